From an optimization exercise on the open Yosys and OpenROAD flow, aimed at small area, a short achievable clock period and few clock cycles per item; shortcuts taken in it are not production practice.
Only simulation tests tie the RTL to the original design; equivalence was not proved.
Runs are listed by start time; runs that overlapped did not see each other's results, and the first one shown may already differ from the original design.
Not every run is shown, and edits may drop behaviour that the tests do not exercise.
No activity file was given, so power comes from the tool's default toggle rates.

$ cat design/flow/config.mk
export PLATFORM = sky130hd
export DESIGN_NAME = top_level_enc
export DESIGN_NICKNAME = top_level_enc
export VERILOG_FILES = /design/flow/design.v
export SDC_FILE = /design/flow/constraint.sdc
export NUM_CORES = 4
export LEC_CHECK = 0
export CAP_MARGIN = 20
export CORE_MARGIN = 2
export CORE_UTILIZATION = 45
export PLACE_DENSITY = 0.6
export SLEW_MARGIN = 20
$ cat design/flow/constraint.sdc
create_clock -name core_clock -period 10.0 [get_ports {clk}]
set_input_delay 2.0000 -clock core_clock [delete_from_list [all_inputs] [get_ports {clk}]]
set_output_delay 2.0000 -clock core_clock [all_outputs]
set_load 0.01 [all_outputs]
$ cat design/flow/design.v
`timescale 1ns / 1ps
module top_level_enc(
	input  clk,
	input  reset,
	input  start,
	input  [127:0] message,
	input  [127:0] e_key,
	input  [127:0] n,
	output [127:0] c,
	output reg done
    );
	localparam K  = 4;
	localparam IT = 33;
	localparam RB = 132;
	localparam [2:0] IDLE = 3'd0, DBL = 3'd1, PREP = 3'd2, ITER = 3'd3,
	                 CONV = 3'd4, FIN = 3'd5;
	localparam [1:0] K_SQ = 2'd0, K_MM = 2'd1, K_FN = 2'd2;
	reg  [2:0]   state;
	reg  [1:0]   kind;         
	reg  [7:0]   cnt;
	reg  [7:0]   bitidx;       
	reg          ebq;          
	reg          found;        
	reg  [128:0] X;           
	reg  [127:0] M;            
	reg  [127:0] N;            
	reg  [K-1:0] np;           
	reg  [129:0] Ss, Sc;      
	reg          cin;          
	reg  [K-1:0] adig;         
	assign c = X[127:0];
	function [K-1:0] negInv(input [K-1:0] v);
		reg [K+1:0] x;
		integer t;
		begin
			x = v;                       
			for (t = 0; t < 3; t = t + 1)
				x = x * (2 - v * x);
			negInv = -x;
		end
	endfunction
	wire selB_X = (kind == K_SQ);
	wire selB_M = (kind == K_MM);
	wire selB_1 = (kind == K_FN);
	wire [128:0] B = ({129{selB_X}} & X) | ({129{selB_M}} & {1'b0, M}) | {128'd0, selB_1};
	wire [128:0] pp0 = {129{adig[0]}} & B;
	wire [128:0] pp1 = {129{adig[1]}} & B;
	wire [128:0] pp2 = {129{adig[2]}} & B;
	wire [128:0] pp3 = {129{adig[3]}} & B;
	wire [K-1:0] vlow = Ss[K-1:0] + Sc[K-1:0] + {{(K-1){1'b0}}, cin} + (pp0[K-1:0] << 0) + (pp1[K-1:0] << 1) + (pp2[K-1:0] << 2) + (pp3[K-1:0] << 3);
	wire [2*K-1:0] qfull = vlow * np;
	wire [K-1:0] q = qfull[K-1:0];
	wire [127:0] qq0 = {128{q[0]}} & N;
	wire [127:0] qq1 = {128{q[1]}} & N;
	wire [127:0] qq2 = {128{q[2]}} & N;
	wire [127:0] qq3 = {128{q[3]}} & N;
	wire [133:0] ts, tc;
  wire f0_s = Ss[0] ^ Sc[0] ^ cin;
  wire f0_c = (Ss[0] & Sc[0]) | (Ss[0] & cin) | (Sc[0] & cin);
  wire f1_s = pp0[0] ^ f0_s ^ qq0[0];
  wire f1_c = (pp0[0] & f0_s) | (pp0[0] & qq0[0]) | (f0_s & qq0[0]);
  wire f2_s = Ss[1] ^ Sc[1] ^ f0_c;
  wire f2_c = (Ss[1] & Sc[1]) | (Ss[1] & f0_c) | (Sc[1] & f0_c);
  wire f3_s = pp0[1] ^ pp1[0] ^ f2_s;
  wire f3_c = (pp0[1] & pp1[0]) | (pp0[1] & f2_s) | (pp1[0] & f2_s);
  wire f4_s = f3_s ^ qq0[1] ^ qq1[0];
  wire f4_c = (f3_s & qq0[1]) | (f3_s & qq1[0]) | (qq0[1] & qq1[0]);
  wire f5_s = Ss[2] ^ Sc[2] ^ pp0[2];
  wire f5_c = (Ss[2] & Sc[2]) | (Ss[2] & pp0[2]) | (Sc[2] & pp0[2]);
  wire f6_s = pp1[1] ^ pp2[0] ^ f2_c;
  wire f6_c = (pp1[1] & pp2[0]) | (pp1[1] & f2_c) | (pp2[0] & f2_c);
  wire f7_s = f5_s ^ f6_s ^ f3_c;
  wire f7_c = (f5_s & f6_s) | (f5_s & f3_c) | (f6_s & f3_c);
  wire f8_s = qq0[2] ^ qq1[1] ^ qq2[0];
  wire f8_c = (qq0[2] & qq1[1]) | (qq0[2] & qq2[0]) | (qq1[1] & qq2[0]);
  wire f9_s = f7_s ^ f4_c ^ f8_s;
  wire f9_c = (f7_s & f4_c) | (f7_s & f8_s) | (f4_c & f8_s);
  wire f10_s = Ss[3] ^ Sc[3] ^ pp0[3];
  wire f10_c = (Ss[3] & Sc[3]) | (Ss[3] & pp0[3]) | (Sc[3] & pp0[3]);
  wire f11_s = pp1[2] ^ pp2[1] ^ pp3[0];
  wire f11_c = (pp1[2] & pp2[1]) | (pp1[2] & pp3[0]) | (pp2[1] & pp3[0]);
  wire f12_s = f5_c ^ f10_s ^ f11_s;
  wire f12_c = (f5_c & f10_s) | (f5_c & f11_s) | (f10_s & f11_s);
  wire f13_s = f6_c ^ qq0[3] ^ qq1[2];
  wire f13_c = (f6_c & qq0[3]) | (f6_c & qq1[2]) | (qq0[3] & qq1[2]);
  wire f14_s = qq2[1] ^ qq3[0] ^ f12_s;
  wire f14_c = (qq2[1] & qq3[0]) | (qq2[1] & f12_s) | (qq3[0] & f12_s);
  wire f15_s = f7_c ^ f8_c ^ f13_s;
  wire f15_c = (f7_c & f8_c) | (f7_c & f13_s) | (f8_c & f13_s);
  wire f16_s = f14_s ^ f9_c ^ f15_s;
  wire f16_c = (f14_s & f9_c) | (f14_s & f15_s) | (f9_c & f15_s);
  wire f17_s = Ss[4] ^ Sc[4] ^ pp0[4];
  wire f17_c = (Ss[4] & Sc[4]) | (Ss[4] & pp0[4]) | (Sc[4] & pp0[4]);
  wire f18_s = pp1[3] ^ pp2[2] ^ pp3[1];
  wire f18_c = (pp1[3] & pp2[2]) | (pp1[3] & pp3[1]) | (pp2[2] & pp3[1]);
  wire f19_s = f10_c ^ f11_c ^ f17_s;
  wire f19_c = (f10_c & f11_c) | (f10_c & f17_s) | (f11_c & f17_s);
  wire f20_s = f18_s ^ f12_c ^ qq0[4];
  wire f20_c = (f18_s & f12_c) | (f18_s & qq0[4]) | (f12_c & qq0[4]);
  wire f21_s = qq1[3] ^ qq2[2] ^ qq3[1];
  wire f21_c = (qq1[3] & qq2[2]) | (qq1[3] & qq3[1]) | (qq2[2] & qq3[1]);
  wire f22_s = f19_s ^ f13_c ^ f14_c;
  wire f22_c = (f19_s & f13_c) | (f19_s & f14_c) | (f13_c & f14_c);
  wire f23_s = f20_s ^ f21_s ^ f15_c;
  wire f23_c = (f20_s & f21_s) | (f20_s & f15_c) | (f21_s & f15_c);
  wire f24_s = f22_s ^ f16_c ^ f23_s;
  wire f24_c = (f22_s & f16_c) | (f22_s & f23_s) | (f16_c & f23_s);
  wire f25_s = Ss[5] ^ Sc[5] ^ pp0[5];
  wire f25_c = (Ss[5] & Sc[5]) | (Ss[5] & pp0[5]) | (Sc[5] & pp0[5]);
  wire f26_s = pp1[4] ^ pp2[3] ^ pp3[2];
  wire f26_c = (pp1[4] & pp2[3]) | (pp1[4] & pp3[2]) | (pp2[3] & pp3[2]);
  wire f27_s = f17_c ^ f18_c ^ f25_s;
  wire f27_c = (f17_c & f18_c) | (f17_c & f25_s) | (f18_c & f25_s);
  wire f28_s = f26_s ^ f19_c ^ qq0[5];
  wire f28_c = (f26_s & f19_c) | (f26_s & qq0[5]) | (f19_c & qq0[5]);
  wire f29_s = qq1[4] ^ qq2[3] ^ qq3[2];
  wire f29_c = (qq1[4] & qq2[3]) | (qq1[4] & qq3[2]) | (qq2[3] & qq3[2]);
  wire f30_s = f27_s ^ f20_c ^ f21_c;
  wire f30_c = (f27_s & f20_c) | (f27_s & f21_c) | (f20_c & f21_c);
  wire f31_s = f28_s ^ f29_s ^ f22_c;
  wire f31_c = (f28_s & f29_s) | (f28_s & f22_c) | (f29_s & f22_c);
  wire f32_s = f30_s ^ f23_c ^ f31_s;
  wire f32_c = (f30_s & f23_c) | (f30_s & f31_s) | (f23_c & f31_s);
  wire f33_s = Ss[6] ^ Sc[6] ^ pp0[6];
  wire f33_c = (Ss[6] & Sc[6]) | (Ss[6] & pp0[6]) | (Sc[6] & pp0[6]);
  wire f34_s = pp1[5] ^ pp2[4] ^ pp3[3];
  wire f34_c = (pp1[5] & pp2[4]) | (pp1[5] & pp3[3]) | (pp2[4] & pp3[3]);
  wire f35_s = f25_c ^ f26_c ^ f33_s;
  wire f35_c = (f25_c & f26_c) | (f25_c & f33_s) | (f26_c & f33_s);
  wire f36_s = f34_s ^ f27_c ^ qq0[6];
  wire f36_c = (f34_s & f27_c) | (f34_s & qq0[6]) | (f27_c & qq0[6]);
  wire f37_s = qq1[5] ^ qq2[4] ^ qq3[3];
  wire f37_c = (qq1[5] & qq2[4]) | (qq1[5] & qq3[3]) | (qq2[4] & qq3[3]);
  wire f38_s = f35_s ^ f28_c ^ f29_c;
  wire f38_c = (f35_s & f28_c) | (f35_s & f29_c) | (f28_c & f29_c);
  wire f39_s = f36_s ^ f37_s ^ f30_c;
  wire f39_c = (f36_s & f37_s) | (f36_s & f30_c) | (f37_s & f30_c);
  wire f40_s = f38_s ^ f31_c ^ f39_s;
  wire f40_c = (f38_s & f31_c) | (f38_s & f39_s) | (f31_c & f39_s);
  wire f41_s = Ss[7] ^ Sc[7] ^ pp0[7];
  wire f41_c = (Ss[7] & Sc[7]) | (Ss[7] & pp0[7]) | (Sc[7] & pp0[7]);
  wire f42_s = pp1[6] ^ pp2[5] ^ pp3[4];
  wire f42_c = (pp1[6] & pp2[5]) | (pp1[6] & pp3[4]) | (pp2[5] & pp3[4]);
  wire f43_s = f33_c ^ f34_c ^ f41_s;
  wire f43_c = (f33_c & f34_c) | (f33_c & f41_s) | (f34_c & f41_s);
  wire f44_s = f42_s ^ f35_c ^ qq0[7];
  wire f44_c = (f42_s & f35_c) | (f42_s & qq0[7]) | (f35_c & qq0[7]);
  wire f45_s = qq1[6] ^ qq2[5] ^ qq3[4];
  wire f45_c = (qq1[6] & qq2[5]) | (qq1[6] & qq3[4]) | (qq2[5] & qq3[4]);
  wire f46_s = f43_s ^ f36_c ^ f37_c;
  wire f46_c = (f43_s & f36_c) | (f43_s & f37_c) | (f36_c & f37_c);
  wire f47_s = f44_s ^ f45_s ^ f38_c;
  wire f47_c = (f44_s & f45_s) | (f44_s & f38_c) | (f45_s & f38_c);
  wire f48_s = f46_s ^ f39_c ^ f47_s;
  wire f48_c = (f46_s & f39_c) | (f46_s & f47_s) | (f39_c & f47_s);
  wire f49_s = Ss[8] ^ Sc[8] ^ pp0[8];
  wire f49_c = (Ss[8] & Sc[8]) | (Ss[8] & pp0[8]) | (Sc[8] & pp0[8]);
  wire f50_s = pp1[7] ^ pp2[6] ^ pp3[5];
  wire f50_c = (pp1[7] & pp2[6]) | (pp1[7] & pp3[5]) | (pp2[6] & pp3[5]);
  wire f51_s = f41_c ^ f42_c ^ f49_s;
  wire f51_c = (f41_c & f42_c) | (f41_c & f49_s) | (f42_c & f49_s);
  wire f52_s = f50_s ^ f43_c ^ qq0[8];
  wire f52_c = (f50_s & f43_c) | (f50_s & qq0[8]) | (f43_c & qq0[8]);
  wire f53_s = qq1[7] ^ qq2[6] ^ qq3[5];
  wire f53_c = (qq1[7] & qq2[6]) | (qq1[7] & qq3[5]) | (qq2[6] & qq3[5]);
  wire f54_s = f51_s ^ f44_c ^ f45_c;
  wire f54_c = (f51_s & f44_c) | (f51_s & f45_c) | (f44_c & f45_c);
  wire f55_s = f52_s ^ f53_s ^ f46_c;
  wire f55_c = (f52_s & f53_s) | (f52_s & f46_c) | (f53_s & f46_c);
  wire f56_s = f54_s ^ f47_c ^ f55_s;
  wire f56_c = (f54_s & f47_c) | (f54_s & f55_s) | (f47_c & f55_s);
  wire f57_s = Ss[9] ^ Sc[9] ^ pp0[9];
  wire f57_c = (Ss[9] & Sc[9]) | (Ss[9] & pp0[9]) | (Sc[9] & pp0[9]);
  wire f58_s = pp1[8] ^ pp2[7] ^ pp3[6];
  wire f58_c = (pp1[8] & pp2[7]) | (pp1[8] & pp3[6]) | (pp2[7] & pp3[6]);
  wire f59_s = f49_c ^ f50_c ^ f57_s;
  wire f59_c = (f49_c & f50_c) | (f49_c & f57_s) | (f50_c & f57_s);
  wire f60_s = f58_s ^ f51_c ^ qq0[9];
  wire f60_c = (f58_s & f51_c) | (f58_s & qq0[9]) | (f51_c & qq0[9]);
  wire f61_s = qq1[8] ^ qq2[7] ^ qq3[6];
  wire f61_c = (qq1[8] & qq2[7]) | (qq1[8] & qq3[6]) | (qq2[7] & qq3[6]);
  wire f62_s = f59_s ^ f52_c ^ f53_c;
  wire f62_c = (f59_s & f52_c) | (f59_s & f53_c) | (f52_c & f53_c);
  wire f63_s = f60_s ^ f61_s ^ f54_c;
  wire f63_c = (f60_s & f61_s) | (f60_s & f54_c) | (f61_s & f54_c);
  wire f64_s = f62_s ^ f55_c ^ f63_s;
  wire f64_c = (f62_s & f55_c) | (f62_s & f63_s) | (f55_c & f63_s);
  wire f65_s = Ss[10] ^ Sc[10] ^ pp0[10];
  wire f65_c = (Ss[10] & Sc[10]) | (Ss[10] & pp0[10]) | (Sc[10] & pp0[10]);
  wire f66_s = pp1[9] ^ pp2[8] ^ pp3[7];
  wire f66_c = (pp1[9] & pp2[8]) | (pp1[9] & pp3[7]) | (pp2[8] & pp3[7]);
  wire f67_s = f57_c ^ f58_c ^ f65_s;
  wire f67_c = (f57_c & f58_c) | (f57_c & f65_s) | (f58_c & f65_s);
  wire f68_s = f66_s ^ f59_c ^ qq0[10];
  wire f68_c = (f66_s & f59_c) | (f66_s & qq0[10]) | (f59_c & qq0[10]);
  wire f69_s = qq1[9] ^ qq2[8] ^ qq3[7];
  wire f69_c = (qq1[9] & qq2[8]) | (qq1[9] & qq3[7]) | (qq2[8] & qq3[7]);
  wire f70_s = f67_s ^ f60_c ^ f61_c;
  wire f70_c = (f67_s & f60_c) | (f67_s & f61_c) | (f60_c & f61_c);
  wire f71_s = f68_s ^ f69_s ^ f62_c;
  wire f71_c = (f68_s & f69_s) | (f68_s & f62_c) | (f69_s & f62_c);
  wire f72_s = f70_s ^ f63_c ^ f71_s;
  wire f72_c = (f70_s & f63_c) | (f70_s & f71_s) | (f63_c & f71_s);
  wire f73_s = Ss[11] ^ Sc[11] ^ pp0[11];
  wire f73_c = (Ss[11] & Sc[11]) | (Ss[11] & pp0[11]) | (Sc[11] & pp0[11]);
  wire f74_s = pp1[10] ^ pp2[9] ^ pp3[8];
  wire f74_c = (pp1[10] & pp2[9]) | (pp1[10] & pp3[8]) | (pp2[9] & pp3[8]);
  wire f75_s = f65_c ^ f66_c ^ f73_s;
  wire f75_c = (f65_c & f66_c) | (f65_c & f73_s) | (f66_c & f73_s);
  wire f76_s = f74_s ^ f67_c ^ qq0[11];
  wire f76_c = (f74_s & f67_c) | (f74_s & qq0[11]) | (f67_c & qq0[11]);
  wire f77_s = qq1[10] ^ qq2[9] ^ qq3[8];
  wire f77_c = (qq1[10] & qq2[9]) | (qq1[10] & qq3[8]) | (qq2[9] & qq3[8]);
  wire f78_s = f75_s ^ f68_c ^ f69_c;
  wire f78_c = (f75_s & f68_c) | (f75_s & f69_c) | (f68_c & f69_c);
  wire f79_s = f76_s ^ f77_s ^ f70_c;
  wire f79_c = (f76_s & f77_s) | (f76_s & f70_c) | (f77_s & f70_c);
  wire f80_s = f78_s ^ f71_c ^ f79_s;
  wire f80_c = (f78_s & f71_c) | (f78_s & f79_s) | (f71_c & f79_s);
  wire f81_s = Ss[12] ^ Sc[12] ^ pp0[12];
  wire f81_c = (Ss[12] & Sc[12]) | (Ss[12] & pp0[12]) | (Sc[12] & pp0[12]);
  wire f82_s = pp1[11] ^ pp2[10] ^ pp3[9];
  wire f82_c = (pp1[11] & pp2[10]) | (pp1[11] & pp3[9]) | (pp2[10] & pp3[9]);
  wire f83_s = f73_c ^ f74_c ^ f81_s;
  wire f83_c = (f73_c & f74_c) | (f73_c & f81_s) | (f74_c & f81_s);
  wire f84_s = f82_s ^ f75_c ^ qq0[12];
  wire f84_c = (f82_s & f75_c) | (f82_s & qq0[12]) | (f75_c & qq0[12]);
  wire f85_s = qq1[11] ^ qq2[10] ^ qq3[9];
  wire f85_c = (qq1[11] & qq2[10]) | (qq1[11] & qq3[9]) | (qq2[10] & qq3[9]);
  wire f86_s = f83_s ^ f76_c ^ f77_c;
  wire f86_c = (f83_s & f76_c) | (f83_s & f77_c) | (f76_c & f77_c);
  wire f87_s = f84_s ^ f85_s ^ f78_c;
  wire f87_c = (f84_s & f85_s) | (f84_s & f78_c) | (f85_s & f78_c);
  wire f88_s = f86_s ^ f79_c ^ f87_s;
  wire f88_c = (f86_s & f79_c) | (f86_s & f87_s) | (f79_c & f87_s);
  wire f89_s = Ss[13] ^ Sc[13] ^ pp0[13];
  wire f89_c = (Ss[13] & Sc[13]) | (Ss[13] & pp0[13]) | (Sc[13] & pp0[13]);
  wire f90_s = pp1[12] ^ pp2[11] ^ pp3[10];
  wire f90_c = (pp1[12] & pp2[11]) | (pp1[12] & pp3[10]) | (pp2[11] & pp3[10]);
  wire f91_s = f81_c ^ f82_c ^ f89_s;
  wire f91_c = (f81_c & f82_c) | (f81_c & f89_s) | (f82_c & f89_s);
  wire f92_s = f90_s ^ f83_c ^ qq0[13];
  wire f92_c = (f90_s & f83_c) | (f90_s & qq0[13]) | (f83_c & qq0[13]);
  wire f93_s = qq1[12] ^ qq2[11] ^ qq3[10];
  wire f93_c = (qq1[12] & qq2[11]) | (qq1[12] & qq3[10]) | (qq2[11] & qq3[10]);
  wire f94_s = f91_s ^ f84_c ^ f85_c;
  wire f94_c = (f91_s & f84_c) | (f91_s & f85_c) | (f84_c & f85_c);
  wire f95_s = f92_s ^ f93_s ^ f86_c;
  wire f95_c = (f92_s & f93_s) | (f92_s & f86_c) | (f93_s & f86_c);
  wire f96_s = f94_s ^ f87_c ^ f95_s;
  wire f96_c = (f94_s & f87_c) | (f94_s & f95_s) | (f87_c & f95_s);
  wire f97_s = Ss[14] ^ Sc[14] ^ pp0[14];
  wire f97_c = (Ss[14] & Sc[14]) | (Ss[14] & pp0[14]) | (Sc[14] & pp0[14]);
  wire f98_s = pp1[13] ^ pp2[12] ^ pp3[11];
  wire f98_c = (pp1[13] & pp2[12]) | (pp1[13] & pp3[11]) | (pp2[12] & pp3[11]);
  wire f99_s = f89_c ^ f90_c ^ f97_s;
  wire f99_c = (f89_c & f90_c) | (f89_c & f97_s) | (f90_c & f97_s);
  wire f100_s = f98_s ^ f91_c ^ qq0[14];
  wire f100_c = (f98_s & f91_c) | (f98_s & qq0[14]) | (f91_c & qq0[14]);
  wire f101_s = qq1[13] ^ qq2[12] ^ qq3[11];
  wire f101_c = (qq1[13] & qq2[12]) | (qq1[13] & qq3[11]) | (qq2[12] & qq3[11]);
  wire f102_s = f99_s ^ f92_c ^ f93_c;
  wire f102_c = (f99_s & f92_c) | (f99_s & f93_c) | (f92_c & f93_c);
  wire f103_s = f100_s ^ f101_s ^ f94_c;
  wire f103_c = (f100_s & f101_s) | (f100_s & f94_c) | (f101_s & f94_c);
  wire f104_s = f102_s ^ f95_c ^ f103_s;
  wire f104_c = (f102_s & f95_c) | (f102_s & f103_s) | (f95_c & f103_s);
  wire f105_s = Ss[15] ^ Sc[15] ^ pp0[15];
  wire f105_c = (Ss[15] & Sc[15]) | (Ss[15] & pp0[15]) | (Sc[15] & pp0[15]);
  wire f106_s = pp1[14] ^ pp2[13] ^ pp3[12];
  wire f106_c = (pp1[14] & pp2[13]) | (pp1[14] & pp3[12]) | (pp2[13] & pp3[12]);
  wire f107_s = f97_c ^ f98_c ^ f105_s;
  wire f107_c = (f97_c & f98_c) | (f97_c & f105_s) | (f98_c & f105_s);
  wire f108_s = f106_s ^ f99_c ^ qq0[15];
  wire f108_c = (f106_s & f99_c) | (f106_s & qq0[15]) | (f99_c & qq0[15]);
  wire f109_s = qq1[14] ^ qq2[13] ^ qq3[12];
  wire f109_c = (qq1[14] & qq2[13]) | (qq1[14] & qq3[12]) | (qq2[13] & qq3[12]);
  wire f110_s = f107_s ^ f100_c ^ f101_c;
  wire f110_c = (f107_s & f100_c) | (f107_s & f101_c) | (f100_c & f101_c);
  wire f111_s = f108_s ^ f109_s ^ f102_c;
  wire f111_c = (f108_s & f109_s) | (f108_s & f102_c) | (f109_s & f102_c);
  wire f112_s = f110_s ^ f103_c ^ f111_s;
  wire f112_c = (f110_s & f103_c) | (f110_s & f111_s) | (f103_c & f111_s);
  wire f113_s = Ss[16] ^ Sc[16] ^ pp0[16];
  wire f113_c = (Ss[16] & Sc[16]) | (Ss[16] & pp0[16]) | (Sc[16] & pp0[16]);
  wire f114_s = pp1[15] ^ pp2[14] ^ pp3[13];
  wire f114_c = (pp1[15] & pp2[14]) | (pp1[15] & pp3[13]) | (pp2[14] & pp3[13]);
  wire f115_s = f105_c ^ f106_c ^ f113_s;
  wire f115_c = (f105_c & f106_c) | (f105_c & f113_s) | (f106_c & f113_s);
  wire f116_s = f114_s ^ f107_c ^ qq0[16];
  wire f116_c = (f114_s & f107_c) | (f114_s & qq0[16]) | (f107_c & qq0[16]);
  wire f117_s = qq1[15] ^ qq2[14] ^ qq3[13];
  wire f117_c = (qq1[15] & qq2[14]) | (qq1[15] & qq3[13]) | (qq2[14] & qq3[13]);
  wire f118_s = f115_s ^ f108_c ^ f109_c;
  wire f118_c = (f115_s & f108_c) | (f115_s & f109_c) | (f108_c & f109_c);
  wire f119_s = f116_s ^ f117_s ^ f110_c;
  wire f119_c = (f116_s & f117_s) | (f116_s & f110_c) | (f117_s & f110_c);
  wire f120_s = f118_s ^ f111_c ^ f119_s;
  wire f120_c = (f118_s & f111_c) | (f118_s & f119_s) | (f111_c & f119_s);
  wire f121_s = Ss[17] ^ Sc[17] ^ pp0[17];
  wire f121_c = (Ss[17] & Sc[17]) | (Ss[17] & pp0[17]) | (Sc[17] & pp0[17]);
  wire f122_s = pp1[16] ^ pp2[15] ^ pp3[14];
  wire f122_c = (pp1[16] & pp2[15]) | (pp1[16] & pp3[14]) | (pp2[15] & pp3[14]);
  wire f123_s = f113_c ^ f114_c ^ f121_s;
  wire f123_c = (f113_c & f114_c) | (f113_c & f121_s) | (f114_c & f121_s);
  wire f124_s = f122_s ^ f115_c ^ qq0[17];
  wire f124_c = (f122_s & f115_c) | (f122_s & qq0[17]) | (f115_c & qq0[17]);
  wire f125_s = qq1[16] ^ qq2[15] ^ qq3[14];
  wire f125_c = (qq1[16] & qq2[15]) | (qq1[16] & qq3[14]) | (qq2[15] & qq3[14]);
  wire f126_s = f123_s ^ f116_c ^ f117_c;
  wire f126_c = (f123_s & f116_c) | (f123_s & f117_c) | (f116_c & f117_c);
  wire f127_s = f124_s ^ f125_s ^ f118_c;
  wire f127_c = (f124_s & f125_s) | (f124_s & f118_c) | (f125_s & f118_c);
  wire f128_s = f126_s ^ f119_c ^ f127_s;
  wire f128_c = (f126_s & f119_c) | (f126_s & f127_s) | (f119_c & f127_s);
  wire f129_s = Ss[18] ^ Sc[18] ^ pp0[18];
  wire f129_c = (Ss[18] & Sc[18]) | (Ss[18] & pp0[18]) | (Sc[18] & pp0[18]);
  wire f130_s = pp1[17] ^ pp2[16] ^ pp3[15];
  wire f130_c = (pp1[17] & pp2[16]) | (pp1[17] & pp3[15]) | (pp2[16] & pp3[15]);
  wire f131_s = f121_c ^ f122_c ^ f129_s;
  wire f131_c = (f121_c & f122_c) | (f121_c & f129_s) | (f122_c & f129_s);
  wire f132_s = f130_s ^ f123_c ^ qq0[18];
  wire f132_c = (f130_s & f123_c) | (f130_s & qq0[18]) | (f123_c & qq0[18]);
  wire f133_s = qq1[17] ^ qq2[16] ^ qq3[15];
  wire f133_c = (qq1[17] & qq2[16]) | (qq1[17] & qq3[15]) | (qq2[16] & qq3[15]);
  wire f134_s = f131_s ^ f124_c ^ f125_c;
  wire f134_c = (f131_s & f124_c) | (f131_s & f125_c) | (f124_c & f125_c);
  wire f135_s = f132_s ^ f133_s ^ f126_c;
  wire f135_c = (f132_s & f133_s) | (f132_s & f126_c) | (f133_s & f126_c);
  wire f136_s = f134_s ^ f127_c ^ f135_s;
  wire f136_c = (f134_s & f127_c) | (f134_s & f135_s) | (f127_c & f135_s);
  wire f137_s = Ss[19] ^ Sc[19] ^ pp0[19];
  wire f137_c = (Ss[19] & Sc[19]) | (Ss[19] & pp0[19]) | (Sc[19] & pp0[19]);
  wire f138_s = pp1[18] ^ pp2[17] ^ pp3[16];
  wire f138_c = (pp1[18] & pp2[17]) | (pp1[18] & pp3[16]) | (pp2[17] & pp3[16]);
  wire f139_s = f129_c ^ f130_c ^ f137_s;
  wire f139_c = (f129_c & f130_c) | (f129_c & f137_s) | (f130_c & f137_s);
  wire f140_s = f138_s ^ f131_c ^ qq0[19];
  wire f140_c = (f138_s & f131_c) | (f138_s & qq0[19]) | (f131_c & qq0[19]);
  wire f141_s = qq1[18] ^ qq2[17] ^ qq3[16];
  wire f141_c = (qq1[18] & qq2[17]) | (qq1[18] & qq3[16]) | (qq2[17] & qq3[16]);
  wire f142_s = f139_s ^ f132_c ^ f133_c;
  wire f142_c = (f139_s & f132_c) | (f139_s & f133_c) | (f132_c & f133_c);
  wire f143_s = f140_s ^ f141_s ^ f134_c;
  wire f143_c = (f140_s & f141_s) | (f140_s & f134_c) | (f141_s & f134_c);
  wire f144_s = f142_s ^ f135_c ^ f143_s;
  wire f144_c = (f142_s & f135_c) | (f142_s & f143_s) | (f135_c & f143_s);
  wire f145_s = Ss[20] ^ Sc[20] ^ pp0[20];
  wire f145_c = (Ss[20] & Sc[20]) | (Ss[20] & pp0[20]) | (Sc[20] & pp0[20]);
  wire f146_s = pp1[19] ^ pp2[18] ^ pp3[17];
  wire f146_c = (pp1[19] & pp2[18]) | (pp1[19] & pp3[17]) | (pp2[18] & pp3[17]);
  wire f147_s = f137_c ^ f138_c ^ f145_s;
  wire f147_c = (f137_c & f138_c) | (f137_c & f145_s) | (f138_c & f145_s);
  wire f148_s = f146_s ^ f139_c ^ qq0[20];
  wire f148_c = (f146_s & f139_c) | (f146_s & qq0[20]) | (f139_c & qq0[20]);
  wire f149_s = qq1[19] ^ qq2[18] ^ qq3[17];
  wire f149_c = (qq1[19] & qq2[18]) | (qq1[19] & qq3[17]) | (qq2[18] & qq3[17]);
  wire f150_s = f147_s ^ f140_c ^ f141_c;
  wire f150_c = (f147_s & f140_c) | (f147_s & f141_c) | (f140_c & f141_c);
  wire f151_s = f148_s ^ f149_s ^ f142_c;
  wire f151_c = (f148_s & f149_s) | (f148_s & f142_c) | (f149_s & f142_c);
  wire f152_s = f150_s ^ f143_c ^ f151_s;
  wire f152_c = (f150_s & f143_c) | (f150_s & f151_s) | (f143_c & f151_s);
  wire f153_s = Ss[21] ^ Sc[21] ^ pp0[21];
  wire f153_c = (Ss[21] & Sc[21]) | (Ss[21] & pp0[21]) | (Sc[21] & pp0[21]);
  wire f154_s = pp1[20] ^ pp2[19] ^ pp3[18];
  wire f154_c = (pp1[20] & pp2[19]) | (pp1[20] & pp3[18]) | (pp2[19] & pp3[18]);
  wire f155_s = f145_c ^ f146_c ^ f153_s;
  wire f155_c = (f145_c & f146_c) | (f145_c & f153_s) | (f146_c & f153_s);
  wire f156_s = f154_s ^ f147_c ^ qq0[21];
  wire f156_c = (f154_s & f147_c) | (f154_s & qq0[21]) | (f147_c & qq0[21]);
  wire f157_s = qq1[20] ^ qq2[19] ^ qq3[18];
  wire f157_c = (qq1[20] & qq2[19]) | (qq1[20] & qq3[18]) | (qq2[19] & qq3[18]);
  wire f158_s = f155_s ^ f148_c ^ f149_c;
  wire f158_c = (f155_s & f148_c) | (f155_s & f149_c) | (f148_c & f149_c);
  wire f159_s = f156_s ^ f157_s ^ f150_c;
  wire f159_c = (f156_s & f157_s) | (f156_s & f150_c) | (f157_s & f150_c);
  wire f160_s = f158_s ^ f151_c ^ f159_s;
  wire f160_c = (f158_s & f151_c) | (f158_s & f159_s) | (f151_c & f159_s);
  wire f161_s = Ss[22] ^ Sc[22] ^ pp0[22];
  wire f161_c = (Ss[22] & Sc[22]) | (Ss[22] & pp0[22]) | (Sc[22] & pp0[22]);
  wire f162_s = pp1[21] ^ pp2[20] ^ pp3[19];
  wire f162_c = (pp1[21] & pp2[20]) | (pp1[21] & pp3[19]) | (pp2[20] & pp3[19]);
  wire f163_s = f153_c ^ f154_c ^ f161_s;
  wire f163_c = (f153_c & f154_c) | (f153_c & f161_s) | (f154_c & f161_s);
  wire f164_s = f162_s ^ f155_c ^ qq0[22];
  wire f164_c = (f162_s & f155_c) | (f162_s & qq0[22]) | (f155_c & qq0[22]);
  wire f165_s = qq1[21] ^ qq2[20] ^ qq3[19];
  wire f165_c = (qq1[21] & qq2[20]) | (qq1[21] & qq3[19]) | (qq2[20] & qq3[19]);
  wire f166_s = f163_s ^ f156_c ^ f157_c;
  wire f166_c = (f163_s & f156_c) | (f163_s & f157_c) | (f156_c & f157_c);
  wire f167_s = f164_s ^ f165_s ^ f158_c;
  wire f167_c = (f164_s & f165_s) | (f164_s & f158_c) | (f165_s & f158_c);
  wire f168_s = f166_s ^ f159_c ^ f167_s;
  wire f168_c = (f166_s & f159_c) | (f166_s & f167_s) | (f159_c & f167_s);
  wire f169_s = Ss[23] ^ Sc[23] ^ pp0[23];
  wire f169_c = (Ss[23] & Sc[23]) | (Ss[23] & pp0[23]) | (Sc[23] & pp0[23]);
  wire f170_s = pp1[22] ^ pp2[21] ^ pp3[20];
  wire f170_c = (pp1[22] & pp2[21]) | (pp1[22] & pp3[20]) | (pp2[21] & pp3[20]);
  wire f171_s = f161_c ^ f162_c ^ f169_s;
  wire f171_c = (f161_c & f162_c) | (f161_c & f169_s) | (f162_c & f169_s);
  wire f172_s = f170_s ^ f163_c ^ qq0[23];
  wire f172_c = (f170_s & f163_c) | (f170_s & qq0[23]) | (f163_c & qq0[23]);
  wire f173_s = qq1[22] ^ qq2[21] ^ qq3[20];
  wire f173_c = (qq1[22] & qq2[21]) | (qq1[22] & qq3[20]) | (qq2[21] & qq3[20]);
  wire f174_s = f171_s ^ f164_c ^ f165_c;
  wire f174_c = (f171_s & f164_c) | (f171_s & f165_c) | (f164_c & f165_c);
  wire f175_s = f172_s ^ f173_s ^ f166_c;
  wire f175_c = (f172_s & f173_s) | (f172_s & f166_c) | (f173_s & f166_c);
  wire f176_s = f174_s ^ f167_c ^ f175_s;
  wire f176_c = (f174_s & f167_c) | (f174_s & f175_s) | (f167_c & f175_s);
  wire f177_s = Ss[24] ^ Sc[24] ^ pp0[24];
  wire f177_c = (Ss[24] & Sc[24]) | (Ss[24] & pp0[24]) | (Sc[24] & pp0[24]);
  wire f178_s = pp1[23] ^ pp2[22] ^ pp3[21];
  wire f178_c = (pp1[23] & pp2[22]) | (pp1[23] & pp3[21]) | (pp2[22] & pp3[21]);
  wire f179_s = f169_c ^ f170_c ^ f177_s;
  wire f179_c = (f169_c & f170_c) | (f169_c & f177_s) | (f170_c & f177_s);
  wire f180_s = f178_s ^ f171_c ^ qq0[24];
  wire f180_c = (f178_s & f171_c) | (f178_s & qq0[24]) | (f171_c & qq0[24]);
  wire f181_s = qq1[23] ^ qq2[22] ^ qq3[21];
  wire f181_c = (qq1[23] & qq2[22]) | (qq1[23] & qq3[21]) | (qq2[22] & qq3[21]);
  wire f182_s = f179_s ^ f172_c ^ f173_c;
  wire f182_c = (f179_s & f172_c) | (f179_s & f173_c) | (f172_c & f173_c);
  wire f183_s = f180_s ^ f181_s ^ f174_c;
  wire f183_c = (f180_s & f181_s) | (f180_s & f174_c) | (f181_s & f174_c);
  wire f184_s = f182_s ^ f175_c ^ f183_s;
  wire f184_c = (f182_s & f175_c) | (f182_s & f183_s) | (f175_c & f183_s);
  wire f185_s = Ss[25] ^ Sc[25] ^ pp0[25];
  wire f185_c = (Ss[25] & Sc[25]) | (Ss[25] & pp0[25]) | (Sc[25] & pp0[25]);
  wire f186_s = pp1[24] ^ pp2[23] ^ pp3[22];
  wire f186_c = (pp1[24] & pp2[23]) | (pp1[24] & pp3[22]) | (pp2[23] & pp3[22]);
  wire f187_s = f177_c ^ f178_c ^ f185_s;
  wire f187_c = (f177_c & f178_c) | (f177_c & f185_s) | (f178_c & f185_s);
  wire f188_s = f186_s ^ f179_c ^ qq0[25];
  wire f188_c = (f186_s & f179_c) | (f186_s & qq0[25]) | (f179_c & qq0[25]);
  wire f189_s = qq1[24] ^ qq2[23] ^ qq3[22];
  wire f189_c = (qq1[24] & qq2[23]) | (qq1[24] & qq3[22]) | (qq2[23] & qq3[22]);
  wire f190_s = f187_s ^ f180_c ^ f181_c;
  wire f190_c = (f187_s & f180_c) | (f187_s & f181_c) | (f180_c & f181_c);
  wire f191_s = f188_s ^ f189_s ^ f182_c;
  wire f191_c = (f188_s & f189_s) | (f188_s & f182_c) | (f189_s & f182_c);
  wire f192_s = f190_s ^ f183_c ^ f191_s;
  wire f192_c = (f190_s & f183_c) | (f190_s & f191_s) | (f183_c & f191_s);
  wire f193_s = Ss[26] ^ Sc[26] ^ pp0[26];
  wire f193_c = (Ss[26] & Sc[26]) | (Ss[26] & pp0[26]) | (Sc[26] & pp0[26]);
  wire f194_s = pp1[25] ^ pp2[24] ^ pp3[23];
  wire f194_c = (pp1[25] & pp2[24]) | (pp1[25] & pp3[23]) | (pp2[24] & pp3[23]);
  wire f195_s = f185_c ^ f186_c ^ f193_s;
  wire f195_c = (f185_c & f186_c) | (f185_c & f193_s) | (f186_c & f193_s);
  wire f196_s = f194_s ^ f187_c ^ qq0[26];
  wire f196_c = (f194_s & f187_c) | (f194_s & qq0[26]) | (f187_c & qq0[26]);
  wire f197_s = qq1[25] ^ qq2[24] ^ qq3[23];
  wire f197_c = (qq1[25] & qq2[24]) | (qq1[25] & qq3[23]) | (qq2[24] & qq3[23]);
  wire f198_s = f195_s ^ f188_c ^ f189_c;
  wire f198_c = (f195_s & f188_c) | (f195_s & f189_c) | (f188_c & f189_c);
  wire f199_s = f196_s ^ f197_s ^ f190_c;
  wire f199_c = (f196_s & f197_s) | (f196_s & f190_c) | (f197_s & f190_c);
  wire f200_s = f198_s ^ f191_c ^ f199_s;
  wire f200_c = (f198_s & f191_c) | (f198_s & f199_s) | (f191_c & f199_s);
  wire f201_s = Ss[27] ^ Sc[27] ^ pp0[27];
  wire f201_c = (Ss[27] & Sc[27]) | (Ss[27] & pp0[27]) | (Sc[27] & pp0[27]);
  wire f202_s = pp1[26] ^ pp2[25] ^ pp3[24];
  wire f202_c = (pp1[26] & pp2[25]) | (pp1[26] & pp3[24]) | (pp2[25] & pp3[24]);
  wire f203_s = f193_c ^ f194_c ^ f201_s;
  wire f203_c = (f193_c & f194_c) | (f193_c & f201_s) | (f194_c & f201_s);
  wire f204_s = f202_s ^ f195_c ^ qq0[27];
  wire f204_c = (f202_s & f195_c) | (f202_s & qq0[27]) | (f195_c & qq0[27]);
  wire f205_s = qq1[26] ^ qq2[25] ^ qq3[24];
  wire f205_c = (qq1[26] & qq2[25]) | (qq1[26] & qq3[24]) | (qq2[25] & qq3[24]);
  wire f206_s = f203_s ^ f196_c ^ f197_c;
  wire f206_c = (f203_s & f196_c) | (f203_s & f197_c) | (f196_c & f197_c);
  wire f207_s = f204_s ^ f205_s ^ f198_c;
  wire f207_c = (f204_s & f205_s) | (f204_s & f198_c) | (f205_s & f198_c);
  wire f208_s = f206_s ^ f199_c ^ f207_s;
  wire f208_c = (f206_s & f199_c) | (f206_s & f207_s) | (f199_c & f207_s);
  wire f209_s = Ss[28] ^ Sc[28] ^ pp0[28];
  wire f209_c = (Ss[28] & Sc[28]) | (Ss[28] & pp0[28]) | (Sc[28] & pp0[28]);
  wire f210_s = pp1[27] ^ pp2[26] ^ pp3[25];
  wire f210_c = (pp1[27] & pp2[26]) | (pp1[27] & pp3[25]) | (pp2[26] & pp3[25]);
  wire f211_s = f201_c ^ f202_c ^ f209_s;
  wire f211_c = (f201_c & f202_c) | (f201_c & f209_s) | (f202_c & f209_s);
  wire f212_s = f210_s ^ f203_c ^ qq0[28];
  wire f212_c = (f210_s & f203_c) | (f210_s & qq0[28]) | (f203_c & qq0[28]);
  wire f213_s = qq1[27] ^ qq2[26] ^ qq3[25];
  wire f213_c = (qq1[27] & qq2[26]) | (qq1[27] & qq3[25]) | (qq2[26] & qq3[25]);
  wire f214_s = f211_s ^ f204_c ^ f205_c;
  wire f214_c = (f211_s & f204_c) | (f211_s & f205_c) | (f204_c & f205_c);
  wire f215_s = f212_s ^ f213_s ^ f206_c;
  wire f215_c = (f212_s & f213_s) | (f212_s & f206_c) | (f213_s & f206_c);
  wire f216_s = f214_s ^ f207_c ^ f215_s;
  wire f216_c = (f214_s & f207_c) | (f214_s & f215_s) | (f207_c & f215_s);
  wire f217_s = Ss[29] ^ Sc[29] ^ pp0[29];
  wire f217_c = (Ss[29] & Sc[29]) | (Ss[29] & pp0[29]) | (Sc[29] & pp0[29]);
  wire f218_s = pp1[28] ^ pp2[27] ^ pp3[26];
  wire f218_c = (pp1[28] & pp2[27]) | (pp1[28] & pp3[26]) | (pp2[27] & pp3[26]);
  wire f219_s = f209_c ^ f210_c ^ f217_s;
  wire f219_c = (f209_c & f210_c) | (f209_c & f217_s) | (f210_c & f217_s);
  wire f220_s = f218_s ^ f211_c ^ qq0[29];
  wire f220_c = (f218_s & f211_c) | (f218_s & qq0[29]) | (f211_c & qq0[29]);
  wire f221_s = qq1[28] ^ qq2[27] ^ qq3[26];
  wire f221_c = (qq1[28] & qq2[27]) | (qq1[28] & qq3[26]) | (qq2[27] & qq3[26]);
  wire f222_s = f219_s ^ f212_c ^ f213_c;
  wire f222_c = (f219_s & f212_c) | (f219_s & f213_c) | (f212_c & f213_c);
  wire f223_s = f220_s ^ f221_s ^ f214_c;
  wire f223_c = (f220_s & f221_s) | (f220_s & f214_c) | (f221_s & f214_c);
  wire f224_s = f222_s ^ f215_c ^ f223_s;
  wire f224_c = (f222_s & f215_c) | (f222_s & f223_s) | (f215_c & f223_s);
  wire f225_s = Ss[30] ^ Sc[30] ^ pp0[30];
  wire f225_c = (Ss[30] & Sc[30]) | (Ss[30] & pp0[30]) | (Sc[30] & pp0[30]);
  wire f226_s = pp1[29] ^ pp2[28] ^ pp3[27];
  wire f226_c = (pp1[29] & pp2[28]) | (pp1[29] & pp3[27]) | (pp2[28] & pp3[27]);
  wire f227_s = f217_c ^ f218_c ^ f225_s;
  wire f227_c = (f217_c & f218_c) | (f217_c & f225_s) | (f218_c & f225_s);
  wire f228_s = f226_s ^ f219_c ^ qq0[30];
  wire f228_c = (f226_s & f219_c) | (f226_s & qq0[30]) | (f219_c & qq0[30]);
  wire f229_s = qq1[29] ^ qq2[28] ^ qq3[27];
  wire f229_c = (qq1[29] & qq2[28]) | (qq1[29] & qq3[27]) | (qq2[28] & qq3[27]);
  wire f230_s = f227_s ^ f220_c ^ f221_c;
  wire f230_c = (f227_s & f220_c) | (f227_s & f221_c) | (f220_c & f221_c);
  wire f231_s = f228_s ^ f229_s ^ f222_c;
  wire f231_c = (f228_s & f229_s) | (f228_s & f222_c) | (f229_s & f222_c);
  wire f232_s = f230_s ^ f223_c ^ f231_s;
  wire f232_c = (f230_s & f223_c) | (f230_s & f231_s) | (f223_c & f231_s);
  wire f233_s = Ss[31] ^ Sc[31] ^ pp0[31];
  wire f233_c = (Ss[31] & Sc[31]) | (Ss[31] & pp0[31]) | (Sc[31] & pp0[31]);
  wire f234_s = pp1[30] ^ pp2[29] ^ pp3[28];
  wire f234_c = (pp1[30] & pp2[29]) | (pp1[30] & pp3[28]) | (pp2[29] & pp3[28]);
  wire f235_s = f225_c ^ f226_c ^ f233_s;
  wire f235_c = (f225_c & f226_c) | (f225_c & f233_s) | (f226_c & f233_s);
  wire f236_s = f234_s ^ f227_c ^ qq0[31];
  wire f236_c = (f234_s & f227_c) | (f234_s & qq0[31]) | (f227_c & qq0[31]);
  wire f237_s = qq1[30] ^ qq2[29] ^ qq3[28];
  wire f237_c = (qq1[30] & qq2[29]) | (qq1[30] & qq3[28]) | (qq2[29] & qq3[28]);
  wire f238_s = f235_s ^ f228_c ^ f229_c;
  wire f238_c = (f235_s & f228_c) | (f235_s & f229_c) | (f228_c & f229_c);
  wire f239_s = f236_s ^ f237_s ^ f230_c;
  wire f239_c = (f236_s & f237_s) | (f236_s & f230_c) | (f237_s & f230_c);
  wire f240_s = f238_s ^ f231_c ^ f239_s;
  wire f240_c = (f238_s & f231_c) | (f238_s & f239_s) | (f231_c & f239_s);
  wire f241_s = Ss[32] ^ Sc[32] ^ pp0[32];
  wire f241_c = (Ss[32] & Sc[32]) | (Ss[32] & pp0[32]) | (Sc[32] & pp0[32]);
  wire f242_s = pp1[31] ^ pp2[30] ^ pp3[29];
  wire f242_c = (pp1[31] & pp2[30]) | (pp1[31] & pp3[29]) | (pp2[30] & pp3[29]);
  wire f243_s = f233_c ^ f234_c ^ f241_s;
  wire f243_c = (f233_c & f234_c) | (f233_c & f241_s) | (f234_c & f241_s);
  wire f244_s = f242_s ^ f235_c ^ qq0[32];
  wire f244_c = (f242_s & f235_c) | (f242_s & qq0[32]) | (f235_c & qq0[32]);
  wire f245_s = qq1[31] ^ qq2[30] ^ qq3[29];
  wire f245_c = (qq1[31] & qq2[30]) | (qq1[31] & qq3[29]) | (qq2[30] & qq3[29]);
  wire f246_s = f243_s ^ f236_c ^ f237_c;
  wire f246_c = (f243_s & f236_c) | (f243_s & f237_c) | (f236_c & f237_c);
  wire f247_s = f244_s ^ f245_s ^ f238_c;
  wire f247_c = (f244_s & f245_s) | (f244_s & f238_c) | (f245_s & f238_c);
  wire f248_s = f246_s ^ f239_c ^ f247_s;
  wire f248_c = (f246_s & f239_c) | (f246_s & f247_s) | (f239_c & f247_s);
  wire f249_s = Ss[33] ^ Sc[33] ^ pp0[33];
  wire f249_c = (Ss[33] & Sc[33]) | (Ss[33] & pp0[33]) | (Sc[33] & pp0[33]);
  wire f250_s = pp1[32] ^ pp2[31] ^ pp3[30];
  wire f250_c = (pp1[32] & pp2[31]) | (pp1[32] & pp3[30]) | (pp2[31] & pp3[30]);
  wire f251_s = f241_c ^ f242_c ^ f249_s;
  wire f251_c = (f241_c & f242_c) | (f241_c & f249_s) | (f242_c & f249_s);
  wire f252_s = f250_s ^ f243_c ^ qq0[33];
  wire f252_c = (f250_s & f243_c) | (f250_s & qq0[33]) | (f243_c & qq0[33]);
  wire f253_s = qq1[32] ^ qq2[31] ^ qq3[30];
  wire f253_c = (qq1[32] & qq2[31]) | (qq1[32] & qq3[30]) | (qq2[31] & qq3[30]);
  wire f254_s = f251_s ^ f244_c ^ f245_c;
  wire f254_c = (f251_s & f244_c) | (f251_s & f245_c) | (f244_c & f245_c);
  wire f255_s = f252_s ^ f253_s ^ f246_c;
  wire f255_c = (f252_s & f253_s) | (f252_s & f246_c) | (f253_s & f246_c);
  wire f256_s = f254_s ^ f247_c ^ f255_s;
  wire f256_c = (f254_s & f247_c) | (f254_s & f255_s) | (f247_c & f255_s);
  wire f257_s = Ss[34] ^ Sc[34] ^ pp0[34];
  wire f257_c = (Ss[34] & Sc[34]) | (Ss[34] & pp0[34]) | (Sc[34] & pp0[34]);
  wire f258_s = pp1[33] ^ pp2[32] ^ pp3[31];
  wire f258_c = (pp1[33] & pp2[32]) | (pp1[33] & pp3[31]) | (pp2[32] & pp3[31]);
  wire f259_s = f249_c ^ f250_c ^ f257_s;
  wire f259_c = (f249_c & f250_c) | (f249_c & f257_s) | (f250_c & f257_s);
  wire f260_s = f258_s ^ f251_c ^ qq0[34];
  wire f260_c = (f258_s & f251_c) | (f258_s & qq0[34]) | (f251_c & qq0[34]);
  wire f261_s = qq1[33] ^ qq2[32] ^ qq3[31];
  wire f261_c = (qq1[33] & qq2[32]) | (qq1[33] & qq3[31]) | (qq2[32] & qq3[31]);
  wire f262_s = f259_s ^ f252_c ^ f253_c;
  wire f262_c = (f259_s & f252_c) | (f259_s & f253_c) | (f252_c & f253_c);
  wire f263_s = f260_s ^ f261_s ^ f254_c;
  wire f263_c = (f260_s & f261_s) | (f260_s & f254_c) | (f261_s & f254_c);
  wire f264_s = f262_s ^ f255_c ^ f263_s;
  wire f264_c = (f262_s & f255_c) | (f262_s & f263_s) | (f255_c & f263_s);
  wire f265_s = Ss[35] ^ Sc[35] ^ pp0[35];
  wire f265_c = (Ss[35] & Sc[35]) | (Ss[35] & pp0[35]) | (Sc[35] & pp0[35]);
  wire f266_s = pp1[34] ^ pp2[33] ^ pp3[32];
  wire f266_c = (pp1[34] & pp2[33]) | (pp1[34] & pp3[32]) | (pp2[33] & pp3[32]);
  wire f267_s = f257_c ^ f258_c ^ f265_s;
  wire f267_c = (f257_c & f258_c) | (f257_c & f265_s) | (f258_c & f265_s);
  wire f268_s = f266_s ^ f259_c ^ qq0[35];
  wire f268_c = (f266_s & f259_c) | (f266_s & qq0[35]) | (f259_c & qq0[35]);
  wire f269_s = qq1[34] ^ qq2[33] ^ qq3[32];
  wire f269_c = (qq1[34] & qq2[33]) | (qq1[34] & qq3[32]) | (qq2[33] & qq3[32]);
  wire f270_s = f267_s ^ f260_c ^ f261_c;
  wire f270_c = (f267_s & f260_c) | (f267_s & f261_c) | (f260_c & f261_c);
  wire f271_s = f268_s ^ f269_s ^ f262_c;
  wire f271_c = (f268_s & f269_s) | (f268_s & f262_c) | (f269_s & f262_c);
  wire f272_s = f270_s ^ f263_c ^ f271_s;
  wire f272_c = (f270_s & f263_c) | (f270_s & f271_s) | (f263_c & f271_s);
  wire f273_s = Ss[36] ^ Sc[36] ^ pp0[36];
  wire f273_c = (Ss[36] & Sc[36]) | (Ss[36] & pp0[36]) | (Sc[36] & pp0[36]);
  wire f274_s = pp1[35] ^ pp2[34] ^ pp3[33];
  wire f274_c = (pp1[35] & pp2[34]) | (pp1[35] & pp3[33]) | (pp2[34] & pp3[33]);
  wire f275_s = f265_c ^ f266_c ^ f273_s;
  wire f275_c = (f265_c & f266_c) | (f265_c & f273_s) | (f266_c & f273_s);
  wire f276_s = f274_s ^ f267_c ^ qq0[36];
  wire f276_c = (f274_s & f267_c) | (f274_s & qq0[36]) | (f267_c & qq0[36]);
  wire f277_s = qq1[35] ^ qq2[34] ^ qq3[33];
  wire f277_c = (qq1[35] & qq2[34]) | (qq1[35] & qq3[33]) | (qq2[34] & qq3[33]);
  wire f278_s = f275_s ^ f268_c ^ f269_c;
  wire f278_c = (f275_s & f268_c) | (f275_s & f269_c) | (f268_c & f269_c);
  wire f279_s = f276_s ^ f277_s ^ f270_c;
  wire f279_c = (f276_s & f277_s) | (f276_s & f270_c) | (f277_s & f270_c);
  wire f280_s = f278_s ^ f271_c ^ f279_s;
  wire f280_c = (f278_s & f271_c) | (f278_s & f279_s) | (f271_c & f279_s);
  wire f281_s = Ss[37] ^ Sc[37] ^ pp0[37];
  wire f281_c = (Ss[37] & Sc[37]) | (Ss[37] & pp0[37]) | (Sc[37] & pp0[37]);
  wire f282_s = pp1[36] ^ pp2[35] ^ pp3[34];
  wire f282_c = (pp1[36] & pp2[35]) | (pp1[36] & pp3[34]) | (pp2[35] & pp3[34]);
  wire f283_s = f273_c ^ f274_c ^ f281_s;
  wire f283_c = (f273_c & f274_c) | (f273_c & f281_s) | (f274_c & f281_s);
  wire f284_s = f282_s ^ f275_c ^ qq0[37];
  wire f284_c = (f282_s & f275_c) | (f282_s & qq0[37]) | (f275_c & qq0[37]);
  wire f285_s = qq1[36] ^ qq2[35] ^ qq3[34];
  wire f285_c = (qq1[36] & qq2[35]) | (qq1[36] & qq3[34]) | (qq2[35] & qq3[34]);
  wire f286_s = f283_s ^ f276_c ^ f277_c;
  wire f286_c = (f283_s & f276_c) | (f283_s & f277_c) | (f276_c & f277_c);
  wire f287_s = f284_s ^ f285_s ^ f278_c;
  wire f287_c = (f284_s & f285_s) | (f284_s & f278_c) | (f285_s & f278_c);
  wire f288_s = f286_s ^ f279_c ^ f287_s;
  wire f288_c = (f286_s & f279_c) | (f286_s & f287_s) | (f279_c & f287_s);
  wire f289_s = Ss[38] ^ Sc[38] ^ pp0[38];
  wire f289_c = (Ss[38] & Sc[38]) | (Ss[38] & pp0[38]) | (Sc[38] & pp0[38]);
  wire f290_s = pp1[37] ^ pp2[36] ^ pp3[35];
  wire f290_c = (pp1[37] & pp2[36]) | (pp1[37] & pp3[35]) | (pp2[36] & pp3[35]);
  wire f291_s = f281_c ^ f282_c ^ f289_s;
  wire f291_c = (f281_c & f282_c) | (f281_c & f289_s) | (f282_c & f289_s);
  wire f292_s = f290_s ^ f283_c ^ qq0[38];
  wire f292_c = (f290_s & f283_c) | (f290_s & qq0[38]) | (f283_c & qq0[38]);
  wire f293_s = qq1[37] ^ qq2[36] ^ qq3[35];
  wire f293_c = (qq1[37] & qq2[36]) | (qq1[37] & qq3[35]) | (qq2[36] & qq3[35]);
  wire f294_s = f291_s ^ f284_c ^ f285_c;
  wire f294_c = (f291_s & f284_c) | (f291_s & f285_c) | (f284_c & f285_c);
  wire f295_s = f292_s ^ f293_s ^ f286_c;
  wire f295_c = (f292_s & f293_s) | (f292_s & f286_c) | (f293_s & f286_c);
  wire f296_s = f294_s ^ f287_c ^ f295_s;
  wire f296_c = (f294_s & f287_c) | (f294_s & f295_s) | (f287_c & f295_s);
  wire f297_s = Ss[39] ^ Sc[39] ^ pp0[39];
  wire f297_c = (Ss[39] & Sc[39]) | (Ss[39] & pp0[39]) | (Sc[39] & pp0[39]);
  wire f298_s = pp1[38] ^ pp2[37] ^ pp3[36];
  wire f298_c = (pp1[38] & pp2[37]) | (pp1[38] & pp3[36]) | (pp2[37] & pp3[36]);
  wire f299_s = f289_c ^ f290_c ^ f297_s;
  wire f299_c = (f289_c & f290_c) | (f289_c & f297_s) | (f290_c & f297_s);
  wire f300_s = f298_s ^ f291_c ^ qq0[39];
  wire f300_c = (f298_s & f291_c) | (f298_s & qq0[39]) | (f291_c & qq0[39]);
  wire f301_s = qq1[38] ^ qq2[37] ^ qq3[36];
  wire f301_c = (qq1[38] & qq2[37]) | (qq1[38] & qq3[36]) | (qq2[37] & qq3[36]);
  wire f302_s = f299_s ^ f292_c ^ f293_c;
  wire f302_c = (f299_s & f292_c) | (f299_s & f293_c) | (f292_c & f293_c);
  wire f303_s = f300_s ^ f301_s ^ f294_c;
  wire f303_c = (f300_s & f301_s) | (f300_s & f294_c) | (f301_s & f294_c);
  wire f304_s = f302_s ^ f295_c ^ f303_s;
  wire f304_c = (f302_s & f295_c) | (f302_s & f303_s) | (f295_c & f303_s);
  wire f305_s = Ss[40] ^ Sc[40] ^ pp0[40];
  wire f305_c = (Ss[40] & Sc[40]) | (Ss[40] & pp0[40]) | (Sc[40] & pp0[40]);
  wire f306_s = pp1[39] ^ pp2[38] ^ pp3[37];
  wire f306_c = (pp1[39] & pp2[38]) | (pp1[39] & pp3[37]) | (pp2[38] & pp3[37]);
  wire f307_s = f297_c ^ f298_c ^ f305_s;
  wire f307_c = (f297_c & f298_c) | (f297_c & f305_s) | (f298_c & f305_s);
  wire f308_s = f306_s ^ f299_c ^ qq0[40];
  wire f308_c = (f306_s & f299_c) | (f306_s & qq0[40]) | (f299_c & qq0[40]);
  wire f309_s = qq1[39] ^ qq2[38] ^ qq3[37];
  wire f309_c = (qq1[39] & qq2[38]) | (qq1[39] & qq3[37]) | (qq2[38] & qq3[37]);
  wire f310_s = f307_s ^ f300_c ^ f301_c;
  wire f310_c = (f307_s & f300_c) | (f307_s & f301_c) | (f300_c & f301_c);
  wire f311_s = f308_s ^ f309_s ^ f302_c;
  wire f311_c = (f308_s & f309_s) | (f308_s & f302_c) | (f309_s & f302_c);
  wire f312_s = f310_s ^ f303_c ^ f311_s;
  wire f312_c = (f310_s & f303_c) | (f310_s & f311_s) | (f303_c & f311_s);
  wire f313_s = Ss[41] ^ Sc[41] ^ pp0[41];
  wire f313_c = (Ss[41] & Sc[41]) | (Ss[41] & pp0[41]) | (Sc[41] & pp0[41]);
  wire f314_s = pp1[40] ^ pp2[39] ^ pp3[38];
  wire f314_c = (pp1[40] & pp2[39]) | (pp1[40] & pp3[38]) | (pp2[39] & pp3[38]);
  wire f315_s = f305_c ^ f306_c ^ f313_s;
  wire f315_c = (f305_c & f306_c) | (f305_c & f313_s) | (f306_c & f313_s);
  wire f316_s = f314_s ^ f307_c ^ qq0[41];
  wire f316_c = (f314_s & f307_c) | (f314_s & qq0[41]) | (f307_c & qq0[41]);
  wire f317_s = qq1[40] ^ qq2[39] ^ qq3[38];
  wire f317_c = (qq1[40] & qq2[39]) | (qq1[40] & qq3[38]) | (qq2[39] & qq3[38]);
  wire f318_s = f315_s ^ f308_c ^ f309_c;
  wire f318_c = (f315_s & f308_c) | (f315_s & f309_c) | (f308_c & f309_c);
  wire f319_s = f316_s ^ f317_s ^ f310_c;
  wire f319_c = (f316_s & f317_s) | (f316_s & f310_c) | (f317_s & f310_c);
  wire f320_s = f318_s ^ f311_c ^ f319_s;
  wire f320_c = (f318_s & f311_c) | (f318_s & f319_s) | (f311_c & f319_s);
  wire f321_s = Ss[42] ^ Sc[42] ^ pp0[42];
  wire f321_c = (Ss[42] & Sc[42]) | (Ss[42] & pp0[42]) | (Sc[42] & pp0[42]);
  wire f322_s = pp1[41] ^ pp2[40] ^ pp3[39];
  wire f322_c = (pp1[41] & pp2[40]) | (pp1[41] & pp3[39]) | (pp2[40] & pp3[39]);
  wire f323_s = f313_c ^ f314_c ^ f321_s;
  wire f323_c = (f313_c & f314_c) | (f313_c & f321_s) | (f314_c & f321_s);
  wire f324_s = f322_s ^ f315_c ^ qq0[42];
  wire f324_c = (f322_s & f315_c) | (f322_s & qq0[42]) | (f315_c & qq0[42]);
  wire f325_s = qq1[41] ^ qq2[40] ^ qq3[39];
  wire f325_c = (qq1[41] & qq2[40]) | (qq1[41] & qq3[39]) | (qq2[40] & qq3[39]);
  wire f326_s = f323_s ^ f316_c ^ f317_c;
  wire f326_c = (f323_s & f316_c) | (f323_s & f317_c) | (f316_c & f317_c);
  wire f327_s = f324_s ^ f325_s ^ f318_c;
  wire f327_c = (f324_s & f325_s) | (f324_s & f318_c) | (f325_s & f318_c);
  wire f328_s = f326_s ^ f319_c ^ f327_s;
  wire f328_c = (f326_s & f319_c) | (f326_s & f327_s) | (f319_c & f327_s);
  wire f329_s = Ss[43] ^ Sc[43] ^ pp0[43];
  wire f329_c = (Ss[43] & Sc[43]) | (Ss[43] & pp0[43]) | (Sc[43] & pp0[43]);
  wire f330_s = pp1[42] ^ pp2[41] ^ pp3[40];
  wire f330_c = (pp1[42] & pp2[41]) | (pp1[42] & pp3[40]) | (pp2[41] & pp3[40]);
  wire f331_s = f321_c ^ f322_c ^ f329_s;
  wire f331_c = (f321_c & f322_c) | (f321_c & f329_s) | (f322_c & f329_s);
  wire f332_s = f330_s ^ f323_c ^ qq0[43];
  wire f332_c = (f330_s & f323_c) | (f330_s & qq0[43]) | (f323_c & qq0[43]);
  wire f333_s = qq1[42] ^ qq2[41] ^ qq3[40];
  wire f333_c = (qq1[42] & qq2[41]) | (qq1[42] & qq3[40]) | (qq2[41] & qq3[40]);
  wire f334_s = f331_s ^ f324_c ^ f325_c;
  wire f334_c = (f331_s & f324_c) | (f331_s & f325_c) | (f324_c & f325_c);
  wire f335_s = f332_s ^ f333_s ^ f326_c;
  wire f335_c = (f332_s & f333_s) | (f332_s & f326_c) | (f333_s & f326_c);
  wire f336_s = f334_s ^ f327_c ^ f335_s;
  wire f336_c = (f334_s & f327_c) | (f334_s & f335_s) | (f327_c & f335_s);
  wire f337_s = Ss[44] ^ Sc[44] ^ pp0[44];
  wire f337_c = (Ss[44] & Sc[44]) | (Ss[44] & pp0[44]) | (Sc[44] & pp0[44]);
  wire f338_s = pp1[43] ^ pp2[42] ^ pp3[41];
  wire f338_c = (pp1[43] & pp2[42]) | (pp1[43] & pp3[41]) | (pp2[42] & pp3[41]);
  wire f339_s = f329_c ^ f330_c ^ f337_s;
  wire f339_c = (f329_c & f330_c) | (f329_c & f337_s) | (f330_c & f337_s);
  wire f340_s = f338_s ^ f331_c ^ qq0[44];
  wire f340_c = (f338_s & f331_c) | (f338_s & qq0[44]) | (f331_c & qq0[44]);
  wire f341_s = qq1[43] ^ qq2[42] ^ qq3[41];
  wire f341_c = (qq1[43] & qq2[42]) | (qq1[43] & qq3[41]) | (qq2[42] & qq3[41]);
  wire f342_s = f339_s ^ f332_c ^ f333_c;
  wire f342_c = (f339_s & f332_c) | (f339_s & f333_c) | (f332_c & f333_c);
  wire f343_s = f340_s ^ f341_s ^ f334_c;
  wire f343_c = (f340_s & f341_s) | (f340_s & f334_c) | (f341_s & f334_c);
  wire f344_s = f342_s ^ f335_c ^ f343_s;
  wire f344_c = (f342_s & f335_c) | (f342_s & f343_s) | (f335_c & f343_s);
  wire f345_s = Ss[45] ^ Sc[45] ^ pp0[45];
  wire f345_c = (Ss[45] & Sc[45]) | (Ss[45] & pp0[45]) | (Sc[45] & pp0[45]);
  wire f346_s = pp1[44] ^ pp2[43] ^ pp3[42];
  wire f346_c = (pp1[44] & pp2[43]) | (pp1[44] & pp3[42]) | (pp2[43] & pp3[42]);
  wire f347_s = f337_c ^ f338_c ^ f345_s;
  wire f347_c = (f337_c & f338_c) | (f337_c & f345_s) | (f338_c & f345_s);
  wire f348_s = f346_s ^ f339_c ^ qq0[45];
  wire f348_c = (f346_s & f339_c) | (f346_s & qq0[45]) | (f339_c & qq0[45]);
  wire f349_s = qq1[44] ^ qq2[43] ^ qq3[42];
  wire f349_c = (qq1[44] & qq2[43]) | (qq1[44] & qq3[42]) | (qq2[43] & qq3[42]);
  wire f350_s = f347_s ^ f340_c ^ f341_c;
  wire f350_c = (f347_s & f340_c) | (f347_s & f341_c) | (f340_c & f341_c);
  wire f351_s = f348_s ^ f349_s ^ f342_c;
  wire f351_c = (f348_s & f349_s) | (f348_s & f342_c) | (f349_s & f342_c);
  wire f352_s = f350_s ^ f343_c ^ f351_s;
  wire f352_c = (f350_s & f343_c) | (f350_s & f351_s) | (f343_c & f351_s);
  wire f353_s = Ss[46] ^ Sc[46] ^ pp0[46];
  wire f353_c = (Ss[46] & Sc[46]) | (Ss[46] & pp0[46]) | (Sc[46] & pp0[46]);
  wire f354_s = pp1[45] ^ pp2[44] ^ pp3[43];
  wire f354_c = (pp1[45] & pp2[44]) | (pp1[45] & pp3[43]) | (pp2[44] & pp3[43]);
  wire f355_s = f345_c ^ f346_c ^ f353_s;
  wire f355_c = (f345_c & f346_c) | (f345_c & f353_s) | (f346_c & f353_s);
  wire f356_s = f354_s ^ f347_c ^ qq0[46];
  wire f356_c = (f354_s & f347_c) | (f354_s & qq0[46]) | (f347_c & qq0[46]);
  wire f357_s = qq1[45] ^ qq2[44] ^ qq3[43];
  wire f357_c = (qq1[45] & qq2[44]) | (qq1[45] & qq3[43]) | (qq2[44] & qq3[43]);
  wire f358_s = f355_s ^ f348_c ^ f349_c;
  wire f358_c = (f355_s & f348_c) | (f355_s & f349_c) | (f348_c & f349_c);
  wire f359_s = f356_s ^ f357_s ^ f350_c;
  wire f359_c = (f356_s & f357_s) | (f356_s & f350_c) | (f357_s & f350_c);
  wire f360_s = f358_s ^ f351_c ^ f359_s;
  wire f360_c = (f358_s & f351_c) | (f358_s & f359_s) | (f351_c & f359_s);
  wire f361_s = Ss[47] ^ Sc[47] ^ pp0[47];
  wire f361_c = (Ss[47] & Sc[47]) | (Ss[47] & pp0[47]) | (Sc[47] & pp0[47]);
  wire f362_s = pp1[46] ^ pp2[45] ^ pp3[44];
  wire f362_c = (pp1[46] & pp2[45]) | (pp1[46] & pp3[44]) | (pp2[45] & pp3[44]);
  wire f363_s = f353_c ^ f354_c ^ f361_s;
  wire f363_c = (f353_c & f354_c) | (f353_c & f361_s) | (f354_c & f361_s);
  wire f364_s = f362_s ^ f355_c ^ qq0[47];
  wire f364_c = (f362_s & f355_c) | (f362_s & qq0[47]) | (f355_c & qq0[47]);
  wire f365_s = qq1[46] ^ qq2[45] ^ qq3[44];
  wire f365_c = (qq1[46] & qq2[45]) | (qq1[46] & qq3[44]) | (qq2[45] & qq3[44]);
  wire f366_s = f363_s ^ f356_c ^ f357_c;
  wire f366_c = (f363_s & f356_c) | (f363_s & f357_c) | (f356_c & f357_c);
  wire f367_s = f364_s ^ f365_s ^ f358_c;
  wire f367_c = (f364_s & f365_s) | (f364_s & f358_c) | (f365_s & f358_c);
  wire f368_s = f366_s ^ f359_c ^ f367_s;
  wire f368_c = (f366_s & f359_c) | (f366_s & f367_s) | (f359_c & f367_s);
  wire f369_s = Ss[48] ^ Sc[48] ^ pp0[48];
  wire f369_c = (Ss[48] & Sc[48]) | (Ss[48] & pp0[48]) | (Sc[48] & pp0[48]);
  wire f370_s = pp1[47] ^ pp2[46] ^ pp3[45];
  wire f370_c = (pp1[47] & pp2[46]) | (pp1[47] & pp3[45]) | (pp2[46] & pp3[45]);
  wire f371_s = f361_c ^ f362_c ^ f369_s;
  wire f371_c = (f361_c & f362_c) | (f361_c & f369_s) | (f362_c & f369_s);
  wire f372_s = f370_s ^ f363_c ^ qq0[48];
  wire f372_c = (f370_s & f363_c) | (f370_s & qq0[48]) | (f363_c & qq0[48]);
  wire f373_s = qq1[47] ^ qq2[46] ^ qq3[45];
  wire f373_c = (qq1[47] & qq2[46]) | (qq1[47] & qq3[45]) | (qq2[46] & qq3[45]);
  wire f374_s = f371_s ^ f364_c ^ f365_c;
  wire f374_c = (f371_s & f364_c) | (f371_s & f365_c) | (f364_c & f365_c);
  wire f375_s = f372_s ^ f373_s ^ f366_c;
  wire f375_c = (f372_s & f373_s) | (f372_s & f366_c) | (f373_s & f366_c);
  wire f376_s = f374_s ^ f367_c ^ f375_s;
  wire f376_c = (f374_s & f367_c) | (f374_s & f375_s) | (f367_c & f375_s);
  wire f377_s = Ss[49] ^ Sc[49] ^ pp0[49];
  wire f377_c = (Ss[49] & Sc[49]) | (Ss[49] & pp0[49]) | (Sc[49] & pp0[49]);
  wire f378_s = pp1[48] ^ pp2[47] ^ pp3[46];
  wire f378_c = (pp1[48] & pp2[47]) | (pp1[48] & pp3[46]) | (pp2[47] & pp3[46]);
  wire f379_s = f369_c ^ f370_c ^ f377_s;
  wire f379_c = (f369_c & f370_c) | (f369_c & f377_s) | (f370_c & f377_s);
  wire f380_s = f378_s ^ f371_c ^ qq0[49];
  wire f380_c = (f378_s & f371_c) | (f378_s & qq0[49]) | (f371_c & qq0[49]);
  wire f381_s = qq1[48] ^ qq2[47] ^ qq3[46];
  wire f381_c = (qq1[48] & qq2[47]) | (qq1[48] & qq3[46]) | (qq2[47] & qq3[46]);
  wire f382_s = f379_s ^ f372_c ^ f373_c;
  wire f382_c = (f379_s & f372_c) | (f379_s & f373_c) | (f372_c & f373_c);
  wire f383_s = f380_s ^ f381_s ^ f374_c;
  wire f383_c = (f380_s & f381_s) | (f380_s & f374_c) | (f381_s & f374_c);
  wire f384_s = f382_s ^ f375_c ^ f383_s;
  wire f384_c = (f382_s & f375_c) | (f382_s & f383_s) | (f375_c & f383_s);
  wire f385_s = Ss[50] ^ Sc[50] ^ pp0[50];
  wire f385_c = (Ss[50] & Sc[50]) | (Ss[50] & pp0[50]) | (Sc[50] & pp0[50]);
  wire f386_s = pp1[49] ^ pp2[48] ^ pp3[47];
  wire f386_c = (pp1[49] & pp2[48]) | (pp1[49] & pp3[47]) | (pp2[48] & pp3[47]);
  wire f387_s = f377_c ^ f378_c ^ f385_s;
  wire f387_c = (f377_c & f378_c) | (f377_c & f385_s) | (f378_c & f385_s);
  wire f388_s = f386_s ^ f379_c ^ qq0[50];
  wire f388_c = (f386_s & f379_c) | (f386_s & qq0[50]) | (f379_c & qq0[50]);
  wire f389_s = qq1[49] ^ qq2[48] ^ qq3[47];
  wire f389_c = (qq1[49] & qq2[48]) | (qq1[49] & qq3[47]) | (qq2[48] & qq3[47]);
  wire f390_s = f387_s ^ f380_c ^ f381_c;
  wire f390_c = (f387_s & f380_c) | (f387_s & f381_c) | (f380_c & f381_c);
  wire f391_s = f388_s ^ f389_s ^ f382_c;
  wire f391_c = (f388_s & f389_s) | (f388_s & f382_c) | (f389_s & f382_c);
  wire f392_s = f390_s ^ f383_c ^ f391_s;
  wire f392_c = (f390_s & f383_c) | (f390_s & f391_s) | (f383_c & f391_s);
  wire f393_s = Ss[51] ^ Sc[51] ^ pp0[51];
  wire f393_c = (Ss[51] & Sc[51]) | (Ss[51] & pp0[51]) | (Sc[51] & pp0[51]);
  wire f394_s = pp1[50] ^ pp2[49] ^ pp3[48];
  wire f394_c = (pp1[50] & pp2[49]) | (pp1[50] & pp3[48]) | (pp2[49] & pp3[48]);
  wire f395_s = f385_c ^ f386_c ^ f393_s;
  wire f395_c = (f385_c & f386_c) | (f385_c & f393_s) | (f386_c & f393_s);
  wire f396_s = f394_s ^ f387_c ^ qq0[51];
  wire f396_c = (f394_s & f387_c) | (f394_s & qq0[51]) | (f387_c & qq0[51]);
  wire f397_s = qq1[50] ^ qq2[49] ^ qq3[48];
  wire f397_c = (qq1[50] & qq2[49]) | (qq1[50] & qq3[48]) | (qq2[49] & qq3[48]);
  wire f398_s = f395_s ^ f388_c ^ f389_c;
  wire f398_c = (f395_s & f388_c) | (f395_s & f389_c) | (f388_c & f389_c);
  wire f399_s = f396_s ^ f397_s ^ f390_c;
  wire f399_c = (f396_s & f397_s) | (f396_s & f390_c) | (f397_s & f390_c);
  wire f400_s = f398_s ^ f391_c ^ f399_s;
  wire f400_c = (f398_s & f391_c) | (f398_s & f399_s) | (f391_c & f399_s);
  wire f401_s = Ss[52] ^ Sc[52] ^ pp0[52];
  wire f401_c = (Ss[52] & Sc[52]) | (Ss[52] & pp0[52]) | (Sc[52] & pp0[52]);
  wire f402_s = pp1[51] ^ pp2[50] ^ pp3[49];
  wire f402_c = (pp1[51] & pp2[50]) | (pp1[51] & pp3[49]) | (pp2[50] & pp3[49]);
  wire f403_s = f393_c ^ f394_c ^ f401_s;
  wire f403_c = (f393_c & f394_c) | (f393_c & f401_s) | (f394_c & f401_s);
  wire f404_s = f402_s ^ f395_c ^ qq0[52];
  wire f404_c = (f402_s & f395_c) | (f402_s & qq0[52]) | (f395_c & qq0[52]);
  wire f405_s = qq1[51] ^ qq2[50] ^ qq3[49];
  wire f405_c = (qq1[51] & qq2[50]) | (qq1[51] & qq3[49]) | (qq2[50] & qq3[49]);
  wire f406_s = f403_s ^ f396_c ^ f397_c;
  wire f406_c = (f403_s & f396_c) | (f403_s & f397_c) | (f396_c & f397_c);
  wire f407_s = f404_s ^ f405_s ^ f398_c;
  wire f407_c = (f404_s & f405_s) | (f404_s & f398_c) | (f405_s & f398_c);
  wire f408_s = f406_s ^ f399_c ^ f407_s;
  wire f408_c = (f406_s & f399_c) | (f406_s & f407_s) | (f399_c & f407_s);
  wire f409_s = Ss[53] ^ Sc[53] ^ pp0[53];
  wire f409_c = (Ss[53] & Sc[53]) | (Ss[53] & pp0[53]) | (Sc[53] & pp0[53]);
  wire f410_s = pp1[52] ^ pp2[51] ^ pp3[50];
  wire f410_c = (pp1[52] & pp2[51]) | (pp1[52] & pp3[50]) | (pp2[51] & pp3[50]);
  wire f411_s = f401_c ^ f402_c ^ f409_s;
  wire f411_c = (f401_c & f402_c) | (f401_c & f409_s) | (f402_c & f409_s);
  wire f412_s = f410_s ^ f403_c ^ qq0[53];
  wire f412_c = (f410_s & f403_c) | (f410_s & qq0[53]) | (f403_c & qq0[53]);
  wire f413_s = qq1[52] ^ qq2[51] ^ qq3[50];
  wire f413_c = (qq1[52] & qq2[51]) | (qq1[52] & qq3[50]) | (qq2[51] & qq3[50]);
  wire f414_s = f411_s ^ f404_c ^ f405_c;
  wire f414_c = (f411_s & f404_c) | (f411_s & f405_c) | (f404_c & f405_c);
  wire f415_s = f412_s ^ f413_s ^ f406_c;
  wire f415_c = (f412_s & f413_s) | (f412_s & f406_c) | (f413_s & f406_c);
  wire f416_s = f414_s ^ f407_c ^ f415_s;
  wire f416_c = (f414_s & f407_c) | (f414_s & f415_s) | (f407_c & f415_s);
  wire f417_s = Ss[54] ^ Sc[54] ^ pp0[54];
  wire f417_c = (Ss[54] & Sc[54]) | (Ss[54] & pp0[54]) | (Sc[54] & pp0[54]);
  wire f418_s = pp1[53] ^ pp2[52] ^ pp3[51];
  wire f418_c = (pp1[53] & pp2[52]) | (pp1[53] & pp3[51]) | (pp2[52] & pp3[51]);
  wire f419_s = f409_c ^ f410_c ^ f417_s;
  wire f419_c = (f409_c & f410_c) | (f409_c & f417_s) | (f410_c & f417_s);
  wire f420_s = f418_s ^ f411_c ^ qq0[54];
  wire f420_c = (f418_s & f411_c) | (f418_s & qq0[54]) | (f411_c & qq0[54]);
  wire f421_s = qq1[53] ^ qq2[52] ^ qq3[51];
  wire f421_c = (qq1[53] & qq2[52]) | (qq1[53] & qq3[51]) | (qq2[52] & qq3[51]);
  wire f422_s = f419_s ^ f412_c ^ f413_c;
  wire f422_c = (f419_s & f412_c) | (f419_s & f413_c) | (f412_c & f413_c);
  wire f423_s = f420_s ^ f421_s ^ f414_c;
  wire f423_c = (f420_s & f421_s) | (f420_s & f414_c) | (f421_s & f414_c);
  wire f424_s = f422_s ^ f415_c ^ f423_s;
  wire f424_c = (f422_s & f415_c) | (f422_s & f423_s) | (f415_c & f423_s);
  wire f425_s = Ss[55] ^ Sc[55] ^ pp0[55];
  wire f425_c = (Ss[55] & Sc[55]) | (Ss[55] & pp0[55]) | (Sc[55] & pp0[55]);
  wire f426_s = pp1[54] ^ pp2[53] ^ pp3[52];
  wire f426_c = (pp1[54] & pp2[53]) | (pp1[54] & pp3[52]) | (pp2[53] & pp3[52]);
  wire f427_s = f417_c ^ f418_c ^ f425_s;
  wire f427_c = (f417_c & f418_c) | (f417_c & f425_s) | (f418_c & f425_s);
  wire f428_s = f426_s ^ f419_c ^ qq0[55];
  wire f428_c = (f426_s & f419_c) | (f426_s & qq0[55]) | (f419_c & qq0[55]);
  wire f429_s = qq1[54] ^ qq2[53] ^ qq3[52];
  wire f429_c = (qq1[54] & qq2[53]) | (qq1[54] & qq3[52]) | (qq2[53] & qq3[52]);
  wire f430_s = f427_s ^ f420_c ^ f421_c;
  wire f430_c = (f427_s & f420_c) | (f427_s & f421_c) | (f420_c & f421_c);
  wire f431_s = f428_s ^ f429_s ^ f422_c;
  wire f431_c = (f428_s & f429_s) | (f428_s & f422_c) | (f429_s & f422_c);
  wire f432_s = f430_s ^ f423_c ^ f431_s;
  wire f432_c = (f430_s & f423_c) | (f430_s & f431_s) | (f423_c & f431_s);
  wire f433_s = Ss[56] ^ Sc[56] ^ pp0[56];
  wire f433_c = (Ss[56] & Sc[56]) | (Ss[56] & pp0[56]) | (Sc[56] & pp0[56]);
  wire f434_s = pp1[55] ^ pp2[54] ^ pp3[53];
  wire f434_c = (pp1[55] & pp2[54]) | (pp1[55] & pp3[53]) | (pp2[54] & pp3[53]);
  wire f435_s = f425_c ^ f426_c ^ f433_s;
  wire f435_c = (f425_c & f426_c) | (f425_c & f433_s) | (f426_c & f433_s);
  wire f436_s = f434_s ^ f427_c ^ qq0[56];
  wire f436_c = (f434_s & f427_c) | (f434_s & qq0[56]) | (f427_c & qq0[56]);
  wire f437_s = qq1[55] ^ qq2[54] ^ qq3[53];
  wire f437_c = (qq1[55] & qq2[54]) | (qq1[55] & qq3[53]) | (qq2[54] & qq3[53]);
  wire f438_s = f435_s ^ f428_c ^ f429_c;
  wire f438_c = (f435_s & f428_c) | (f435_s & f429_c) | (f428_c & f429_c);
  wire f439_s = f436_s ^ f437_s ^ f430_c;
  wire f439_c = (f436_s & f437_s) | (f436_s & f430_c) | (f437_s & f430_c);
  wire f440_s = f438_s ^ f431_c ^ f439_s;
  wire f440_c = (f438_s & f431_c) | (f438_s & f439_s) | (f431_c & f439_s);
  wire f441_s = Ss[57] ^ Sc[57] ^ pp0[57];
  wire f441_c = (Ss[57] & Sc[57]) | (Ss[57] & pp0[57]) | (Sc[57] & pp0[57]);
  wire f442_s = pp1[56] ^ pp2[55] ^ pp3[54];
  wire f442_c = (pp1[56] & pp2[55]) | (pp1[56] & pp3[54]) | (pp2[55] & pp3[54]);
  wire f443_s = f433_c ^ f434_c ^ f441_s;
  wire f443_c = (f433_c & f434_c) | (f433_c & f441_s) | (f434_c & f441_s);
  wire f444_s = f442_s ^ f435_c ^ qq0[57];
  wire f444_c = (f442_s & f435_c) | (f442_s & qq0[57]) | (f435_c & qq0[57]);
  wire f445_s = qq1[56] ^ qq2[55] ^ qq3[54];
  wire f445_c = (qq1[56] & qq2[55]) | (qq1[56] & qq3[54]) | (qq2[55] & qq3[54]);
  wire f446_s = f443_s ^ f436_c ^ f437_c;
  wire f446_c = (f443_s & f436_c) | (f443_s & f437_c) | (f436_c & f437_c);
  wire f447_s = f444_s ^ f445_s ^ f438_c;
  wire f447_c = (f444_s & f445_s) | (f444_s & f438_c) | (f445_s & f438_c);
  wire f448_s = f446_s ^ f439_c ^ f447_s;
  wire f448_c = (f446_s & f439_c) | (f446_s & f447_s) | (f439_c & f447_s);
  wire f449_s = Ss[58] ^ Sc[58] ^ pp0[58];
  wire f449_c = (Ss[58] & Sc[58]) | (Ss[58] & pp0[58]) | (Sc[58] & pp0[58]);
  wire f450_s = pp1[57] ^ pp2[56] ^ pp3[55];
  wire f450_c = (pp1[57] & pp2[56]) | (pp1[57] & pp3[55]) | (pp2[56] & pp3[55]);
  wire f451_s = f441_c ^ f442_c ^ f449_s;
  wire f451_c = (f441_c & f442_c) | (f441_c & f449_s) | (f442_c & f449_s);
  wire f452_s = f450_s ^ f443_c ^ qq0[58];
  wire f452_c = (f450_s & f443_c) | (f450_s & qq0[58]) | (f443_c & qq0[58]);
  wire f453_s = qq1[57] ^ qq2[56] ^ qq3[55];
  wire f453_c = (qq1[57] & qq2[56]) | (qq1[57] & qq3[55]) | (qq2[56] & qq3[55]);
  wire f454_s = f451_s ^ f444_c ^ f445_c;
  wire f454_c = (f451_s & f444_c) | (f451_s & f445_c) | (f444_c & f445_c);
  wire f455_s = f452_s ^ f453_s ^ f446_c;
  wire f455_c = (f452_s & f453_s) | (f452_s & f446_c) | (f453_s & f446_c);
  wire f456_s = f454_s ^ f447_c ^ f455_s;
  wire f456_c = (f454_s & f447_c) | (f454_s & f455_s) | (f447_c & f455_s);
  wire f457_s = Ss[59] ^ Sc[59] ^ pp0[59];
  wire f457_c = (Ss[59] & Sc[59]) | (Ss[59] & pp0[59]) | (Sc[59] & pp0[59]);
  wire f458_s = pp1[58] ^ pp2[57] ^ pp3[56];
  wire f458_c = (pp1[58] & pp2[57]) | (pp1[58] & pp3[56]) | (pp2[57] & pp3[56]);
  wire f459_s = f449_c ^ f450_c ^ f457_s;
  wire f459_c = (f449_c & f450_c) | (f449_c & f457_s) | (f450_c & f457_s);
  wire f460_s = f458_s ^ f451_c ^ qq0[59];
  wire f460_c = (f458_s & f451_c) | (f458_s & qq0[59]) | (f451_c & qq0[59]);
  wire f461_s = qq1[58] ^ qq2[57] ^ qq3[56];
  wire f461_c = (qq1[58] & qq2[57]) | (qq1[58] & qq3[56]) | (qq2[57] & qq3[56]);
  wire f462_s = f459_s ^ f452_c ^ f453_c;
  wire f462_c = (f459_s & f452_c) | (f459_s & f453_c) | (f452_c & f453_c);
  wire f463_s = f460_s ^ f461_s ^ f454_c;
  wire f463_c = (f460_s & f461_s) | (f460_s & f454_c) | (f461_s & f454_c);
  wire f464_s = f462_s ^ f455_c ^ f463_s;
  wire f464_c = (f462_s & f455_c) | (f462_s & f463_s) | (f455_c & f463_s);
  wire f465_s = Ss[60] ^ Sc[60] ^ pp0[60];
  wire f465_c = (Ss[60] & Sc[60]) | (Ss[60] & pp0[60]) | (Sc[60] & pp0[60]);
  wire f466_s = pp1[59] ^ pp2[58] ^ pp3[57];
  wire f466_c = (pp1[59] & pp2[58]) | (pp1[59] & pp3[57]) | (pp2[58] & pp3[57]);
  wire f467_s = f457_c ^ f458_c ^ f465_s;
  wire f467_c = (f457_c & f458_c) | (f457_c & f465_s) | (f458_c & f465_s);
  wire f468_s = f466_s ^ f459_c ^ qq0[60];
  wire f468_c = (f466_s & f459_c) | (f466_s & qq0[60]) | (f459_c & qq0[60]);
  wire f469_s = qq1[59] ^ qq2[58] ^ qq3[57];
  wire f469_c = (qq1[59] & qq2[58]) | (qq1[59] & qq3[57]) | (qq2[58] & qq3[57]);
  wire f470_s = f467_s ^ f460_c ^ f461_c;
  wire f470_c = (f467_s & f460_c) | (f467_s & f461_c) | (f460_c & f461_c);
  wire f471_s = f468_s ^ f469_s ^ f462_c;
  wire f471_c = (f468_s & f469_s) | (f468_s & f462_c) | (f469_s & f462_c);
  wire f472_s = f470_s ^ f463_c ^ f471_s;
  wire f472_c = (f470_s & f463_c) | (f470_s & f471_s) | (f463_c & f471_s);
  wire f473_s = Ss[61] ^ Sc[61] ^ pp0[61];
  wire f473_c = (Ss[61] & Sc[61]) | (Ss[61] & pp0[61]) | (Sc[61] & pp0[61]);
  wire f474_s = pp1[60] ^ pp2[59] ^ pp3[58];
  wire f474_c = (pp1[60] & pp2[59]) | (pp1[60] & pp3[58]) | (pp2[59] & pp3[58]);
  wire f475_s = f465_c ^ f466_c ^ f473_s;
  wire f475_c = (f465_c & f466_c) | (f465_c & f473_s) | (f466_c & f473_s);
  wire f476_s = f474_s ^ f467_c ^ qq0[61];
  wire f476_c = (f474_s & f467_c) | (f474_s & qq0[61]) | (f467_c & qq0[61]);
  wire f477_s = qq1[60] ^ qq2[59] ^ qq3[58];
  wire f477_c = (qq1[60] & qq2[59]) | (qq1[60] & qq3[58]) | (qq2[59] & qq3[58]);
  wire f478_s = f475_s ^ f468_c ^ f469_c;
  wire f478_c = (f475_s & f468_c) | (f475_s & f469_c) | (f468_c & f469_c);
  wire f479_s = f476_s ^ f477_s ^ f470_c;
  wire f479_c = (f476_s & f477_s) | (f476_s & f470_c) | (f477_s & f470_c);
  wire f480_s = f478_s ^ f471_c ^ f479_s;
  wire f480_c = (f478_s & f471_c) | (f478_s & f479_s) | (f471_c & f479_s);
  wire f481_s = Ss[62] ^ Sc[62] ^ pp0[62];
  wire f481_c = (Ss[62] & Sc[62]) | (Ss[62] & pp0[62]) | (Sc[62] & pp0[62]);
  wire f482_s = pp1[61] ^ pp2[60] ^ pp3[59];
  wire f482_c = (pp1[61] & pp2[60]) | (pp1[61] & pp3[59]) | (pp2[60] & pp3[59]);
  wire f483_s = f473_c ^ f474_c ^ f481_s;
  wire f483_c = (f473_c & f474_c) | (f473_c & f481_s) | (f474_c & f481_s);
  wire f484_s = f482_s ^ f475_c ^ qq0[62];
  wire f484_c = (f482_s & f475_c) | (f482_s & qq0[62]) | (f475_c & qq0[62]);
  wire f485_s = qq1[61] ^ qq2[60] ^ qq3[59];
  wire f485_c = (qq1[61] & qq2[60]) | (qq1[61] & qq3[59]) | (qq2[60] & qq3[59]);
  wire f486_s = f483_s ^ f476_c ^ f477_c;
  wire f486_c = (f483_s & f476_c) | (f483_s & f477_c) | (f476_c & f477_c);
  wire f487_s = f484_s ^ f485_s ^ f478_c;
  wire f487_c = (f484_s & f485_s) | (f484_s & f478_c) | (f485_s & f478_c);
  wire f488_s = f486_s ^ f479_c ^ f487_s;
  wire f488_c = (f486_s & f479_c) | (f486_s & f487_s) | (f479_c & f487_s);
  wire f489_s = Ss[63] ^ Sc[63] ^ pp0[63];
  wire f489_c = (Ss[63] & Sc[63]) | (Ss[63] & pp0[63]) | (Sc[63] & pp0[63]);
  wire f490_s = pp1[62] ^ pp2[61] ^ pp3[60];
  wire f490_c = (pp1[62] & pp2[61]) | (pp1[62] & pp3[60]) | (pp2[61] & pp3[60]);
  wire f491_s = f481_c ^ f482_c ^ f489_s;
  wire f491_c = (f481_c & f482_c) | (f481_c & f489_s) | (f482_c & f489_s);
  wire f492_s = f490_s ^ f483_c ^ qq0[63];
  wire f492_c = (f490_s & f483_c) | (f490_s & qq0[63]) | (f483_c & qq0[63]);
  wire f493_s = qq1[62] ^ qq2[61] ^ qq3[60];
  wire f493_c = (qq1[62] & qq2[61]) | (qq1[62] & qq3[60]) | (qq2[61] & qq3[60]);
  wire f494_s = f491_s ^ f484_c ^ f485_c;
  wire f494_c = (f491_s & f484_c) | (f491_s & f485_c) | (f484_c & f485_c);
  wire f495_s = f492_s ^ f493_s ^ f486_c;
  wire f495_c = (f492_s & f493_s) | (f492_s & f486_c) | (f493_s & f486_c);
  wire f496_s = f494_s ^ f487_c ^ f495_s;
  wire f496_c = (f494_s & f487_c) | (f494_s & f495_s) | (f487_c & f495_s);
  wire f497_s = Ss[64] ^ Sc[64] ^ pp0[64];
  wire f497_c = (Ss[64] & Sc[64]) | (Ss[64] & pp0[64]) | (Sc[64] & pp0[64]);
  wire f498_s = pp1[63] ^ pp2[62] ^ pp3[61];
  wire f498_c = (pp1[63] & pp2[62]) | (pp1[63] & pp3[61]) | (pp2[62] & pp3[61]);
  wire f499_s = f489_c ^ f490_c ^ f497_s;
  wire f499_c = (f489_c & f490_c) | (f489_c & f497_s) | (f490_c & f497_s);
  wire f500_s = f498_s ^ f491_c ^ qq0[64];
  wire f500_c = (f498_s & f491_c) | (f498_s & qq0[64]) | (f491_c & qq0[64]);
  wire f501_s = qq1[63] ^ qq2[62] ^ qq3[61];
  wire f501_c = (qq1[63] & qq2[62]) | (qq1[63] & qq3[61]) | (qq2[62] & qq3[61]);
  wire f502_s = f499_s ^ f492_c ^ f493_c;
  wire f502_c = (f499_s & f492_c) | (f499_s & f493_c) | (f492_c & f493_c);
  wire f503_s = f500_s ^ f501_s ^ f494_c;
  wire f503_c = (f500_s & f501_s) | (f500_s & f494_c) | (f501_s & f494_c);
  wire f504_s = f502_s ^ f495_c ^ f503_s;
  wire f504_c = (f502_s & f495_c) | (f502_s & f503_s) | (f495_c & f503_s);
  wire f505_s = Ss[65] ^ Sc[65] ^ pp0[65];
  wire f505_c = (Ss[65] & Sc[65]) | (Ss[65] & pp0[65]) | (Sc[65] & pp0[65]);
  wire f506_s = pp1[64] ^ pp2[63] ^ pp3[62];
  wire f506_c = (pp1[64] & pp2[63]) | (pp1[64] & pp3[62]) | (pp2[63] & pp3[62]);
  wire f507_s = f497_c ^ f498_c ^ f505_s;
  wire f507_c = (f497_c & f498_c) | (f497_c & f505_s) | (f498_c & f505_s);
  wire f508_s = f506_s ^ f499_c ^ qq0[65];
  wire f508_c = (f506_s & f499_c) | (f506_s & qq0[65]) | (f499_c & qq0[65]);
  wire f509_s = qq1[64] ^ qq2[63] ^ qq3[62];
  wire f509_c = (qq1[64] & qq2[63]) | (qq1[64] & qq3[62]) | (qq2[63] & qq3[62]);
  wire f510_s = f507_s ^ f500_c ^ f501_c;
  wire f510_c = (f507_s & f500_c) | (f507_s & f501_c) | (f500_c & f501_c);
  wire f511_s = f508_s ^ f509_s ^ f502_c;
  wire f511_c = (f508_s & f509_s) | (f508_s & f502_c) | (f509_s & f502_c);
  wire f512_s = f510_s ^ f503_c ^ f511_s;
  wire f512_c = (f510_s & f503_c) | (f510_s & f511_s) | (f503_c & f511_s);
  wire f513_s = Ss[66] ^ Sc[66] ^ pp0[66];
  wire f513_c = (Ss[66] & Sc[66]) | (Ss[66] & pp0[66]) | (Sc[66] & pp0[66]);
  wire f514_s = pp1[65] ^ pp2[64] ^ pp3[63];
  wire f514_c = (pp1[65] & pp2[64]) | (pp1[65] & pp3[63]) | (pp2[64] & pp3[63]);
  wire f515_s = f505_c ^ f506_c ^ f513_s;
  wire f515_c = (f505_c & f506_c) | (f505_c & f513_s) | (f506_c & f513_s);
  wire f516_s = f514_s ^ f507_c ^ qq0[66];
  wire f516_c = (f514_s & f507_c) | (f514_s & qq0[66]) | (f507_c & qq0[66]);
  wire f517_s = qq1[65] ^ qq2[64] ^ qq3[63];
  wire f517_c = (qq1[65] & qq2[64]) | (qq1[65] & qq3[63]) | (qq2[64] & qq3[63]);
  wire f518_s = f515_s ^ f508_c ^ f509_c;
  wire f518_c = (f515_s & f508_c) | (f515_s & f509_c) | (f508_c & f509_c);
  wire f519_s = f516_s ^ f517_s ^ f510_c;
  wire f519_c = (f516_s & f517_s) | (f516_s & f510_c) | (f517_s & f510_c);
  wire f520_s = f518_s ^ f511_c ^ f519_s;
  wire f520_c = (f518_s & f511_c) | (f518_s & f519_s) | (f511_c & f519_s);
  wire f521_s = Ss[67] ^ Sc[67] ^ pp0[67];
  wire f521_c = (Ss[67] & Sc[67]) | (Ss[67] & pp0[67]) | (Sc[67] & pp0[67]);
  wire f522_s = pp1[66] ^ pp2[65] ^ pp3[64];
  wire f522_c = (pp1[66] & pp2[65]) | (pp1[66] & pp3[64]) | (pp2[65] & pp3[64]);
  wire f523_s = f513_c ^ f514_c ^ f521_s;
  wire f523_c = (f513_c & f514_c) | (f513_c & f521_s) | (f514_c & f521_s);
  wire f524_s = f522_s ^ f515_c ^ qq0[67];
  wire f524_c = (f522_s & f515_c) | (f522_s & qq0[67]) | (f515_c & qq0[67]);
  wire f525_s = qq1[66] ^ qq2[65] ^ qq3[64];
  wire f525_c = (qq1[66] & qq2[65]) | (qq1[66] & qq3[64]) | (qq2[65] & qq3[64]);
  wire f526_s = f523_s ^ f516_c ^ f517_c;
  wire f526_c = (f523_s & f516_c) | (f523_s & f517_c) | (f516_c & f517_c);
  wire f527_s = f524_s ^ f525_s ^ f518_c;
  wire f527_c = (f524_s & f525_s) | (f524_s & f518_c) | (f525_s & f518_c);
  wire f528_s = f526_s ^ f519_c ^ f527_s;
  wire f528_c = (f526_s & f519_c) | (f526_s & f527_s) | (f519_c & f527_s);
  wire f529_s = Ss[68] ^ Sc[68] ^ pp0[68];
  wire f529_c = (Ss[68] & Sc[68]) | (Ss[68] & pp0[68]) | (Sc[68] & pp0[68]);
  wire f530_s = pp1[67] ^ pp2[66] ^ pp3[65];
  wire f530_c = (pp1[67] & pp2[66]) | (pp1[67] & pp3[65]) | (pp2[66] & pp3[65]);
  wire f531_s = f521_c ^ f522_c ^ f529_s;
  wire f531_c = (f521_c & f522_c) | (f521_c & f529_s) | (f522_c & f529_s);
  wire f532_s = f530_s ^ f523_c ^ qq0[68];
  wire f532_c = (f530_s & f523_c) | (f530_s & qq0[68]) | (f523_c & qq0[68]);
  wire f533_s = qq1[67] ^ qq2[66] ^ qq3[65];
  wire f533_c = (qq1[67] & qq2[66]) | (qq1[67] & qq3[65]) | (qq2[66] & qq3[65]);
  wire f534_s = f531_s ^ f524_c ^ f525_c;
  wire f534_c = (f531_s & f524_c) | (f531_s & f525_c) | (f524_c & f525_c);
  wire f535_s = f532_s ^ f533_s ^ f526_c;
  wire f535_c = (f532_s & f533_s) | (f532_s & f526_c) | (f533_s & f526_c);
  wire f536_s = f534_s ^ f527_c ^ f535_s;
  wire f536_c = (f534_s & f527_c) | (f534_s & f535_s) | (f527_c & f535_s);
  wire f537_s = Ss[69] ^ Sc[69] ^ pp0[69];
  wire f537_c = (Ss[69] & Sc[69]) | (Ss[69] & pp0[69]) | (Sc[69] & pp0[69]);
  wire f538_s = pp1[68] ^ pp2[67] ^ pp3[66];
  wire f538_c = (pp1[68] & pp2[67]) | (pp1[68] & pp3[66]) | (pp2[67] & pp3[66]);
  wire f539_s = f529_c ^ f530_c ^ f537_s;
  wire f539_c = (f529_c & f530_c) | (f529_c & f537_s) | (f530_c & f537_s);
  wire f540_s = f538_s ^ f531_c ^ qq0[69];
  wire f540_c = (f538_s & f531_c) | (f538_s & qq0[69]) | (f531_c & qq0[69]);
  wire f541_s = qq1[68] ^ qq2[67] ^ qq3[66];
  wire f541_c = (qq1[68] & qq2[67]) | (qq1[68] & qq3[66]) | (qq2[67] & qq3[66]);
  wire f542_s = f539_s ^ f532_c ^ f533_c;
  wire f542_c = (f539_s & f532_c) | (f539_s & f533_c) | (f532_c & f533_c);
  wire f543_s = f540_s ^ f541_s ^ f534_c;
  wire f543_c = (f540_s & f541_s) | (f540_s & f534_c) | (f541_s & f534_c);
  wire f544_s = f542_s ^ f535_c ^ f543_s;
  wire f544_c = (f542_s & f535_c) | (f542_s & f543_s) | (f535_c & f543_s);
  wire f545_s = Ss[70] ^ Sc[70] ^ pp0[70];
  wire f545_c = (Ss[70] & Sc[70]) | (Ss[70] & pp0[70]) | (Sc[70] & pp0[70]);
  wire f546_s = pp1[69] ^ pp2[68] ^ pp3[67];
  wire f546_c = (pp1[69] & pp2[68]) | (pp1[69] & pp3[67]) | (pp2[68] & pp3[67]);
  wire f547_s = f537_c ^ f538_c ^ f545_s;
  wire f547_c = (f537_c & f538_c) | (f537_c & f545_s) | (f538_c & f545_s);
  wire f548_s = f546_s ^ f539_c ^ qq0[70];
  wire f548_c = (f546_s & f539_c) | (f546_s & qq0[70]) | (f539_c & qq0[70]);
  wire f549_s = qq1[69] ^ qq2[68] ^ qq3[67];
  wire f549_c = (qq1[69] & qq2[68]) | (qq1[69] & qq3[67]) | (qq2[68] & qq3[67]);
  wire f550_s = f547_s ^ f540_c ^ f541_c;
  wire f550_c = (f547_s & f540_c) | (f547_s & f541_c) | (f540_c & f541_c);
  wire f551_s = f548_s ^ f549_s ^ f542_c;
  wire f551_c = (f548_s & f549_s) | (f548_s & f542_c) | (f549_s & f542_c);
  wire f552_s = f550_s ^ f543_c ^ f551_s;
  wire f552_c = (f550_s & f543_c) | (f550_s & f551_s) | (f543_c & f551_s);
  wire f553_s = Ss[71] ^ Sc[71] ^ pp0[71];
  wire f553_c = (Ss[71] & Sc[71]) | (Ss[71] & pp0[71]) | (Sc[71] & pp0[71]);
  wire f554_s = pp1[70] ^ pp2[69] ^ pp3[68];
  wire f554_c = (pp1[70] & pp2[69]) | (pp1[70] & pp3[68]) | (pp2[69] & pp3[68]);
  wire f555_s = f545_c ^ f546_c ^ f553_s;
  wire f555_c = (f545_c & f546_c) | (f545_c & f553_s) | (f546_c & f553_s);
  wire f556_s = f554_s ^ f547_c ^ qq0[71];
  wire f556_c = (f554_s & f547_c) | (f554_s & qq0[71]) | (f547_c & qq0[71]);
  wire f557_s = qq1[70] ^ qq2[69] ^ qq3[68];
  wire f557_c = (qq1[70] & qq2[69]) | (qq1[70] & qq3[68]) | (qq2[69] & qq3[68]);
  wire f558_s = f555_s ^ f548_c ^ f549_c;
  wire f558_c = (f555_s & f548_c) | (f555_s & f549_c) | (f548_c & f549_c);
  wire f559_s = f556_s ^ f557_s ^ f550_c;
  wire f559_c = (f556_s & f557_s) | (f556_s & f550_c) | (f557_s & f550_c);
  wire f560_s = f558_s ^ f551_c ^ f559_s;
  wire f560_c = (f558_s & f551_c) | (f558_s & f559_s) | (f551_c & f559_s);
  wire f561_s = Ss[72] ^ Sc[72] ^ pp0[72];
  wire f561_c = (Ss[72] & Sc[72]) | (Ss[72] & pp0[72]) | (Sc[72] & pp0[72]);
  wire f562_s = pp1[71] ^ pp2[70] ^ pp3[69];
  wire f562_c = (pp1[71] & pp2[70]) | (pp1[71] & pp3[69]) | (pp2[70] & pp3[69]);
  wire f563_s = f553_c ^ f554_c ^ f561_s;
  wire f563_c = (f553_c & f554_c) | (f553_c & f561_s) | (f554_c & f561_s);
  wire f564_s = f562_s ^ f555_c ^ qq0[72];
  wire f564_c = (f562_s & f555_c) | (f562_s & qq0[72]) | (f555_c & qq0[72]);
  wire f565_s = qq1[71] ^ qq2[70] ^ qq3[69];
  wire f565_c = (qq1[71] & qq2[70]) | (qq1[71] & qq3[69]) | (qq2[70] & qq3[69]);
  wire f566_s = f563_s ^ f556_c ^ f557_c;
  wire f566_c = (f563_s & f556_c) | (f563_s & f557_c) | (f556_c & f557_c);
  wire f567_s = f564_s ^ f565_s ^ f558_c;
  wire f567_c = (f564_s & f565_s) | (f564_s & f558_c) | (f565_s & f558_c);
  wire f568_s = f566_s ^ f559_c ^ f567_s;
  wire f568_c = (f566_s & f559_c) | (f566_s & f567_s) | (f559_c & f567_s);
  wire f569_s = Ss[73] ^ Sc[73] ^ pp0[73];
  wire f569_c = (Ss[73] & Sc[73]) | (Ss[73] & pp0[73]) | (Sc[73] & pp0[73]);
  wire f570_s = pp1[72] ^ pp2[71] ^ pp3[70];
  wire f570_c = (pp1[72] & pp2[71]) | (pp1[72] & pp3[70]) | (pp2[71] & pp3[70]);
  wire f571_s = f561_c ^ f562_c ^ f569_s;
  wire f571_c = (f561_c & f562_c) | (f561_c & f569_s) | (f562_c & f569_s);
  wire f572_s = f570_s ^ f563_c ^ qq0[73];
  wire f572_c = (f570_s & f563_c) | (f570_s & qq0[73]) | (f563_c & qq0[73]);
  wire f573_s = qq1[72] ^ qq2[71] ^ qq3[70];
  wire f573_c = (qq1[72] & qq2[71]) | (qq1[72] & qq3[70]) | (qq2[71] & qq3[70]);
  wire f574_s = f571_s ^ f564_c ^ f565_c;
  wire f574_c = (f571_s & f564_c) | (f571_s & f565_c) | (f564_c & f565_c);
  wire f575_s = f572_s ^ f573_s ^ f566_c;
  wire f575_c = (f572_s & f573_s) | (f572_s & f566_c) | (f573_s & f566_c);
  wire f576_s = f574_s ^ f567_c ^ f575_s;
  wire f576_c = (f574_s & f567_c) | (f574_s & f575_s) | (f567_c & f575_s);
  wire f577_s = Ss[74] ^ Sc[74] ^ pp0[74];
  wire f577_c = (Ss[74] & Sc[74]) | (Ss[74] & pp0[74]) | (Sc[74] & pp0[74]);
  wire f578_s = pp1[73] ^ pp2[72] ^ pp3[71];
  wire f578_c = (pp1[73] & pp2[72]) | (pp1[73] & pp3[71]) | (pp2[72] & pp3[71]);
  wire f579_s = f569_c ^ f570_c ^ f577_s;
  wire f579_c = (f569_c & f570_c) | (f569_c & f577_s) | (f570_c & f577_s);
  wire f580_s = f578_s ^ f571_c ^ qq0[74];
  wire f580_c = (f578_s & f571_c) | (f578_s & qq0[74]) | (f571_c & qq0[74]);
  wire f581_s = qq1[73] ^ qq2[72] ^ qq3[71];
  wire f581_c = (qq1[73] & qq2[72]) | (qq1[73] & qq3[71]) | (qq2[72] & qq3[71]);
  wire f582_s = f579_s ^ f572_c ^ f573_c;
  wire f582_c = (f579_s & f572_c) | (f579_s & f573_c) | (f572_c & f573_c);
  wire f583_s = f580_s ^ f581_s ^ f574_c;
  wire f583_c = (f580_s & f581_s) | (f580_s & f574_c) | (f581_s & f574_c);
  wire f584_s = f582_s ^ f575_c ^ f583_s;
  wire f584_c = (f582_s & f575_c) | (f582_s & f583_s) | (f575_c & f583_s);
  wire f585_s = Ss[75] ^ Sc[75] ^ pp0[75];
  wire f585_c = (Ss[75] & Sc[75]) | (Ss[75] & pp0[75]) | (Sc[75] & pp0[75]);
  wire f586_s = pp1[74] ^ pp2[73] ^ pp3[72];
  wire f586_c = (pp1[74] & pp2[73]) | (pp1[74] & pp3[72]) | (pp2[73] & pp3[72]);
  wire f587_s = f577_c ^ f578_c ^ f585_s;
  wire f587_c = (f577_c & f578_c) | (f577_c & f585_s) | (f578_c & f585_s);
  wire f588_s = f586_s ^ f579_c ^ qq0[75];
  wire f588_c = (f586_s & f579_c) | (f586_s & qq0[75]) | (f579_c & qq0[75]);
  wire f589_s = qq1[74] ^ qq2[73] ^ qq3[72];
  wire f589_c = (qq1[74] & qq2[73]) | (qq1[74] & qq3[72]) | (qq2[73] & qq3[72]);
  wire f590_s = f587_s ^ f580_c ^ f581_c;
  wire f590_c = (f587_s & f580_c) | (f587_s & f581_c) | (f580_c & f581_c);
  wire f591_s = f588_s ^ f589_s ^ f582_c;
  wire f591_c = (f588_s & f589_s) | (f588_s & f582_c) | (f589_s & f582_c);
  wire f592_s = f590_s ^ f583_c ^ f591_s;
  wire f592_c = (f590_s & f583_c) | (f590_s & f591_s) | (f583_c & f591_s);
  wire f593_s = Ss[76] ^ Sc[76] ^ pp0[76];
  wire f593_c = (Ss[76] & Sc[76]) | (Ss[76] & pp0[76]) | (Sc[76] & pp0[76]);
  wire f594_s = pp1[75] ^ pp2[74] ^ pp3[73];
  wire f594_c = (pp1[75] & pp2[74]) | (pp1[75] & pp3[73]) | (pp2[74] & pp3[73]);
  wire f595_s = f585_c ^ f586_c ^ f593_s;
  wire f595_c = (f585_c & f586_c) | (f585_c & f593_s) | (f586_c & f593_s);
  wire f596_s = f594_s ^ f587_c ^ qq0[76];
  wire f596_c = (f594_s & f587_c) | (f594_s & qq0[76]) | (f587_c & qq0[76]);
  wire f597_s = qq1[75] ^ qq2[74] ^ qq3[73];
  wire f597_c = (qq1[75] & qq2[74]) | (qq1[75] & qq3[73]) | (qq2[74] & qq3[73]);
  wire f598_s = f595_s ^ f588_c ^ f589_c;
  wire f598_c = (f595_s & f588_c) | (f595_s & f589_c) | (f588_c & f589_c);
  wire f599_s = f596_s ^ f597_s ^ f590_c;
  wire f599_c = (f596_s & f597_s) | (f596_s & f590_c) | (f597_s & f590_c);
  wire f600_s = f598_s ^ f591_c ^ f599_s;
  wire f600_c = (f598_s & f591_c) | (f598_s & f599_s) | (f591_c & f599_s);
  wire f601_s = Ss[77] ^ Sc[77] ^ pp0[77];
  wire f601_c = (Ss[77] & Sc[77]) | (Ss[77] & pp0[77]) | (Sc[77] & pp0[77]);
  wire f602_s = pp1[76] ^ pp2[75] ^ pp3[74];
  wire f602_c = (pp1[76] & pp2[75]) | (pp1[76] & pp3[74]) | (pp2[75] & pp3[74]);
  wire f603_s = f593_c ^ f594_c ^ f601_s;
  wire f603_c = (f593_c & f594_c) | (f593_c & f601_s) | (f594_c & f601_s);
  wire f604_s = f602_s ^ f595_c ^ qq0[77];
  wire f604_c = (f602_s & f595_c) | (f602_s & qq0[77]) | (f595_c & qq0[77]);
  wire f605_s = qq1[76] ^ qq2[75] ^ qq3[74];
  wire f605_c = (qq1[76] & qq2[75]) | (qq1[76] & qq3[74]) | (qq2[75] & qq3[74]);
  wire f606_s = f603_s ^ f596_c ^ f597_c;
  wire f606_c = (f603_s & f596_c) | (f603_s & f597_c) | (f596_c & f597_c);
  wire f607_s = f604_s ^ f605_s ^ f598_c;
  wire f607_c = (f604_s & f605_s) | (f604_s & f598_c) | (f605_s & f598_c);
  wire f608_s = f606_s ^ f599_c ^ f607_s;
  wire f608_c = (f606_s & f599_c) | (f606_s & f607_s) | (f599_c & f607_s);
  wire f609_s = Ss[78] ^ Sc[78] ^ pp0[78];
  wire f609_c = (Ss[78] & Sc[78]) | (Ss[78] & pp0[78]) | (Sc[78] & pp0[78]);
  wire f610_s = pp1[77] ^ pp2[76] ^ pp3[75];
  wire f610_c = (pp1[77] & pp2[76]) | (pp1[77] & pp3[75]) | (pp2[76] & pp3[75]);
  wire f611_s = f601_c ^ f602_c ^ f609_s;
  wire f611_c = (f601_c & f602_c) | (f601_c & f609_s) | (f602_c & f609_s);
  wire f612_s = f610_s ^ f603_c ^ qq0[78];
  wire f612_c = (f610_s & f603_c) | (f610_s & qq0[78]) | (f603_c & qq0[78]);
  wire f613_s = qq1[77] ^ qq2[76] ^ qq3[75];
  wire f613_c = (qq1[77] & qq2[76]) | (qq1[77] & qq3[75]) | (qq2[76] & qq3[75]);
  wire f614_s = f611_s ^ f604_c ^ f605_c;
  wire f614_c = (f611_s & f604_c) | (f611_s & f605_c) | (f604_c & f605_c);
  wire f615_s = f612_s ^ f613_s ^ f606_c;
  wire f615_c = (f612_s & f613_s) | (f612_s & f606_c) | (f613_s & f606_c);
  wire f616_s = f614_s ^ f607_c ^ f615_s;
  wire f616_c = (f614_s & f607_c) | (f614_s & f615_s) | (f607_c & f615_s);
  wire f617_s = Ss[79] ^ Sc[79] ^ pp0[79];
  wire f617_c = (Ss[79] & Sc[79]) | (Ss[79] & pp0[79]) | (Sc[79] & pp0[79]);
  wire f618_s = pp1[78] ^ pp2[77] ^ pp3[76];
  wire f618_c = (pp1[78] & pp2[77]) | (pp1[78] & pp3[76]) | (pp2[77] & pp3[76]);
  wire f619_s = f609_c ^ f610_c ^ f617_s;
  wire f619_c = (f609_c & f610_c) | (f609_c & f617_s) | (f610_c & f617_s);
  wire f620_s = f618_s ^ f611_c ^ qq0[79];
  wire f620_c = (f618_s & f611_c) | (f618_s & qq0[79]) | (f611_c & qq0[79]);
  wire f621_s = qq1[78] ^ qq2[77] ^ qq3[76];
  wire f621_c = (qq1[78] & qq2[77]) | (qq1[78] & qq3[76]) | (qq2[77] & qq3[76]);
  wire f622_s = f619_s ^ f612_c ^ f613_c;
  wire f622_c = (f619_s & f612_c) | (f619_s & f613_c) | (f612_c & f613_c);
  wire f623_s = f620_s ^ f621_s ^ f614_c;
  wire f623_c = (f620_s & f621_s) | (f620_s & f614_c) | (f621_s & f614_c);
  wire f624_s = f622_s ^ f615_c ^ f623_s;
  wire f624_c = (f622_s & f615_c) | (f622_s & f623_s) | (f615_c & f623_s);
  wire f625_s = Ss[80] ^ Sc[80] ^ pp0[80];
  wire f625_c = (Ss[80] & Sc[80]) | (Ss[80] & pp0[80]) | (Sc[80] & pp0[80]);
  wire f626_s = pp1[79] ^ pp2[78] ^ pp3[77];
  wire f626_c = (pp1[79] & pp2[78]) | (pp1[79] & pp3[77]) | (pp2[78] & pp3[77]);
  wire f627_s = f617_c ^ f618_c ^ f625_s;
  wire f627_c = (f617_c & f618_c) | (f617_c & f625_s) | (f618_c & f625_s);
  wire f628_s = f626_s ^ f619_c ^ qq0[80];
  wire f628_c = (f626_s & f619_c) | (f626_s & qq0[80]) | (f619_c & qq0[80]);
  wire f629_s = qq1[79] ^ qq2[78] ^ qq3[77];
  wire f629_c = (qq1[79] & qq2[78]) | (qq1[79] & qq3[77]) | (qq2[78] & qq3[77]);
  wire f630_s = f627_s ^ f620_c ^ f621_c;
  wire f630_c = (f627_s & f620_c) | (f627_s & f621_c) | (f620_c & f621_c);
  wire f631_s = f628_s ^ f629_s ^ f622_c;
  wire f631_c = (f628_s & f629_s) | (f628_s & f622_c) | (f629_s & f622_c);
  wire f632_s = f630_s ^ f623_c ^ f631_s;
  wire f632_c = (f630_s & f623_c) | (f630_s & f631_s) | (f623_c & f631_s);
  wire f633_s = Ss[81] ^ Sc[81] ^ pp0[81];
  wire f633_c = (Ss[81] & Sc[81]) | (Ss[81] & pp0[81]) | (Sc[81] & pp0[81]);
  wire f634_s = pp1[80] ^ pp2[79] ^ pp3[78];
  wire f634_c = (pp1[80] & pp2[79]) | (pp1[80] & pp3[78]) | (pp2[79] & pp3[78]);
  wire f635_s = f625_c ^ f626_c ^ f633_s;
  wire f635_c = (f625_c & f626_c) | (f625_c & f633_s) | (f626_c & f633_s);
  wire f636_s = f634_s ^ f627_c ^ qq0[81];
  wire f636_c = (f634_s & f627_c) | (f634_s & qq0[81]) | (f627_c & qq0[81]);
  wire f637_s = qq1[80] ^ qq2[79] ^ qq3[78];
  wire f637_c = (qq1[80] & qq2[79]) | (qq1[80] & qq3[78]) | (qq2[79] & qq3[78]);
  wire f638_s = f635_s ^ f628_c ^ f629_c;
  wire f638_c = (f635_s & f628_c) | (f635_s & f629_c) | (f628_c & f629_c);
  wire f639_s = f636_s ^ f637_s ^ f630_c;
  wire f639_c = (f636_s & f637_s) | (f636_s & f630_c) | (f637_s & f630_c);
  wire f640_s = f638_s ^ f631_c ^ f639_s;
  wire f640_c = (f638_s & f631_c) | (f638_s & f639_s) | (f631_c & f639_s);
  wire f641_s = Ss[82] ^ Sc[82] ^ pp0[82];
  wire f641_c = (Ss[82] & Sc[82]) | (Ss[82] & pp0[82]) | (Sc[82] & pp0[82]);
  wire f642_s = pp1[81] ^ pp2[80] ^ pp3[79];
  wire f642_c = (pp1[81] & pp2[80]) | (pp1[81] & pp3[79]) | (pp2[80] & pp3[79]);
  wire f643_s = f633_c ^ f634_c ^ f641_s;
  wire f643_c = (f633_c & f634_c) | (f633_c & f641_s) | (f634_c & f641_s);
  wire f644_s = f642_s ^ f635_c ^ qq0[82];
  wire f644_c = (f642_s & f635_c) | (f642_s & qq0[82]) | (f635_c & qq0[82]);
  wire f645_s = qq1[81] ^ qq2[80] ^ qq3[79];
  wire f645_c = (qq1[81] & qq2[80]) | (qq1[81] & qq3[79]) | (qq2[80] & qq3[79]);
  wire f646_s = f643_s ^ f636_c ^ f637_c;
  wire f646_c = (f643_s & f636_c) | (f643_s & f637_c) | (f636_c & f637_c);
  wire f647_s = f644_s ^ f645_s ^ f638_c;
  wire f647_c = (f644_s & f645_s) | (f644_s & f638_c) | (f645_s & f638_c);
  wire f648_s = f646_s ^ f639_c ^ f647_s;
  wire f648_c = (f646_s & f639_c) | (f646_s & f647_s) | (f639_c & f647_s);
  wire f649_s = Ss[83] ^ Sc[83] ^ pp0[83];
  wire f649_c = (Ss[83] & Sc[83]) | (Ss[83] & pp0[83]) | (Sc[83] & pp0[83]);
  wire f650_s = pp1[82] ^ pp2[81] ^ pp3[80];
  wire f650_c = (pp1[82] & pp2[81]) | (pp1[82] & pp3[80]) | (pp2[81] & pp3[80]);
  wire f651_s = f641_c ^ f642_c ^ f649_s;
  wire f651_c = (f641_c & f642_c) | (f641_c & f649_s) | (f642_c & f649_s);
  wire f652_s = f650_s ^ f643_c ^ qq0[83];
  wire f652_c = (f650_s & f643_c) | (f650_s & qq0[83]) | (f643_c & qq0[83]);
  wire f653_s = qq1[82] ^ qq2[81] ^ qq3[80];
  wire f653_c = (qq1[82] & qq2[81]) | (qq1[82] & qq3[80]) | (qq2[81] & qq3[80]);
  wire f654_s = f651_s ^ f644_c ^ f645_c;
  wire f654_c = (f651_s & f644_c) | (f651_s & f645_c) | (f644_c & f645_c);
  wire f655_s = f652_s ^ f653_s ^ f646_c;
  wire f655_c = (f652_s & f653_s) | (f652_s & f646_c) | (f653_s & f646_c);
  wire f656_s = f654_s ^ f647_c ^ f655_s;
  wire f656_c = (f654_s & f647_c) | (f654_s & f655_s) | (f647_c & f655_s);
  wire f657_s = Ss[84] ^ Sc[84] ^ pp0[84];
  wire f657_c = (Ss[84] & Sc[84]) | (Ss[84] & pp0[84]) | (Sc[84] & pp0[84]);
  wire f658_s = pp1[83] ^ pp2[82] ^ pp3[81];
  wire f658_c = (pp1[83] & pp2[82]) | (pp1[83] & pp3[81]) | (pp2[82] & pp3[81]);
  wire f659_s = f649_c ^ f650_c ^ f657_s;
  wire f659_c = (f649_c & f650_c) | (f649_c & f657_s) | (f650_c & f657_s);
  wire f660_s = f658_s ^ f651_c ^ qq0[84];
  wire f660_c = (f658_s & f651_c) | (f658_s & qq0[84]) | (f651_c & qq0[84]);
  wire f661_s = qq1[83] ^ qq2[82] ^ qq3[81];
  wire f661_c = (qq1[83] & qq2[82]) | (qq1[83] & qq3[81]) | (qq2[82] & qq3[81]);
  wire f662_s = f659_s ^ f652_c ^ f653_c;
  wire f662_c = (f659_s & f652_c) | (f659_s & f653_c) | (f652_c & f653_c);
  wire f663_s = f660_s ^ f661_s ^ f654_c;
  wire f663_c = (f660_s & f661_s) | (f660_s & f654_c) | (f661_s & f654_c);
  wire f664_s = f662_s ^ f655_c ^ f663_s;
  wire f664_c = (f662_s & f655_c) | (f662_s & f663_s) | (f655_c & f663_s);
  wire f665_s = Ss[85] ^ Sc[85] ^ pp0[85];
  wire f665_c = (Ss[85] & Sc[85]) | (Ss[85] & pp0[85]) | (Sc[85] & pp0[85]);
  wire f666_s = pp1[84] ^ pp2[83] ^ pp3[82];
  wire f666_c = (pp1[84] & pp2[83]) | (pp1[84] & pp3[82]) | (pp2[83] & pp3[82]);
  wire f667_s = f657_c ^ f658_c ^ f665_s;
  wire f667_c = (f657_c & f658_c) | (f657_c & f665_s) | (f658_c & f665_s);
  wire f668_s = f666_s ^ f659_c ^ qq0[85];
  wire f668_c = (f666_s & f659_c) | (f666_s & qq0[85]) | (f659_c & qq0[85]);
  wire f669_s = qq1[84] ^ qq2[83] ^ qq3[82];
  wire f669_c = (qq1[84] & qq2[83]) | (qq1[84] & qq3[82]) | (qq2[83] & qq3[82]);
  wire f670_s = f667_s ^ f660_c ^ f661_c;
  wire f670_c = (f667_s & f660_c) | (f667_s & f661_c) | (f660_c & f661_c);
  wire f671_s = f668_s ^ f669_s ^ f662_c;
  wire f671_c = (f668_s & f669_s) | (f668_s & f662_c) | (f669_s & f662_c);
  wire f672_s = f670_s ^ f663_c ^ f671_s;
  wire f672_c = (f670_s & f663_c) | (f670_s & f671_s) | (f663_c & f671_s);
  wire f673_s = Ss[86] ^ Sc[86] ^ pp0[86];
  wire f673_c = (Ss[86] & Sc[86]) | (Ss[86] & pp0[86]) | (Sc[86] & pp0[86]);
  wire f674_s = pp1[85] ^ pp2[84] ^ pp3[83];
  wire f674_c = (pp1[85] & pp2[84]) | (pp1[85] & pp3[83]) | (pp2[84] & pp3[83]);
  wire f675_s = f665_c ^ f666_c ^ f673_s;
  wire f675_c = (f665_c & f666_c) | (f665_c & f673_s) | (f666_c & f673_s);
  wire f676_s = f674_s ^ f667_c ^ qq0[86];
  wire f676_c = (f674_s & f667_c) | (f674_s & qq0[86]) | (f667_c & qq0[86]);
  wire f677_s = qq1[85] ^ qq2[84] ^ qq3[83];
  wire f677_c = (qq1[85] & qq2[84]) | (qq1[85] & qq3[83]) | (qq2[84] & qq3[83]);
  wire f678_s = f675_s ^ f668_c ^ f669_c;
  wire f678_c = (f675_s & f668_c) | (f675_s & f669_c) | (f668_c & f669_c);
  wire f679_s = f676_s ^ f677_s ^ f670_c;
  wire f679_c = (f676_s & f677_s) | (f676_s & f670_c) | (f677_s & f670_c);
  wire f680_s = f678_s ^ f671_c ^ f679_s;
  wire f680_c = (f678_s & f671_c) | (f678_s & f679_s) | (f671_c & f679_s);
  wire f681_s = Ss[87] ^ Sc[87] ^ pp0[87];
  wire f681_c = (Ss[87] & Sc[87]) | (Ss[87] & pp0[87]) | (Sc[87] & pp0[87]);
  wire f682_s = pp1[86] ^ pp2[85] ^ pp3[84];
  wire f682_c = (pp1[86] & pp2[85]) | (pp1[86] & pp3[84]) | (pp2[85] & pp3[84]);
  wire f683_s = f673_c ^ f674_c ^ f681_s;
  wire f683_c = (f673_c & f674_c) | (f673_c & f681_s) | (f674_c & f681_s);
  wire f684_s = f682_s ^ f675_c ^ qq0[87];
  wire f684_c = (f682_s & f675_c) | (f682_s & qq0[87]) | (f675_c & qq0[87]);
  wire f685_s = qq1[86] ^ qq2[85] ^ qq3[84];
  wire f685_c = (qq1[86] & qq2[85]) | (qq1[86] & qq3[84]) | (qq2[85] & qq3[84]);
  wire f686_s = f683_s ^ f676_c ^ f677_c;
  wire f686_c = (f683_s & f676_c) | (f683_s & f677_c) | (f676_c & f677_c);
  wire f687_s = f684_s ^ f685_s ^ f678_c;
  wire f687_c = (f684_s & f685_s) | (f684_s & f678_c) | (f685_s & f678_c);
  wire f688_s = f686_s ^ f679_c ^ f687_s;
  wire f688_c = (f686_s & f679_c) | (f686_s & f687_s) | (f679_c & f687_s);
  wire f689_s = Ss[88] ^ Sc[88] ^ pp0[88];
  wire f689_c = (Ss[88] & Sc[88]) | (Ss[88] & pp0[88]) | (Sc[88] & pp0[88]);
  wire f690_s = pp1[87] ^ pp2[86] ^ pp3[85];
  wire f690_c = (pp1[87] & pp2[86]) | (pp1[87] & pp3[85]) | (pp2[86] & pp3[85]);
  wire f691_s = f681_c ^ f682_c ^ f689_s;
  wire f691_c = (f681_c & f682_c) | (f681_c & f689_s) | (f682_c & f689_s);
  wire f692_s = f690_s ^ f683_c ^ qq0[88];
  wire f692_c = (f690_s & f683_c) | (f690_s & qq0[88]) | (f683_c & qq0[88]);
  wire f693_s = qq1[87] ^ qq2[86] ^ qq3[85];
  wire f693_c = (qq1[87] & qq2[86]) | (qq1[87] & qq3[85]) | (qq2[86] & qq3[85]);
  wire f694_s = f691_s ^ f684_c ^ f685_c;
  wire f694_c = (f691_s & f684_c) | (f691_s & f685_c) | (f684_c & f685_c);
  wire f695_s = f692_s ^ f693_s ^ f686_c;
  wire f695_c = (f692_s & f693_s) | (f692_s & f686_c) | (f693_s & f686_c);
  wire f696_s = f694_s ^ f687_c ^ f695_s;
  wire f696_c = (f694_s & f687_c) | (f694_s & f695_s) | (f687_c & f695_s);
  wire f697_s = Ss[89] ^ Sc[89] ^ pp0[89];
  wire f697_c = (Ss[89] & Sc[89]) | (Ss[89] & pp0[89]) | (Sc[89] & pp0[89]);
  wire f698_s = pp1[88] ^ pp2[87] ^ pp3[86];
  wire f698_c = (pp1[88] & pp2[87]) | (pp1[88] & pp3[86]) | (pp2[87] & pp3[86]);
  wire f699_s = f689_c ^ f690_c ^ f697_s;
  wire f699_c = (f689_c & f690_c) | (f689_c & f697_s) | (f690_c & f697_s);
  wire f700_s = f698_s ^ f691_c ^ qq0[89];
  wire f700_c = (f698_s & f691_c) | (f698_s & qq0[89]) | (f691_c & qq0[89]);
  wire f701_s = qq1[88] ^ qq2[87] ^ qq3[86];
  wire f701_c = (qq1[88] & qq2[87]) | (qq1[88] & qq3[86]) | (qq2[87] & qq3[86]);
  wire f702_s = f699_s ^ f692_c ^ f693_c;
  wire f702_c = (f699_s & f692_c) | (f699_s & f693_c) | (f692_c & f693_c);
  wire f703_s = f700_s ^ f701_s ^ f694_c;
  wire f703_c = (f700_s & f701_s) | (f700_s & f694_c) | (f701_s & f694_c);
  wire f704_s = f702_s ^ f695_c ^ f703_s;
  wire f704_c = (f702_s & f695_c) | (f702_s & f703_s) | (f695_c & f703_s);
  wire f705_s = Ss[90] ^ Sc[90] ^ pp0[90];
  wire f705_c = (Ss[90] & Sc[90]) | (Ss[90] & pp0[90]) | (Sc[90] & pp0[90]);
  wire f706_s = pp1[89] ^ pp2[88] ^ pp3[87];
  wire f706_c = (pp1[89] & pp2[88]) | (pp1[89] & pp3[87]) | (pp2[88] & pp3[87]);
  wire f707_s = f697_c ^ f698_c ^ f705_s;
  wire f707_c = (f697_c & f698_c) | (f697_c & f705_s) | (f698_c & f705_s);
  wire f708_s = f706_s ^ f699_c ^ qq0[90];
  wire f708_c = (f706_s & f699_c) | (f706_s & qq0[90]) | (f699_c & qq0[90]);
  wire f709_s = qq1[89] ^ qq2[88] ^ qq3[87];
  wire f709_c = (qq1[89] & qq2[88]) | (qq1[89] & qq3[87]) | (qq2[88] & qq3[87]);
  wire f710_s = f707_s ^ f700_c ^ f701_c;
  wire f710_c = (f707_s & f700_c) | (f707_s & f701_c) | (f700_c & f701_c);
  wire f711_s = f708_s ^ f709_s ^ f702_c;
  wire f711_c = (f708_s & f709_s) | (f708_s & f702_c) | (f709_s & f702_c);
  wire f712_s = f710_s ^ f703_c ^ f711_s;
  wire f712_c = (f710_s & f703_c) | (f710_s & f711_s) | (f703_c & f711_s);
  wire f713_s = Ss[91] ^ Sc[91] ^ pp0[91];
  wire f713_c = (Ss[91] & Sc[91]) | (Ss[91] & pp0[91]) | (Sc[91] & pp0[91]);
  wire f714_s = pp1[90] ^ pp2[89] ^ pp3[88];
  wire f714_c = (pp1[90] & pp2[89]) | (pp1[90] & pp3[88]) | (pp2[89] & pp3[88]);
  wire f715_s = f705_c ^ f706_c ^ f713_s;
  wire f715_c = (f705_c & f706_c) | (f705_c & f713_s) | (f706_c & f713_s);
  wire f716_s = f714_s ^ f707_c ^ qq0[91];
  wire f716_c = (f714_s & f707_c) | (f714_s & qq0[91]) | (f707_c & qq0[91]);
  wire f717_s = qq1[90] ^ qq2[89] ^ qq3[88];
  wire f717_c = (qq1[90] & qq2[89]) | (qq1[90] & qq3[88]) | (qq2[89] & qq3[88]);
  wire f718_s = f715_s ^ f708_c ^ f709_c;
  wire f718_c = (f715_s & f708_c) | (f715_s & f709_c) | (f708_c & f709_c);
  wire f719_s = f716_s ^ f717_s ^ f710_c;
  wire f719_c = (f716_s & f717_s) | (f716_s & f710_c) | (f717_s & f710_c);
  wire f720_s = f718_s ^ f711_c ^ f719_s;
  wire f720_c = (f718_s & f711_c) | (f718_s & f719_s) | (f711_c & f719_s);
  wire f721_s = Ss[92] ^ Sc[92] ^ pp0[92];
  wire f721_c = (Ss[92] & Sc[92]) | (Ss[92] & pp0[92]) | (Sc[92] & pp0[92]);
  wire f722_s = pp1[91] ^ pp2[90] ^ pp3[89];
  wire f722_c = (pp1[91] & pp2[90]) | (pp1[91] & pp3[89]) | (pp2[90] & pp3[89]);
  wire f723_s = f713_c ^ f714_c ^ f721_s;
  wire f723_c = (f713_c & f714_c) | (f713_c & f721_s) | (f714_c & f721_s);
  wire f724_s = f722_s ^ f715_c ^ qq0[92];
  wire f724_c = (f722_s & f715_c) | (f722_s & qq0[92]) | (f715_c & qq0[92]);
  wire f725_s = qq1[91] ^ qq2[90] ^ qq3[89];
  wire f725_c = (qq1[91] & qq2[90]) | (qq1[91] & qq3[89]) | (qq2[90] & qq3[89]);
  wire f726_s = f723_s ^ f716_c ^ f717_c;
  wire f726_c = (f723_s & f716_c) | (f723_s & f717_c) | (f716_c & f717_c);
  wire f727_s = f724_s ^ f725_s ^ f718_c;
  wire f727_c = (f724_s & f725_s) | (f724_s & f718_c) | (f725_s & f718_c);
  wire f728_s = f726_s ^ f719_c ^ f727_s;
  wire f728_c = (f726_s & f719_c) | (f726_s & f727_s) | (f719_c & f727_s);
  wire f729_s = Ss[93] ^ Sc[93] ^ pp0[93];
  wire f729_c = (Ss[93] & Sc[93]) | (Ss[93] & pp0[93]) | (Sc[93] & pp0[93]);
  wire f730_s = pp1[92] ^ pp2[91] ^ pp3[90];
  wire f730_c = (pp1[92] & pp2[91]) | (pp1[92] & pp3[90]) | (pp2[91] & pp3[90]);
  wire f731_s = f721_c ^ f722_c ^ f729_s;
  wire f731_c = (f721_c & f722_c) | (f721_c & f729_s) | (f722_c & f729_s);
  wire f732_s = f730_s ^ f723_c ^ qq0[93];
  wire f732_c = (f730_s & f723_c) | (f730_s & qq0[93]) | (f723_c & qq0[93]);
  wire f733_s = qq1[92] ^ qq2[91] ^ qq3[90];
  wire f733_c = (qq1[92] & qq2[91]) | (qq1[92] & qq3[90]) | (qq2[91] & qq3[90]);
  wire f734_s = f731_s ^ f724_c ^ f725_c;
  wire f734_c = (f731_s & f724_c) | (f731_s & f725_c) | (f724_c & f725_c);
  wire f735_s = f732_s ^ f733_s ^ f726_c;
  wire f735_c = (f732_s & f733_s) | (f732_s & f726_c) | (f733_s & f726_c);
  wire f736_s = f734_s ^ f727_c ^ f735_s;
  wire f736_c = (f734_s & f727_c) | (f734_s & f735_s) | (f727_c & f735_s);
  wire f737_s = Ss[94] ^ Sc[94] ^ pp0[94];
  wire f737_c = (Ss[94] & Sc[94]) | (Ss[94] & pp0[94]) | (Sc[94] & pp0[94]);
  wire f738_s = pp1[93] ^ pp2[92] ^ pp3[91];
  wire f738_c = (pp1[93] & pp2[92]) | (pp1[93] & pp3[91]) | (pp2[92] & pp3[91]);
  wire f739_s = f729_c ^ f730_c ^ f737_s;
  wire f739_c = (f729_c & f730_c) | (f729_c & f737_s) | (f730_c & f737_s);
  wire f740_s = f738_s ^ f731_c ^ qq0[94];
  wire f740_c = (f738_s & f731_c) | (f738_s & qq0[94]) | (f731_c & qq0[94]);
  wire f741_s = qq1[93] ^ qq2[92] ^ qq3[91];
  wire f741_c = (qq1[93] & qq2[92]) | (qq1[93] & qq3[91]) | (qq2[92] & qq3[91]);
  wire f742_s = f739_s ^ f732_c ^ f733_c;
  wire f742_c = (f739_s & f732_c) | (f739_s & f733_c) | (f732_c & f733_c);
  wire f743_s = f740_s ^ f741_s ^ f734_c;
  wire f743_c = (f740_s & f741_s) | (f740_s & f734_c) | (f741_s & f734_c);
  wire f744_s = f742_s ^ f735_c ^ f743_s;
  wire f744_c = (f742_s & f735_c) | (f742_s & f743_s) | (f735_c & f743_s);
  wire f745_s = Ss[95] ^ Sc[95] ^ pp0[95];
  wire f745_c = (Ss[95] & Sc[95]) | (Ss[95] & pp0[95]) | (Sc[95] & pp0[95]);
  wire f746_s = pp1[94] ^ pp2[93] ^ pp3[92];
  wire f746_c = (pp1[94] & pp2[93]) | (pp1[94] & pp3[92]) | (pp2[93] & pp3[92]);
  wire f747_s = f737_c ^ f738_c ^ f745_s;
  wire f747_c = (f737_c & f738_c) | (f737_c & f745_s) | (f738_c & f745_s);
  wire f748_s = f746_s ^ f739_c ^ qq0[95];
  wire f748_c = (f746_s & f739_c) | (f746_s & qq0[95]) | (f739_c & qq0[95]);
  wire f749_s = qq1[94] ^ qq2[93] ^ qq3[92];
  wire f749_c = (qq1[94] & qq2[93]) | (qq1[94] & qq3[92]) | (qq2[93] & qq3[92]);
  wire f750_s = f747_s ^ f740_c ^ f741_c;
  wire f750_c = (f747_s & f740_c) | (f747_s & f741_c) | (f740_c & f741_c);
  wire f751_s = f748_s ^ f749_s ^ f742_c;
  wire f751_c = (f748_s & f749_s) | (f748_s & f742_c) | (f749_s & f742_c);
  wire f752_s = f750_s ^ f743_c ^ f751_s;
  wire f752_c = (f750_s & f743_c) | (f750_s & f751_s) | (f743_c & f751_s);
  wire f753_s = Ss[96] ^ Sc[96] ^ pp0[96];
  wire f753_c = (Ss[96] & Sc[96]) | (Ss[96] & pp0[96]) | (Sc[96] & pp0[96]);
  wire f754_s = pp1[95] ^ pp2[94] ^ pp3[93];
  wire f754_c = (pp1[95] & pp2[94]) | (pp1[95] & pp3[93]) | (pp2[94] & pp3[93]);
  wire f755_s = f745_c ^ f746_c ^ f753_s;
  wire f755_c = (f745_c & f746_c) | (f745_c & f753_s) | (f746_c & f753_s);
  wire f756_s = f754_s ^ f747_c ^ qq0[96];
  wire f756_c = (f754_s & f747_c) | (f754_s & qq0[96]) | (f747_c & qq0[96]);
  wire f757_s = qq1[95] ^ qq2[94] ^ qq3[93];
  wire f757_c = (qq1[95] & qq2[94]) | (qq1[95] & qq3[93]) | (qq2[94] & qq3[93]);
  wire f758_s = f755_s ^ f748_c ^ f749_c;
  wire f758_c = (f755_s & f748_c) | (f755_s & f749_c) | (f748_c & f749_c);
  wire f759_s = f756_s ^ f757_s ^ f750_c;
  wire f759_c = (f756_s & f757_s) | (f756_s & f750_c) | (f757_s & f750_c);
  wire f760_s = f758_s ^ f751_c ^ f759_s;
  wire f760_c = (f758_s & f751_c) | (f758_s & f759_s) | (f751_c & f759_s);
  wire f761_s = Ss[97] ^ Sc[97] ^ pp0[97];
  wire f761_c = (Ss[97] & Sc[97]) | (Ss[97] & pp0[97]) | (Sc[97] & pp0[97]);
  wire f762_s = pp1[96] ^ pp2[95] ^ pp3[94];
  wire f762_c = (pp1[96] & pp2[95]) | (pp1[96] & pp3[94]) | (pp2[95] & pp3[94]);
  wire f763_s = f753_c ^ f754_c ^ f761_s;
  wire f763_c = (f753_c & f754_c) | (f753_c & f761_s) | (f754_c & f761_s);
  wire f764_s = f762_s ^ f755_c ^ qq0[97];
  wire f764_c = (f762_s & f755_c) | (f762_s & qq0[97]) | (f755_c & qq0[97]);
  wire f765_s = qq1[96] ^ qq2[95] ^ qq3[94];
  wire f765_c = (qq1[96] & qq2[95]) | (qq1[96] & qq3[94]) | (qq2[95] & qq3[94]);
  wire f766_s = f763_s ^ f756_c ^ f757_c;
  wire f766_c = (f763_s & f756_c) | (f763_s & f757_c) | (f756_c & f757_c);
  wire f767_s = f764_s ^ f765_s ^ f758_c;
  wire f767_c = (f764_s & f765_s) | (f764_s & f758_c) | (f765_s & f758_c);
  wire f768_s = f766_s ^ f759_c ^ f767_s;
  wire f768_c = (f766_s & f759_c) | (f766_s & f767_s) | (f759_c & f767_s);
  wire f769_s = Ss[98] ^ Sc[98] ^ pp0[98];
  wire f769_c = (Ss[98] & Sc[98]) | (Ss[98] & pp0[98]) | (Sc[98] & pp0[98]);
  wire f770_s = pp1[97] ^ pp2[96] ^ pp3[95];
  wire f770_c = (pp1[97] & pp2[96]) | (pp1[97] & pp3[95]) | (pp2[96] & pp3[95]);
  wire f771_s = f761_c ^ f762_c ^ f769_s;
  wire f771_c = (f761_c & f762_c) | (f761_c & f769_s) | (f762_c & f769_s);
  wire f772_s = f770_s ^ f763_c ^ qq0[98];
  wire f772_c = (f770_s & f763_c) | (f770_s & qq0[98]) | (f763_c & qq0[98]);
  wire f773_s = qq1[97] ^ qq2[96] ^ qq3[95];
  wire f773_c = (qq1[97] & qq2[96]) | (qq1[97] & qq3[95]) | (qq2[96] & qq3[95]);
  wire f774_s = f771_s ^ f764_c ^ f765_c;
  wire f774_c = (f771_s & f764_c) | (f771_s & f765_c) | (f764_c & f765_c);
  wire f775_s = f772_s ^ f773_s ^ f766_c;
  wire f775_c = (f772_s & f773_s) | (f772_s & f766_c) | (f773_s & f766_c);
  wire f776_s = f774_s ^ f767_c ^ f775_s;
  wire f776_c = (f774_s & f767_c) | (f774_s & f775_s) | (f767_c & f775_s);
  wire f777_s = Ss[99] ^ Sc[99] ^ pp0[99];
  wire f777_c = (Ss[99] & Sc[99]) | (Ss[99] & pp0[99]) | (Sc[99] & pp0[99]);
  wire f778_s = pp1[98] ^ pp2[97] ^ pp3[96];
  wire f778_c = (pp1[98] & pp2[97]) | (pp1[98] & pp3[96]) | (pp2[97] & pp3[96]);
  wire f779_s = f769_c ^ f770_c ^ f777_s;
  wire f779_c = (f769_c & f770_c) | (f769_c & f777_s) | (f770_c & f777_s);
  wire f780_s = f778_s ^ f771_c ^ qq0[99];
  wire f780_c = (f778_s & f771_c) | (f778_s & qq0[99]) | (f771_c & qq0[99]);
  wire f781_s = qq1[98] ^ qq2[97] ^ qq3[96];
  wire f781_c = (qq1[98] & qq2[97]) | (qq1[98] & qq3[96]) | (qq2[97] & qq3[96]);
  wire f782_s = f779_s ^ f772_c ^ f773_c;
  wire f782_c = (f779_s & f772_c) | (f779_s & f773_c) | (f772_c & f773_c);
  wire f783_s = f780_s ^ f781_s ^ f774_c;
  wire f783_c = (f780_s & f781_s) | (f780_s & f774_c) | (f781_s & f774_c);
  wire f784_s = f782_s ^ f775_c ^ f783_s;
  wire f784_c = (f782_s & f775_c) | (f782_s & f783_s) | (f775_c & f783_s);
  wire f785_s = Ss[100] ^ Sc[100] ^ pp0[100];
  wire f785_c = (Ss[100] & Sc[100]) | (Ss[100] & pp0[100]) | (Sc[100] & pp0[100]);
  wire f786_s = pp1[99] ^ pp2[98] ^ pp3[97];
  wire f786_c = (pp1[99] & pp2[98]) | (pp1[99] & pp3[97]) | (pp2[98] & pp3[97]);
  wire f787_s = f777_c ^ f778_c ^ f785_s;
  wire f787_c = (f777_c & f778_c) | (f777_c & f785_s) | (f778_c & f785_s);
  wire f788_s = f786_s ^ f779_c ^ qq0[100];
  wire f788_c = (f786_s & f779_c) | (f786_s & qq0[100]) | (f779_c & qq0[100]);
  wire f789_s = qq1[99] ^ qq2[98] ^ qq3[97];
  wire f789_c = (qq1[99] & qq2[98]) | (qq1[99] & qq3[97]) | (qq2[98] & qq3[97]);
  wire f790_s = f787_s ^ f780_c ^ f781_c;
  wire f790_c = (f787_s & f780_c) | (f787_s & f781_c) | (f780_c & f781_c);
  wire f791_s = f788_s ^ f789_s ^ f782_c;
  wire f791_c = (f788_s & f789_s) | (f788_s & f782_c) | (f789_s & f782_c);
  wire f792_s = f790_s ^ f783_c ^ f791_s;
  wire f792_c = (f790_s & f783_c) | (f790_s & f791_s) | (f783_c & f791_s);
  wire f793_s = Ss[101] ^ Sc[101] ^ pp0[101];
  wire f793_c = (Ss[101] & Sc[101]) | (Ss[101] & pp0[101]) | (Sc[101] & pp0[101]);
  wire f794_s = pp1[100] ^ pp2[99] ^ pp3[98];
  wire f794_c = (pp1[100] & pp2[99]) | (pp1[100] & pp3[98]) | (pp2[99] & pp3[98]);
  wire f795_s = f785_c ^ f786_c ^ f793_s;
  wire f795_c = (f785_c & f786_c) | (f785_c & f793_s) | (f786_c & f793_s);
  wire f796_s = f794_s ^ f787_c ^ qq0[101];
  wire f796_c = (f794_s & f787_c) | (f794_s & qq0[101]) | (f787_c & qq0[101]);
  wire f797_s = qq1[100] ^ qq2[99] ^ qq3[98];
  wire f797_c = (qq1[100] & qq2[99]) | (qq1[100] & qq3[98]) | (qq2[99] & qq3[98]);
  wire f798_s = f795_s ^ f788_c ^ f789_c;
  wire f798_c = (f795_s & f788_c) | (f795_s & f789_c) | (f788_c & f789_c);
  wire f799_s = f796_s ^ f797_s ^ f790_c;
  wire f799_c = (f796_s & f797_s) | (f796_s & f790_c) | (f797_s & f790_c);
  wire f800_s = f798_s ^ f791_c ^ f799_s;
  wire f800_c = (f798_s & f791_c) | (f798_s & f799_s) | (f791_c & f799_s);
  wire f801_s = Ss[102] ^ Sc[102] ^ pp0[102];
  wire f801_c = (Ss[102] & Sc[102]) | (Ss[102] & pp0[102]) | (Sc[102] & pp0[102]);
  wire f802_s = pp1[101] ^ pp2[100] ^ pp3[99];
  wire f802_c = (pp1[101] & pp2[100]) | (pp1[101] & pp3[99]) | (pp2[100] & pp3[99]);
  wire f803_s = f793_c ^ f794_c ^ f801_s;
  wire f803_c = (f793_c & f794_c) | (f793_c & f801_s) | (f794_c & f801_s);
  wire f804_s = f802_s ^ f795_c ^ qq0[102];
  wire f804_c = (f802_s & f795_c) | (f802_s & qq0[102]) | (f795_c & qq0[102]);
  wire f805_s = qq1[101] ^ qq2[100] ^ qq3[99];
  wire f805_c = (qq1[101] & qq2[100]) | (qq1[101] & qq3[99]) | (qq2[100] & qq3[99]);
  wire f806_s = f803_s ^ f796_c ^ f797_c;
  wire f806_c = (f803_s & f796_c) | (f803_s & f797_c) | (f796_c & f797_c);
  wire f807_s = f804_s ^ f805_s ^ f798_c;
  wire f807_c = (f804_s & f805_s) | (f804_s & f798_c) | (f805_s & f798_c);
  wire f808_s = f806_s ^ f799_c ^ f807_s;
  wire f808_c = (f806_s & f799_c) | (f806_s & f807_s) | (f799_c & f807_s);
  wire f809_s = Ss[103] ^ Sc[103] ^ pp0[103];
  wire f809_c = (Ss[103] & Sc[103]) | (Ss[103] & pp0[103]) | (Sc[103] & pp0[103]);
  wire f810_s = pp1[102] ^ pp2[101] ^ pp3[100];
  wire f810_c = (pp1[102] & pp2[101]) | (pp1[102] & pp3[100]) | (pp2[101] & pp3[100]);
  wire f811_s = f801_c ^ f802_c ^ f809_s;
  wire f811_c = (f801_c & f802_c) | (f801_c & f809_s) | (f802_c & f809_s);
  wire f812_s = f810_s ^ f803_c ^ qq0[103];
  wire f812_c = (f810_s & f803_c) | (f810_s & qq0[103]) | (f803_c & qq0[103]);
  wire f813_s = qq1[102] ^ qq2[101] ^ qq3[100];
  wire f813_c = (qq1[102] & qq2[101]) | (qq1[102] & qq3[100]) | (qq2[101] & qq3[100]);
  wire f814_s = f811_s ^ f804_c ^ f805_c;
  wire f814_c = (f811_s & f804_c) | (f811_s & f805_c) | (f804_c & f805_c);
  wire f815_s = f812_s ^ f813_s ^ f806_c;
  wire f815_c = (f812_s & f813_s) | (f812_s & f806_c) | (f813_s & f806_c);
  wire f816_s = f814_s ^ f807_c ^ f815_s;
  wire f816_c = (f814_s & f807_c) | (f814_s & f815_s) | (f807_c & f815_s);
  wire f817_s = Ss[104] ^ Sc[104] ^ pp0[104];
  wire f817_c = (Ss[104] & Sc[104]) | (Ss[104] & pp0[104]) | (Sc[104] & pp0[104]);
  wire f818_s = pp1[103] ^ pp2[102] ^ pp3[101];
  wire f818_c = (pp1[103] & pp2[102]) | (pp1[103] & pp3[101]) | (pp2[102] & pp3[101]);
  wire f819_s = f809_c ^ f810_c ^ f817_s;
  wire f819_c = (f809_c & f810_c) | (f809_c & f817_s) | (f810_c & f817_s);
  wire f820_s = f818_s ^ f811_c ^ qq0[104];
  wire f820_c = (f818_s & f811_c) | (f818_s & qq0[104]) | (f811_c & qq0[104]);
  wire f821_s = qq1[103] ^ qq2[102] ^ qq3[101];
  wire f821_c = (qq1[103] & qq2[102]) | (qq1[103] & qq3[101]) | (qq2[102] & qq3[101]);
  wire f822_s = f819_s ^ f812_c ^ f813_c;
  wire f822_c = (f819_s & f812_c) | (f819_s & f813_c) | (f812_c & f813_c);
  wire f823_s = f820_s ^ f821_s ^ f814_c;
  wire f823_c = (f820_s & f821_s) | (f820_s & f814_c) | (f821_s & f814_c);
  wire f824_s = f822_s ^ f815_c ^ f823_s;
  wire f824_c = (f822_s & f815_c) | (f822_s & f823_s) | (f815_c & f823_s);
  wire f825_s = Ss[105] ^ Sc[105] ^ pp0[105];
  wire f825_c = (Ss[105] & Sc[105]) | (Ss[105] & pp0[105]) | (Sc[105] & pp0[105]);
  wire f826_s = pp1[104] ^ pp2[103] ^ pp3[102];
  wire f826_c = (pp1[104] & pp2[103]) | (pp1[104] & pp3[102]) | (pp2[103] & pp3[102]);
  wire f827_s = f817_c ^ f818_c ^ f825_s;
  wire f827_c = (f817_c & f818_c) | (f817_c & f825_s) | (f818_c & f825_s);
  wire f828_s = f826_s ^ f819_c ^ qq0[105];
  wire f828_c = (f826_s & f819_c) | (f826_s & qq0[105]) | (f819_c & qq0[105]);
  wire f829_s = qq1[104] ^ qq2[103] ^ qq3[102];
  wire f829_c = (qq1[104] & qq2[103]) | (qq1[104] & qq3[102]) | (qq2[103] & qq3[102]);
  wire f830_s = f827_s ^ f820_c ^ f821_c;
  wire f830_c = (f827_s & f820_c) | (f827_s & f821_c) | (f820_c & f821_c);
  wire f831_s = f828_s ^ f829_s ^ f822_c;
  wire f831_c = (f828_s & f829_s) | (f828_s & f822_c) | (f829_s & f822_c);
  wire f832_s = f830_s ^ f823_c ^ f831_s;
  wire f832_c = (f830_s & f823_c) | (f830_s & f831_s) | (f823_c & f831_s);
  wire f833_s = Ss[106] ^ Sc[106] ^ pp0[106];
  wire f833_c = (Ss[106] & Sc[106]) | (Ss[106] & pp0[106]) | (Sc[106] & pp0[106]);
  wire f834_s = pp1[105] ^ pp2[104] ^ pp3[103];
  wire f834_c = (pp1[105] & pp2[104]) | (pp1[105] & pp3[103]) | (pp2[104] & pp3[103]);
  wire f835_s = f825_c ^ f826_c ^ f833_s;
  wire f835_c = (f825_c & f826_c) | (f825_c & f833_s) | (f826_c & f833_s);
  wire f836_s = f834_s ^ f827_c ^ qq0[106];
  wire f836_c = (f834_s & f827_c) | (f834_s & qq0[106]) | (f827_c & qq0[106]);
  wire f837_s = qq1[105] ^ qq2[104] ^ qq3[103];
  wire f837_c = (qq1[105] & qq2[104]) | (qq1[105] & qq3[103]) | (qq2[104] & qq3[103]);
  wire f838_s = f835_s ^ f828_c ^ f829_c;
  wire f838_c = (f835_s & f828_c) | (f835_s & f829_c) | (f828_c & f829_c);
  wire f839_s = f836_s ^ f837_s ^ f830_c;
  wire f839_c = (f836_s & f837_s) | (f836_s & f830_c) | (f837_s & f830_c);
  wire f840_s = f838_s ^ f831_c ^ f839_s;
  wire f840_c = (f838_s & f831_c) | (f838_s & f839_s) | (f831_c & f839_s);
  wire f841_s = Ss[107] ^ Sc[107] ^ pp0[107];
  wire f841_c = (Ss[107] & Sc[107]) | (Ss[107] & pp0[107]) | (Sc[107] & pp0[107]);
  wire f842_s = pp1[106] ^ pp2[105] ^ pp3[104];
  wire f842_c = (pp1[106] & pp2[105]) | (pp1[106] & pp3[104]) | (pp2[105] & pp3[104]);
  wire f843_s = f833_c ^ f834_c ^ f841_s;
  wire f843_c = (f833_c & f834_c) | (f833_c & f841_s) | (f834_c & f841_s);
  wire f844_s = f842_s ^ f835_c ^ qq0[107];
  wire f844_c = (f842_s & f835_c) | (f842_s & qq0[107]) | (f835_c & qq0[107]);
  wire f845_s = qq1[106] ^ qq2[105] ^ qq3[104];
  wire f845_c = (qq1[106] & qq2[105]) | (qq1[106] & qq3[104]) | (qq2[105] & qq3[104]);
  wire f846_s = f843_s ^ f836_c ^ f837_c;
  wire f846_c = (f843_s & f836_c) | (f843_s & f837_c) | (f836_c & f837_c);
  wire f847_s = f844_s ^ f845_s ^ f838_c;
  wire f847_c = (f844_s & f845_s) | (f844_s & f838_c) | (f845_s & f838_c);
  wire f848_s = f846_s ^ f839_c ^ f847_s;
  wire f848_c = (f846_s & f839_c) | (f846_s & f847_s) | (f839_c & f847_s);
  wire f849_s = Ss[108] ^ Sc[108] ^ pp0[108];
  wire f849_c = (Ss[108] & Sc[108]) | (Ss[108] & pp0[108]) | (Sc[108] & pp0[108]);
  wire f850_s = pp1[107] ^ pp2[106] ^ pp3[105];
  wire f850_c = (pp1[107] & pp2[106]) | (pp1[107] & pp3[105]) | (pp2[106] & pp3[105]);
  wire f851_s = f841_c ^ f842_c ^ f849_s;
  wire f851_c = (f841_c & f842_c) | (f841_c & f849_s) | (f842_c & f849_s);
  wire f852_s = f850_s ^ f843_c ^ qq0[108];
  wire f852_c = (f850_s & f843_c) | (f850_s & qq0[108]) | (f843_c & qq0[108]);
  wire f853_s = qq1[107] ^ qq2[106] ^ qq3[105];
  wire f853_c = (qq1[107] & qq2[106]) | (qq1[107] & qq3[105]) | (qq2[106] & qq3[105]);
  wire f854_s = f851_s ^ f844_c ^ f845_c;
  wire f854_c = (f851_s & f844_c) | (f851_s & f845_c) | (f844_c & f845_c);
  wire f855_s = f852_s ^ f853_s ^ f846_c;
  wire f855_c = (f852_s & f853_s) | (f852_s & f846_c) | (f853_s & f846_c);
  wire f856_s = f854_s ^ f847_c ^ f855_s;
  wire f856_c = (f854_s & f847_c) | (f854_s & f855_s) | (f847_c & f855_s);
  wire f857_s = Ss[109] ^ Sc[109] ^ pp0[109];
  wire f857_c = (Ss[109] & Sc[109]) | (Ss[109] & pp0[109]) | (Sc[109] & pp0[109]);
  wire f858_s = pp1[108] ^ pp2[107] ^ pp3[106];
  wire f858_c = (pp1[108] & pp2[107]) | (pp1[108] & pp3[106]) | (pp2[107] & pp3[106]);
  wire f859_s = f849_c ^ f850_c ^ f857_s;
  wire f859_c = (f849_c & f850_c) | (f849_c & f857_s) | (f850_c & f857_s);
  wire f860_s = f858_s ^ f851_c ^ qq0[109];
  wire f860_c = (f858_s & f851_c) | (f858_s & qq0[109]) | (f851_c & qq0[109]);
  wire f861_s = qq1[108] ^ qq2[107] ^ qq3[106];
  wire f861_c = (qq1[108] & qq2[107]) | (qq1[108] & qq3[106]) | (qq2[107] & qq3[106]);
  wire f862_s = f859_s ^ f852_c ^ f853_c;
  wire f862_c = (f859_s & f852_c) | (f859_s & f853_c) | (f852_c & f853_c);
  wire f863_s = f860_s ^ f861_s ^ f854_c;
  wire f863_c = (f860_s & f861_s) | (f860_s & f854_c) | (f861_s & f854_c);
  wire f864_s = f862_s ^ f855_c ^ f863_s;
  wire f864_c = (f862_s & f855_c) | (f862_s & f863_s) | (f855_c & f863_s);
  wire f865_s = Ss[110] ^ Sc[110] ^ pp0[110];
  wire f865_c = (Ss[110] & Sc[110]) | (Ss[110] & pp0[110]) | (Sc[110] & pp0[110]);
  wire f866_s = pp1[109] ^ pp2[108] ^ pp3[107];
  wire f866_c = (pp1[109] & pp2[108]) | (pp1[109] & pp3[107]) | (pp2[108] & pp3[107]);
  wire f867_s = f857_c ^ f858_c ^ f865_s;
  wire f867_c = (f857_c & f858_c) | (f857_c & f865_s) | (f858_c & f865_s);
  wire f868_s = f866_s ^ f859_c ^ qq0[110];
  wire f868_c = (f866_s & f859_c) | (f866_s & qq0[110]) | (f859_c & qq0[110]);
  wire f869_s = qq1[109] ^ qq2[108] ^ qq3[107];
  wire f869_c = (qq1[109] & qq2[108]) | (qq1[109] & qq3[107]) | (qq2[108] & qq3[107]);
  wire f870_s = f867_s ^ f860_c ^ f861_c;
  wire f870_c = (f867_s & f860_c) | (f867_s & f861_c) | (f860_c & f861_c);
  wire f871_s = f868_s ^ f869_s ^ f862_c;
  wire f871_c = (f868_s & f869_s) | (f868_s & f862_c) | (f869_s & f862_c);
  wire f872_s = f870_s ^ f863_c ^ f871_s;
  wire f872_c = (f870_s & f863_c) | (f870_s & f871_s) | (f863_c & f871_s);
  wire f873_s = Ss[111] ^ Sc[111] ^ pp0[111];
  wire f873_c = (Ss[111] & Sc[111]) | (Ss[111] & pp0[111]) | (Sc[111] & pp0[111]);
  wire f874_s = pp1[110] ^ pp2[109] ^ pp3[108];
  wire f874_c = (pp1[110] & pp2[109]) | (pp1[110] & pp3[108]) | (pp2[109] & pp3[108]);
  wire f875_s = f865_c ^ f866_c ^ f873_s;
  wire f875_c = (f865_c & f866_c) | (f865_c & f873_s) | (f866_c & f873_s);
  wire f876_s = f874_s ^ f867_c ^ qq0[111];
  wire f876_c = (f874_s & f867_c) | (f874_s & qq0[111]) | (f867_c & qq0[111]);
  wire f877_s = qq1[110] ^ qq2[109] ^ qq3[108];
  wire f877_c = (qq1[110] & qq2[109]) | (qq1[110] & qq3[108]) | (qq2[109] & qq3[108]);
  wire f878_s = f875_s ^ f868_c ^ f869_c;
  wire f878_c = (f875_s & f868_c) | (f875_s & f869_c) | (f868_c & f869_c);
  wire f879_s = f876_s ^ f877_s ^ f870_c;
  wire f879_c = (f876_s & f877_s) | (f876_s & f870_c) | (f877_s & f870_c);
  wire f880_s = f878_s ^ f871_c ^ f879_s;
  wire f880_c = (f878_s & f871_c) | (f878_s & f879_s) | (f871_c & f879_s);
  wire f881_s = Ss[112] ^ Sc[112] ^ pp0[112];
  wire f881_c = (Ss[112] & Sc[112]) | (Ss[112] & pp0[112]) | (Sc[112] & pp0[112]);
  wire f882_s = pp1[111] ^ pp2[110] ^ pp3[109];
  wire f882_c = (pp1[111] & pp2[110]) | (pp1[111] & pp3[109]) | (pp2[110] & pp3[109]);
  wire f883_s = f873_c ^ f874_c ^ f881_s;
  wire f883_c = (f873_c & f874_c) | (f873_c & f881_s) | (f874_c & f881_s);
  wire f884_s = f882_s ^ f875_c ^ qq0[112];
  wire f884_c = (f882_s & f875_c) | (f882_s & qq0[112]) | (f875_c & qq0[112]);
  wire f885_s = qq1[111] ^ qq2[110] ^ qq3[109];
  wire f885_c = (qq1[111] & qq2[110]) | (qq1[111] & qq3[109]) | (qq2[110] & qq3[109]);
  wire f886_s = f883_s ^ f876_c ^ f877_c;
  wire f886_c = (f883_s & f876_c) | (f883_s & f877_c) | (f876_c & f877_c);
  wire f887_s = f884_s ^ f885_s ^ f878_c;
  wire f887_c = (f884_s & f885_s) | (f884_s & f878_c) | (f885_s & f878_c);
  wire f888_s = f886_s ^ f879_c ^ f887_s;
  wire f888_c = (f886_s & f879_c) | (f886_s & f887_s) | (f879_c & f887_s);
  wire f889_s = Ss[113] ^ Sc[113] ^ pp0[113];
  wire f889_c = (Ss[113] & Sc[113]) | (Ss[113] & pp0[113]) | (Sc[113] & pp0[113]);
  wire f890_s = pp1[112] ^ pp2[111] ^ pp3[110];
  wire f890_c = (pp1[112] & pp2[111]) | (pp1[112] & pp3[110]) | (pp2[111] & pp3[110]);
  wire f891_s = f881_c ^ f882_c ^ f889_s;
  wire f891_c = (f881_c & f882_c) | (f881_c & f889_s) | (f882_c & f889_s);
  wire f892_s = f890_s ^ f883_c ^ qq0[113];
  wire f892_c = (f890_s & f883_c) | (f890_s & qq0[113]) | (f883_c & qq0[113]);
  wire f893_s = qq1[112] ^ qq2[111] ^ qq3[110];
  wire f893_c = (qq1[112] & qq2[111]) | (qq1[112] & qq3[110]) | (qq2[111] & qq3[110]);
  wire f894_s = f891_s ^ f884_c ^ f885_c;
  wire f894_c = (f891_s & f884_c) | (f891_s & f885_c) | (f884_c & f885_c);
  wire f895_s = f892_s ^ f893_s ^ f886_c;
  wire f895_c = (f892_s & f893_s) | (f892_s & f886_c) | (f893_s & f886_c);
  wire f896_s = f894_s ^ f887_c ^ f895_s;
  wire f896_c = (f894_s & f887_c) | (f894_s & f895_s) | (f887_c & f895_s);
  wire f897_s = Ss[114] ^ Sc[114] ^ pp0[114];
  wire f897_c = (Ss[114] & Sc[114]) | (Ss[114] & pp0[114]) | (Sc[114] & pp0[114]);
  wire f898_s = pp1[113] ^ pp2[112] ^ pp3[111];
  wire f898_c = (pp1[113] & pp2[112]) | (pp1[113] & pp3[111]) | (pp2[112] & pp3[111]);
  wire f899_s = f889_c ^ f890_c ^ f897_s;
  wire f899_c = (f889_c & f890_c) | (f889_c & f897_s) | (f890_c & f897_s);
  wire f900_s = f898_s ^ f891_c ^ qq0[114];
  wire f900_c = (f898_s & f891_c) | (f898_s & qq0[114]) | (f891_c & qq0[114]);
  wire f901_s = qq1[113] ^ qq2[112] ^ qq3[111];
  wire f901_c = (qq1[113] & qq2[112]) | (qq1[113] & qq3[111]) | (qq2[112] & qq3[111]);
  wire f902_s = f899_s ^ f892_c ^ f893_c;
  wire f902_c = (f899_s & f892_c) | (f899_s & f893_c) | (f892_c & f893_c);
  wire f903_s = f900_s ^ f901_s ^ f894_c;
  wire f903_c = (f900_s & f901_s) | (f900_s & f894_c) | (f901_s & f894_c);
  wire f904_s = f902_s ^ f895_c ^ f903_s;
  wire f904_c = (f902_s & f895_c) | (f902_s & f903_s) | (f895_c & f903_s);
  wire f905_s = Ss[115] ^ Sc[115] ^ pp0[115];
  wire f905_c = (Ss[115] & Sc[115]) | (Ss[115] & pp0[115]) | (Sc[115] & pp0[115]);
  wire f906_s = pp1[114] ^ pp2[113] ^ pp3[112];
  wire f906_c = (pp1[114] & pp2[113]) | (pp1[114] & pp3[112]) | (pp2[113] & pp3[112]);
  wire f907_s = f897_c ^ f898_c ^ f905_s;
  wire f907_c = (f897_c & f898_c) | (f897_c & f905_s) | (f898_c & f905_s);
  wire f908_s = f906_s ^ f899_c ^ qq0[115];
  wire f908_c = (f906_s & f899_c) | (f906_s & qq0[115]) | (f899_c & qq0[115]);
  wire f909_s = qq1[114] ^ qq2[113] ^ qq3[112];
  wire f909_c = (qq1[114] & qq2[113]) | (qq1[114] & qq3[112]) | (qq2[113] & qq3[112]);
  wire f910_s = f907_s ^ f900_c ^ f901_c;
  wire f910_c = (f907_s & f900_c) | (f907_s & f901_c) | (f900_c & f901_c);
  wire f911_s = f908_s ^ f909_s ^ f902_c;
  wire f911_c = (f908_s & f909_s) | (f908_s & f902_c) | (f909_s & f902_c);
  wire f912_s = f910_s ^ f903_c ^ f911_s;
  wire f912_c = (f910_s & f903_c) | (f910_s & f911_s) | (f903_c & f911_s);
  wire f913_s = Ss[116] ^ Sc[116] ^ pp0[116];
  wire f913_c = (Ss[116] & Sc[116]) | (Ss[116] & pp0[116]) | (Sc[116] & pp0[116]);
  wire f914_s = pp1[115] ^ pp2[114] ^ pp3[113];
  wire f914_c = (pp1[115] & pp2[114]) | (pp1[115] & pp3[113]) | (pp2[114] & pp3[113]);
  wire f915_s = f905_c ^ f906_c ^ f913_s;
  wire f915_c = (f905_c & f906_c) | (f905_c & f913_s) | (f906_c & f913_s);
  wire f916_s = f914_s ^ f907_c ^ qq0[116];
  wire f916_c = (f914_s & f907_c) | (f914_s & qq0[116]) | (f907_c & qq0[116]);
  wire f917_s = qq1[115] ^ qq2[114] ^ qq3[113];
  wire f917_c = (qq1[115] & qq2[114]) | (qq1[115] & qq3[113]) | (qq2[114] & qq3[113]);
  wire f918_s = f915_s ^ f908_c ^ f909_c;
  wire f918_c = (f915_s & f908_c) | (f915_s & f909_c) | (f908_c & f909_c);
  wire f919_s = f916_s ^ f917_s ^ f910_c;
  wire f919_c = (f916_s & f917_s) | (f916_s & f910_c) | (f917_s & f910_c);
  wire f920_s = f918_s ^ f911_c ^ f919_s;
  wire f920_c = (f918_s & f911_c) | (f918_s & f919_s) | (f911_c & f919_s);
  wire f921_s = Ss[117] ^ Sc[117] ^ pp0[117];
  wire f921_c = (Ss[117] & Sc[117]) | (Ss[117] & pp0[117]) | (Sc[117] & pp0[117]);
  wire f922_s = pp1[116] ^ pp2[115] ^ pp3[114];
  wire f922_c = (pp1[116] & pp2[115]) | (pp1[116] & pp3[114]) | (pp2[115] & pp3[114]);
  wire f923_s = f913_c ^ f914_c ^ f921_s;
  wire f923_c = (f913_c & f914_c) | (f913_c & f921_s) | (f914_c & f921_s);
  wire f924_s = f922_s ^ f915_c ^ qq0[117];
  wire f924_c = (f922_s & f915_c) | (f922_s & qq0[117]) | (f915_c & qq0[117]);
  wire f925_s = qq1[116] ^ qq2[115] ^ qq3[114];
  wire f925_c = (qq1[116] & qq2[115]) | (qq1[116] & qq3[114]) | (qq2[115] & qq3[114]);
  wire f926_s = f923_s ^ f916_c ^ f917_c;
  wire f926_c = (f923_s & f916_c) | (f923_s & f917_c) | (f916_c & f917_c);
  wire f927_s = f924_s ^ f925_s ^ f918_c;
  wire f927_c = (f924_s & f925_s) | (f924_s & f918_c) | (f925_s & f918_c);
  wire f928_s = f926_s ^ f919_c ^ f927_s;
  wire f928_c = (f926_s & f919_c) | (f926_s & f927_s) | (f919_c & f927_s);
  wire f929_s = Ss[118] ^ Sc[118] ^ pp0[118];
  wire f929_c = (Ss[118] & Sc[118]) | (Ss[118] & pp0[118]) | (Sc[118] & pp0[118]);
  wire f930_s = pp1[117] ^ pp2[116] ^ pp3[115];
  wire f930_c = (pp1[117] & pp2[116]) | (pp1[117] & pp3[115]) | (pp2[116] & pp3[115]);
  wire f931_s = f921_c ^ f922_c ^ f929_s;
  wire f931_c = (f921_c & f922_c) | (f921_c & f929_s) | (f922_c & f929_s);
  wire f932_s = f930_s ^ f923_c ^ qq0[118];
  wire f932_c = (f930_s & f923_c) | (f930_s & qq0[118]) | (f923_c & qq0[118]);
  wire f933_s = qq1[117] ^ qq2[116] ^ qq3[115];
  wire f933_c = (qq1[117] & qq2[116]) | (qq1[117] & qq3[115]) | (qq2[116] & qq3[115]);
  wire f934_s = f931_s ^ f924_c ^ f925_c;
  wire f934_c = (f931_s & f924_c) | (f931_s & f925_c) | (f924_c & f925_c);
  wire f935_s = f932_s ^ f933_s ^ f926_c;
  wire f935_c = (f932_s & f933_s) | (f932_s & f926_c) | (f933_s & f926_c);
  wire f936_s = f934_s ^ f927_c ^ f935_s;
  wire f936_c = (f934_s & f927_c) | (f934_s & f935_s) | (f927_c & f935_s);
  wire f937_s = Ss[119] ^ Sc[119] ^ pp0[119];
  wire f937_c = (Ss[119] & Sc[119]) | (Ss[119] & pp0[119]) | (Sc[119] & pp0[119]);
  wire f938_s = pp1[118] ^ pp2[117] ^ pp3[116];
  wire f938_c = (pp1[118] & pp2[117]) | (pp1[118] & pp3[116]) | (pp2[117] & pp3[116]);
  wire f939_s = f929_c ^ f930_c ^ f937_s;
  wire f939_c = (f929_c & f930_c) | (f929_c & f937_s) | (f930_c & f937_s);
  wire f940_s = f938_s ^ f931_c ^ qq0[119];
  wire f940_c = (f938_s & f931_c) | (f938_s & qq0[119]) | (f931_c & qq0[119]);
  wire f941_s = qq1[118] ^ qq2[117] ^ qq3[116];
  wire f941_c = (qq1[118] & qq2[117]) | (qq1[118] & qq3[116]) | (qq2[117] & qq3[116]);
  wire f942_s = f939_s ^ f932_c ^ f933_c;
  wire f942_c = (f939_s & f932_c) | (f939_s & f933_c) | (f932_c & f933_c);
  wire f943_s = f940_s ^ f941_s ^ f934_c;
  wire f943_c = (f940_s & f941_s) | (f940_s & f934_c) | (f941_s & f934_c);
  wire f944_s = f942_s ^ f935_c ^ f943_s;
  wire f944_c = (f942_s & f935_c) | (f942_s & f943_s) | (f935_c & f943_s);
  wire f945_s = Ss[120] ^ Sc[120] ^ pp0[120];
  wire f945_c = (Ss[120] & Sc[120]) | (Ss[120] & pp0[120]) | (Sc[120] & pp0[120]);
  wire f946_s = pp1[119] ^ pp2[118] ^ pp3[117];
  wire f946_c = (pp1[119] & pp2[118]) | (pp1[119] & pp3[117]) | (pp2[118] & pp3[117]);
  wire f947_s = f937_c ^ f938_c ^ f945_s;
  wire f947_c = (f937_c & f938_c) | (f937_c & f945_s) | (f938_c & f945_s);
  wire f948_s = f946_s ^ f939_c ^ qq0[120];
  wire f948_c = (f946_s & f939_c) | (f946_s & qq0[120]) | (f939_c & qq0[120]);
  wire f949_s = qq1[119] ^ qq2[118] ^ qq3[117];
  wire f949_c = (qq1[119] & qq2[118]) | (qq1[119] & qq3[117]) | (qq2[118] & qq3[117]);
  wire f950_s = f947_s ^ f940_c ^ f941_c;
  wire f950_c = (f947_s & f940_c) | (f947_s & f941_c) | (f940_c & f941_c);
  wire f951_s = f948_s ^ f949_s ^ f942_c;
  wire f951_c = (f948_s & f949_s) | (f948_s & f942_c) | (f949_s & f942_c);
  wire f952_s = f950_s ^ f943_c ^ f951_s;
  wire f952_c = (f950_s & f943_c) | (f950_s & f951_s) | (f943_c & f951_s);
  wire f953_s = Ss[121] ^ Sc[121] ^ pp0[121];
  wire f953_c = (Ss[121] & Sc[121]) | (Ss[121] & pp0[121]) | (Sc[121] & pp0[121]);
  wire f954_s = pp1[120] ^ pp2[119] ^ pp3[118];
  wire f954_c = (pp1[120] & pp2[119]) | (pp1[120] & pp3[118]) | (pp2[119] & pp3[118]);
  wire f955_s = f945_c ^ f946_c ^ f953_s;
  wire f955_c = (f945_c & f946_c) | (f945_c & f953_s) | (f946_c & f953_s);
  wire f956_s = f954_s ^ f947_c ^ qq0[121];
  wire f956_c = (f954_s & f947_c) | (f954_s & qq0[121]) | (f947_c & qq0[121]);
  wire f957_s = qq1[120] ^ qq2[119] ^ qq3[118];
  wire f957_c = (qq1[120] & qq2[119]) | (qq1[120] & qq3[118]) | (qq2[119] & qq3[118]);
  wire f958_s = f955_s ^ f948_c ^ f949_c;
  wire f958_c = (f955_s & f948_c) | (f955_s & f949_c) | (f948_c & f949_c);
  wire f959_s = f956_s ^ f957_s ^ f950_c;
  wire f959_c = (f956_s & f957_s) | (f956_s & f950_c) | (f957_s & f950_c);
  wire f960_s = f958_s ^ f951_c ^ f959_s;
  wire f960_c = (f958_s & f951_c) | (f958_s & f959_s) | (f951_c & f959_s);
  wire f961_s = Ss[122] ^ Sc[122] ^ pp0[122];
  wire f961_c = (Ss[122] & Sc[122]) | (Ss[122] & pp0[122]) | (Sc[122] & pp0[122]);
  wire f962_s = pp1[121] ^ pp2[120] ^ pp3[119];
  wire f962_c = (pp1[121] & pp2[120]) | (pp1[121] & pp3[119]) | (pp2[120] & pp3[119]);
  wire f963_s = f953_c ^ f954_c ^ f961_s;
  wire f963_c = (f953_c & f954_c) | (f953_c & f961_s) | (f954_c & f961_s);
  wire f964_s = f962_s ^ f955_c ^ qq0[122];
  wire f964_c = (f962_s & f955_c) | (f962_s & qq0[122]) | (f955_c & qq0[122]);
  wire f965_s = qq1[121] ^ qq2[120] ^ qq3[119];
  wire f965_c = (qq1[121] & qq2[120]) | (qq1[121] & qq3[119]) | (qq2[120] & qq3[119]);
  wire f966_s = f963_s ^ f956_c ^ f957_c;
  wire f966_c = (f963_s & f956_c) | (f963_s & f957_c) | (f956_c & f957_c);
  wire f967_s = f964_s ^ f965_s ^ f958_c;
  wire f967_c = (f964_s & f965_s) | (f964_s & f958_c) | (f965_s & f958_c);
  wire f968_s = f966_s ^ f959_c ^ f967_s;
  wire f968_c = (f966_s & f959_c) | (f966_s & f967_s) | (f959_c & f967_s);
  wire f969_s = Ss[123] ^ Sc[123] ^ pp0[123];
  wire f969_c = (Ss[123] & Sc[123]) | (Ss[123] & pp0[123]) | (Sc[123] & pp0[123]);
  wire f970_s = pp1[122] ^ pp2[121] ^ pp3[120];
  wire f970_c = (pp1[122] & pp2[121]) | (pp1[122] & pp3[120]) | (pp2[121] & pp3[120]);
  wire f971_s = f961_c ^ f962_c ^ f969_s;
  wire f971_c = (f961_c & f962_c) | (f961_c & f969_s) | (f962_c & f969_s);
  wire f972_s = f970_s ^ f963_c ^ qq0[123];
  wire f972_c = (f970_s & f963_c) | (f970_s & qq0[123]) | (f963_c & qq0[123]);
  wire f973_s = qq1[122] ^ qq2[121] ^ qq3[120];
  wire f973_c = (qq1[122] & qq2[121]) | (qq1[122] & qq3[120]) | (qq2[121] & qq3[120]);
  wire f974_s = f971_s ^ f964_c ^ f965_c;
  wire f974_c = (f971_s & f964_c) | (f971_s & f965_c) | (f964_c & f965_c);
  wire f975_s = f972_s ^ f973_s ^ f966_c;
  wire f975_c = (f972_s & f973_s) | (f972_s & f966_c) | (f973_s & f966_c);
  wire f976_s = f974_s ^ f967_c ^ f975_s;
  wire f976_c = (f974_s & f967_c) | (f974_s & f975_s) | (f967_c & f975_s);
  wire f977_s = Ss[124] ^ Sc[124] ^ pp0[124];
  wire f977_c = (Ss[124] & Sc[124]) | (Ss[124] & pp0[124]) | (Sc[124] & pp0[124]);
  wire f978_s = pp1[123] ^ pp2[122] ^ pp3[121];
  wire f978_c = (pp1[123] & pp2[122]) | (pp1[123] & pp3[121]) | (pp2[122] & pp3[121]);
  wire f979_s = f969_c ^ f970_c ^ f977_s;
  wire f979_c = (f969_c & f970_c) | (f969_c & f977_s) | (f970_c & f977_s);
  wire f980_s = f978_s ^ f971_c ^ qq0[124];
  wire f980_c = (f978_s & f971_c) | (f978_s & qq0[124]) | (f971_c & qq0[124]);
  wire f981_s = qq1[123] ^ qq2[122] ^ qq3[121];
  wire f981_c = (qq1[123] & qq2[122]) | (qq1[123] & qq3[121]) | (qq2[122] & qq3[121]);
  wire f982_s = f979_s ^ f972_c ^ f973_c;
  wire f982_c = (f979_s & f972_c) | (f979_s & f973_c) | (f972_c & f973_c);
  wire f983_s = f980_s ^ f981_s ^ f974_c;
  wire f983_c = (f980_s & f981_s) | (f980_s & f974_c) | (f981_s & f974_c);
  wire f984_s = f982_s ^ f975_c ^ f983_s;
  wire f984_c = (f982_s & f975_c) | (f982_s & f983_s) | (f975_c & f983_s);
  wire f985_s = Ss[125] ^ Sc[125] ^ pp0[125];
  wire f985_c = (Ss[125] & Sc[125]) | (Ss[125] & pp0[125]) | (Sc[125] & pp0[125]);
  wire f986_s = pp1[124] ^ pp2[123] ^ pp3[122];
  wire f986_c = (pp1[124] & pp2[123]) | (pp1[124] & pp3[122]) | (pp2[123] & pp3[122]);
  wire f987_s = f977_c ^ f978_c ^ f985_s;
  wire f987_c = (f977_c & f978_c) | (f977_c & f985_s) | (f978_c & f985_s);
  wire f988_s = f986_s ^ f979_c ^ qq0[125];
  wire f988_c = (f986_s & f979_c) | (f986_s & qq0[125]) | (f979_c & qq0[125]);
  wire f989_s = qq1[124] ^ qq2[123] ^ qq3[122];
  wire f989_c = (qq1[124] & qq2[123]) | (qq1[124] & qq3[122]) | (qq2[123] & qq3[122]);
  wire f990_s = f987_s ^ f980_c ^ f981_c;
  wire f990_c = (f987_s & f980_c) | (f987_s & f981_c) | (f980_c & f981_c);
  wire f991_s = f988_s ^ f989_s ^ f982_c;
  wire f991_c = (f988_s & f989_s) | (f988_s & f982_c) | (f989_s & f982_c);
  wire f992_s = f990_s ^ f983_c ^ f991_s;
  wire f992_c = (f990_s & f983_c) | (f990_s & f991_s) | (f983_c & f991_s);
  wire f993_s = Ss[126] ^ Sc[126] ^ pp0[126];
  wire f993_c = (Ss[126] & Sc[126]) | (Ss[126] & pp0[126]) | (Sc[126] & pp0[126]);
  wire f994_s = pp1[125] ^ pp2[124] ^ pp3[123];
  wire f994_c = (pp1[125] & pp2[124]) | (pp1[125] & pp3[123]) | (pp2[124] & pp3[123]);
  wire f995_s = f985_c ^ f986_c ^ f993_s;
  wire f995_c = (f985_c & f986_c) | (f985_c & f993_s) | (f986_c & f993_s);
  wire f996_s = f994_s ^ f987_c ^ qq0[126];
  wire f996_c = (f994_s & f987_c) | (f994_s & qq0[126]) | (f987_c & qq0[126]);
  wire f997_s = qq1[125] ^ qq2[124] ^ qq3[123];
  wire f997_c = (qq1[125] & qq2[124]) | (qq1[125] & qq3[123]) | (qq2[124] & qq3[123]);
  wire f998_s = f995_s ^ f988_c ^ f989_c;
  wire f998_c = (f995_s & f988_c) | (f995_s & f989_c) | (f988_c & f989_c);
  wire f999_s = f996_s ^ f997_s ^ f990_c;
  wire f999_c = (f996_s & f997_s) | (f996_s & f990_c) | (f997_s & f990_c);
  wire f1000_s = f998_s ^ f991_c ^ f999_s;
  wire f1000_c = (f998_s & f991_c) | (f998_s & f999_s) | (f991_c & f999_s);
  wire f1001_s = Ss[127] ^ Sc[127] ^ pp0[127];
  wire f1001_c = (Ss[127] & Sc[127]) | (Ss[127] & pp0[127]) | (Sc[127] & pp0[127]);
  wire f1002_s = pp1[126] ^ pp2[125] ^ pp3[124];
  wire f1002_c = (pp1[126] & pp2[125]) | (pp1[126] & pp3[124]) | (pp2[125] & pp3[124]);
  wire f1003_s = f993_c ^ f994_c ^ f1001_s;
  wire f1003_c = (f993_c & f994_c) | (f993_c & f1001_s) | (f994_c & f1001_s);
  wire f1004_s = f1002_s ^ f995_c ^ qq0[127];
  wire f1004_c = (f1002_s & f995_c) | (f1002_s & qq0[127]) | (f995_c & qq0[127]);
  wire f1005_s = qq1[126] ^ qq2[125] ^ qq3[124];
  wire f1005_c = (qq1[126] & qq2[125]) | (qq1[126] & qq3[124]) | (qq2[125] & qq3[124]);
  wire f1006_s = f1003_s ^ f996_c ^ f997_c;
  wire f1006_c = (f1003_s & f996_c) | (f1003_s & f997_c) | (f996_c & f997_c);
  wire f1007_s = f1004_s ^ f1005_s ^ f998_c;
  wire f1007_c = (f1004_s & f1005_s) | (f1004_s & f998_c) | (f1005_s & f998_c);
  wire f1008_s = f1006_s ^ f999_c ^ f1007_s;
  wire f1008_c = (f1006_s & f999_c) | (f1006_s & f1007_s) | (f999_c & f1007_s);
  wire f1009_s = Ss[128] ^ Sc[128] ^ pp0[128];
  wire f1009_c = (Ss[128] & Sc[128]) | (Ss[128] & pp0[128]) | (Sc[128] & pp0[128]);
  wire f1010_s = pp1[127] ^ pp2[126] ^ pp3[125];
  wire f1010_c = (pp1[127] & pp2[126]) | (pp1[127] & pp3[125]) | (pp2[126] & pp3[125]);
  wire f1011_s = f1001_c ^ f1002_c ^ f1009_s;
  wire f1011_c = (f1001_c & f1002_c) | (f1001_c & f1009_s) | (f1002_c & f1009_s);
  wire f1012_s = f1010_s ^ f1003_c ^ qq1[127];
  wire f1012_c = (f1010_s & f1003_c) | (f1010_s & qq1[127]) | (f1003_c & qq1[127]);
  wire f1013_s = qq2[126] ^ qq3[125] ^ f1011_s;
  wire f1013_c = (qq2[126] & qq3[125]) | (qq2[126] & f1011_s) | (qq3[125] & f1011_s);
  wire f1014_s = f1004_c ^ f1005_c ^ f1012_s;
  wire f1014_c = (f1004_c & f1005_c) | (f1004_c & f1012_s) | (f1005_c & f1012_s);
  wire f1015_s = f1013_s ^ f1006_c ^ f1014_s;
  wire f1015_c = (f1013_s & f1006_c) | (f1013_s & f1014_s) | (f1006_c & f1014_s);
  wire f1016_s = f1007_c ^ f1015_s ^ f1008_c;
  wire f1016_c = (f1007_c & f1015_s) | (f1007_c & f1008_c) | (f1015_s & f1008_c);
  wire f1017_s = Ss[129] ^ Sc[129] ^ pp1[128];
  wire f1017_c = (Ss[129] & Sc[129]) | (Ss[129] & pp1[128]) | (Sc[129] & pp1[128]);
  wire f1018_s = pp2[127] ^ pp3[126] ^ f1009_c;
  wire f1018_c = (pp2[127] & pp3[126]) | (pp2[127] & f1009_c) | (pp3[126] & f1009_c);
  wire f1019_s = f1010_c ^ f1017_s ^ f1018_s;
  wire f1019_c = (f1010_c & f1017_s) | (f1010_c & f1018_s) | (f1017_s & f1018_s);
  wire f1020_s = f1011_c ^ qq2[127] ^ qq3[126];
  wire f1020_c = (f1011_c & qq2[127]) | (f1011_c & qq3[126]) | (qq2[127] & qq3[126]);
  wire f1021_s = f1012_c ^ f1013_c ^ f1019_s;
  wire f1021_c = (f1012_c & f1013_c) | (f1012_c & f1019_s) | (f1013_c & f1019_s);
  wire f1022_s = f1020_s ^ f1014_c ^ f1021_s;
  wire f1022_c = (f1020_s & f1014_c) | (f1020_s & f1021_s) | (f1014_c & f1021_s);
  wire f1023_s = f1015_c ^ f1022_s ^ f1016_c;
  wire f1023_c = (f1015_c & f1022_s) | (f1015_c & f1016_c) | (f1022_s & f1016_c);
  wire f1024_s = pp2[128] ^ pp3[127] ^ f1017_c;
  wire f1024_c = (pp2[128] & pp3[127]) | (pp2[128] & f1017_c) | (pp3[127] & f1017_c);
  wire f1025_s = f1018_c ^ f1024_s ^ qq3[127];
  wire f1025_c = (f1018_c & f1024_s) | (f1018_c & qq3[127]) | (f1024_s & qq3[127]);
  wire f1026_s = f1019_c ^ f1020_c ^ f1025_s;
  wire f1026_c = (f1019_c & f1020_c) | (f1019_c & f1025_s) | (f1020_c & f1025_s);
  wire f1027_s = f1021_c ^ f1026_s ^ f1022_c;
  wire f1027_c = (f1021_c & f1026_s) | (f1021_c & f1022_c) | (f1026_s & f1022_c);
  wire f1028_s = pp3[128] ^ f1024_c ^ f1025_c;
  wire f1028_c = (pp3[128] & f1024_c) | (pp3[128] & f1025_c) | (f1024_c & f1025_c);
  wire f1029_s = f1026_c ^ f1028_s ^ f1027_c;
  wire f1029_c = (f1026_c & f1028_s) | (f1026_c & f1027_c) | (f1028_s & f1027_c);
  assign ts[0] = f1_s;
  assign tc[0] = 1'b0;
  assign ts[1] = f1_c;
  assign tc[1] = f4_s;
  assign ts[2] = f9_s;
  assign tc[2] = 1'b0;
  assign ts[3] = f16_s;
  assign tc[3] = 1'b0;
  assign ts[4] = f24_s;
  assign tc[4] = 1'b0;
  assign ts[5] = f24_c;
  assign tc[5] = f32_s;
  assign ts[6] = f32_c;
  assign tc[6] = f40_s;
  assign ts[7] = f40_c;
  assign tc[7] = f48_s;
  assign ts[8] = f48_c;
  assign tc[8] = f56_s;
  assign ts[9] = f56_c;
  assign tc[9] = f64_s;
  assign ts[10] = f64_c;
  assign tc[10] = f72_s;
  assign ts[11] = f72_c;
  assign tc[11] = f80_s;
  assign ts[12] = f80_c;
  assign tc[12] = f88_s;
  assign ts[13] = f88_c;
  assign tc[13] = f96_s;
  assign ts[14] = f96_c;
  assign tc[14] = f104_s;
  assign ts[15] = f104_c;
  assign tc[15] = f112_s;
  assign ts[16] = f112_c;
  assign tc[16] = f120_s;
  assign ts[17] = f120_c;
  assign tc[17] = f128_s;
  assign ts[18] = f128_c;
  assign tc[18] = f136_s;
  assign ts[19] = f136_c;
  assign tc[19] = f144_s;
  assign ts[20] = f144_c;
  assign tc[20] = f152_s;
  assign ts[21] = f152_c;
  assign tc[21] = f160_s;
  assign ts[22] = f160_c;
  assign tc[22] = f168_s;
  assign ts[23] = f168_c;
  assign tc[23] = f176_s;
  assign ts[24] = f176_c;
  assign tc[24] = f184_s;
  assign ts[25] = f184_c;
  assign tc[25] = f192_s;
  assign ts[26] = f192_c;
  assign tc[26] = f200_s;
  assign ts[27] = f200_c;
  assign tc[27] = f208_s;
  assign ts[28] = f208_c;
  assign tc[28] = f216_s;
  assign ts[29] = f216_c;
  assign tc[29] = f224_s;
  assign ts[30] = f224_c;
  assign tc[30] = f232_s;
  assign ts[31] = f232_c;
  assign tc[31] = f240_s;
  assign ts[32] = f240_c;
  assign tc[32] = f248_s;
  assign ts[33] = f248_c;
  assign tc[33] = f256_s;
  assign ts[34] = f256_c;
  assign tc[34] = f264_s;
  assign ts[35] = f264_c;
  assign tc[35] = f272_s;
  assign ts[36] = f272_c;
  assign tc[36] = f280_s;
  assign ts[37] = f280_c;
  assign tc[37] = f288_s;
  assign ts[38] = f288_c;
  assign tc[38] = f296_s;
  assign ts[39] = f296_c;
  assign tc[39] = f304_s;
  assign ts[40] = f304_c;
  assign tc[40] = f312_s;
  assign ts[41] = f312_c;
  assign tc[41] = f320_s;
  assign ts[42] = f320_c;
  assign tc[42] = f328_s;
  assign ts[43] = f328_c;
  assign tc[43] = f336_s;
  assign ts[44] = f336_c;
  assign tc[44] = f344_s;
  assign ts[45] = f344_c;
  assign tc[45] = f352_s;
  assign ts[46] = f352_c;
  assign tc[46] = f360_s;
  assign ts[47] = f360_c;
  assign tc[47] = f368_s;
  assign ts[48] = f368_c;
  assign tc[48] = f376_s;
  assign ts[49] = f376_c;
  assign tc[49] = f384_s;
  assign ts[50] = f384_c;
  assign tc[50] = f392_s;
  assign ts[51] = f392_c;
  assign tc[51] = f400_s;
  assign ts[52] = f400_c;
  assign tc[52] = f408_s;
  assign ts[53] = f408_c;
  assign tc[53] = f416_s;
  assign ts[54] = f416_c;
  assign tc[54] = f424_s;
  assign ts[55] = f424_c;
  assign tc[55] = f432_s;
  assign ts[56] = f432_c;
  assign tc[56] = f440_s;
  assign ts[57] = f440_c;
  assign tc[57] = f448_s;
  assign ts[58] = f448_c;
  assign tc[58] = f456_s;
  assign ts[59] = f456_c;
  assign tc[59] = f464_s;
  assign ts[60] = f464_c;
  assign tc[60] = f472_s;
  assign ts[61] = f472_c;
  assign tc[61] = f480_s;
  assign ts[62] = f480_c;
  assign tc[62] = f488_s;
  assign ts[63] = f488_c;
  assign tc[63] = f496_s;
  assign ts[64] = f496_c;
  assign tc[64] = f504_s;
  assign ts[65] = f504_c;
  assign tc[65] = f512_s;
  assign ts[66] = f512_c;
  assign tc[66] = f520_s;
  assign ts[67] = f520_c;
  assign tc[67] = f528_s;
  assign ts[68] = f528_c;
  assign tc[68] = f536_s;
  assign ts[69] = f536_c;
  assign tc[69] = f544_s;
  assign ts[70] = f544_c;
  assign tc[70] = f552_s;
  assign ts[71] = f552_c;
  assign tc[71] = f560_s;
  assign ts[72] = f560_c;
  assign tc[72] = f568_s;
  assign ts[73] = f568_c;
  assign tc[73] = f576_s;
  assign ts[74] = f576_c;
  assign tc[74] = f584_s;
  assign ts[75] = f584_c;
  assign tc[75] = f592_s;
  assign ts[76] = f592_c;
  assign tc[76] = f600_s;
  assign ts[77] = f600_c;
  assign tc[77] = f608_s;
  assign ts[78] = f608_c;
  assign tc[78] = f616_s;
  assign ts[79] = f616_c;
  assign tc[79] = f624_s;
  assign ts[80] = f624_c;
  assign tc[80] = f632_s;
  assign ts[81] = f632_c;
  assign tc[81] = f640_s;
  assign ts[82] = f640_c;
  assign tc[82] = f648_s;
  assign ts[83] = f648_c;
  assign tc[83] = f656_s;
  assign ts[84] = f656_c;
  assign tc[84] = f664_s;
  assign ts[85] = f664_c;
  assign tc[85] = f672_s;
  assign ts[86] = f672_c;
  assign tc[86] = f680_s;
  assign ts[87] = f680_c;
  assign tc[87] = f688_s;
  assign ts[88] = f688_c;
  assign tc[88] = f696_s;
  assign ts[89] = f696_c;
  assign tc[89] = f704_s;
  assign ts[90] = f704_c;
  assign tc[90] = f712_s;
  assign ts[91] = f712_c;
  assign tc[91] = f720_s;
  assign ts[92] = f720_c;
  assign tc[92] = f728_s;
  assign ts[93] = f728_c;
  assign tc[93] = f736_s;
  assign ts[94] = f736_c;
  assign tc[94] = f744_s;
  assign ts[95] = f744_c;
  assign tc[95] = f752_s;
  assign ts[96] = f752_c;
  assign tc[96] = f760_s;
  assign ts[97] = f760_c;
  assign tc[97] = f768_s;
  assign ts[98] = f768_c;
  assign tc[98] = f776_s;
  assign ts[99] = f776_c;
  assign tc[99] = f784_s;
  assign ts[100] = f784_c;
  assign tc[100] = f792_s;
  assign ts[101] = f792_c;
  assign tc[101] = f800_s;
  assign ts[102] = f800_c;
  assign tc[102] = f808_s;
  assign ts[103] = f808_c;
  assign tc[103] = f816_s;
  assign ts[104] = f816_c;
  assign tc[104] = f824_s;
  assign ts[105] = f824_c;
  assign tc[105] = f832_s;
  assign ts[106] = f832_c;
  assign tc[106] = f840_s;
  assign ts[107] = f840_c;
  assign tc[107] = f848_s;
  assign ts[108] = f848_c;
  assign tc[108] = f856_s;
  assign ts[109] = f856_c;
  assign tc[109] = f864_s;
  assign ts[110] = f864_c;
  assign tc[110] = f872_s;
  assign ts[111] = f872_c;
  assign tc[111] = f880_s;
  assign ts[112] = f880_c;
  assign tc[112] = f888_s;
  assign ts[113] = f888_c;
  assign tc[113] = f896_s;
  assign ts[114] = f896_c;
  assign tc[114] = f904_s;
  assign ts[115] = f904_c;
  assign tc[115] = f912_s;
  assign ts[116] = f912_c;
  assign tc[116] = f920_s;
  assign ts[117] = f920_c;
  assign tc[117] = f928_s;
  assign ts[118] = f928_c;
  assign tc[118] = f936_s;
  assign ts[119] = f936_c;
  assign tc[119] = f944_s;
  assign ts[120] = f944_c;
  assign tc[120] = f952_s;
  assign ts[121] = f952_c;
  assign tc[121] = f960_s;
  assign ts[122] = f960_c;
  assign tc[122] = f968_s;
  assign ts[123] = f968_c;
  assign tc[123] = f976_s;
  assign ts[124] = f976_c;
  assign tc[124] = f984_s;
  assign ts[125] = f984_c;
  assign tc[125] = f992_s;
  assign ts[126] = f992_c;
  assign tc[126] = f1000_s;
  assign ts[127] = f1000_c;
  assign tc[127] = f1008_s;
  assign ts[128] = f1016_s;
  assign tc[128] = 1'b0;
  assign ts[129] = f1023_s;
  assign tc[129] = 1'b0;
  assign ts[130] = f1023_c;
  assign tc[130] = f1027_s;
  assign ts[131] = f1029_s;
  assign tc[131] = 1'b0;
  assign ts[132] = f1028_c;
  assign tc[132] = f1029_c;
  assign ts[133] = 1'b0;
  assign tc[133] = 1'b0;
	wire [129:0] Ss_n = ts[133:K];
	wire [129:0] Sc_n = tc[133:K];
	wire        cin_n = |ts[K-1:0];
	wire selP_S  = (state == CONV);
	wire selP_X2 = (state == DBL);
	wire selP_X  = !(state == CONV || state == DBL || (state == PREP && !found));
	wire selQ_N  = (state == DBL || state == FIN);
	wire [129:0] P  = ({130{selP_S}} & Ss) | ({130{selP_X2}} & {X, 1'b0}) | ({130{selP_X}} & {1'b0, X});
	wire [129:0] Qv = ({130{selP_S}} & Sc) | ({130{selQ_N}} & ~{2'b0, N});
	wire         ci = selP_S ? cin : 1'b1;
	wire [129:0] sum = P + Qv + {129'd0, ci};
	wire         neg = sum[129];
	wire take_sum = (state == CONV) || (state == PREP && !found) ||
	                ((state == DBL || state == FIN) && !neg);
	wire [128:0] X_n = take_sum ? sum[128:0] : P[128:0];
	wire [131:0] Xpad = X;
	wire [7:0] cnt1 = cnt + 8'd1;
	wire [K-1:0] dig_next = Xpad >> (cnt1 * K);
	always @(posedge clk) begin
		N   <= n;
		np  <= negInv(n[K-1:0]);
		ebq <= (start || bitidx[7]) ? 1'b0 : e_key[bitidx[6:0]];
		Ss  <= (state == ITER) ? Ss_n : 130'd0;
		Sc  <= (state == ITER) ? Sc_n : 130'd0;
		cin <= (state == ITER) ? cin_n : 1'b0;
		if (start && !reset) X <= {1'b0, message};
		else X <= X_n;
		case (state)
			ITER:    adig <= dig_next;
			CONV:    adig <= sum[K-1:0];
			default: adig <= X[K-1:0];
		endcase
		if (state == PREP) M <= X[127:0];
		if (reset) begin
			state <= IDLE;
			done  <= 1'b0;
		end else if (start) begin
			state  <= DBL;
			done   <= 1'b0;
			cnt    <= 8'd0;
			bitidx <= 8'd127;
			found  <= 1'b0;
		end else begin
			done <= 1'b0;
			case (state)
				DBL: begin
					if (!found) begin
						if (ebq) found <= 1'b1;
						else if (!bitidx[7]) bitidx <= bitidx - 8'd1;
					end
					cnt <= cnt1;
					if (cnt == RB - 1) state <= PREP;
				end
				PREP: begin
					cnt <= 8'd0;
					if (!found) begin
						done  <= 1'b1;
						state <= IDLE;
					end else begin
						kind  <= bitidx[7] ? K_FN : K_SQ;
						state <= ITER;
					end
				end
				ITER: begin
					cnt <= cnt1;
					if (cnt == IT - 1) state <= CONV;
				end
				CONV: begin
					cnt   <= 8'd0;
					state <= ITER;
					if (kind == K_FN) state <= FIN;
					else if (kind == K_SQ && ebq) kind <= K_MM;
					else begin
						bitidx <= bitidx - 8'd1;
						kind   <= (bitidx == 8'd0) ? K_FN : K_SQ;
					end
				end
				FIN: begin
					done  <= 1'b1;
					state <= IDLE;
				end
				default: state <= IDLE;
			endcase
		end
	end
endmodule
$ cat design/flow/run.sh
#!/bin/bash
# synth_recipe.tcl (not shown) runs the flow's synth.tcl, then flattens the netlist and writes it again
# the make line also repeats each setting of config.mk as NAME=value (left out here)
make -C /OpenROAD-flow-scripts/flow DESIGN_CONFIG=/design/flow/config.mk WORK_HOME=/design/flow/orfs CLKGATE_MAP_FILE= SYNTH_SCRIPT=/design/flow/synth_recipe.tcl finish
==> results_dict.tcl, run 1 <==
set metrics [dict create \
    status "no timing/DRC/antenna violations" \
    pre_repair_dr_iteration_count 6 \
    final_util_pct 51.3 \
    area.growth.synth_to_final_pct 12.9 \
    drcViolationCount 0 \
    vdd.ir_drop.worst_uv 146 \
    synth_top_cells_by_count "sky130_fd_sc_hd__inv_1, sky130_fd_sc_hd__fa_1, sky130_fd_sc_hd__nand2_1" \
    power-per-cell-area_nw_per_um2 211 \
    postCtsResizedCells 0 \
    core_area_sq_um 148000 \
    cpMaxStageDelayCell "sky130_fd_sc_hd__a222oi_1" \
    finalSetupViolations 0 \
    netlist.area_leader.share_pct 30.5 \
    drv_cap 0 \
    worst-path-max-fanout 73 \
    numPortBuffers 515 \
    detailedRoute.firstIterationViolations 4290 \
    critPathTopFamily "simple AND/OR/NAND/NOR gates" \
    grt_max_degree 145 \
    startpoint_of_the_most_critical_register_to_register_path "state[1]" \
    yosys.cell_count.top_type "sky130_fd_sc_hd__inv_1" \
    share_clk_of_total_power_pct 20.7 \
    vias_per_cell 5.48 \
    post_synth_instance_area_sq_um 67400 \
    yosys_most_used_dff "sky130_fd_sc_hd__dfxtp_1" \
    grt_first_pass_wirelength_um 344000 \
    final_max_slew_viol_count 0 \
    yosys-top-cells-area "sky130_fd_sc_hd__fa_1, sky130_fd_sc_hd__dfxtp_1, sky130_fd_sc_hd__inv_1" \
    detailed_place_hpwl_um 175000 \
    ctsHtreeMaxLevel 3 \
    most_common_cell_on_crit_path "sky130_fd_sc_hd__buf_4" \
    ant_nets 0 \
    totalWireLength_um 225000 \
    ys_seq_elements 671 \
    worst_r2r_path_depth 20 \
    worstSetupEndpointType "flip-flop" \
    slew-limit-headroom_pct 21.3 \
    fillcell_total 13936 \
    post_cts_buffers 0 \
    cts-root-buf "sky130_fd_sc_hd__clkbuf_16" \
    cp-start-kind "flip-flop" \
    syn_area_per_cell_sq_um 9.01 \
    worstPathCellList "nor3b_4, nor2b_1, nor2_4, buf_4, a222oi_1, inv_1, ha_1, nand2_1, nor4_2, a221oi_1, o21a_1, or2_2, a31oi_2, o21ai_2, o211ai_4, buf_4, nand2_4, buf_4, a221oi_1, nor2_1" \
    number_of_distinct_standard_cells_referenced_by_the_synthesized_netlist 88 \
    whs_path_depth 1 \
    design.portCount 516 \
    critical_path_buf_inv_count 4 \
    achievable_freq_mhz 128 \
    routedWlPerCell_um 23.4 \
    worst-slew-pin-transition_ps 1180 \
    cts_num_sinks 671 \
    tritoncts_clock_tree "built" \
    grt_pass1_vias 55621 \
    synthArstFlopShare_pct 0 \
    drive_gt1_share_pct 4.27 \
    worstSetupPathType "reg2reg" \
    grt_setup_unrepaired "no" \
    seqPwrFrac_pct 24.0 \
    floorplan.initialDensity_pct 45.5 \
    netSwitchingFraction_pct 46.6 \
    synth_sequential_area_ratio_pct 22.1 \
    syn-instance-count 7482 \
    fin_setup_tns_ps 0 \
    cell_internal_pwr_mw 8.58 \
    clockBufferDepth 3 \
    min_period_over_period_pct 78.2 \
    setup.reg_to_reg.worst_slack_ps 2180 \
    ys.warnings.count 1 \
    cts.hold.buffers_added 0 \
    clock_latency_late_sink_ps 740 \
    post_synthesis_cell_type_with_the_largest_combined_area "sky130_fd_sc_hd__fa_1" \
    nets 9191 \
    die_x_um 391 \
    detailroute.via_count 52787 \
    gp_congestion 0.953 \
    final_period_minus_worst_setup_slack_ps 7820 \
    die_span_in_y_um 391 \
    critPathRequiredTime_ps 10610 \
    die_area_sq_um 153000 \
    crit-reg2reg-capture "X[48]" \
    clock-skew-final_ps 50.9 \
    worst_setup_hold_path_clk_slew_ps 60 \
    leakage_nw 34.6 \
    gr-usage-all-layers_pct 29.7 \
    power.combinational.fraction_pct 55.2 \
    worst_ep_arrival_time_ps 8420 \
    finalHoldViolCount 0 \
    min_to "ebq" \
    worst_path_largest_cell_delay_ps 790 \
    hold_path_class "reg2reg" \
    placementRows 141 \
    cts_inserted_buffers 88 \
    synth-edff-count 147 \
    overflow 0 \
    net-switching-power_mw 7.48 \
    hold_start "bitidx[7]" \
    antenna_found_initial 5 \
]
==> cells by family (layout without fill, tap and decap cells) <==
group,Yosys count,in the layout,share of synthesized area (%)
adder cells (fa/ha/maj),1177,1177,33.3
AO/OA/AOI/OAI,940,940,9.66
buffers and inverters,1955,2175,11.7
multiplexers,216,216,4.74
other,0,1,0
XOR/XNOR,150,150,1.95
AND/OR/NAND/NOR,2373,2373,16.5
flip-flops,671,671,22.1
==> final cells by class <==
class / instances / area (sq um) / share of cell area, %
Multi-Input combinational cell: 4856 / 44700 / 58.8
Sequential cell: 671 / 14900 / 19.6
Timing Repair Buffer: 561 / 5590 / 7.35
Inverter: 1450 / 5440 / 7.16
Clock buffer: 116 / 2450 / 3.22
Tap cell: 1930 / 2410 / 3.18
Clock inverter: 48 / 500 / 0.658
Antenna cell: 1 / 2.50 / 0.00329
==> state kept, by name (all words and copies together), names as in the netlist <==
register,cells
X,129
N,127
found,1
ebq,1
kind,2
cnt,8
state,3
M,128
done,1
bitidx,8
cin,1
adig,4
Ss,129
Sc,125
np,4
==> through the flow <==
stage | setup slack (ps) | instance area [sq um] | std cells | hold WS (ps) | power, mW
finish | 2180 | 76100 | 9633 | 532 | 16.1
global route | 1820 | 76000 | 9632 | 548 | 17.5
CTS | 2150 | 76000 | 9630 | 535 | 16.1
detailed placement | 2190 | 73000 | 9466 | 529 | 12.7
global placement | 2250 | 73000 | 9466 | 530 | 12.5
floorplan | 1800 | 67400 | 7482 | 465 | 9.85
==> power by group through the flow <==
stage | registers, mW | clock network (mW) | logic [mW]
after floorplan | 3.39 | 0 | 6.46
after CTS | 3.84 | 3.39 | 8.89
after global placement | 3.90 | 0 | 8.61
after detailed placement | 3.90 | 0 | 8.83
after global routing | 3.88 | 3.48 | 10.1
final | 3.86 | 3.33 | 8.87
==> worst register-to-register path, stage by stage (launching register included) <==
cell and delay, ps:
sky130_fd_sc_hd__dfxtp_1 650, sky130_fd_sc_hd__nor3b_4 280, sky130_fd_sc_hd__nor2b_1 320, sky130_fd_sc_hd__nor2_4 70, sky130_fd_sc_hd__buf_4 380, sky130_fd_sc_hd__a222oi_1 880
sky130_fd_sc_hd__inv_1 100, sky130_fd_sc_hd__ha_1 410, sky130_fd_sc_hd__nand2_1 150, sky130_fd_sc_hd__nor4_2 590, sky130_fd_sc_hd__a221oi_1 260, sky130_fd_sc_hd__o21a_1 290
sky130_fd_sc_hd__or2_2 350, sky130_fd_sc_hd__a31oi_2 350, sky130_fd_sc_hd__o21ai_2 140, sky130_fd_sc_hd__o211ai_4 190, sky130_fd_sc_hd__buf_4 540, sky130_fd_sc_hd__nand2_4 650
sky130_fd_sc_hd__buf_4 560, sky130_fd_sc_hd__a221oi_1 470, sky130_fd_sc_hd__nor2_1 70
==> metal layers <==
metal	share of wire, %	global-route usage, %
met2	45	46.8
met3	8.4	6.84
met1	42	39.9
met5	0.015	0
met4	4.4	11.0
==> worst max path at each step <==
stage / start / end / slack [ps] / depth (start not counted)
after floorplan: state[2] / X[100] / 1800 / 23
after global placement: state[0] / X[20] / 2250 / 20
after detailed placement: state[0] / X[3] / 2190 / 20
after CTS: state[0] / X[46] / 2150 / 20
after global routing: state[1] / X[3] / 1820 / 20
final: state[1] / X[48] / 2180 / 20
==> cell usage in the layout (no fill, tap or decap), types with 90 or more instances in the layout <==
master / count
sky130_fd_sc_hd__fa_1: 1028
sky130_fd_sc_hd__o22ai_1: 124
sky130_fd_sc_hd__clkdlybuf4s50_1: 515
sky130_fd_sc_hd__nor2_1: 465
sky130_fd_sc_hd__ha_1: 145
sky130_fd_sc_hd__and2_1: 667
sky130_fd_sc_hd__inv_1: 1448
sky130_fd_sc_hd__mux2i_1: 132
sky130_fd_sc_hd__edfxtp_1: 147
sky130_fd_sc_hd__clkbuf_16: 90
sky130_fd_sc_hd__a21oi_1: 193
sky130_fd_sc_hd__nand2_1: 987
sky130_fd_sc_hd__o21ai_0: 104
sky130_fd_sc_hd__a22oi_1: 119
sky130_fd_sc_hd__dfxtp_1: 520
sky130_fd_sc_hd__a221oi_1: 106
Testbench counts, summed over its fixed seeds: cycles 124,660, ops 24.
==> run 2: too many edits to list; what changed since run 1 <==
design/flow/design.v: 2471 -> 2463 lines; modules unchanged: 0
  top_level_enc: edited, 2470 -> 2458 lines, shown in part
  csa_fa: new, 4 lines
==> module top_level_enc, changes in run 2, first 43 of 4853 lines <==
@@ -12,10 +12,7 @@
 	localparam IT = 33;
 	localparam RB = 132;
-	localparam [2:0] IDLE = 3'd0, DBL = 3'd1, PREP = 3'd2, ITER = 3'd3,
-	                 CONV = 3'd4, FIN = 3'd5;
-	localparam [1:0] K_SQ = 2'd0, K_MM = 2'd1, K_FN = 2'd2;
-	reg  [2:0]   state;
-	reg  [1:0]   kind;         
-	reg  [7:0]   cnt;
+	reg sIDLE, sDBL, sPREP, sITER, sCONV, sFIN1, sFIN2, sONE;
+	reg kSQ, kMM, kFN;
+	reg  [7:0]   cnt;          
 	reg  [7:0]   bitidx;       
 	reg          ebq;          
@@ -25,6 +22,6 @@
 	reg  [127:0] N;            
 	reg  [K-1:0] np;           
-	reg  [129:0] Ss, Sc;      
-	reg          cin;          
+	reg  [129:0] nSs, nSc;    
+	reg          ncin;         
 	reg  [K-1:0] adig;         
 	assign c = X[127:0];
@@ -39,2386 +36,2374 @@
 		end
 	endfunction
-	wire selB_X = (kind == K_SQ);
-	wire selB_M = (kind == K_MM);
-	wire selB_1 = (kind == K_FN);
-	wire [128:0] B = ({129{selB_X}} & X) | ({129{selB_M}} & {1'b0, M}) | {128'd0, selB_1};
-	wire [128:0] pp0 = {129{adig[0]}} & B;
-	wire [128:0] pp1 = {129{adig[1]}} & B;
-	wire [128:0] pp2 = {129{adig[2]}} & B;
-	wire [128:0] pp3 = {129{adig[3]}} & B;
-	wire [K-1:0] vlow = Ss[K-1:0] + Sc[K-1:0] + {{(K-1){1'b0}}, cin} + (pp0[K-1:0] << 0) + (pp1[K-1:0] << 1) + (pp2[K-1:0] << 2) + (pp3[K-1:0] << 3);
+	wire [128:0] B = ({129{kSQ}} & X) | ({129{kMM}} & {1'b0, M}) | {128'd0, kFN};
+	wire [128:0] ppn0 = ~({129{adig[0]}} & B);
+	wire [128:0] ppn1 = ~({129{adig[1]}} & B);
+	wire [128:0] ppn2 = ~({129{adig[2]}} & B);
+	wire [128:0] ppn3 = ~({129{adig[3]}} & B);
+	wire [K-1:0] vlow = ~nSs[K-1:0] + ~nSc[K-1:0] + {{(K-1){1'b0}}, ~ncin} + ((~ppn0[K-1:0]) << 0) + ((~ppn1[K-1:0]) << 1) + ((~ppn2[K-1:0]) << 2) + ((~ppn3[K-1:0]) << 3);
 	wire [2*K-1:0] qfull = vlow * np;
 	wire [K-1:0] q = qfull[K-1:0];
==> module csa_fa as of run 2 <==
module csa_fa(input a, input b, input c, output s, output co);
	assign s  = a ^ b ^ c;
	assign co = (a & b) | (a & c) | (b & c);
endmodule
--- a/design/flow/config.mk
+++ b/design/flow/config.mk
@@ -6,7 +6,12 @@
 export NUM_CORES = 4
 export LEC_CHECK = 0
+export ABC_CLOCK_PERIOD_IN_PS = 3000
 export CAP_MARGIN = 20
 export CORE_MARGIN = 2
 export CORE_UTILIZATION = 45
 export PLACE_DENSITY = 0.6
+export SETUP_SLACK_MARGIN = 5
 export SLEW_MARGIN = 20
+export SYNTH_HIERARCHICAL = 1
+export SYNTH_MINIMUM_KEEP_SIZE = 0
+export TNS_END_PERCENT = 100
==> run 2 against run 1 <==
  * Still clean on timing, DRC and antenna
  * Final cell count down 16%
  * Synthesized cell count fell by 22%
  * Sequential power about the same
  * Worst setup slack improved by 1300 ps
  * Hold slack lost 59 ps
  * Sequential share of layout area grew 0.53 points
  * Utilization rose by 4.7 points
  * Die area decreased by 10%
  * Power up 59%
  * First-iteration DRC count grew 9.1%
  * Sequential cell count increased by 5
  * Clock skew is 17 ps lower
  * Critical path type unchanged
==> results_dict.tcl, run 2 <==
set metrics [dict create \
    worstSetupEndpointType "flip-flop" \
    die_span_in_y_um 370 \
    pre_repair_dr_iteration_count 7 \
    clock-skew-final_ps 34.0 \
    status "no timing/DRC/antenna violations" \
    final_period_minus_worst_setup_slack_ps 6560 \
    worst_slack_ps 3440 \
    worst_setup_hold_path_clk_slew_ps 60 \
    finalHoldViolCount 0 \
    synthArstFlopShare_pct 0 \
    drv_cap 0 \
    worst-slew-pin-transition_ps 1130 \
    syn_area_per_cell_sq_um 10.3 \
    vdd.ir_drop.worst_uv 259 \
    fillcell_total 11573 \
    clockBufferDepth 3 \
    cts-root-buf "sky130_fd_sc_hd__clkbuf_16" \
    startpoint_of_the_most_critical_register_to_register_path "kMM" \
    fin_setup_tns_ps 0 \
    power-per-cell-area_nw_per_um2 341 \
    final_common_cell "sky130_fd_sc_hd__nand2_1" \
    totalWireLength_um 227000 \
    placementRows 134 \
    floorplan.initialDensity_pct 45.3 \
    most-common-layout-cells "sky130_fd_sc_hd__nand2_1, sky130_fd_sc_hd__fa_1, sky130_fd_sc_hd__dfxtp_1" \
    min_to "sFIN2" \
    antenna_found_initial 11 \
    ctsHtreeMaxLevel 3 \
    grt_pass1_vias 51572 \
    hold_start "sFIN2" \
    ys.warnings.count 7 \
    final_area_sq_um 74700 \
    dpl-instance-area_sq_um 67000 \
    yosys.cell_count.top_type "sky130_fd_sc_hd__nand2_1" \
    slew-limit-headroom_pct 24.5 \
    gp_congestion 0.961 \
    critPathRequiredTime_ps 10560 \
    overflow 0 \
    layout_top_registers "X x129, nSs x129, M x128" \
    vias_per_cell 6.00 \
    clock_latency_late_sink_ps 720 \
    detailroute.via_count 48802 \
    grt_first_pass_wirelength_um 335000 \
    achievable_freq_mhz 152 \
    cts_num_sinks 676 \
    crit-reg2reg-capture "nSc[34]" \
    die_area_sq_um 137000 \
    drive_gt1_share_pct 17.1 \
    preCtsSetupSlack_ps 2970 \
    min_period_over_period_pct 65.6 \
    routedWlPerCell_um 28.0 \
    whs_path_depth 1 \
    syn-instance-count 5849 \
    number_of_distinct_standard_cells_referenced_by_the_synthesized_netlist 79 \
    cp-start-kind "flip-flop" \
    grt_max_degree 86 \
    final_max_slew_viol_count 0 \
    setup.reg_to_reg.worst_slack_ps 3440 \
    worst_ep_arrival_time_ps 7120 \
    grt_setup_unrepaired "yes" \
    synth-edff-count 148 \
    hold_path_class "reg2reg" \
    synth_top_cells_by_count "sky130_fd_sc_hd__nand2_1, sky130_fd_sc_hd__fa_1, sky130_fd_sc_hd__dfxtp_1" \
    gr-usage-all-layers_pct 33.0 \
    ys_seq_elements 676 \
    seq_area_sq_um 15000 \
    detailed_place_hpwl_um 164000 \
    finalSetupViolations 0 \
    worst_r2r_path_depth 26 \
    core_area_sq_um 133000 \
    yosys_most_used_dff "sky130_fd_sc_hd__dfxtp_1" \
    numPortBuffers 515 \
    multiInputGateArea_sq_um 46100 \
    worstSetupPathType "reg2reg" \
    worst-path-max-fanout 7 \
    post_synthesis_cell_type_with_the_largest_combined_area "sky130_fd_sc_hd__fa_1" \
    synth_sequential_area_ratio_pct 24.9 \
    die_x_um 370 \
    post_synth_instance_area_sq_um 60400 \
    yosys-top-cells-area "sky130_fd_sc_hd__fa_1, sky130_fd_sc_hd__dfxtp_1, sky130_fd_sc_hd__nand2_1" \
    cts_inserted_buffers 87 \
    netlist.area_leader.share_pct 34.4 \
    area.growth.synth_to_final_pct 23.8 \
    design.portCount 516 \
    leakage_nw 24.8 \
    detailedRoute.firstIterationViolations 4681 \
    ant_nets 0 \
    nets 7861 \
    tritoncts_clock_tree "built" \
    drcViolationCount 0 \
]
[run 2: changes by cell type after synthesis, sizes merged, moves of 61 or more]
| cell | before | now |
|---|---|---|
| a221o | 10 | 76 |
| a221oi | 108 | 6 |
| a22o | 0 | 127 |
| a22oi | 119 | 1 |
| and2 | 668 | 18 |
| buf | 185 | 41 |
| inv | 1449 | 73 |
| mux2 | 2 | 69 |
| mux2i | 132 | 10 |
| nand2 | 989 | 1391 |
| nand2b | 14 | 273 |
| nor2 | 469 | 222 |
| o21ai | 111 | 172 |
| xor2 | 61 | 180 |
[run 2: repair_timing]
action                                  in CTS  in global routing
endpoints found under the hold margin        0                  0
gates resized for setup                    474                194
setup buffers                              103                 36
hold buffers                                 0                  0
endpoints found under the setup margin     452                359
cloned                                      23                  5
pin swaps                                   76                 71
[run 2: stage by stage]
step	utilization, %	power (mW)	hold WS [ps]	cells
3_3_place_gp	50.2	18.6	437	7809
5_1_grt	56.0	27.5	508	8133
3_5_place_dp	50.2	18.9	454	7810
4_1_cts	55.1	24.5	463	8091
6_report	56.0	25.5	472	8133
2_1_floorplan	-	14.2	423	5854
[run 2: report_power, final]
part	switching, mW	internal [mW]	total, mW
combinational	9.47	8.84	18.3
sequential	0.719	3.14	3.86
clock	1.35	1.99	3.34
[run 2: worst max path at each step]
stage	to	slack [ps]	cells past startpoint	from
after floorplan	nSs[125]	3800	22	kMM
after global placement	nSc[46]	2370	18	adig[1]
after detailed placement	nSc[24]	2970	19	adig[1]
after CTS	nSs[125]	3520	22	kMM
after global routing	nSc[19]	3310	25	kMM
final	nSc[34]	3440	26	kMM
[run 2: cell families after synthesis]
group,after synthesis,share of synthesized area (%)
and+or+nand+nor,2109,15.1
adders and majority gates,1176,37.3
AOI/OAI and AO/OA,995,11.4
DFF,676,24.9
buffers and inverters,452,2.83
xor gates and xnor gates,280,4.06
muxes,160,4.48
other,1,0.00621
[run 2: metal layers]
metal / global-route usage [%] / vias to the layer above / part of all wire (%)
li1: - / 20688 / -
met1: 42.5 / 25215 / 39
met2: 53.7 / 2383 / 48
met3: 7.68 / 508 / 9.0
met4: 13.5 / 8 / 4.6
met5: 0 / - / 0.024
[run 2: modules after synthesis, one instance, submodules excluded]
module | flops+latches | cells | copies in the design
top_level_enc | 676 | 4819 | 1
csa_fa | 0 | 1 | 1030
[run 2: cell type report]
cell class / count / share of cell area, %
multi-input combinational: 4726 / 61.7
sequential: 676 / 20.1
timing repair buffer: 733 / 10.8
clock buffer: 126 / 3.64
tap: 1768 / 2.96
inverter: 73 / 0.395
clock inverter: 29 / 0.379
timing repair inverter: 1 / 0.0117
antenna: 1 / 0.00335
[run 2: worst max-delay path, cell delays in order, from the launching register on]
cell and delay [ps]:
sky130_fd_sc_hd__edfxtp_1 480, sky130_fd_sc_hd__buf_12 170, sky130_fd_sc_hd__a221o_1 350, sky130_fd_sc_hd__and2_4 190, sky130_fd_sc_hd__fa_1 500, sky130_fd_sc_hd__fa_1 430
sky130_fd_sc_hd__and2_1 160, sky130_fd_sc_hd__ha_1 290, sky130_fd_sc_hd__ha_2 190, sky130_fd_sc_hd__xor2_2 150, sky130_fd_sc_hd__xnor2_2 150, sky130_fd_sc_hd__xnor2_2 160
sky130_fd_sc_hd__xnor2_2 240, sky130_fd_sc_hd__xnor2_4 180, sky130_fd_sc_hd__clkbuf_16 220, sky130_fd_sc_hd__buf_6 110, sky130_fd_sc_hd__buf_12 130, sky130_fd_sc_hd__buf_12 110
sky130_fd_sc_hd__buf_12 90, sky130_fd_sc_hd__buf_16 160, sky130_fd_sc_hd__buf_12 120, sky130_fd_sc_hd__nand2_4 40, sky130_fd_sc_hd__fa_2 340, sky130_fd_sc_hd__fa_2 350
sky130_fd_sc_hd__fa_1 510, sky130_fd_sc_hd__fa_2 430, sky130_fd_sc_hd__nand2b_1 140
Testbench counts for the RTL of run 2, summed over its fixed seeds: cycles 124,684, ops 24.
--- run 3: outline of the changes from run 2 ---
design/flow/design.v: 2463 -> 2759 lines; modules unchanged: 1
  top_level_enc: edited, 2458 -> 2492 lines, shown in part
  q_xor: new, 3 lines
  q_carry: new, 14 lines
  q_bit1: new, 39 lines
  q_bit2: new, 71 lines
  q_bit3: new, 135 lines
==> module top_level_enc, changes in run 3, first 47 of 3774 lines <==
@@ -21,19 +21,8 @@
 	reg  [127:0] M;            
 	reg  [127:0] N;            
-	reg  [K-1:0] np;           
-	reg  [129:0] nSs, nSc;    
+	reg  [133:0] nSs, nSc;    
 	reg          ncin;         
 	reg  [K-1:0] adig;         
 	assign c = X[127:0];
-	function [K-1:0] negInv(input [K-1:0] v);
-		reg [K+1:0] x;
-		integer t;
-		begin
-			x = v;                       
-			for (t = 0; t < 3; t = t + 1)
-				x = x * (2 - v * x);
-			negInv = -x;
-		end
-	endfunction
 	wire [128:0] B = ({129{kSQ}} & X) | ({129{kMM}} & {1'b0, M}) | {128'd0, kFN};
 	wire [128:0] ppn0 = ~({129{adig[0]}} & B);
@@ -41,2340 +30,2390 @@
 	wire [128:0] ppn2 = ~({129{adig[2]}} & B);
 	wire [128:0] ppn3 = ~({129{adig[3]}} & B);
-	wire [K-1:0] vlow = ~nSs[K-1:0] + ~nSc[K-1:0] + {{(K-1){1'b0}}, ~ncin} + ((~ppn0[K-1:0]) << 0) + ((~ppn1[K-1:0]) << 1) + ((~ppn2[K-1:0]) << 2) + ((~ppn3[K-1:0]) << 3);
-	wire [2*K-1:0] qfull = vlow * np;
-	wire [K-1:0] q = qfull[K-1:0];
+	wire [K-1:0] qp, qv;
+	wire [K-1:0] qg = ~(nSs[K-1:0] | nSc[K-1:0]);
+	wire [K:1]   qk;
+	wire         qc0 = ~ncin;
+	wire [K-1:0] q;
+	q_carry qcarry (.g(qg), .p(qp), .ci(qc0), .k(qk));
+	assign q[0] = qv[0];
+	q_xor qx0 (.a(nSs[0]), .b(nSc[0]), .y(qp[0]));
+	q_xor qy0 (.a(qp[0]), .b(qc0), .y(qv[0]));
+	q_xor qx1 (.a(nSs[1]), .b(nSc[1]), .y(qp[1]));
+	q_xor qy1 (.a(qp[1]), .b(qk[1]), .y(qv[1]));
+	q_xor qx2 (.a(nSs[2]), .b(nSc[2]), .y(qp[2]));
+	q_xor qy2 (.a(qp[2]), .b(qk[2]), .y(qv[2]));
+	q_xor qx3 (.a(nSs[3]), .b(nSc[3]), .y(qp[3]));
+	q_xor qy3 (.a(qp[3]), .b(qk[3]), .y(qv[3]));
+	q_bit1 qb1 (.v(qv[1:0]), .nl(N[K-1:1]), .q(q[1]));
+	q_bit2 qb2 (.v(qv[2:0]), .nl(N[K-1:1]), .q(q[2]));
+	q_bit3 qb3 (.v(qv[3:0]), .nl(N[K-1:1]), .q(q[3]));
 	wire [127:0] qqn0 = ~({128{q[0]}} & N);
 	wire [127:0] qqn1 = ~({128{q[1]}} & N);
==> module q_xor as of run 3 <==
module q_xor(input a, input b, output y);
	assign y = a ^ b;
endmodule
==> module q_carry as of run 3 <==
module q_carry(input [3:0] g, input [3:0] p, input ci, output [4:1] k);
	genvar i;
	generate
		for (i = 1; i <= 4; i = i + 1) begin : c
			wire [i:0] t;
			assign t[0] = ci;
			genvar j;
			for (j = 1; j <= i; j = j + 1) begin : l
				assign t[j] = g[j-1] | (p[j-1] & t[j-1]);
			end
			assign k[i] = t[i];
		end
	endgenerate
endmodule
==> module q_bit1 as of run 3 <==
module q_bit1(input [1:0] v, input [3:1] nl, output reg q);
	always @* begin
		case ({nl, v})
			5'd0: q = 1'b0;
			5'd1: q = 1'b1;
			5'd2: q = 1'b1;
			5'd3: q = 1'b0;
			5'd4: q = 1'b0;
			5'd5: q = 1'b0;
			5'd6: q = 1'b1;
			5'd7: q = 1'b1;
			5'd8: q = 1'b0;
			5'd9: q = 1'b1;
			5'd10: q = 1'b1;
			5'd11: q = 1'b0;
			5'd12: q = 1'b0;
			5'd13: q = 1'b0;
			5'd14: q = 1'b1;
			5'd15: q = 1'b1;
			5'd16: q = 1'b0;
			5'd17: q = 1'b1;
			5'd18: q = 1'b1;
			5'd19: q = 1'b0;
			5'd20: q = 1'b0;
			5'd21: q = 1'b0;
			5'd22: q = 1'b1;
			5'd23: q = 1'b1;
			5'd24: q = 1'b0;
			5'd25: q = 1'b1;
			5'd26: q = 1'b1;
			5'd27: q = 1'b0;
			5'd28: q = 1'b0;
			5'd29: q = 1'b0;
			5'd30: q = 1'b1;
			5'd31: q = 1'b1;
			default: q = 1'b0;
		endcase
	end
endmodule
==> module q_bit2 as of run 3 <==
module q_bit2(input [2:0] v, input [3:1] nl, output reg q);
	always @* begin
		case ({nl, v})
			6'd0: q = 1'b0;
			6'd1: q = 1'b1;
			6'd2: q = 1'b1;
			6'd3: q = 1'b1;
			6'd4: q = 1'b1;
			6'd5: q = 1'b0;
			6'd6: q = 1'b0;
			6'd7: q = 1'b0;
			6'd8: q = 1'b0;
			6'd9: q = 1'b1;
			6'd10: q = 1'b0;
			6'd11: q = 1'b1;
			6'd12: q = 1'b1;
			6'd13: q = 1'b0;
			6'd14: q = 1'b1;
			6'd15: q = 1'b0;
			6'd16: q = 1'b0;
			6'd17: q = 1'b0;
			6'd18: q = 1'b1;
			6'd19: q = 1'b0;
			6'd20: q = 1'b1;
			6'd21: q = 1'b1;
			6'd22: q = 1'b0;
			6'd23: q = 1'b1;
			6'd24: q = 1'b0;
			6'd25: q = 1'b0;
			6'd26: q = 1'b0;
			6'd27: q = 1'b0;
			6'd28: q = 1'b1;
			6'd29: q = 1'b1;
			6'd30: q = 1'b1;
			6'd31: q = 1'b1;
			6'd32: q = 1'b0;
			6'd33: q = 1'b1;
			6'd34: q = 1'b1;
			6'd35: q = 1'b1;
			6'd36: q = 1'b1;
			6'd37: q = 1'b0;
			6'd38: q = 1'b0;
			6'd39: q = 1'b0;
			6'd40: q = 1'b0;
			6'd41: q = 1'b1;
			6'd42: q = 1'b0;
			6'd43: q = 1'b1;
			6'd44: q = 1'b1;
			6'd45: q = 1'b0;
			6'd46: q = 1'b1;
			6'd47: q = 1'b0;
			6'd48: q = 1'b0;
			6'd49: q = 1'b0;
			6'd50: q = 1'b1;
			6'd51: q = 1'b0;
			6'd52: q = 1'b1;
			6'd53: q = 1'b1;
			6'd54: q = 1'b0;
			6'd55: q = 1'b1;
			6'd56: q = 1'b0;
			6'd57: q = 1'b0;
			6'd58: q = 1'b0;
			6'd59: q = 1'b0;
			6'd60: q = 1'b1;
			6'd61: q = 1'b1;
			6'd62: q = 1'b1;
			6'd63: q = 1'b1;
			default: q = 1'b0;
		endcase
	end
endmodule
==> module q_bit3 as of run 3 <==
module q_bit3(input [3:0] v, input [3:1] nl, output reg q);
	always @* begin
		case ({nl, v})
			7'd0: q = 1'b0;
			7'd1: q = 1'b1;
			7'd2: q = 1'b1;
			7'd3: q = 1'b1;
			7'd4: q = 1'b1;
			7'd5: q = 1'b1;
			7'd6: q = 1'b1;
			7'd7: q = 1'b1;
			7'd8: q = 1'b1;
			7'd9: q = 1'b0;
			7'd10: q = 1'b0;
			7'd11: q = 1'b0;
			7'd12: q = 1'b0;
			7'd13: q = 1'b0;
			7'd14: q = 1'b0;
			7'd15: q = 1'b0;
			7'd16: q = 1'b0;
			7'd17: q = 1'b0;
			7'd18: q = 1'b1;
			7'd19: q = 1'b1;
			7'd20: q = 1'b0;
			7'd21: q = 1'b1;
			7'd22: q = 1'b1;
			7'd23: q = 1'b0;
			7'd24: q = 1'b1;
			7'd25: q = 1'b1;
			7'd26: q = 1'b0;
			7'd27: q = 1'b0;
			7'd28: q = 1'b1;
			7'd29: q = 1'b0;
			7'd30: q = 1'b0;
			7'd31: q = 1'b1;
			7'd32: q = 1'b0;
			7'd33: q = 1'b0;
			7'd34: q = 1'b0;
			7'd35: q = 1'b1;
			7'd36: q = 1'b1;
			7'd37: q = 1'b1;
			7'd38: q = 1'b0;
			7'd39: q = 1'b0;
			7'd40: q = 1'b1;
			7'd41: q = 1'b1;
			7'd42: q = 1'b1;
			7'd43: q = 1'b0;
			7'd44: q = 1'b0;
			7'd45: q = 1'b0;
			7'd46: q = 1'b1;
			7'd47: q = 1'b1;
			7'd48: q = 1'b0;
			7'd49: q = 1'b1;
			7'd50: q = 1'b0;
			7'd51: q = 1'b1;
			7'd52: q = 1'b0;
			7'd53: q = 1'b1;
			7'd54: q = 1'b0;
			7'd55: q = 1'b1;
			7'd56: q = 1'b1;
			7'd57: q = 1'b0;
			7'd58: q = 1'b1;
			7'd59: q = 1'b0;
			7'd60: q = 1'b1;
			7'd61: q = 1'b0;
			7'd62: q = 1'b1;
			7'd63: q = 1'b0;
			7'd64: q = 1'b0;
			7'd65: q = 1'b0;
			7'd66: q = 1'b1;
			7'd67: q = 1'b0;
			7'd68: q = 1'b1;
			7'd69: q = 1'b0;
			7'd70: q = 1'b1;
			7'd71: q = 1'b0;
			7'd72: q = 1'b1;
			7'd73: q = 1'b1;
			7'd74: q = 1'b0;
			7'd75: q = 1'b1;
			7'd76: q = 1'b0;
			7'd77: q = 1'b1;
			7'd78: q = 1'b0;
			7'd79: q = 1'b1;
			7'd80: q = 1'b0;
			7'd81: q = 1'b1;
			7'd82: q = 1'b1;
			7'd83: q = 1'b0;
			7'd84: q = 1'b0;
			7'd85: q = 1'b0;
			7'd86: q = 1'b1;
			7'd87: q = 1'b1;
			7'd88: q = 1'b1;
			7'd89: q = 1'b0;
			7'd90: q = 1'b0;
			7'd91: q = 1'b1;
			7'd92: q = 1'b1;
			7'd93: q = 1'b1;
			7'd94: q = 1'b0;
			7'd95: q = 1'b0;
			7'd96: q = 1'b0;
			7'd97: q = 1'b1;
			7'd98: q = 1'b0;
			7'd99: q = 1'b0;
			7'd100: q = 1'b1;
			7'd101: q = 1'b0;
			7'd102: q = 1'b0;
			7'd103: q = 1'b1;
			7'd104: q = 1'b1;
			7'd105: q = 1'b0;
			7'd106: q = 1'b1;
			7'd107: q = 1'b1;
			7'd108: q = 1'b0;
			7'd109: q = 1'b1;
			7'd110: q = 1'b1;
			7'd111: q = 1'b0;
			7'd112: q = 1'b0;
			7'd113: q = 1'b0;
			7'd114: q = 1'b0;
			7'd115: q = 1'b0;
			7'd116: q = 1'b0;
			7'd117: q = 1'b0;
			7'd118: q = 1'b0;
			7'd119: q = 1'b0;
			7'd120: q = 1'b1;
			7'd121: q = 1'b1;
			7'd122: q = 1'b1;
			7'd123: q = 1'b1;
			7'd124: q = 1'b1;
			7'd125: q = 1'b1;
			7'd126: q = 1'b1;
			7'd127: q = 1'b1;
			default: q = 1'b0;
		endcase
	end
endmodule
==> run 3 against run 2 <==
  * Sequential cell count grew 8
  * Count of clock-buffer cells in the layout shrank 5
  * Via count grew 2.5%
  * Critical path type unchanged
  * Still clean on timing, DRC and antenna
  * Synthesized cell count grew 2.7%
  * Wire length grew 6.8%
  * Design area shrank 1.3%
  * Largest power group unchanged
  * Clock power grew 2%
  * Non-clock buffer count shrank 85
==> results_dict.tcl, run 3 <==
set metrics [dict create \
    slew-limit-headroom_pct 20.1 \
    cell_internal_pwr_mw 9.18 \
    grt_first_pass_wirelength_um 354000 \
    gp_congestion 1.02 \
    core_area_sq_um 135000 \
    clock-skew-final_ps 26.4 \
    tritoncts_clock_tree "built" \
    worst_ep_arrival_time_ps 5640 \
    antenna_found_initial 5 \
    hold_start "sFIN2" \
    die_span_in_y_um 373 \
    critPathTopFamily "adder cells" \
    syn_area_per_cell_sq_um 10.2 \
    worst_setup_path_startpoint "nSs[0]" \
    routedWlPerCell_um 29.5 \
    cts_num_sinks 684 \
    min_period_over_period_pct 50.6 \
    clock_latency_late_sink_ps 730 \
    worst_path_largest_cell_delay_ps 540 \
    grt_setup_unrepaired "yes" \
    vdd.ir_drop.worst_uv 131 \
    nets 7930 \
    total_power_mw 16.5 \
    achievable_freq_mhz 197 \
    worst-path-max-fanout 5 \
    finalHoldViolCount 0 \
    syn-instance-count 6004 \
    regMostFlops "nSc" \
    post_synth_instance_area_sq_um 61300 \
    netSwitchingFraction_pct 44.4 \
    grt_max_degree 84 \
    startpoint_of_the_most_critical_register_to_register_path "nSs[0]" \
    worstPathCellList "xor2_4, a21o_4, a21o_4, xor2_4, buf_4, nand2b_1, a21boi_0, a221oi_2, mux2i_2, o22ai_4, buf_8, clkbuf_16, clkbuf_16, buf_12, nand2_4, fa_2, fa_2, fa_2, fa_1, nand2b_4" \
    stdcell_count 8223 \
    power.combinational.fraction_pct 55.5 \
    ctsHtreeMaxLevel 3 \
    drcViolationCount 0 \
    floorplan.initialDensity_pct 45.3 \
    net-switching-power_mw 7.34 \
    most-common-layout-cells "sky130_fd_sc_hd__nand2_1, sky130_fd_sc_hd__fa_1, sky130_fd_sc_hd__dfxtp_1" \
    hold_path_class "reg2reg" \
    die_x_um 373 \
    worst_setup_hold_path_clk_slew_ps 60 \
    detailed_place_hpwl_um 174000 \
    final_period_minus_worst_setup_slack_ps 5060 \
    worstSetupPathType "reg2reg" \
    placementRows 135 \
    vias_per_cell 6.08 \
    worst-slew-pin-transition_ps 1190 \
    cts_inserted_buffers 88 \
    clockBufferDepth 3 \
    overflow 0 \
    power-per-cell-area_nw_per_um2 224 \
    post-place-cells 7963 \
    critPathRequiredTime_ps 10580 \
    numPortBuffers 515 \
    status "no timing/DRC/antenna violations" \
    detailedRoute.firstIterationViolations 4615 \
    ant_nets 0 \
    pre_repair_dr_iteration_count 8 \
    preCtsSetupSlack_ps 3320 \
    fin_setup_tns_ps 0 \
    gr-usage-all-layers_pct 34.2 \
    worstSetupEndpointType "flip-flop" \
    fin_worst_hold_slack_ps 515 \
    area.growth.synth_to_final_pct 20.3 \
    cpMaxStageDelayCell "sky130_fd_sc_hd__fa_2" \
    layout_top_registers "nSc x133, nSs x132, X x129" \
    cts-root-buf "sky130_fd_sc_hd__clkbuf_16" \
    final_max_slew_viol_count 0 \
    drive_gt1_share_pct 12.5 \
    final_common_cell "sky130_fd_sc_hd__nand2_1" \
    seqPwrFrac_pct 23.8 \
    finalSetupViolations 0 \
    flip_flop_count_of_the_largest_register_all_copies_and_words_added 133 \
    cp-start-kind "flip-flop" \
    leakage_nw 23.3 \
    design.portCount 516 \
    drv_cap 0 \
    worst_slack_ps 4940 \
    most_common_cell_on_crit_path "sky130_fd_sc_hd__fa_2" \
    critical_path_buf_inv_count 5 \
    die_area_sq_um 139000 \
    share_clk_of_total_power_pct 20.7 \
    grt_pass1_vias 53326 \
    totalWireLength_um 243000 \
    cts.hold.buffers_added 0 \
    ys.warnings.count 10 \
    detailroute.via_count 50005 \
]
## run 3: timing repair
| action | in CTS | in global routing |
|---|---|---|
| setup endpoints to repair | 482 | 355 |
| gates resized for setup | 130 | 319 |
| gates cloned | 21 | 10 |
| buffers inserted | 43 | 18 |
| pin swaps | 22 | 117 |
## run 3: final cells by class
type	count	area (sq um)
fillers	11928	61600
clock inverters	42	493
clock buffers	121	2560
multi-input cells	4820	45500
flip-flops and latches	684	15200
repair buffers	648	7200
repair inverters	2	20.0
well taps	1781	2230
diodes	5	12.5
inverters	120	485
## run 3: path summary, 6_finish.rpt
check,to,slack (ps),cells after the start
worst max-delay path,nSs[92],4940,20
worst min-delay path,sFIN2,510,1
worst max register to register,nSs[92],4940,20
worst min register to register,sFIN2,510,1
## run 3: through the flow
step | instance area [sq um] | utilization (%)
6_report | 73700 | 54.5
2_1_floorplan | 61300 | -
3_5_place_dp | 67700 | 50.0
4_1_cts | 72300 | 53.4
3_3_place_gp | 67700 | 50.0
5_1_grt | 73700 | 54.5
## run 3: routing by layer
metal  routed length [um]  part of all wire [%]  GRT usage [%]
met1                89900                    37           42.2
met2               116000                    48           56.5
met4                14600                   6.0           17.3
met5                   11                0.0045              0
met3                22400                   9.2           7.76
## run 3: worst reg2reg max path, delay by kind of cell, from the launching register on
family,cells,cell delay (ps)
AO/OA/AOI/OAI,5,1100
XOR/XNOR,2,440
adder cells (fa/ha/maj),4,1710
multiplexers,1,130
flip-flops,1,370
AND/OR/NAND/NOR,3,270
buffers and inverters,5,880
## run 3: power groups by stage
stage               combinational [mW]  clock (mW)  sequential, mW
floorplan                         5.84           0            3.52
global placement                  8.50           0            3.99
detailed placement                8.52           0            3.99
CTS                               8.83        3.46            3.91
global route                      9.99        3.56            3.95
finish                            9.16        3.42            3.94
Testbench counts for the RTL of run 3, summed over its fixed seeds: cycles 128,255, ops 24.
--- run 4: outline of the changes from run 3 ---
design/flow/design.v: 2759 -> 2083 lines; modules unchanged: 2
  top_level_enc: edited, 2492 -> 2004 lines, shown in part
  q_h3: new, 71 lines
  removed: q_carry, q_bit1, q_bit2, q_bit3
==> module top_level_enc, changes in run 4, first 46 of 2385 lines <==
@@ -12,5 +12,5 @@
 	localparam IT = 33;
 	localparam RB = 132;
-	reg sIDLE, sDBL, sPREP, sITER, sCONV, sFIN1, sFIN2, sONE;
+	reg sIDLE, sTRI, sDBL, sPREP, sITER, sCONV, sFIN1, sFIN2, sONE;
 	reg kSQ, kMM, kFN;
 	reg  [7:0]   cnt;          
@@ -21,4 +21,6 @@
 	reg  [127:0] M;            
 	reg  [127:0] N;            
+	reg  [129:0] N3;           
+	reg  [3:0]   np;           
 	reg  [133:0] nSs, nSc;    
 	reg          ncin;         
@@ -30,29 +32,43 @@
 	wire [128:0] ppn2 = ~({129{adig[2]}} & B);
 	wire [128:0] ppn3 = ~({129{adig[3]}} & B);
-	wire [K-1:0] qp, qv;
-	wire [K-1:0] qg = ~(nSs[K-1:0] | nSc[K-1:0]);
-	wire [K:1]   qk;
-	wire         qc0 = ~ncin;
-	wire [K-1:0] q;
-	q_carry qcarry (.g(qg), .p(qp), .ci(qc0), .k(qk));
-	assign q[0] = qv[0];
+	wire [3:0] qp, qv;
+	wire [3:0] qg = ~(nSs[3:0] | nSc[3:0]);
+	wire       qc0 = ~ncin;
 	q_xor qx0 (.a(nSs[0]), .b(nSc[0]), .y(qp[0]));
-	q_xor qy0 (.a(qp[0]), .b(qc0), .y(qv[0]));
 	q_xor qx1 (.a(nSs[1]), .b(nSc[1]), .y(qp[1]));
-	q_xor qy1 (.a(qp[1]), .b(qk[1]), .y(qv[1]));
 	q_xor qx2 (.a(nSs[2]), .b(nSc[2]), .y(qp[2]));
-	q_xor qy2 (.a(qp[2]), .b(qk[2]), .y(qv[2]));
 	q_xor qx3 (.a(nSs[3]), .b(nSc[3]), .y(qp[3]));
-	q_xor qy3 (.a(qp[3]), .b(qk[3]), .y(qv[3]));
-	q_bit1 qb1 (.v(qv[1:0]), .nl(N[K-1:1]), .q(q[1]));
-	q_bit2 qb2 (.v(qv[2:0]), .nl(N[K-1:1]), .q(q[2]));
-	q_bit3 qb3 (.v(qv[3:0]), .nl(N[K-1:1]), .q(q[3]));
-	wire [127:0] qqn0 = ~({128{q[0]}} & N);
-	wire [127:0] qqn1 = ~({128{q[1]}} & N);
-	wire [127:0] qqn2 = ~({128{q[2]}} & N);
-	wire [127:0] qqn3 = ~({128{q[3]}} & N);
+	wire qk1 = qg[0] | (qp[0] & qc0);
+	wire qk2 = qg[1] | (qp[1] & qg[0]) | (qp[1] & qp[0] & qc0);
+	wire qk3 = qg[2] | (qp[2] & qg[1]) | (qp[2] & qp[1] & qg[0]) | (qp[2] & qp[1] & qp[0] & qc0);
+	q_xor qy0 (.a(qp[0]), .b(qc0), .y(qv[0]));
==> module q_h3 as of run 4 <==
module q_h3(input [2:0] v, input [3:1] np, output reg h);
	always @* begin
		case ({np, v})
			6'd0: h = 1'b0;
			6'd1: h = 1'b0;
			6'd2: h = 1'b0;
			6'd3: h = 1'b0;
			6'd4: h = 1'b0;
			6'd5: h = 1'b0;
			6'd6: h = 1'b0;
			6'd7: h = 1'b0;
			6'd8: h = 1'b0;
			6'd9: h = 1'b0;
			6'd10: h = 1'b0;
			6'd11: h = 1'b1;
			6'd12: h = 1'b1;
			6'd13: h = 1'b1;
			6'd14: h = 1'b0;
			6'd15: h = 1'b0;
			6'd16: h = 1'b0;
			6'd17: h = 1'b0;
			6'd18: h = 1'b1;
			6'd19: h = 1'b1;
			6'd20: h = 1'b0;
			6'd21: h = 1'b1;
			6'd22: h = 1'b1;
			6'd23: h = 1'b0;
			6'd24: h = 1'b0;
			6'd25: h = 1'b0;
			6'd26: h = 1'b1;
			6'd27: h = 1'b0;
			6'd28: h = 1'b1;
			6'd29: h = 1'b0;
			6'd30: h = 1'b1;
			6'd31: h = 1'b0;
			6'd32: h = 1'b0;
			6'd33: h = 1'b1;
			6'd34: h = 1'b0;
			6'd35: h = 1'b1;
			6'd36: h = 1'b0;
			6'd37: h = 1'b1;
			6'd38: h = 1'b0;
			6'd39: h = 1'b1;
			6'd40: h = 1'b0;
			6'd41: h = 1'b1;
			6'd42: h = 1'b0;
			6'd43: h = 1'b0;
			6'd44: h = 1'b1;
			6'd45: h = 1'b0;
			6'd46: h = 1'b0;
			6'd47: h = 1'b1;
			6'd48: h = 1'b0;
			6'd49: h = 1'b1;
			6'd50: h = 1'b1;
			6'd51: h = 1'b0;
			6'd52: h = 1'b0;
			6'd53: h = 1'b0;
			6'd54: h = 1'b1;
			6'd55: h = 1'b1;
			6'd56: h = 1'b0;
			6'd57: h = 1'b1;
			6'd58: h = 1'b1;
			6'd59: h = 1'b1;
			6'd60: h = 1'b1;
			6'd61: h = 1'b1;
			6'd62: h = 1'b1;
			6'd63: h = 1'b1;
			default: h = 1'b0;
		endcase
	end
endmodule
==> run 4 against run 3 <==
  * Sequential cell count grew 134
  * Final cell count grew 2.7%
  * Global-route usage fell by 0.92 points
  * Count of clock-buffer cells in the layout increased by 13
==> results_dict.tcl, run 4 <==
set metrics [dict create \
    syn_area_per_cell_sq_um 10.5 \
    worst-slew-pin-transition_ps 1080 \
    final_period_minus_worst_setup_slack_ps 4970 \
    post_synthesis_cell_type_with_the_largest_combined_area "sky130_fd_sc_hd__fa_1" \
    ys.warnings.count 8 \
    synth_top_cells_by_count "sky130_fd_sc_hd__nand2_1, sky130_fd_sc_hd__fa_1, sky130_fd_sc_hd__dfxtp_1" \
    yosys.cell_count.top_type "sky130_fd_sc_hd__nand2_1" \
    synthArstFlopShare_pct 0 \
    worst_ep_arrival_time_ps 5390 \
    number_of_distinct_standard_cells_referenced_by_the_synthesized_netlist 85 \
    finalSetupViolations 0 \
    area.growth.synth_to_final_pct 19.2 \
    die_area_sq_um 145000 \
    core_area_sq_um 141000 \
    cts_inserted_buffers 97 \
    flip_flop_count_of_the_largest_register_all_copies_and_words_added 133 \
    net-switching-power_mw 4.96 \
    slew-limit-headroom_pct 28.1 \
    critPathRequiredTime_ps 10420 \
    ant_nets 0 \
    totalWireLength_um 248000 \
    cp-start-kind "flip-flop" \
    routedWlPerCell_um 29.4 \
    worstSetupEndpointType "flip-flop" \
    clock-skew-final_ps 53.2 \
    vdd.ir_drop.worst_uv 136 \
    yosys_most_used_dff "sky130_fd_sc_hd__dfxtp_1" \
    stdcell_count 8445 \
    netlist.area_leader.share_pct 24.2 \
    syn-instance-count 6114 \
    finalHoldViolCount 0 \
    drive_gt1_share_pct 13.4 \
    worst_setup_hold_path_clk_slew_ps 60 \
    achievable_freq_mhz 201 \
    ys_seq_elements 818 \
    cts.hold.buffers_added 0 \
    design.portCount 516 \
    antenna_found_initial 5 \
    yosys-top-cells-area "sky130_fd_sc_hd__fa_1, sky130_fd_sc_hd__dfxtp_1, sky130_fd_sc_hd__edfxtp_1" \
    min_period_over_period_pct 49.7 \
    final_common_cell "sky130_fd_sc_hd__nand2_1" \
    clockBufferDepth 3 \
    grt_max_degree 186 \
    power-per-cell-area_nw_per_um2 171 \
    cts_num_sinks 818 \
    nets 7780 \
    power.combinational.fraction_pct 38.9 \
    leakage_nw 24.9 \
    worstSetupPathType "reg2reg" \
    final_max_slew_viol_count 0 \
    detailed_place_hpwl_um 175000 \
    die_x_um 381 \
    drcViolationCount 0 \
    grt_pass1_vias 54885 \
    total_power_mw 13.1 \
    floorplan.initialDensity_pct 45.3 \
    post_synth_instance_area_sq_um 64100 \
    cts-root-buf "sky130_fd_sc_hd__clkbuf_16" \
    fin_worst_hold_slack_ps 509 \
    gp_congestion 0.960 \
    grt_first_pass_wirelength_um 363000 \
    synth-edff-count 278 \
    fillcell_total 12418 \
    ctsHtreeMaxLevel 3 \
    detailroute.via_count 52570 \
    fin_setup_tns_ps 0 \
    pre_repair_dr_iteration_count 6 \
    most-common-layout-cells "sky130_fd_sc_hd__nand2_1, sky130_fd_sc_hd__fa_1, sky130_fd_sc_hd__dfxtp_1" \
    placementRows 138 \
    post-place-cells 8163 \
    multiInputGateArea_sq_um 43900 \
    seq_area_sq_um 19200 \
    share_clk_of_total_power_pct 28.6 \
    grt_setup_unrepaired "yes" \
    seqPwrFrac_pct 32.5 \
    layout_top_registers "nSc x133, nSs x132, N3 x130" \
    synth_sequential_area_ratio_pct 29.9 \
    worst-path-max-fanout 6 \
    tritoncts_clock_tree "built" \
    cell_internal_pwr_mw 8.13 \
    overflow 0 \
    vias_per_cell 6.22 \
    die_span_in_y_um 381 \
    netSwitchingFraction_pct 37.9 \
    hold_path_class "reg2reg" \
    drv_cap 0 \
    status "no timing/DRC/antenna violations" \
    numPortBuffers 515 \
    gr-usage-all-layers_pct 33.3 \
    regMostFlops "nSc" \
    clock_latency_late_sink_ps 760 \
    detailedRoute.firstIterationViolations 5167 \
]
[run 4: kinds of logic (layout without fill, tap and decap cells)]
family	after synthesis	in the layout	share of synthesized area (%)
simple gates	1779	1782	12.5
flops	818	818	29.9
other cells	1	3	0.00585
buf+inv	510	945	3.00
xor+xnor	271	271	3.71
mux	397	397	8.40
fa+ha+maj	922	922	27.1
compound gates	1416	1417	15.4
[run 4: path summary, 6_finish.rpt]
kind | depth (start not counted) | end | from | slack, ps
setup / recovery | 15 | N3[77] | X[128] | 5030
hold / removal | 1 | sFIN2 | sFIN2 | 510
setup reg to reg | 15 | N3[77] | X[128] | 5030
hold reg to reg | 1 | sFIN2 | sFIN2 | 510
[run 4: repair_timing]
action | 4_1_cts | 5_1_grt
pin swaps | 25 | 15
buffers inserted | 48 | 22
cloned | 17 | 9
resized for setup | 128 | 94
setup endpoints to repair | 574 | 387
endpoints found under the hold margin | 0 | 0
[run 4: power by group through the flow]
stage / combinational (mW) / sequential, mW / clock [mW]
finish: 5.09 / 4.25 / 3.74
global route: 5.58 / 4.26 / 3.91
CTS: 4.99 / 4.24 / 3.79
detailed placement: 4.82 / 4.31 / 0
global placement: 4.76 / 4.32 / 0
floorplan: 3.25 / 4.03 / 0
[run 4: metrics by stage]
| step | worst slack (ps) | instance area [sq um] | utilization, % |
|---|---|---|---|
| 5_1_grt | 4960 | 76400 | 54.0 |
| 2_1_floorplan | 4950 | 64200 | - |
| 4_1_cts | 5000 | 75600 | 53.4 |
| 6_report | 5030 | 76400 | 54.0 |
| 3_3_place_gp | 3110 | 70700 | 50.0 |
| 3_5_place_dp | 2930 | 70800 | 50.0 |
[run 4: worst max-delay path, cell delays in order, from the launching register on]
cell and delay (ps):
sky130_fd_sc_hd__dfxtp_4 420, sky130_fd_sc_hd__clkinvlp_4 130, sky130_fd_sc_hd__a21oi_4 220, sky130_fd_sc_hd__buf_12 160, sky130_fd_sc_hd__buf_4 150, sky130_fd_sc_hd__xor2_1 160
sky130_fd_sc_hd__o22ai_1 110, sky130_fd_sc_hd__ha_1 410, sky130_fd_sc_hd__a21o_1 240, sky130_fd_sc_hd__a31o_2 240, sky130_fd_sc_hd__o21ai_0 420, sky130_fd_sc_hd__nand3_1 360
sky130_fd_sc_hd__a31oi_4 450, sky130_fd_sc_hd__o31ai_4 140, sky130_fd_sc_hd__a311oi_1 550, sky130_fd_sc_hd__xnor2_1 450
[run 4: per-module statistics from Yosys, one instance, submodules excluded]
module         cell area, sq um  copies in the design  flip-flops and latches  cells
q_xor                      8.76                    11                       0      1
top_level_enc             48400                     1                     818   5308
csa_fa                     20.0                   772                       0      1
q_h3                        176                     1                       0     23
[run 4: cell type report]
type                    instances  share of cell area (%)
diodes                          1                 0.00328
multi-input cells            4791                    57.5
flip-flops and latches        818                    25.1
well taps                    1890                    3.10
repair buffers                664                    9.37
inverters                      97                   0.516
repair inverters                2                  0.0229
clock buffers                 134                    3.69
clock inverters                48                   0.623
[run 4: per-layer routing]
metal  part of all wire (%)  global-route usage, %  vias up
met2                     47                   54.0     2892
met4                    6.1                   18.1       10
met3                    9.4                   7.28      637
met1                     38                   41.5    26534
li1                       -                      -    22497
met5                  0.025                      0        -
Testbench counts for the RTL of run 4, summed over its fixed seeds: cycles 128,279, ops 24.
## Run 5: large edit since run 4, in outline
design/flow/design.v: 2083 -> 2030 lines; modules unchanged: 2
  top_level_enc: edited, 2004 -> 2022 lines, shown in part
  removed: q_h3
==> module top_level_enc, changes in run 5, first 36 of 1873 lines <==
@@ -23,4 +23,5 @@
 	reg  [129:0] N3;           
 	reg  [3:0]   np;           
+	reg          np12, np123;   
 	reg  [133:0] nSs, nSc;    
 	reg          ncin;         
@@ -52,6 +53,9 @@
 	assign qm2 = (qv[1] & np[1] & ~qv[0]) | (qv[0] & np[2]);
 	q_xor qz2 (.a(qv[2]), .b(qm2), .y(q[2]));
-	q_h3 qh (.v(qv[2:0]), .np(np[3:1]), .h(qh3));
-	q_xor qz3 (.a(qv[3]), .b(qh3), .y(q[3]));
+	wire qh0 = (qv[1] & ~qv[0] & np[2]) | (~qv[1] & qv[0] & np[3]) | (qv[1] & qv[0] & np123);
+	wire qhg = qv[0] ? np12 : (~qv[1] & np[1]);
+	wire qt3;
+	q_xor qz4 (.a(qh0), .b(qv[2] & qhg), .y(qt3));
+	q_xor qz3 (.a(qv[3]), .b(qt3), .y(q[3]));
 	wire qs01 = q[0] & ~q[1], qs02 = ~q[0] & q[1], qs03 = q[0] & q[1];
 	wire qs11 = q[2] & ~q[3], qs12 = ~q[2] & q[3], qs13 = q[2] & q[3];
@@ -855,1082 +859,1099 @@
   wire h6_c = h0_c | f255_c;
   wire f384_s, f384_c;
-  csa_fa uf384 (.a(ppn1[0]), .b(qqn0[5]), .c(qqn1[3]), .s(f384_s), .co(f384_c));
+  csa_fa uf384 (.a(ppn1[0]), .b(f1_s), .c(f0_c), .s(f384_s), .co(f384_c));
+  wire h7_s = ~(ppn1[1] ^ f257_s);
+  wire h7_c = ppn1[1] | f257_s;
   wire f385_s, f385_c;
-  csa_fa uf385 (.a(ppn1[1]), .b(qqn0[6]), .c(qqn1[4]), .s(f385_s), .co(f385_c));
+  csa_fa uf385 (.a(f129_s), .b(f257_c), .c(h5_s), .s(f385_s), .co(f385_c));
   wire f386_s, f386_c;
-  csa_fa uf386 (.a(f129_s), .b(qqn0[7]), .c(qqn1[5]), .s(f386_s), .co(f386_c));
+  csa_fa uf386 (.a(f130_s), .b(h5_c), .c(f258_s), .s(f386_s), .co(f386_c));
   wire f387_s, f387_c;
-  csa_fa uf387 (.a(f130_s), .b(qqn0[8]), .c(qqn1[6]), .s(f387_s), .co(f387_c));
+  csa_fa uf387 (.a(f131_s), .b(f258_c), .c(f259_s), .s(f387_s), .co(f387_c));
   wire f388_s, f388_c;
-  csa_fa uf388 (.a(f131_s), .b(qqn0[9]), .c(qqn1[7]), .s(f388_s), .co(f388_c));
--- a/design/flow/config.mk
+++ b/design/flow/config.mk
@@ -6,9 +6,8 @@
 export NUM_CORES = 4
 export LEC_CHECK = 0
-export ABC_CLOCK_PERIOD_IN_PS = 3000
 export CAP_MARGIN = 20
 export CORE_MARGIN = 2
-export CORE_UTILIZATION = 45
-export PLACE_DENSITY = 0.6
+export CORE_UTILIZATION = 50
+export PLACE_DENSITY = 0.62
 export SETUP_SLACK_MARGIN = 5
 export SLEW_MARGIN = 20
==> run 5 against run 4 <==
  * Still clean on timing, DRC and antenna
  * Sequential power up 19%
  * Clock power grew 5%
  * Die area down 9.7%
  * Critical path type unchanged
==> results_dict.tcl, run 5 <==
set metrics [dict create \
    nets 7765 \
    finalHoldViolCount 0 \
    cp-start-kind "flip-flop" \
    syn_area_per_cell_sq_um 10.4 \
    worst_ep_arrival_time_ps 5590 \
    vdd.ir_drop.worst_uv 145 \
    syn-instance-count 6167 \
    worst-path-max-fanout 34 \
    achievable_freq_mhz 201 \
    hold_start "sFIN2" \
    critPathRequiredTime_ps 10610 \
    die_area_sq_um 131000 \
    netlist.area_leader.share_pct 24.1 \
    preCtsSetupSlack_ps 3640 \
    placementRows 131 \
    detailedRoute.firstIterationViolations 5744 \
    vias_per_cell 6.40 \
    antenna_found_initial 8 \
    area.growth.synth_to_final_pct 16.8 \
    tritoncts_clock_tree "built" \
    worstSetupEndpointType "flip-flop" \
    min_to "done" \
    ys.warnings.count 7 \
    worst_setup_hold_path_clk_slew_ps 60 \
    fin_worst_hold_slack_ps 474 \
    most_common_cell_on_crit_path "sky130_fd_sc_hd__o21ai_0" \
    clock-skew-final_ps 32.6 \
    gr-usage-all-layers_pct 36.4 \
    synth_top_cells_by_count "sky130_fd_sc_hd__nand2_1, sky130_fd_sc_hd__fa_1, sky130_fd_sc_hd__dfxtp_1" \
    leakage_nw 25.0 \
    synthArstFlopShare_pct 0 \
    critical_path_buf_inv_count 2 \
    design.portCount 516 \
    worst_r2r_path_depth 16 \
    clockBufferDepth 3 \
    min_period_over_period_pct 49.8 \
    grt_pass1_vias 53319 \
    finalSetupViolations 0 \
    pre_repair_dr_iteration_count 7 \
    post_synth_instance_area_sq_um 64200 \
    numPortBuffers 515 \
    drive_gt1_share_pct 11.7 \
    startpoint_of_the_most_critical_register_to_register_path "sCONV" \
    worst_path_largest_cell_delay_ps 450 \
    worstPathCellList "bufinv_16, o21ai_0, a221o_1, ha_1, a21oi_1, o21ai_0, a221oi_1, o211ai_2, a21oi_4, buf_12, o21ai_4, a31oi_4, o21ai_2, a221oi_4, mux2_2, a211o_1" \
    critPathTopFamily "compound AO/OA/AOI/OAI gates" \
    number_of_distinct_standard_cells_referenced_by_the_synthesized_netlist 91 \
    most-common-layout-cells "sky130_fd_sc_hd__nand2_1, sky130_fd_sc_hd__fa_1, sky130_fd_sc_hd__dfxtp_1" \
    whs_path_depth 1 \
    overflow 0 \
    ctsHtreeMaxLevel 3 \
    hold_path_class "reg2reg" \
    crit-reg2reg-capture "qN" \
    die_x_um 362 \
    core_area_sq_um 128000 \
    yosys_most_used_dff "sky130_fd_sc_hd__dfxtp_1" \
    cts-root-buf "sky130_fd_sc_hd__clkbuf_16" \
    gp_congestion 1.00 \
    total_power_mw 18.2 \
    drcViolationCount 0 \
    die_span_in_y_um 362 \
    fillcell_total 10896 \
    grt_setup_unrepaired "yes" \
    floorplan.initialDensity_pct 50.3 \
    detailroute.via_count 52514 \
    setup.reg_to_reg.worst_slack_ps 5020 \
    routedWlPerCell_um 29.4 \
    regMostFlops "nSc" \
    cts_num_sinks 825 \
    worst-slew-pin-transition_ps 1180 \
    slew-limit-headroom_pct 21.3 \
    yosys-top-cells-area "sky130_fd_sc_hd__fa_1, sky130_fd_sc_hd__dfxtp_1, sky130_fd_sc_hd__edfxtp_1" \
    cpMaxStageDelayCell "sky130_fd_sc_hd__mux2_2" \
    yosys.cell_count.top_type "sky130_fd_sc_hd__nand2_1" \
    synth_sequential_area_ratio_pct 30.1 \
    fin_setup_tns_ps 0 \
    drv_cap 0 \
    post_synthesis_cell_type_with_the_largest_combined_area "sky130_fd_sc_hd__fa_1" \
    cts.hold.buffers_added 0 \
    flip_flop_count_of_the_largest_register_all_copies_and_words_added 134 \
    totalWireLength_um 241000 \
    final_max_slew_viol_count 0 \
    worstSetupPathType "reg2reg" \
    worst_slack_ps 5020 \
    status "no timing/DRC/antenna violations" \
    synth-edff-count 278 \
    ys_seq_elements 825 \
    final_period_minus_worst_setup_slack_ps 4980 \
    final_common_cell "sky130_fd_sc_hd__nand2_1" \
    crit_cells 16 \
    grt_first_pass_wirelength_um 356000 \
    detailed_place_hpwl_um 175000 \
    clock_latency_late_sink_ps 740 \
    power-per-cell-area_nw_per_um2 243 \
    cts_inserted_buffers 97 \
    grt_max_degree 149 \
    layout_top_registers "nSc x134, nSs x133, N3 x130" \
    ant_nets 0 \
]
## run 5: timing repair
item / CTS / global route
setup buffers: 15 / 15
gates resized for setup: 71 / 46
cloned: 4 / 3
pin swaps: 8 / 8
endpoints found under the setup margin: 547 / 268
## run 5: report_power, final
group | switching, mW | total (mW) | internal [mW] | leakage (nW)
registers | 0.986 | 5.05 | 4.07 | 7.08
clock network | 1.63 | 3.91 | 2.28 | 1.70
logic | 5.17 | 9.25 | 4.08 | 16.2
total | 7.78 | 18.2 | 10.4 | 25.0
## run 5: logic make-up (layout without fill, tap and decap cells)
| logic type | count (synthesis) | in the layout | share of synthesized area, % |
|---|---|---|---|
| XOR/XNOR | 281 | 281 | 3.83 |
| buffers and inverters | 527 | 898 | 3.15 |
| multiplexers | 397 | 397 | 8.36 |
| other | 1 | 8 | 0.00584 |
| adder cells (fa/ha/maj) | 925 | 925 | 27.1 |
| AND/OR/NAND/NOR | 1834 | 1834 | 12.7 |
| flip-flops | 825 | 825 | 30.1 |
| AO/OA/AOI/OAI | 1377 | 1377 | 14.8 |
## run 5: per-module statistics from Yosys (local to each module, per instance)
| module | copies in the design | flip-flops and latches | cells inside | cell area, sq um |
|---|---|---|---|---|
| top_level_enc | 1 | 825 | 5383 | 48600 |
| q_xor | 12 | 0 | 1 | 8.76 |
| csa_fa | 772 | 0 | 1 | 20.0 |
## run 5: per-layer routing
metal / share of wire (%) / GRT usage [%]
met3: 10 / 8.32
met1: 40 / 50.0
met2: 45 / 56.4
met5: 0.015 / 0
met4: 4.2 / 13.2
## run 5: metrics by stage
stage / utilization, % / cells / area, sq um
after global routing: 58.8 / 8202 / 75000
final: 58.8 / 8207 / 75000
after detailed placement: 55.2 / 7978 / 70400
after floorplan: - / 6167 / 64200
after global placement: 55.2 / 7976 / 70400
after CTS: 58.5 / 8181 / 74500
## run 5: area by class of cell
class | instances | area, sq um | share of cell area (%)
Multi-Input combinational cell | 4815 | 43300 | 57.8
Sequential cell | 825 | 19300 | 25.8
Timing Repair Buffer | 603 | 6290 | 8.39
Clock buffer | 117 | 2700 | 3.60
Tap cell | 1662 | 2080 | 2.77
Clock inverter | 67 | 779 | 1.04
Inverter | 109 | 440 | 0.587
Timing Repair inverter | 2 | 17.5 | 0.0234
Antenna cell | 7 | 17.5 | 0.0234
## run 5: worst register-to-register path: stages, from the launching register on
cell and delay (ps):
sky130_fd_sc_hd__dfxtp_2 420, sky130_fd_sc_hd__bufinv_16 340, sky130_fd_sc_hd__o21ai_0 140, sky130_fd_sc_hd__a221o_1 310, sky130_fd_sc_hd__ha_1 360, sky130_fd_sc_hd__a21oi_1 270
sky130_fd_sc_hd__o21ai_0 200, sky130_fd_sc_hd__a221oi_1 410, sky130_fd_sc_hd__o211ai_2 260, sky130_fd_sc_hd__a21oi_4 220, sky130_fd_sc_hd__buf_12 150, sky130_fd_sc_hd__o21ai_4 140
sky130_fd_sc_hd__a31oi_4 300, sky130_fd_sc_hd__o21ai_2 190, sky130_fd_sc_hd__a221oi_4 390, sky130_fd_sc_hd__mux2_2 450, sky130_fd_sc_hd__a211o_1 310
## run 5: worst max-delay path by stage
stage | from | to
CTS | sTRI | qN
finish | sCONV | qN
global route | sCONV | qN
detailed placement | qNi | qN
global placement | qNi | qN
floorplan | sTRI | qN
Testbench counts for the RTL of run 5, summed over its fixed seeds: cycles 128,279, ops 24.
## Run 6: large edit since run 5, in outline
design/flow/design.v: 2030 -> 2922 lines; modules unchanged: 2
  top_level_enc: edited, 2022 -> 2914 lines, shown in part
==> module top_level_enc, changes in run 6, first 53 of 3603 lines <==
@@ -9,6 +9,6 @@
 	output reg done
     );
-	localparam K  = 4;
-	localparam IT = 33;
+	localparam K  = 6;
+	localparam IT = 22;
 	localparam RB = 132;
 	reg sIDLE, sTRI, sDBL, sPREP, sITER, sCONV, sFIN1, sFIN2, sONE;
@@ -17,4 +17,6 @@
 	reg  [7:0]   bitidx;       
 	reg          ebq;          
+	reg  [7:0]   em;           
+	reg  [7:0]   ei1, ei2;     
 	reg          found;        
 	reg  [128:0] X;           
@@ -22,7 +24,7 @@
 	reg  [127:0] N;            
 	reg  [129:0] N3;           
-	reg  [3:0]   np;           
+	reg  [5:0]   np;           
 	reg          np12, np123;   
-	reg  [133:0] nSs, nSc;    
+	reg  [135:0] nSs, nSc;    
 	reg          ncin;         
 	reg  [K-1:0] adig;         
@@ -33,38 +35,106 @@
 	wire [128:0] ppn2 = ~({129{adig[2]}} & B);
 	wire [128:0] ppn3 = ~({129{adig[3]}} & B);
-	wire [3:0] qp, qv;
-	wire [3:0] qg = ~(nSs[3:0] | nSc[3:0]);
-	wire       qc0 = ~ncin;
+	wire [128:0] ppn4 = ~({129{adig[4]}} & B);
+	wire [128:0] ppn5 = ~({129{adig[5]}} & B);
+	wire [5:0] qp, qv;
+	wire [5:0] qg = ~(nSs[5:0] | nSc[5:0]);
+	wire [6:0] qk;
+	assign qk[0] = ~ncin;
 	q_xor qx0 (.a(nSs[0]), .b(nSc[0]), .y(qp[0]));
 	q_xor qx1 (.a(nSs[1]), .b(nSc[1]), .y(qp[1]));
 	q_xor qx2 (.a(nSs[2]), .b(nSc[2]), .y(qp[2]));
 	q_xor qx3 (.a(nSs[3]), .b(nSc[3]), .y(qp[3]));
-	wire qk1 = qg[0] | (qp[0] & qc0);
-	wire qk2 = qg[1] | (qp[1] & qg[0]) | (qp[1] & qp[0] & qc0);
-	wire qk3 = qg[2] | (qp[2] & qg[1]) | (qp[2] & qp[1] & qg[0]) | (qp[2] & qp[1] & qp[0] & qc0);
-	q_xor qy0 (.a(qp[0]), .b(qc0), .y(qv[0]));
-	q_xor qy1 (.a(qp[1]), .b(qk1), .y(qv[1]));
-	q_xor qy2 (.a(qp[2]), .b(qk2), .y(qv[2]));
-	q_xor qy3 (.a(qp[3]), .b(qk3), .y(qv[3]));
-	wire [3:0] q;
-	wire qm2, qh3;
-	assign q[0] = qv[0];
-	q_xor qz1 (.a(qv[1]), .b(qv[0] & np[1]), .y(q[1]));
==> run 6 against run 5 <==
  * Critical path depth decreased by 4
  * Clock skew increased by 0.68 ps
  * Final cell count increased by 22%
  * Maximum frequency decreased by 1.0%
  * Via count increased by 26%
  * Still clean on timing, DRC and antenna
==> results_dict.tcl, run 6 <==
set metrics [dict create \
    status "no timing/DRC/antenna violations" \
    worst_setup_hold_path_clk_slew_ps 70 \
    drv_cap 0 \
    area.growth.synth_to_final_pct 17.5 \
    grt_first_pass_wirelength_um 462000 \
    worstSetupPathType "reg2reg" \
    die_area_sq_um 161000 \
    gr-usage-all-layers_pct 38.8 \
    ys.warnings.count 12 \
    fin_setup_tns_ps 0 \
    slew-limit-headroom_pct 29.9 \
    totalWireLength_um 328000 \
    vdd.ir_drop.worst_uv 203 \
    whs_path_depth 1 \
    min_to "ei2[7]" \
    syn_area_per_cell_sq_um 10.2 \
    hold_start "ei1[7]" \
    final_max_slew_viol_count 0 \
    most_common_cell_on_crit_path "sky130_fd_sc_hd__fa_1" \
    worst_ep_arrival_time_ps 5640 \
    cts_inserted_buffers 104 \
    fin_worst_hold_slack_ps 422 \
    cts_num_sinks 856 \
    synth_sequential_area_ratio_pct 25.3 \
    placementRows 145 \
    clock-skew-final_ps 33.3 \
    layout_top_registers "nSc x136, nSs x136, N3 x130" \
    post_synth_instance_area_sq_um 78800 \
    hold_path_class "reg2reg" \
    nets 9620 \
    pre_repair_dr_iteration_count 7 \
    leakage_nw 30.0 \
    min_period_over_period_pct 50.3 \
    synth_top_cells_by_count "sky130_fd_sc_hd__nand2_1, sky130_fd_sc_hd__fa_1, sky130_fd_sc_hd__dfxtp_1" \
    post_synthesis_cell_type_with_the_largest_combined_area "sky130_fd_sc_hd__fa_1" \
    achievable_freq_mhz 199 \
    ctsHtreeMaxLevel 3 \
    crit-reg2reg-capture "nSs[101]" \
    grt_setup_unrepaired "yes" \
    yosys-top-cells-area "sky130_fd_sc_hd__fa_1, sky130_fd_sc_hd__dfxtp_1, sky130_fd_sc_hd__edfxtp_1" \
    worst-path-max-fanout 10 \
    setup.reg_to_reg.worst_slack_ps 4970 \
    yosys.cell_count.top_type "sky130_fd_sc_hd__nand2_1" \
    detailed_place_hpwl_um 220000 \
    cp-start-kind "flip-flop" \
    cts-root-buf "sky130_fd_sc_hd__clkbuf_16" \
    final_period_minus_worst_setup_slack_ps 5030 \
    overflow 0 \
    power.combinational.fraction_pct 63.7 \
    worst_path_largest_cell_delay_ps 530 \
    worst-slew-pin-transition_ps 1050 \
    antenna_found_initial 16 \
    grt_max_degree 132 \
    final_common_cell "sky130_fd_sc_hd__nand2_1" \
    power-per-cell-area_nw_per_um2 288 \
    detailroute.via_count 66226 \
    net-switching-power_mw 12.2 \
    total_power_mw 26.7 \
    drcViolationCount 0 \
    clockBufferDepth 3 \
    fillcell_total 13262 \
    worst_r2r_path_depth 12 \
    finalHoldViolCount 0 \
    floorplan.initialDensity_pct 50.4 \
    netSwitchingFraction_pct 45.9 \
    startpoint_of_the_most_critical_register_to_register_path "kMM" \
    worstPathCellList "clkbuf_16, buf_4, a22o_1, nand2_1, fa_1, fa_1, fa_1, fa_1, fa_1, fa_1, fa_1, nand2b_1" \
    cpMaxStageDelayCell "sky130_fd_sc_hd__fa_1" \
    numPortBuffers 515 \
    die_x_um 401 \
    drive_gt1_share_pct 15.2 \
    synth-edff-count 278 \
    die_span_in_y_um 401 \
    grt_pass1_vias 67494 \
    synthArstFlopShare_pct 0 \
    core_area_sq_um 156000 \
    critPathRequiredTime_ps 10600 \
    gp_congestion 0.981 \
    finalSetupViolations 0 \
    share_clk_of_total_power_pct 16.1 \
    cell_internal_pwr_mw 14.4 \
    ys_seq_elements 856 \
    cts.hold.buffers_added 0 \
    syn-instance-count 7721 \
    netlist.area_leader.share_pct 29.5 \
    design.portCount 516 \
    vias_per_cell 6.59 \
    most-common-layout-cells "sky130_fd_sc_hd__nand2_1, sky130_fd_sc_hd__fa_1, sky130_fd_sc_hd__dfxtp_1" \
    worstSetupEndpointType "flip-flop" \
    clock_latency_late_sink_ps 760 \
    detailedRoute.firstIterationViolations 7942 \
    ant_nets 0 \
    yosys_most_used_dff "sky130_fd_sc_hd__dfxtp_1" \
    number_of_distinct_standard_cells_referenced_by_the_synthesized_netlist 89 \
    seqPwrFrac_pct 20.2 \
    routedWlPerCell_um 32.7 \
    tritoncts_clock_tree "built" \
]
## run 6: cell families (layout without fill, tap and decap cells)
group           Yosys count  after routing  share of synthesized area, %
simple gates           2261           2262                          12.6
fa+ha+maj              1343           1343                          32.4
flops                   856            856                          25.3
compound gates         1614           1614                          13.8
xor+xnor                296            296                          3.29
buf+inv                 808           1066                          3.99
other cells               0              4                             0
mux                     543            543                          8.72
## run 6: power by group through the flow
stage                     clock network (mW)  registers [mW]  logic (mW)
after floorplan                            0            4.70        11.4
after CTS                               4.32            5.35        16.6
final                                   4.30            5.39        17.0
after detailed placement                   0            5.52        16.0
after global routing                    4.44            5.36        18.9
after global placement                     0            5.53        15.7
## run 6: how the worst max path moves through the flow
| stage | start | endpoint | slack (ps) | depth (start not counted) |
|---|---|---|---|---|
| 2_1_floorplan | nSs[0] | nSs[78] | 5080 | 18 |
| 5_1_grt | kSQ | nSs[31] | 4890 | 12 |
| 4_1_cts | kMM | nSs[78] | 4970 | 12 |
| 3_3_place_gp | nSs[0] | ncin | 2650 | 19 |
| 3_5_place_dp | nSs[0] | nSs[73] | 2520 | 18 |
| 6_report | kMM | nSs[101] | 4970 | 12 |
## run 6: metal layers
layer / track usage [%] / up-vias / routed length (um)
li1: - / 27127 / -
met1: 50.6 / 33445 / 120000
met2: 59.5 / 4539 / 144000
met3: 9.30 / 1099 / 38400
met4: 21.7 / 16 / 24700
met5: 0 / - / 113
## run 6: Yosys stat by module (local to each module, per instance)
module         area (sq um)  cells inside
q_xor                  8.76             1
csa_fa                 20.0             1
top_level_enc         55500          6549
## run 6: what timing repair did
item                       CTS  global route
cloned                      18            21
setup endpoints to repair  540           431
gates resized for setup    214           262
setup buffers               55            32
pin swaps                   17            25
hold endpoints to repair     0             0
## run 6: area by class of cell
type | count | area [sq um] | area share (%)
Tap cell | 2058 | 2570 | 2.78
Timing Repair inverter | 2 | 20.0 | 0.0216
Clock inverter | 55 | 722 | 0.780
Antenna cell | 4 | 10.0 | 0.0108
Clock buffer | 141 | 3120 | 3.37
Sequential cell | 856 | 20000 | 21.6
Multi-Input combinational cell | 6058 | 57500 | 62.1
Timing Repair Buffer | 697 | 7960 | 8.61
Inverter | 171 | 663 | 0.717
## run 6: through the flow
stage	worst slack (ps)	std cells	util (%)	area [sq um]
2_1_floorplan	5080	7721	-	78800
3_5_place_dp	2520	9716	54.2	84800
5_1_grt	4890	10038	59.2	92500
6_report	4970	10042	59.2	92500
3_3_place_gp	2650	9716	54.2	84800
4_1_cts	4970	9985	57.9	90600
## run 6: worst max-delay path: cells and delay by family (launching register included)
family	cells	cell delay [ps]
buf+inv	2	460
simple gates	2	280
flops	1	460
fa+ha+maj	7	3300
compound gates	1	350
Testbench counts for the RTL of run 6, summed over its fixed seeds: cycles 88,998, ops 24.
--- run 7: outline of the changes from run 6 ---
design/flow/design.v: 2922 -> 3900 lines; modules unchanged: 2
  top_level_enc: edited, 2914 -> 3892 lines, shown in part
==> module top_level_enc, changes in run 7, first 46 of 5006 lines <==
@@ -9,7 +9,7 @@
 	output reg done
     );
-	localparam K  = 6;
-	localparam IT = 22;
-	localparam RB = 132;
+	localparam K  = 8;
+	localparam IT = 17;
+	localparam RB = 136;
 	reg sIDLE, sTRI, sDBL, sPREP, sITER, sCONV, sFIN1, sFIN2, sONE;
 	reg kSQ, kMM, kFN;
@@ -24,7 +24,7 @@
 	reg  [127:0] N;            
 	reg  [129:0] N3;           
-	reg  [5:0]   np;           
+	reg  [7:0]   np;           
 	reg          np12, np123;   
-	reg  [135:0] nSs, nSc;    
+	reg  [137:0] nSs, nSc;    
 	reg          ncin;         
 	reg  [K-1:0] adig;         
@@ -37,8 +37,8 @@
 	wire [128:0] ppn4 = ~({129{adig[4]}} & B);
 	wire [128:0] ppn5 = ~({129{adig[5]}} & B);
-	wire [5:0] qp, qv;
-	wire [5:0] qg = ~(nSs[5:0] | nSc[5:0]);
-	wire [6:0] qk;
-	assign qk[0] = ~ncin;
+	wire [128:0] ppn6 = ~({129{adig[6]}} & B);
+	wire [128:0] ppn7 = ~({129{adig[7]}} & B);
+	wire [7:0] qp, qv;
+	wire [7:0] qg = ~(nSs[7:0] | nSc[7:0]);
 	q_xor qx0 (.a(nSs[0]), .b(nSc[0]), .y(qp[0]));
 	q_xor qx1 (.a(nSs[1]), .b(nSc[1]), .y(qp[1]));
@@ -47,4 +47,8 @@
 	q_xor qx4 (.a(nSs[4]), .b(nSc[4]), .y(qp[4]));
 	q_xor qx5 (.a(nSs[5]), .b(nSc[5]), .y(qp[5]));
+	q_xor qx6 (.a(nSs[6]), .b(nSc[6]), .y(qp[6]));
+	q_xor qx7 (.a(nSs[7]), .b(nSc[7]), .y(qp[7]));
+	wire [8:0] qk;
+	assign qk[0] = ~ncin;
 	assign qk[1] = (qg[0]) | (qp[0] & qk[0]);
 	assign qk[2] = (qg[0] & qp[1]) | (qg[1]) | (qp[0] & qp[1] & qk[0]);
@@ -52,4 +56,6 @@
 	assign qk[4] = (qg[0] & qp[1] & qp[2] & qp[3]) | (qg[1] & qp[2] & qp[3]) | (qg[2] & qp[3]) | (qg[3]) | (qp[0] & qp[1] & qp[2] & qp[3] & qk[0]);
 	assign qk[5] = (qg[0] & qp[1] & qp[2] & qp[3] & qp[4]) | (qg[1] & qp[2] & qp[3] & qp[4]) | (qg[2] & qp[3] & qp[4]) | (qg[3] & qp[4]) | (qg[4]) | (qp[0] & qp[1] & qp[2] & qp[3] & qp[4] & qk[0]);
==> run 7 against run 6 <==
  * The layout now fails its checks (slew limit)
  * Wire length up 22%
  * Die area grew 19%
  * Combinational power rose by 100%
  * Critical path depth is 13 higher
  * Maximum frequency is 22% lower
==> results_dict.tcl, run 7 <==
set metrics [dict create \
    post_synth_instance_area_sq_um 93600 \
    vdd.ir_drop.worst_uv 297 \
    layout_top_registers "nSc x138, nSs x138, N3 x130" \
    min_to "ei2[7]" \
    netSwitchingFraction_pct 47.0 \
    tritoncts_clock_tree "built" \
    fin_setup_tns_ps 0 \
    worst_setup_hold_path_clk_slew_ps 70 \
    net-switching-power_mw 20.9 \
    number_of_distinct_standard_cells_referenced_by_the_synthesized_netlist 91 \
    drv_cap 0 \
    dpl-instance-area_sq_um 101000 \
    most-common-layout-cells "sky130_fd_sc_hd__nand2_1, sky130_fd_sc_hd__fa_1, sky130_fd_sc_hd__dfxtp_1" \
    hold_path_class "reg2reg" \
    final_max_slew_viol_count 76 \
    cp-start-kind "flip-flop" \
    detailroute.via_count 79976 \
    hold_start "ei1[7]" \
    die_area_sq_um 191000 \
    final_common_cell "sky130_fd_sc_hd__nand2_1" \
    crit-reg2reg-capture "nSs[28]" \
    yosys-top-cells-area "sky130_fd_sc_hd__fa_1, sky130_fd_sc_hd__dfxtp_1, sky130_fd_sc_hd__edfxtp_1" \
    synth-edff-count 278 \
    clockBufferDepth 3 \
    cts.hold.buffers_added 0 \
    drive_gt1_share_pct 15.6 \
    stdcell_count 12025 \
    routedWlPerCell_um 33.4 \
    critPathTopFamily "adder cells" \
    final_util_pct 59.1 \
    worst_slack_ps 3570 \
    cpMaxStageDelayCell "sky130_fd_sc_hd__fa_1" \
    grt_first_pass_wirelength_um 576000 \
    slew-limit-headroom_pct -17.3 \
    grt_setup_unrepaired "yes" \
    clock-skew-final_ps 39.7 \
    numPortBuffers 515 \
    antenna_found_initial 27 \
    clock_latency_late_sink_ps 820 \
    finalSetupViolations 0 \
    yosys.cell_count.top_type "sky130_fd_sc_hd__nand2_1" \
    total_power_mw 44.5 \
    drcViolationCount 0 \
    power.combinational.fraction_pct 76.5 \
    post_synthesis_cell_type_with_the_largest_combined_area "sky130_fd_sc_hd__fa_1" \
    worst_r2r_path_depth 25 \
    worst_path_largest_cell_delay_ps 550 \
    pre_repair_dr_iteration_count 7 \
    cts-root-buf "sky130_fd_sc_hd__clkbuf_16" \
    gr-usage-all-layers_pct 41.2 \
    ys.warnings.count 14 \
    vias_per_cell 6.65 \
    netlist.area_leader.share_pct 33.4 \
    syn_area_per_cell_sq_um 10.1 \
    placementRows 158 \
    cell_internal_pwr_mw 23.6 \
    critPathRequiredTime_ps 10620 \
    gp_congestion 0.992 \
    core_area_sq_um 186000 \
    synth_top_cells_by_count "sky130_fd_sc_hd__nand2_1, sky130_fd_sc_hd__fa_1, sky130_fd_sc_hd__clkbuf_1" \
    synthArstFlopShare_pct 0 \
    syn-instance-count 9290 \
    worst_ep_arrival_time_ps 7050 \
    critical_path_buf_inv_count 5 \
    ys_seq_elements 904 \
    most_common_cell_on_crit_path "sky130_fd_sc_hd__a21o_1" \
    grt_pass1_vias 81889 \
    die_x_um 437 \
    area.growth.synth_to_final_pct 17.3 \
    worstSetupPathType "reg2reg" \
    share_clk_of_total_power_pct 10.0 \
    seqPwrFrac_pct 13.4 \
    final_period_minus_worst_setup_slack_ps 6430 \
    worst-path-max-fanout 86 \
    cts_inserted_buffers 110 \
    ant_nets 0 \
    whs_path_depth 1 \
    fin_worst_hold_slack_ps 432 \
    die_span_in_y_um 437 \
    finalHoldViolCount 0 \
    min_period_over_period_pct 64.3 \
    status "complete, but fails checks" \
    startpoint_of_the_most_critical_register_to_register_path "nSc[0]" \
    overflow 0 \
    cts_num_sinks 904 \
    preCtsSetupSlack_ps 2350 \
    yosys_most_used_dff "sky130_fd_sc_hd__dfxtp_1" \
    totalWireLength_um 401000 \
    leakage_nw 36.0 \
    setup.reg_to_reg.worst_slack_ps 3570 \
    worstSetupEndpointType "flip-flop" \
    nets 11627 \
    fillcell_total 15714 \
    synth_sequential_area_ratio_pct 22.3 \
    ctsHtreeMaxLevel 3 \
    check-failures "slew limit" \
    power-per-cell-area_nw_per_um2 406 \
    detailedRoute.firstIterationViolations 10491 \
    floorplan.initialDensity_pct 50.4 \
    grt_max_degree 190 \
    final_area_sq_um 110000 \
    post-place-cells 11639 \
    worst-slew-pin-transition_ps 1760 \
    detailed_place_hpwl_um 285000 \
    achievable_freq_mhz 155 \
    design.portCount 516 \
]
[run 7: layout make-up]
type,count,area [sq um],area share (%)
clock inverters,66,742,0.676
repair inverters,2,25.0,0.0228
diodes,9,22.5,0.0205
clock buffers,144,3160,2.88
repair buffers,775,8770,7.98
flip-flops and latches,904,21000,19.1
multi-input cells,7415,72100,65.7
inverters,230,900,0.819
well taps,2480,3100,2.83
[run 7: power groups by stage]
stage	combinational (mW)	clock [mW]	sequential [mW]
after global routing	38.2	4.62	5.92
after CTS	32.7	4.49	5.88
after floorplan	22.6	0	5.00
final	34.1	4.48	5.98
after detailed placement	31.3	0	5.97
after global placement	31.0	0	5.99
[run 7: worst max path at each step]
stage,start,to,slack (ps),cells past startpoint
global placement,nSc[0],nSs[38],2480,27
global route,nSc[0],nSs[49],3500,31
floorplan,nSs[0],nSs[106],4450,29
detailed placement,nSc[0],nSs[27],2350,27
CTS,nSc[0],nSs[114],3790,29
finish,nSc[0],nSs[28],3570,25
[run 7: what timing repair did]
| item | in CTS | in global routing |
|---|---|---|
| buffers inserted | 78 | 45 |
| gates resized for setup | 396 | 223 |
| gates cloned | 37 | 7 |
| pin swaps | 199 | 145 |
| endpoints found under the setup margin | 591 | 429 |
[run 7: logic make-up after synthesis]
| family | count (synthesis) | share of synthesized area, % |
|---|---|---|
| muxes | 545 | 7.37 |
| adders and majority gates | 1802 | 36.6 |
| AOI/OAI and AO/OA | 2003 | 14.2 |
| and+or+nand+nor | 2732 | 12.5 |
| buffers and inverters | 976 | 3.94 |
| xor gates and xnor gates | 327 | 3.06 |
| other | 1 | 0.00400 |
| DFF | 904 | 22.3 |
[run 7: Yosys stat by module (local to each module, per instance)]
module,area (sq um),times used,cells inside
q_xor,8.76,24,1
top_level_enc,62600,1,7727
csa_fa,20.0,1539,1
[run 7: layer usage]
| metal | GRT usage (%) | part of all wire (%) | routed length [um] | vias up |
|---|---|---|---|---|
| li1 | - | - | - | 32329 |
| met1 | 53.3 | 37 | 147000 | 40389 |
| met2 | 61.3 | 43 | 173000 | 5918 |
| met3 | 11.6 | 12 | 48900 | 1316 |
| met4 | 25.7 | 7.9 | 31700 | 24 |
| met5 | 0 | 0.065 | 261 | - |
Testbench counts for the RTL of run 7, summed over its fixed seeds: cycles 71,239, ops 24.
--- run 8: outline of the changes from run 7 ---
design/flow/design.v: 3900 -> 3354 lines; modules unchanged: 2
  top_level_enc: edited, 3892 -> 3338 lines, shown in part
  q_dec: new, 5 lines
  q_aoi: new, 3 lines
==> module top_level_enc, changes in run 8, first 46 of 5433 lines <==
@@ -9,7 +9,7 @@
 	output reg done
     );
-	localparam K  = 8;
-	localparam IT = 17;
-	localparam RB = 136;
+	localparam K  = 6;
+	localparam IT = 22;
+	localparam RB = 132;
 	reg sIDLE, sTRI, sDBL, sPREP, sITER, sCONV, sFIN1, sFIN2, sONE;
 	reg kSQ, kMM, kFN;
@@ -24,7 +24,7 @@
 	reg  [127:0] N;            
 	reg  [129:0] N3;           
-	reg  [7:0]   np;           
+	reg  [5:0]   np;           
 	reg          np12, np123;   
-	reg  [137:0] nSs, nSc;    
+	reg  [135:0] nSs, nSc;    
 	reg          ncin;         
 	reg  [K-1:0] adig;         
@@ -37,8 +37,8 @@
 	wire [128:0] ppn4 = ~({129{adig[4]}} & B);
 	wire [128:0] ppn5 = ~({129{adig[5]}} & B);
-	wire [128:0] ppn6 = ~({129{adig[6]}} & B);
-	wire [128:0] ppn7 = ~({129{adig[7]}} & B);
-	wire [7:0] qp, qv;
-	wire [7:0] qg = ~(nSs[7:0] | nSc[7:0]);
+	wire [5:0] qp, qv;
+	wire [5:0] qg = ~(nSs[5:0] | nSc[5:0]);
+	wire [6:0] qk;
+	assign qk[0] = ~ncin;
 	q_xor qx0 (.a(nSs[0]), .b(nSc[0]), .y(qp[0]));
 	q_xor qx1 (.a(nSs[1]), .b(nSc[1]), .y(qp[1]));
@@ -47,8 +47,4 @@
 	q_xor qx4 (.a(nSs[4]), .b(nSc[4]), .y(qp[4]));
 	q_xor qx5 (.a(nSs[5]), .b(nSc[5]), .y(qp[5]));
-	q_xor qx6 (.a(nSs[6]), .b(nSc[6]), .y(qp[6]));
-	q_xor qx7 (.a(nSs[7]), .b(nSc[7]), .y(qp[7]));
-	wire [8:0] qk;
-	assign qk[0] = ~ncin;
 	assign qk[1] = (qg[0]) | (qp[0] & qk[0]);
 	assign qk[2] = (qg[0] & qp[1]) | (qg[1]) | (qp[0] & qp[1] & qk[0]);
@@ -56,6 +52,4 @@
 	assign qk[4] = (qg[0] & qp[1] & qp[2] & qp[3]) | (qg[1] & qp[2] & qp[3]) | (qg[2] & qp[3]) | (qg[3]) | (qp[0] & qp[1] & qp[2] & qp[3] & qk[0]);
 	assign qk[5] = (qg[0] & qp[1] & qp[2] & qp[3] & qp[4]) | (qg[1] & qp[2] & qp[3] & qp[4]) | (qg[2] & qp[3] & qp[4]) | (qg[3] & qp[4]) | (qg[4]) | (qp[0] & qp[1] & qp[2] & qp[3] & qp[4] & qk[0]);
==> module q_dec as of run 8 <==
module q_dec(input l, input h, output s1, output s2, output s3);
	assign s1 = l & ~h;
	assign s2 = ~l & h;
	assign s3 = l & h;
endmodule
==> module q_aoi as of run 8 <==
module q_aoi(input s1, input s2, input s3, input a1, input a2, input a3, output y);
	assign y = ~((s1 & a1) | (s2 & a2) | (s3 & a3));
endmodule
==> run 8 against run 7 <==
  * The layout still fails its checks (slew limit)
  * Non-clock buffer count shrank 50
  * Final cell count decreased by 22%
  * Global-route usage increased by 0.52 points
  * Clock power down 9.8%
  * Utilization grew 1.8 points
  * Critical path depth up 2
  * Register-to-register slack gained 1200 ps
  * Hold slack lost 2.0 ps
  * Design area decreased by 18%
  * Count of clock-buffer cells in the layout down 3
  * Critical endpoint is now nSs[7]
  * Largest power group unchanged
==> results_dict.tcl, run 8 <==
set metrics [dict create \
    finalHoldViolCount 0 \
    cp-start-kind "flip-flop" \
    min_period_over_period_pct 52.2 \
    grtUsageMet1_pct 53.1 \
    hold_path_class "reg2reg" \
    area.growth.synth_to_final_pct 21.2 \
    routedWlPerCell_um 35.2 \
    post-place-cells 8976 \
    synth_top_cells_by_count "sky130_fd_sc_hd__nand2_1, sky130_fd_sc_hd__fa_1, sky130_fd_sc_hd__dfxtp_1" \
    global_routing_usage_on_met3_pct 12.4 \
    post_synth_instance_area_sq_um 74000 \
    syn_area_per_cell_sq_um 10.8 \
    most_common_cell_on_crit_path "sky130_fd_sc_hd__nand2_2" \
    power-per-cell-area_nw_per_um2 303 \
    leakage_nw 29.5 \
    vdd.ir_drop.worst_uv 308 \
    grt_first_pass_wirelength_um 461000 \
    detailroute.via_count 64948 \
    detailed_place_hpwl_um 221000 \
    grt_pass1_vias 65865 \
    synth_sequential_area_ratio_pct 27.3 \
    cts_inserted_buffers 105 \
    global_route.peak_usage_layer "met2" \
    worstSetupPathType "reg2reg" \
    worst_path_largest_cell_delay_ps 550 \
    worst_r2r_path_depth 27 \
    fin_setup_tns_ps 0 \
    die_x_um 389 \
    final_period_minus_worst_setup_slack_ps 5220 \
    cts_num_sinks 869 \
    nets 9089 \
    most-common-layout-cells "sky130_fd_sc_hd__nand2_1, sky130_fd_sc_hd__fa_1, sky130_fd_sc_hd__dfxtp_1" \
    worst-path-max-fanout 7 \
    cts-root-buf "sky130_fd_sc_hd__clkbuf_16" \
    grt_setup_unrepaired "yes" \
    tritoncts_clock_tree "built" \
    finalSetupViolations 0 \
    post_synthesis_cell_type_with_the_largest_combined_area "sky130_fd_sc_hd__fa_1" \
    clockBufferDepth 3 \
    die_area_sq_um 151000 \
    worst_setup_hold_path_clk_slew_ps 70 \
    stdcell_count 9383 \
    cpMaxStageDelayCell "sky130_fd_sc_hd__fa_1" \
    fin_worst_hold_slack_ps 430 \
    slew-limit-headroom_pct -0.158 \
    worst-slew-pin-transition_ps 1500 \
    check-failures "slew limit" \
    worst_ep_arrival_time_ps 5810 \
    numPortBuffers 515 \
    drv_cap 0 \
    netlist.area_leader.share_pct 31.4 \
    totalWireLength_um 330000 \
    yosys_most_used_dff "sky130_fd_sc_hd__dfxtp_1" \
    number_of_distinct_standard_cells_referenced_by_the_synthesized_netlist 84 \
    layout_top_registers "nSc x136, nSs x136, N3 x130" \
    design.portCount 516 \
    seq_area_sq_um 20200 \
    ys_seq_elements 869 \
    antenna_found_initial 16 \
    vias_per_cell 6.92 \
    drcViolationCount 0 \
    synth-edff-count 278 \
    pre_repair_dr_iteration_count 15 \
    yosys.cell_count.top_type "sky130_fd_sc_hd__nand2_1" \
    placementRows 141 \
    overflow 0 \
    ant_nets 0 \
    achievable_freq_mhz 191 \
    core_area_sq_um 147000 \
    ys.warnings.count 12 \
    clock-skew-final_ps 30.1 \
    use_met2_pct 64.1 \
    grt_max_degree 110 \
    final_common_cell "sky130_fd_sc_hd__nand2_1" \
    clock_latency_late_sink_ps 760 \
    gr-usage-all-layers_pct 41.8 \
    detailedRoute.firstIterationViolations 11182 \
    whs_path_depth 1 \
    multiInputGateArea_sq_um 54600 \
    floorplan.initialDensity_pct 50.3 \
    synthArstFlopShare_pct 0 \
    critPathRequiredTime_ps 10590 \
    gp_congestion 0.988 \
    final_max_slew_viol_count 11 \
    yosys-top-cells-area "sky130_fd_sc_hd__fa_1, sky130_fd_sc_hd__dfxtp_1, sky130_fd_sc_hd__edfxtp_1" \
    die_span_in_y_um 389 \
    ctsHtreeMaxLevel 3 \
    drive_gt1_share_pct 14.6 \
    syn-instance-count 6829 \
    worstSetupEndpointType "flip-flop" \
    fillcell_total 12120 \
    status "complete, but fails checks" \
]
==> run 8: cell count changes after synthesis, sizes merged, moves of 180 or more <==
cell	previous run	this run
nand2	1796	1313
fa	1562	1161
a222oi	0	389
clkbuf	652	331
a21oi	536	265
a22oi	266	15
mux2	318	69
nor2	336	156
==> run 8: through the flow <==
stage | setup slack, ps | utilization, % | total power, mW | cell area, sq um
finish | 4780 | 60.9 | 27.2 | 89700
global placement | 3290 | 54.9 | 20.9 | 80900
detailed placement | 3240 | 54.9 | 21.1 | 80900
global route | 4660 | 60.9 | 29.0 | 89700
floorplan | 4970 | - | 15.7 | 74100
CTS | 4920 | 58.8 | 25.7 | 86600
==> run 8: cell families after synthesis <==
kind of cell,synth area share (%)
AND/OR/NAND/NOR,12.2
AO/OA/AOI/OAI,16.3
adder cells (fa/ha/maj),34.6
flip-flops,27.3
buffers and inverters,2.68
XOR/XNOR,3.53
multiplexers,3.41
other,0.00507
==> run 8: modules after synthesis, one instance, submodules excluded <==
module / copies in the design / flops+latches / area, sq um / cells inside
csa_fa: 1155 / 0 / 20.0 / 1
q_aoi: 389 / 0 / 10.0 / 1
q_dec: 15 / 0 / 22.5 / 3
q_xor: 17 / 0 / 8.76 / 1
top_level_enc: 1 / 869 / 46500 / 5223
==> run 8: final timing paths <==
kind / start / to / slack (ps)
max reg2reg: nSc[0] / nSs[7] / 4780
min: ei1[7] / ei2[7] / 430
min reg2reg: ei1[7] / ei2[7] / 430
max: nSc[0] / nSs[7] / 4780
==> run 8: cell type report <==
type                            instances  area share, %
Inverter                              168          0.727
Sequential cell                       869           22.6
Clock inverter                         58          0.669
Multi-Input combinational cell       5481           60.8
Timing Repair inverter                  2         0.0195
Antenna cell                            9         0.0251
Timing Repair Buffer                  725           9.21
Clock buffer                          141           3.28
Tap cell                             1930           2.69
==> run 8: timing repair <==
action	CTS	global route
gates cloned	36	33
resized for setup	238	434
endpoints found under the setup margin	578	382
hold buffers	0	0
setup buffers	55	73
pin swaps	104	267
==> run 8: critical path: cells and delay by family (launching register included) <==
family,cells,cell delay (ps)
adder cells (fa/ha/maj),2,1000
AO/OA/AOI/OAI,6,1230
buffers and inverters,6,840
XOR/XNOR,3,580
AND/OR/NAND/NOR,10,1060
flip-flops,1,370
==> run 8: report_power, final <==
part / internal, mW / switching, mW
Clock: 2.30 / 1.74
Sequential: 4.27 / 1.20
Combinational: 8.22 / 9.47
==> run 8: metal layers <==
metal | up-vias | wire length [um]
met5 | - | 127
met2 | 5126 | 145000
met1 | 32764 | 116000
met4 | 12 | 24900
li1 | 25817 | -
met3 | 1229 | 44500
Testbench counts for the RTL of run 8, summed over its fixed seeds: cycles 88,998, ops 24.
==> run 9: too many edits to list; what changed since run 8 <==
design/flow/design.v: 3354 -> 3336 lines; modules unchanged: 4
  top_level_enc: edited, 3338 -> 3320 lines, shown in part
==> module top_level_enc, changes in run 9, first 32 of 1698 lines <==
@@ -1603,265 +1603,265 @@
   wire h6_c = h1_c | ppn3[128];
   wire f509_s, f509_c;
-  csa_fa uf509 (.a(f3_c), .b(ppn4[0]), .c(h4_c), .s(f509_s), .co(f509_c));
-  wire h7_s = ~(f256_s ^ f383_c);
-  wire h7_c = f256_s | f383_c;
+  csa_fa uf509 (.a(f3_c), .b(h4_c), .c(ppn4[0]), .s(f509_s), .co(f509_c));
+  wire h7_s = ~(f383_c ^ f256_s);
+  wire h7_c = f383_c | f256_s;
   wire f510_s, f510_c;
-  csa_fa uf510 (.a(f256_c), .b(f257_s), .c(f384_c), .s(f510_s), .co(f510_c));
+  csa_fa uf510 (.a(f256_c), .b(f384_c), .c(f257_s), .s(f510_s), .co(f510_c));
   wire f511_s, f511_c;
-  csa_fa uf511 (.a(f257_c), .b(f258_s), .c(f385_c), .s(f511_s), .co(f511_c));
+  csa_fa uf511 (.a(f257_c), .b(f385_c), .c(f258_s), .s(f511_s), .co(f511_c));
   wire f512_s, f512_c;
-  csa_fa uf512 (.a(f258_c), .b(f259_s), .c(f386_c), .s(f512_s), .co(f512_c));
+  csa_fa uf512 (.a(f258_c), .b(f386_c), .c(f259_s), .s(f512_s), .co(f512_c));
   wire f513_s, f513_c;
-  csa_fa uf513 (.a(f259_c), .b(f260_s), .c(f387_c), .s(f513_s), .co(f513_c));
+  csa_fa uf513 (.a(f259_c), .b(f387_c), .c(f260_s), .s(f513_s), .co(f513_c));
   wire f514_s, f514_c;
-  csa_fa uf514 (.a(f260_c), .b(f261_s), .c(f388_c), .s(f514_s), .co(f514_c));
+  csa_fa uf514 (.a(f260_c), .b(f388_c), .c(f261_s), .s(f514_s), .co(f514_c));
   wire f515_s, f515_c;
-  csa_fa uf515 (.a(f261_c), .b(f262_s), .c(f389_c), .s(f515_s), .co(f515_c));
+  csa_fa uf515 (.a(f261_c), .b(f389_c), .c(f262_s), .s(f515_s), .co(f515_c));
   wire f516_s, f516_c;
-  csa_fa uf516 (.a(f262_c), .b(f263_s), .c(f390_c), .s(f516_s), .co(f516_c));
+  csa_fa uf516 (.a(f262_c), .b(f390_c), .c(f263_s), .s(f516_s), .co(f516_c));
   wire f517_s, f517_c;
-  csa_fa uf517 (.a(f263_c), .b(f264_s), .c(f391_c), .s(f517_s), .co(f517_c));
--- a/design/flow/config.mk
+++ b/design/flow/config.mk
@@ -6,10 +6,10 @@
 export NUM_CORES = 4
 export LEC_CHECK = 0
-export CAP_MARGIN = 20
+export CAP_MARGIN = 30
 export CORE_MARGIN = 2
 export CORE_UTILIZATION = 50
 export PLACE_DENSITY = 0.62
 export SETUP_SLACK_MARGIN = 5
-export SLEW_MARGIN = 20
+export SLEW_MARGIN = 30
 export SYNTH_HIERARCHICAL = 1
 export SYNTH_MINIMUM_KEEP_SIZE = 0
==> run 9 against run 8 <==
  * The run now finishes clean
  * Design area fell by 1.3%
  * Highest routed layer unchanged
  * First-iteration DRC count fell by 11%
  * Count of clock-buffer cells in the layout fell by 13
  * Sequential share of layout area rose by 0.27 points
  * Worst setup slack got worse by 29 ps
  * Largest power group unchanged
  * Non-clock buffer count fell by 18
  * Via count fell by 2.5%
  * Clock skew rose by 1.4 ps
  * Hold slack improved by 5.9 ps
  * Global-route usage fell by 2.6 points
  * Utilization fell by 0.72 points
==> results_dict.tcl, run 9 <==
set metrics [dict create \
    status "no timing/DRC/antenna violations" \
    grt_max_degree 197 \
    min_period_over_period_pct 52.5 \
    cts-root-buf "sky130_fd_sc_hd__clkbuf_16" \
    synth_top_family_by_area "adder cells" \
    critPathRequiredTime_ps 10600 \
    final_period_minus_worst_setup_slack_ps 5250 \
    regMostFlops "nSc" \
    synth-edff-count 278 \
    worst-path-max-fanout 7 \
    tritoncts_clock_tree "built" \
    finalHoldViolCount 0 \
    leakage_nw 28.5 \
    worstSetupEndpointType "flip-flop" \
    overflow 0 \
    syn_area_per_cell_sq_um 10.9 \
    post_synth_instance_area_sq_um 73800 \
    vdd.ir_drop.worst_uv 185 \
    numPortBuffers 515 \
    ant_nets 0 \
    grt_pass1_vias 64052 \
    ctsHtreeMaxLevel 3 \
    worst_path_largest_cell_delay_ps 520 \
    clockBufferDepth 3 \
    synth_compound_area_share_pct 16.2 \
    final_area_sq_um 88600 \
    drive_gt1_share_pct 13.9 \
    finalSetupViolations 0 \
    syn-instance-count 6781 \
    flip_flop_count_of_the_largest_register_all_copies_and_words_added 136 \
    stdcell_count 9269 \
    most-common-layout-cells "sky130_fd_sc_hd__nand2_1, sky130_fd_sc_hd__fa_1, sky130_fd_sc_hd__dfxtp_1" \
    detailedRoute.firstIterationViolations 9986 \
    totalWireLength_um 305000 \
    yosys_most_used_dff "sky130_fd_sc_hd__dfxtp_1" \
    fin_setup_tns_ps 0 \
    worst_ep_arrival_time_ps 5850 \
    yosys-mux-area-fraction_pct 3.57 \
    slew-limit-headroom_pct 35.4 \
    worst_setup_hold_path_clk_slew_ps 60 \
    final_max_slew_viol_count 0 \
    critPathTopFamily "compound AO/OA/AOI/OAI gates" \
    seq_area_sq_um 20200 \
    gp_congestion 0.998 \
    multiInputGateArea_sq_um 54000 \
    clock_latency_late_sink_ps 760 \
    final_util_pct 60.2 \
    synth_simple_gate_area_share_pct 12.2 \
    routedWlPerCell_um 32.9 \
    final_common_cell "sky130_fd_sc_hd__nand2_1" \
    netlist.area_leader.share_pct 31.5 \
    cts_num_sinks 868 \
    drcViolationCount 0 \
    worst-slew-pin-transition_ps 969 \
    cpMaxStageDelayCell "sky130_fd_sc_hd__fa_1" \
    grt_setup_unrepaired "yes" \
    achievable_freq_mhz 190 \
    synth_top_cells_by_count "sky130_fd_sc_hd__nand2_1, sky130_fd_sc_hd__fa_1, sky130_fd_sc_hd__dfxtp_1" \
    die_x_um 388 \
    dpl-instance-area_sq_um 80800 \
    placementRows 141 \
    most_common_cell_on_crit_path "sky130_fd_sc_hd__nand2_2" \
    worstSetupPathType "reg2reg" \
    layout_top_registers "nSc x136, nSs x135, N3 x130" \
    yosys.cell_count.top_type "sky130_fd_sc_hd__nand2_1" \
    synthArstFlopShare_pct 0 \
    total_power_mw 25.5 \
    hold_path_class "reg2reg" \
    synth_sequential_area_ratio_pct 27.3 \
    cts_inserted_buffers 103 \
    pre_repair_dr_iteration_count 13 \
    die_area_sq_um 151000 \
    drv_cap 0 \
    area.growth.synth_to_final_pct 19.9 \
    critical_path_buf_inv_count 4 \
    nets 8972 \
    number_of_distinct_standard_cells_referenced_by_the_synthesized_netlist 86 \
    post_synthesis_cell_type_with_the_largest_combined_area "sky130_fd_sc_hd__fa_1" \
    post-place-cells 8919 \
    fillcell_total 12332 \
    ys_seq_elements 868 \
    cp-start-kind "flip-flop" \
    design.portCount 516 \
    core_area_sq_um 147000 \
    grt_first_pass_wirelength_um 437000 \
    floorplan.initialDensity_pct 50.2 \
    detailed_place_hpwl_um 218000 \
    vias_per_cell 6.83 \
    detailroute.via_count 63333 \
    power-per-cell-area_nw_per_um2 287 \
    die_span_in_y_um 388 \
    synth_xor_xnor_area_share_pct 3.57 \
    yosys-top-cells-area "sky130_fd_sc_hd__fa_1, sky130_fd_sc_hd__dfxtp_1, sky130_fd_sc_hd__edfxtp_1" \
    clock-skew-final_ps 31.5 \
    antenna_found_initial 10 \
    synth_adder_area_share_pct 34.5 \
    gr-usage-all-layers_pct 39.1 \
    ys.warnings.count 12 \
]
[run 9: through the flow]
stage / hold WS (ps) / setup WS (ps)
after floorplan: 403 / 4810
after global placement: 408 / 3200
after detailed placement: 416 / 3060
after CTS: 437 / 4910
after global routing: 465 / 4560
final: 436 / 4750
[run 9: path summary, 6_finish.rpt]
kind | start | to | slack (ps) | cells past startpoint
max | nSc[0] | nSs[82] | 4750 | 27
min | ei1[1] | ei2[1] | 440 | 1
max reg2reg | nSc[0] | nSs[82] | 4750 | 27
min reg2reg | ei1[1] | ei2[1] | 440 | 1
[run 9: layout make-up]
class                      instances  area share, %
tap                             1930           2.73
antenna                            3        0.00848
timing repair inverter             2         0.0226
sequential                       868           22.8
multi-input combinational       5420           61.0
clock buffer                     128           3.19
timing repair buffer             707           8.82
inverter                         144          0.643
clock inverter                    67          0.739
[run 9: report_power, final]
part / switching, mW / internal (mW) / leakage [nW] / total [mW]
Sequential: 1.17 / 4.28 / 7.45 / 5.45
Clock: 1.70 / 2.29 / 1.70 / 3.99
Combinational: 8.63 / 7.39 / 19.4 / 16.0
Total: 11.5 / 14.0 / 28.5 / 25.5
[run 9: per-module statistics from Yosys (local to each module, per instance)]
| module | cell area [sq um] | copies in the design |
|---|---|---|
| top_level_enc | 46300 | 1 |
| q_xor | 8.76 | 17 |
| csa_fa | 20.0 | 1155 |
| q_aoi | 10.0 | 390 |
| q_dec | 22.5 | 15 |
[run 9: logic make-up after synthesis]
logic type                 after synthesis
AOI/OAI and AO/OA                     1576
xor gates and xnor gates               301
adders and majority gates             1339
buffers and inverters                  523
DFF                                    868
muxes                                  163
other                                    2
and+or+nand+nor                       2009
[run 9: layer usage]
layer	share of wire (%)	up-vias	global-route usage [%]
met5	0.030	-	0
met4	6.6	14	19.4
met1	37	32012	51.7
met2	44	4693	60.1
li1	-	25568	-
met3	12	1046	9.89
[run 9: what timing repair did]
action	CTS	global route
pin swaps	103	179
resized for setup	244	366
endpoints found under the setup margin	560	400
setup buffers	53	55
gates cloned	19	24
hold buffers	0	0
endpoints found under the hold margin	0	0
[run 9: worst reg2reg max path, stage by stage, from the launching register on]
cell and delay (ps):
sky130_fd_sc_hd__dfxtp_4 350, sky130_fd_sc_hd__xor2_2 190, sky130_fd_sc_hd__o2bb2ai_2 150, sky130_fd_sc_hd__nand2_1 90, sky130_fd_sc_hd__nand2_2 150, sky130_fd_sc_hd__nand2_2 90, sky130_fd_sc_hd__nand2_4 90, sky130_fd_sc_hd__nand2_4 60
sky130_fd_sc_hd__nand2_4 110, sky130_fd_sc_hd__nand2_2 60, sky130_fd_sc_hd__nand2_2 90, sky130_fd_sc_hd__xor2_2 210, sky130_fd_sc_hd__nand2_1 100, sky130_fd_sc_hd__o21ai_2 70, sky130_fd_sc_hd__a21oi_2 70, sky130_fd_sc_hd__a31oi_2 230
sky130_fd_sc_hd__xor2_1 220, sky130_fd_sc_hd__a22o_1 240, sky130_fd_sc_hd__xor2_4 230, sky130_fd_sc_hd__buf_12 170, sky130_fd_sc_hd__buf_16 150, sky130_fd_sc_hd__buf_12 120, sky130_fd_sc_hd__nor2b_4 80, sky130_fd_sc_hd__clkbuf_16 200
sky130_fd_sc_hd__a222oi_1 460, sky130_fd_sc_hd__fa_1 520, sky130_fd_sc_hd__fa_2 420, sky130_fd_sc_hd__nand2b_1 160
Testbench counts for the RTL of run 9, summed over its fixed seeds: cycles 88,998, ops 24.

[afterwards: timing with drivers on the ports]
In the flow no input, the clock included, has a driving cell. The finished layouts below were timed again as built, in two steps.
Step 1 sets driving cells, clkbuf_16 on the clock port and buf_2 on the other inputs (assumed; they add their load-dependent delay and slew).
Step 2 adds t to the input delays and takes it off the output delays; t is the mean of the earliest and latest rising clock arrival at the registers after step 1. Input paths then give back, and output paths get back, about the clock's delay inside the block.
Three values: no drivers, after step 1, after step 2; two values: the first two.
| run | t (ns) | slack for setup (ns) | worst hold slack (ns) |
|---|---|---|---|
| run 1 | 0.790 | 2.184 / 2.184 / 2.184 | 0.532 / 0.532 / 0.532 |
| run 2 | 0.790 | 3.438 / 3.438 / 3.438 | 0.472 / 0.472 / 0.472 |
| run 3 | 0.790 | 4.935 / 4.935 / 4.932 | 0.515 / 0.515 / 0.515 |
| run 4 | 0.823 | 5.028 / 5.028 / 4.979 | 0.509 / 0.509 / 0.509 |
| run 5 | 0.798 | 5.017 / 5.017 / 5.017 | 0.474 / 0.474 / 0.474 |
| run 6 | 0.820 | 4.965 / 4.965 / 4.965 | 0.422 / 0.422 / 0.422 |
| run 7 | 0.899 | 3.567 / 3.567 / 3.567 | 0.432 / 0.432 / 0.432 |
| run 8 | 0.831 | 4.775 / 4.775 / 4.775 | 0.430 / 0.430 / 0.430 |
| run 9 | 0.835 | 4.746 / 4.746 / 4.746 | 0.436 / 0.436 / 0.436 |
The setup slack of run 4, which loses most, moves by 0.000 ns with the drivers and by -0.049 ns with both steps.
